From an optimization exercise on the open Yosys and OpenROAD flow, aimed at small area, a short achievable clock period and few clock cycles per item; shortcuts taken in it are not production practice.
RTL that was checked went through simulation tests only; none was proved equivalent to the original.
Runs are listed by start time; runs that overlapped did not see each other's results, and the first one shown may already differ from the original design.
Not every run is shown, and edits may drop behaviour that the tests do not exercise.
For runs 2, 3, 6, 7, 16 to 18, 21, 22, 25 and 26, only the layout was checked, not whether the RTL still works.

$ cat design/flow/config.mk
export PLATFORM = sky130hd
export DESIGN_NAME = booth_multiplier
export DESIGN_NICKNAME = booth_multiplier
export VERILOG_FILES = /design/flow/design.v
export SDC_FILE = /design/flow/constraint.sdc
export NUM_CORES = 4
export LEC_CHECK = 0
export CAP_MARGIN = 20
export CORE_MARGIN = 2
export CORE_UTILIZATION = 40
export SLEW_MARGIN = 20
$ cat design/flow/constraint.sdc
create_clock -name core_clock -period 5.0 [get_ports {clk}]
set_input_delay 1.0000 -clock core_clock [delete_from_list [all_inputs] [get_ports {clk}]]
set_output_delay 1.0000 -clock core_clock [all_outputs]
set_load 0.01 [all_outputs]
$ cat design/flow/design.v
module booth_multiplier #(
  parameter MUL_WIDTH = 32
) (
  input                        clk,
  input                        rst_n,
  input                        start,
  input                        sign,
  input      [  MUL_WIDTH-1:0] data_in1,
  input      [  MUL_WIDTH-1:0] data_in2,
  output     [2*MUL_WIDTH-1:0] data_out,
  output reg                   ready
);
  reg  [    MUL_WIDTH:0] multiplicand;
  reg  [2*MUL_WIDTH+2:0] product;
  reg                    running;
  reg  [  MUL_WIDTH-1:0] counter;
  reg                    shift_right;
  wire [    MUL_WIDTH:0] in1;
  wire [    MUL_WIDTH:0] in2;
  wire [    MUL_WIDTH:0] sum_result;
  wire [    MUL_WIDTH:0] sub_result;
  wire [            1:0] booth_state;
  assign in1         = sign ? {data_in1[MUL_WIDTH-1], data_in1} : {1'b0, data_in1};
  assign in2         = sign ? {data_in2[MUL_WIDTH-1], data_in2} : {1'b0, data_in2};
  assign sum_result  = product[2*MUL_WIDTH+2:MUL_WIDTH+2] + multiplicand;
  assign sub_result  = product[2*MUL_WIDTH+2:MUL_WIDTH+2] - multiplicand;
  assign data_out    = product[2*MUL_WIDTH:1];
  assign booth_state = product[1:0];
  always @(posedge clk) begin
    if (counter == MUL_WIDTH + 1) begin
      ready   <= 'b1;
      running <= 'b0;
    end else begin
      if (running == 'b1) begin
        if (shift_right == 'b0 && booth_state == 2'b01) begin
          product     <= {sum_result, product[MUL_WIDTH+1:0]};
          shift_right <= 'b1;
        end else if (shift_right == 'b0 && booth_state == 2'b10) begin
          product     <= {sub_result, product[MUL_WIDTH+1:0]};
          shift_right <= 'b1;
        end else begin
          shift_right <= 'b0;
          product     <= {product[2*MUL_WIDTH+2], product[2*MUL_WIDTH+2:1]};
          counter     <= counter + 1;
        end
      end
    end
    if (running == 'b0 && start == 'b1) begin
      multiplicand <= in1;
      product      <= {{(MUL_WIDTH + 1) {1'b0}}, in2, 1'b0};
      running      <= 'b1;
      ready        <= 'b0;
      counter      <= 'd0;
      shift_right  <= 'b0;
    end
    if (rst_n == 'b0) begin
      multiplicand <= {(MUL_WIDTH + 1) {1'b0}};
      product      <= {(2 * MUL_WIDTH + 3) {1'b0}};
      ready        <= 'b1;
      running      <= 'b0;
      counter      <= 'd0;
      shift_right  <= 'b0;
    end
  end
endmodule
$ cat design/flow/run.sh
#!/bin/bash
# synth_recipe.tcl (not shown) runs the flow's synth.tcl, then flattens the netlist and writes it again
# the make line also repeats each setting of config.mk as NAME=value (left out here)
make -C /OpenROAD-flow-scripts/flow DESIGN_CONFIG=/design/flow/config.mk WORK_HOME=/design/flow/orfs CLKGATE_MAP_FILE= SYNTH_SCRIPT=/design/flow/synth_recipe.tcl finish
==> flow_summary.yaml, run 1 <==
routing:
  remaining_drc_errors: 0
  avgViaCountPerCell: 5.58
  drt-initial-drc-count: 574
  vias: 9289
  ant_nets: 0
  dr.pass1.iters: 6
  routed_wl_microns: 28200
  avgRoutedWirePerCell_microns: 17.0
critical_path:
  slowest_stage: "or4_4"
  worstSetupStartpointType: "register"
  r2r_start: "multiplicand[10]"
  reg2reg_slack_ns: 1.63
  critPathMaxFanout: 12
  path_buf_inv: 1
  startpoint: "multiplicand[10]"
  cp.required_ns: 5.36
  reg2reg_depth: 10
  critical_path_class: "register to register"
  max_stage_delay_ns: 0.59
  cp-end-kind: "register"
  crit_family: "compound AO/OA/AOI/OAI gates"
  timing.rr.end: "product[63]"
  cp.arrival_ns: 3.73
  path_cells: "inv_1 -> ha_1 -> or4_4 -> a2111oi_4 -> nor3b_1 -> o21bai_1 -> a41o_1 -> a211oi_1 -> or4_1 -> a31oi_1"
grt:
  grt_pass1_wl_microns: 46100
  overflow: 0
  grt_max_degree: 100
  grt.total_usage_pct: 21.8
  antenna_found_initial: 0
  grt_pass1_vias: 8867
placement:
  dp_hpwl_microns: 18900
  dp.cells: 1632
  gp_congestion: 0.864
  port-buffer-count: 132
finish:
  diodes: 0
  drive_gt1_share_pct: 5.52
  syn2layout_area_growth_pct: 16.2
  layout.nets: 1463
  seq_area_sq_mm: 0.00270
  multiInputGateArea_sq_mm: 0.00603
  finalNonFillerCells: 1664
  fillers: 2442
synthesis:
  synthArstFlopShare_pct: 0
  synth_top_area_share_pct: 27.6
  yosys_warnings: 1
  syn_nets: 1448
  synth_area_leaders: "dfxtp_1 (28%), ha_1 (8.4%), nand2_1 (7.7%)"
  syn-cell-area_sq_mm: 0.00980
  ys_ff_latch: 135
  synth_edf_count: 0
  netlist_instances: 1312
  synth.largest_area_cell: "dfxtp_1"
  avgSynthCellArea_sq_um: 7.47
  yosysSeqAreaShare_pct: 27.6
  synth_flop_cell: "dfxtp_1"
  ys_types: 90
hold_path:
  hold_path.class: "register to register"
  min_delay_path_depth: 2
  hold_start: "multiplicand[30]"
  worstHoldEndpoint: "multiplicand[30]"
clock_network:
  cts_tree: "built"
  cts_buffers: 17
  insertion_delay_ns: 0.44
  cts.root.buffer_cell: "clkbuf_16"
  clkTransAtPathRegs_ns: 0.07
  cts.sinks: 135
  post_cts_resized: 0
  cts_hold_buf: 0
  cts.path.max_buffers: 2
  htreeDepth: 4
  cts_setup_buffers: 0
sta:
  worst_pin_slew_ns: 1.04
  setup_tns_ns: 0
  rsz0062_at_grt: "no"
  setup_violations: 0
  clock.fmax_mhz: 297
  slew_violations: 0
  final.min_clock_period_ns: 3.37
  maxSlewHeadroom_pct: 30.9
  hold_viol_final: 0
  fin_skew_ns: 0.0135
  fin_crit_sh_pct: 67.3
die:
  core-area_sq_mm: 0.0242
  die_w_microns: 161
  rows: 57
  ioPinCount: 133
  die_y_microns: 161
  dieArea_sq_mm: 0.0258
  start_util_pct: 40.5
outcome:
  status: "timing/DRC/antenna clean"
run:
  max-cap-violations: 0
routing by layer:
metal  up-vias  share of wire [%]  track usage, %
met2       331                 44            34.2
met5         -                  0               0
met3        39                8.1            6.20
met1      4285                 47            29.1
met4         0                1.5            6.96
li1       4634                  -               -
worst register-to-register path, stage by stage, from the launching register on:
cell and delay, ns:
dfxtp_1 0.36, inv_1 0.06, ha_1 0.42, or4_4 0.59, a2111oi_4 0.43, nor3b_1 0.12
o21bai_1 0.35, a41o_1 0.30, a211oi_1 0.12, or4_1 0.42, a31oi_1 0.13
cells in the mapped netlist (12+ instances only):
cell,number
a211oi_1,16
a21o_1,17
a21oi_1,113
a311oi_1,43
buf_4,64
clkbuf_1,64
dfxtp_1,135
ha_1,66
inv_1,69
nand2_1,200
nand2b_1,13
nand3_1,26
nand4_1,16
nor2_1,135
nor3_1,16
o211ai_1,12
o21ai_0,56
o21bai_1,15
xnor2_1,13
xor2_1,23
per-stage QoR:
stage | worst slack [ns] | utilization, % | hold WS (ns) | area (sq um)
after global routing | 1.44 | 47.1 | 0.493 | 11400
after detailed placement | 1.71 | 44.7 | 0.470 | 10800
after floorplan | 2.03 | - | 0.453 | 9800
after CTS | 1.70 | 47.1 | 0.479 | 11400
final | 1.63 | 47.1 | 0.473 | 11400
after global placement | 1.76 | 44.7 | 0.463 | 10800
placed cells by master (no fill, tap or decap), types with 5 or more instances in the layout:
master	n
o21ai_0	56
nand2b_1	12
a221o_1	10
nand2_1	199
xnor2_1	13
nor4_1	10
a211oi_1	16
a21o_1	17
and4_1	7
nand4_1	16
a311oi_1	43
dfxtp_1	135
a22oi_1	8
xor2_1	23
or3_1	8
ha_1	66
inv_1	68
nor2b_1	8
nand3_1	26
inv_6	6
o31ai_1	11
a21oi_1	113
clkdlybuf4s50_1	132
clkbuf_16	17
and3_1	8
o211ai_1	12
nor2_1	135
mux2i_1	5
buf_4	12
nor3_1	16
o21bai_1	15
o22ai_1	7
a31oi_1	6
o221ai_1	10
registers in the layout, summed over array words and instances (netlist names):
register and count:
ready 1, product 67, multiplicand 33, counter 32, running 1, shift_right 1
how the worst max path moves through the flow:
stage / to / slack, ns / depth (start not counted)
floorplan: product[66] / 2.03 / 13
global placement: product[65] / 1.76 / 10
detailed placement: product[65] / 1.71 / 10
CTS: product[65] / 1.70 / 10
global route: product[62] / 1.44 / 11
finish: product[63] / 1.63 / 10
kinds of logic (layout without fill, tap and decap cells):
kind of cell	Yosys count	in the layout	share of synthesized area [%]
AO/OA/AOI/OAI	380	380	27.2
XOR/XNOR	36	36	3.22
adder cells (fa/ha/maj)	68	68	8.84
buffers and inverters	217	245	11.1
flip-flops	135	135	27.6
multiplexers	5	5	0.511
AND/OR/NAND/NOR	471	471	21.6
cell type report:
class	count	share of cell area [%]
Clock inverter	15	1.33
Multi-Input combinational cell	960	53.0
Inverter	69	2.27
Clock buffer	17	3.74
Tap cell	324	3.56
Sequential cell	135	23.7
Timing Repair Buffer	144	12.4
Testbench counts, summed over its fixed seeds: cycles 163,969, items 3,200.
Power of run 1 is not shown: the default activity estimate is doubtful for this run.
==> run 2, diff against run 1 <==
==> design/flow/design.v (replaced) <==
module booth_multiplier #(
  parameter MUL_WIDTH = 32
) (
  input                        clk,
  input                        rst_n,
  input                        start,
  input                        sign,
  input      [  MUL_WIDTH-1:0] data_in1,
  input      [  MUL_WIDTH-1:0] data_in2,
  output     [2*MUL_WIDTH-1:0] data_out,
  output reg                   ready
);
  reg  [32:0] a_r;          
  reg  [33:17] b_r;         
  reg  [49:0] r0, r1, r2;     
  reg  [17:0] lo_r;         
  wire [32:0] a_in = {sign & data_in1[31], data_in1};
  wire [33:0] b_in = {{2{sign & data_in2[31]}}, data_in2};
  wire [32:0] am = ready ? a_in : a_r;
  wire [8:0] x0, x1, x2;
  assign x0[0] = ~ready & b_r[17];
  assign x1[0] = ready ? b_in[0] : b_r[18];
  assign x2[0] = ready ? b_in[1] : b_r[19];
  assign x0[1] = ready ? b_in[1] : b_r[19];
  assign x1[1] = ready ? b_in[2] : b_r[20];
  assign x2[1] = ready ? b_in[3] : b_r[21];
  assign x0[2] = ready ? b_in[3] : b_r[21];
  assign x1[2] = ready ? b_in[4] : b_r[22];
  assign x2[2] = ready ? b_in[5] : b_r[23];
  assign x0[3] = ready ? b_in[5] : b_r[23];
  assign x1[3] = ready ? b_in[6] : b_r[24];
  assign x2[3] = ready ? b_in[7] : b_r[25];
  assign x0[4] = ready ? b_in[7] : b_r[25];
  assign x1[4] = ready ? b_in[8] : b_r[26];
  assign x2[4] = ready ? b_in[9] : b_r[27];
  assign x0[5] = ready ? b_in[9] : b_r[27];
  assign x1[5] = ready ? b_in[10] : b_r[28];
  assign x2[5] = ready ? b_in[11] : b_r[29];
  assign x0[6] = ready ? b_in[11] : b_r[29];
  assign x1[6] = ready ? b_in[12] : b_r[30];
  assign x2[6] = ready ? b_in[13] : b_r[31];
  assign x0[7] = ready ? b_in[13] : b_r[31];
  assign x1[7] = ready ? b_in[14] : b_r[32];
  assign x2[7] = ready ? b_in[15] : b_r[33];
  assign x0[8] = ready & b_in[15];
  assign x1[8] = ready & b_in[16];
  assign x2[8] = ready & b_in[17];
  wire [8:0] neg, one, two;
  wire [33:0] ax = {am[32], am};
  wire [33:0] ax1 = {am, 1'b0};
  wire [33:0] pp0;
  wire [33:0] pp1;
  wire [33:0] pp2;
  wire [33:0] pp3;
  wire [33:0] pp4;
  wire [33:0] pp5;
  wire [33:0] pp6;
  wire [33:0] pp7;
  wire [33:0] pp8;
  genvar g;
  generate
    for (g = 0; g < 9; g = g + 1) begin : g_booth
      assign neg[g] = x2[g];
      assign one[g] = x1[g] ^ x0[g];
      assign two[g] = (x2[g] & ~x1[g] & ~x0[g]) | (~x2[g] & x1[g] & x0[g]);
    end
  endgenerate
  assign pp0 = (({34{one[0]}} & ax) | ({34{two[0]}} & ax1)) ^ {34{neg[0]}};
  assign pp1 = (({34{one[1]}} & ax) | ({34{two[1]}} & ax1)) ^ {34{neg[1]}};
  assign pp2 = (({34{one[2]}} & ax) | ({34{two[2]}} & ax1)) ^ {34{neg[2]}};
  assign pp3 = (({34{one[3]}} & ax) | ({34{two[3]}} & ax1)) ^ {34{neg[3]}};
  assign pp4 = (({34{one[4]}} & ax) | ({34{two[4]}} & ax1)) ^ {34{neg[4]}};
  assign pp5 = (({34{one[5]}} & ax) | ({34{two[5]}} & ax1)) ^ {34{neg[5]}};
  assign pp6 = (({34{one[6]}} & ax) | ({34{two[6]}} & ax1)) ^ {34{neg[6]}};
  assign pp7 = (({34{one[7]}} & ax) | ({34{two[7]}} & ax1)) ^ {34{neg[7]}};
  assign pp8 = (({34{one[8]}} & ax) | ({34{two[8]}} & ax1)) ^ {34{neg[8]}};
  wire [31:0] acc0 = r0[49:18] & {32{~ready}};
  wire [31:0] acc1 = r1[49:18] & {32{~ready}};
  wire [31:0] acc2 = r2[49:18] & {32{~ready}};
  wire [19:0] lo_sum = {2'd0, r0[17:0]} + {2'd0, r1[17:0]} + {2'd0, r2[17:0]};
  wire [1:0] lo_cy = lo_sum[19:18] & {2{~ready}};
  wire [63:0] t0, t1, t2;
  wire hs0;
  wire hc0;
  wire hs1;
  wire hc1;
  wire hs2;
  wire hc2;
  wire fs0;
  wire fc0;
  wire hs3;
  wire hc3;
  wire fs1;
  wire fc1;
  wire hs4;
  wire hc4;
  wire fs2;
  wire fc2;
  wire fs3;
  wire fc3;
  wire hs5;
  wire hc5;
  wire fs4;
  wire fc4;
  wire fs5;
  wire fc5;
  wire fs6;
  wire fc6;
  wire fs7;
  wire fc7;
  wire fs8;
  wire fc8;
  wire fs9;
  wire fc9;
  wire hs6;
  wire hc6;
  wire fs10;
  wire fc10;
  wire fs11;
  wire fc11;
  wire fs12;
  wire fc12;
  wire fs13;
  wire fc13;
  wire fs14;
  wire fc14;
  wire fs15;
  wire fc15;
  wire fs16;
  wire fc16;
  wire fs17;
  wire fc17;
  wire fs18;
  wire fc18;
  wire fs19;
  wire fc19;
  wire fs20;
  wire fc20;
  wire hs7;
  wire hc7;
  wire fs21;
  wire fc21;
  wire fs22;
  wire fc22;
  wire fs23;
  wire fc23;
  wire fs24;
  wire fc24;
  wire fs25;
  wire fc25;
  wire fs26;
  wire fc26;
  wire fs27;
  wire fc27;
  wire hs8;
  wire hc8;
  wire fs28;
  wire fc28;
  wire fs29;
  wire fc29;
  wire fs30;
  wire fc30;
  wire fs31;
  wire fc31;
  wire fs32;
  wire fc32;
  wire fs33;
  wire fc33;
  wire fs34;
  wire fc34;
  wire hs9;
  wire hc9;
  wire fs35;
  wire fc35;
  wire fs36;
  wire fc36;
  wire fs37;
  wire fc37;
  wire fs38;
  wire fc38;
  wire fs39;
  wire fc39;
  wire fs40;
  wire fc40;
  wire fs41;
  wire fc41;
  wire hs10;
  wire hc10;
  wire fs42;
  wire fc42;
  wire fs43;
  wire fc43;
  wire fs44;
  wire fc44;
  wire fs45;
  wire fc45;
  wire fs46;
  wire fc46;
  wire fs47;
  wire fc47;
  wire fs48;
  wire fc48;
  wire hs11;
  wire hc11;
  wire fs49;
  wire fc49;
  wire fs50;
  wire fc50;
  wire fs51;
  wire fc51;
  wire fs52;
  wire fc52;
  wire fs53;
  wire fc53;
  wire fs54;
  wire fc54;
  wire fs55;
  wire fc55;
  wire hs12;
  wire hc12;
  wire fs56;
  wire fc56;
  wire fs57;
  wire fc57;
  wire fs58;
  wire fc58;
  wire fs59;
  wire fc59;
  wire fs60;
  wire fc60;
  wire fs61;
  wire fc61;
  wire fs62;
  wire fc62;
  wire hs13;
  wire hc13;
  wire fs63;
  wire fc63;
  wire fs64;
  wire fc64;
  wire hs14;
  wire hc14;
  wire fs65;
  wire fc65;
  wire hs15;
  wire hc15;
  wire fs66;
  wire fc66;
  wire hs16;
  wire hc16;
  wire hs17;
  wire hc17;
  wire fs67;
  wire fc67;
  wire hs18;
  wire hc18;
  wire fs68;
  wire fc68;
  wire hs19;
  wire hc19;
  wire fs69;
  wire fc69;
  wire fs70;
  wire fc70;
  wire hs20;
  wire hc20;
  wire fs71;
  wire fc71;
  wire fs72;
  wire fc72;
  wire hs21;
  wire hc21;
  wire fs73;
  wire fc73;
  wire fs74;
  wire fc74;
  wire fs75;
  wire fc75;
  wire fs76;
  wire fc76;
  wire fs77;
  wire fc77;
  wire fs78;
  wire fc78;
  wire fs79;
  wire fc79;
  wire fs80;
  wire fc80;
  wire fs81;
  wire fc81;
  wire fs82;
  wire fc82;
  wire fs83;
  wire fc83;
  wire fs84;
  wire fc84;
  wire fs85;
  wire fc85;
  wire fs86;
  wire fc86;
  wire fs87;
  wire fc87;
  wire fs88;
  wire fc88;
  wire fs89;
  wire fc89;
  wire fs90;
  wire fc90;
  wire fs91;
  wire fc91;
  wire fs92;
  wire fc92;
  wire fs93;
  wire fc93;
  wire fs94;
  wire fc94;
  wire fs95;
  wire fc95;
  wire fs96;
  wire fc96;
  wire fs97;
  wire fc97;
  wire fs98;
  wire fc98;
  wire fs99;
  wire fc99;
  wire fs100;
  wire fc100;
  wire fs101;
  wire fc101;
  wire fs102;
  wire fc102;
  wire fs103;
  wire fc103;
  wire fs104;
  wire fc104;
  wire fs105;
  wire fc105;
  wire fs106;
  wire fc106;
  wire fs107;
  wire fc107;
  wire fs108;
  wire fc108;
  wire fs109;
  wire fc109;
  wire fs110;
  wire fc110;
  wire fs111;
  wire fc111;
  wire fs112;
  wire fc112;
  wire fs113;
  wire fc113;
  wire fs114;
  wire fc114;
  wire fs115;
  wire fc115;
  wire fs116;
  wire fc116;
  wire fs117;
  wire fc117;
  wire fs118;
  wire fc118;
  wire fs119;
  wire fc119;
  wire fs120;
  wire fc120;
  wire fs121;
  wire fc121;
  wire fs122;
  wire fc122;
  wire fs123;
  wire fc123;
  wire fs124;
  wire fc124;
  wire fs125;
  wire fc125;
  wire fs126;
  wire fc126;
  wire fs127;
  wire fc127;
  wire fs128;
  wire fc128;
  wire fs129;
  wire fc129;
  wire fs130;
  wire fc130;
  wire fs131;
  wire fc131;
  wire fs132;
  wire fc132;
  wire fs133;
  wire fc133;
  wire fs134;
  wire fc134;
  wire fs135;
  wire fc135;
  wire fs136;
  wire fc136;
  wire fs137;
  wire fc137;
  wire fs138;
  wire fc138;
  wire fs139;
  wire fc139;
  wire fs140;
  wire fc140;
  wire fs141;
  wire fc141;
  wire fs142;
  wire fc142;
  wire fs143;
  wire fc143;
  wire fs144;
  wire fc144;
  wire fs145;
  wire fc145;
  wire fs146;
  wire fc146;
  wire fs147;
  wire fc147;
  wire fs148;
  wire fc148;
  wire fs149;
  wire fc149;
  wire fs150;
  wire fc150;
  wire fs151;
  wire fc151;
  wire fs152;
  wire fc152;
  wire hs22;
  wire hc22;
  wire fs153;
  wire fc153;
  wire fs154;
  wire fc154;
  wire fs155;
  wire fc155;
  wire hs23;
  wire hc23;
  wire fs156;
  wire fc156;
  wire hs24;
  wire hc24;
  wire fs157;
  wire fc157;
  wire fs158;
  wire fc158;
  wire fs159;
  wire fc159;
  wire hs25;
  wire hc25;
  wire fs160;
  wire fc160;
  wire hs26;
  wire hc26;
  wire fs161;
  wire fc161;
  wire fs162;
  wire fc162;
  wire fs163;
  wire fc163;
  wire fs164;
  wire fc164;
  wire fs165;
  wire fc165;
  wire fs166;
  wire fc166;
  wire fs167;
  wire fc167;
  wire fs168;
  wire fc168;
  wire fs169;
  wire fc169;
  wire fs170;
  wire fc170;
  wire fs171;
  wire fc171;
  wire fs172;
  wire fc172;
  wire fs173;
  wire fc173;
  wire fs174;
  wire fc174;
  wire fs175;
  wire fc175;
  wire fs176;
  wire fc176;
  wire fs177;
  wire fc177;
  wire fs178;
  wire fc178;
  wire fs179;
  wire fc179;
  wire fs180;
  wire fc180;
  wire fs181;
  wire fc181;
  wire fs182;
  wire fc182;
  wire fs183;
  wire fc183;
  wire fs184;
  wire fc184;
  wire fs185;
  wire fc185;
  wire fs186;
  wire fc186;
  wire fs187;
  wire fc187;
  wire fs188;
  wire fc188;
  wire fs189;
  wire fc189;
  wire fs190;
  wire fc190;
  wire fs191;
  wire fc191;
  wire fs192;
  wire fc192;
  wire fs193;
  wire fc193;
  wire fs194;
  wire fc194;
  wire fs195;
  wire fc195;
  wire fs196;
  wire fc196;
  wire fs197;
  wire fc197;
  wire fs198;
  wire fc198;
  wire fs199;
  wire fc199;
  wire fs200;
  wire fc200;
  wire fs201;
  wire fc201;
  wire fs202;
  wire fc202;
  wire fs203;
  wire fc203;
  wire fs204;
  wire fc204;
  wire fs205;
  wire fc205;
  wire fs206;
  wire fc206;
  wire fs207;
  wire fc207;
  wire fs208;
  wire fc208;
  wire fs209;
  wire fc209;
  wire fs210;
  wire fc210;
  wire fs211;
  wire fc211;
  wire fs212;
  wire fc212;
  wire fs213;
  wire fc213;
  wire fs214;
  wire fc214;
  wire fs215;
  wire fc215;
  wire fs216;
  wire fc216;
  wire fs217;
  wire fc217;
  wire fs218;
  wire fc218;
  wire fs219;
  wire fc219;
  wire fs220;
  wire fc220;
  wire fs221;
  wire fc221;
  wire fs222;
  wire fc222;
  wire fs223;
  wire fc223;
  wire fs224;
  wire fc224;
  wire fs225;
  wire fc225;
  wire fs226;
  wire fc226;
  wire fs227;
  wire fc227;
  wire fs228;
  wire fc228;
  wire fs229;
  wire fc229;
  wire fs230;
  wire fc230;
  wire fs231;
  wire fc231;
  wire fs232;
  wire fc232;
  wire fs233;
  wire fc233;
  wire fs234;
  wire fc234;
  wire fs235;
  wire fc235;
  wire fs236;
  wire fc236;
  wire fs237;
  wire fc237;
  wire hs27;
  wire hc27;
  wire fs238;
  wire fc238;
  wire hs28;
  wire hc28;
  wire hs29;
  wire hc29;
  wire fs239;
  wire fc239;
  wire fs240;
  wire fc240;
  wire fs241;
  wire fc241;
  wire fs242;
  wire fc242;
  wire fs243;
  wire fc243;
  wire fs244;
  wire fc244;
  wire fs245;
  wire fc245;
  wire fs246;
  wire fc246;
  wire fs247;
  wire fc247;
  wire fs248;
  wire fc248;
  wire fs249;
  wire fc249;
  wire fs250;
  wire fc250;
  wire fs251;
  wire fc251;
  wire fs252;
  wire fc252;
  wire fs253;
  wire fc253;
  wire fs254;
  wire fc254;
  wire fs255;
  wire fc255;
  wire fs256;
  wire fc256;
  wire fs257;
  wire fc257;
  wire fs258;
  wire fc258;
  wire fs259;
  wire fc259;
  wire fs260;
  wire fc260;
  wire fs261;
  wire fc261;
  wire fs262;
  wire fc262;
  wire fs263;
  wire fc263;
  wire fs264;
  wire fc264;
  wire fs265;
  wire fc265;
  wire fs266;
  wire fc266;
  wire fs267;
  wire fc267;
  wire fs268;
  wire fc268;
  wire fs269;
  wire fc269;
  wire fs270;
  wire fc270;
  wire fs271;
  wire fc271;
  wire fs272;
  wire fc272;
  wire fs273;
  wire fc273;
  wire fs274;
  wire fc274;
  wire fs275;
  wire fc275;
  wire fs276;
  wire fc276;
  wire fs277;
  wire fc277;
  wire fs278;
  wire fc278;
  wire fs279;
  wire fc279;
  wire fs280;
  wire fc280;
  wire fs281;
  wire fc281;
  wire fs282;
  wire fc282;
  wire fs283;
  wire fc283;
  assign hs0 = ~ready ^ acc0[16];
  assign hc0 = ~ready & acc0[16];
  assign hs1 = acc0[10] ^ acc1[10];
  assign hc1 = acc0[10] & acc1[10];
  assign hs2 = acc0[11] ^ acc1[11];
  assign hc2 = acc0[11] & acc1[11];
  assign fs0 = acc0[12] ^ acc1[12] ^ acc2[12];
  assign fc0 = (acc0[12] & acc1[12]) | (acc0[12] & acc2[12]) | (acc1[12] & acc2[12]);
  assign hs3 = neg[6] ^ pp0[12];
  assign hc3 = neg[6] & pp0[12];
  assign fs1 = acc0[13] ^ acc1[13] ^ acc2[13];
  assign fc1 = (acc0[13] & acc1[13]) | (acc0[13] & acc2[13]) | (acc1[13] & acc2[13]);
  assign hs4 = pp0[13] ^ pp1[11];
  assign hc4 = pp0[13] & pp1[11];
  assign fs2 = acc0[14] ^ acc1[14] ^ acc2[14];
  assign fc2 = (acc0[14] & acc1[14]) | (acc0[14] & acc2[14]) | (acc1[14] & acc2[14]);
  assign fs3 = neg[7] ^ pp0[14] ^ pp1[12];
  assign fc3 = (neg[7] & pp0[14]) | (neg[7] & pp1[12]) | (pp0[14] & pp1[12]);
  assign hs5 = pp2[10] ^ pp3[8];
  assign hc5 = pp2[10] & pp3[8];
  assign fs4 = ~ready ^ acc0[15] ^ acc1[15];
  assign fc4 = (~ready & acc0[15]) | (~ready & acc1[15]) | (acc0[15] & acc1[15]);
  assign fs5 = acc2[15] ^ pp0[15] ^ pp1[13];
  assign fc5 = (acc2[15] & pp0[15]) | (acc2[15] & pp1[13]) | (pp0[15] & pp1[13]);
  assign fs6 = pp2[11] ^ pp3[9] ^ pp4[7];
  assign fc6 = (pp2[11] & pp3[9]) | (pp2[11] & pp4[7]) | (pp3[9] & pp4[7]);
  assign fs7 = acc1[16] ^ acc2[16] ^ hs0;
  assign fc7 = (acc1[16] & acc2[16]) | (acc1[16] & hs0) | (acc2[16] & hs0);
  assign fs8 = neg[8] ^ pp0[16] ^ pp1[14];
  assign fc8 = (neg[8] & pp0[16]) | (neg[8] & pp1[14]) | (pp0[16] & pp1[14]);
  assign fs9 = pp2[12] ^ pp3[10] ^ pp4[8];
  assign fc9 = (pp2[12] & pp3[10]) | (pp2[12] & pp4[8]) | (pp3[10] & pp4[8]);
  assign hs6 = pp5[6] ^ pp6[4];
  assign hc6 = pp5[6] & pp6[4];
  assign fs10 = acc0[17] ^ acc1[17] ^ acc2[17];
  assign fc10 = (acc0[17] & acc1[17]) | (acc0[17] & acc2[17]) | (acc1[17] & acc2[17]);
  assign fs11 = hc0 ^ pp0[17] ^ pp1[15];
  assign fc11 = (hc0 & pp0[17]) | (hc0 & pp1[15]) | (pp0[17] & pp1[15]);
  assign fs12 = pp2[13] ^ pp3[11] ^ pp4[9];
  assign fc12 = (pp2[13] & pp3[11]) | (pp2[13] & pp4[9]) | (pp3[11] & pp4[9]);
  assign fs13 = pp5[7] ^ pp6[5] ^ pp7[3];
  assign fc13 = (pp5[7] & pp6[5]) | (pp5[7] & pp7[3]) | (pp6[5] & pp7[3]);
  assign fs14 = ~ready ^ acc0[18] ^ acc1[18];
  assign fc14 = (~ready & acc0[18]) | (~ready & acc1[18]) | (acc0[18] & acc1[18]);
  assign fs15 = acc2[18] ^ pp0[18] ^ pp1[16];
  assign fc15 = (acc2[18] & pp0[18]) | (acc2[18] & pp1[16]) | (pp0[18] & pp1[16]);
  assign fs16 = pp2[14] ^ pp3[12] ^ pp4[10];
  assign fc16 = (pp2[14] & pp3[12]) | (pp2[14] & pp4[10]) | (pp3[12] & pp4[10]);
  assign fs17 = pp5[8] ^ pp6[6] ^ pp7[4];
  assign fc17 = (pp5[8] & pp6[6]) | (pp5[8] & pp7[4]) | (pp6[6] & pp7[4]);
  assign fs18 = acc0[19] ^ acc1[19] ^ acc2[19];
  assign fc18 = (acc0[19] & acc1[19]) | (acc0[19] & acc2[19]) | (acc1[19] & acc2[19]);
  assign fs19 = pp0[19] ^ pp1[17] ^ pp2[15];
  assign fc19 = (pp0[19] & pp1[17]) | (pp0[19] & pp2[15]) | (pp1[17] & pp2[15]);
  assign fs20 = pp3[13] ^ pp4[11] ^ pp5[9];
  assign fc20 = (pp3[13] & pp4[11]) | (pp3[13] & pp5[9]) | (pp4[11] & pp5[9]);
  assign hs7 = pp6[7] ^ pp7[5];
  assign hc7 = pp6[7] & pp7[5];
  assign fs21 = ~ready ^ acc0[20] ^ acc1[20];
  assign fc21 = (~ready & acc0[20]) | (~ready & acc1[20]) | (acc0[20] & acc1[20]);
  assign fs22 = acc2[20] ^ pp0[20] ^ pp1[18];
  assign fc22 = (acc2[20] & pp0[20]) | (acc2[20] & pp1[18]) | (pp0[20] & pp1[18]);
  assign fs23 = pp2[16] ^ pp3[14] ^ pp4[12];
  assign fc23 = (pp2[16] & pp3[14]) | (pp2[16] & pp4[12]) | (pp3[14] & pp4[12]);
  assign fs24 = pp5[10] ^ pp6[8] ^ pp7[6];
  assign fc24 = (pp5[10] & pp6[8]) | (pp5[10] & pp7[6]) | (pp6[8] & pp7[6]);
  assign fs25 = acc0[21] ^ acc1[21] ^ acc2[21];
  assign fc25 = (acc0[21] & acc1[21]) | (acc0[21] & acc2[21]) | (acc1[21] & acc2[21]);
  assign fs26 = pp0[21] ^ pp1[19] ^ pp2[17];
  assign fc26 = (pp0[21] & pp1[19]) | (pp0[21] & pp2[17]) | (pp1[19] & pp2[17]);
  assign fs27 = pp3[15] ^ pp4[13] ^ pp5[11];
  assign fc27 = (pp3[15] & pp4[13]) | (pp3[15] & pp5[11]) | (pp4[13] & pp5[11]);
  assign hs8 = pp6[9] ^ pp7[7];
  assign hc8 = pp6[9] & pp7[7];
  assign fs28 = ~ready ^ acc0[22] ^ acc1[22];
  assign fc28 = (~ready & acc0[22]) | (~ready & acc1[22]) | (acc0[22] & acc1[22]);
  assign fs29 = acc2[22] ^ pp0[22] ^ pp1[20];
  assign fc29 = (acc2[22] & pp0[22]) | (acc2[22] & pp1[20]) | (pp0[22] & pp1[20]);
  assign fs30 = pp2[18] ^ pp3[16] ^ pp4[14];
  assign fc30 = (pp2[18] & pp3[16]) | (pp2[18] & pp4[14]) | (pp3[16] & pp4[14]);
  assign fs31 = pp5[12] ^ pp6[10] ^ pp7[8];
  assign fc31 = (pp5[12] & pp6[10]) | (pp5[12] & pp7[8]) | (pp6[10] & pp7[8]);
  assign fs32 = acc0[23] ^ acc1[23] ^ acc2[23];
  assign fc32 = (acc0[23] & acc1[23]) | (acc0[23] & acc2[23]) | (acc1[23] & acc2[23]);
  assign fs33 = pp0[23] ^ pp1[21] ^ pp2[19];
  assign fc33 = (pp0[23] & pp1[21]) | (pp0[23] & pp2[19]) | (pp1[21] & pp2[19]);
  assign fs34 = pp3[17] ^ pp4[15] ^ pp5[13];
  assign fc34 = (pp3[17] & pp4[15]) | (pp3[17] & pp5[13]) | (pp4[15] & pp5[13]);
  assign hs9 = pp6[11] ^ pp7[9];
  assign hc9 = pp6[11] & pp7[9];
  assign fs35 = ~ready ^ acc0[24] ^ acc1[24];
  assign fc35 = (~ready & acc0[24]) | (~ready & acc1[24]) | (acc0[24] & acc1[24]);
  assign fs36 = acc2[24] ^ pp0[24] ^ pp1[22];
  assign fc36 = (acc2[24] & pp0[24]) | (acc2[24] & pp1[22]) | (pp0[24] & pp1[22]);
  assign fs37 = pp2[20] ^ pp3[18] ^ pp4[16];
  assign fc37 = (pp2[20] & pp3[18]) | (pp2[20] & pp4[16]) | (pp3[18] & pp4[16]);
  assign fs38 = pp5[14] ^ pp6[12] ^ pp7[10];
  assign fc38 = (pp5[14] & pp6[12]) | (pp5[14] & pp7[10]) | (pp6[12] & pp7[10]);
  assign fs39 = acc0[25] ^ acc1[25] ^ acc2[25];
  assign fc39 = (acc0[25] & acc1[25]) | (acc0[25] & acc2[25]) | (acc1[25] & acc2[25]);
  assign fs40 = pp0[25] ^ pp1[23] ^ pp2[21];
  assign fc40 = (pp0[25] & pp1[23]) | (pp0[25] & pp2[21]) | (pp1[23] & pp2[21]);
  assign fs41 = pp3[19] ^ pp4[17] ^ pp5[15];
  assign fc41 = (pp3[19] & pp4[17]) | (pp3[19] & pp5[15]) | (pp4[17] & pp5[15]);
  assign hs10 = pp6[13] ^ pp7[11];
  assign hc10 = pp6[13] & pp7[11];
  assign fs42 = ~ready ^ acc0[26] ^ acc1[26];
  assign fc42 = (~ready & acc0[26]) | (~ready & acc1[26]) | (acc0[26] & acc1[26]);
  assign fs43 = acc2[26] ^ pp0[26] ^ pp1[24];
  assign fc43 = (acc2[26] & pp0[26]) | (acc2[26] & pp1[24]) | (pp0[26] & pp1[24]);
  assign fs44 = pp2[22] ^ pp3[20] ^ pp4[18];
  assign fc44 = (pp2[22] & pp3[20]) | (pp2[22] & pp4[18]) | (pp3[20] & pp4[18]);
  assign fs45 = pp5[16] ^ pp6[14] ^ pp7[12];
  assign fc45 = (pp5[16] & pp6[14]) | (pp5[16] & pp7[12]) | (pp6[14] & pp7[12]);
  assign fs46 = acc0[27] ^ acc1[27] ^ acc2[27];
  assign fc46 = (acc0[27] & acc1[27]) | (acc0[27] & acc2[27]) | (acc1[27] & acc2[27]);
  assign fs47 = pp0[27] ^ pp1[25] ^ pp2[23];
  assign fc47 = (pp0[27] & pp1[25]) | (pp0[27] & pp2[23]) | (pp1[25] & pp2[23]);
  assign fs48 = pp3[21] ^ pp4[19] ^ pp5[17];
  assign fc48 = (pp3[21] & pp4[19]) | (pp3[21] & pp5[17]) | (pp4[19] & pp5[17]);
  assign hs11 = pp6[15] ^ pp7[13];
  assign hc11 = pp6[15] & pp7[13];
  assign fs49 = ~ready ^ acc0[28] ^ acc1[28];
  assign fc49 = (~ready & acc0[28]) | (~ready & acc1[28]) | (acc0[28] & acc1[28]);
  assign fs50 = acc2[28] ^ pp0[28] ^ pp1[26];
  assign fc50 = (acc2[28] & pp0[28]) | (acc2[28] & pp1[26]) | (pp0[28] & pp1[26]);
  assign fs51 = pp2[24] ^ pp3[22] ^ pp4[20];
  assign fc51 = (pp2[24] & pp3[22]) | (pp2[24] & pp4[20]) | (pp3[22] & pp4[20]);
  assign fs52 = pp5[18] ^ pp6[16] ^ pp7[14];
  assign fc52 = (pp5[18] & pp6[16]) | (pp5[18] & pp7[14]) | (pp6[16] & pp7[14]);
  assign fs53 = acc0[29] ^ acc1[29] ^ acc2[29];
  assign fc53 = (acc0[29] & acc1[29]) | (acc0[29] & acc2[29]) | (acc1[29] & acc2[29]);
  assign fs54 = pp0[29] ^ pp1[27] ^ pp2[25];
  assign fc54 = (pp0[29] & pp1[27]) | (pp0[29] & pp2[25]) | (pp1[27] & pp2[25]);
  assign fs55 = pp3[23] ^ pp4[21] ^ pp5[19];
  assign fc55 = (pp3[23] & pp4[21]) | (pp3[23] & pp5[19]) | (pp4[21] & pp5[19]);
  assign hs12 = pp6[17] ^ pp7[15];
  assign hc12 = pp6[17] & pp7[15];
  assign fs56 = ~ready ^ acc0[30] ^ acc1[30];
  assign fc56 = (~ready & acc0[30]) | (~ready & acc1[30]) | (acc0[30] & acc1[30]);
  assign fs57 = acc2[30] ^ pp0[30] ^ pp1[28];
  assign fc57 = (acc2[30] & pp0[30]) | (acc2[30] & pp1[28]) | (pp0[30] & pp1[28]);
  assign fs58 = pp2[26] ^ pp3[24] ^ pp4[22];
  assign fc58 = (pp2[26] & pp3[24]) | (pp2[26] & pp4[22]) | (pp3[24] & pp4[22]);
  assign fs59 = pp5[20] ^ pp6[18] ^ pp7[16];
  assign fc59 = (pp5[20] & pp6[18]) | (pp5[20] & pp7[16]) | (pp6[18] & pp7[16]);
  assign fs60 = acc0[31] ^ acc1[31] ^ acc2[31];
  assign fc60 = (acc0[31] & acc1[31]) | (acc0[31] & acc2[31]) | (acc1[31] & acc2[31]);
  assign fs61 = pp0[31] ^ pp1[29] ^ pp2[27];
  assign fc61 = (pp0[31] & pp1[29]) | (pp0[31] & pp2[27]) | (pp1[29] & pp2[27]);
  assign fs62 = pp3[25] ^ pp4[23] ^ pp5[21];
  assign fc62 = (pp3[25] & pp4[23]) | (pp3[25] & pp5[21]) | (pp4[23] & pp5[21]);
  assign hs13 = pp6[19] ^ pp7[17];
  assign hc13 = pp6[19] & pp7[17];
  assign fs63 = ~ready ^ pp0[32] ^ pp1[30];
  assign fc63 = (~ready & pp0[32]) | (~ready & pp1[30]) | (pp0[32] & pp1[30]);
  assign fs64 = pp2[28] ^ pp3[26] ^ pp4[24];
  assign fc64 = (pp2[28] & pp3[26]) | (pp2[28] & pp4[24]) | (pp3[26] & pp4[24]);
  assign hs14 = pp5[22] ^ pp6[20];
  assign hc14 = pp5[22] & pp6[20];
  assign fs65 = pp1[31] ^ pp2[29] ^ pp3[27];
  assign fc65 = (pp1[31] & pp2[29]) | (pp1[31] & pp3[27]) | (pp2[29] & pp3[27]);
  assign hs15 = pp4[25] ^ pp5[23];
  assign hc15 = pp4[25] & pp5[23];
  assign fs66 = ~ready ^ pp1[32] ^ pp2[30];
  assign fc66 = (~ready & pp1[32]) | (~ready & pp2[30]) | (pp1[32] & pp2[30]);
  assign hs16 = acc0[4] ^ acc1[4];
  assign hc16 = acc0[4] & acc1[4];
  assign hs17 = acc0[5] ^ acc1[5];
  assign hc17 = acc0[5] & acc1[5];
  assign fs67 = acc0[6] ^ acc1[6] ^ acc2[6];
  assign fc67 = (acc0[6] & acc1[6]) | (acc0[6] & acc2[6]) | (acc1[6] & acc2[6]);
  assign hs18 = neg[3] ^ pp0[6];
  assign hc18 = neg[3] & pp0[6];
  assign fs68 = acc0[7] ^ acc1[7] ^ acc2[7];
  assign fc68 = (acc0[7] & acc1[7]) | (acc0[7] & acc2[7]) | (acc1[7] & acc2[7]);
  assign hs19 = pp0[7] ^ pp1[5];
  assign hc19 = pp0[7] & pp1[5];
  assign fs69 = acc0[8] ^ acc1[8] ^ acc2[8];
  assign fc69 = (acc0[8] & acc1[8]) | (acc0[8] & acc2[8]) | (acc1[8] & acc2[8]);
  assign fs70 = neg[4] ^ pp0[8] ^ pp1[6];
  assign fc70 = (neg[4] & pp0[8]) | (neg[4] & pp1[6]) | (pp0[8] & pp1[6]);
  assign hs20 = pp2[4] ^ pp3[2];
  assign hc20 = pp2[4] & pp3[2];
  assign fs71 = acc0[9] ^ acc1[9] ^ acc2[9];
  assign fc71 = (acc0[9] & acc1[9]) | (acc0[9] & acc2[9]) | (acc1[9] & acc2[9]);
  assign fs72 = pp0[9] ^ pp1[7] ^ pp2[5];
  assign fc72 = (pp0[9] & pp1[7]) | (pp0[9] & pp2[5]) | (pp1[7] & pp2[5]);
  assign hs21 = pp3[3] ^ pp4[1];
  assign hc21 = pp3[3] & pp4[1];
  assign fs73 = acc2[10] ^ hs1 ^ neg[5];
  assign fc73 = (acc2[10] & hs1) | (acc2[10] & neg[5]) | (hs1 & neg[5]);
  assign fs74 = pp0[10] ^ pp1[8] ^ pp2[6];
  assign fc74 = (pp0[10] & pp1[8]) | (pp0[10] & pp2[6]) | (pp1[8] & pp2[6]);
  assign fs75 = pp3[4] ^ pp4[2] ^ pp5[0];
  assign fc75 = (pp3[4] & pp4[2]) | (pp3[4] & pp5[0]) | (pp4[2] & pp5[0]);
  assign fs76 = acc2[11] ^ hc1 ^ hs2;
  assign fc76 = (acc2[11] & hc1) | (acc2[11] & hs2) | (hc1 & hs2);
  assign fs77 = pp0[11] ^ pp1[9] ^ pp2[7];
  assign fc77 = (pp0[11] & pp1[9]) | (pp0[11] & pp2[7]) | (pp1[9] & pp2[7]);
  assign fs78 = pp3[5] ^ pp4[3] ^ pp5[1];
  assign fc78 = (pp3[5] & pp4[3]) | (pp3[5] & pp5[1]) | (pp4[3] & pp5[1]);
  assign fs79 = hc2 ^ fs0 ^ pp1[10];
  assign fc79 = (hc2 & fs0) | (hc2 & pp1[10]) | (fs0 & pp1[10]);
  assign fs80 = pp2[8] ^ pp3[6] ^ pp4[4];
  assign fc80 = (pp2[8] & pp3[6]) | (pp2[8] & pp4[4]) | (pp3[6] & pp4[4]);
  assign fs81 = pp5[2] ^ pp6[0] ^ hs3;
  assign fc81 = (pp5[2] & pp6[0]) | (pp5[2] & hs3) | (pp6[0] & hs3);
  assign fs82 = fc0 ^ fs1 ^ pp2[9];
  assign fc82 = (fc0 & fs1) | (fc0 & pp2[9]) | (fs1 & pp2[9]);
  assign fs83 = pp3[7] ^ pp4[5] ^ pp5[3];
  assign fc83 = (pp3[7] & pp4[5]) | (pp3[7] & pp5[3]) | (pp4[5] & pp5[3]);
  assign fs84 = pp6[1] ^ hc3 ^ hs4;
  assign fc84 = (pp6[1] & hc3) | (pp6[1] & hs4) | (hc3 & hs4);
  assign fs85 = fc1 ^ fs2 ^ pp4[6];
  assign fc85 = (fc1 & fs2) | (fc1 & pp4[6]) | (fs2 & pp4[6]);
  assign fs86 = pp5[4] ^ pp6[2] ^ pp7[0];
  assign fc86 = (pp5[4] & pp6[2]) | (pp5[4] & pp7[0]) | (pp6[2] & pp7[0]);
  assign fs87 = hc4 ^ hs5 ^ fs3;
  assign fc87 = (hc4 & hs5) | (hc4 & fs3) | (hs5 & fs3);
  assign fs88 = fc2 ^ fs4 ^ pp5[5];
  assign fc88 = (fc2 & fs4) | (fc2 & pp5[5]) | (fs4 & pp5[5]);
  assign fs89 = pp6[3] ^ pp7[1] ^ hc5;
  assign fc89 = (pp6[3] & pp7[1]) | (pp6[3] & hc5) | (pp7[1] & hc5);
  assign fs90 = fc3 ^ fs5 ^ fs6;
  assign fc90 = (fc3 & fs5) | (fc3 & fs6) | (fs5 & fs6);
  assign fs91 = fc4 ^ fs7 ^ pp7[2];
  assign fc91 = (fc4 & fs7) | (fc4 & pp7[2]) | (fs7 & pp7[2]);
  assign fs92 = pp8[0] ^ hs6 ^ fc5;
  assign fc92 = (pp8[0] & hs6) | (pp8[0] & fc5) | (hs6 & fc5);
  assign fs93 = fc6 ^ fs8 ^ fs9;
  assign fc93 = (fc6 & fs8) | (fc6 & fs9) | (fs8 & fs9);
  assign fs94 = fs10 ^ fc7 ^ pp8[1];
  assign fc94 = (fs10 & fc7) | (fs10 & pp8[1]) | (fc7 & pp8[1]);
  assign fs95 = hc6 ^ fc8 ^ fc9;
  assign fc95 = (hc6 & fc8) | (hc6 & fc9) | (fc8 & fc9);
  assign fs96 = fs11 ^ fs12 ^ fs13;
  assign fc96 = (fs11 & fs12) | (fs11 & fs13) | (fs12 & fs13);
  assign fs97 = fc10 ^ fs14 ^ pp8[2];
  assign fc97 = (fc10 & fs14) | (fc10 & pp8[2]) | (fs14 & pp8[2]);
  assign fs98 = fc11 ^ fc12 ^ fc13;
  assign fc98 = (fc11 & fc12) | (fc11 & fc13) | (fc12 & fc13);
  assign fs99 = fs15 ^ fs16 ^ fs17;
  assign fc99 = (fs15 & fs16) | (fs15 & fs17) | (fs16 & fs17);
  assign fs100 = fc14 ^ fs18 ^ pp8[3];
  assign fc100 = (fc14 & fs18) | (fc14 & pp8[3]) | (fs18 & pp8[3]);
  assign fs101 = hs7 ^ fc15 ^ fc16;
  assign fc101 = (hs7 & fc15) | (hs7 & fc16) | (fc15 & fc16);
  assign fs102 = fc17 ^ fs19 ^ fs20;
  assign fc102 = (fc17 & fs19) | (fc17 & fs20) | (fs19 & fs20);
  assign fs103 = fc18 ^ fs21 ^ pp8[4];
  assign fc103 = (fc18 & fs21) | (fc18 & pp8[4]) | (fs21 & pp8[4]);
  assign fs104 = hc7 ^ fc19 ^ fc20;
  assign fc104 = (hc7 & fc19) | (hc7 & fc20) | (fc19 & fc20);
  assign fs105 = fs22 ^ fs23 ^ fs24;
  assign fc105 = (fs22 & fs23) | (fs22 & fs24) | (fs23 & fs24);
  assign fs106 = fc21 ^ fs25 ^ pp8[5];
  assign fc106 = (fc21 & fs25) | (fc21 & pp8[5]) | (fs25 & pp8[5]);
  assign fs107 = hs8 ^ fc22 ^ fc23;
  assign fc107 = (hs8 & fc22) | (hs8 & fc23) | (fc22 & fc23);
  assign fs108 = fc24 ^ fs26 ^ fs27;
  assign fc108 = (fc24 & fs26) | (fc24 & fs27) | (fs26 & fs27);
  assign fs109 = fc25 ^ fs28 ^ pp8[6];
  assign fc109 = (fc25 & fs28) | (fc25 & pp8[6]) | (fs28 & pp8[6]);
  assign fs110 = hc8 ^ fc26 ^ fc27;
  assign fc110 = (hc8 & fc26) | (hc8 & fc27) | (fc26 & fc27);
  assign fs111 = fs29 ^ fs30 ^ fs31;
  assign fc111 = (fs29 & fs30) | (fs29 & fs31) | (fs30 & fs31);
  assign fs112 = fc28 ^ fs32 ^ pp8[7];
  assign fc112 = (fc28 & fs32) | (fc28 & pp8[7]) | (fs32 & pp8[7]);
  assign fs113 = hs9 ^ fc29 ^ fc30;
  assign fc113 = (hs9 & fc29) | (hs9 & fc30) | (fc29 & fc30);
  assign fs114 = fc31 ^ fs33 ^ fs34;
  assign fc114 = (fc31 & fs33) | (fc31 & fs34) | (fs33 & fs34);
  assign fs115 = fc32 ^ fs35 ^ pp8[8];
  assign fc115 = (fc32 & fs35) | (fc32 & pp8[8]) | (fs35 & pp8[8]);
  assign fs116 = hc9 ^ fc33 ^ fc34;
  assign fc116 = (hc9 & fc33) | (hc9 & fc34) | (fc33 & fc34);
  assign fs117 = fs36 ^ fs37 ^ fs38;
  assign fc117 = (fs36 & fs37) | (fs36 & fs38) | (fs37 & fs38);
  assign fs118 = fc35 ^ fs39 ^ pp8[9];
  assign fc118 = (fc35 & fs39) | (fc35 & pp8[9]) | (fs39 & pp8[9]);
  assign fs119 = hs10 ^ fc36 ^ fc37;
  assign fc119 = (hs10 & fc36) | (hs10 & fc37) | (fc36 & fc37);
  assign fs120 = fc38 ^ fs40 ^ fs41;
  assign fc120 = (fc38 & fs40) | (fc38 & fs41) | (fs40 & fs41);
  assign fs121 = fc39 ^ fs42 ^ pp8[10];
  assign fc121 = (fc39 & fs42) | (fc39 & pp8[10]) | (fs42 & pp8[10]);
  assign fs122 = hc10 ^ fc40 ^ fc41;
  assign fc122 = (hc10 & fc40) | (hc10 & fc41) | (fc40 & fc41);
  assign fs123 = fs43 ^ fs44 ^ fs45;
  assign fc123 = (fs43 & fs44) | (fs43 & fs45) | (fs44 & fs45);
  assign fs124 = fc42 ^ fs46 ^ pp8[11];
  assign fc124 = (fc42 & fs46) | (fc42 & pp8[11]) | (fs46 & pp8[11]);
  assign fs125 = hs11 ^ fc43 ^ fc44;
  assign fc125 = (hs11 & fc43) | (hs11 & fc44) | (fc43 & fc44);
  assign fs126 = fc45 ^ fs47 ^ fs48;
  assign fc126 = (fc45 & fs47) | (fc45 & fs48) | (fs47 & fs48);
  assign fs127 = fc46 ^ fs49 ^ pp8[12];
  assign fc127 = (fc46 & fs49) | (fc46 & pp8[12]) | (fs49 & pp8[12]);
  assign fs128 = hc11 ^ fc47 ^ fc48;
  assign fc128 = (hc11 & fc47) | (hc11 & fc48) | (fc47 & fc48);
  assign fs129 = fs50 ^ fs51 ^ fs52;
  assign fc129 = (fs50 & fs51) | (fs50 & fs52) | (fs51 & fs52);
  assign fs130 = fc49 ^ fs53 ^ pp8[13];
  assign fc130 = (fc49 & fs53) | (fc49 & pp8[13]) | (fs53 & pp8[13]);
  assign fs131 = hs12 ^ fc50 ^ fc51;
  assign fc131 = (hs12 & fc50) | (hs12 & fc51) | (fc50 & fc51);
  assign fs132 = fc52 ^ fs54 ^ fs55;
  assign fc132 = (fc52 & fs54) | (fc52 & fs55) | (fs54 & fs55);
  assign fs133 = fc53 ^ fs56 ^ pp8[14];
  assign fc133 = (fc53 & fs56) | (fc53 & pp8[14]) | (fs56 & pp8[14]);
  assign fs134 = hc12 ^ fc54 ^ fc55;
  assign fc134 = (hc12 & fc54) | (hc12 & fc55) | (fc54 & fc55);
  assign fs135 = fs57 ^ fs58 ^ fs59;
  assign fc135 = (fs57 & fs58) | (fs57 & fs59) | (fs58 & fs59);
  assign fs136 = fc56 ^ fs60 ^ pp8[15];
  assign fc136 = (fc56 & fs60) | (fc56 & pp8[15]) | (fs60 & pp8[15]);
  assign fs137 = hs13 ^ fc57 ^ fc58;
  assign fc137 = (hs13 & fc57) | (hs13 & fc58) | (fc57 & fc58);
  assign fs138 = fc59 ^ fs61 ^ fs62;
  assign fc138 = (fc59 & fs61) | (fc59 & fs62) | (fs61 & fs62);
  assign fs139 = fc60 ^ pp7[18] ^ pp8[16];
  assign fc139 = (fc60 & pp7[18]) | (fc60 & pp8[16]) | (pp7[18] & pp8[16]);
  assign fs140 = hc13 ^ hs14 ^ fc61;
  assign fc140 = (hc13 & hs14) | (hc13 & fc61) | (hs14 & fc61);
  assign fs141 = fc62 ^ fs63 ^ fs64;
  assign fc141 = (fc62 & fs63) | (fc62 & fs64) | (fs63 & fs64);
  assign fs142 = pp6[21] ^ pp7[19] ^ pp8[17];
  assign fc142 = (pp6[21] & pp7[19]) | (pp6[21] & pp8[17]) | (pp7[19] & pp8[17]);
  assign fs143 = ~pp0[33] ^ hc14 ^ hs15;
  assign fc143 = (~pp0[33] & hc14) | (~pp0[33] & hs15) | (hc14 & hs15);
  assign fs144 = fc63 ^ fc64 ^ fs65;
  assign fc144 = (fc63 & fc64) | (fc63 & fs65) | (fc64 & fs65);
  assign fs145 = pp3[28] ^ pp4[26] ^ pp5[24];
  assign fc145 = (pp3[28] & pp4[26]) | (pp3[28] & pp5[24]) | (pp4[26] & pp5[24]);
  assign fs146 = pp6[22] ^ pp7[20] ^ pp8[18];
  assign fc146 = (pp6[22] & pp7[20]) | (pp6[22] & pp8[18]) | (pp7[20] & pp8[18]);
  assign fs147 = hc15 ^ fc65 ^ fs66;
  assign fc147 = (hc15 & fc65) | (hc15 & fs66) | (fc65 & fs66);
  assign fs148 = pp2[31] ^ pp3[29] ^ pp4[27];
  assign fc148 = (pp2[31] & pp3[29]) | (pp2[31] & pp4[27]) | (pp3[29] & pp4[27]);
  assign fs149 = pp5[25] ^ pp6[23] ^ pp7[21];
  assign fc149 = (pp5[25] & pp6[23]) | (pp5[25] & pp7[21]) | (pp6[23] & pp7[21]);
  assign fs150 = pp8[19] ^ ~pp1[33] ^ fc66;
  assign fc150 = (pp8[19] & ~pp1[33]) | (pp8[19] & fc66) | (~pp1[33] & fc66);
  assign fs151 = ~ready ^ pp2[32] ^ pp3[30];
  assign fc151 = (~ready & pp2[32]) | (~ready & pp3[30]) | (pp2[32] & pp3[30]);
  assign fs152 = pp4[28] ^ pp5[26] ^ pp6[24];
  assign fc152 = (pp4[28] & pp5[26]) | (pp4[28] & pp6[24]) | (pp5[26] & pp6[24]);
  assign hs22 = pp7[22] ^ pp8[20];
  assign hc22 = pp7[22] & pp8[20];
  assign fs153 = pp3[31] ^ pp4[29] ^ pp5[27];
  assign fc153 = (pp3[31] & pp4[29]) | (pp3[31] & pp5[27]) | (pp4[29] & pp5[27]);
  assign fs154 = pp6[25] ^ pp7[23] ^ pp8[21];
  assign fc154 = (pp6[25] & pp7[23]) | (pp6[25] & pp8[21]) | (pp7[23] & pp8[21]);
  assign fs155 = ~ready ^ pp3[32] ^ pp4[30];
  assign fc155 = (~ready & pp3[32]) | (~ready & pp4[30]) | (pp3[32] & pp4[30]);
  assign hs23 = pp5[28] ^ pp6[26];
  assign hc23 = pp5[28] & pp6[26];
  assign fs156 = pp4[31] ^ pp5[29] ^ pp6[27];
  assign fc156 = (pp4[31] & pp5[29]) | (pp4[31] & pp6[27]) | (pp5[29] & pp6[27]);
  assign hs24 = ~ready ^ pp4[32];
  assign hc24 = ~ready & pp4[32];
  assign fs157 = acc0[0] ^ acc1[0] ^ acc2[0];
  assign fc157 = (acc0[0] & acc1[0]) | (acc0[0] & acc2[0]) | (acc1[0] & acc2[0]);
  assign fs158 = acc0[1] ^ acc1[1] ^ acc2[1];
  assign fc158 = (acc0[1] & acc1[1]) | (acc0[1] & acc2[1]) | (acc1[1] & acc2[1]);
  assign fs159 = acc0[2] ^ acc1[2] ^ acc2[2];
  assign fc159 = (acc0[2] & acc1[2]) | (acc0[2] & acc2[2]) | (acc1[2] & acc2[2]);
  assign hs25 = neg[1] ^ pp0[2];
  assign hc25 = neg[1] & pp0[2];
  assign fs160 = acc0[3] ^ acc1[3] ^ acc2[3];
  assign fc160 = (acc0[3] & acc1[3]) | (acc0[3] & acc2[3]) | (acc1[3] & acc2[3]);
  assign hs26 = pp0[3] ^ pp1[1];
  assign hc26 = pp0[3] & pp1[1];
  assign fs161 = acc2[4] ^ hs16 ^ neg[2];
  assign fc161 = (acc2[4] & hs16) | (acc2[4] & neg[2]) | (hs16 & neg[2]);
  assign fs162 = pp0[4] ^ pp1[2] ^ pp2[0];
  assign fc162 = (pp0[4] & pp1[2]) | (pp0[4] & pp2[0]) | (pp1[2] & pp2[0]);
  assign fs163 = acc2[5] ^ hc16 ^ hs17;
  assign fc163 = (acc2[5] & hc16) | (acc2[5] & hs17) | (hc16 & hs17);
  assign fs164 = pp0[5] ^ pp1[3] ^ pp2[1];
  assign fc164 = (pp0[5] & pp1[3]) | (pp0[5] & pp2[1]) | (pp1[3] & pp2[1]);
  assign fs165 = hc17 ^ fs67 ^ pp1[4];
  assign fc165 = (hc17 & fs67) | (hc17 & pp1[4]) | (fs67 & pp1[4]);
  assign fs166 = pp2[2] ^ pp3[0] ^ hs18;
  assign fc166 = (pp2[2] & pp3[0]) | (pp2[2] & hs18) | (pp3[0] & hs18);
  assign fs167 = fc67 ^ fs68 ^ pp2[3];
  assign fc167 = (fc67 & fs68) | (fc67 & pp2[3]) | (fs68 & pp2[3]);
  assign fs168 = pp3[1] ^ hc18 ^ hs19;
  assign fc168 = (pp3[1] & hc18) | (pp3[1] & hs19) | (hc18 & hs19);
  assign fs169 = fc68 ^ fs69 ^ pp4[0];
  assign fc169 = (fc68 & fs69) | (fc68 & pp4[0]) | (fs69 & pp4[0]);
  assign fs170 = hc19 ^ hs20 ^ fs70;
  assign fc170 = (hc19 & hs20) | (hc19 & fs70) | (hs20 & fs70);
  assign fs171 = fc69 ^ fs71 ^ hc20;
  assign fc171 = (fc69 & fs71) | (fc69 & hc20) | (fs71 & hc20);
  assign fs172 = hs21 ^ fc70 ^ fs72;
  assign fc172 = (hs21 & fc70) | (hs21 & fs72) | (fc70 & fs72);
  assign fs173 = fc71 ^ fs73 ^ hc21;
  assign fc173 = (fc71 & fs73) | (fc71 & hc21) | (fs73 & hc21);
  assign fs174 = fc72 ^ fs74 ^ fs75;
  assign fc174 = (fc72 & fs74) | (fc72 & fs75) | (fs74 & fs75);
  assign fs175 = fs76 ^ fc73 ^ fc74;
  assign fc175 = (fs76 & fc73) | (fs76 & fc74) | (fc73 & fc74);
  assign fs176 = fc75 ^ fs77 ^ fs78;
  assign fc176 = (fc75 & fs77) | (fc75 & fs78) | (fs77 & fs78);
  assign fs177 = fc76 ^ fc77 ^ fc78;
  assign fc177 = (fc76 & fc77) | (fc76 & fc78) | (fc77 & fc78);
  assign fs178 = fs79 ^ fs80 ^ fs81;
  assign fc178 = (fs79 & fs80) | (fs79 & fs81) | (fs80 & fs81);
  assign fs179 = fc79 ^ fc80 ^ fs82;
  assign fc179 = (fc79 & fc80) | (fc79 & fs82) | (fc80 & fs82);
  assign fs180 = fs83 ^ fc81 ^ fs84;
  assign fc180 = (fs83 & fc81) | (fs83 & fs84) | (fc81 & fs84);
  assign fs181 = fc82 ^ fc83 ^ fs85;
  assign fc181 = (fc82 & fc83) | (fc82 & fs85) | (fc83 & fs85);
  assign fs182 = fs86 ^ fc84 ^ fs87;
  assign fc182 = (fs86 & fc84) | (fs86 & fs87) | (fc84 & fs87);
  assign fs183 = fc85 ^ fc86 ^ fs88;
  assign fc183 = (fc85 & fc86) | (fc85 & fs88) | (fc86 & fs88);
  assign fs184 = fs89 ^ fc87 ^ fs90;
  assign fc184 = (fs89 & fc87) | (fs89 & fs90) | (fc87 & fs90);
  assign fs185 = fc88 ^ fs91 ^ fc89;
  assign fc185 = (fc88 & fs91) | (fc88 & fc89) | (fs91 & fc89);
  assign fs186 = fc90 ^ fs92 ^ fs93;
  assign fc186 = (fc90 & fs92) | (fc90 & fs93) | (fs92 & fs93);
  assign fs187 = fc91 ^ fs94 ^ fc92;
  assign fc187 = (fc91 & fs94) | (fc91 & fc92) | (fs94 & fc92);
  assign fs188 = fc93 ^ fs95 ^ fs96;
  assign fc188 = (fc93 & fs95) | (fc93 & fs96) | (fs95 & fs96);
  assign fs189 = fc94 ^ fs97 ^ fc95;
  assign fc189 = (fc94 & fs97) | (fc94 & fc95) | (fs97 & fc95);
  assign fs190 = fc96 ^ fs98 ^ fs99;
  assign fc190 = (fc96 & fs98) | (fc96 & fs99) | (fs98 & fs99);
  assign fs191 = fc97 ^ fs100 ^ fc98;
  assign fc191 = (fc97 & fs100) | (fc97 & fc98) | (fs100 & fc98);
  assign fs192 = fc99 ^ fs101 ^ fs102;
  assign fc192 = (fc99 & fs101) | (fc99 & fs102) | (fs101 & fs102);
  assign fs193 = fc100 ^ fs103 ^ fc101;
  assign fc193 = (fc100 & fs103) | (fc100 & fc101) | (fs103 & fc101);
  assign fs194 = fc102 ^ fs104 ^ fs105;
  assign fc194 = (fc102 & fs104) | (fc102 & fs105) | (fs104 & fs105);
  assign fs195 = fc103 ^ fs106 ^ fc104;
  assign fc195 = (fc103 & fs106) | (fc103 & fc104) | (fs106 & fc104);
  assign fs196 = fc105 ^ fs107 ^ fs108;
  assign fc196 = (fc105 & fs107) | (fc105 & fs108) | (fs107 & fs108);
  assign fs197 = fc106 ^ fs109 ^ fc107;
  assign fc197 = (fc106 & fs109) | (fc106 & fc107) | (fs109 & fc107);
  assign fs198 = fc108 ^ fs110 ^ fs111;
  assign fc198 = (fc108 & fs110) | (fc108 & fs111) | (fs110 & fs111);
  assign fs199 = fc109 ^ fs112 ^ fc110;
  assign fc199 = (fc109 & fs112) | (fc109 & fc110) | (fs112 & fc110);
  assign fs200 = fc111 ^ fs113 ^ fs114;
  assign fc200 = (fc111 & fs113) | (fc111 & fs114) | (fs113 & fs114);
  assign fs201 = fc112 ^ fs115 ^ fc113;
  assign fc201 = (fc112 & fs115) | (fc112 & fc113) | (fs115 & fc113);
  assign fs202 = fc114 ^ fs116 ^ fs117;
  assign fc202 = (fc114 & fs116) | (fc114 & fs117) | (fs116 & fs117);
  assign fs203 = fc115 ^ fs118 ^ fc116;
  assign fc203 = (fc115 & fs118) | (fc115 & fc116) | (fs118 & fc116);
  assign fs204 = fc117 ^ fs119 ^ fs120;
  assign fc204 = (fc117 & fs119) | (fc117 & fs120) | (fs119 & fs120);
  assign fs205 = fc118 ^ fs121 ^ fc119;
  assign fc205 = (fc118 & fs121) | (fc118 & fc119) | (fs121 & fc119);
  assign fs206 = fc120 ^ fs122 ^ fs123;
  assign fc206 = (fc120 & fs122) | (fc120 & fs123) | (fs122 & fs123);
  assign fs207 = fc121 ^ fs124 ^ fc122;
  assign fc207 = (fc121 & fs124) | (fc121 & fc122) | (fs124 & fc122);
  assign fs208 = fc123 ^ fs125 ^ fs126;
  assign fc208 = (fc123 & fs125) | (fc123 & fs126) | (fs125 & fs126);
  assign fs209 = fc124 ^ fs127 ^ fc125;
  assign fc209 = (fc124 & fs127) | (fc124 & fc125) | (fs127 & fc125);
  assign fs210 = fc126 ^ fs128 ^ fs129;
  assign fc210 = (fc126 & fs128) | (fc126 & fs129) | (fs128 & fs129);
  assign fs211 = fc127 ^ fs130 ^ fc128;
  assign fc211 = (fc127 & fs130) | (fc127 & fc128) | (fs130 & fc128);
  assign fs212 = fc129 ^ fs131 ^ fs132;
  assign fc212 = (fc129 & fs131) | (fc129 & fs132) | (fs131 & fs132);
  assign fs213 = fc130 ^ fs133 ^ fc131;
  assign fc213 = (fc130 & fs133) | (fc130 & fc131) | (fs133 & fc131);
  assign fs214 = fc132 ^ fs134 ^ fs135;
  assign fc214 = (fc132 & fs134) | (fc132 & fs135) | (fs134 & fs135);
  assign fs215 = fc133 ^ fs136 ^ fc134;
  assign fc215 = (fc133 & fs136) | (fc133 & fc134) | (fs136 & fc134);
  assign fs216 = fc135 ^ fs137 ^ fs138;
  assign fc216 = (fc135 & fs137) | (fc135 & fs138) | (fs137 & fs138);
  assign fs217 = fc136 ^ fs139 ^ fc137;
  assign fc217 = (fc136 & fs139) | (fc136 & fc137) | (fs139 & fc137);
  assign fs218 = fc138 ^ fs140 ^ fs141;
  assign fc218 = (fc138 & fs140) | (fc138 & fs141) | (fs140 & fs141);
  assign fs219 = fc139 ^ fs142 ^ fs143;
  assign fc219 = (fc139 & fs142) | (fc139 & fs143) | (fs142 & fs143);
  assign fs220 = fc140 ^ fc141 ^ fs144;
  assign fc220 = (fc140 & fc141) | (fc140 & fs144) | (fc141 & fs144);
  assign fs221 = fc142 ^ fs145 ^ fs146;
  assign fc221 = (fc142 & fs145) | (fc142 & fs146) | (fs145 & fs146);
  assign fs222 = fc143 ^ fc144 ^ fs147;
  assign fc222 = (fc143 & fc144) | (fc143 & fs147) | (fc144 & fs147);
  assign fs223 = fc145 ^ fc146 ^ fs148;
  assign fc223 = (fc145 & fc146) | (fc145 & fs148) | (fc146 & fs148);
  assign fs224 = fs149 ^ fc147 ^ fs150;
  assign fc224 = (fs149 & fc147) | (fs149 & fs150) | (fc147 & fs150);
  assign fs225 = hs22 ^ fc148 ^ fc149;
  assign fc225 = (hs22 & fc148) | (hs22 & fc149) | (fc148 & fc149);
  assign fs226 = fs151 ^ fs152 ^ fc150;
  assign fc226 = (fs151 & fs152) | (fs151 & fc150) | (fs152 & fc150);
  assign fs227 = ~pp2[33] ^ hc22 ^ fc151;
  assign fc227 = (~pp2[33] & hc22) | (~pp2[33] & fc151) | (hc22 & fc151);
  assign fs228 = fc152 ^ fs153 ^ fs154;
  assign fc228 = (fc152 & fs153) | (fc152 & fs154) | (fs153 & fs154);
  assign fs229 = pp7[24] ^ pp8[22] ^ hs23;
  assign fc229 = (pp7[24] & pp8[22]) | (pp7[24] & hs23) | (pp8[22] & hs23);
  assign fs230 = fc153 ^ fc154 ^ fs155;
  assign fc230 = (fc153 & fc154) | (fc153 & fs155) | (fc154 & fs155);
  assign fs231 = pp7[25] ^ pp8[23] ^ ~pp3[33];
  assign fc231 = (pp7[25] & pp8[23]) | (pp7[25] & ~pp3[33]) | (pp8[23] & ~pp3[33]);
  assign fs232 = hc23 ^ fc155 ^ fs156;
  assign fc232 = (hc23 & fc155) | (hc23 & fs156) | (fc155 & fs156);
  assign fs233 = pp5[30] ^ pp6[28] ^ pp7[26];
  assign fc233 = (pp5[30] & pp6[28]) | (pp5[30] & pp7[26]) | (pp6[28] & pp7[26]);
  assign fs234 = pp8[24] ^ hs24 ^ fc156;
  assign fc234 = (pp8[24] & hs24) | (pp8[24] & fc156) | (hs24 & fc156);
  assign fs235 = pp5[31] ^ pp6[29] ^ pp7[27];
  assign fc235 = (pp5[31] & pp6[29]) | (pp5[31] & pp7[27]) | (pp6[29] & pp7[27]);
  assign fs236 = pp8[25] ^ ~pp4[33] ^ hc24;
  assign fc236 = (pp8[25] & ~pp4[33]) | (pp8[25] & hc24) | (~pp4[33] & hc24);
  assign fs237 = ~ready ^ pp5[32] ^ pp6[30];
  assign fc237 = (~ready & pp5[32]) | (~ready & pp6[30]) | (pp5[32] & pp6[30]);
  assign hs27 = pp7[28] ^ pp8[26];
  assign hc27 = pp7[28] & pp8[26];
  assign fs238 = pp6[31] ^ pp7[29] ^ pp8[27];
  assign fc238 = (pp6[31] & pp7[29]) | (pp6[31] & pp8[27]) | (pp7[29] & pp8[27]);
  assign hs28 = ~ready ^ pp6[32];
  assign hc28 = ~ready & pp6[32];
  assign hs29 = fs157 ^ lo_cy[0];
  assign hc29 = fs157 & lo_cy[0];
  assign fs239 = fc157 ^ fs158 ^ lo_cy[1];
  assign fc239 = (fc157 & fs158) | (fc157 & lo_cy[1]) | (fs158 & lo_cy[1]);
  assign fs240 = fc158 ^ fs159 ^ pp1[0];
  assign fc240 = (fc158 & fs159) | (fc158 & pp1[0]) | (fs159 & pp1[0]);
  assign fs241 = fc159 ^ fs160 ^ hc25;
  assign fc241 = (fc159 & fs160) | (fc159 & hc25) | (fs160 & hc25);
  assign fs242 = fc160 ^ fs161 ^ hc26;
  assign fc242 = (fc160 & fs161) | (fc160 & hc26) | (fs161 & hc26);
  assign fs243 = fs163 ^ fc161 ^ fc162;
  assign fc243 = (fs163 & fc161) | (fs163 & fc162) | (fc161 & fc162);
  assign fs244 = fc163 ^ fc164 ^ fs165;
  assign fc244 = (fc163 & fc164) | (fc163 & fs165) | (fc164 & fs165);
  assign fs245 = fc165 ^ fs167 ^ fc166;
  assign fc245 = (fc165 & fs167) | (fc165 & fc166) | (fs167 & fc166);
  assign fs246 = fc167 ^ fs169 ^ fc168;
  assign fc246 = (fc167 & fs169) | (fc167 & fc168) | (fs169 & fc168);
  assign fs247 = fc169 ^ fs171 ^ fc170;
  assign fc247 = (fc169 & fs171) | (fc169 & fc170) | (fs171 & fc170);
  assign fs248 = fc171 ^ fs173 ^ fc172;
  assign fc248 = (fc171 & fs173) | (fc171 & fc172) | (fs173 & fc172);
  assign fs249 = fc173 ^ fc174 ^ fs175;
  assign fc249 = (fc173 & fc174) | (fc173 & fs175) | (fc174 & fs175);
  assign fs250 = fc175 ^ fc176 ^ fs177;
  assign fc250 = (fc175 & fc176) | (fc175 & fs177) | (fc176 & fs177);
  assign fs251 = fc177 ^ fs179 ^ fc178;
  assign fc251 = (fc177 & fs179) | (fc177 & fc178) | (fs179 & fc178);
  assign fs252 = fc179 ^ fs181 ^ fc180;
  assign fc252 = (fc179 & fs181) | (fc179 & fc180) | (fs181 & fc180);
  assign fs253 = fc181 ^ fs183 ^ fc182;
  assign fc253 = (fc181 & fs183) | (fc181 & fc182) | (fs183 & fc182);
  assign fs254 = fc183 ^ fs185 ^ fc184;
  assign fc254 = (fc183 & fs185) | (fc183 & fc184) | (fs185 & fc184);
  assign fs255 = fc185 ^ fs187 ^ fc186;
  assign fc255 = (fc185 & fs187) | (fc185 & fc186) | (fs187 & fc186);
  assign fs256 = fc187 ^ fs189 ^ fc188;
  assign fc256 = (fc187 & fs189) | (fc187 & fc188) | (fs189 & fc188);
  assign fs257 = fc189 ^ fs191 ^ fc190;
  assign fc257 = (fc189 & fs191) | (fc189 & fc190) | (fs191 & fc190);
  assign fs258 = fc191 ^ fs193 ^ fc192;
  assign fc258 = (fc191 & fs193) | (fc191 & fc192) | (fs193 & fc192);
  assign fs259 = fc193 ^ fs195 ^ fc194;
  assign fc259 = (fc193 & fs195) | (fc193 & fc194) | (fs195 & fc194);
  assign fs260 = fc195 ^ fs197 ^ fc196;
  assign fc260 = (fc195 & fs197) | (fc195 & fc196) | (fs197 & fc196);
  assign fs261 = fc197 ^ fs199 ^ fc198;
  assign fc261 = (fc197 & fs199) | (fc197 & fc198) | (fs199 & fc198);
  assign fs262 = fc199 ^ fs201 ^ fc200;
  assign fc262 = (fc199 & fs201) | (fc199 & fc200) | (fs201 & fc200);
  assign fs263 = fc201 ^ fs203 ^ fc202;
  assign fc263 = (fc201 & fs203) | (fc201 & fc202) | (fs203 & fc202);
  assign fs264 = fc203 ^ fs205 ^ fc204;
  assign fc264 = (fc203 & fs205) | (fc203 & fc204) | (fs205 & fc204);
  assign fs265 = fc205 ^ fs207 ^ fc206;
  assign fc265 = (fc205 & fs207) | (fc205 & fc206) | (fs207 & fc206);
  assign fs266 = fc207 ^ fs209 ^ fc208;
  assign fc266 = (fc207 & fs209) | (fc207 & fc208) | (fs209 & fc208);
  assign fs267 = fc209 ^ fs211 ^ fc210;
  assign fc267 = (fc209 & fs211) | (fc209 & fc210) | (fs211 & fc210);
  assign fs268 = fc211 ^ fs213 ^ fc212;
  assign fc268 = (fc211 & fs213) | (fc211 & fc212) | (fs213 & fc212);
  assign fs269 = fc213 ^ fs215 ^ fc214;
  assign fc269 = (fc213 & fs215) | (fc213 & fc214) | (fs215 & fc214);
  assign fs270 = fc215 ^ fs217 ^ fc216;
  assign fc270 = (fc215 & fs217) | (fc215 & fc216) | (fs217 & fc216);
  assign fs271 = fc217 ^ fs219 ^ fc218;
  assign fc271 = (fc217 & fs219) | (fc217 & fc218) | (fs219 & fc218);
  assign fs272 = fs221 ^ fc219 ^ fc220;
  assign fc272 = (fs221 & fc219) | (fs221 & fc220) | (fc219 & fc220);
  assign fs273 = fc221 ^ fs223 ^ fc222;
  assign fc273 = (fc221 & fs223) | (fc221 & fc222) | (fs223 & fc222);
  assign fs274 = fc223 ^ fs225 ^ fc224;
  assign fc274 = (fc223 & fs225) | (fc223 & fc224) | (fs225 & fc224);
  assign fs275 = fc225 ^ fs227 ^ fs228;
  assign fc275 = (fc225 & fs227) | (fc225 & fs228) | (fs227 & fs228);
  assign fs276 = fs229 ^ fc227 ^ fc228;
  assign fc276 = (fs229 & fc227) | (fs229 & fc228) | (fc227 & fc228);
  assign fs277 = fs231 ^ fc229 ^ fc230;
  assign fc277 = (fs231 & fc229) | (fs231 & fc230) | (fc229 & fc230);
  assign fs278 = fc231 ^ fs233 ^ fc232;
  assign fc278 = (fc231 & fs233) | (fc231 & fc232) | (fs233 & fc232);
  assign fs279 = fc233 ^ fs235 ^ fs236;
  assign fc279 = (fc233 & fs235) | (fc233 & fs236) | (fs235 & fs236);
  assign fs280 = hs27 ^ fc235 ^ fs237;
  assign fc280 = (hs27 & fc235) | (hs27 & fs237) | (fc235 & fs237);
  assign fs281 = ~pp5[33] ^ hc27 ^ fc237;
  assign fc281 = (~pp5[33] & hc27) | (~pp5[33] & fc237) | (hc27 & fc237);
  assign fs282 = pp7[30] ^ pp8[28] ^ hs28;
  assign fc282 = (pp7[30] & pp8[28]) | (pp7[30] & hs28) | (pp8[28] & hs28);
  assign fs283 = pp7[31] ^ pp8[29] ^ ~pp6[33];
  assign fc283 = (pp7[31] & pp8[29]) | (pp7[31] & ~pp6[33]) | (pp8[29] & ~pp6[33]);
  assign t0[0] = hs29;
  assign t1[0] = neg[0];
  assign t2[0] = pp0[0];
  assign t0[1] = hc29;
  assign t1[1] = fs239;
  assign t2[1] = pp0[1];
  assign t0[2] = fc239;
  assign t1[2] = hs25;
  assign t2[2] = fs240;
  assign t0[3] = hs26;
  assign t1[3] = fc240;
  assign t2[3] = fs241;
  assign t0[4] = fs162;
  assign t1[4] = fc241;
  assign t2[4] = fs242;
  assign t0[5] = fs164;
  assign t1[5] = fc242;
  assign t2[5] = fs243;
  assign t0[6] = fs166;
  assign t1[6] = fc243;
  assign t2[6] = fs244;
  assign t0[7] = fs168;
  assign t1[7] = fc244;
  assign t2[7] = fs245;
  assign t0[8] = fs170;
  assign t1[8] = fc245;
  assign t2[8] = fs246;
  assign t0[9] = fs172;
  assign t1[9] = fc246;
  assign t2[9] = fs247;
  assign t0[10] = fs174;
  assign t1[10] = fc247;
  assign t2[10] = fs248;
  assign t0[11] = fs176;
  assign t1[11] = fc248;
  assign t2[11] = fs249;
  assign t0[12] = fs178;
  assign t1[12] = fc249;
  assign t2[12] = fs250;
  assign t0[13] = fs180;
  assign t1[13] = fc250;
  assign t2[13] = fs251;
  assign t0[14] = fs182;
  assign t1[14] = fc251;
  assign t2[14] = fs252;
  assign t0[15] = fs184;
  assign t1[15] = fc252;
  assign t2[15] = fs253;
  assign t0[16] = fs186;
  assign t1[16] = fc253;
  assign t2[16] = fs254;
  assign t0[17] = fs188;
  assign t1[17] = fc254;
  assign t2[17] = fs255;
  assign t0[18] = fs190;
  assign t1[18] = fc255;
  assign t2[18] = fs256;
  assign t0[19] = fs192;
  assign t1[19] = fc256;
  assign t2[19] = fs257;
  assign t0[20] = fs194;
  assign t1[20] = fc257;
  assign t2[20] = fs258;
  assign t0[21] = fs196;
  assign t1[21] = fc258;
  assign t2[21] = fs259;
  assign t0[22] = fs198;
  assign t1[22] = fc259;
  assign t2[22] = fs260;
  assign t0[23] = fs200;
  assign t1[23] = fc260;
  assign t2[23] = fs261;
  assign t0[24] = fs202;
  assign t1[24] = fc261;
  assign t2[24] = fs262;
  assign t0[25] = fs204;
  assign t1[25] = fc262;
  assign t2[25] = fs263;
  assign t0[26] = fs206;
  assign t1[26] = fc263;
  assign t2[26] = fs264;
  assign t0[27] = fs208;
  assign t1[27] = fc264;
  assign t2[27] = fs265;
  assign t0[28] = fs210;
  assign t1[28] = fc265;
  assign t2[28] = fs266;
  assign t0[29] = fs212;
  assign t1[29] = fc266;
  assign t2[29] = fs267;
  assign t0[30] = fs214;
  assign t1[30] = fc267;
  assign t2[30] = fs268;
  assign t0[31] = fs216;
  assign t1[31] = fc268;
  assign t2[31] = fs269;
  assign t0[32] = fs218;
  assign t1[32] = fc269;
  assign t2[32] = fs270;
  assign t0[33] = fs220;
  assign t1[33] = fc270;
  assign t2[33] = fs271;
  assign t0[34] = fs222;
  assign t1[34] = fc271;
  assign t2[34] = fs272;
  assign t0[35] = fs224;
  assign t1[35] = fc272;
  assign t2[35] = fs273;
  assign t0[36] = fs226;
  assign t1[36] = fc273;
  assign t2[36] = fs274;
  assign t0[37] = fc226;
  assign t1[37] = fs275;
  assign t2[37] = fc274;
  assign t0[38] = fs230;
  assign t1[38] = fc275;
  assign t2[38] = fs276;
  assign t0[39] = fs232;
  assign t1[39] = fc276;
  assign t2[39] = fs277;
  assign t0[40] = fs234;
  assign t1[40] = fc277;
  assign t2[40] = fs278;
  assign t0[41] = fc234;
  assign t1[41] = fs279;
  assign t2[41] = fc278;
  assign t0[42] = fc236;
  assign t1[42] = fs280;
  assign t2[42] = fc279;
  assign t0[43] = fs238;
  assign t1[43] = fc280;
  assign t2[43] = fs281;
  assign t0[44] = fc238;
  assign t1[44] = fs282;
  assign t2[44] = fc281;
  assign t0[45] = hc28;
  assign t1[45] = fs283;
  assign t2[45] = fc282;
  assign t0[46] = pp7[32];
  assign t1[46] = pp8[30];
  assign t2[46] = fc283;
  assign t0[47] = pp8[31];
  assign t1[47] = ~pp7[33];
  assign t2[47] = 1'b0;
  assign t0[48] = pp8[32];
  assign t1[48] = 1'b0;
  assign t2[48] = 1'b0;
  assign t0[49] = ~pp8[33];
  assign t1[49] = 1'b0;
  assign t2[49] = 1'b0;
  assign t0[50] = 1'b0;
  assign t1[50] = 1'b0;
  assign t2[50] = 1'b0;
  assign t0[51] = 1'b0;
  assign t1[51] = 1'b0;
  assign t2[51] = 1'b0;
  assign t0[52] = 1'b0;
  assign t1[52] = 1'b0;
  assign t2[52] = 1'b0;
  assign t0[53] = 1'b0;
  assign t1[53] = 1'b0;
  assign t2[53] = 1'b0;
  assign t0[54] = 1'b0;
  assign t1[54] = 1'b0;
  assign t2[54] = 1'b0;
  assign t0[55] = 1'b0;
  assign t1[55] = 1'b0;
  assign t2[55] = 1'b0;
  assign t0[56] = 1'b0;
  assign t1[56] = 1'b0;
  assign t2[56] = 1'b0;
  assign t0[57] = 1'b0;
  assign t1[57] = 1'b0;
  assign t2[57] = 1'b0;
  assign t0[58] = 1'b0;
  assign t1[58] = 1'b0;
  assign t2[58] = 1'b0;
  assign t0[59] = 1'b0;
  assign t1[59] = 1'b0;
  assign t2[59] = 1'b0;
  assign t0[60] = 1'b0;
  assign t1[60] = 1'b0;
  assign t2[60] = 1'b0;
  assign t0[61] = 1'b0;
  assign t1[61] = 1'b0;
  assign t2[61] = 1'b0;
  assign t0[62] = 1'b0;
  assign t1[62] = 1'b0;
  assign t2[62] = 1'b0;
  assign t0[63] = 1'b0;
  assign t1[63] = 1'b0;
  assign t2[63] = 1'b0;
  assign data_out = {r0[45:0] + r1[45:0] + r2[45:0], lo_r};
  always @(posedge clk) begin
    a_r <= a_in;
    b_r <= b_in[33:17];
    if (!ready) lo_r <= lo_sum[17:0];
    if (!ready || start) begin
      r0 <= t0[49:0];
      r1 <= t1[49:0];
      r2 <= t2[49:0];
    end
    ready <= ~(rst_n & ready & start);
  end
endmodule
==> design/flow/flow/run.sh (new file) <==
#!/bin/bash
# Own layout flow: the standard layout (standard.sh) with one change to
# synthesis.  Yosys's synth is called with -noabc as well, which drops the
# generic "abc -fast" pass that runs before ORFS's full-adder extraction, so
# extract_fa sees the design's full adders as written and maps them without
# polarity inverters around the adder cells.  Everything else is unchanged:
# fsm and share are still skipped, the design is flattened and renamed the
# same way, and ABC still maps the remaining logic after adder extraction.
set -euo pipefail
sed 's/yosys synth -nofsm -noshare /yosys synth -nofsm -noshare -noabc /' synth_recipe.tcl > own_synth.tcl
grep -q -- '-noabc' own_synth.tcl
sed 's#synth_recipe\.tcl#own_synth.tcl#g' standard.sh > own_standard.sh
grep -q 'own_synth\.tcl' own_standard.sh
bash own_standard.sh > flow.log 2>&1
==> design/flow/standard.sh (new file) <==
#!/bin/bash
# synth_recipe.tcl (not shown) runs the flow's synth.tcl, then flattens the netlist and writes it again
# the make line also repeats each setting of config.mk as NAME=value (left out here)
make -C /OpenROAD-flow-scripts/flow DESIGN_CONFIG=/design/flow/config.mk WORK_HOME=/design/flow/orfs CLKGATE_MAP_FILE= SYNTH_SCRIPT=/design/flow/synth_recipe.tcl "${@:-finish}"
removed: design/flow/run.sh
==> run 2 against run 1 <==
- routed wire length increased to 3.6 times the previous value
- the layout now fails its checks (negative setup slack)
- non-clock buffer count increased by 255
- via count grew 150%
- synthesized cell count rose by 98%
- area after synthesis grew to 2.5 times the previous value
- largest cell class unchanged
- first-iteration DRC count grew to 4.6 times the previous value
- register-to-register slack got worse by 1.1 ns
- die area increased by 150%
- setup slack worse by 1.7 ns
- clock skew grew 0.025 ns
- sequential share of layout area down 4.0 points
- cell count rose by 110%
- critical path type is now register to output port
==> flow_summary.yaml, run 2 <==
outcome:
  status: "complete, but fails checks"
  so_faults: "negative setup slack"
sta:
  worst_pin_slew_ns: 0.782
  hold_viol_final: 0
  clock.fmax_mhz: 198
  fin_crit_sh_pct: 101
  fin_skew_ns: 0.0384
  whs_ns: 0.800
  setup_ws_ns: -0.0597
  slew_violations: 0
  setup_violations: 6
  rsz0062_at_grt: "yes"
  maxSlewHeadroom_pct: 47.6
  final.min_clock_period_ns: 5.06
hold_path:
  hold_path.class: "register to register"
finish:
  regMostFlops: "r0"
  layout.nets: 3206
  fillers: 5721
  multiInputGateArea_sq_mm: 0.0180
  drive_gt1_share_pct: 15.9
  largest_reg_flops: 50
  seq_area_sq_mm: 0.00590
  mostFrequentLayoutCell: "fa_1"
  design_area_sq_mm: 0.0299
  final_cell_mix: "fa_1 (323), a21oi_1 (316), o21ai_0 (284)"
  syn2layout_area_growth_pct: 20.4
  diodes: 0
  top_regs: "r0 x50, r1 x48, r2 x47"
die:
  die_w_microns: 253
  rows: 91
  start_util_pct: 40.4
  ioPinCount: 133
  core-area_sq_mm: 0.0615
  dieArea_sq_mm: 0.0641
  die_y_microns: 253
synthesis:
  synthArstFlopShare_pct: 0
  syn-cell-area_sq_mm: 0.0248
  synth_area_leaders: "fa_1 (26%), edfxtp_1 (20%), a21oi_1 (6.6%)"
  netlist_instances: 2592
  yosysMostFrequentCell: "a21oi_1"
  synth_flop_cell: "edfxtp_1"
  synth_edf_count: 163
  ys_ff_latch: 213
  yosysSeqAreaShare_pct: 23.8
  yosys_warnings: 1
  synth.largest_area_cell: "fa_1"
  avgSynthCellArea_sq_um: 9.58
  syn_nets: 3063
  synth_top_area_share_pct: 26.2
  ys_types: 67
  synth_common_cells: "a21oi_1 (328), fa_1 (325), o21ai_0 (289)"
routing:
  ant_nets: 0
  avgRoutedWirePerCell_microns: 29.0
  dr.pass1.iters: 8
  vias: 22900
  drt-initial-drc-count: 2628
  avgViaCountPerCell: 6.45
  remaining_drc_errors: 0
  routed_wl_microns: 103000
clock_network:
  clkTransAtPathRegs_ns: 0.06
  cts.sinks: 213
  cts_buffers: 28
  cts_hold_buf: 0
  cts.path.max_buffers: 3
  insertion_delay_ns: 0.60
  cts.root.buffer_cell: "clkbuf_16"
  cts_tree: "built"
  htreeDepth: 1
run:
  max-cap-violations: 0
critical_path:
  path_cells: "fa_1 -> ha_1 -> a21o_1 -> a31o_4 -> o2111a_2 -> nor4_4 -> buf_4 -> o21ai_4 -> a31oi_4 -> o21ai_2 -> a21oi_2 -> xnor2_1 -> buf_2"
  cp-end-kind: "output port"
  cp.required_ns: 4.00
  max_stage_delay_ns: 0.53
  cp.arrival_ns: 4.06
  critical_path_class: "register to output port"
  reg2reg_slack_ns: 0.49
  worstSetupStartpointType: "register"
  slowest_stage: "fa_1"
  critPathMaxFanout: 3
grt:
  grt_pass1_vias: 22800
  grt.total_usage_pct: 32.1
  overflow: 0
  grt_max_degree: 98
  grt_pass1_wl_microns: 152000
  antenna_found_initial: 1
placement:
  dp_hpwl_microns: 78000
  port-buffer-count: 132
  gp_congestion: 0.976
  place_area_sq_mm: 0.0286
## run 2: worst max-delay path: cells and delay by family, from the launching register on
kind                     cells  cell delay [ns]
AND/OR/NAND/NOR              1             0.38
adder cells (fa/ha/maj)      2             0.86
flip-flops                   1             0.40
buffers and inverters        2             0.33
AO/OA/AOI/OAI                7             1.38
XOR/XNOR                     1             0.15
## run 2: worst paths after layout
check,startpoint,endpoint,cells past startpoint
worst max-delay path,r0[5],data_out[62],13
worst min-delay path,r2[1],lo_r[1],2
worst max register to register,ready,r2[19],10
worst min register to register,r2[1],lo_r[1],2
## run 2: timing repair
action / CTS / global route
setup endpoints to repair: 29 / 24
pin swaps: 35 / 38
gates resized for setup: 92 / 49
buffers inserted: 12 / 7
## run 2: kinds of logic after synthesis
family,share of synthesized area [%]
buf+inv,5.63
fa+ha+maj,30.2
simple gates,7.41
mux,3.44
xor+xnor,4.55
flops,23.8
compound gates,25.0
## run 2: metal layers
metal	global-route usage [%]	wire length [microns]	share of wire [%]	vias up
li1	-	-	-	9762
met1	40.6	38000	37	11300
met2	51.6	47300	46	1503
met3	5.95	10400	10	319
met4	18.5	7230	7.0	0
met5	0	0	0	-
## run 2: through the flow
step / setup slack [ns] / util (%) / setup TNS (ns) / std cells
2_1_floorplan: 0.232 / - / 0 / 2592
3_3_place_gp: -0.276 / 46.5 / -0.995 / 3479
3_5_place_dp: -0.286 / 46.5 / -1.27 / 3479
4_1_cts: -0.249 / 48.3 / -1.27 / 3542
5_1_grt: -0.262 / 48.6 / -1.47 / 3546
6_report: -0.0597 / 48.6 / -0.107 / 3546
## run 2: final cells by class
cell class,instances,area share (%)
Clock buffer,32,2.40
Clock inverter,19,0.607
Inverter,62,0.779
Multi-Input combinational cell,2031,60.2
Sequential cell,213,19.7
Tap cell,790,3.31
Timing Repair Buffer,399,12.9
Power of run 2 is not shown: the default activity estimate is doubtful for this run.
==> run 3, diff against run 2 <==
--- a/design/flow/design.v
+++ b/design/flow/design.v
@@ -1528,7 +1528,9 @@
   assign t0[63] = 1'b0;
   assign t1[63] = 1'b0;
   assign t2[63] = 1'b0;
-  assign data_out = {r0[45:0] + r1[45:0] + r2[45:0], lo_r};
+  wire [45:0] os0 = r0[45:0] ^ r1[45:0] ^ r2[45:0];
+  wire [45:0] oc0 = (r0[45:0] & r1[45:0]) | (r0[45:0] & r2[45:0]) | (r1[45:0] & r2[45:0]);
+  assign data_out = {os0 + {oc0[44:0], 1'b0}, lo_r};
   always @(posedge clk) begin
     a_r <= a_in;
     b_r <= b_in[33:17];
==> design/flow/flow/run.sh (replaced) <==
#!/bin/bash
# Own layout flow: the standard layout (standard.sh) with two changes.
#  1. Synthesis: Yosys's synth is also given -noabc, which drops the generic
#     "abc -fast" pass that runs before ORFS's full-adder extraction, so
#     extract_fa sees the design's full adders as written and maps them
#     without polarity inverters around the adder cells.  fsm and share are
#     still skipped, the design is flattened and renamed the same way, and ABC
#     still maps the remaining logic after adder extraction.
#  2. Port buffers: every input and output port still gets a buffer, but a
#     plain sky130_fd_sc_hd__buf_2 instead of the slow clkdlybuf4s50_1 that
#     buffer_ports picks by default.
# Each tool's output goes to flow.log here and to ORFS's own logs under orfs/logs.
set -euo pipefail
sed 's/yosys synth -nofsm -noshare /yosys synth -nofsm -noshare -noabc /' synth_recipe.tcl > own_synth.tcl
grep -q -- '-noabc' own_synth.tcl
sed -e 's#synth_recipe\.tcl#own_synth.tcl#g' \
    -e "s#CLKGATE_MAP_FILE= #CLKGATE_MAP_FILE= 'BUFFER_PORTS_ARGS=-buffer_cell sky130_fd_sc_hd__buf_2' #" \
    standard.sh > own_standard.sh
grep -q 'own_synth\.tcl' own_standard.sh
grep -q 'BUFFER_PORTS_ARGS' own_standard.sh
bash own_standard.sh > flow.log 2>&1
==> run 3 against run 2 <==
- cell count up 12%
- critical endpoint is now data_out[57]
- the layout still fails its checks (negative setup slack)
- count of clock-buffer cells in the layout up 2
- hold slack worse by 0.30 ns
==> flow_summary.yaml, run 3 <==
critical_path:
  cp-end-kind: "output port"
  path_buf_inv: 5
  max_stage_delay_ns: 0.56
  worstSetupStartpointType: "register"
  path_cells: "fa_1 -> ha_4 -> buf_6 -> o21a_1 -> o211ai_1 -> buf_4 -> a211oi_4 -> o211ai_2 -> a21oi_4 -> a31oi_4 -> buf_12 -> buf_8 -> o31ai_4 -> nor2_2 -> xnor2_1 -> buf_2"
  cp.arrival_ns: 4.06
  critPathMaxFanout: 5
  r2r_start: "ready"
  cp.required_ns: 4.00
  startpoint: "r2[8]"
  crit_family: "compound AO/OA/AOI/OAI gates"
  critical_path_class: "register to output port"
  slowest_stage: "fa_1"
sta:
  rsz0062_at_grt: "yes"
  setup_violations: 3
  slew_violations: 0
  setup_ws_ns: -0.0563
  worst_pin_slew_ns: 1.09
  clock.fmax_mhz: 198
  fin_crit_sh_pct: 101
  hold_viol_final: 0
  maxSlewHeadroom_pct: 27.2
  fin_skew_ns: 0.0372
  final.min_clock_period_ns: 5.06
grt:
  grt_max_degree: 103
  grt.total_usage_pct: 35.6
  antenna_found_initial: 3
  grt_pass1_wl_microns: 185000
  grt_pass1_vias: 26200
  overflow: 0
hold_path:
  hold_path.class: "primary input to register"
  hold_start: "data_in2[18]"
die:
  ioPinCount: 133
  die_w_microns: 267
  die_y_microns: 267
  start_util_pct: 40.3
  rows: 96
  dieArea_sq_mm: 0.0711
  core-area_sq_mm: 0.0685
synthesis:
  ys_ff_latch: 213
  syn-cell-area_sq_mm: 0.0276
  avgSynthCellArea_sq_um: 9.20
  synth_area_leaders: "fa_1 (24%), edfxtp_1 (18%), o21ai_0 (7.2%)"
  yosysSeqAreaShare_pct: 21.4
  synth_common_cells: "o21ai_0 (398), fa_1 (326), a21oi_1 (301)"
  synthArstFlopShare_pct: 0
  netlist_instances: 2998
  syn_nets: 3487
  synth.largest_area_cell: "fa_1"
  synth_flop_cell: "edfxtp_1"
  ys_types: 67
  yosysMostFrequentCell: "o21ai_0"
  yosys_warnings: 1
  synth_top_area_share_pct: 23.7
  synth_edf_count: 163
clock_network:
  cts.sinks: 213
  clkTransAtPathRegs_ns: 0.06
  cts_hold_buf: 0
  insertion_delay_ns: 0.60
  htreeDepth: 1
  cts_tree: "built"
  cts_buffers: 28
  cts.path.max_buffers: 3
  cts.root.buffer_cell: "clkbuf_16"
finish:
  final_util_pct: 46.4
  regMostFlops: "r0"
  finalNonFillerCells: 3967
  mostFrequentLayoutCell: "o21ai_0"
  largest_reg_flops: 50
  diodes: 0
  drive_gt1_share_pct: 18.6
  top_regs: "r0 x50, r1 x48, r2 x47"
  final_cell_mix: "o21ai_0 (392), fa_1 (322), a21oi_1 (294)"
  syn2layout_area_growth_pct: 15.3
  layout.nets: 3552
placement:
  dp_hpwl_microns: 95500
  port-buffer-count: 132
  gp_congestion: 1.01
  dp.cells: 3895
routing:
  drt-initial-drc-count: 4109
  remaining_drc_errors: 0
  vias: 27500
  ant_nets: 0
  avgViaCountPerCell: 6.92
  routed_wl_microns: 129000
  dr.pass1.iters: 6
  avgRoutedWirePerCell_microns: 32.4
outcome:
  status: "complete, but fails checks"
  so_faults: "negative setup slack"
run:
  max-cap-violations: 0
==> run 3: cell types whose count changed in the layout (fill, tap and decap cells not counted), moves of 22 or more <==
| cell | change |
|---|---|
| a21oi_1 | -22 |
| a221oi_1 | +22 |
| a22oi_1 | +67 |
| buf_2 | +121 |
| clkdlybuf4s50_1 | -101 |
| mux2i_1 | -33 |
| mux2i_2 | +27 |
| nand2_1 | -53 |
| nand3_1 | +110 |
| o21ai_0 | +108 |
| o221ai_1 | +56 |
| o311ai_0 | +22 |
| xnor2_1 | -26 |
==> run 3: per-layer routing <==
metal  GRT usage (%)  routed length, microns  vias to the layer above
met4            21.9                    9810                        2
met3            6.32                   12700                      379
li1                -                       -                    11500
met2            56.2                   58000                     1954
met1            45.4                   48200                    13700
met5               0                      18                        -
==> run 3: area by class of cell <==
type | count | area, sq um
clock buffer | 34 | 808
clock inverter | 18 | 277
fill | 6474 | 36700
inverter | 61 | 229
multi-input combinational | 2377 | 20500
sequential | 213 | 5900
tap | 882 | 1100
timing repair buffer | 382 | 2990
==> run 3: logic make-up (layout without fill, tap and decap cells) <==
kind of cell | count (synthesis) | after routing | share of synthesized area, %
buffers and inverters | 408 | 495 | 6.17
XOR/XNOR | 108 | 108 | 3.43
adder cells (fa/ha/maj) | 421 | 421 | 28.0
AO/OA/AOI/OAI | 1313 | 1313 | 29.9
multiplexers | 83 | 83 | 3.28
flip-flops | 213 | 213 | 21.4
AND/OR/NAND/NOR | 452 | 452 | 7.88
==> run 3: repair_timing <==
action	in CTS	in global routing
pin swaps	21	17
gates resized for setup	31	24
setup buffers	13	7
endpoints found under the setup margin	19	17
==> run 3: final timing paths <==
| path | slack (ns) | depth (start not counted) | endpoint |
|---|---|---|---|
| hold / removal | 0.50 | 1 | b_r[18] |
| setup reg to reg | 0.20 | 9 | r2[21] |
| hold reg to reg | 0.68 | 1 | lo_r[0] |
| setup / recovery | -0.06 | 16 | data_out[57] |
==> run 3: stage by stage <==
step,instance area [sq um],hold WS [ns],worst slack (ns),setup TNS (ns)
2_1_floorplan,27600,0.595,0.117,0
3_3_place_gp,30300,0.660,-0.0892,-0.161
3_5_place_dp,30300,0.655,0.0361,0
4_1_cts,31600,0.482,-0.0641,-0.133
5_1_grt,31800,0.493,-0.209,-1.36
6_report,31800,0.503,-0.0563,-0.105
==> run 3: worst reg2reg max path: cells and delay by family (launching register included) <==
family                     cells  cell delay (ns)
buffers and inverters          2             0.61
DFF                            1             0.65
adders and majority gates      4             1.98
muxes                          1             0.56
AOI/OAI and AO/OA              2             0.72
Power of run 3 is not shown: the default activity estimate is doubtful for this run.
==> run 4, diff against run 3 <==
--- a/design/flow/design.v
+++ b/design/flow/design.v
@@ -16,35 +16,36 @@
   reg  [17:0] lo_r;         
   wire [32:0] a_in = {sign & data_in1[31], data_in1};
   wire [33:0] b_in = {{2{sign & data_in2[31]}}, data_in2};
-  wire [32:0] am = ready ? a_in : a_r;
+  reg         idle_r;
+  wire [32:0] am = idle_r ? a_in : a_r;
   wire [8:0] x0, x1, x2;
-  assign x0[0] = ~ready & b_r[17];
-  assign x1[0] = ready ? b_in[0] : b_r[18];
-  assign x2[0] = ready ? b_in[1] : b_r[19];
-  assign x0[1] = ready ? b_in[1] : b_r[19];
-  assign x1[1] = ready ? b_in[2] : b_r[20];
-  assign x2[1] = ready ? b_in[3] : b_r[21];
-  assign x0[2] = ready ? b_in[3] : b_r[21];
-  assign x1[2] = ready ? b_in[4] : b_r[22];
-  assign x2[2] = ready ? b_in[5] : b_r[23];
-  assign x0[3] = ready ? b_in[5] : b_r[23];
-  assign x1[3] = ready ? b_in[6] : b_r[24];
-  assign x2[3] = ready ? b_in[7] : b_r[25];
-  assign x0[4] = ready ? b_in[7] : b_r[25];
-  assign x1[4] = ready ? b_in[8] : b_r[26];
-  assign x2[4] = ready ? b_in[9] : b_r[27];
-  assign x0[5] = ready ? b_in[9] : b_r[27];
-  assign x1[5] = ready ? b_in[10] : b_r[28];
-  assign x2[5] = ready ? b_in[11] : b_r[29];
-  assign x0[6] = ready ? b_in[11] : b_r[29];
-  assign x1[6] = ready ? b_in[12] : b_r[30];
-  assign x2[6] = ready ? b_in[13] : b_r[31];
-  assign x0[7] = ready ? b_in[13] : b_r[31];
-  assign x1[7] = ready ? b_in[14] : b_r[32];
-  assign x2[7] = ready ? b_in[15] : b_r[33];
-  assign x0[8] = ready & b_in[15];
-  assign x1[8] = ready & b_in[16];
-  assign x2[8] = ready & b_in[17];
+  assign x0[0] = ~idle_r & b_r[17];
+  assign x1[0] = idle_r ? b_in[0] : b_r[18];
+  assign x2[0] = idle_r ? b_in[1] : b_r[19];
+  assign x0[1] = idle_r ? b_in[1] : b_r[19];
+  assign x1[1] = idle_r ? b_in[2] : b_r[20];
+  assign x2[1] = idle_r ? b_in[3] : b_r[21];
+  assign x0[2] = idle_r ? b_in[3] : b_r[21];
+  assign x1[2] = idle_r ? b_in[4] : b_r[22];
+  assign x2[2] = idle_r ? b_in[5] : b_r[23];
+  assign x0[3] = idle_r ? b_in[5] : b_r[23];
+  assign x1[3] = idle_r ? b_in[6] : b_r[24];
+  assign x2[3] = idle_r ? b_in[7] : b_r[25];
+  assign x0[4] = idle_r ? b_in[7] : b_r[25];
+  assign x1[4] = idle_r ? b_in[8] : b_r[26];
+  assign x2[4] = idle_r ? b_in[9] : b_r[27];
+  assign x0[5] = idle_r ? b_in[9] : b_r[27];
+  assign x1[5] = idle_r ? b_in[10] : b_r[28];
+  assign x2[5] = idle_r ? b_in[11] : b_r[29];
+  assign x0[6] = idle_r ? b_in[11] : b_r[29];
+  assign x1[6] = idle_r ? b_in[12] : b_r[30];
+  assign x2[6] = idle_r ? b_in[13] : b_r[31];
+  assign x0[7] = idle_r ? b_in[13] : b_r[31];
+  assign x1[7] = idle_r ? b_in[14] : b_r[32];
+  assign x2[7] = idle_r ? b_in[15] : b_r[33];
+  assign x0[8] = idle_r & b_in[15];
+  assign x1[8] = idle_r & b_in[16];
+  assign x2[8] = idle_r & b_in[17];
   wire [8:0] neg, one, two;
   wire [33:0] ax = {am[32], am};
   wire [33:0] ax1 = {am, 1'b0};
@@ -1541,5 +1542,6 @@
       r2 <= t2[49:0];
     end
     ready <= ~(rst_n & ready & start);
+    idle_r <= ~(rst_n & idle_r & start);
   end
 endmodule
--- a/design/flow/config.mk
+++ b/design/flow/config.mk
@@ -5,6 +5,7 @@
 export SDC_FILE = /design/flow/constraint.sdc
 export NUM_CORES = 4
 export LEC_CHECK = 0
+export ABC_CLOCK_PERIOD_IN_PS = 3800
 export CAP_MARGIN = 20
 export CORE_MARGIN = 2
 export CORE_UTILIZATION = 40
==> run 4 against run 3 <==
- the run now finishes clean
- first-iteration DRC count fell by 20%
- hold slack better by 0.0070 ns
- routed wire length fell by 4.7%
- die area is 3.6% lower
- cell area shrank 4.4%
- flip-flop and latch count increased by 1
- cell count down 5.6%
- critical path depth is 4 lower
- maximum frequency rose by 2.4%
==> flow_summary.yaml, run 4 <==
grt:
  grt.total_usage_pct: 35.2
  grt_pass1_wl_microns: 174000
  grt_pass1_vias: 24300
  antenna_found_initial: 3
  overflow: 0
  grt_max_degree: 83
sta:
  clock.fmax_mhz: 202
  slew_violations: 0
  worst_pin_slew_ns: 1.12
  maxSlewHeadroom_pct: 24.8
  setup_ws_ns: 0.0604
  fin_skew_ns: 0.0197
  fin_crit_sh_pct: 98.8
  hold_viol_final: 0
  setup_tns_ns: 0
  rsz0062_at_grt: "yes"
  setup_violations: 0
  final.min_clock_period_ns: 4.94
placement:
  place_area_sq_mm: 0.0292
  pre_cts_ws_ns: 0.233
  port-buffer-count: 132
  dp_hpwl_microns: 90200
  gp_congestion: 1.00
critical_path:
  crit_path_frequent_cell: "a31oi_4"
  worstSetupStartpointType: "register"
  cp.arrival_ns: 3.94
  critPathMaxFanout: 3
  critical_path_class: "register to output port"
  cp.required_ns: 4.00
  slowest_stage: "fa_1"
  cp-end-kind: "output port"
  max_stage_delay_ns: 0.54
  path_cells: "fa_1 -> ha_1 -> a2111oi_4 -> o21ai_2 -> a31oi_4 -> o21ai_4 -> a211oi_4 -> o31ai_4 -> a31oi_4 -> o31ai_2 -> xor2_1 -> buf_2"
routing:
  dr.pass1.iters: 6
  drt-initial-drc-count: 3287
  avgViaCountPerCell: 6.74
  avgRoutedWirePerCell_microns: 32.8
  vias: 25200
  ant_nets: 0
  routed_wl_microns: 123000
  remaining_drc_errors: 0
synthesis:
  yosys-mux-area-fraction_pct: 3.44
  synth_area_leaders: "fa_1 (25%), edfxtp_1 (18%), a21oi_1 (5.2%)"
  synth_compound_area_share_pct: 27.7
  yosysSeqAreaShare_pct: 22.3
  synth_flop_cell: "edfxtp_1"
  ys_ff_latch: 214
  synth_common_cells: "fa_1 (326), a21oi_1 (275), o21ai_0 (232)"
  avgSynthCellArea_sq_um: 9.57
  synth.largest_area_cell: "fa_1"
  synth_top_area_share_pct: 24.6
  ys_types: 75
  synthAdderAreaFrac_pct: 29.1
  yosys_warnings: 1
  netlist_instances: 2774
  synth_top_family_by_area: "adder cells"
  yosysMostFrequentCell: "fa_1"
  synthArstFlopShare_pct: 0
  syn-cell-area_sq_mm: 0.0266
  synth_edf_count: 163
  syn_nets: 3263
  synthXorXnorAreaFrac_pct: 4.75
  yosys.area_share.simple_pct: 7.01
hold_path:
  hold_path.class: "primary input to register"
finish:
  syn2layout_area_growth_pct: 14.4
  drive_gt1_share_pct: 18.5
  layout.nets: 3348
  top_regs: "r0 x50, r1 x48, r2 x47"
  mostFrequentLayoutCell: "fa_1"
  final_cell_mix: "fa_1 (324), a21oi_1 (267), o21ai_0 (230)"
  fillers: 6175
  seq_area_sq_mm: 0.00592
  design_area_sq_mm: 0.0304
  largest_reg_flops: 50
  multiInputGateArea_sq_mm: 0.0195
  regMostFlops: "r0"
clock_network:
  cts.path.max_buffers: 3
  cts.root.buffer_cell: "clkbuf_16"
  cts.sinks: 214
  insertion_delay_ns: 0.59
  cts_tree: "built"
  cts_buffers: 27
  htreeDepth: 1
  clkTransAtPathRegs_ns: 0.06
die:
  rows: 94
  ioPinCount: 133
  dieArea_sq_mm: 0.0685
  die_w_microns: 262
  core-area_sq_mm: 0.0657
  die_y_microns: 262
  start_util_pct: 40.4
run:
  max-cap-violations: 0
outcome:
  status: "timing/DRC/antenna clean"
## run 4: changes by cell type after synthesis, moves of 21 or more
cell | before | now
xnor2_1 | 86 | 121
o311ai_0 | 22 | 0
a21oi_1 | 301 | 275
buf_2 | 97 | 71
nand3_1 | 123 | 57
a21boi_0 | 2 | 28
o21ai_1 | 7 | 88
o21ai_0 | 398 | 232
nand2_1 | 104 | 83
o221ai_1 | 135 | 92
## run 4: cells by family after synthesis
| family | count (synthesis) |
|---|---|
| mux | 84 |
| flops | 214 |
| xor+xnor | 144 |
| simple gates | 376 |
| fa+ha+maj | 421 |
| compound gates | 1162 |
| buf+inv | 373 |
## run 4: timing repair
item | in CTS | in global routing
pin swaps | 6 | 11
resized for setup | 13 | 27
cloned | 0 | 0
hold endpoints to repair | 0 | 0
hold buffers | 0 | 0
setup buffers | 3 | 6
endpoints found under the setup margin | 13 | 12
## run 4: per-layer routing
| layer | up-vias | GRT usage, % | routed length (microns) |
|---|---|---|---|
| met5 | - | 0 | 0 |
| met4 | 0 | 26.7 | 11600 |
| met3 | 403 | 6.86 | 11100 |
| met2 | 1661 | 54.9 | 54800 |
| met1 | 12600 | 43.2 | 45200 |
| li1 | 10500 | - | - |
## run 4: layout make-up
type	count	area share [%]
tap	864	3.56
multi-input combinational	2187	64.2
clock inverter	18	0.614
antenna	1	0.00824
timing repair buffer	367	9.09
sequential	214	19.5
inverter	62	0.766
clock buffer	31	2.27
## run 4: critical path: cells and delay by family (launching register included)
kind | cells | cell delay (ns)
DFF | 1 | 0.43
xor gates and xnor gates | 1 | 0.14
AOI/OAI and AO/OA | 8 | 1.79
buffers and inverters | 1 | 0.15
adders and majority gates | 2 | 0.84
## run 4: worst paths after layout
path | start | end | slack, ns | cells after the start
min | data_in2[21] | b_r[21] | 0.51 | 1
min reg2reg | r2[0] | lo_r[0] | 0.67 | 1
max reg2reg | idle_r | r2[18] | 0.35 | 9
max | r0[6] | data_out[62] | 0.06 | 12
## run 4: through the flow
stage	hold slack [ns]	instances	util (%)
after floorplan	0.595	2774	-
after global placement	0.617	3685	44.4
after detailed placement	0.658	3685	44.4
after CTS	0.486	3737	45.9
after global routing	0.504	3743	46.2
final	0.510	3744	46.2
Testbench counts for the RTL of run 4, summed over its fixed seeds: cycles 6,408, items 3,200.
Power of run 4 is not shown: the default activity estimate is doubtful for this run.
==> run 5, diff against run 4 <==
--- a/design/flow/config.mk
+++ b/design/flow/config.mk
@@ -5,7 +5,6 @@
 export SDC_FILE = /design/flow/constraint.sdc
 export NUM_CORES = 4
 export LEC_CHECK = 0
-export ABC_CLOCK_PERIOD_IN_PS = 3800
 export CAP_MARGIN = 20
 export CORE_MARGIN = 2
 export CORE_UTILIZATION = 40
==> run 5 against run 4 <==
- register-to-register slack is essentially flat
- first-iteration DRC count is the same
- synthesized cell count is the same
- sequential share of layout area is the same
- setup slack is the same
- critical path type unchanged
- largest cell class unchanged
==> flow_summary.yaml, run 5 <==
routing:
  avgRoutedWirePerCell_microns: 32.8
  ant_nets: 0
  routed_wl_microns: 123000
  remaining_drc_errors: 0
  avgViaCountPerCell: 6.74
  dr.pass1.iters: 6
  drt-initial-drc-count: 3287
  vias: 25200
sta:
  clock.fmax_mhz: 202
  maxSlewHeadroom_pct: 24.8
  rsz0062_at_grt: "yes"
  slew_violations: 0
  final.min_clock_period_ns: 4.94
  setup_violations: 0
  whs_ns: 0.510
  hold_viol_final: 0
  worst_pin_slew_ns: 1.12
  fin_crit_sh_pct: 98.8
  setup_ws_ns: 0.0604
  fin_skew_ns: 0.0197
die:
  ioPinCount: 133
  die_w_microns: 262
  dieArea_sq_mm: 0.0685
  die_y_microns: 262
  rows: 94
  core-area_sq_mm: 0.0657
  start_util_pct: 40.4
clock_network:
  cts_buffers: 27
  cts_hold_buf: 0
  cts.path.max_buffers: 3
  clkTransAtPathRegs_ns: 0.06
  insertion_delay_ns: 0.59
  htreeDepth: 1
  cts.root.buffer_cell: "clkbuf_16"
  cts.sinks: 214
  cts_tree: "built"
finish:
  fillers: 6175
  regMostFlops: "r0"
  largest_reg_flops: 50
  drive_gt1_share_pct: 18.5
  layout.nets: 3348
  top_regs: "r0 x50, r1 x48, r2 x47"
  mostFrequentLayoutCell: "fa_1"
  final_cell_mix: "fa_1 (324), a21oi_1 (267), o21ai_0 (230)"
  syn2layout_area_growth_pct: 14.4
  finalNonFillerCells: 3744
placement:
  port-buffer-count: 132
  dp_hpwl_microns: 90200
  dp.cells: 3685
  pre_cts_ws_ns: 0.233
  gp_congestion: 1.00
critical_path:
  cp.arrival_ns: 3.94
  cp.required_ns: 4.00
  critPathMaxFanout: 3
  worstSetupStartpointType: "register"
  cp-end-kind: "output port"
  critical_path_class: "register to output port"
synthesis:
  synth_flop_cell: "edfxtp_1"
  yosysMostFrequentCell: "fa_1"
  synth_top_area_share_pct: 24.6
  syn-cell-area_sq_mm: 0.0266
  netlist_instances: 2774
  syn_nets: 3263
  yosysSeqAreaShare_pct: 22.3
  synth.largest_area_cell: "fa_1"
  yosys_warnings: 1
  synthArstFlopShare_pct: 0
  ys_types: 75
  avgSynthCellArea_sq_um: 9.57
  synth_edf_count: 163
  synth_common_cells: "fa_1 (326), a21oi_1 (275), o21ai_0 (232)"
  ys_ff_latch: 214
  synth_area_leaders: "fa_1 (25%), edfxtp_1 (18%), a21oi_1 (5.2%)"
grt:
  grt_pass1_vias: 24300
  grt_max_degree: 83
  grt_pass1_wl_microns: 174000
  grt.total_usage_pct: 35.2
  antenna_found_initial: 3
  overflow: 0
run:
  max-cap-violations: 0
hold_path:
  hold_path.class: "primary input to register"
outcome:
  status: "timing/DRC/antenna clean"
run 5: stage by stage:
stage / area (sq um) / TNS (ns) / util, %
floorplan: 26600 / 0 / -
finish: 30400 / 0 / 46.2
detailed placement: 29200 / 0 / 44.4
CTS: 30200 / 0 / 45.9
global route: 30400 / -0.111 / 46.2
global placement: 29200 / 0 / 44.4
run 5: worst max-delay path, cell delays in order, from the launching register on:
cell and delay, ns:
edfxtp_1 0.43, fa_1 0.54, ha_1 0.30, a2111oi_4 0.38, o21ai_2 0.17, a31oi_4 0.27, o21ai_4 0.13, a211oi_4 0.36
o31ai_4 0.12, a31oi_4 0.26, o31ai_2 0.10, xor2_1 0.14, buf_2 0.15
run 5: worst paths after layout:
| check | start | end | slack (ns) | cells past startpoint |
|---|---|---|---|---|
| max reg2reg | idle_r | r2[18] | 0.35 | 9 |
| max | r0[6] | data_out[62] | 0.06 | 12 |
| min | data_in2[21] | b_r[21] | 0.51 | 1 |
| min reg2reg | r2[0] | lo_r[0] | 0.67 | 1 |
run 5: area by class of cell:
type                    instances  area [sq um]  share of cell area (%)
multi-input cells            2187         19500                    64.2
well taps                     864          1080                    3.56
clock inverters                18           186                   0.614
repair buffers                367          2760                    9.09
diodes                          1          2.50                 0.00824
inverters                      62           233                   0.766
clock buffers                  31           691                    2.27
flip-flops and latches        214          5920                    19.5
run 5: layer usage:
metal	share of wire, %	GRT usage, %	wire, microns
met4	9.5	26.7	11600
met1	37	43.2	45200
met2	45	54.9	54800
met5	0	0	0
met3	9.0	6.86	11100
run 5: kinds of logic after synthesis:
kind of cell | after synthesis | synth area share [%]
flip-flops | 214 | 22.3
AND/OR/NAND/NOR | 376 | 7.01
multiplexers | 84 | 3.44
buffers and inverters | 373 | 5.76
adder cells (fa/ha/maj) | 421 | 29.1
AO/OA/AOI/OAI | 1162 | 27.7
XOR/XNOR | 144 | 4.75
run 5: timing repair:
item,CTS,global route
pin swaps,6,11
setup endpoints to repair,13,12
buffers inserted,3,6
gates resized for setup,13,27
Power of run 5 is not shown: the default activity estimate is doubtful for this run.
==> run 6: too many edits to list; what changed since run 5 <==
design/flow/design.v: 1547 -> 1568 lines; modules unchanged: 0
  booth_multiplier: edited, 1547 -> 1568 lines, shown in part
==> module booth_multiplier, changes in run 6, first 56 of 2026 lines <==
@@ -12,13 +12,15 @@
 );
   reg  [32:0] a_r;          
   reg  [33:17] b_r;         
-  reg  [49:0] r0, r1, r2;     
+  reg  [49:0] r0, r1;     
   reg  [17:0] lo_r;         
   wire [32:0] a_in = {sign & data_in1[31], data_in1};
   wire [33:0] b_in = {{2{sign & data_in2[31]}}, data_in2};
-  reg         idle_r;
-  wire [32:0] am = idle_r ? a_in : a_r;
+  wire go = ready & start & rst_n;    
+  reg         idle_a0, idle_r, idle_g;
+  wire [32:0] am0 = idle_a0 ? a_in : a_r;
   wire [8:0] x0, x1, x2;
+  wire [8:0] neg, one, two;
   assign x0[0] = ~idle_r & b_r[17];
   assign x1[0] = idle_r ? b_in[0] : b_r[18];
   assign x2[0] = idle_r ? b_in[1] : b_r[19];
@@ -46,9 +48,42 @@
   assign x0[8] = idle_r & b_in[15];
   assign x1[8] = idle_r & b_in[16];
   assign x2[8] = idle_r & b_in[17];
-  wire [8:0] neg, one, two;
-  wire [33:0] ax = {am[32], am};
-  wire [33:0] ax1 = {am, 1'b0};
+  wire [8:0] neg_d = x2;
+  wire [8:0] one_d = x1 ^ x0;
+  wire [8:0] two_d = (x2 & ~x1 & ~x0) | (~x2 & x1 & x0);
+  assign neg[0] = neg_d[0];
+  assign one[0] = one_d[0];
+  assign two[0] = two_d[0];
+  assign neg[1] = neg_d[1];
+  assign one[1] = one_d[1];
+  assign two[1] = two_d[1];
+  assign neg[2] = neg_d[2];
+  assign one[2] = one_d[2];
+  assign two[2] = two_d[2];
+  assign neg[3] = neg_d[3];
+  assign one[3] = one_d[3];
+  assign two[3] = two_d[3];
+  assign neg[4] = neg_d[4];
+  assign one[4] = one_d[4];
+  assign two[4] = two_d[4];
+  assign neg[5] = neg_d[5];
+  assign one[5] = one_d[5];
+  assign two[5] = two_d[5];
+  assign neg[6] = neg_d[6];
+  assign one[6] = one_d[6];
+  assign two[6] = two_d[6];
+  assign neg[7] = neg_d[7];
+  assign one[7] = one_d[7];
+  assign two[7] = two_d[7];
+  assign neg[8] = neg_d[8];
+  assign one[8] = one_d[8];
+  assign two[8] = two_d[8];
--- a/design/flow/config.mk
+++ b/design/flow/config.mk
@@ -8,4 +8,5 @@
 export CAP_MARGIN = 20
 export CORE_MARGIN = 2
 export CORE_UTILIZATION = 40
+export SETUP_SLACK_MARGIN = 0.3
 export SLEW_MARGIN = 20
==> run 6 against run 5 <==
- flip-flop and latch count is 44 lower
- routed wire length decreased by 18%
- count of clock-buffer cells in the layout fell by 13
- non-clock buffer count grew 36
- critical endpoint is now r1[22]
- synthesized cell count rose by 1.9%
- area after synthesis is 6.6% lower
- global-route usage fell by 3.8 points
==> flow_summary.yaml, run 6 <==
outcome:
  status: "timing/DRC/antenna clean"
routing:
  drt-initial-drc-count: 2903
  vias: 24600
  dr.pass1.iters: 11
  ant_nets: 0
  avgViaCountPerCell: 6.68
  routed_wl_microns: 101000
  avgRoutedWirePerCell_microns: 27.4
  remaining_drc_errors: 0
finish:
  drive_gt1_share_pct: 19.2
  regMostFlops: "r0"
  layout.nets: 3318
  seq_area_sq_mm: 0.00459
  multiInputGateArea_sq_mm: 0.0189
  final_cell_mix: "o21ai_0 (316), fa_1 (295), a21oi_1 (278)"
  finalNonFillerCells: 3680
  largest_reg_flops: 50
  design_area_sq_mm: 0.0286
  mostFrequentLayoutCell: "o21ai_0"
  top_regs: "r0 x50, r1 x49, a_r x33"
  fillers: 5837
  syn2layout_area_growth_pct: 15.4
synthesis:
  synth_edf_count: 117
  ys_ff_latch: 170
  synth_compound_area_share_pct: 28.6
  synth_area_leaders: "fa_1 (24%), edfxtp_1 (14%), o21ai_0 (6.4%)"
  synthArstFlopShare_pct: 0
  synthXorXnorAreaFrac_pct: 5.55
  synth.largest_area_cell: "fa_1"
  syn-cell-area_sq_mm: 0.0248
  yosys_warnings: 1
  synth_top_family_by_area: "compound AO/OA/AOI/OAI gates"
  yosys-mux-area-fraction_pct: 3.56
  yosysSeqAreaShare_pct: 18.4
  yosysMostFrequentCell: "o21ai_0"
  synth_flop_cell: "edfxtp_1"
  syn_nets: 3268
  avgSynthCellArea_sq_um: 8.77
  netlist_instances: 2826
  ys_types: 70
  yosys.area_share.simple_pct: 9.00
  synth_common_cells: "o21ai_0 (317), fa_1 (297), clkbuf_1 (295)"
  synthAdderAreaFrac_pct: 27.9
  synth_top_area_share_pct: 24.0
sta:
  hold_viol_final: 0
  fin_crit_sh_pct: 93.2
  worst_pin_slew_ns: 1.05
  rsz0062_at_grt: "yes"
  maxSlewHeadroom_pct: 29.9
  clock.fmax_mhz: 215
  fin_skew_ns: 0.0233
  setup_ws_ns: 0.342
  setup_violations: 0
  slew_violations: 0
  final.min_clock_period_ns: 4.66
clock_network:
  cts.sinks: 170
  insertion_delay_ns: 0.52
  clkTransAtPathRegs_ns: 0.08
  cts_tree: "built"
  htreeDepth: 4
  cts.path.max_buffers: 2
  cts_buffers: 17
  cts.root.buffer_cell: "clkbuf_16"
grt:
  grt_pass1_vias: 23600
  overflow: 0
  grt_pass1_wl_microns: 150000
  grt_max_degree: 66
  grt.total_usage_pct: 31.4
  antenna_found_initial: 1
placement:
  dp.cells: 3637
  place_area_sq_mm: 0.0277
  gp_congestion: 0.979
  pre_cts_ws_ns: -0.0958
  port-buffer-count: 132
  dp_hpwl_microns: 74800
critical_path:
  cp.arrival_ns: 4.89
  critical_path_class: "register to register"
  cp-end-kind: "register"
  cp.required_ns: 5.23
  critPathMaxFanout: 21
  worstSetupStartpointType: "register"
run:
  max-cap-violations: 0
die:
  core-area_sq_mm: 0.0615
  rows: 91
  start_util_pct: 40.3
  die_w_microns: 253
  dieArea_sq_mm: 0.0640
  die_y_microns: 253
  ioPinCount: 133
hold_path:
  hold_path.class: "primary input to register"
run 6: repair_timing:
action	CTS	global route
gates cloned	0	3
pin swaps	0	6
resized for setup	3	31
endpoints found under the setup margin	3	46
hold buffers	0	0
buffers inserted	0	7
run 6: layout make-up:
type | instances | share of cell area (%)
Clock inverter | 14 | 0.472
Clock buffer | 18 | 1.50
Multi-Input combinational cell | 2221 | 65.9
Sequential cell | 170 | 16.0
Tap cell | 790 | 3.45
Timing Repair Buffer | 403 | 11.8
Inverter | 63 | 0.831
Antenna cell | 1 | 0.00874
run 6: worst paths after layout:
| path | slack, ns | startpoint | cells past startpoint | to |
|---|---|---|---|---|
| worst max-delay path | 0.34 | idle_r | 11 | r1[22] |
| worst min-delay path | 0.58 | data_in2[20] | 1 | b_r[20] |
| worst max register to register | 0.34 | idle_r | 11 | r1[22] |
| worst min register to register | 0.58 | r1[0] | 1 | lo_r[0] |
run 6: per-layer routing:
metal | part of all wire (%) | wire length [microns] | vias up | track usage (%)
met5 | 0 | 0 | - | 0.154
met1 | 37 | 37200 | 12000 | 37.3
met3 | 8.5 | 8520 | 399 | 6.41
met2 | 46 | 46000 | 1617 | 50.1
met4 | 8.9 | 9000 | 0 | 23.8
li1 | - | - | 10600 | -
run 6: kinds of logic (layout without fill, tap and decap cells):
group,after synthesis,in the layout
AOI/OAI and AO/OA,1148,1148
xor gates and xnor gates,157,157
adders and majority gates,374,374
buffers and inverters,435,498
DFF,170,170
muxes,83,83
other,0,1
and+or+nand+nor,459,459
run 6: metrics by stage:
stage	TNS (ns)	util, %	hold WS, ns
global placement	-0.338	45.1	0.561
global route	0	46.5	0.560
detailed placement	-0.460	45.1	0.559
CTS	0	46.1	0.554
finish	0	46.5	0.576
floorplan	0	-	0.449
run 6: worst max-delay path: stages, from the launching register on:
cell and delay (ns):
dfxtp_4 0.41, buf_12 0.16, mux2_2 0.38, nand2_1 0.12
buf_12 0.17, o22ai_1 0.08, a221oi_1 0.54, fa_1 0.58
fa_1 0.49, fa_1 0.42, fa_1 0.54, fa_1 0.45
Power of run 6 is not shown: the default activity estimate is doubtful for this run.
==> run 7, diff against run 6 <==
--- a/design/flow/design.v
+++ b/design/flow/design.v
@@ -11,79 +11,112 @@
   output reg                   ready
 );
   reg  [32:0] a_r;          
-  reg  [33:17] b_r;         
   reg  [49:0] r0, r1;     
   reg  [17:0] lo_r;         
   wire [32:0] a_in = {sign & data_in1[31], data_in1};
   wire [33:0] b_in = {{2{sign & data_in2[31]}}, data_in2};
   wire go = ready & start & rst_n;    
-  reg         idle_a0, idle_r, idle_g;
+  reg         idle_a0, idle_a1, idle_r, idle_g;
   wire [32:0] am0 = idle_a0 ? a_in : a_r;
-  wire [8:0] x0, x1, x2;
+  wire [32:0] am1 = idle_a1 ? a_in : a_r;
+  wire [8:0] xp0, xp1, xp2, xb0, xb1, xb2;
   wire [8:0] neg, one, two;
-  assign x0[0] = ~idle_r & b_r[17];
-  assign x1[0] = idle_r ? b_in[0] : b_r[18];
-  assign x2[0] = idle_r ? b_in[1] : b_r[19];
-  assign x0[1] = idle_r ? b_in[1] : b_r[19];
-  assign x1[1] = idle_r ? b_in[2] : b_r[20];
-  assign x2[1] = idle_r ? b_in[3] : b_r[21];
-  assign x0[2] = idle_r ? b_in[3] : b_r[21];
-  assign x1[2] = idle_r ? b_in[4] : b_r[22];
-  assign x2[2] = idle_r ? b_in[5] : b_r[23];
-  assign x0[3] = idle_r ? b_in[5] : b_r[23];
-  assign x1[3] = idle_r ? b_in[6] : b_r[24];
-  assign x2[3] = idle_r ? b_in[7] : b_r[25];
-  assign x0[4] = idle_r ? b_in[7] : b_r[25];
-  assign x1[4] = idle_r ? b_in[8] : b_r[26];
-  assign x2[4] = idle_r ? b_in[9] : b_r[27];
-  assign x0[5] = idle_r ? b_in[9] : b_r[27];
-  assign x1[5] = idle_r ? b_in[10] : b_r[28];
-  assign x2[5] = idle_r ? b_in[11] : b_r[29];
-  assign x0[6] = idle_r ? b_in[11] : b_r[29];
-  assign x1[6] = idle_r ? b_in[12] : b_r[30];
-  assign x2[6] = idle_r ? b_in[13] : b_r[31];
-  assign x0[7] = idle_r ? b_in[13] : b_r[31];
-  assign x1[7] = idle_r ? b_in[14] : b_r[32];
-  assign x2[7] = idle_r ? b_in[15] : b_r[33];
-  assign x0[8] = idle_r & b_in[15];
-  assign x1[8] = idle_r & b_in[16];
-  assign x2[8] = idle_r & b_in[17];
-  wire [8:0] neg_d = x2;
-  wire [8:0] one_d = x1 ^ x0;
-  wire [8:0] two_d = (x2 & ~x1 & ~x0) | (~x2 & x1 & x0);
-  assign neg[0] = neg_d[0];
-  assign one[0] = one_d[0];
-  assign two[0] = two_d[0];
-  assign neg[1] = neg_d[1];
-  assign one[1] = one_d[1];
-  assign two[1] = two_d[1];
-  assign neg[2] = neg_d[2];
-  assign one[2] = one_d[2];
-  assign two[2] = two_d[2];
-  assign neg[3] = neg_d[3];
-  assign one[3] = one_d[3];
-  assign two[3] = two_d[3];
-  assign neg[4] = neg_d[4];
-  assign one[4] = one_d[4];
-  assign two[4] = two_d[4];
-  assign neg[5] = neg_d[5];
-  assign one[5] = one_d[5];
-  assign two[5] = two_d[5];
-  assign neg[6] = neg_d[6];
-  assign one[6] = one_d[6];
-  assign two[6] = two_d[6];
-  assign neg[7] = neg_d[7];
-  assign one[7] = one_d[7];
-  assign two[7] = two_d[7];
-  assign neg[8] = neg_d[8];
-  assign one[8] = one_d[8];
-  assign two[8] = two_d[8];
+  reg  [7:0] negb_r, oneb_r, twob_r;
+  assign xp0[0] = 1'b0;
+  assign xb0[0] = b_in[17];
+  assign xp1[0] = b_in[0];
+  assign xb1[0] = b_in[18];
+  assign xp2[0] = b_in[1];
+  assign xb2[0] = b_in[19];
+  assign xp0[1] = b_in[1];
+  assign xb0[1] = b_in[19];
+  assign xp1[1] = b_in[2];
+  assign xb1[1] = b_in[20];
+  assign xp2[1] = b_in[3];
+  assign xb2[1] = b_in[21];
+  assign xp0[2] = b_in[3];
+  assign xb0[2] = b_in[21];
+  assign xp1[2] = b_in[4];
+  assign xb1[2] = b_in[22];
+  assign xp2[2] = b_in[5];
+  assign xb2[2] = b_in[23];
+  assign xp0[3] = b_in[5];
+  assign xb0[3] = b_in[23];
+  assign xp1[3] = b_in[6];
+  assign xb1[3] = b_in[24];
+  assign xp2[3] = b_in[7];
+  assign xb2[3] = b_in[25];
+  assign xp0[4] = b_in[7];
+  assign xb0[4] = b_in[25];
+  assign xp1[4] = b_in[8];
+  assign xb1[4] = b_in[26];
+  assign xp2[4] = b_in[9];
+  assign xb2[4] = b_in[27];
+  assign xp0[5] = b_in[9];
+  assign xb0[5] = b_in[27];
+  assign xp1[5] = b_in[10];
+  assign xb1[5] = b_in[28];
+  assign xp2[5] = b_in[11];
+  assign xb2[5] = b_in[29];
+  assign xp0[6] = b_in[11];
+  assign xb0[6] = b_in[29];
+  assign xp1[6] = b_in[12];
+  assign xb1[6] = b_in[30];
+  assign xp2[6] = b_in[13];
+  assign xb2[6] = b_in[31];
+  assign xp0[7] = b_in[13];
+  assign xb0[7] = b_in[31];
+  assign xp1[7] = b_in[14];
+  assign xb1[7] = b_in[32];
+  assign xp2[7] = b_in[15];
+  assign xb2[7] = b_in[33];
+  assign xp0[8] = b_in[15];
+  assign xb0[8] = 1'b0;
+  assign xp1[8] = b_in[16];
+  assign xb1[8] = 1'b0;
+  assign xp2[8] = b_in[17];
+  assign xb2[8] = 1'b0;
+  wire [8:0] negp = xp2;
+  wire [8:0] onep = xp1 ^ xp0;
+  wire [8:0] twop = (xp2 & ~xp1 & ~xp0) | (~xp2 & xp1 & xp0);
+  wire [8:0] negb = xb2;
+  wire [8:0] oneb = xb1 ^ xb0;
+  wire [8:0] twob = (xb2 & ~xb1 & ~xb0) | (~xb2 & xb1 & xb0);
+  assign neg[0] = idle_r ? negp[0] : negb_r[0];
+  assign one[0] = idle_r ? onep[0] : oneb_r[0];
+  assign two[0] = idle_r ? twop[0] : twob_r[0];
+  assign neg[1] = idle_r ? negp[1] : negb_r[1];
+  assign one[1] = idle_r ? onep[1] : oneb_r[1];
+  assign two[1] = idle_r ? twop[1] : twob_r[1];
+  assign neg[2] = idle_r ? negp[2] : negb_r[2];
+  assign one[2] = idle_r ? onep[2] : oneb_r[2];
+  assign two[2] = idle_r ? twop[2] : twob_r[2];
+  assign neg[3] = idle_r ? negp[3] : negb_r[3];
+  assign one[3] = idle_r ? onep[3] : oneb_r[3];
+  assign two[3] = idle_r ? twop[3] : twob_r[3];
+  assign neg[4] = idle_r ? negp[4] : negb_r[4];
+  assign one[4] = idle_r ? onep[4] : oneb_r[4];
+  assign two[4] = idle_r ? twop[4] : twob_r[4];
+  assign neg[5] = idle_r ? negp[5] : negb_r[5];
+  assign one[5] = idle_r ? onep[5] : oneb_r[5];
+  assign two[5] = idle_r ? twop[5] : twob_r[5];
+  assign neg[6] = idle_r ? negp[6] : negb_r[6];
+  assign one[6] = idle_r ? onep[6] : oneb_r[6];
+  assign two[6] = idle_r ? twop[6] : twob_r[6];
+  assign neg[7] = idle_r ? negp[7] : negb_r[7];
+  assign one[7] = idle_r ? onep[7] : oneb_r[7];
+  assign two[7] = idle_r ? twop[7] : twob_r[7];
+  assign neg[8] = idle_r & negp[8];
+  assign one[8] = idle_r & onep[8];
+  assign two[8] = idle_r & twop[8];
   wire [33:0] axi = {a_in[32], a_in};
   wire [33:0] axi1 = {a_in, 1'b0};
   wire [33:0] axr = {a_r[32], a_r};
   wire [33:0] axr1 = {a_r, 1'b0};
   wire [33:0] ax0 = {am0[32], am0};
   wire [33:0] ax1_0 = {am0, 1'b0};
+  wire [33:0] ax1 = {am1[32], am1};
+  wire [33:0] ax1_1 = {am1, 1'b0};
   wire [33:0] pp0;
   wire [33:0] pp1;
   wire [33:0] pp2;
@@ -97,10 +130,10 @@
   assign pp1 = (({34{one[1]}} & ax0) | ({34{two[1]}} & ax1_0)) ^ {34{neg[1]}};
   assign pp2 = (({34{one[2]}} & ax0) | ({34{two[2]}} & ax1_0)) ^ {34{neg[2]}};
   assign pp3 = (({34{one[3]}} & ax0) | ({34{two[3]}} & ax1_0)) ^ {34{neg[3]}};
-  assign pp4 = (({34{one[4]}} & ax0) | ({34{two[4]}} & ax1_0)) ^ {34{neg[4]}};
-  assign pp5 = (({34{one[5]}} & ax0) | ({34{two[5]}} & ax1_0)) ^ {34{neg[5]}};
-  assign pp6 = (({34{one[6]}} & ax0) | ({34{two[6]}} & ax1_0)) ^ {34{neg[6]}};
-  assign pp7 = (({34{one[7]}} & ax0) | ({34{two[7]}} & ax1_0)) ^ {34{neg[7]}};
+  assign pp4 = (({34{one[4]}} & ax1) | ({34{two[4]}} & ax1_1)) ^ {34{neg[4]}};
+  assign pp5 = (({34{one[5]}} & ax1) | ({34{two[5]}} & ax1_1)) ^ {34{neg[5]}};
+  assign pp6 = (({34{one[6]}} & ax1) | ({34{two[6]}} & ax1_1)) ^ {34{neg[6]}};
+  assign pp7 = (({34{one[7]}} & ax1) | ({34{two[7]}} & ax1_1)) ^ {34{neg[7]}};
   assign pp8 = (({34{one[8]}} & axi) | ({34{two[8]}} & axi1)) ^ {34{neg[8]}};
   wire [31:0] acc0 = r0[49:18] & {32{~idle_g}};
   wire [31:0] acc1 = r1[49:18] & {32{~idle_g}};
@@ -1554,7 +1587,30 @@
   assign data_out = {r0[45:0] + r1[45:0], lo_r};
   always @(posedge clk) begin
     a_r <= a_in;
-    b_r <= b_in[33:17];
+    negb_r[0] <= negb[0];
+    negb_r[1] <= negb[1];
+    negb_r[2] <= negb[2];
+    negb_r[3] <= negb[3];
+    negb_r[4] <= negb[4];
+    negb_r[5] <= negb[5];
+    negb_r[6] <= negb[6];
+    negb_r[7] <= negb[7];
+    oneb_r[0] <= oneb[0];
+    oneb_r[1] <= oneb[1];
+    oneb_r[2] <= oneb[2];
+    oneb_r[3] <= oneb[3];
+    oneb_r[4] <= oneb[4];
+    oneb_r[5] <= oneb[5];
+    oneb_r[6] <= oneb[6];
+    oneb_r[7] <= oneb[7];
+    twob_r[0] <= twob[0];
+    twob_r[1] <= twob[1];
+    twob_r[2] <= twob[2];
+    twob_r[3] <= twob[3];
+    twob_r[4] <= twob[4];
+    twob_r[5] <= twob[5];
+    twob_r[6] <= twob[6];
+    twob_r[7] <= twob[7];
     if (!ready) lo_r <= lo_sum[17:0];
     if (!ready || start) begin
       r0 <= t0[49:0];
@@ -1562,6 +1618,7 @@
     end
     ready <= ~go;
     idle_a0 <= ~(rst_n & idle_a0 & start);
+    idle_a1 <= ~(rst_n & idle_a1 & start);
     idle_r <= ~(rst_n & idle_r & start);
     idle_g <= ~(rst_n & idle_g & start);
   end
==> run 7 against run 6 <==
- die area shrank 14%
- critical path depth is the same
- register-to-register slack gained 0.19 ns
- hold slack lost 0.066 ns
- flip-flop and latch count grew 8
- setup slack gained 0.16 ns
- count of clock-buffer cells in the layout grew 2
- highest routed layer is now met5
==> flow_summary.yaml, run 7 <==
critical_path:
  timing.rr.end: "r1[17]"
  worstSetupStartpointType: "register"
  path_cells: "ha_1 -> fa_1 -> a211oi_2 -> o21ai_2 -> a21boi_2 -> o221ai_2 -> a31oi_1 -> nor4bb_1 -> or3_1 -> xnor2_1 -> buf_2"
  reg2reg_slack_ns: 0.53
  path_buf_inv: 1
  critical_path_class: "register to output port"
  cp.required_ns: 4.00
  max_stage_delay_ns: 0.45
  slowest_stage: "fa_1"
  critPathMaxFanout: 4
  cp-end-kind: "output port"
  cp.arrival_ns: 3.49
  crit_family: "compound AO/OA/AOI/OAI gates"
  reg2reg_depth: 9
  r2r_start: "idle_r"
clock_network:
  insertion_delay_ns: 0.47
  cts.sinks: 178
  clkTransAtPathRegs_ns: 0.07
  cts.path.max_buffers: 2
  cts_buffers: 17
  htreeDepth: 4
  cts.root.buffer_cell: "clkbuf_16"
  cts_tree: "built"
routing:
  dr.pass1.iters: 8
  vias: 15700
  ant_nets: 0
  remaining_drc_errors: 0
  routed_wl_microns: 65300
  avgViaCountPerCell: 5.85
  avgRoutedWirePerCell_microns: 24.4
  drt-initial-drc-count: 1513
hold_path:
  hold_path.class: "register to register"
  min_delay_path_depth: 1
  hold_start: "idle_g"
  worstHoldEndpoint: "idle_g"
placement:
  port-buffer-count: 132
  dp_hpwl_microns: 52000
  gp_congestion: 0.922
sta:
  final.min_clock_period_ns: 4.49
  slew_violations: 0
  hold_viol_final: 0
  setup_violations: 0
  fin_crit_sh_pct: 89.9
  worst_pin_slew_ns: 0.810
  setup_tns_ns: 0
  maxSlewHeadroom_pct: 46.0
  fin_skew_ns: 0.0136
  clock.fmax_mhz: 223
  rsz0062_at_grt: "no"
synthesis:
  yosys_warnings: 1
  synth_edf_count: 117
  synth_flop_cell: "edfxtp_1"
  synth_common_cells: "xnor2_1 (342), fa_1 (297), a22oi_1 (287)"
  avgSynthCellArea_sq_um: 11.1
  yosysSeqAreaShare_pct: 22.3
  ys_ff_latch: 178
  syn-cell-area_sq_mm: 0.0212
  synth_top_area_share_pct: 28.0
  synthArstFlopShare_pct: 0
  ys_types: 69
  yosysMostFrequentCell: "xnor2_1"
  netlist_instances: 1914
  syn_nets: 2356
  synth_area_leaders: "fa_1 (28%), edfxtp_1 (17%), xnor2_1 (14%)"
  synth.largest_area_cell: "fa_1"
grt:
  overflow: 0
  grt_pass1_wl_microns: 101000
  grt_max_degree: 54
  grt_pass1_vias: 16500
  grt.total_usage_pct: 24.8
  antenna_found_initial: 1
die:
  start_util_pct: 40.4
  die_w_microns: 234
  ioPinCount: 133
  dieArea_sq_mm: 0.0549
  die_y_microns: 234
  core-area_sq_mm: 0.0524
  rows: 84
finish:
  layout.nets: 2421
  syn2layout_area_growth_pct: 10.6
  drive_gt1_share_pct: 16.6
  top_regs: "r0 x50, r1 x49, a_r x33"
  mostFrequentLayoutCell: "xnor2_1"
  regMostFlops: "r0"
  final_cell_mix: "xnor2_1 (342), fa_1 (297), a22oi_1 (287)"
  largest_reg_flops: 50
run:
  max-cap-violations: 0
outcome:
  status: "timing/DRC/antenna clean"
==> run 7: cell types whose count changed after synthesis, sizes merged, moves of 19 or more <==
cell / delta
nand3: -159
nor2: -38
mux2: +31
clkbuf: -215
xnor2: +202
a22oi: +218
a21oi: -214
buf: -19
mux2i: -38
a221oi: -89
o221ai: -69
o22ai: -238
o21ai: -277
==> run 7: what timing repair did <==
item | in CTS | in global routing
hold buffers | 0 | 0
endpoints found under the setup margin | 0 | 5
setup buffers | 0 | 1
hold endpoints to repair | 0 | 0
resized for setup | 0 | 4
==> run 7: area by class of cell <==
type | instances | area [sq um]
sequential | 178 | 4740
clock inverter | 12 | 159
multi-input combinational | 1542 | 15700
fill | 4896 | 29000
inverter | 56 | 213
timing repair buffer | 184 | 1310
tap | 688 | 861
clock buffer | 20 | 437
antenna | 1 | 2.50
==> run 7: logic make-up after synthesis <==
logic type / after synthesis / share of synthesized area, %
buffers and inverters: 194 / 4.02
XOR/XNOR: 365 / 15.1
AO/OA/AOI/OAI: 485 / 16.3
flip-flops: 178 / 22.3
multiplexers: 76 / 3.98
AND/OR/NAND/NOR: 242 / 5.69
adder cells (fa/ha/maj): 374 / 32.6
==> run 7: how the worst max path moves through the flow <==
stage | depth (start not counted) | endpoint | slack (ns) | start
after detailed placement | 12 | r1[19] | 0.22 | data_in2[2]
final | 11 | data_out[42] | 0.51 | r0[0]
after floorplan | 10 | r1[18] | 0.31 | data_in2[17]
after global routing | 11 | data_out[42] | 0.33 | r0[0]
after global placement | 13 | r1[19] | 0.19 | data_in2[1]
after CTS | 11 | data_out[54] | 0.33 | r0[0]
==> run 7: layer usage <==
metal / GRT usage, % / part of all wire [%]
met1: 30.6 / 40
met2: 42.5 / 49
met3: 3.98 / 5.8
met4: 11.1 / 4.8
met5: 0 / 0.020
==> run 7: metrics by stage <==
step	cells	utilization (%)	area (sq um)	worst slack, ns	hold WS, ns
6_report	2681	44.7	23400	0.507	0.510
5_1_grt	2680	44.7	23400	0.328	0.535
4_1_cts	2679	44.7	23400	0.333	0.516
3_5_place_dp	2647	43.5	22800	0.216	0.498
3_3_place_gp	2647	43.5	22800	0.186	0.489
2_1_floorplan	1914	-	21200	0.308	0.449
Power of run 7 is not shown: the default activity estimate is doubtful for this run.
==> run 8, diff against run 7 <==
--- a/design/flow/design.v
+++ b/design/flow/design.v
@@ -16,9 +16,8 @@
   wire [32:0] a_in = {sign & data_in1[31], data_in1};
   wire [33:0] b_in = {{2{sign & data_in2[31]}}, data_in2};
   wire go = ready & start & rst_n;    
-  reg         idle_a0, idle_a1, idle_r, idle_g;
+  reg         idle_a0, idle_r, idle_g;
   wire [32:0] am0 = idle_a0 ? a_in : a_r;
-  wire [32:0] am1 = idle_a1 ? a_in : a_r;
   wire [8:0] xp0, xp1, xp2, xb0, xb1, xb2;
   wire [8:0] neg, one, two;
   reg  [7:0] negb_r, oneb_r, twob_r;
@@ -115,8 +114,6 @@
   wire [33:0] axr1 = {a_r, 1'b0};
   wire [33:0] ax0 = {am0[32], am0};
   wire [33:0] ax1_0 = {am0, 1'b0};
-  wire [33:0] ax1 = {am1[32], am1};
-  wire [33:0] ax1_1 = {am1, 1'b0};
   wire [33:0] pp0;
   wire [33:0] pp1;
   wire [33:0] pp2;
@@ -130,10 +127,10 @@
   assign pp1 = (({34{one[1]}} & ax0) | ({34{two[1]}} & ax1_0)) ^ {34{neg[1]}};
   assign pp2 = (({34{one[2]}} & ax0) | ({34{two[2]}} & ax1_0)) ^ {34{neg[2]}};
   assign pp3 = (({34{one[3]}} & ax0) | ({34{two[3]}} & ax1_0)) ^ {34{neg[3]}};
-  assign pp4 = (({34{one[4]}} & ax1) | ({34{two[4]}} & ax1_1)) ^ {34{neg[4]}};
-  assign pp5 = (({34{one[5]}} & ax1) | ({34{two[5]}} & ax1_1)) ^ {34{neg[5]}};
-  assign pp6 = (({34{one[6]}} & ax1) | ({34{two[6]}} & ax1_1)) ^ {34{neg[6]}};
-  assign pp7 = (({34{one[7]}} & ax1) | ({34{two[7]}} & ax1_1)) ^ {34{neg[7]}};
+  assign pp4 = (({34{one[4]}} & ax0) | ({34{two[4]}} & ax1_0)) ^ {34{neg[4]}};
+  assign pp5 = (({34{one[5]}} & ax0) | ({34{two[5]}} & ax1_0)) ^ {34{neg[5]}};
+  assign pp6 = (({34{one[6]}} & ax0) | ({34{two[6]}} & ax1_0)) ^ {34{neg[6]}};
+  assign pp7 = (({34{one[7]}} & ax0) | ({34{two[7]}} & ax1_0)) ^ {34{neg[7]}};
   assign pp8 = (({34{one[8]}} & axi) | ({34{two[8]}} & axi1)) ^ {34{neg[8]}};
   wire [31:0] acc0 = r0[49:18] & {32{~idle_g}};
   wire [31:0] acc1 = r1[49:18] & {32{~idle_g}};
@@ -1618,7 +1615,6 @@
     end
     ready <= ~go;
     idle_a0 <= ~(rst_n & idle_a0 & start);
-    idle_a1 <= ~(rst_n & idle_a1 & start);
     idle_r <= ~(rst_n & idle_r & start);
     idle_g <= ~(rst_n & idle_g & start);
   end
==> run 8 against run 7 <==
- highest routed layer unchanged
- clock skew is 0.0028 ns lower
- routed wire length is 2.1% higher
- utilization is 0.17 points lower
- register-to-register slack worse by 0.09 ns
- cell count is 1.6% lower
==> flow_summary.yaml, run 8 <==
outcome:
  status: "timing/DRC/antenna clean"
die:
  dieArea_sq_mm: 0.0537
  core-area_sq_mm: 0.0513
  die_y_microns: 232
  die_w_microns: 232
  start_util_pct: 40.5
  ioPinCount: 133
  rows: 83
finish:
  finalNonFillerCells: 2639
  syn2layout_area_growth_pct: 10.1
  top_regs: "r0 x50, r1 x49, a_r x33"
  regMostFlops: "r0"
  final_cell_mix: "xnor2_1 (337), fa_1 (297), a22oi_1 (288)"
  largest_reg_flops: 50
  layout.nets: 2386
  mostFrequentLayoutCell: "xnor2_1"
  final_util_pct: 44.5
  multiInputGateArea_sq_mm: 0.0152
  drive_gt1_share_pct: 15.4
  fillers: 4835
  seq_area_sq_mm: 0.00472
synthesis:
  synth_top_area_share_pct: 28.6
  synth_compound_area_share_pct: 16.1
  synth_flop_cell: "edfxtp_1"
  avgSynthCellArea_sq_um: 10.9
  synth_area_leaders: "fa_1 (29%), edfxtp_1 (17%), xnor2_1 (14%)"
  yosys_warnings: 1
  syn-cell-area_sq_mm: 0.0208
  synthAdderAreaFrac_pct: 33.3
  yosysSeqAreaShare_pct: 22.7
  synth_common_cells: "xnor2_1 (337), fa_1 (297), a22oi_1 (288)"
  synthArstFlopShare_pct: 0
  ys_ff_latch: 177
  netlist_instances: 1900
  yosys-mux-area-fraction_pct: 2.28
  synth.largest_area_cell: "fa_1"
  yosysMostFrequentCell: "xnor2_1"
  yosys.area_share.simple_pct: 5.79
  synth_top_family_by_area: "adder cells"
  syn_nets: 2342
  synth_edf_count: 117
  ys_types: 60
  synthXorXnorAreaFrac_pct: 15.4
placement:
  port-buffer-count: 132
  dp_hpwl_microns: 49700
  dp.cells: 2605
  gp_congestion: 0.950
sta:
  worst_pin_slew_ns: 0.731
  rsz0062_at_grt: "no"
  fin_crit_sh_pct: 91.3
  clock.fmax_mhz: 219
  final.min_clock_period_ns: 4.56
  fin_skew_ns: 0.0108
  slew_violations: 0
  setup_violations: 0
  hold_viol_final: 0
  setup_tns_ns: 0
  maxSlewHeadroom_pct: 51.2
routing:
  routed_wl_microns: 66700
  vias: 15600
  remaining_drc_errors: 0
  ant_nets: 0
  avgRoutedWirePerCell_microns: 25.3
  avgViaCountPerCell: 5.93
  dr.pass1.iters: 6
  drt-initial-drc-count: 1779
grt:
  busiest_layer: "met2"
  use_met1_pct: 33.8
  grtUsageMet3_pct: 6.45
  grt_max_degree: 37
  overflow: 0
  grt_pass1_wl_microns: 101000
  antenna_found_initial: 5
  grt_pass1_vias: 16200
  met2_usage_pct: 39.1
  grt.total_usage_pct: 25.3
hold_path:
  min_delay_path_depth: 1
  hold_path.class: "register to register"
critical_path:
  cp.arrival_ns: 4.80
  cp-end-kind: "register"
  worstSetupStartpointType: "register"
  critPathMaxFanout: 33
  reg2reg_depth: 9
  critical_path_class: "register to register"
  cp.required_ns: 5.24
clock_network:
  cts_buffers: 17
  cts.root.buffer_cell: "clkbuf_16"
  insertion_delay_ns: 0.50
  cts.sinks: 177
  clkTransAtPathRegs_ns: 0.07
  cts_setup_buffers: 0
  cts.path.max_buffers: 2
  cts_tree: "built"
  htreeDepth: 4
run:
  max-cap-violations: 0
## run 8: final cells by class
type                       count  share of cell area (%)
tap                          680                    3.72
clock inverter                11                   0.422
multi-input combinational   1499                    66.5
clock buffer                  21                    2.02
antenna                        2                  0.0219
sequential                   177                    20.7
timing repair buffer         187                    5.58
inverter                      62                    1.03
## run 8: cells by family (layout without fill, tap and decap cells)
group,after synthesis,in the layout
AOI/OAI and AO/OA,469,469
xor gates and xnor gates,364,364
adders and majority gates,374,374
buffers and inverters,224,281
DFF,177,177
muxes,43,43
other,0,2
and+or+nand+nor,249,249
## run 8: critical path, stage by stage (launching register included)
cell and delay [ns]:
dfxtp_1 0.33, buf_4 0.38, mux2_2 0.60, a22oi_1 0.27
xnor2_1 0.12, fa_1 0.69, fa_1 0.49, fa_1 0.42
fa_1 0.57, fa_1 0.41
## run 8: through the flow
stage	cell area, sq um	setup WS, ns	hold WS (ns)
6_report	22800	0.436	0.409
5_1_grt	22800	0.300	0.442
4_1_cts	22800	0.402	0.412
3_5_place_dp	22300	0.140	0.395
3_3_place_gp	22300	0.179	0.392
2_1_floorplan	20800	0.314	0.449
## run 8: what timing repair did
action,4_1_cts,5_1_grt
pin swaps,0,1
gates resized for setup,1,3
endpoints found under the setup margin,3,11
hold buffers,0,0
## run 8: metal layers
layer	up-vias	wire, microns	part of all wire [%]
li1	6700	-	-
met1	7985	27800	42
met2	805	30000	45
met3	154	6080	9.1
met4	2	2700	4.0
met5	-	13	0.019
## run 8: path summary, 6_finish.rpt
| path | startpoint | endpoint | slack (ns) |
|---|---|---|---|
| max | idle_a0 | r1[25] | 0.44 |
| min | idle_a0 | idle_a0 | 0.41 |
| max reg2reg | idle_a0 | r1[25] | 0.44 |
| min reg2reg | idle_a0 | idle_a0 | 0.41 |
Testbench counts for the RTL of run 8, summed over its fixed seeds: cycles 6,408, items 3,200.
Power of run 8 is not shown: the default activity estimate is doubtful for this run.
==> run 9, diff against run 8 <==
--- a/design/flow/config.mk
+++ b/design/flow/config.mk
@@ -8,5 +8,5 @@
 export CAP_MARGIN = 20
 export CORE_MARGIN = 2
 export CORE_UTILIZATION = 40
-export SETUP_SLACK_MARGIN = 0.3
+export SETUP_SLACK_MARGIN = 0.6
 export SLEW_MARGIN = 20
==> run 9 against run 8 <==
- maximum frequency increased by 4.1%
- register-to-register slack improved by 0.24 ns
- critical path type is now register to output port
- non-clock buffer count increased by 25
- die area unchanged
- cell count increased by 0.87%
- via count decreased by 0.39%
==> flow_summary.yaml, run 9 <==
synthesis:
  synthAdderAreaFrac_pct: 33.3
  synth_top_area_share_pct: 28.6
  synth_common_cells: "xnor2_1 (337), fa_1 (297), a22oi_1 (288)"
  synth_compound_area_share_pct: 16.1
  syn-cell-area_sq_mm: 0.0208
  synth_flop_cell: "edfxtp_1"
  synth_area_leaders: "fa_1 (29%), edfxtp_1 (17%), xnor2_1 (14%)"
  netlist_instances: 1900
  ys_ff_latch: 177
  syn_nets: 2342
  synth_edf_count: 117
  synth.largest_area_cell: "fa_1"
  avgSynthCellArea_sq_um: 10.9
  synthXorXnorAreaFrac_pct: 15.4
  yosysMostFrequentCell: "xnor2_1"
  yosysSeqAreaShare_pct: 22.7
  yosys.area_share.simple_pct: 5.79
  yosys_warnings: 1
  yosys-mux-area-fraction_pct: 2.28
  ys_types: 60
  synth_top_family_by_area: "adder cells"
  synthArstFlopShare_pct: 0
placement:
  place_area_sq_mm: 0.0224
  port-buffer-count: 132
  gp_congestion: 0.923
  dp_hpwl_microns: 50100
routing:
  avgRoutedWirePerCell_microns: 25.2
  vias: 15600
  drt-initial-drc-count: 1715
  routed-wl-met3_microns: 6000
  ant_nets: 0
  dr.pass1.iters: 7
  avgViaCountPerCell: 5.85
  routed_wl_microns: 67200
  m1WireLength_microns: 28800
  highest_layer: "met4"
  wl_met2_microns: 30100
  remaining_drc_errors: 0
critical_path:
  max_stage_delay_ns: 0.37
  reg2reg_slack_ns: 0.68
  cp.arrival_ns: 3.38
  worstSetupStartpointType: "register"
  path_buf_inv: 1
  cp-end-kind: "output port"
  critical_path_class: "register to output port"
  slowest_stage: "edfxtp_1"
  reg2reg_depth: 10
  r2r_start: "idle_g"
  path_cells: "ha_2 -> fa_2 -> a21oi_2 -> o21ai_2 -> a21oi_4 -> o31ai_4 -> a41oi_2 -> o21ai_4 -> a31o_4 -> a221oi_2 -> xnor2_1 -> buf_2"
  critPathMaxFanout: 5
  crit_family: "compound AO/OA/AOI/OAI gates"
  timing.rr.end: "r1[22]"
  cp.required_ns: 4.00
sta:
  setup_violations: 0
  maxSlewHeadroom_pct: 49.0
  final.min_clock_period_ns: 4.38
  worst_pin_slew_ns: 0.764
  fin_skew_ns: 0.0189
  clock.fmax_mhz: 228
  rsz0062_at_grt: "yes"
  fin_crit_sh_pct: 87.7
  hold_viol_final: 0
  slew_violations: 0
die:
  core-area_sq_mm: 0.0513
  die_y_microns: 232
  start_util_pct: 40.5
  ioPinCount: 133
  rows: 83
  dieArea_sq_mm: 0.0537
  die_w_microns: 232
finish:
  diodes: 0
  fillers: 4828
  largest_reg_flops: 50
  top_regs: "r0 x50, r1 x49, a_r x33"
  regMostFlops: "r0"
  design_area_sq_mm: 0.0235
  mostFrequentLayoutCell: "xnor2_1"
  syn2layout_area_growth_pct: 13.0
  layout.nets: 2411
  final_cell_mix: "xnor2_1 (336), fa_1 (290), a22oi_1 (288)"
  drive_gt1_share_pct: 18.2
clock_network:
  insertion_delay_ns: 0.50
  cts_buffers: 17
  cts.sinks: 177
  clkTransAtPathRegs_ns: 0.07
  cts_tree: "built"
  htreeDepth: 4
  cts.path.max_buffers: 2
  cts.root.buffer_cell: "clkbuf_16"
  cts_hold_buf: 0
hold_path:
  hold_start: "idle_a0"
  min_delay_path_depth: 1
  hold_path.class: "register to register"
  worstHoldEndpoint: "idle_a0"
grt:
  overflow: 0
  grt_max_degree: 75
  grt.total_usage_pct: 25.3
  grt_pass1_wl_microns: 101000
  antenna_found_initial: 1
  grt_pass1_vias: 15700
run:
  max-cap-violations: 0
outcome:
  status: "timing/DRC/antenna clean"
-- run 9: cell counts after synthesis --
No cell type changed its count.
-- run 9: repair_timing --
item / 4_1_cts / 5_1_grt
endpoints found under the setup margin: 19 / 39
cloned: 0 / 4
pin swaps: 18 / 17
resized for setup: 17 / 41
buffers inserted: 8 / 6
-- run 9: per-stage QoR --
step,cells,setup slack [ns],util [%],hold WS (ns),TNS (ns)
after floorplan,1900,0.582,-,0.449,0
after global placement,2611,-0.00951,43.6,0.393,-0.00951
after detailed placement,2611,-0.0248,43.6,0.400,-0.0248
after CTS,2651,0.541,45.0,0.429,0
after global routing,2662,0.491,45.7,0.468,0
final,2662,0.616,45.7,0.455,0
-- run 9: layout make-up --
type | count | area [sq um] | area share [%]
Clock buffer | 18 | 429 | 1.83
Sequential cell | 177 | 4720 | 20.1
Multi-Input combinational cell | 1499 | 15400 | 65.9
Clock inverter | 14 | 154 | 0.656
Timing Repair Buffer | 212 | 1600 | 6.82
Tap cell | 680 | 851 | 3.63
Inverter | 62 | 250 | 1.07
-- run 9: logic make-up (layout without fill, tap and decap cells) --
logic type,after synthesis,after routing
buf+inv,224,306
flops,177,177
compound gates,469,469
xor+xnor,364,364
simple gates,249,249
fa+ha+maj,374,374
mux,43,43
-- run 9: how the worst max path moves through the flow --
stage | startpoint | to | slack (ns) | depth (start not counted)
global placement | data_in2[5] | r1[22] | -0.01 | 9
detailed placement | data_in2[5] | r1[22] | -0.02 | 9
CTS | r1[0] | data_out[56] | 0.54 | 12
floorplan | data_in2[17] | r1[17] | 0.58 | 10
global route | r0[0] | data_out[40] | 0.49 | 12
finish | r1[0] | data_out[56] | 0.62 | 12
-- run 9: layer usage --
layer,vias to the layer above,GRT usage (%)
met5,-,0
met4,0,8.33
met3,113,6.20
met2,737,38.3
met1,7975,35.4
li1,6760,-
Power of run 9 is not shown: the default activity estimate is doubtful for this run.
==> run 10, diff against run 9 <==
--- a/design/flow/config.mk
+++ b/design/flow/config.mk
@@ -8,5 +8,5 @@
 export CAP_MARGIN = 20
 export CORE_MARGIN = 2
 export CORE_UTILIZATION = 40
-export SETUP_SLACK_MARGIN = 0.6
+export SETUP_SLACK_MARGIN = 0.9
 export SLEW_MARGIN = 20
==> run 10 against run 9 <==
- critical path type unchanged
- first-iteration DRC count is 6.3% lower
- non-clock buffer count is 91 higher
- via count is 5.8% higher
- global-route usage is 1.7 points higher
- die area stayed put
- routed wire length is 10% higher
- clock skew is 0.0021 ns lower
- flip-flop and latch count stayed put
- still clean on timing, DRC and antenna
- utilization is 5.1 points higher
==> flow_summary.yaml, run 10 <==
outcome:
  status: "timing/DRC/antenna clean"
finish:
  final_cell_mix: "xnor2_1 (306), a22oi_1 (229), fa_1 (196)"
  drive_gt1_share_pct: 33.6
  final_util_pct: 50.8
  diodes: 0
  mostFrequentLayoutCell: "xnor2_1"
  fillers: 4474
  syn2layout_area_growth_pct: 25.5
  largest_reg_flops: 50
  regMostFlops: "r0"
  layout.nets: 2503
  top_regs: "r0 x50, r1 x49, a_r x33"
grt:
  overflow: 0
  grt_pass1_wl_microns: 107000
  grt.total_usage_pct: 27.0
  antenna_found_initial: 1
  grt_pass1_vias: 16800
  grt_max_degree: 37
synthesis:
  synthArstFlopShare_pct: 0
  synthAdderAreaFrac_pct: 33.3
  yosysSeqAreaShare_pct: 22.7
  synthXorXnorAreaFrac_pct: 15.4
  synth_edf_count: 117
  synth_flop_cell: "edfxtp_1"
  synth_top_family_by_area: "adder cells"
  yosys_warnings: 1
  yosys.area_share.simple_pct: 5.79
  synth_top_area_share_pct: 28.6
  syn_nets: 2342
  ys_types: 60
  netlist_instances: 1900
  ys_ff_latch: 177
  yosysMostFrequentCell: "xnor2_1"
  syn-cell-area_sq_mm: 0.0208
  avgSynthCellArea_sq_um: 10.9
  synth.largest_area_cell: "fa_1"
  synth_area_leaders: "fa_1 (29%), edfxtp_1 (17%), xnor2_1 (14%)"
  synth_common_cells: "xnor2_1 (337), fa_1 (297), a22oi_1 (288)"
  yosys-mux-area-fraction_pct: 2.28
  synth_compound_area_share_pct: 16.1
critical_path:
  worstSetupStartpointType: "register"
  crit_cells: 12
  r2r_start: "idle_a0"
  reg2reg_depth: 10
  cp-end-kind: "output port"
  critPathMaxFanout: 4
  cp.arrival_ns: 3.44
  path_cells: "ha_4 -> fa_2 -> a21oi_2 -> o21ai_2 -> a21oi_4 -> o31ai_4 -> a21o_1 -> a21o_1 -> a221o_1 -> a221oi_2 -> xnor2_1 -> buf_2"
  timing.rr.end: "r1[23]"
  crit_path_frequent_cell: "a21o_1"
  max_stage_delay_ns: 0.43
  cp.required_ns: 4.00
  critical_path_class: "register to output port"
  reg2reg_slack_ns: 0.78
  crit_family: "compound AO/OA/AOI/OAI gates"
  endpoint: "data_out[40]"
  startpoint: "r0[0]"
  path_buf_inv: 1
  slowest_stage: "edfxtp_1"
die:
  rows: 83
  dieArea_sq_mm: 0.0537
  core-area_sq_mm: 0.0513
  die_y_microns: 232
  ioPinCount: 133
  die_w_microns: 232
  start_util_pct: 40.5
clock_network:
  cts.root.buffer_cell: "clkbuf_16"
  insertion_delay_ns: 0.51
  clkTransAtPathRegs_ns: 0.08
  cts.path.max_buffers: 2
  cts.sinks: 177
  cts_buffers: 17
  htreeDepth: 4
  cts_hold_buf: 0
  cts_tree: "built"
routing:
  avgRoutedWirePerCell_microns: 26.8
  drt-initial-drc-count: 1607
  ant_nets: 0
  vias: 16500
  dr.pass1.iters: 6
  remaining_drc_errors: 0
  avgViaCountPerCell: 5.99
  routed_wl_microns: 73900
hold_path:
  hold_path.class: "register to register"
placement:
  gp_congestion: 0.926
  dp_hpwl_microns: 50200
  port-buffer-count: 132
sta:
  worst_pin_slew_ns: 0.754
  hold_viol_final: 0
  fin_skew_ns: 0.0168
  setup_violations: 0
  rsz0062_at_grt: "yes"
  final.min_clock_period_ns: 4.44
  maxSlewHeadroom_pct: 49.7
  fin_crit_sh_pct: 88.7
  clock.fmax_mhz: 225
  slew_violations: 0
  setup_tns_ns: 0
run:
  max-cap-violations: 0
run 10: per-stage QoR:
step                std cells  instance area, sq um  setup slack (ns)  hold slack [ns]
floorplan                1900                 21200             0.582            0.449
global placement         2615                 22600             0.208            0.392
detailed placement       2615                 22600             0.147            0.394
CTS                      2708                 24900             0.570            0.462
global route             2754                 26100             0.435            0.484
finish                   2754                 26100             0.563            0.469
run 10: worst reg2reg max path, cell delays in order (launching register included):
cell and delay, ns:
dfxtp_2 0.39, buf_12 0.19, mux2_4 0.40, buf_4 0.22, a22oi_2 0.17, xnor2_1 0.12
fa_1 0.63, fa_2 0.48, fa_2 0.37, fa_2 0.57, fa_2 0.43
run 10: how the worst min path moves through the flow:
stage,start,to,cells past startpoint
after global placement,idle_a0,idle_a0,1
after global routing,idle_a0,idle_a0,1
final,idle_a0,idle_a0,1
after detailed placement,idle_a0,idle_a0,1
after floorplan,ready,ready,1
after CTS,idle_a0,idle_a0,1
run 10: logic make-up (layout without fill, tap and decap cells):
logic type,after synthesis,count (layout)
fa+ha+maj,374,374
buf+inv,224,397
xor+xnor,364,364
flops,177,177
simple gates,249,249
mux,43,44
compound gates,469,469
run 10: layout make-up:
class / instances / area, sq um / share of cell area, %
inverters: 62 / 262 / 1.00
clock buffers: 17 / 425 / 1.63
well taps: 680 / 851 / 3.26
multi-input cells: 1500 / 16800 / 64.5
repair buffers: 303 / 2830 / 10.9
flip-flops and latches: 177 / 4720 / 18.1
clock inverters: 15 / 160 / 0.614
run 10: timing repair:
action,CTS,global route
pin swaps,147,113
buffers inserted,47,41
setup endpoints to repair,80,73
gates resized for setup,213,144
cloned,14,5
run 10: metal layers:
layer	track usage (%)	vias to the layer above	wire length [microns]
li1	-	6941	-
met1	35.6	8371	29300
met2	41.0	964	32900
met3	7.44	209	7620
met4	12.7	0	4140
met5	0	-	0
Power of run 10 is not shown: the default activity estimate is doubtful for this run.
==> run 11, diff against run 10 <==
--- a/design/flow/config.mk
+++ b/design/flow/config.mk
@@ -7,6 +7,6 @@
 export LEC_CHECK = 0
 export CAP_MARGIN = 20
 export CORE_MARGIN = 2
-export CORE_UTILIZATION = 40
-export SETUP_SLACK_MARGIN = 0.9
+export CORE_UTILIZATION = 70
+export SETUP_SLACK_MARGIN = 0.6
 export SLEW_MARGIN = 20
==> run 11 against run 10 <==
- utilization rose by 27 points
- critical path depth fell by 1
- hold slack got worse by 0.013 ns
- cell area fell by 12%
- cell count fell by 14%
- clock skew rose by 0.0083 ns
- global-route usage rose by 14 points
- count of clock-buffer cells in the layout did not move
- still clean on timing, DRC and antenna
==> flow_summary.yaml, run 11 <==
synthesis:
  ys_types: 60
  synth_compound_area_share_pct: 16.1
  synthXorXnorAreaFrac_pct: 15.4
  avgSynthCellArea_sq_um: 10.9
  synth_flop_cell: "edfxtp_1"
  synth_top_area_share_pct: 28.6
  syn-cell-area_sq_mm: 0.0208
  synthArstFlopShare_pct: 0
  ys_ff_latch: 177
  yosys_warnings: 1
  netlist_instances: 1900
  yosys.area_share.simple_pct: 5.79
  synth_common_cells: "xnor2_1 (337), fa_1 (297), a22oi_1 (288)"
  yosysSeqAreaShare_pct: 22.7
  synth_area_leaders: "fa_1 (29%), edfxtp_1 (17%), xnor2_1 (14%)"
  synth_top_family_by_area: "adder cells"
  synth.largest_area_cell: "fa_1"
  synthAdderAreaFrac_pct: 33.3
  synth_edf_count: 117
  yosys-mux-area-fraction_pct: 2.28
  syn_nets: 2342
  yosysMostFrequentCell: "xnor2_1"
grt:
  grt_max_degree: 57
  grt_pass1_vias: 16200
  overflow: 0
  antenna_found_initial: 1
  grt.total_usage_pct: 41.4
  grt_pass1_wl_microns: 96200
sta:
  setup_tns_ns: 0
  worst_pin_slew_ns: 0.842
  rsz0062_at_grt: "yes"
  clock.fmax_mhz: 225
  hold_viol_final: 0
  slew_violations: 0
  fin_crit_sh_pct: 88.8
  fin_skew_ns: 0.0251
  final.min_clock_period_ns: 4.44
  setup_violations: 0
  maxSlewHeadroom_pct: 43.9
clock_network:
  cts_hold_buf: 0
  cts.path.max_buffers: 2
  clkTransAtPathRegs_ns: 0.08
  cts.root.buffer_cell: "clkbuf_16"
  cts_tree: "built"
  cts.sinks: 177
  htreeDepth: 4
  cts_buffers: 17
  insertion_delay_ns: 0.47
routing:
  avgViaCountPerCell: 6.96
  drt-initial-drc-count: 2766
  vias: 16500
  avgRoutedWirePerCell_microns: 26.8
  ant_nets: 0
  dr.pass1.iters: 10
  remaining_drc_errors: 0
  routed_wl_microns: 63500
critical_path:
  timing.rr.end: "r1[33]"
  worstSetupStartpointType: "register"
  critical_path_class: "register to register"
  reg2reg_depth: 11
  critPathMaxFanout: 18
  startpoint: "idle_r"
  reg2reg_slack_ns: 0.56
  endpoint: "r1[33]"
  cp.required_ns: 5.18
  cp.arrival_ns: 4.62
  r2r_start: "idle_r"
  cp-end-kind: "register"
hold_path:
  hold_path.class: "register to register"
  hold_start: "idle_a0"
  min_delay_path_depth: 1
die:
  rows: 63
  die_w_microns: 176
  die_y_microns: 176
  ioPinCount: 133
  dieArea_sq_mm: 0.0311
  start_util_pct: 70.6
  core-area_sq_mm: 0.0294
finish:
  diodes: 0
  final_cell_mix: "xnor2_1 (336), fa_1 (289), a22oi_1 (288)"
  layout.nets: 2406
  multiInputGateArea_sq_mm: 0.0153
  syn2layout_area_growth_pct: 10.1
  mostFrequentLayoutCell: "xnor2_1"
  fillers: 1970
  drive_gt1_share_pct: 17.3
  regMostFlops: "r0"
  top_regs: "r0 x50, r1 x49, a_r x33"
  largest_reg_flops: 50
  seq_area_sq_mm: 0.00472
outcome:
  status: "timing/DRC/antenna clean"
placement:
  port-buffer-count: 132
  dp_hpwl_microns: 46500
  gp_congestion: 1.00
run:
  max-cap-violations: 0
-- run 11: cell counts after synthesis --
No cell type changed its count.
-- run 11: layout make-up --
| type | count | share of cell area (%) |
|---|---|---|
| repair buffers | 207 | 6.60 |
| multi-input cells | 1499 | 67.0 |
| clock inverters | 15 | 0.711 |
| flip-flops and latches | 177 | 20.7 |
| clock buffers | 17 | 1.86 |
| well taps | 390 | 2.13 |
| inverters | 62 | 1.07 |
-- run 11: per-layer routing --
layer	vias to the layer above	track usage, %	wire (microns)
li1	6750	-	-
met2	1438	61.3	27000
met4	2	15.8	3250
met5	-	1.12	13
met3	277	12.0	9250
met1	7999	58.2	24000
-- run 11: cells by family after synthesis --
group           count (synthesis)
compound gates                469
fa+ha+maj                     374
xor+xnor                      364
simple gates                  249
buf+inv                       224
flops                         177
mux                            43
-- run 11: critical path, cell delays in order, from the launching register on --
cell and delay [ns]:
dfxtp_4 0.46, buf_4 0.21, mux2i_1 0.23, buf_4 0.21, inv_2 0.16, buf_12 0.21, xnor2_1 0.26, fa_1 0.50
fa_1 0.43, fa_1 0.47, fa_1 0.57, fa_1 0.45
-- run 11: metrics by stage --
| stage | hold slack, ns | setup slack (ns) | std cells | area (sq um) | utilization (%) |
|---|---|---|---|---|---|
| 4_1_cts | 0.422 | 0.550 | 2353 | 22600 | 76.9 |
| 5_1_grt | 0.473 | 0.552 | 2367 | 22900 | 77.8 |
| 6_report | 0.456 | 0.561 | 2367 | 22900 | 77.8 |
| 3_5_place_dp | 0.404 | 0.00993 | 2319 | 22000 | 74.8 |
| 2_1_floorplan | 0.449 | 0.582 | 1900 | 20900 | - |
| 3_3_place_gp | 0.394 | 0.0254 | 2319 | 22000 | 74.8 |
-- run 11: timing repair --
item                       4_1_cts  5_1_grt
setup endpoints to repair       45       48
cloned                           0        3
resized for setup                9       21
buffers inserted                 2       11
pin swaps                        2       12
-- run 11: how the worst min path moves through the flow --
| stage | to | slack (ns) |
|---|---|---|
| after CTS | idle_a0 | 0.42 |
| after global routing | idle_a0 | 0.47 |
| final | idle_a0 | 0.46 |
| after floorplan | ready | 0.45 |
| after global placement | idle_a0 | 0.39 |
| after detailed placement | idle_a0 | 0.40 |
Power of run 11 is not shown: the default activity estimate is doubtful for this run.
==> run 12, diff against run 11 <==
--- a/design/flow/config.mk
+++ b/design/flow/config.mk
@@ -7,6 +7,6 @@
 export LEC_CHECK = 0
 export CAP_MARGIN = 20
 export CORE_MARGIN = 2
-export CORE_UTILIZATION = 70
-export SETUP_SLACK_MARGIN = 0.6
+export CORE_UTILIZATION = 55
+export SETUP_SLACK_MARGIN = 0.5
 export SLEW_MARGIN = 20
==> run 12 against run 11 <==
- still clean on timing, DRC and antenna
- clock skew decreased by 0.0073 ns
- cell count increased by 5.0%
- maximum frequency increased by 1.1%
- utilization decreased by 16 points
- via count decreased by 5.1%
- sequential share of layout area decreased by 0.13 points
- setup slack improved by 0.049 ns
- critical path type unchanged
- critical endpoint is now r1[19]
==> flow_summary.yaml, run 12 <==
synthesis:
  yosysSeqAreaShare_pct: 22.7
  yosysMostFrequentCell: "xnor2_1"
  syn_nets: 2342
  avgSynthCellArea_sq_um: 10.9
  synth_common_cells: "xnor2_1 (337), fa_1 (297), a22oi_1 (288)"
  synth.largest_area_cell: "fa_1"
  ys_types: 60
  synth_edf_count: 117
  yosys_warnings: 1
  synthArstFlopShare_pct: 0
  ys_ff_latch: 177
  syn-cell-area_sq_mm: 0.0208
  synth_area_leaders: "fa_1 (29%), edfxtp_1 (17%), xnor2_1 (14%)"
  synth_top_area_share_pct: 28.6
  synth_flop_cell: "edfxtp_1"
  netlist_instances: 1900
routing:
  routed_wl_microns: 64500
  avgViaCountPerCell: 6.29
  drt-initial-drc-count: 1685
  remaining_drc_errors: 0
  ant_nets: 0
  vias: 15600
  avgRoutedWirePerCell_microns: 26.0
  dr.pass1.iters: 8
die:
  die_y_microns: 198
  rows: 71
  die_w_microns: 198
  core-area_sq_mm: 0.0374
  start_util_pct: 55.5
  dieArea_sq_mm: 0.0393
  ioPinCount: 133
critical_path:
  reg2reg_slack_ns: 0.61
  crit_family: "adder cells"
  max_stage_delay_ns: 0.57
  cp.required_ns: 5.21
  crit_cells: 10
  critical_path_class: "register to register"
  cp-end-kind: "register"
  path_cells: "buf_8 -> mux2_2 -> buf_4 -> a22oi_1 -> xnor2_1 -> fa_1 -> fa_1 -> fa_1 -> fa_1 -> fa_1"
  crit_path_frequent_cell: "fa_1"
  reg2reg_depth: 10
  critPathMaxFanout: 33
  slowest_stage: "fa_1"
  path_buf_inv: 2
  worstSetupStartpointType: "register"
  cp.arrival_ns: 4.60
grt:
  met2_usage_pct: 48.9
  busiest_layer: "met1"
  grt.total_usage_pct: 34.0
  grt_pass1_vias: 15600
  grtUsageMet3_pct: 8.72
  grt_pass1_wl_microns: 98100
  grt_max_degree: 46
  overflow: 0
  antenna_found_initial: 0
  use_met1_pct: 50.2
sta:
  worst_pin_slew_ns: 0.829
  slew_violations: 0
  final.min_clock_period_ns: 4.39
  rsz0062_at_grt: "yes"
  fin_crit_sh_pct: 87.8
  fin_skew_ns: 0.0178
  clock.fmax_mhz: 228
  setup_tns_ns: 0
  setup_violations: 0
  hold_viol_final: 0
  maxSlewHeadroom_pct: 44.7
clock_network:
  htreeDepth: 4
  cts_buffers: 17
  cts.path.max_buffers: 2
  cts_hold_buf: 0
  insertion_delay_ns: 0.47
  cts_tree: "built"
  cts.root.buffer_cell: "clkbuf_16"
  cts.sinks: 177
  clkTransAtPathRegs_ns: 0.08
outcome:
  status: "timing/DRC/antenna clean"
placement:
  place_area_sq_mm: 0.0222
  gp_congestion: 0.952
  port-buffer-count: 132
  dp_hpwl_microns: 48800
finish:
  diodes: 0
  mostFrequentLayoutCell: "xnor2_1"
  regMostFlops: "r0"
  syn2layout_area_growth_pct: 10.8
  layout.nets: 2404
  top_regs: "r0 x50, r1 x49, a_r x33"
  largest_reg_flops: 50
  design_area_sq_mm: 0.0230
  final_util_pct: 61.5
  drive_gt1_share_pct: 16.7
  final_cell_mix: "xnor2_1 (337), fa_1 (294), a22oi_1 (288)"
hold_path:
  min_delay_path_depth: 1
  hold_path.class: "register to register"
run:
  max-cap-violations: 0
run 12: cell counts after synthesis:
Identical to the previous run, type by type.
run 12: metal layers:
metal  routed length (microns)  up-vias
met4                      2020        0
met3                      6790      118
li1                          -     6745
met1                     28600     7905
met5                         0        -
met2                     27200      866
run 12: worst paths after layout:
| path | startpoint | endpoint |
|---|---|---|
| worst min register to register | idle_a0 | idle_a0 |
| worst max-delay path | idle_a0 | r1[19] |
| worst min-delay path | idle_a0 | idle_a0 |
| worst max register to register | idle_a0 | r1[19] |
run 12: cells by family after synthesis:
kind of cell | synth area share [%]
AO/OA/AOI/OAI | 16.1
XOR/XNOR | 15.4
adder cells (fa/ha/maj) | 33.3
buffers and inverters | 4.51
flip-flops | 22.7
multiplexers | 2.28
AND/OR/NAND/NOR | 5.79
run 12: repair_timing:
action | 4_1_cts | 5_1_grt
setup buffers | 1 | 6
endpoints found under the setup margin | 36 | 36
resized for setup | 5 | 14
pin swaps | 1 | 5
cloned | 0 | 1
run 12: per-stage QoR:
step	instances	hold WS [ns]	setup WS [ns]
detailed placement	2446	0.394	0.0627
global route	2486	0.452	0.477
CTS	2479	0.412	0.505
global placement	2446	0.392	0.0403
finish	2486	0.439	0.610
floorplan	1900	0.449	0.506
run 12: cell type report:
type / count / area (sq um)
Sequential cell: 177 / 4720
Tap cell: 511 / 639
Clock inverter: 15 / 160
Clock buffer: 17 / 425
Timing Repair Buffer: 205 / 1540
Inverter: 62 / 244
Multi-Input combinational cell: 1499 / 15300
Fill cell: 3151 / 14400
run 12: worst register-to-register path, cell delays in order, from the launching register on:
cell and delay [ns]:
dfxtp_1 0.36, buf_8 0.28, mux2_2 0.49, buf_4 0.22, a22oi_1 0.21, xnor2_1 0.12
fa_1 0.57, fa_1 0.47, fa_1 0.41, fa_1 0.51, fa_1 0.50
Power of run 12 is not shown: the default activity estimate is doubtful for this run.
==> run 13, diff against run 12 <==
--- a/design/flow/config.mk
+++ b/design/flow/config.mk
@@ -8,5 +8,5 @@
 export CAP_MARGIN = 20
 export CORE_MARGIN = 2
 export CORE_UTILIZATION = 55
-export SETUP_SLACK_MARGIN = 0.5
+export SETUP_SLACK_MARGIN = 0.7
 export SLEW_MARGIN = 20
==> run 13 against run 12 <==
- utilization is 1.7 points higher
- critical endpoint is now data_out[56]
- routed wire length is 3.7% higher
- register-to-register slack better by 0.12 ns
==> flow_summary.yaml, run 13 <==
outcome:
  status: "timing/DRC/antenna clean"
sta:
  final.min_clock_period_ns: 4.33
  worst_pin_slew_ns: 1.05
  rsz0062_at_grt: "yes"
  clock.fmax_mhz: 231
  whs_ns: 0.458
  hold_viol_final: 0
  fin_crit_sh_pct: 86.6
  fin_skew_ns: 0.0123
  setup_violations: 0
  slew_violations: 0
  setup_ws_ns: 0.672
  maxSlewHeadroom_pct: 29.8
clock_network:
  insertion_delay_ns: 0.48
  htreeDepth: 4
  cts_buffers: 17
  cts_hold_buf: 0
  cts_tree: "built"
  cts.root.buffer_cell: "clkbuf_16"
  cts.path.max_buffers: 2
  clkTransAtPathRegs_ns: 0.08
  cts.sinks: 177
routing:
  drt-initial-drc-count: 1650
  routed_wl_microns: 66900
  ant_nets: 0
  avgViaCountPerCell: 6.37
  vias: 16000
  dr.pass1.iters: 6
  remaining_drc_errors: 0
  avgRoutedWirePerCell_microns: 26.7
critical_path:
  timing.rr.end: "r1[29]"
  startpoint: "r1[0]"
  r2r_start: "idle_a0"
  cp.required_ns: 4.00
  cp-end-kind: "output port"
  critical_path_class: "register to output port"
  critPathMaxFanout: 5
  cp.arrival_ns: 3.33
  endpoint: "data_out[56]"
  worstSetupStartpointType: "register"
  reg2reg_slack_ns: 0.73
  reg2reg_depth: 9
finish:
  final_cell_mix: "xnor2_1 (331), a22oi_1 (272), fa_1 (266)"
  diodes: 0
  mostFrequentLayoutCell: "xnor2_1"
  syn2layout_area_growth_pct: 13.8
  final_util_pct: 63.2
  regMostFlops: "r0"
  drive_gt1_share_pct: 21.2
  largest_reg_flops: 50
  top_regs: "r0 x50, r1 x49, a_r x33"
  fillers: 3117
  layout.nets: 2424
placement:
  pre_cts_ws_ns: -0.0655
  dp_hpwl_microns: 49400
  port-buffer-count: 132
  gp_congestion: 0.983
run:
  max-cap-violations: 0
synthesis:
  ys_types: 60
  synth.largest_area_cell: "fa_1"
  syn_nets: 2342
  synth_common_cells: "xnor2_1 (337), fa_1 (297), a22oi_1 (288)"
  synthArstFlopShare_pct: 0
  netlist_instances: 1900
  synth_flop_cell: "edfxtp_1"
  yosys_warnings: 1
  yosysMostFrequentCell: "xnor2_1"
  avgSynthCellArea_sq_um: 10.9
  synth_top_area_share_pct: 28.6
  synth_area_leaders: "fa_1 (29%), edfxtp_1 (17%), xnor2_1 (14%)"
  synth_edf_count: 117
  ys_ff_latch: 177
  yosysSeqAreaShare_pct: 22.7
  syn-cell-area_sq_mm: 0.0208
grt:
  grt_pass1_wl_microns: 99300
  grt.total_usage_pct: 34.5
  grt_pass1_vias: 15400
  antenna_found_initial: 0
  overflow: 0
  grt_max_degree: 69
die:
  start_util_pct: 55.5
  ioPinCount: 133
  die_w_microns: 198
  core-area_sq_mm: 0.0374
  die_y_microns: 198
  dieArea_sq_mm: 0.0393
  rows: 71
hold_path:
  hold_path.class: "register to register"
## run 13: cell count changes in the layout (fill, tap and decap cells not counted), moves of 3 or more
cell       change
buf_4         +18
a21oi_1        -8
clkbuf_16      +5
a22oi_2       +16
xnor2_1        -6
fa_1          -28
ha_4           +3
a22oi_1       -16
ha_2           +6
a21oi_2        +8
inv_8          +5
fa_2          +28
ha_1           -9
xnor2_2        +6
## run 13: how the worst min path moves through the flow
| stage | start | slack (ns) | endpoint | depth (start not counted) |
|---|---|---|---|---|
| 3_3_place_gp | idle_a0 | 0.39 | idle_a0 | 1 |
| 5_1_grt | idle_a0 | 0.48 | idle_a0 | 1 |
| 4_1_cts | idle_a0 | 0.46 | idle_a0 | 1 |
| 6_report | idle_a0 | 0.46 | idle_a0 | 1 |
| 2_1_floorplan | ready | 0.45 | ready | 1 |
| 3_5_place_dp | idle_a0 | 0.40 | idle_a0 | 1 |
## run 13: critical path, stage by stage, from the launching register on
cell and delay [ns]:
edfxtp_1 0.38, ha_2 0.21, fa_2 0.37, a21oi_2 0.18, o21ai_2 0.10, a21oi_4 0.20
o31ai_4 0.10, a41oi_2 0.33, o21ai_4 0.13, a31o_4 0.26, a221oi_4 0.26, xnor2_1 0.16
buf_2 0.16
## run 13: logic make-up (layout without fill, tap and decap cells)
group / Yosys count / after routing / synth area share (%)
compound gates: 469 / 469 / 16.1
xor+xnor: 364 / 364 / 15.4
simple gates: 249 / 249 / 5.79
mux: 43 / 43 / 2.28
flops: 177 / 177 / 22.7
buf+inv: 224 / 319 / 4.51
fa+ha+maj: 374 / 374 / 33.3
## run 13: metrics by stage
| step | std cells | instance area, sq um | setup TNS [ns] |
|---|---|---|---|
| finish | 2506 | 23600 | 0 |
| CTS | 2490 | 23000 | 0 |
| global route | 2506 | 23600 | 0 |
| global placement | 2445 | 22200 | -0.0379 |
| detailed placement | 2445 | 22200 | -0.331 |
| floorplan | 1900 | 21000 | 0 |
## run 13: routing by layer
| metal | wire length [microns] | global-route usage [%] |
|---|---|---|
| met4 | 2540 | 11.5 |
| met5 | 0 | 0 |
| met1 | 28100 | 51.2 |
| met2 | 28500 | 49.4 |
| met3 | 7840 | 8.57 |
## run 13: what timing repair did
action                     CTS  global route
gates resized for setup     23            80
pin swaps                   13            36
cloned                       2             6
setup buffers               11            10
setup endpoints to repair   68            56
hold endpoints to repair     0             0
## run 13: layout make-up
class / count / area (sq um) / area share [%]
Clock buffer: 17 / 425 / 1.80
Clock inverter: 15 / 155 / 0.657
Inverter: 62 / 246 / 1.04
Multi-Input combinational cell: 1499 / 15600 / 66.2
Sequential cell: 177 / 4720 / 20.0
Tap cell: 511 / 639 / 2.71
Timing Repair Buffer: 225 / 1800 / 7.60
Power of run 13 is not shown: the default activity estimate is doubtful for this run.
==> run 14, diff against run 13 <==
==> design/flow/config.mk (replaced) <==
export PLATFORM = sky130hd
export DESIGN_NAME = booth_multiplier
export DESIGN_NICKNAME = booth_multiplier
export VERILOG_FILES = /design/flow/design.v
export SDC_FILE = /design/flow/constraint.sdc
export NUM_CORES = 4
export LEC_CHECK = 0
export CAP_MARGIN = 5
export CORE_MARGIN = 2
export CORE_UTILIZATION = 55
export SETUP_SLACK_MARGIN = 0.6
export SLEW_MARGIN = 5
==> run 14 against run 13 <==
- global-route usage decreased by 0.13 points
- clock skew increased by 0.0066 ns
- maximum frequency is essentially flat
- area after synthesis unchanged
- cell area fell by 1.8%
- hold slack about the same
- cell count down 0.24%
- flip-flop and latch count is the same
==> flow_summary.yaml, run 14 <==
outcome:
  status: "timing/DRC/antenna clean"
grt:
  grt_pass1_vias: 15600
  met2_usage_pct: 50.8
  grt_max_degree: 61
  busiest_layer: "met2"
  overflow: 0
  grtUsageMet3_pct: 9.78
  grt_pass1_wl_microns: 98900
  use_met1_pct: 49.6
  antenna_found_initial: 0
  grt.total_usage_pct: 34.4
sta:
  final.min_clock_period_ns: 4.32
  worst_pin_slew_ns: 0.954
  rsz0062_at_grt: "yes"
  slew_violations: 0
  hold_viol_final: 0
  setup_violations: 0
  fin_crit_sh_pct: 86.5
  clock.fmax_mhz: 231
  setup_tns_ns: 0
  fin_skew_ns: 0.0189
  maxSlewHeadroom_pct: 36.4
die:
  core-area_sq_mm: 0.0374
  start_util_pct: 55.5
  ioPinCount: 133
  die_y_microns: 198
  die_w_microns: 198
  rows: 71
  dieArea_sq_mm: 0.0393
finish:
  fillers: 3106
  finalNonFillerCells: 2500
  largest_reg_flops: 50
  diodes: 0
  design_area_sq_mm: 0.0232
  mostFrequentLayoutCell: "xnor2_1"
  final_cell_mix: "xnor2_1 (337), fa_1 (290), a22oi_1 (288)"
  regMostFlops: "r0"
  final_util_pct: 62.1
  drive_gt1_share_pct: 18.0
  layout.nets: 2418
  syn2layout_area_growth_pct: 11.8
  top_regs: "r0 x50, r1 x49, a_r x33"
synthesis:
  avgSynthCellArea_sq_um: 10.9
  yosys_warnings: 1
  synthArstFlopShare_pct: 0
  yosysSeqAreaShare_pct: 22.7
  syn_nets: 2342
  netlist_instances: 1900
  synth_flop_cell: "edfxtp_1"
  synth_edf_count: 117
  syn-cell-area_sq_mm: 0.0208
  synth_common_cells: "xnor2_1 (337), fa_1 (297), a22oi_1 (288)"
  yosysMostFrequentCell: "xnor2_1"
  synth_area_leaders: "fa_1 (29%), edfxtp_1 (17%), xnor2_1 (14%)"
  ys_ff_latch: 177
  ys_types: 60
  synth.largest_area_cell: "fa_1"
  synth_top_area_share_pct: 28.6
critical_path:
  startpoint: "r0[0]"
  critPathMaxFanout: 4
  worstSetupStartpointType: "register"
  reg2reg_slack_ns: 0.70
  r2r_start: "idle_a0"
  cp.arrival_ns: 3.32
  critical_path_class: "register to output port"
  cp.required_ns: 4.00
  cp-end-kind: "output port"
clock_network:
  cts_tree: "built"
  clkTransAtPathRegs_ns: 0.08
  cts.path.max_buffers: 2
  cts_buffers: 17
  htreeDepth: 4
  cts_hold_buf: 0
  insertion_delay_ns: 0.47
  cts.sinks: 177
  cts.root.buffer_cell: "clkbuf_16"
placement:
  gp_congestion: 0.981
  port-buffer-count: 132
  dp_hpwl_microns: 49400
  dp.cells: 2450
  place_area_sq_mm: 0.0222
routing:
  avgViaCountPerCell: 6.29
  ant_nets: 0
  dr.pass1.iters: 6
  avgRoutedWirePerCell_microns: 26.6
  vias: 15700
  routed_wl_microns: 66500
  remaining_drc_errors: 0
  drt-initial-drc-count: 1549
hold_path:
  hold_path.class: "register to register"
  hold_start: "idle_a0"
run:
  max-cap-violations: 0
[run 14: timing repair]
item / CTS / global route
gates resized for setup: 9 / 34
setup endpoints to repair: 48 / 39
pin swaps: 9 / 22
buffers inserted: 6 / 8
cloned: 0 / 4
endpoints found under the hold margin: 0 / 0
[run 14: worst max-delay path, cell delays in order (launching register included)]
cell and delay [ns]:
edfxtp_1 0.38, ha_2 0.21, fa_2 0.38, a21oi_4 0.16, o21ai_2 0.10, a21oi_4 0.19, o31ai_4 0.14, a21o_1 0.18
a21o_1 0.16, a221o_1 0.35, a221oi_2 0.29, xnor2_1 0.15, buf_2 0.15
[run 14: path summary, 6_finish.rpt]
kind,to,depth (start not counted)
max,data_out[40],12
min,idle_a0,1
max reg2reg,r1[18],10
min reg2reg,idle_a0,1
[run 14: cell families after synthesis]
family,count (synthesis),synth area share [%]
AOI/OAI and AO/OA,469,16.1
and+or+nand+nor,249,5.79
muxes,43,2.28
buffers and inverters,224,4.51
adders and majority gates,374,33.3
xor gates and xnor gates,364,15.4
DFF,177,22.7
[run 14: cell type report]
type                       count  area, sq um  area share, %
clock buffer                  18          429           1.85
multi-input combinational   1499        15400           66.2
sequential                   177         4720           20.3
tap                          511          639           2.76
clock inverter                14          159          0.685
timing repair buffer         219         1640           7.07
inverter                      62          249           1.07
[run 14: metrics by stage]
stage	hold WS, ns	worst slack (ns)
5_1_grt	0.487	0.567
3_5_place_dp	0.403	-0.0608
6_report	0.457	0.676
3_3_place_gp	0.391	-0.0462
2_1_floorplan	0.449	0.582
4_1_cts	0.422	0.597
[run 14: per-layer routing]
| layer | share of wire, % | routed length, microns |
|---|---|---|
| met1 | 43 | 28300 |
| met2 | 44 | 29100 |
| met3 | 11 | 7310 |
| met4 | 2.7 | 1820 |
| met5 | 0 | 0 |
Power of run 14 is not shown: the default activity estimate is doubtful for this run.
==> run 15, diff against run 14 <==
--- a/design/flow/config.mk
+++ b/design/flow/config.mk
@@ -5,8 +5,8 @@
 export SDC_FILE = /design/flow/constraint.sdc
 export NUM_CORES = 4
 export LEC_CHECK = 0
-export CAP_MARGIN = 5
+export CAP_MARGIN = 20
 export CORE_MARGIN = 2
 export CORE_UTILIZATION = 55
 export SETUP_SLACK_MARGIN = 0.6
-export SLEW_MARGIN = 5
+export SLEW_MARGIN = 20
==> run 15 against run 14 <==
- setup slack did not move
- register-to-register slack about the same
- critical path type unchanged
- global-route usage stayed put
- highest routed layer unchanged
- cell area did not move
- critical path depth unchanged
==> flow_summary.yaml, run 15 <==
finish:
  diodes: 0
  multiInputGateArea_sq_mm: 0.0154
  top_regs: "r0 x50, r1 x49, a_r x33"
  layout.nets: 2418
  regMostFlops: "r0"
  drive_gt1_share_pct: 18.0
  mostFrequentLayoutCell: "xnor2_1"
  final_cell_mix: "xnor2_1 (337), fa_1 (290), a22oi_1 (288)"
  syn2layout_area_growth_pct: 11.8
  fillers: 3106
  largest_reg_flops: 50
  final_util_pct: 62.1
  seq_area_sq_mm: 0.00472
synthesis:
  netlist_instances: 1900
  synthArstFlopShare_pct: 0
  syn-cell-area_sq_mm: 0.0208
  avgSynthCellArea_sq_um: 10.9
  ys_ff_latch: 177
  synth_common_cells: "xnor2_1 (337), fa_1 (297), a22oi_1 (288)"
  syn_nets: 2342
  synth_top_area_share_pct: 28.6
  synth_edf_count: 117
  synth.largest_area_cell: "fa_1"
  yosysSeqAreaShare_pct: 22.7
  yosys_warnings: 1
  synth_flop_cell: "edfxtp_1"
  yosysMostFrequentCell: "xnor2_1"
  synth_area_leaders: "fa_1 (29%), edfxtp_1 (17%), xnor2_1 (14%)"
  ys_types: 60
hold_path:
  hold_start: "idle_a0"
  hold_path.class: "register to register"
clock_network:
  cts_hold_buf: 0
  cts.sinks: 177
  htreeDepth: 4
  cts.root.buffer_cell: "clkbuf_16"
  cts_tree: "built"
  cts_buffers: 17
  insertion_delay_ns: 0.47
  cts.path.max_buffers: 2
  clkTransAtPathRegs_ns: 0.08
critical_path:
  critical_path_class: "register to output port"
  worstSetupStartpointType: "register"
  cp-end-kind: "output port"
  startpoint: "r0[0]"
  critPathMaxFanout: 4
  r2r_start: "idle_a0"
  cp.arrival_ns: 3.32
  cp.required_ns: 4.00
sta:
  hold_viol_final: 0
  maxSlewHeadroom_pct: 36.4
  fin_skew_ns: 0.0189
  worst_pin_slew_ns: 0.954
  fin_crit_sh_pct: 86.5
  final.min_clock_period_ns: 4.32
  clock.fmax_mhz: 231
  slew_violations: 0
  setup_violations: 0
  rsz0062_at_grt: "yes"
die:
  dieArea_sq_mm: 0.0393
  die_w_microns: 198
  rows: 71
  ioPinCount: 133
  start_util_pct: 55.5
  die_y_microns: 198
  core-area_sq_mm: 0.0374
placement:
  port-buffer-count: 132
  dp_hpwl_microns: 49400
  gp_congestion: 0.981
grt:
  overflow: 0
  antenna_found_initial: 0
  grt_pass1_wl_microns: 98900
  grt_pass1_vias: 15600
  grt.total_usage_pct: 34.4
  grt_max_degree: 61
routing:
  avgRoutedWirePerCell_microns: 26.6
  dr.pass1.iters: 6
  drt-initial-drc-count: 1549
  remaining_drc_errors: 0
  ant_nets: 0
  vias: 15700
  routed_wl_microns: 66500
  avgViaCountPerCell: 6.29
outcome:
  status: "timing/DRC/antenna clean"
run:
  max-cap-violations: 0
-- run 15: cell counts in the layout (fill, tap and decap cells not counted) --
No cell type changed its count.
-- run 15: per-stage QoR --
stage	instance area (sq um)	setup WS, ns	cells	hold slack (ns)	TNS (ns)
after floorplan	20900	0.582	1900	0.449	0
after global placement	22200	-0.0462	2450	0.391	-0.115
after detailed placement	22200	-0.0608	2450	0.403	-0.280
after CTS	22900	0.597	2488	0.422	0
after global routing	23200	0.567	2500	0.487	0
final	23200	0.676	2500	0.457	0
-- run 15: what timing repair did --
action | 4_1_cts | 5_1_grt
endpoints found under the setup margin | 48 | 39
pin swaps | 9 | 22
gates cloned | 0 | 4
buffers inserted | 6 | 8
resized for setup | 9 | 34
-- run 15: final timing paths --
check / slack [ns] / endpoint / depth (start not counted)
max: 0.68 / data_out[40] / 12
min: 0.46 / idle_a0 / 1
max reg2reg: 0.70 / r1[18] / 10
min reg2reg: 0.46 / idle_a0 / 1
-- run 15: kinds of logic after synthesis --
family	after synthesis	synth area share (%)
and+or+nand+nor	249	5.79
adders and majority gates	374	33.3
xor gates and xnor gates	364	15.4
muxes	43	2.28
DFF	177	22.7
AOI/OAI and AO/OA	469	16.1
buffers and inverters	224	4.51
-- run 15: final cells by class --
class                   count  share of cell area (%)
repair buffers            219                    7.07
flip-flops and latches    177                    20.3
clock buffers              18                    1.85
clock inverters            14                   0.685
inverters                  62                    1.07
multi-input cells        1499                    66.2
well taps                 511                    2.76
-- run 15: per-layer routing --
metal / global-route usage [%] / wire (microns) / up-vias
li1: - / - / 6774
met5: 0 / 0 / -
met2: 50.8 / 29100 / 900
met4: 9.41 / 1820 / 0
met1: 49.6 / 28300 / 7951
met3: 9.78 / 7310 / 95
-- run 15: worst max-delay path, cell delays in order (launching register included) --
cell      delay [ns]
edfxtp_1        0.38
ha_2            0.21
fa_2            0.38
a21oi_4         0.16
o21ai_2         0.10
a21oi_4         0.19
o31ai_4         0.14
a21o_1          0.18
a21o_1          0.16
a221o_1         0.35
a221oi_2        0.29
xnor2_1         0.15
buf_2           0.15
Power of run 15 is not shown: the default activity estimate is doubtful for this run.
==> run 16, diff against run 15 <==
--- a/design/flow/design.v
+++ b/design/flow/design.v
@@ -16,8 +16,9 @@
   wire [32:0] a_in = {sign & data_in1[31], data_in1};
   wire [33:0] b_in = {{2{sign & data_in2[31]}}, data_in2};
   wire go = ready & start & rst_n;    
-  reg         idle_a0, idle_r, idle_g;
+  reg         idle_a0, idle_a1, idle_r, idle_g;
   wire [32:0] am0 = idle_a0 ? a_in : a_r;
+  wire [32:0] am1 = idle_a1 ? a_in : a_r;
   wire [8:0] xp0, xp1, xp2, xb0, xb1, xb2;
   wire [8:0] neg, one, two;
   reg  [7:0] negb_r, oneb_r, twob_r;
@@ -114,6 +115,8 @@
   wire [33:0] axr1 = {a_r, 1'b0};
   wire [33:0] ax0 = {am0[32], am0};
   wire [33:0] ax1_0 = {am0, 1'b0};
+  wire [33:0] ax1 = {am1[32], am1};
+  wire [33:0] ax1_1 = {am1, 1'b0};
   wire [33:0] pp0;
   wire [33:0] pp1;
   wire [33:0] pp2;
@@ -127,10 +130,10 @@
   assign pp1 = (({34{one[1]}} & ax0) | ({34{two[1]}} & ax1_0)) ^ {34{neg[1]}};
   assign pp2 = (({34{one[2]}} & ax0) | ({34{two[2]}} & ax1_0)) ^ {34{neg[2]}};
   assign pp3 = (({34{one[3]}} & ax0) | ({34{two[3]}} & ax1_0)) ^ {34{neg[3]}};
-  assign pp4 = (({34{one[4]}} & ax0) | ({34{two[4]}} & ax1_0)) ^ {34{neg[4]}};
-  assign pp5 = (({34{one[5]}} & ax0) | ({34{two[5]}} & ax1_0)) ^ {34{neg[5]}};
-  assign pp6 = (({34{one[6]}} & ax0) | ({34{two[6]}} & ax1_0)) ^ {34{neg[6]}};
-  assign pp7 = (({34{one[7]}} & ax0) | ({34{two[7]}} & ax1_0)) ^ {34{neg[7]}};
+  assign pp4 = (({34{one[4]}} & ax1) | ({34{two[4]}} & ax1_1)) ^ {34{neg[4]}};
+  assign pp5 = (({34{one[5]}} & ax1) | ({34{two[5]}} & ax1_1)) ^ {34{neg[5]}};
+  assign pp6 = (({34{one[6]}} & ax1) | ({34{two[6]}} & ax1_1)) ^ {34{neg[6]}};
+  assign pp7 = (({34{one[7]}} & ax1) | ({34{two[7]}} & ax1_1)) ^ {34{neg[7]}};
   assign pp8 = (({34{one[8]}} & axi) | ({34{two[8]}} & axi1)) ^ {34{neg[8]}};
   wire [31:0] acc0 = r0[49:18] & {32{~idle_g}};
   wire [31:0] acc1 = r1[49:18] & {32{~idle_g}};
@@ -1615,6 +1618,7 @@
     end
     ready <= ~go;
     idle_a0 <= ~(rst_n & idle_a0 & start);
+    idle_a1 <= ~(rst_n & idle_a1 & start);
     idle_r <= ~(rst_n & idle_r & start);
     idle_g <= ~(rst_n & idle_g & start);
   end
==> run 16 against run 15 <==
- via count grew 1.8%
- routed wire length grew 0.86%
- register-to-register slack is essentially flat
- critical path type unchanged
- synthesized cell count grew 0.74%
- clock skew shrank 0.0019 ns
- highest routed layer is now met5
- flip-flop and latch count grew 1
- global-route usage shrank 0.86 points
==> flow_summary.yaml, run 16 <==
synthesis:
  syn_nets: 2356
  ys_types: 69
  synth.largest_area_cell: "fa_1"
  yosys-mux-area-fraction_pct: 3.98
  yosysMostFrequentCell: "xnor2_1"
  ys_ff_latch: 178
  synthXorXnorAreaFrac_pct: 15.1
  netlist_instances: 1914
  synth_compound_area_share_pct: 16.3
  synth_top_area_share_pct: 28.0
  yosysSeqAreaShare_pct: 22.3
  syn-cell-area_sq_mm: 0.0212
  synth_flop_cell: "edfxtp_1"
  synth_edf_count: 117
  synth_common_cells: "xnor2_1 (342), fa_1 (297), a22oi_1 (287)"
  synthAdderAreaFrac_pct: 32.6
  yosys.area_share.simple_pct: 5.69
  synth_top_family_by_area: "adder cells"
  yosys_warnings: 1
  synth_area_leaders: "fa_1 (28%), edfxtp_1 (17%), xnor2_1 (14%)"
  avgSynthCellArea_sq_um: 11.1
  synthArstFlopShare_pct: 0
clock_network:
  cts.root.buffer_cell: "clkbuf_16"
  cts_hold_buf: 0
  cts.sinks: 178
  cts_tree: "built"
  cts.path.max_buffers: 2
  htreeDepth: 4
  cts_buffers: 17
  insertion_delay_ns: 0.47
  clkTransAtPathRegs_ns: 0.08
critical_path:
  cp.arrival_ns: 3.33
  max_stage_delay_ns: 0.41
  worstSetupStartpointType: "register"
  cp-end-kind: "output port"
  critPathMaxFanout: 6
  reg2reg_slack_ns: 0.69
  reg2reg_depth: 9
  r2r_start: "idle_a0"
  path_buf_inv: 1
  critical_path_class: "register to output port"
  slowest_stage: "ha_2"
  cp.required_ns: 4.00
  crit_family: "compound AO/OA/AOI/OAI gates"
  path_cells: "ha_2 -> nand3_1 -> nor3_1 -> o21ai_2 -> a31o_2 -> o21ai_4 -> a41oi_4 -> o31a_1 -> xnor2_1 -> buf_2"
  timing.rr.end: "r1[22]"
finish:
  drive_gt1_share_pct: 20.3
  syn2layout_area_growth_pct: 12.2
  mostFrequentLayoutCell: "xnor2_1"
  final_cell_mix: "xnor2_1 (342), fa_1 (280), a22oi_1 (276)"
  layout.nets: 2445
  top_regs: "r0 x50, r1 x49, a_r x33"
  finalNonFillerCells: 2527
  diodes: 0
  regMostFlops: "r0"
  largest_reg_flops: 50
  final_util_pct: 62.8
placement:
  gp_congestion: 0.959
  dp.cells: 2477
  dp_hpwl_microns: 52000
  port-buffer-count: 132
die:
  die_w_microns: 200
  start_util_pct: 56.0
  rows: 71
  ioPinCount: 133
  core-area_sq_mm: 0.0378
  dieArea_sq_mm: 0.0401
  die_y_microns: 200
grt:
  overflow: 0
  grt_pass1_wl_microns: 101000
  grt_pass1_vias: 16400
  grt_max_degree: 51
  antenna_found_initial: 1
  grt.total_usage_pct: 33.5
sta:
  whs_ns: 0.420
  slew_violations: 0
  setup_tns_ns: 0
  hold_viol_final: 0
  setup_violations: 0
  fin_skew_ns: 0.0170
  final.min_clock_period_ns: 4.33
  clock.fmax_mhz: 231
  worst_pin_slew_ns: 0.902
  fin_crit_sh_pct: 86.7
  maxSlewHeadroom_pct: 39.8
  rsz0062_at_grt: "yes"
routing:
  drt-initial-drc-count: 1499
  avgViaCountPerCell: 6.33
  dr.pass1.iters: 9
  ant_nets: 0
  vias: 16000
  avgRoutedWirePerCell_microns: 26.5
  routed_wl_microns: 67100
  remaining_drc_errors: 0
run:
  max-cap-violations: 0
hold_path:
  min_delay_path_depth: 1
  hold_path.class: "register to register"
  hold_start: "idle_a1"
  worstHoldEndpoint: "idle_a1"
outcome:
  status: "timing/DRC/antenna clean"
[run 16: cell types whose count changed after synthesis, moves of 6 or more]
| cell | before | now |
|---|---|---|
| clkbuf_1 | 111 | 81 |
| mux2_2 | 34 | 64 |
| nand2_1 | 88 | 69 |
| buf_2 | 17 | 30 |
| buf_1 | 15 | 6 |
| inv_1 | 52 | 46 |
| nor2b_1 | 57 | 51 |
[run 16: cell type report]
cell class,count,area [sq um]
flip-flops and latches,178,4740
well taps,511,639
clock inverters,13,181
clock buffers,19,464
multi-input cells,1542,16000
repair buffers,208,1540
fillers,3109,14100
inverters,56,219
[run 16: worst reg2reg max path: stages (launching register included)]
cell     delay [ns]
dfxtp_1        0.34
buf_4          0.25
mux2_2         0.50
a22oi_1        0.33
xnor2_1        0.14
fa_1           0.66
fa_1           0.49
fa_2           0.38
fa_1           0.53
fa_1           0.43
[run 16: repair_timing]
item,in CTS,in global routing
setup endpoints to repair,33,33
pin swaps,4,13
gates resized for setup,13,49
gates cloned,0,4
buffers inserted,1,13
[run 16: worst max-delay path by stage]
stage	startpoint	endpoint	slack, ns	depth (start not counted)
2_1_floorplan	data_in2[17]	r1[17]	0.58	10
3_3_place_gp	data_in2[0]	r1[27]	0.21	9
3_5_place_dp	data_in2[0]	r1[27]	0.20	9
4_1_cts	r0[0]	data_out[42]	0.60	11
5_1_grt	r1[7]	data_out[62]	0.55	10
6_report	r0[12]	data_out[63]	0.67	10
[run 16: logic make-up after synthesis]
logic type                 Yosys count
and+or+nand+nor                    242
adders and majority gates          374
xor gates and xnor gates           365
muxes                               76
DFF                                178
buffers and inverters              194
AOI/OAI and AO/OA                  485
[run 16: metal layers]
metal | global-route usage, % | part of all wire (%)
met1 | 40.8 | 38
met2 | 57.3 | 49
met3 | 4.33 | 6.0
met4 | 19.8 | 6.5
met5 | 0 | 0.019
[run 16: through the flow]
stage | area, sq um | worst slack [ns]
after floorplan | 21400 | 0.577
after global placement | 22600 | 0.208
after detailed placement | 22600 | 0.195
after CTS | 23300 | 0.601
after global routing | 23800 | 0.549
final | 23800 | 0.667
Power of run 16 is not shown: the default activity estimate is doubtful for this run.
==> run 17: too many edits to list; what changed since run 16 <==
design/flow/design.v: 1625 -> 1693 lines; modules unchanged: 0
  booth_multiplier: edited, 1625 -> 1693 lines, shown in part
==> module booth_multiplier, changes in run 17, first 35 of 1749 lines <==
@@ -16,9 +16,8 @@
   wire [32:0] a_in = {sign & data_in1[31], data_in1};
   wire [33:0] b_in = {{2{sign & data_in2[31]}}, data_in2};
   wire go = ready & start & rst_n;    
-  reg         idle_a0, idle_a1, idle_r, idle_g;
+  reg         idle_a0, idle_r, idle_g;
   wire [32:0] am0 = idle_a0 ? a_in : a_r;
-  wire [32:0] am1 = idle_a1 ? a_in : a_r;
   wire [8:0] xp0, xp1, xp2, xb0, xb1, xb2;
   wire [8:0] neg, one, two;
   reg  [7:0] negb_r, oneb_r, twob_r;
@@ -115,8 +114,6 @@
   wire [33:0] axr1 = {a_r, 1'b0};
   wire [33:0] ax0 = {am0[32], am0};
   wire [33:0] ax1_0 = {am0, 1'b0};
-  wire [33:0] ax1 = {am1[32], am1};
-  wire [33:0] ax1_1 = {am1, 1'b0};
   wire [33:0] pp0;
   wire [33:0] pp1;
   wire [33:0] pp2;
@@ -130,10 +127,10 @@
   assign pp1 = (({34{one[1]}} & ax0) | ({34{two[1]}} & ax1_0)) ^ {34{neg[1]}};
   assign pp2 = (({34{one[2]}} & ax0) | ({34{two[2]}} & ax1_0)) ^ {34{neg[2]}};
   assign pp3 = (({34{one[3]}} & ax0) | ({34{two[3]}} & ax1_0)) ^ {34{neg[3]}};
-  assign pp4 = (({34{one[4]}} & ax1) | ({34{two[4]}} & ax1_1)) ^ {34{neg[4]}};
-  assign pp5 = (({34{one[5]}} & ax1) | ({34{two[5]}} & ax1_1)) ^ {34{neg[5]}};
-  assign pp6 = (({34{one[6]}} & ax1) | ({34{two[6]}} & ax1_1)) ^ {34{neg[6]}};
-  assign pp7 = (({34{one[7]}} & ax1) | ({34{two[7]}} & ax1_1)) ^ {34{neg[7]}};
+  assign pp4 = (({34{one[4]}} & ax0) | ({34{two[4]}} & ax1_0)) ^ {34{neg[4]}};
+  assign pp5 = (({34{one[5]}} & ax0) | ({34{two[5]}} & ax1_0)) ^ {34{neg[5]}};
+  assign pp6 = (({34{one[6]}} & ax0) | ({34{two[6]}} & ax1_0)) ^ {34{neg[6]}};
+  assign pp7 = (({34{one[7]}} & ax0) | ({34{two[7]}} & ax1_0)) ^ {34{neg[7]}};
   assign pp8 = (({34{one[8]}} & axi) | ({34{two[8]}} & axi1)) ^ {34{neg[8]}};
   wire [31:0] acc0 = r0[49:18] & {32{~idle_g}};
   wire [31:0] acc1 = r1[49:18] & {32{~idle_g}};
==> run 17 against run 16 <==
- flip-flop and latch count decreased by 1
- critical endpoint is now data_out[58]
- via count decreased by 0.19%
- first-iteration DRC count increased by 7.1%
- cell count increased by 0.20%
- cell area increased by 0.85%
- synthesized cell count increased by 0.42%
- utilization increased by 0.83 points
- maximum frequency decreased by 1.1%
- still clean on timing, DRC and antenna
- register-to-register slack improved by 0.03 ns
- global-route usage increased by 0.90 points
- clock skew decreased by 0.0017 ns
- die area decreased by 0.77%
==> flow_summary.yaml, run 17 <==
synthesis:
  syn_nets: 2382
  synthXorXnorAreaFrac_pct: 15.2
  yosys_warnings: 1
  synth_area_leaders: "fa_1 (28%), edfxtp_1 (17%), xnor2_1 (14%)"
  synth_compound_area_share_pct: 15.8
  synth.largest_area_cell: "fa_1"
  synth_flop_cell: "edfxtp_1"
  yosys.area_share.simple_pct: 6.16
  netlist_instances: 1922
  ys_ff_latch: 177
  yosys-mux-area-fraction_pct: 2.25
  synthArstFlopShare_pct: 0
  yosysSeqAreaShare_pct: 22.4
  synth_top_area_share_pct: 28.3
  avgSynthCellArea_sq_um: 10.9
  yosysMostFrequentCell: "xnor2_1"
  synthAdderAreaFrac_pct: 33.9
  syn-cell-area_sq_mm: 0.0210
  synth_edf_count: 117
  synth_common_cells: "xnor2_1 (341), fa_1 (297), a22oi_1 (287)"
  synth_top_family_by_area: "adder cells"
  ys_types: 65
placement:
  dp.cells: 2465
  dp_hpwl_microns: 48800
  gp_congestion: 0.922
  port-buffer-count: 132
finish:
  largest_reg_flops: 50
  diodes: 0
  mostFrequentLayoutCell: "xnor2_1"
  drive_gt1_share_pct: 20.3
  regMostFlops: "r0"
  final_cell_mix: "xnor2_1 (336), a22oi_1 (280), fa_1 (271)"
  syn2layout_area_growth_pct: 14.0
  finalNonFillerCells: 2532
  top_regs: "r0 x50, r1 x49, a_r x33"
  layout.nets: 2468
  fillers: 3111
sta:
  rsz0062_at_grt: "yes"
  fin_skew_ns: 0.0153
  clock.fmax_mhz: 228
  setup_violations: 0
  maxSlewHeadroom_pct: 41.3
  hold_viol_final: 0
  final.min_clock_period_ns: 4.38
  setup_tns_ns: 0
  worst_pin_slew_ns: 0.879
  fin_crit_sh_pct: 87.6
  slew_violations: 0
hold_path:
  hold_start: "idle_a0"
  worstHoldEndpoint: "idle_a0"
  min_delay_path_depth: 1
  hold_path.class: "register to register"
grt:
  grt_pass1_vias: 16200
  overflow: 0
  antenna_found_initial: 2
  grt_max_degree: 39
  grt.total_usage_pct: 34.4
  grt_pass1_wl_microns: 100000
critical_path:
  max_stage_delay_ns: 0.55
  r2r_start: "idle_r"
  reg2reg_depth: 9
  timing.rr.end: "r1[33]"
  reg2reg_slack_ns: 0.72
  cp-end-kind: "output port"
  path_cells: "ha_4 -> nand4_1 -> or3_4 -> nor2_1 -> o211ai_1 -> o211a_2 -> a311oi_4 -> a31oi_4 -> o21ba_4 -> xnor2_2 -> buf_2"
  critical_path_class: "register to output port"
  critPathMaxFanout: 8
  worstSetupStartpointType: "register"
  cp.arrival_ns: 3.38
  cp.required_ns: 4.00
  slowest_stage: "edfxtp_1"
die:
  die_w_microns: 200
  die_y_microns: 200
  core-area_sq_mm: 0.0377
  start_util_pct: 55.9
  dieArea_sq_mm: 0.0398
  rows: 71
  ioPinCount: 133
clock_network:
  htreeDepth: 4
  cts.sinks: 177
  cts_tree: "built"
  cts_hold_buf: 0
  insertion_delay_ns: 0.47
  cts_buffers: 17
  cts.path.max_buffers: 2
  clkTransAtPathRegs_ns: 0.07
  cts.root.buffer_cell: "clkbuf_16"
routing:
  ant_nets: 0
  vias: 16000
  remaining_drc_errors: 0
  routed_wl_microns: 67700
  avgViaCountPerCell: 6.31
  avgRoutedWirePerCell_microns: 26.7
  drt-initial-drc-count: 1605
  dr.pass1.iters: 6
run:
  max-cap-violations: 0
outcome:
  status: "timing/DRC/antenna clean"
run 17: area by class of cell:
type / instances / area, sq um / area share, %
clock inverters: 12 / 158 / 0.657
clock buffers: 20 / 437 / 1.82
multi-input cells: 1525 / 15900 / 66.5
flip-flops and latches: 177 / 4720 / 19.7
well taps: 511 / 639 / 2.67
inverters: 61 / 231 / 0.965
repair buffers: 226 / 1850 / 7.72
run 17: through the flow:
stage | utilization, % | hold slack, ns | area [sq um] | worst slack (ns)
global route | 63.7 | 0.495 | 24000 | 0.493
detailed placement | 59.7 | 0.433 | 22500 | 0.165
finish | 63.7 | 0.470 | 24000 | 0.621
floorplan | - | 0.449 | 21300 | 0.500
CTS | 61.8 | 0.449 | 23300 | 0.552
global placement | 59.7 | 0.431 | 22500 | 0.196
run 17: repair_timing:
action,4_1_cts,5_1_grt
cloned,0,7
gates resized for setup,31,73
pin swaps,8,51
setup buffers,5,23
endpoints found under the hold margin,0,0
endpoints found under the setup margin,23,36
run 17: metal layers:
metal  up-vias  global-route usage [%]  wire (microns)
met4         2                    11.6            2360
li1       6889                       -               -
met1      8059                    48.8           27800
met2       882                    51.5           30000
met3       134                    8.84            7410
met5         -                       0              10
run 17: cell families after synthesis:
logic type / Yosys count
AND/OR/NAND/NOR: 259
XOR/XNOR: 364
adder cells (fa/ha/maj): 392
flip-flops: 177
AO/OA/AOI/OAI: 467
buffers and inverters: 220
multiplexers: 43
run 17: how the worst max path moves through the flow:
| stage | start | endpoint | slack [ns] |
|---|---|---|---|
| final | r0[19] | data_out[58] | 0.62 |
| after floorplan | data_in2[9] | r1[33] | 0.50 |
| after global placement | data_in2[7] | r1[26] | 0.20 |
| after detailed placement | data_in2[7] | r1[24] | 0.17 |
| after global routing | r1[19] | data_out[58] | 0.49 |
| after CTS | r0[18] | data_out[57] | 0.55 |
run 17: worst max-delay path, delay by kind of cell (launching register included):
family | cells | cell delay (ns)
xor+xnor | 1 | 0.12
flops | 1 | 0.55
simple gates | 3 | 0.61
fa+ha+maj | 1 | 0.39
compound gates | 5 | 1.07
buf+inv | 1 | 0.14
Power of run 17 is not shown: the default activity estimate is doubtful for this run.
==> run 18: too many edits to list; what changed since run 17 <==
design/flow/design.v: 1693 -> 1617 lines; modules unchanged: 0
  booth_multiplier: edited, 1693 -> 1617 lines, shown in part
==> module booth_multiplier, changes in run 18, first 131 of 1206 lines <==
@@ -139,182 +139,144 @@
   wire [63:0] t0, t1;
   wire hs0;
   wire hc0;
-  wire fs0;
-  wire fc0;
   wire hs1;
   wire hc1;
-  wire fs1;
-  wire fc1;
+  wire fs0;
+  wire fc0;
   wire hs2;
   wire hc2;
+  wire fs1;
+  wire fc1;
   wire fs2;
   wire fc2;
-  wire hs3;
-  wire hc3;
   wire fs3;
   wire fc3;
-  wire hs4;
-  wire hc4;
   wire fs4;
   wire fc4;
-  wire hs5;
-  wire hc5;
   wire fs5;
   wire fc5;
-  wire hs6;
-  wire hc6;
   wire fs6;
   wire fc6;
-  wire hs7;
-  wire hc7;
   wire fs7;
   wire fc7;
-  wire hs8;
-  wire hc8;
-  wire hs9;
-  wire hc9;
-  wire hs10;
-  wire hc10;
+  wire hs3;
+  wire hc3;
   wire fs8;
   wire fc8;
-  wire hs11;
-  wire hc11;
   wire fs9;
   wire fc9;
-  wire hs12;
-  wire hc12;
   wire fs10;
   wire fc10;
   wire fs11;
   wire fc11;
-  wire hs13;
-  wire hc13;
   wire fs12;
   wire fc12;
+  wire hs4;
+  wire hc4;
   wire fs13;
   wire fc13;
-  wire hs14;
-  wire hc14;
   wire fs14;
   wire fc14;
   wire fs15;
   wire fc15;
-  wire hs15;
-  wire hc15;
   wire fs16;
   wire fc16;
   wire fs17;
   wire fc17;
-  wire hs16;
-  wire hc16;
+  wire hs5;
+  wire hc5;
   wire fs18;
   wire fc18;
   wire fs19;
   wire fc19;
-  wire hs17;
-  wire hc17;
   wire fs20;
   wire fc20;
   wire fs21;
   wire fc21;
-  wire hs18;
-  wire hc18;
   wire fs22;
   wire fc22;
+  wire hs6;
+  wire hc6;
   wire fs23;
   wire fc23;
-  wire hs19;
-  wire hc19;
   wire fs24;
   wire fc24;
   wire fs25;
   wire fc25;
-  wire hs20;
-  wire hc20;
   wire fs26;
   wire fc26;
   wire fs27;
   wire fc27;
-  wire hs21;
-  wire hc21;
+  wire hs7;
+  wire hc7;
   wire fs28;
   wire fc28;
   wire fs29;
   wire fc29;
-  wire hs22;
-  wire hc22;
   wire fs30;
   wire fc30;
   wire fs31;
   wire fc31;
-  wire hs23;
-  wire hc23;
   wire fs32;
   wire fc32;
+  wire hs8;
==> run 18 against run 17 <==
- global-route usage increased by 0.80 points
- utilization is 1.2 points higher
- die area fell by 0.79%
- cell count up 1.4%
- flip-flop and latch count unchanged
- routed wire length grew 2.4%
- largest cell class unchanged
- critical path depth rose by 1
- still clean
- first-iteration DRC count down 12%
- maximum frequency fell by 4.1%
- cell area rose by 1.4%
- hold slack worse by 0.019 ns
==> flow_summary.yaml, run 18 <==
outcome:
  status: "timing/DRC/antenna clean"
clock_network:
  cts_hold_buf: 0
  htreeDepth: 4
  cts.sinks: 177
  cts.root.buffer_cell: "clkbuf_16"
  cts.path.max_buffers: 2
  cts_buffers: 17
  insertion_delay_ns: 0.46
  clkTransAtPathRegs_ns: 0.08
  cts_tree: "built"
die:
  core-area_sq_mm: 0.0375
  start_util_pct: 55.7
  ioPinCount: 133
  rows: 71
  die_w_microns: 199
  dieArea_sq_mm: 0.0395
  die_y_microns: 199
synthesis:
  yosys-mux-area-fraction_pct: 2.31
  synth_area_leaders: "fa_1 (28%), edfxtp_1 (17%), xnor2_1 (14%)"
  synth_common_cells: "xnor2_1 (335), fa_1 (297), a22oi_1 (288)"
  synth_flop_cell: "edfxtp_1"
  yosys.area_share.simple_pct: 6.18
  syn_nets: 2365
  netlist_instances: 1923
  yosys_warnings: 1
  yosysSeqAreaShare_pct: 22.6
  synth_top_family_by_area: "adder cells"
  ys_types: 69
  synth_top_area_share_pct: 28.5
  synthArstFlopShare_pct: 0
  synthAdderAreaFrac_pct: 33.1
  avgSynthCellArea_sq_um: 10.9
  synth.largest_area_cell: "fa_1"
  synth_compound_area_share_pct: 16.1
  yosysMostFrequentCell: "xnor2_1"
  ys_ff_latch: 177
  synth_edf_count: 117
  syn-cell-area_sq_mm: 0.0209
  synthXorXnorAreaFrac_pct: 15.1
hold_path:
  hold_path.class: "register to register"
grt:
  overflow: 0
  grt_pass1_vias: 16800
  busiest_layer: "met2"
  antenna_found_initial: 0
  grt.total_usage_pct: 35.2
  use_met1_pct: 41.4
  grtUsageMet3_pct: 5.92
  grt_pass1_wl_microns: 102000
  grt_max_degree: 42
  met2_usage_pct: 59.9
critical_path:
  slowest_stage: "a221o_1"
  endpoint: "data_out[62]"
  r2r_start: "idle_a0"
  critical_path_class: "register to output port"
  reg2reg_slack_ns: 0.71
  cp.required_ns: 4.00
  startpoint: "r0[0]"
  critPathMaxFanout: 4
  path_buf_inv: 2
  timing.rr.end: "r1[26]"
  max_stage_delay_ns: 0.40
  cp-end-kind: "output port"
  path_cells: "ha_2 -> fa_2 -> a21o_4 -> a221o_1 -> a2111oi_4 -> buf_6 -> nor3_4 -> nor3b_4 -> o21ai_2 -> a2111oi_2 -> nor3b_1 -> buf_2"
  reg2reg_depth: 9
  crit_cells: 12
  worstSetupStartpointType: "register"
  crit_family: "compound AO/OA/AOI/OAI gates"
  cp.arrival_ns: 3.57
finish:
  seq_area_sq_mm: 0.00472
  diodes: 0
  layout.nets: 2485
  multiInputGateArea_sq_mm: 0.0159
  final_cell_mix: "xnor2_1 (332), a22oi_1 (273), fa_1 (236)"
  top_regs: "r0 x50, r1 x49, a_r x33"
  drive_gt1_share_pct: 24.5
  regMostFlops: "r0"
  largest_reg_flops: 50
  syn2layout_area_growth_pct: 16.6
  mostFrequentLayoutCell: "xnor2_1"
  fillers: 3076
placement:
  port-buffer-count: 132
  dp_hpwl_microns: 49900
  gp_congestion: 0.919
routing:
  dr.pass1.iters: 6
  ant_nets: 0
  avgViaCountPerCell: 6.30
  avgRoutedWirePerCell_microns: 27.0
  vias: 16200
  remaining_drc_errors: 0
  drt-initial-drc-count: 1416
  routed_wl_microns: 69200
sta:
  rsz0062_at_grt: "yes"
  setup_violations: 0
  fin_skew_ns: 0.0148
  fin_crit_sh_pct: 91.3
  setup_tns_ns: 0
  worst_pin_slew_ns: 0.810
  clock.fmax_mhz: 219
  final.min_clock_period_ns: 4.57
  maxSlewHeadroom_pct: 45.7
  hold_viol_final: 0
  slew_violations: 0
run:
  max-cap-violations: 0
## run 18: changes by cell type after synthesis, moves of 5 or more
cell      previous run  this run
a21o_1              25        20
a21oi_1             61        66
buf_1               21        29
buf_2               13         2
clkbuf_1           105       113
ha_1                95        77
nor2_1              58        63
o21ai_0             35        41
xnor2_1            341       335
## run 18: worst register-to-register path, delay by kind of cell, from the launching register on
family | cells | cell delay [ns]
buffers and inverters | 1 | 0.21
xor gates and xnor gates | 1 | 0.14
muxes | 1 | 0.60
DFF | 1 | 0.39
adders and majority gates | 5 | 2.42
AOI/OAI and AO/OA | 1 | 0.27
## run 18: how the worst min path moves through the flow
stage	startpoint	endpoint	slack, ns	cells after the start
6_report	idle_a0	idle_a0	0.45	1
5_1_grt	idle_a0	idle_a0	0.46	1
4_1_cts	idle_a0	idle_a0	0.43	1
3_5_place_dp	idle_a0	idle_a0	0.40	1
3_3_place_gp	idle_a0	idle_a0	0.39	1
2_1_floorplan	ready	ready	0.45	1
## run 18: cell families after synthesis
family,after synthesis
muxes,44
xor gates and xnor gates,361
buffers and inverters,230
adders and majority gates,374
DFF,177
and+or+nand+nor,259
AOI/OAI and AO/OA,478
## run 18: layout make-up
cell class | instances | share of cell area (%)
repair buffers | 266 | 9.20
inverters | 65 | 1.04
clock buffers | 17 | 1.75
multi-input cells | 1516 | 65.4
clock inverters | 15 | 0.617
flip-flops and latches | 177 | 19.4
well taps | 511 | 2.63
## run 18: metal layers
| layer | up-vias | wire length [microns] |
|---|---|---|
| met5 | - | 0 |
| li1 | 6955 | - |
| met4 | 0 | 5030 |
| met2 | 845 | 33800 |
| met1 | 8178 | 25400 |
| met3 | 203 | 5040 |
## run 18: repair_timing
| action | 4_1_cts | 5_1_grt |
|---|---|---|
| endpoints found under the hold margin | 0 | 0 |
| gates resized for setup | 20 | 114 |
| pin swaps | 8 | 69 |
| setup buffers | 3 | 37 |
| setup endpoints to repair | 63 | 55 |
| gates cloned | 1 | 9 |
## run 18: through the flow
stage | setup WS (ns) | hold slack (ns) | util [%] | instance area (sq um) | cells
floorplan | 0.372 | 0.449 | - | 21300 | 1923
global placement | 0.103 | 0.393 | 60.3 | 22600 | 2485
detailed placement | 0.0775 | 0.397 | 60.3 | 22600 | 2485
CTS | 0.372 | 0.428 | 62.2 | 23300 | 2521
global route | 0.316 | 0.464 | 64.9 | 24300 | 2567
finish | 0.434 | 0.450 | 64.9 | 24300 | 2567
Power of run 18 is not shown: the default activity estimate is doubtful for this run.
==> run 19, diff against run 18 <==
==> design/flow/design.v: back to that of run 8 <==
--- a/design/flow/config.mk
+++ b/design/flow/config.mk
@@ -8,5 +8,6 @@
 export CAP_MARGIN = 20
 export CORE_MARGIN = 2
 export CORE_UTILIZATION = 55
+export PLACE_DENSITY = 0.7
 export SETUP_SLACK_MARGIN = 0.6
 export SLEW_MARGIN = 20
==> run 19 against run 18 <==
- synthesized cell count shrank 1.2%
- cell count shrank 2.3%
- hold slack gained 0.00084 ns
- register-to-register slack lost 0.04 ns
- setup slack gained 0.20 ns
- non-clock buffer count shrank 38
- sequential share of layout area grew 0.83 points
- utilization shrank 2.5 points
- clock skew grew 0.0025 ns
- via count shrank 1.4%
- routed wire length shrank 8.2%
==> flow_summary.yaml, run 19 <==
finish:
  largest_reg_flops: 50
  layout.nets: 2427
  fillers: 3030
  top_regs: "r0 x50, r1 x49, a_r x33"
  diodes: 0
  finalNonFillerCells: 2509
  mostFrequentLayoutCell: "xnor2_1"
  regMostFlops: "r0"
  syn2layout_area_growth_pct: 12.4
  design_area_sq_mm: 0.0233
  final_cell_mix: "xnor2_1 (337), a22oi_1 (286), fa_1 (286)"
  drive_gt1_share_pct: 18.8
routing:
  vias: 15900
  routed_wl_microns: 63600
  dr.pass1.iters: 6
  remaining_drc_errors: 0
  drt-initial-drc-count: 2131
  avgRoutedWirePerCell_microns: 25.3
  avgViaCountPerCell: 6.36
  ant_nets: 0
critical_path:
  worstSetupStartpointType: "primary input"
  max_stage_delay_ns: 0.54
  critical_path_class: "primary input to register"
  cp.required_ns: 5.21
  timing.rr.end: "r1[18]"
  critPathMaxFanout: 8
  slowest_stage: "fa_1"
  crit_path_frequent_cell: "fa_1"
  r2r_start: "idle_a0"
  reg2reg_depth: 10
  cp.arrival_ns: 4.58
  path_cells: "buf_2 -> nor2_1 -> a21oi_2 -> a21oi_4 -> buf_12 -> clkbuf_16 -> a22oi_1 -> xnor2_1 -> fa_1 -> fa_1 -> fa_1 -> fa_1 -> fa_1"
  reg2reg_slack_ns: 0.67
  cp-end-kind: "register"
sta:
  rsz0062_at_grt: "yes"
  clock.fmax_mhz: 229
  slew_violations: 0
  worst_pin_slew_ns: 0.871
  setup_violations: 0
  fin_crit_sh_pct: 87.4
  hold_viol_final: 0
  maxSlewHeadroom_pct: 41.9
  fin_skew_ns: 0.0173
  final.min_clock_period_ns: 4.37
synthesis:
  netlist_instances: 1900
  avgSynthCellArea_sq_um: 10.9
  syn_nets: 2342
  synth.largest_area_cell: "fa_1"
  yosysMostFrequentCell: "xnor2_1"
  syn-cell-area_sq_mm: 0.0208
  yosysSeqAreaShare_pct: 22.7
  synth_flop_cell: "edfxtp_1"
  synth_area_leaders: "fa_1 (29%), edfxtp_1 (17%), xnor2_1 (14%)"
  synthArstFlopShare_pct: 0
  synth_common_cells: "xnor2_1 (337), fa_1 (297), a22oi_1 (288)"
  ys_ff_latch: 177
  yosys_warnings: 1
  synth_top_area_share_pct: 28.6
  synth_edf_count: 117
  ys_types: 60
die:
  ioPinCount: 133
  die_y_microns: 198
  core-area_sq_mm: 0.0374
  rows: 71
  die_w_microns: 198
  start_util_pct: 55.5
  dieArea_sq_mm: 0.0393
clock_network:
  insertion_delay_ns: 0.47
  cts.root.buffer_cell: "clkbuf_16"
  htreeDepth: 4
  cts_tree: "built"
  cts.path.max_buffers: 2
  clkTransAtPathRegs_ns: 0.09
  cts.sinks: 177
  cts_buffers: 17
  cts_hold_buf: 0
outcome:
  status: "timing/DRC/antenna clean"
placement:
  dp.cells: 2454
  gp_congestion: 0.989
  place_area_sq_mm: 0.0222
  port-buffer-count: 132
  dp_hpwl_microns: 47500
grt:
  antenna_found_initial: 0
  grtUsageMet3_pct: 9.03
  overflow: 0
  busiest_layer: "met2"
  met2_usage_pct: 48.8
  grt_pass1_vias: 15800
  grt_max_degree: 61
  grt.total_usage_pct: 32.7
  grt_pass1_wl_microns: 95600
  use_met1_pct: 46.1
run:
  max-cap-violations: 0
hold_path:
  worstHoldEndpoint: "idle_a0"
  hold_start: "idle_a0"
  hold_path.class: "register to register"
  min_delay_path_depth: 1
-- run 19: layout make-up --
| class | instances | area, sq um | area share, % |
|---|---|---|---|
| timing repair buffer | 228 | 1720 | 7.37 |
| clock buffer | 17 | 425 | 1.82 |
| inverter | 62 | 248 | 1.06 |
| multi-input combinational | 1499 | 15400 | 66.0 |
| clock inverter | 15 | 176 | 0.756 |
| tap | 511 | 639 | 2.74 |
| sequential | 177 | 4720 | 20.2 |
-- run 19: layer usage --
| layer | vias up | wire length [microns] |
|---|---|---|
| met2 | 1079 | 27300 |
| li1 | 6797 | - |
| met5 | - | 0 |
| met1 | 7896 | 26000 |
| met4 | 0 | 2720 |
| met3 | 176 | 7520 |
-- run 19: what timing repair did --
action                                  CTS  global route
gates cloned                              0             5
pin swaps                                13            35
endpoints found under the setup margin   61            49
resized for setup                        10            40
setup buffers                             7            11
-- run 19: stage by stage --
step / worst slack [ns] / hold WS (ns) / TNS [ns] / util [%]
2_1_floorplan: 0.582 / 0.449 / 0 / -
3_3_place_gp: -0.143 / 0.390 / -1.61 / 59.5
3_5_place_dp: -0.151 / 0.400 / -2.74 / 59.5
4_1_cts: 0.590 / 0.418 / 0 / 61.3
5_1_grt: 0.547 / 0.471 / 0 / 62.4
6_report: 0.632 / 0.451 / 0 / 62.4
-- run 19: worst max path at each step --
stage | cells past startpoint | slack [ns] | to | from
after floorplan | 10 | 0.58 | r1[17] | data_in2[17]
after global placement | 9 | -0.14 | r1[31] | data_in2[5]
after detailed placement | 9 | -0.15 | r1[33] | data_in2[5]
after CTS | 12 | 0.59 | data_out[40] | r1[0]
after global routing | 14 | 0.55 | r1[23] | data_in2[3]
final | 13 | 0.63 | r1[23] | data_in2[3]
-- run 19: logic make-up (layout without fill, tap and decap cells) --
| kind of cell | count (synthesis) | after routing | synth area share (%) |
|---|---|---|---|
| DFF | 177 | 177 | 22.7 |
| xor gates and xnor gates | 364 | 364 | 15.4 |
| buffers and inverters | 224 | 322 | 4.51 |
| adders and majority gates | 374 | 374 | 33.3 |
| and+or+nand+nor | 249 | 249 | 5.79 |
| muxes | 43 | 43 | 2.28 |
| AOI/OAI and AO/OA | 469 | 469 | 16.1 |
-- run 19: worst max-delay path: cells and delay by family --
family | cells | cell delay, ns
and+or+nand+nor | 1 | 0.07
xor gates and xnor gates | 1 | 0.19
adders and majority gates | 5 | 2.29
AOI/OAI and AO/OA | 3 | 0.53
buffers and inverters | 3 | 0.47
Testbench counts for the RTL of run 19, summed over its fixed seeds: cycles 6,408, items 3,200.
Power of run 19 is not shown: the default activity estimate is doubtful for this run.
==> run 20, diff against run 19 <==
--- a/design/flow/config.mk
+++ b/design/flow/config.mk
@@ -8,6 +8,6 @@
 export CAP_MARGIN = 20
 export CORE_MARGIN = 2
 export CORE_UTILIZATION = 55
-export PLACE_DENSITY = 0.7
 export SETUP_SLACK_MARGIN = 0.6
 export SLEW_MARGIN = 20
+export TNS_END_PERCENT = 100
==> run 20 against run 19 <==
- critical endpoint is now data_out[40]
- cell count decreased by 0.36%
- still clean
- cell area down 0.57%
- flip-flop and latch count is the same
- first-iteration DRC count fell by 27%
- utilization is 0.36 points lower
- setup slack improved by 0.044 ns
- clock skew up 0.0016 ns
==> flow_summary.yaml, run 20 <==
placement:
  port-buffer-count: 132
  dp_hpwl_microns: 49400
  gp_congestion: 0.981
  dp.cells: 2450
grt:
  grt_max_degree: 61
  grt_pass1_vias: 15600
  grt.total_usage_pct: 34.4
  grt_pass1_wl_microns: 98900
  overflow: 0
  antenna_found_initial: 0
finish:
  drive_gt1_share_pct: 18.0
  final_cell_mix: "xnor2_1 (337), fa_1 (290), a22oi_1 (288)"
  largest_reg_flops: 50
  finalNonFillerCells: 2500
  layout.nets: 2418
  regMostFlops: "r0"
  multiInputGateArea_sq_mm: 0.0154
  syn2layout_area_growth_pct: 11.8
  final_util_pct: 62.1
  mostFrequentLayoutCell: "xnor2_1"
  fillers: 3106
  seq_area_sq_mm: 0.00472
  top_regs: "r0 x50, r1 x49, a_r x33"
  diodes: 0
synthesis:
  yosys_warnings: 1
  ys_ff_latch: 177
  synth_common_cells: "xnor2_1 (337), fa_1 (297), a22oi_1 (288)"
  syn-cell-area_sq_mm: 0.0208
  syn_nets: 2342
  synth_flop_cell: "edfxtp_1"
  yosysMostFrequentCell: "xnor2_1"
  ys_types: 60
  netlist_instances: 1900
  synthArstFlopShare_pct: 0
  synth_top_area_share_pct: 28.6
  synth.largest_area_cell: "fa_1"
  synth_area_leaders: "fa_1 (29%), edfxtp_1 (17%), xnor2_1 (14%)"
  avgSynthCellArea_sq_um: 10.9
  yosysSeqAreaShare_pct: 22.7
  synth_edf_count: 117
routing:
  avgRoutedWirePerCell_microns: 26.6
  drt-initial-drc-count: 1549
  vias: 15700
  avgViaCountPerCell: 6.29
  ant_nets: 0
  routed_wl_microns: 66500
  remaining_drc_errors: 0
  dr.pass1.iters: 6
die:
  rows: 71
  dieArea_sq_mm: 0.0393
  core-area_sq_mm: 0.0374
  die_w_microns: 198
  die_y_microns: 198
  ioPinCount: 133
  start_util_pct: 55.5
hold_path:
  hold_start: "idle_a0"
  min_delay_path_depth: 1
  hold_path.class: "register to register"
  worstHoldEndpoint: "idle_a0"
outcome:
  status: "timing/DRC/antenna clean"
clock_network:
  cts_tree: "built"
  cts_buffers: 17
  insertion_delay_ns: 0.47
  clkTransAtPathRegs_ns: 0.08
  htreeDepth: 4
  cts.root.buffer_cell: "clkbuf_16"
  cts_hold_buf: 0
  cts.path.max_buffers: 2
  cts.sinks: 177
sta:
  slew_violations: 0
  whs_ns: 0.457
  hold_viol_final: 0
  worst_pin_slew_ns: 0.954
  maxSlewHeadroom_pct: 36.4
  setup_tns_ns: 0
  fin_crit_sh_pct: 86.5
  setup_violations: 0
  clock.fmax_mhz: 231
  rsz0062_at_grt: "yes"
  fin_skew_ns: 0.0189
  final.min_clock_period_ns: 4.32
critical_path:
  critical_path_class: "register to output port"
  startpoint: "r0[0]"
  reg2reg_slack_ns: 0.70
  r2r_start: "idle_a0"
  critPathMaxFanout: 4
  timing.rr.end: "r1[18]"
  cp-end-kind: "output port"
  max_stage_delay_ns: 0.38
  path_cells: "ha_2 -> fa_2 -> a21oi_4 -> o21ai_2 -> a21oi_4 -> o31ai_4 -> a21o_1 -> a21o_1 -> a221o_1 -> a221oi_2 -> xnor2_1 -> buf_2"
  reg2reg_depth: 10
  cp.arrival_ns: 3.32
  cp.required_ns: 4.00
  slowest_stage: "edfxtp_1"
  worstSetupStartpointType: "register"
run:
  max-cap-violations: 0
run 20: timing repair:
action,in CTS,in global routing
buffers inserted,6,8
setup endpoints to repair,48,39
cloned,0,4
resized for setup,9,34
pin swaps,9,22
run 20: worst max-delay path, delay by kind of cell, from the launching register on:
family	cells	cell delay, ns
DFF	1	0.38
buffers and inverters	1	0.15
xor gates and xnor gates	1	0.15
adders and majority gates	2	0.59
AOI/OAI and AO/OA	8	1.57
run 20: worst max-delay path by stage:
| stage | end | slack, ns | cells after the start |
|---|---|---|---|
| 2_1_floorplan | r1[17] | 0.58 | 10 |
| 3_3_place_gp | r1[32] | -0.05 | 9 |
| 3_5_place_dp | r1[32] | -0.06 | 9 |
| 4_1_cts | data_out[40] | 0.60 | 12 |
| 5_1_grt | r1[31] | 0.57 | 13 |
| 6_report | data_out[40] | 0.68 | 12 |
run 20: cell families after synthesis:
group | Yosys count | synth area share (%)
AOI/OAI and AO/OA | 469 | 16.1
and+or+nand+nor | 249 | 5.79
muxes | 43 | 2.28
adders and majority gates | 374 | 33.3
DFF | 177 | 22.7
buffers and inverters | 224 | 4.51
xor gates and xnor gates | 364 | 15.4
run 20: final cells by class:
type	instances	share of cell area (%)
tap	511	2.76
clock inverter	14	0.685
timing repair buffer	219	7.07
clock buffer	18	1.85
multi-input combinational	1499	66.2
inverter	62	1.07
sequential	177	20.3
run 20: layer usage:
layer / vias to the layer above / track usage (%) / routed length [microns]
met1: 7951 / 49.6 / 28300
met5: - / 0 / 0
met2: 900 / 50.8 / 29100
li1: 6774 / - / -
met3: 95 / 9.78 / 7310
met4: 0 / 9.41 / 1820
run 20: per-stage QoR:
step	setup WS, ns	cell area, sq um
5_1_grt	0.567	23200
6_report	0.676	23200
2_1_floorplan	0.582	20900
3_3_place_gp	-0.0462	22200
3_5_place_dp	-0.0608	22200
4_1_cts	0.597	22900
Power of run 20 is not shown: the default activity estimate is doubtful for this run.
==> run 21, diff against run 20 <==
--- a/design/flow/design.v
+++ b/design/flow/design.v
@@ -1581,7 +1581,569 @@
   assign t1[62] = 1'b0;
   assign t0[63] = 1'b0;
   assign t1[63] = 1'b0;
-  assign data_out = {r0[45:0] + r1[45:0], lo_r};
+  wire [45:0] oa = r0[45:0];
+  wire [45:0] ob = r1[45:0];
+  wire [45:0] og0 = oa & ob;
+  wire [45:0] op0 = oa ^ ob;
+  wire [45:0] og1, op1;
+  assign og1[0] = og0[0];
+  assign op1[0] = op0[0];
+  assign og1[1] = og0[1] | (op0[1] & og0[0]);
+  assign op1[1] = op0[1] & op0[0];
+  assign og1[2] = og0[2];
+  assign op1[2] = op0[2];
+  assign og1[3] = og0[3] | (op0[3] & og0[2]);
+  assign op1[3] = op0[3] & op0[2];
+  assign og1[4] = og0[4];
+  assign op1[4] = op0[4];
+  assign og1[5] = og0[5] | (op0[5] & og0[4]);
+  assign op1[5] = op0[5] & op0[4];
+  assign og1[6] = og0[6];
+  assign op1[6] = op0[6];
+  assign og1[7] = og0[7] | (op0[7] & og0[6]);
+  assign op1[7] = op0[7] & op0[6];
+  assign og1[8] = og0[8];
+  assign op1[8] = op0[8];
+  assign og1[9] = og0[9] | (op0[9] & og0[8]);
+  assign op1[9] = op0[9] & op0[8];
+  assign og1[10] = og0[10];
+  assign op1[10] = op0[10];
+  assign og1[11] = og0[11] | (op0[11] & og0[10]);
+  assign op1[11] = op0[11] & op0[10];
+  assign og1[12] = og0[12];
+  assign op1[12] = op0[12];
+  assign og1[13] = og0[13] | (op0[13] & og0[12]);
+  assign op1[13] = op0[13] & op0[12];
+  assign og1[14] = og0[14];
+  assign op1[14] = op0[14];
+  assign og1[15] = og0[15] | (op0[15] & og0[14]);
+  assign op1[15] = op0[15] & op0[14];
+  assign og1[16] = og0[16];
+  assign op1[16] = op0[16];
+  assign og1[17] = og0[17] | (op0[17] & og0[16]);
+  assign op1[17] = op0[17] & op0[16];
+  assign og1[18] = og0[18];
+  assign op1[18] = op0[18];
+  assign og1[19] = og0[19] | (op0[19] & og0[18]);
+  assign op1[19] = op0[19] & op0[18];
+  assign og1[20] = og0[20];
+  assign op1[20] = op0[20];
+  assign og1[21] = og0[21] | (op0[21] & og0[20]);
+  assign op1[21] = op0[21] & op0[20];
+  assign og1[22] = og0[22];
+  assign op1[22] = op0[22];
+  assign og1[23] = og0[23] | (op0[23] & og0[22]);
+  assign op1[23] = op0[23] & op0[22];
+  assign og1[24] = og0[24];
+  assign op1[24] = op0[24];
+  assign og1[25] = og0[25] | (op0[25] & og0[24]);
+  assign op1[25] = op0[25] & op0[24];
+  assign og1[26] = og0[26];
+  assign op1[26] = op0[26];
+  assign og1[27] = og0[27] | (op0[27] & og0[26]);
+  assign op1[27] = op0[27] & op0[26];
+  assign og1[28] = og0[28];
+  assign op1[28] = op0[28];
+  assign og1[29] = og0[29] | (op0[29] & og0[28]);
+  assign op1[29] = op0[29] & op0[28];
+  assign og1[30] = og0[30];
+  assign op1[30] = op0[30];
+  assign og1[31] = og0[31] | (op0[31] & og0[30]);
+  assign op1[31] = op0[31] & op0[30];
+  assign og1[32] = og0[32];
+  assign op1[32] = op0[32];
+  assign og1[33] = og0[33] | (op0[33] & og0[32]);
+  assign op1[33] = op0[33] & op0[32];
+  assign og1[34] = og0[34];
+  assign op1[34] = op0[34];
+  assign og1[35] = og0[35] | (op0[35] & og0[34]);
+  assign op1[35] = op0[35] & op0[34];
+  assign og1[36] = og0[36];
+  assign op1[36] = op0[36];
+  assign og1[37] = og0[37] | (op0[37] & og0[36]);
+  assign op1[37] = op0[37] & op0[36];
+  assign og1[38] = og0[38];
+  assign op1[38] = op0[38];
+  assign og1[39] = og0[39] | (op0[39] & og0[38]);
+  assign op1[39] = op0[39] & op0[38];
+  assign og1[40] = og0[40];
+  assign op1[40] = op0[40];
+  assign og1[41] = og0[41] | (op0[41] & og0[40]);
+  assign op1[41] = op0[41] & op0[40];
+  assign og1[42] = og0[42];
+  assign op1[42] = op0[42];
+  assign og1[43] = og0[43] | (op0[43] & og0[42]);
+  assign op1[43] = op0[43] & op0[42];
+  assign og1[44] = og0[44];
+  assign op1[44] = op0[44];
+  assign og1[45] = og0[45] | (op0[45] & og0[44]);
+  assign op1[45] = op0[45] & op0[44];
+  wire [45:0] og2, op2;
+  assign og2[0] = og1[0];
+  assign op2[0] = op1[0];
+  assign og2[1] = og1[1];
+  assign op2[1] = op1[1];
+  assign og2[2] = og1[2] | (op1[2] & og1[1]);
+  assign op2[2] = op1[2] & op1[1];
+  assign og2[3] = og1[3] | (op1[3] & og1[1]);
+  assign op2[3] = op1[3] & op1[1];
+  assign og2[4] = og1[4];
+  assign op2[4] = op1[4];
+  assign og2[5] = og1[5];
+  assign op2[5] = op1[5];
+  assign og2[6] = og1[6] | (op1[6] & og1[5]);
+  assign op2[6] = op1[6] & op1[5];
+  assign og2[7] = og1[7] | (op1[7] & og1[5]);
+  assign op2[7] = op1[7] & op1[5];
+  assign og2[8] = og1[8];
+  assign op2[8] = op1[8];
+  assign og2[9] = og1[9];
+  assign op2[9] = op1[9];
+  assign og2[10] = og1[10] | (op1[10] & og1[9]);
+  assign op2[10] = op1[10] & op1[9];
+  assign og2[11] = og1[11] | (op1[11] & og1[9]);
+  assign op2[11] = op1[11] & op1[9];
+  assign og2[12] = og1[12];
+  assign op2[12] = op1[12];
+  assign og2[13] = og1[13];
+  assign op2[13] = op1[13];
+  assign og2[14] = og1[14] | (op1[14] & og1[13]);
+  assign op2[14] = op1[14] & op1[13];
+  assign og2[15] = og1[15] | (op1[15] & og1[13]);
+  assign op2[15] = op1[15] & op1[13];
+  assign og2[16] = og1[16];
+  assign op2[16] = op1[16];
+  assign og2[17] = og1[17];
+  assign op2[17] = op1[17];
+  assign og2[18] = og1[18] | (op1[18] & og1[17]);
+  assign op2[18] = op1[18] & op1[17];
+  assign og2[19] = og1[19] | (op1[19] & og1[17]);
+  assign op2[19] = op1[19] & op1[17];
+  assign og2[20] = og1[20];
+  assign op2[20] = op1[20];
+  assign og2[21] = og1[21];
+  assign op2[21] = op1[21];
+  assign og2[22] = og1[22] | (op1[22] & og1[21]);
+  assign op2[22] = op1[22] & op1[21];
+  assign og2[23] = og1[23] | (op1[23] & og1[21]);
+  assign op2[23] = op1[23] & op1[21];
+  assign og2[24] = og1[24];
+  assign op2[24] = op1[24];
+  assign og2[25] = og1[25];
+  assign op2[25] = op1[25];
+  assign og2[26] = og1[26] | (op1[26] & og1[25]);
+  assign op2[26] = op1[26] & op1[25];
+  assign og2[27] = og1[27] | (op1[27] & og1[25]);
+  assign op2[27] = op1[27] & op1[25];
+  assign og2[28] = og1[28];
+  assign op2[28] = op1[28];
+  assign og2[29] = og1[29];
+  assign op2[29] = op1[29];
+  assign og2[30] = og1[30] | (op1[30] & og1[29]);
+  assign op2[30] = op1[30] & op1[29];
+  assign og2[31] = og1[31] | (op1[31] & og1[29]);
+  assign op2[31] = op1[31] & op1[29];
+  assign og2[32] = og1[32];
+  assign op2[32] = op1[32];
+  assign og2[33] = og1[33];
+  assign op2[33] = op1[33];
+  assign og2[34] = og1[34] | (op1[34] & og1[33]);
+  assign op2[34] = op1[34] & op1[33];
+  assign og2[35] = og1[35] | (op1[35] & og1[33]);
+  assign op2[35] = op1[35] & op1[33];
+  assign og2[36] = og1[36];
+  assign op2[36] = op1[36];
+  assign og2[37] = og1[37];
+  assign op2[37] = op1[37];
+  assign og2[38] = og1[38] | (op1[38] & og1[37]);
+  assign op2[38] = op1[38] & op1[37];
+  assign og2[39] = og1[39] | (op1[39] & og1[37]);
+  assign op2[39] = op1[39] & op1[37];
+  assign og2[40] = og1[40];
+  assign op2[40] = op1[40];
+  assign og2[41] = og1[41];
+  assign op2[41] = op1[41];
+  assign og2[42] = og1[42] | (op1[42] & og1[41]);
+  assign op2[42] = op1[42] & op1[41];
+  assign og2[43] = og1[43] | (op1[43] & og1[41]);
+  assign op2[43] = op1[43] & op1[41];
+  assign og2[44] = og1[44];
+  assign op2[44] = op1[44];
+  assign og2[45] = og1[45];
+  assign op2[45] = op1[45];
+  wire [45:0] og3, op3;
+  assign og3[0] = og2[0];
+  assign op3[0] = op2[0];
+  assign og3[1] = og2[1];
+  assign op3[1] = op2[1];
+  assign og3[2] = og2[2];
+  assign op3[2] = op2[2];
+  assign og3[3] = og2[3];
+  assign op3[3] = op2[3];
+  assign og3[4] = og2[4] | (op2[4] & og2[3]);
+  assign op3[4] = op2[4] & op2[3];
+  assign og3[5] = og2[5] | (op2[5] & og2[3]);
+  assign op3[5] = op2[5] & op2[3];
+  assign og3[6] = og2[6] | (op2[6] & og2[3]);
+  assign op3[6] = op2[6] & op2[3];
+  assign og3[7] = og2[7] | (op2[7] & og2[3]);
+  assign op3[7] = op2[7] & op2[3];
+  assign og3[8] = og2[8];
+  assign op3[8] = op2[8];
+  assign og3[9] = og2[9];
+  assign op3[9] = op2[9];
+  assign og3[10] = og2[10];
+  assign op3[10] = op2[10];
+  assign og3[11] = og2[11];
+  assign op3[11] = op2[11];
+  assign og3[12] = og2[12] | (op2[12] & og2[11]);
+  assign op3[12] = op2[12] & op2[11];
+  assign og3[13] = og2[13] | (op2[13] & og2[11]);
+  assign op3[13] = op2[13] & op2[11];
+  assign og3[14] = og2[14] | (op2[14] & og2[11]);
+  assign op3[14] = op2[14] & op2[11];
+  assign og3[15] = og2[15] | (op2[15] & og2[11]);
+  assign op3[15] = op2[15] & op2[11];
+  assign og3[16] = og2[16];
+  assign op3[16] = op2[16];
+  assign og3[17] = og2[17];
+  assign op3[17] = op2[17];
+  assign og3[18] = og2[18];
+  assign op3[18] = op2[18];
+  assign og3[19] = og2[19];
+  assign op3[19] = op2[19];
+  assign og3[20] = og2[20] | (op2[20] & og2[19]);
+  assign op3[20] = op2[20] & op2[19];
+  assign og3[21] = og2[21] | (op2[21] & og2[19]);
+  assign op3[21] = op2[21] & op2[19];
+  assign og3[22] = og2[22] | (op2[22] & og2[19]);
+  assign op3[22] = op2[22] & op2[19];
+  assign og3[23] = og2[23] | (op2[23] & og2[19]);
+  assign op3[23] = op2[23] & op2[19];
+  assign og3[24] = og2[24];
+  assign op3[24] = op2[24];
+  assign og3[25] = og2[25];
+  assign op3[25] = op2[25];
+  assign og3[26] = og2[26];
+  assign op3[26] = op2[26];
+  assign og3[27] = og2[27];
+  assign op3[27] = op2[27];
+  assign og3[28] = og2[28] | (op2[28] & og2[27]);
+  assign op3[28] = op2[28] & op2[27];
+  assign og3[29] = og2[29] | (op2[29] & og2[27]);
+  assign op3[29] = op2[29] & op2[27];
+  assign og3[30] = og2[30] | (op2[30] & og2[27]);
+  assign op3[30] = op2[30] & op2[27];
+  assign og3[31] = og2[31] | (op2[31] & og2[27]);
+  assign op3[31] = op2[31] & op2[27];
+  assign og3[32] = og2[32];
+  assign op3[32] = op2[32];
+  assign og3[33] = og2[33];
+  assign op3[33] = op2[33];
+  assign og3[34] = og2[34];
+  assign op3[34] = op2[34];
+  assign og3[35] = og2[35];
+  assign op3[35] = op2[35];
+  assign og3[36] = og2[36] | (op2[36] & og2[35]);
+  assign op3[36] = op2[36] & op2[35];
+  assign og3[37] = og2[37] | (op2[37] & og2[35]);
+  assign op3[37] = op2[37] & op2[35];
+  assign og3[38] = og2[38] | (op2[38] & og2[35]);
+  assign op3[38] = op2[38] & op2[35];
+  assign og3[39] = og2[39] | (op2[39] & og2[35]);
+  assign op3[39] = op2[39] & op2[35];
+  assign og3[40] = og2[40];
+  assign op3[40] = op2[40];
+  assign og3[41] = og2[41];
+  assign op3[41] = op2[41];
+  assign og3[42] = og2[42];
+  assign op3[42] = op2[42];
+  assign og3[43] = og2[43];
+  assign op3[43] = op2[43];
+  assign og3[44] = og2[44] | (op2[44] & og2[43]);
+  assign op3[44] = op2[44] & op2[43];
+  assign og3[45] = og2[45] | (op2[45] & og2[43]);
+  assign op3[45] = op2[45] & op2[43];
+  wire [45:0] og4, op4;
+  assign og4[0] = og3[0];
+  assign op4[0] = op3[0];
+  assign og4[1] = og3[1];
+  assign op4[1] = op3[1];
+  assign og4[2] = og3[2];
+  assign op4[2] = op3[2];
+  assign og4[3] = og3[3];
+  assign op4[3] = op3[3];
+  assign og4[4] = og3[4];
+  assign op4[4] = op3[4];
+  assign og4[5] = og3[5];
+  assign op4[5] = op3[5];
+  assign og4[6] = og3[6];
+  assign op4[6] = op3[6];
+  assign og4[7] = og3[7];
+  assign op4[7] = op3[7];
+  assign og4[8] = og3[8] | (op3[8] & og3[7]);
+  assign op4[8] = op3[8] & op3[7];
+  assign og4[9] = og3[9] | (op3[9] & og3[7]);
+  assign op4[9] = op3[9] & op3[7];
+  assign og4[10] = og3[10] | (op3[10] & og3[7]);
+  assign op4[10] = op3[10] & op3[7];
+  assign og4[11] = og3[11] | (op3[11] & og3[7]);
+  assign op4[11] = op3[11] & op3[7];
+  assign og4[12] = og3[12] | (op3[12] & og3[7]);
+  assign op4[12] = op3[12] & op3[7];
+  assign og4[13] = og3[13] | (op3[13] & og3[7]);
+  assign op4[13] = op3[13] & op3[7];
+  assign og4[14] = og3[14] | (op3[14] & og3[7]);
+  assign op4[14] = op3[14] & op3[7];
+  assign og4[15] = og3[15] | (op3[15] & og3[7]);
+  assign op4[15] = op3[15] & op3[7];
+  assign og4[16] = og3[16];
+  assign op4[16] = op3[16];
+  assign og4[17] = og3[17];
+  assign op4[17] = op3[17];
+  assign og4[18] = og3[18];
+  assign op4[18] = op3[18];
+  assign og4[19] = og3[19];
+  assign op4[19] = op3[19];
+  assign og4[20] = og3[20];
+  assign op4[20] = op3[20];
+  assign og4[21] = og3[21];
+  assign op4[21] = op3[21];
+  assign og4[22] = og3[22];
+  assign op4[22] = op3[22];
+  assign og4[23] = og3[23];
+  assign op4[23] = op3[23];
+  assign og4[24] = og3[24] | (op3[24] & og3[23]);
+  assign op4[24] = op3[24] & op3[23];
+  assign og4[25] = og3[25] | (op3[25] & og3[23]);
+  assign op4[25] = op3[25] & op3[23];
+  assign og4[26] = og3[26] | (op3[26] & og3[23]);
+  assign op4[26] = op3[26] & op3[23];
+  assign og4[27] = og3[27] | (op3[27] & og3[23]);
+  assign op4[27] = op3[27] & op3[23];
+  assign og4[28] = og3[28] | (op3[28] & og3[23]);
+  assign op4[28] = op3[28] & op3[23];
+  assign og4[29] = og3[29] | (op3[29] & og3[23]);
+  assign op4[29] = op3[29] & op3[23];
+  assign og4[30] = og3[30] | (op3[30] & og3[23]);
+  assign op4[30] = op3[30] & op3[23];
+  assign og4[31] = og3[31] | (op3[31] & og3[23]);
+  assign op4[31] = op3[31] & op3[23];
+  assign og4[32] = og3[32];
+  assign op4[32] = op3[32];
+  assign og4[33] = og3[33];
+  assign op4[33] = op3[33];
+  assign og4[34] = og3[34];
+  assign op4[34] = op3[34];
+  assign og4[35] = og3[35];
+  assign op4[35] = op3[35];
+  assign og4[36] = og3[36];
+  assign op4[36] = op3[36];
+  assign og4[37] = og3[37];
+  assign op4[37] = op3[37];
+  assign og4[38] = og3[38];
+  assign op4[38] = op3[38];
+  assign og4[39] = og3[39];
+  assign op4[39] = op3[39];
+  assign og4[40] = og3[40] | (op3[40] & og3[39]);
+  assign op4[40] = op3[40] & op3[39];
+  assign og4[41] = og3[41] | (op3[41] & og3[39]);
+  assign op4[41] = op3[41] & op3[39];
+  assign og4[42] = og3[42] | (op3[42] & og3[39]);
+  assign op4[42] = op3[42] & op3[39];
+  assign og4[43] = og3[43] | (op3[43] & og3[39]);
+  assign op4[43] = op3[43] & op3[39];
+  assign og4[44] = og3[44] | (op3[44] & og3[39]);
+  assign op4[44] = op3[44] & op3[39];
+  assign og4[45] = og3[45] | (op3[45] & og3[39]);
+  assign op4[45] = op3[45] & op3[39];
+  wire [45:0] og5, op5;
+  assign og5[0] = og4[0];
+  assign op5[0] = op4[0];
+  assign og5[1] = og4[1];
+  assign op5[1] = op4[1];
+  assign og5[2] = og4[2];
+  assign op5[2] = op4[2];
+  assign og5[3] = og4[3];
+  assign op5[3] = op4[3];
+  assign og5[4] = og4[4];
+  assign op5[4] = op4[4];
+  assign og5[5] = og4[5];
+  assign op5[5] = op4[5];
+  assign og5[6] = og4[6];
+  assign op5[6] = op4[6];
+  assign og5[7] = og4[7];
+  assign op5[7] = op4[7];
+  assign og5[8] = og4[8];
+  assign op5[8] = op4[8];
+  assign og5[9] = og4[9];
+  assign op5[9] = op4[9];
+  assign og5[10] = og4[10];
+  assign op5[10] = op4[10];
+  assign og5[11] = og4[11];
+  assign op5[11] = op4[11];
+  assign og5[12] = og4[12];
+  assign op5[12] = op4[12];
+  assign og5[13] = og4[13];
+  assign op5[13] = op4[13];
+  assign og5[14] = og4[14];
+  assign op5[14] = op4[14];
+  assign og5[15] = og4[15];
+  assign op5[15] = op4[15];
+  assign og5[16] = og4[16] | (op4[16] & og4[15]);
+  assign op5[16] = op4[16] & op4[15];
+  assign og5[17] = og4[17] | (op4[17] & og4[15]);
+  assign op5[17] = op4[17] & op4[15];
+  assign og5[18] = og4[18] | (op4[18] & og4[15]);
+  assign op5[18] = op4[18] & op4[15];
+  assign og5[19] = og4[19] | (op4[19] & og4[15]);
+  assign op5[19] = op4[19] & op4[15];
+  assign og5[20] = og4[20] | (op4[20] & og4[15]);
+  assign op5[20] = op4[20] & op4[15];
+  assign og5[21] = og4[21] | (op4[21] & og4[15]);
+  assign op5[21] = op4[21] & op4[15];
+  assign og5[22] = og4[22] | (op4[22] & og4[15]);
+  assign op5[22] = op4[22] & op4[15];
+  assign og5[23] = og4[23] | (op4[23] & og4[15]);
+  assign op5[23] = op4[23] & op4[15];
+  assign og5[24] = og4[24] | (op4[24] & og4[15]);
+  assign op5[24] = op4[24] & op4[15];
+  assign og5[25] = og4[25] | (op4[25] & og4[15]);
+  assign op5[25] = op4[25] & op4[15];
+  assign og5[26] = og4[26] | (op4[26] & og4[15]);
+  assign op5[26] = op4[26] & op4[15];
+  assign og5[27] = og4[27] | (op4[27] & og4[15]);
+  assign op5[27] = op4[27] & op4[15];
+  assign og5[28] = og4[28] | (op4[28] & og4[15]);
+  assign op5[28] = op4[28] & op4[15];
+  assign og5[29] = og4[29] | (op4[29] & og4[15]);
+  assign op5[29] = op4[29] & op4[15];
+  assign og5[30] = og4[30] | (op4[30] & og4[15]);
+  assign op5[30] = op4[30] & op4[15];
+  assign og5[31] = og4[31] | (op4[31] & og4[15]);
+  assign op5[31] = op4[31] & op4[15];
+  assign og5[32] = og4[32];
+  assign op5[32] = op4[32];
+  assign og5[33] = og4[33];
+  assign op5[33] = op4[33];
+  assign og5[34] = og4[34];
+  assign op5[34] = op4[34];
+  assign og5[35] = og4[35];
+  assign op5[35] = op4[35];
+  assign og5[36] = og4[36];
+  assign op5[36] = op4[36];
+  assign og5[37] = og4[37];
+  assign op5[37] = op4[37];
+  assign og5[38] = og4[38];
+  assign op5[38] = op4[38];
+  assign og5[39] = og4[39];
+  assign op5[39] = op4[39];
+  assign og5[40] = og4[40];
+  assign op5[40] = op4[40];
+  assign og5[41] = og4[41];
+  assign op5[41] = op4[41];
+  assign og5[42] = og4[42];
+  assign op5[42] = op4[42];
+  assign og5[43] = og4[43];
+  assign op5[43] = op4[43];
+  assign og5[44] = og4[44];
+  assign op5[44] = op4[44];
+  assign og5[45] = og4[45];
+  assign op5[45] = op4[45];
+  wire [45:0] og6, op6;
+  assign og6[0] = og5[0];
+  assign op6[0] = op5[0];
+  assign og6[1] = og5[1];
+  assign op6[1] = op5[1];
+  assign og6[2] = og5[2];
+  assign op6[2] = op5[2];
+  assign og6[3] = og5[3];
+  assign op6[3] = op5[3];
+  assign og6[4] = og5[4];
+  assign op6[4] = op5[4];
+  assign og6[5] = og5[5];
+  assign op6[5] = op5[5];
+  assign og6[6] = og5[6];
+  assign op6[6] = op5[6];
+  assign og6[7] = og5[7];
+  assign op6[7] = op5[7];
+  assign og6[8] = og5[8];
+  assign op6[8] = op5[8];
+  assign og6[9] = og5[9];
+  assign op6[9] = op5[9];
+  assign og6[10] = og5[10];
+  assign op6[10] = op5[10];
+  assign og6[11] = og5[11];
+  assign op6[11] = op5[11];
+  assign og6[12] = og5[12];
+  assign op6[12] = op5[12];
+  assign og6[13] = og5[13];
+  assign op6[13] = op5[13];
+  assign og6[14] = og5[14];
+  assign op6[14] = op5[14];
+  assign og6[15] = og5[15];
+  assign op6[15] = op5[15];
+  assign og6[16] = og5[16];
+  assign op6[16] = op5[16];
+  assign og6[17] = og5[17];
+  assign op6[17] = op5[17];
+  assign og6[18] = og5[18];
+  assign op6[18] = op5[18];
+  assign og6[19] = og5[19];
+  assign op6[19] = op5[19];
+  assign og6[20] = og5[20];
+  assign op6[20] = op5[20];
+  assign og6[21] = og5[21];
+  assign op6[21] = op5[21];
+  assign og6[22] = og5[22];
+  assign op6[22] = op5[22];
+  assign og6[23] = og5[23];
+  assign op6[23] = op5[23];
+  assign og6[24] = og5[24];
+  assign op6[24] = op5[24];
+  assign og6[25] = og5[25];
+  assign op6[25] = op5[25];
+  assign og6[26] = og5[26];
+  assign op6[26] = op5[26];
+  assign og6[27] = og5[27];
+  assign op6[27] = op5[27];
+  assign og6[28] = og5[28];
+  assign op6[28] = op5[28];
+  assign og6[29] = og5[29];
+  assign op6[29] = op5[29];
+  assign og6[30] = og5[30];
+  assign op6[30] = op5[30];
+  assign og6[31] = og5[31];
+  assign op6[31] = op5[31];
+  assign og6[32] = og5[32] | (op5[32] & og5[31]);
+  assign op6[32] = op5[32] & op5[31];
+  assign og6[33] = og5[33] | (op5[33] & og5[31]);
+  assign op6[33] = op5[33] & op5[31];
+  assign og6[34] = og5[34] | (op5[34] & og5[31]);
+  assign op6[34] = op5[34] & op5[31];
+  assign og6[35] = og5[35] | (op5[35] & og5[31]);
+  assign op6[35] = op5[35] & op5[31];
+  assign og6[36] = og5[36] | (op5[36] & og5[31]);
+  assign op6[36] = op5[36] & op5[31];
+  assign og6[37] = og5[37] | (op5[37] & og5[31]);
+  assign op6[37] = op5[37] & op5[31];
+  assign og6[38] = og5[38] | (op5[38] & og5[31]);
+  assign op6[38] = op5[38] & op5[31];
+  assign og6[39] = og5[39] | (op5[39] & og5[31]);
+  assign op6[39] = op5[39] & op5[31];
+  assign og6[40] = og5[40] | (op5[40] & og5[31]);
+  assign op6[40] = op5[40] & op5[31];
+  assign og6[41] = og5[41] | (op5[41] & og5[31]);
+  assign op6[41] = op5[41] & op5[31];
+  assign og6[42] = og5[42] | (op5[42] & og5[31]);
+  assign op6[42] = op5[42] & op5[31];
+  assign og6[43] = og5[43] | (op5[43] & og5[31]);
+  assign op6[43] = op5[43] & op5[31];
+  assign og6[44] = og5[44] | (op5[44] & og5[31]);
+  assign op6[44] = op5[44] & op5[31];
+  assign og6[45] = og5[45] | (op5[45] & og5[31]);
+  assign op6[45] = op5[45] & op5[31];
+  assign data_out = {op0 ^ {og6[44:0], 1'b0}, lo_r};
   always @(posedge clk) begin
     a_r <= a_in;
     negb_r[0] <= negb[0];
--- a/design/flow/config.mk
+++ b/design/flow/config.mk
@@ -10,4 +10,3 @@
 export CORE_UTILIZATION = 55
 export SETUP_SLACK_MARGIN = 0.6
 export SLEW_MARGIN = 20
-export TNS_END_PERCENT = 100
==> run 21 against run 20 <==
- critical path depth is the same
- utilization up 0.87 points
- via count shrank 2.7%
- synthesized cell count is 5.8% lower
- maximum frequency decreased by 2.0%
- area after synthesis fell by 2.5%
- count of clock-buffer cells in the layout rose by 1
- hold slack worse by 0.011 ns
- routed wire length shrank 0.16%
- cell count down 5.2%
- critical path type is now primary input to register
- register-to-register slack improved by 0.02 ns
- global-route usage rose by 1.2 points
==> flow_summary.yaml, run 21 <==
clock_network:
  htreeDepth: 4
  cts_tree: "built"
  cts.path.max_buffers: 2
  clkTransAtPathRegs_ns: 0.08
  insertion_delay_ns: 0.48
  cts_hold_buf: 0
  cts.sinks: 177
  cts_buffers: 17
  cts.root.buffer_cell: "clkbuf_16"
synthesis:
  ys_ff_latch: 177
  syn-cell-area_sq_mm: 0.0202
  avgSynthCellArea_sq_um: 11.3
  synthArstFlopShare_pct: 0
  synth_top_area_share_pct: 29.9
  synth_area_leaders: "fa_1 (30%), edfxtp_1 (17%), xnor2_1 (15%)"
  ys_types: 55
  syn_nets: 2236
  synth_flop_cell: "edfxtp_1"
  synth.largest_area_cell: "fa_1"
  yosysMostFrequentCell: "xnor2_1"
  synth_common_cells: "xnor2_1 (346), fa_1 (302), a22oi_1 (287)"
  yosysSeqAreaShare_pct: 23.3
  synth_edf_count: 117
  netlist_instances: 1789
  yosys_warnings: 1
critical_path:
  reg2reg_slack_ns: 0.72
  cp.arrival_ns: 4.63
  worstSetupStartpointType: "primary input"
  reg2reg_depth: 9
  cp-end-kind: "register"
  max_stage_delay_ns: 0.53
  critPathMaxFanout: 8
  critical_path_class: "primary input to register"
  crit_path_frequent_cell: "fa_1"
  cp.required_ns: 5.22
  slowest_stage: "fa_1"
  path_cells: "buf_8 -> or3b_4 -> a31oi_4 -> buf_6 -> clkbuf_16 -> a22oi_1 -> xnor2_1 -> fa_1 -> fa_1 -> fa_2 -> fa_1 -> fa_2"
  timing.rr.end: "r1[28]"
  r2r_start: "idle_a0"
die:
  core-area_sq_mm: 0.0364
  ioPinCount: 133
  dieArea_sq_mm: 0.0383
  die_y_microns: 196
  rows: 70
  start_util_pct: 55.5
  die_w_microns: 196
placement:
  gp_congestion: 0.913
  port-buffer-count: 132
  dp_hpwl_microns: 47900
routing:
  vias: 15300
  routed_wl_microns: 66400
  avgRoutedWirePerCell_microns: 28.0
  ant_nets: 0
  avgViaCountPerCell: 6.45
  dr.pass1.iters: 5
  drt-initial-drc-count: 1533
  remaining_drc_errors: 0
grt:
  busiest_layer: "met2"
  grt_max_degree: 49
  grt.total_usage_pct: 35.6
  grt_pass1_wl_microns: 99900
  overflow: 0
  grt_pass1_vias: 15800
  use_met1_pct: 47.1
  antenna_found_initial: 4
  met2_usage_pct: 55.4
  grtUsageMet3_pct: 8.90
finish:
  drive_gt1_share_pct: 21.2
  fillers: 2979
  seq_area_sq_mm: 0.00472
  syn2layout_area_growth_pct: 13.3
  largest_reg_flops: 50
  layout.nets: 2335
  multiInputGateArea_sq_mm: 0.0151
  final_cell_mix: "xnor2_1 (345), a22oi_1 (285), fa_1 (254)"
  mostFrequentLayoutCell: "xnor2_1"
  top_regs: "r0 x50, r1 x49, a_r x33"
  regMostFlops: "r0"
hold_path:
  hold_start: "idle_a0"
  worstHoldEndpoint: "idle_a0"
  min_delay_path_depth: 1
  hold_path.class: "register to register"
sta:
  maxSlewHeadroom_pct: 45.3
  slew_violations: 0
  rsz0062_at_grt: "yes"
  setup_tns_ns: 0
  fin_skew_ns: 0.0212
  worst_pin_slew_ns: 0.821
  setup_violations: 0
  fin_crit_sh_pct: 88.3
  hold_viol_final: 0
  final.min_clock_period_ns: 4.41
  clock.fmax_mhz: 227
run:
  max-cap-violations: 0
outcome:
  status: "timing/DRC/antenna clean"
-- run 21: worst max-delay path by stage --
stage / startpoint / end / depth (start not counted)
6_report: data_in2[4] / r1[32] / 12
5_1_grt: r1[11] / data_out[62] / 12
4_1_cts: r1[0] / data_out[55] / 13
3_5_place_dp: data_in2[5] / r1[28] / 11
3_3_place_gp: data_in2[5] / r1[35] / 11
2_1_floorplan: data_in2[4] / r1[22] / 10
-- run 21: routing by layer --
metal	wire length, microns	vias up
met5	27	-
met4	2950	4
met3	6700	175
met2	30400	909
met1	26300	7788
li1	-	6418
-- run 21: area by class of cell --
type                            instances  area share (%)
Inverter                               60            1.03
Clock buffer                           19            2.02
Timing Repair Buffer                  219            7.22
Tap cell                              468            2.55
Antenna cell                            1          0.0109
Multi-Input combinational cell       1413            66.1
Sequential cell                       177            20.6
Clock inverter                         13           0.508
-- run 21: cells by family (layout without fill, tap and decap cells) --
kind of cell / Yosys count / in the layout / synth area share, %
fa+ha+maj: 379 / 379 / 34.6
mux: 43 / 43 / 2.34
xor+xnor: 368 / 368 / 15.9
other cells: 0 / 1 / 0
compound gates: 411 / 411 / 14.7
buf+inv: 199 / 311 / 3.88
simple gates: 212 / 212 / 5.24
flops: 177 / 177 / 23.3
-- run 21: timing repair --
item | in CTS | in global routing
pin swaps | 10 | 33
resized for setup | 23 | 33
endpoints found under the setup margin | 25 | 45
buffers inserted | 5 | 12
hold endpoints to repair | 0 | 0
gates cloned | 0 | 2
-- run 21: per-stage QoR --
| stage | setup slack (ns) | instances | cell area [sq um] | hold slack, ns | utilization [%] |
|---|---|---|---|---|---|
| after floorplan | 0.460 | 1789 | 20500 | 0.436 | - |
| after global placement | 0.126 | 2318 | 21900 | 0.429 | 60.2 |
| after detailed placement | 0.0933 | 2318 | 21900 | 0.430 | 60.2 |
| after CTS | 0.588 | 2355 | 22700 | 0.448 | 62.2 |
| after global routing | 0.436 | 2369 | 22900 | 0.467 | 62.9 |
| final | 0.587 | 2370 | 22900 | 0.446 | 62.9 |
-- run 21: worst max-delay path: cells and delay by family --
| family | cells | cell delay [ns] |
|---|---|---|
| adders and majority gates | 5 | 2.28 |
| xor gates and xnor gates | 1 | 0.21 |
| and+or+nand+nor | 1 | 0.39 |
| buffers and inverters | 3 | 0.41 |
| AOI/OAI and AO/OA | 2 | 0.33 |
Power of run 21 is not shown: the default activity estimate is doubtful for this run.
==> run 22, diff against run 21 <==
--- a/design/flow/config.mk
+++ b/design/flow/config.mk
@@ -8,5 +8,5 @@
 export CAP_MARGIN = 20
 export CORE_MARGIN = 2
 export CORE_UTILIZATION = 55
-export SETUP_SLACK_MARGIN = 0.6
+export SETUP_SLACK_MARGIN = 0.3
 export SLEW_MARGIN = 20
==> run 22 against run 21 <==
- area after synthesis stayed put
- via count is 3.2% lower
- sequential share of layout area is 0.32 points higher
- synthesized cell count stayed put
- setup slack worse by 0.11 ns
- hold slack better by 0.011 ns
- non-clock buffer count stayed put
- routed wire length is 4.4% lower
- first-iteration DRC count is 10% lower
- count of clock-buffer cells in the layout is 1 higher
- cell area is 1.5% lower
- die area stayed put
- critical endpoint is now r1[19]
- highest routed layer is now met4
==> flow_summary.yaml, run 22 <==
outcome:
  status: "timing/DRC/antenna clean"
sta:
  maxSlewHeadroom_pct: 27.0
  rsz0062_at_grt: "no"
  fin_crit_sh_pct: 90.6
  slew_violations: 0
  fin_skew_ns: 0.0167
  hold_viol_final: 0
  worst_pin_slew_ns: 1.08
  clock.fmax_mhz: 221
  setup_violations: 0
  setup_tns_ns: 0
  final.min_clock_period_ns: 4.53
die:
  die_w_microns: 196
  ioPinCount: 133
  core-area_sq_mm: 0.0364
  start_util_pct: 55.5
  dieArea_sq_mm: 0.0383
  rows: 70
  die_y_microns: 196
run:
  max-cap-violations: 0
synthesis:
  avgSynthCellArea_sq_um: 11.3
  synthArstFlopShare_pct: 0
  syn_nets: 2236
  netlist_instances: 1789
  synth.largest_area_cell: "fa_1"
  synth_area_leaders: "fa_1 (30%), edfxtp_1 (17%), xnor2_1 (15%)"
  ys_types: 55
  yosys_warnings: 1
  synth_top_area_share_pct: 29.9
  synth_common_cells: "xnor2_1 (346), fa_1 (302), a22oi_1 (287)"
  synth_flop_cell: "edfxtp_1"
  ys_ff_latch: 177
  syn-cell-area_sq_mm: 0.0202
  synth_edf_count: 117
  yosysSeqAreaShare_pct: 23.3
  yosysMostFrequentCell: "xnor2_1"
finish:
  mostFrequentLayoutCell: "xnor2_1"
  largest_reg_flops: 50
  drive_gt1_share_pct: 17.5
  layout.nets: 2335
  regMostFlops: "r0"
  syn2layout_area_growth_pct: 11.5
  final_cell_mix: "xnor2_1 (346), fa_1 (302), a22oi_1 (287)"
  top_regs: "r0 x50, r1 x49, a_r x33"
routing:
  dr.pass1.iters: 7
  avgRoutedWirePerCell_microns: 26.8
  avgViaCountPerCell: 6.25
  ant_nets: 0
  remaining_drc_errors: 0
  vias: 14800
  routed_wl_microns: 63500
  drt-initial-drc-count: 1378
grt:
  grt_pass1_vias: 15400
  overflow: 0
  grt_pass1_wl_microns: 96800
  grt_max_degree: 51
  antenna_found_initial: 1
  grt.total_usage_pct: 34.5
placement:
  port-buffer-count: 132
  gp_congestion: 0.936
  dp_hpwl_microns: 48900
clock_network:
  cts.root.buffer_cell: "clkbuf_16"
  cts_buffers: 17
  cts.path.max_buffers: 2
  cts.sinks: 177
  cts_hold_buf: 0
  insertion_delay_ns: 0.47
  cts_tree: "built"
  clkTransAtPathRegs_ns: 0.08
  htreeDepth: 4
critical_path:
  cp.arrival_ns: 4.74
  critical_path_class: "primary input to register"
  cp-end-kind: "register"
  worstSetupStartpointType: "primary input"
  cp.required_ns: 5.22
  critPathMaxFanout: 27
hold_path:
  hold_path.class: "register to register"
-- run 22: cell counts after synthesis --
Identical to the previous run, type by type.
-- run 22: area by class of cell --
class                   instances  area [sq um]
flip-flops and latches        177          4720
multi-input cells            1413         14900
diodes                          1          2.50
fillers                      3042         13900
clock buffers                  20           458
clock inverters                12           118
repair buffers                219          1560
well taps                     468           586
inverters                      60           228
-- run 22: what timing repair did --
| item | CTS | global route |
|---|---|---|
| setup buffers | 1 | 0 |
| pin swaps | 1 | 2 |
| setup endpoints to repair | 2 | 10 |
| resized for setup | 1 | 8 |
-- run 22: critical path, cell delays in order --
cell	delay, ns
buf_2	0.10
or3b_2	0.50
a31oi_4	0.22
buf_12	0.22
a22oi_1	0.12
xnor2_1	0.18
fa_1	0.56
fa_1	0.44
fa_1	0.40
fa_1	0.55
fa_1	0.42
-- run 22: layer usage --
metal | GRT usage (%) | share of wire [%] | routed length, microns | up-vias
met4 | 21.0 | 6.8 | 4320 | 0
met2 | 58.4 | 50 | 31500 | 636
met3 | 5.17 | 5.7 | 3630 | 167
li1 | - | - | - | 6422
met5 | 0 | 0 | 0 | -
met1 | 41.8 | 38 | 24000 | 7577
-- run 22: worst paths after layout --
path	startpoint	endpoint	slack (ns)	cells past startpoint
setup reg to reg	idle_r	r1[19]	0.54	10
hold / removal	ready	ready	0.46	1
hold reg to reg	ready	ready	0.46	1
setup / recovery	data_in2[4]	r1[19]	0.47	11
-- run 22: logic make-up after synthesis --
logic type / synth area share [%]
AOI/OAI and AO/OA: 14.7
adders and majority gates: 34.6
xor gates and xnor gates: 15.9
and+or+nand+nor: 5.24
buffers and inverters: 3.88
DFF: 23.3
muxes: 2.34
-- run 22: metrics by stage --
step	cells	area, sq um	utilization [%]	hold WS [ns]	setup slack (ns)
2_1_floorplan	1789	20300	-	0.436	0.300
4_1_cts	2369	22500	61.8	0.464	0.359
3_3_place_gp	2336	21900	60.2	0.433	0.0667
5_1_grt	2370	22600	62.0	0.486	0.318
3_5_place_dp	2336	21900	60.2	0.444	0.0159
6_report	2370	22600	62.0	0.457	0.472
Power of run 22 is not shown: the default activity estimate is doubtful for this run.
==> run 23, diff against run 22 <==
==> design/flow/design.v: back to that of run 8 <==
--- a/design/flow/config.mk
+++ b/design/flow/config.mk
@@ -8,5 +8,6 @@
 export CAP_MARGIN = 20
 export CORE_MARGIN = 2
 export CORE_UTILIZATION = 55
-export SETUP_SLACK_MARGIN = 0.3
+export GPL_TIMING_DRIVEN = 0
+export SETUP_SLACK_MARGIN = 0.6
 export SLEW_MARGIN = 20
==> run 23 against run 22 <==
- sequential share of layout area is 2.1 points lower
- register-to-register slack better by 0.10 ns
- hold slack better by 0.17 ns
- critical endpoint is now data_out[40]
- utilization is 5.1 points higher
- count of clock-buffer cells in the layout is 2 lower
- synthesized cell count is 6.2% higher
- critical path type is now register to output port
- die area is 2.5% higher
- maximum frequency is 2.6% higher
- setup slack better by 0.12 ns
- first-iteration DRC count is 57% higher
- clock skew is 0.0069 ns higher
==> flow_summary.yaml, run 23 <==
sta:
  fin_crit_sh_pct: 88.2
  worst_pin_slew_ns: 0.927
  fin_skew_ns: 0.0236
  setup_ws_ns: 0.589
  setup_violations: 0
  maxSlewHeadroom_pct: 38.2
  final.min_clock_period_ns: 4.41
  hold_viol_final: 0
  clock.fmax_mhz: 227
  slew_violations: 0
  rsz0062_at_grt: "yes"
synthesis:
  synth_flop_cell: "edfxtp_1"
  synth.largest_area_cell: "fa_1"
  synth_common_cells: "xnor2_1 (337), fa_1 (297), a22oi_1 (288)"
  netlist_instances: 1900
  avgSynthCellArea_sq_um: 10.9
  synth_edf_count: 117
  yosysMostFrequentCell: "xnor2_1"
  synthXorXnorAreaFrac_pct: 15.4
  synth_top_family_by_area: "adder cells"
  yosys-mux-area-fraction_pct: 2.28
  ys_types: 60
  yosys_warnings: 1
  yosys.area_share.simple_pct: 5.79
  synthAdderAreaFrac_pct: 33.3
  yosysSeqAreaShare_pct: 22.7
  synth_area_leaders: "fa_1 (29%), edfxtp_1 (17%), xnor2_1 (14%)"
  syn-cell-area_sq_mm: 0.0208
  synth_top_area_share_pct: 28.6
  ys_ff_latch: 177
  synth_compound_area_share_pct: 16.1
  synthArstFlopShare_pct: 0
  syn_nets: 2342
finish:
  seq_area_sq_mm: 0.00472
  final_cell_mix: "xnor2_1 (287), fa_1 (268), a22oi_1 (244)"
  regMostFlops: "r0"
  fillers: 2859
  top_regs: "r0 x50, r1 x49, a_r x33"
  multiInputGateArea_sq_mm: 0.0162
  drive_gt1_share_pct: 28.1
  mostFrequentLayoutCell: "xnor2_1"
  layout.nets: 2555
  syn2layout_area_growth_pct: 20.7
  largest_reg_flops: 50
  diodes: 0
placement:
  port-buffer-count: 131
  gp_congestion: 1.03
  pre_cts_ws_ns: -0.600
  dp_hpwl_microns: 63800
critical_path:
  timing.rr.end: "r1[23]"
  cp.arrival_ns: 3.41
  r2r_start: "idle_r"
  worstSetupStartpointType: "register"
  cp-end-kind: "output port"
  critPathMaxFanout: 3
  startpoint: "r1[0]"
  cp.required_ns: 4.00
  reg2reg_depth: 12
  reg2reg_slack_ns: 0.64
  critical_path_class: "register to output port"
hold_path:
  hold_path.class: "register to register"
  min_delay_path_depth: 1
  hold_start: "ready"
  worstHoldEndpoint: "ready"
die:
  die_y_microns: 198
  die_w_microns: 198
  start_util_pct: 55.5
  ioPinCount: 133
  core-area_sq_mm: 0.0374
  dieArea_sq_mm: 0.0393
  rows: 71
routing:
  dr.pass1.iters: 8
  avgRoutedWirePerCell_microns: 31.1
  avgViaCountPerCell: 6.57
  drt-initial-drc-count: 2166
  routed_wl_microns: 82000
  vias: 17300
  ant_nets: 0
  remaining_drc_errors: 0
grt:
  antenna_found_initial: 2
  grt_max_degree: 53
  grt.total_usage_pct: 42.4
  overflow: 0
  grt_pass1_wl_microns: 117000
  grt_pass1_vias: 17100
clock_network:
  insertion_delay_ns: 0.49
  cts_buffers: 17
  cts_hold_buf: 0
  cts.sinks: 177
  cts.path.max_buffers: 2
  clkTransAtPathRegs_ns: 0.08
  cts.root.buffer_cell: "clkbuf_16"
  cts_tree: "built"
  htreeDepth: 4
run:
  max-cap-violations: 0
outcome:
  status: "timing/DRC/antenna clean"
run 23: cell types whose count changed in the layout (fill, tap and decap cells not counted), moves of 31 or more:
cell and delta:
a22oi_2 +44, buf_4 +31, xnor2_1 -59, fa_1 -34, clkbuf_2 +33, xnor2_2 +50, a22oi_1 -43
run 23: cell type report:
| cell class | count | share of cell area [%] |
|---|---|---|
| multi-input combinational | 1499 | 64.8 |
| sequential | 177 | 18.8 |
| inverter | 62 | 1.02 |
| tap | 511 | 2.55 |
| clock inverter | 14 | 0.729 |
| timing repair buffer | 194 | 4.93 |
| buffer | 162 | 5.45 |
| clock buffer | 18 | 1.71 |
run 23: metal layers:
layer / vias up / GRT usage, % / wire length (microns)
met1: 8726 / 55.9 / 32000
met4: 2 / 20.9 / 4800
met5: - / 0 / 13
li1: 7060 / - / -
met3: 250 / 13.0 / 9710
met2: 1276 / 63.7 / 35500
run 23: timing repair:
item | CTS | global route
resized for setup | 253 | 231
setup buffers | 24 | 38
hold endpoints to repair | 0 | 0
setup endpoints to repair | 85 | 69
pin swaps | 21 | 59
run 23: logic make-up (layout without fill, tap and decap cells):
kind of cell	count (synthesis)	in the layout
AO/OA/AOI/OAI	469	469
adder cells (fa/ha/maj)	374	374
XOR/XNOR	364	364
AND/OR/NAND/NOR	249	249
buffers and inverters	224	450
flip-flops	177	177
multiplexers	43	43
run 23: worst max-delay path by stage:
| stage | cells past startpoint | endpoint | slack (ns) |
|---|---|---|---|
| final | 12 | data_out[40] | 0.59 |
| after detailed placement | 10 | r1[35] | -0.60 |
| after global routing | 11 | data_out[63] | 0.53 |
| after global placement | 10 | r1[31] | -0.54 |
| after floorplan | 10 | r1[17] | 0.58 |
| after CTS | 12 | data_out[40] | 0.58 |
run 23: through the flow:
stage	setup TNS, ns	cell area [sq um]	instances	util, %	hold slack [ns]
floorplan	0	20900	1900	-	0.449
global placement	-52.31	22200	2542	59.5	0.545
detailed placement	-28.58	22300	2543	59.6	0.589
CTS	0	23900	2599	64.0	0.608
global route	0	25100	2637	67.0	0.620
finish	0	25100	2637	67.0	0.631
run 23: worst max-delay path, cell delays in order, from the launching register on:
cell	delay [ns]
edfxtp_1	0.43
ha_4	0.19
fa_2	0.37
a21oi_2	0.18
o21ai_2	0.09
a21oi_4	0.20
o31ai_4	0.10
a21o_1	0.20
a21o_1	0.17
a221o_1	0.37
a221oi_2	0.31
xnor2_1	0.15
buf_2	0.15
Testbench counts for the RTL of run 23, summed over its fixed seeds: cycles 6,408, items 3,200.
Power of run 23 is not shown: the default activity estimate is doubtful for this run.
==> run 24, diff against run 23 <==
--- a/design/flow/config.mk
+++ b/design/flow/config.mk
@@ -8,6 +8,6 @@
 export CAP_MARGIN = 20
 export CORE_MARGIN = 2
 export CORE_UTILIZATION = 55
-export GPL_TIMING_DRIVEN = 0
+export GPL_ROUTABILITY_DRIVEN = 0
 export SETUP_SLACK_MARGIN = 0.6
 export SLEW_MARGIN = 20
==> run 24 against run 23 <==
- critical path type unchanged
- hold slack worse by 0.16 ns
- non-clock buffer count is 133 lower
- count of clock-buffer cells in the layout down 1
- cell count decreased by 5.0%
- register-to-register slack better by 0.04 ns
- routed wire length decreased by 19%
- critical endpoint is now data_out[56]
- largest cell class unchanged
- clock skew is 0.0058 ns lower
- synthesized cell count stayed put
- via count down 9.3%
- utilization is 4.7 points lower
==> flow_summary.yaml, run 24 <==
hold_path:
  hold_path.class: "register to register"
synthesis:
  synthArstFlopShare_pct: 0
  avgSynthCellArea_sq_um: 10.9
  ys_types: 60
  netlist_instances: 1900
  synth_top_area_share_pct: 28.6
  syn-cell-area_sq_mm: 0.0208
  synth.largest_area_cell: "fa_1"
  synth_area_leaders: "fa_1 (29%), edfxtp_1 (17%), xnor2_1 (14%)"
  synth_common_cells: "xnor2_1 (337), fa_1 (297), a22oi_1 (288)"
  syn_nets: 2342
  synth_flop_cell: "edfxtp_1"
  ys_ff_latch: 177
  yosysSeqAreaShare_pct: 22.7
  yosys_warnings: 1
  synth_edf_count: 117
  yosysMostFrequentCell: "xnor2_1"
sta:
  worst_pin_slew_ns: 0.760
  hold_viol_final: 0
  clock.fmax_mhz: 229
  whs_ns: 0.469
  rsz0062_at_grt: "yes"
  setup_tns_ns: 0
  fin_skew_ns: 0.0178
  setup_violations: 0
  final.min_clock_period_ns: 4.37
  slew_violations: 0
  fin_crit_sh_pct: 87.3
  maxSlewHeadroom_pct: 49.2
routing:
  remaining_drc_errors: 0
  routed_wl_microns: 66100
  dr.pass1.iters: 6
  avgRoutedWirePerCell_microns: 26.4
  vias: 15700
  ant_nets: 0
  avgViaCountPerCell: 6.27
  drt-initial-drc-count: 1768
critical_path:
  crit_family: "compound AO/OA/AOI/OAI gates"
  slowest_stage: "edfxtp_1"
  critPathMaxFanout: 5
  max_stage_delay_ns: 0.39
  cp.required_ns: 4.00
  critical_path_class: "register to output port"
  path_buf_inv: 1
  cp.arrival_ns: 3.37
  path_cells: "ha_2 -> fa_2 -> a21oi_4 -> o21ai_2 -> a21oi_4 -> o31ai_4 -> a41oi_4 -> o21ai_4 -> a31o_4 -> a221oi_2 -> xnor2_1 -> buf_2"
  worstSetupStartpointType: "register"
  cp-end-kind: "output port"
  crit_path_frequent_cell: "a21oi_4"
finish:
  regMostFlops: "r0"
  layout.nets: 2422
  drive_gt1_share_pct: 19.0
  mostFrequentLayoutCell: "xnor2_1"
  top_regs: "r0 x50, r1 x49, a_r x33"
  final_cell_mix: "xnor2_1 (337), a22oi_1 (286), fa_1 (274)"
  syn2layout_area_growth_pct: 12.2
  diodes: 0
  largest_reg_flops: 50
  final_util_pct: 62.3
die:
  core-area_sq_mm: 0.0374
  start_util_pct: 55.5
  rows: 71
  die_y_microns: 198
  die_w_microns: 198
  ioPinCount: 133
  dieArea_sq_mm: 0.0393
grt:
  grt.total_usage_pct: 34.3
  grt_pass1_vias: 15800
  grt_pass1_wl_microns: 99500
  antenna_found_initial: 0
  overflow: 0
  grt_max_degree: 45
clock_network:
  cts.root.buffer_cell: "clkbuf_16"
  cts_buffers: 17
  cts.path.max_buffers: 2
  clkTransAtPathRegs_ns: 0.08
  cts.sinks: 177
  cts_tree: "built"
  insertion_delay_ns: 0.48
  htreeDepth: 4
placement:
  port-buffer-count: 132
  dp_hpwl_microns: 49400
run:
  max-cap-violations: 0
outcome:
  status: "timing/DRC/antenna clean"
-- run 24: worst paths after layout --
path         startpoint            to  slack [ns]  cells after the start
max               r0[0]  data_out[56]        0.63                     12
min             idle_a0       idle_a0        0.47                      1
max reg2reg      idle_r        r1[33]        0.68                      9
min reg2reg     idle_a0       idle_a0        0.47                      1
-- run 24: stage by stage --
stage / cell area [sq um] / worst slack [ns] / cells
final: 23300 / 0.633 / 2504
after global routing: 23300 / 0.516 / 2504
after CTS: 22900 / 0.571 / 2491
after detailed placement: 22300 / 0.157 / 2453
after global placement: 22300 / 0.157 / 2453
after floorplan: 20900 / 0.582 / 1900
-- run 24: logic make-up after synthesis --
logic type	Yosys count	synth area share [%]
AOI/OAI and AO/OA	469	16.1
buffers and inverters	224	4.51
xor gates and xnor gates	364	15.4
DFF	177	22.7
muxes	43	2.28
and+or+nand+nor	249	5.79
adders and majority gates	374	33.3
-- run 24: what timing repair did --
action                     CTS  global route
hold buffers                 0             0
cloned                       0             5
resized for setup            9            41
buffers inserted             6             8
setup endpoints to repair   57            38
pin swaps                   12            25
-- run 24: per-layer routing --
| layer | vias to the layer above | global-route usage [%] | wire [microns] |
|---|---|---|---|
| li1 | 6778 | - | - |
| met1 | 7962 | 50.3 | 28900 |
| met2 | 863 | 51.0 | 29300 |
| met3 | 93 | 7.29 | 6130 |
| met4 | 0 | 10.2 | 1800 |
| met5 | - | 0 | 0 |
-- run 24: cell type report --
type	instances	area [sq um]
Multi-Input combinational cell	1499	15400
Fill cell	3090	14100
Sequential cell	177	4720
Timing Repair Buffer	223	1690
Tap cell	511	639
Clock buffer	17	425
Inverter	62	246
Clock inverter	15	165
Power of run 24 is not shown: the default activity estimate is doubtful for this run.
==> run 25, diff against run 24 <==
--- a/design/flow/design.v
+++ b/design/flow/design.v
@@ -867,78 +867,78 @@
   assign hc16 = hc8 & fs7;
   assign fs18 = fs8 ^ fc7 ^ pp0[15];
   assign fc18 = (fs8 & fc7) | (fs8 & pp0[15]) | (fc7 & pp0[15]);
-  assign fs19 = fc8 ^ fs9 ^ pp0[16];
-  assign fc19 = (fc8 & fs9) | (fc8 & pp0[16]) | (fs9 & pp0[16]);
-  assign hs17 = pp1[14] ^ pp2[12];
-  assign hc17 = pp1[14] & pp2[12];
-  assign fs20 = fs10 ^ fc9 ^ pp0[17];
-  assign fc20 = (fs10 & fc9) | (fs10 & pp0[17]) | (fc9 & pp0[17]);
-  assign fs21 = pp1[15] ^ pp2[13] ^ pp3[11];
-  assign fc21 = (pp1[15] & pp2[13]) | (pp1[15] & pp3[11]) | (pp2[13] & pp3[11]);
-  assign fs22 = fs11 ^ fc10 ^ pp0[18];
-  assign fc22 = (fs11 & fc10) | (fs11 & pp0[18]) | (fc10 & pp0[18]);
-  assign fs23 = pp1[16] ^ pp2[14] ^ pp3[12];
-  assign fc23 = (pp1[16] & pp2[14]) | (pp1[16] & pp3[12]) | (pp2[14] & pp3[12]);
-  assign fs24 = hs9 ^ fc11 ^ pp0[19];
-  assign fc24 = (hs9 & fc11) | (hs9 & pp0[19]) | (fc11 & pp0[19]);
-  assign fs25 = pp1[17] ^ pp2[15] ^ pp3[13];
-  assign fc25 = (pp1[17] & pp2[15]) | (pp1[17] & pp3[13]) | (pp2[15] & pp3[13]);
-  assign fs26 = hc9 ^ fs12 ^ pp0[20];
-  assign fc26 = (hc9 & fs12) | (hc9 & pp0[20]) | (fs12 & pp0[20]);
-  assign fs27 = pp1[18] ^ pp2[16] ^ pp3[14];
-  assign fc27 = (pp1[18] & pp2[16]) | (pp1[18] & pp3[14]) | (pp2[16] & pp3[14]);
-  assign fs28 = hs10 ^ fc12 ^ pp0[21];
-  assign fc28 = (hs10 & fc12) | (hs10 & pp0[21]) | (fc12 & pp0[21]);
-  assign fs29 = pp1[19] ^ pp2[17] ^ pp3[15];
-  assign fc29 = (pp1[19] & pp2[17]) | (pp1[19] & pp3[15]) | (pp2[17] & pp3[15]);
-  assign fs30 = hc10 ^ fs13 ^ pp0[22];
-  assign fc30 = (hc10 & fs13) | (hc10 & pp0[22]) | (fs13 & pp0[22]);
-  assign fs31 = pp1[20] ^ pp2[18] ^ pp3[16];
-  assign fc31 = (pp1[20] & pp2[18]) | (pp1[20] & pp3[16]) | (pp2[18] & pp3[16]);
-  assign fs32 = hs11 ^ fc13 ^ pp0[23];
-  assign fc32 = (hs11 & fc13) | (hs11 & pp0[23]) | (fc13 & pp0[23]);
-  assign fs33 = pp1[21] ^ pp2[19] ^ pp3[17];
-  assign fc33 = (pp1[21] & pp2[19]) | (pp1[21] & pp3[17]) | (pp2[19] & pp3[17]);
-  assign fs34 = hc11 ^ fs14 ^ pp0[24];
-  assign fc34 = (hc11 & fs14) | (hc11 & pp0[24]) | (fs14 & pp0[24]);
-  assign fs35 = pp1[22] ^ pp2[20] ^ pp3[18];
-  assign fc35 = (pp1[22] & pp2[20]) | (pp1[22] & pp3[18]) | (pp2[20] & pp3[18]);
-  assign fs36 = hs12 ^ fc14 ^ pp0[25];
-  assign fc36 = (hs12 & fc14) | (hs12 & pp0[25]) | (fc14 & pp0[25]);
-  assign fs37 = pp1[23] ^ pp2[21] ^ pp3[19];
-  assign fc37 = (pp1[23] & pp2[21]) | (pp1[23] & pp3[19]) | (pp2[21] & pp3[19]);
-  assign fs38 = hc12 ^ fs15 ^ pp0[26];
-  assign fc38 = (hc12 & fs15) | (hc12 & pp0[26]) | (fs15 & pp0[26]);
-  assign fs39 = pp1[24] ^ pp2[22] ^ pp3[20];
-  assign fc39 = (pp1[24] & pp2[22]) | (pp1[24] & pp3[20]) | (pp2[22] & pp3[20]);
-  assign fs40 = hs13 ^ fc15 ^ pp0[27];
-  assign fc40 = (hs13 & fc15) | (hs13 & pp0[27]) | (fc15 & pp0[27]);
-  assign fs41 = pp1[25] ^ pp2[23] ^ pp3[21];
-  assign fc41 = (pp1[25] & pp2[23]) | (pp1[25] & pp3[21]) | (pp2[23] & pp3[21]);
-  assign fs42 = hc13 ^ fs16 ^ pp0[28];
-  assign fc42 = (hc13 & fs16) | (hc13 & pp0[28]) | (fs16 & pp0[28]);
-  assign fs43 = pp1[26] ^ pp2[24] ^ pp3[22];
-  assign fc43 = (pp1[26] & pp2[24]) | (pp1[26] & pp3[22]) | (pp2[24] & pp3[22]);
-  assign fs44 = hs14 ^ fc16 ^ pp0[29];
-  assign fc44 = (hs14 & fc16) | (hs14 & pp0[29]) | (fc16 & pp0[29]);
-  assign fs45 = pp1[27] ^ pp2[25] ^ pp3[23];
-  assign fc45 = (pp1[27] & pp2[25]) | (pp1[27] & pp3[23]) | (pp2[25] & pp3[23]);
-  assign fs46 = hc14 ^ fs17 ^ pp0[30];
-  assign fc46 = (hc14 & fs17) | (hc14 & pp0[30]) | (fs17 & pp0[30]);
-  assign fs47 = pp1[28] ^ pp2[26] ^ pp3[24];
-  assign fc47 = (pp1[28] & pp2[26]) | (pp1[28] & pp3[24]) | (pp2[26] & pp3[24]);
-  assign fs48 = hs15 ^ fc17 ^ pp0[31];
-  assign fc48 = (hs15 & fc17) | (hs15 & pp0[31]) | (fc17 & pp0[31]);
-  assign fs49 = pp1[29] ^ pp2[27] ^ pp3[25];
-  assign fc49 = (pp1[29] & pp2[27]) | (pp1[29] & pp3[25]) | (pp2[27] & pp3[25]);
-  assign fs50 = ~idle_g ^ hc15 ^ pp0[32];
-  assign fc50 = (~idle_g & hc15) | (~idle_g & pp0[32]) | (hc15 & pp0[32]);
-  assign fs51 = pp1[30] ^ pp2[28] ^ pp3[26];
-  assign fc51 = (pp1[30] & pp2[28]) | (pp1[30] & pp3[26]) | (pp2[28] & pp3[26]);
-  assign fs52 = pp1[31] ^ pp2[29] ^ pp3[27];
-  assign fc52 = (pp1[31] & pp2[29]) | (pp1[31] & pp3[27]) | (pp2[29] & pp3[27]);
-  assign hs18 = ~idle_g ^ pp1[32];
-  assign hc18 = ~idle_g & pp1[32];
+  assign fs19 = fc8 ^ pp8[0] ^ fs9;
+  assign fc19 = (fc8 & pp8[0]) | (fc8 & fs9) | (pp8[0] & fs9);
+  assign hs17 = pp0[16] ^ pp1[14];
+  assign hc17 = pp0[16] & pp1[14];
+  assign fs20 = fs10 ^ pp8[1] ^ fc9;
+  assign fc20 = (fs10 & pp8[1]) | (fs10 & fc9) | (pp8[1] & fc9);
+  assign fs21 = pp0[17] ^ pp1[15] ^ pp2[13];
+  assign fc21 = (pp0[17] & pp1[15]) | (pp0[17] & pp2[13]) | (pp1[15] & pp2[13]);
+  assign fs22 = fs11 ^ fc10 ^ pp8[2];
+  assign fc22 = (fs11 & fc10) | (fs11 & pp8[2]) | (fc10 & pp8[2]);
+  assign fs23 = pp0[18] ^ pp1[16] ^ pp2[14];
+  assign fc23 = (pp0[18] & pp1[16]) | (pp0[18] & pp2[14]) | (pp1[16] & pp2[14]);
+  assign fs24 = hs9 ^ fc11 ^ pp8[3];
+  assign fc24 = (hs9 & fc11) | (hs9 & pp8[3]) | (fc11 & pp8[3]);
+  assign fs25 = pp0[19] ^ pp1[17] ^ pp2[15];
+  assign fc25 = (pp0[19] & pp1[17]) | (pp0[19] & pp2[15]) | (pp1[17] & pp2[15]);
+  assign fs26 = hc9 ^ fs12 ^ pp8[4];
+  assign fc26 = (hc9 & fs12) | (hc9 & pp8[4]) | (fs12 & pp8[4]);
+  assign fs27 = pp0[20] ^ pp1[18] ^ pp2[16];
+  assign fc27 = (pp0[20] & pp1[18]) | (pp0[20] & pp2[16]) | (pp1[18] & pp2[16]);
+  assign fs28 = hs10 ^ fc12 ^ pp8[5];
+  assign fc28 = (hs10 & fc12) | (hs10 & pp8[5]) | (fc12 & pp8[5]);
+  assign fs29 = pp0[21] ^ pp1[19] ^ pp2[17];
+  assign fc29 = (pp0[21] & pp1[19]) | (pp0[21] & pp2[17]) | (pp1[19] & pp2[17]);
+  assign fs30 = hc10 ^ fs13 ^ pp8[6];
+  assign fc30 = (hc10 & fs13) | (hc10 & pp8[6]) | (fs13 & pp8[6]);
+  assign fs31 = pp0[22] ^ pp1[20] ^ pp2[18];
+  assign fc31 = (pp0[22] & pp1[20]) | (pp0[22] & pp2[18]) | (pp1[20] & pp2[18]);
+  assign fs32 = hs11 ^ fc13 ^ pp8[7];
+  assign fc32 = (hs11 & fc13) | (hs11 & pp8[7]) | (fc13 & pp8[7]);
+  assign fs33 = pp0[23] ^ pp1[21] ^ pp2[19];
+  assign fc33 = (pp0[23] & pp1[21]) | (pp0[23] & pp2[19]) | (pp1[21] & pp2[19]);
+  assign fs34 = hc11 ^ fs14 ^ pp8[8];
+  assign fc34 = (hc11 & fs14) | (hc11 & pp8[8]) | (fs14 & pp8[8]);
+  assign fs35 = pp0[24] ^ pp1[22] ^ pp2[20];
+  assign fc35 = (pp0[24] & pp1[22]) | (pp0[24] & pp2[20]) | (pp1[22] & pp2[20]);
+  assign fs36 = hs12 ^ fc14 ^ pp8[9];
+  assign fc36 = (hs12 & fc14) | (hs12 & pp8[9]) | (fc14 & pp8[9]);
+  assign fs37 = pp0[25] ^ pp1[23] ^ pp2[21];
+  assign fc37 = (pp0[25] & pp1[23]) | (pp0[25] & pp2[21]) | (pp1[23] & pp2[21]);
+  assign fs38 = hc12 ^ fs15 ^ pp8[10];
+  assign fc38 = (hc12 & fs15) | (hc12 & pp8[10]) | (fs15 & pp8[10]);
+  assign fs39 = pp0[26] ^ pp1[24] ^ pp2[22];
+  assign fc39 = (pp0[26] & pp1[24]) | (pp0[26] & pp2[22]) | (pp1[24] & pp2[22]);
+  assign fs40 = hs13 ^ fc15 ^ pp8[11];
+  assign fc40 = (hs13 & fc15) | (hs13 & pp8[11]) | (fc15 & pp8[11]);
+  assign fs41 = pp0[27] ^ pp1[25] ^ pp2[23];
+  assign fc41 = (pp0[27] & pp1[25]) | (pp0[27] & pp2[23]) | (pp1[25] & pp2[23]);
+  assign fs42 = hc13 ^ fs16 ^ pp8[12];
+  assign fc42 = (hc13 & fs16) | (hc13 & pp8[12]) | (fs16 & pp8[12]);
+  assign fs43 = pp0[28] ^ pp1[26] ^ pp2[24];
+  assign fc43 = (pp0[28] & pp1[26]) | (pp0[28] & pp2[24]) | (pp1[26] & pp2[24]);
+  assign fs44 = hs14 ^ fc16 ^ pp8[13];
+  assign fc44 = (hs14 & fc16) | (hs14 & pp8[13]) | (fc16 & pp8[13]);
+  assign fs45 = pp0[29] ^ pp1[27] ^ pp2[25];
+  assign fc45 = (pp0[29] & pp1[27]) | (pp0[29] & pp2[25]) | (pp1[27] & pp2[25]);
+  assign fs46 = hc14 ^ fs17 ^ pp8[14];
+  assign fc46 = (hc14 & fs17) | (hc14 & pp8[14]) | (fs17 & pp8[14]);
+  assign fs47 = pp0[30] ^ pp1[28] ^ pp2[26];
+  assign fc47 = (pp0[30] & pp1[28]) | (pp0[30] & pp2[26]) | (pp1[28] & pp2[26]);
+  assign fs48 = hs15 ^ fc17 ^ pp8[15];
+  assign fc48 = (hs15 & fc17) | (hs15 & pp8[15]) | (fc17 & pp8[15]);
+  assign fs49 = pp0[31] ^ pp1[29] ^ pp2[27];
+  assign fc49 = (pp0[31] & pp1[29]) | (pp0[31] & pp2[27]) | (pp1[29] & pp2[27]);
+  assign fs50 = ~idle_g ^ hc15 ^ pp8[16];
+  assign fc50 = (~idle_g & hc15) | (~idle_g & pp8[16]) | (hc15 & pp8[16]);
+  assign fs51 = pp0[32] ^ pp1[30] ^ pp2[28];
+  assign fc51 = (pp0[32] & pp1[30]) | (pp0[32] & pp2[28]) | (pp1[30] & pp2[28]);
+  assign fs52 = pp8[17] ^ pp1[31] ^ pp2[29];
+  assign fc52 = (pp8[17] & pp1[31]) | (pp8[17] & pp2[29]) | (pp1[31] & pp2[29]);
+  assign hs18 = ~idle_g ^ pp8[18];
+  assign hc18 = ~idle_g & pp8[18];
   assign hs19 = hc5 ^ fs4;
   assign hc19 = hc5 & fs4;
   assign fs53 = hs6 ^ fc4 ^ pp0[9];
@@ -975,144 +975,144 @@
   assign fc66 = (pp4[7] & pp5[5]) | (pp4[7] & pp6[3]) | (pp5[5] & pp6[3]);
   assign fs67 = pp7[1] ^ hc16 ^ fs18;
   assign fc67 = (pp7[1] & hc16) | (pp7[1] & fs18) | (hc16 & fs18);
-  assign fs68 = pp3[10] ^ pp4[8] ^ pp5[6];
-  assign fc68 = (pp3[10] & pp4[8]) | (pp3[10] & pp5[6]) | (pp4[8] & pp5[6]);
-  assign fs69 = pp6[4] ^ pp7[2] ^ pp8[0];
-  assign fc69 = (pp6[4] & pp7[2]) | (pp6[4] & pp8[0]) | (pp7[2] & pp8[0]);
-  assign fs70 = hs17 ^ fc18 ^ fs19;
-  assign fc70 = (hs17 & fc18) | (hs17 & fs19) | (fc18 & fs19);
-  assign fs71 = pp4[9] ^ pp5[7] ^ pp6[5];
-  assign fc71 = (pp4[9] & pp5[7]) | (pp4[9] & pp6[5]) | (pp5[7] & pp6[5]);
-  assign fs72 = pp7[3] ^ pp8[1] ^ hc17;
-  assign fc72 = (pp7[3] & pp8[1]) | (pp7[3] & hc17) | (pp8[1] & hc17);
-  assign fs73 = fc19 ^ fs20 ^ fs21;
-  assign fc73 = (fc19 & fs20) | (fc19 & fs21) | (fs20 & fs21);
-  assign fs74 = pp4[10] ^ pp5[8] ^ pp6[6];
-  assign fc74 = (pp4[10] & pp5[8]) | (pp4[10] & pp6[6]) | (pp5[8] & pp6[6]);
-  assign fs75 = pp7[4] ^ pp8[2] ^ fc20;
-  assign fc75 = (pp7[4] & pp8[2]) | (pp7[4] & fc20) | (pp8[2] & fc20);
-  assign fs76 = fc21 ^ fs22 ^ fs23;
-  assign fc76 = (fc21 & fs22) | (fc21 & fs23) | (fs22 & fs23);
-  assign fs77 = pp4[11] ^ pp5[9] ^ pp6[7];
-  assign fc77 = (pp4[11] & pp5[9]) | (pp4[11] & pp6[7]) | (pp5[9] & pp6[7]);
-  assign fs78 = pp7[5] ^ pp8[3] ^ fc22;
-  assign fc78 = (pp7[5] & pp8[3]) | (pp7[5] & fc22) | (pp8[3] & fc22);
-  assign fs79 = fc23 ^ fs24 ^ fs25;
-  assign fc79 = (fc23 & fs24) | (fc23 & fs25) | (fs24 & fs25);
-  assign fs80 = pp4[12] ^ pp5[10] ^ pp6[8];
-  assign fc80 = (pp4[12] & pp5[10]) | (pp4[12] & pp6[8]) | (pp5[10] & pp6[8]);
-  assign fs81 = pp7[6] ^ pp8[4] ^ fc24;
-  assign fc81 = (pp7[6] & pp8[4]) | (pp7[6] & fc24) | (pp8[4] & fc24);
-  assign fs82 = fc25 ^ fs26 ^ fs27;
-  assign fc82 = (fc25 & fs26) | (fc25 & fs27) | (fs26 & fs27);
-  assign fs83 = pp4[13] ^ pp5[11] ^ pp6[9];
-  assign fc83 = (pp4[13] & pp5[11]) | (pp4[13] & pp6[9]) | (pp5[11] & pp6[9]);
-  assign fs84 = pp7[7] ^ pp8[5] ^ fc26;
-  assign fc84 = (pp7[7] & pp8[5]) | (pp7[7] & fc26) | (pp8[5] & fc26);
-  assign fs85 = fc27 ^ fs28 ^ fs29;
-  assign fc85 = (fc27 & fs28) | (fc27 & fs29) | (fs28 & fs29);
-  assign fs86 = pp4[14] ^ pp5[12] ^ pp6[10];
-  assign fc86 = (pp4[14] & pp5[12]) | (pp4[14] & pp6[10]) | (pp5[12] & pp6[10]);
-  assign fs87 = pp7[8] ^ pp8[6] ^ fc28;
-  assign fc87 = (pp7[8] & pp8[6]) | (pp7[8] & fc28) | (pp8[6] & fc28);
-  assign fs88 = fc29 ^ fs30 ^ fs31;
-  assign fc88 = (fc29 & fs30) | (fc29 & fs31) | (fs30 & fs31);
-  assign fs89 = pp4[15] ^ pp5[13] ^ pp6[11];
-  assign fc89 = (pp4[15] & pp5[13]) | (pp4[15] & pp6[11]) | (pp5[13] & pp6[11]);
-  assign fs90 = pp7[9] ^ pp8[7] ^ fc30;
-  assign fc90 = (pp7[9] & pp8[7]) | (pp7[9] & fc30) | (pp8[7] & fc30);
-  assign fs91 = fc31 ^ fs32 ^ fs33;
-  assign fc91 = (fc31 & fs32) | (fc31 & fs33) | (fs32 & fs33);
-  assign fs92 = pp4[16] ^ pp5[14] ^ pp6[12];
-  assign fc92 = (pp4[16] & pp5[14]) | (pp4[16] & pp6[12]) | (pp5[14] & pp6[12]);
-  assign fs93 = pp7[10] ^ pp8[8] ^ fc32;
-  assign fc93 = (pp7[10] & pp8[8]) | (pp7[10] & fc32) | (pp8[8] & fc32);
-  assign fs94 = fc33 ^ fs34 ^ fs35;
-  assign fc94 = (fc33 & fs34) | (fc33 & fs35) | (fs34 & fs35);
-  assign fs95 = pp4[17] ^ pp5[15] ^ pp6[13];
-  assign fc95 = (pp4[17] & pp5[15]) | (pp4[17] & pp6[13]) | (pp5[15] & pp6[13]);
-  assign fs96 = pp7[11] ^ pp8[9] ^ fc34;
-  assign fc96 = (pp7[11] & pp8[9]) | (pp7[11] & fc34) | (pp8[9] & fc34);
-  assign fs97 = fc35 ^ fs36 ^ fs37;
-  assign fc97 = (fc35 & fs36) | (fc35 & fs37) | (fs36 & fs37);
-  assign fs98 = pp4[18] ^ pp5[16] ^ pp6[14];
-  assign fc98 = (pp4[18] & pp5[16]) | (pp4[18] & pp6[14]) | (pp5[16] & pp6[14]);
-  assign fs99 = pp7[12] ^ pp8[10] ^ fc36;
-  assign fc99 = (pp7[12] & pp8[10]) | (pp7[12] & fc36) | (pp8[10] & fc36);
-  assign fs100 = fc37 ^ fs38 ^ fs39;
-  assign fc100 = (fc37 & fs38) | (fc37 & fs39) | (fs38 & fs39);
-  assign fs101 = pp4[19] ^ pp5[17] ^ pp6[15];
-  assign fc101 = (pp4[19] & pp5[17]) | (pp4[19] & pp6[15]) | (pp5[17] & pp6[15]);
-  assign fs102 = pp7[13] ^ pp8[11] ^ fc38;
-  assign fc102 = (pp7[13] & pp8[11]) | (pp7[13] & fc38) | (pp8[11] & fc38);
-  assign fs103 = fc39 ^ fs40 ^ fs41;
-  assign fc103 = (fc39 & fs40) | (fc39 & fs41) | (fs40 & fs41);
-  assign fs104 = pp4[20] ^ pp5[18] ^ pp6[16];
-  assign fc104 = (pp4[20] & pp5[18]) | (pp4[20] & pp6[16]) | (pp5[18] & pp6[16]);
-  assign fs105 = pp7[14] ^ pp8[12] ^ fc40;
-  assign fc105 = (pp7[14] & pp8[12]) | (pp7[14] & fc40) | (pp8[12] & fc40);
-  assign fs106 = fc41 ^ fs42 ^ fs43;
-  assign fc106 = (fc41 & fs42) | (fc41 & fs43) | (fs42 & fs43);
-  assign fs107 = pp4[21] ^ pp5[19] ^ pp6[17];
-  assign fc107 = (pp4[21] & pp5[19]) | (pp4[21] & pp6[17]) | (pp5[19] & pp6[17]);
-  assign fs108 = pp7[15] ^ pp8[13] ^ fc42;
-  assign fc108 = (pp7[15] & pp8[13]) | (pp7[15] & fc42) | (pp8[13] & fc42);
-  assign fs109 = fc43 ^ fs44 ^ fs45;
-  assign fc109 = (fc43 & fs44) | (fc43 & fs45) | (fs44 & fs45);
-  assign fs110 = pp4[22] ^ pp5[20] ^ pp6[18];
-  assign fc110 = (pp4[22] & pp5[20]) | (pp4[22] & pp6[18]) | (pp5[20] & pp6[18]);
-  assign fs111 = pp7[16] ^ pp8[14] ^ fc44;
-  assign fc111 = (pp7[16] & pp8[14]) | (pp7[16] & fc44) | (pp8[14] & fc44);
-  assign fs112 = fc45 ^ fs46 ^ fs47;
-  assign fc112 = (fc45 & fs46) | (fc45 & fs47) | (fs46 & fs47);
-  assign fs113 = pp4[23] ^ pp5[21] ^ pp6[19];
-  assign fc113 = (pp4[23] & pp5[21]) | (pp4[23] & pp6[19]) | (pp5[21] & pp6[19]);
-  assign fs114 = pp7[17] ^ pp8[15] ^ fc46;
-  assign fc114 = (pp7[17] & pp8[15]) | (pp7[17] & fc46) | (pp8[15] & fc46);
-  assign fs115 = fc47 ^ fs48 ^ fs49;
-  assign fc115 = (fc47 & fs48) | (fc47 & fs49) | (fs48 & fs49);
-  assign fs116 = pp4[24] ^ pp5[22] ^ pp6[20];
-  assign fc116 = (pp4[24] & pp5[22]) | (pp4[24] & pp6[20]) | (pp5[22] & pp6[20]);
-  assign fs117 = pp7[18] ^ pp8[16] ^ fc48;
-  assign fc117 = (pp7[18] & pp8[16]) | (pp7[18] & fc48) | (pp8[16] & fc48);
-  assign fs118 = fc49 ^ fs50 ^ fs51;
-  assign fc118 = (fc49 & fs50) | (fc49 & fs51) | (fs50 & fs51);
-  assign fs119 = pp4[25] ^ pp5[23] ^ pp6[21];
-  assign fc119 = (pp4[25] & pp5[23]) | (pp4[25] & pp6[21]) | (pp5[23] & pp6[21]);
-  assign fs120 = pp7[19] ^ pp8[17] ^ ~pp0[33];
-  assign fc120 = (pp7[19] & pp8[17]) | (pp7[19] & ~pp0[33]) | (pp8[17] & ~pp0[33]);
+  assign fs68 = pp2[12] ^ pp3[10] ^ pp4[8];
+  assign fc68 = (pp2[12] & pp3[10]) | (pp2[12] & pp4[8]) | (pp3[10] & pp4[8]);
+  assign fs69 = pp5[6] ^ pp6[4] ^ pp7[2];
+  assign fc69 = (pp5[6] & pp6[4]) | (pp5[6] & pp7[2]) | (pp6[4] & pp7[2]);
+  assign fs70 = fs19 ^ hs17 ^ fc18;
+  assign fc70 = (fs19 & hs17) | (fs19 & fc18) | (hs17 & fc18);
+  assign fs71 = pp3[11] ^ pp4[9] ^ pp5[7];
+  assign fc71 = (pp3[11] & pp4[9]) | (pp3[11] & pp5[7]) | (pp4[9] & pp5[7]);
+  assign fs72 = pp6[5] ^ pp7[3] ^ fc19;
+  assign fc72 = (pp6[5] & pp7[3]) | (pp6[5] & fc19) | (pp7[3] & fc19);
+  assign fs73 = fs20 ^ hc17 ^ fs21;
+  assign fc73 = (fs20 & hc17) | (fs20 & fs21) | (hc17 & fs21);
+  assign fs74 = pp3[12] ^ pp4[10] ^ pp5[8];
+  assign fc74 = (pp3[12] & pp4[10]) | (pp3[12] & pp5[8]) | (pp4[10] & pp5[8]);
+  assign fs75 = pp6[6] ^ pp7[4] ^ fs22;
+  assign fc75 = (pp6[6] & pp7[4]) | (pp6[6] & fs22) | (pp7[4] & fs22);
+  assign fs76 = fc20 ^ fc21 ^ fs23;
+  assign fc76 = (fc20 & fc21) | (fc20 & fs23) | (fc21 & fs23);
+  assign fs77 = pp3[13] ^ pp4[11] ^ pp5[9];
+  assign fc77 = (pp3[13] & pp4[11]) | (pp3[13] & pp5[9]) | (pp4[11] & pp5[9]);
+  assign fs78 = pp6[7] ^ pp7[5] ^ fc22;
+  assign fc78 = (pp6[7] & pp7[5]) | (pp6[7] & fc22) | (pp7[5] & fc22);
+  assign fs79 = fs24 ^ fc23 ^ fs25;
+  assign fc79 = (fs24 & fc23) | (fs24 & fs25) | (fc23 & fs25);
+  assign fs80 = pp3[14] ^ pp4[12] ^ pp5[10];
+  assign fc80 = (pp3[14] & pp4[12]) | (pp3[14] & pp5[10]) | (pp4[12] & pp5[10]);
+  assign fs81 = pp6[8] ^ pp7[6] ^ fc24;
+  assign fc81 = (pp6[8] & pp7[6]) | (pp6[8] & fc24) | (pp7[6] & fc24);
+  assign fs82 = fs26 ^ fc25 ^ fs27;
+  assign fc82 = (fs26 & fc25) | (fs26 & fs27) | (fc25 & fs27);
+  assign fs83 = pp3[15] ^ pp4[13] ^ pp5[11];
+  assign fc83 = (pp3[15] & pp4[13]) | (pp3[15] & pp5[11]) | (pp4[13] & pp5[11]);
+  assign fs84 = pp6[9] ^ pp7[7] ^ fc26;
+  assign fc84 = (pp6[9] & pp7[7]) | (pp6[9] & fc26) | (pp7[7] & fc26);
+  assign fs85 = fs28 ^ fc27 ^ fs29;
+  assign fc85 = (fs28 & fc27) | (fs28 & fs29) | (fc27 & fs29);
+  assign fs86 = pp3[16] ^ pp4[14] ^ pp5[12];
+  assign fc86 = (pp3[16] & pp4[14]) | (pp3[16] & pp5[12]) | (pp4[14] & pp5[12]);
+  assign fs87 = pp6[10] ^ pp7[8] ^ fc28;
+  assign fc87 = (pp6[10] & pp7[8]) | (pp6[10] & fc28) | (pp7[8] & fc28);
+  assign fs88 = fs30 ^ fc29 ^ fs31;
+  assign fc88 = (fs30 & fc29) | (fs30 & fs31) | (fc29 & fs31);
+  assign fs89 = pp3[17] ^ pp4[15] ^ pp5[13];
+  assign fc89 = (pp3[17] & pp4[15]) | (pp3[17] & pp5[13]) | (pp4[15] & pp5[13]);
+  assign fs90 = pp6[11] ^ pp7[9] ^ fc30;
+  assign fc90 = (pp6[11] & pp7[9]) | (pp6[11] & fc30) | (pp7[9] & fc30);
+  assign fs91 = fs32 ^ fc31 ^ fs33;
+  assign fc91 = (fs32 & fc31) | (fs32 & fs33) | (fc31 & fs33);
+  assign fs92 = pp3[18] ^ pp4[16] ^ pp5[14];
+  assign fc92 = (pp3[18] & pp4[16]) | (pp3[18] & pp5[14]) | (pp4[16] & pp5[14]);
+  assign fs93 = pp6[12] ^ pp7[10] ^ fc32;
+  assign fc93 = (pp6[12] & pp7[10]) | (pp6[12] & fc32) | (pp7[10] & fc32);
+  assign fs94 = fs34 ^ fc33 ^ fs35;
+  assign fc94 = (fs34 & fc33) | (fs34 & fs35) | (fc33 & fs35);
+  assign fs95 = pp3[19] ^ pp4[17] ^ pp5[15];
+  assign fc95 = (pp3[19] & pp4[17]) | (pp3[19] & pp5[15]) | (pp4[17] & pp5[15]);
+  assign fs96 = pp6[13] ^ pp7[11] ^ fc34;
+  assign fc96 = (pp6[13] & pp7[11]) | (pp6[13] & fc34) | (pp7[11] & fc34);
+  assign fs97 = fs36 ^ fc35 ^ fs37;
+  assign fc97 = (fs36 & fc35) | (fs36 & fs37) | (fc35 & fs37);
+  assign fs98 = pp3[20] ^ pp4[18] ^ pp5[16];
+  assign fc98 = (pp3[20] & pp4[18]) | (pp3[20] & pp5[16]) | (pp4[18] & pp5[16]);
+  assign fs99 = pp6[14] ^ pp7[12] ^ fc36;
+  assign fc99 = (pp6[14] & pp7[12]) | (pp6[14] & fc36) | (pp7[12] & fc36);
+  assign fs100 = fs38 ^ fc37 ^ fs39;
+  assign fc100 = (fs38 & fc37) | (fs38 & fs39) | (fc37 & fs39);
+  assign fs101 = pp3[21] ^ pp4[19] ^ pp5[17];
+  assign fc101 = (pp3[21] & pp4[19]) | (pp3[21] & pp5[17]) | (pp4[19] & pp5[17]);
+  assign fs102 = pp6[15] ^ pp7[13] ^ fc38;
+  assign fc102 = (pp6[15] & pp7[13]) | (pp6[15] & fc38) | (pp7[13] & fc38);
+  assign fs103 = fs40 ^ fc39 ^ fs41;
+  assign fc103 = (fs40 & fc39) | (fs40 & fs41) | (fc39 & fs41);
+  assign fs104 = pp3[22] ^ pp4[20] ^ pp5[18];
+  assign fc104 = (pp3[22] & pp4[20]) | (pp3[22] & pp5[18]) | (pp4[20] & pp5[18]);
+  assign fs105 = pp6[16] ^ pp7[14] ^ fc40;
+  assign fc105 = (pp6[16] & pp7[14]) | (pp6[16] & fc40) | (pp7[14] & fc40);
+  assign fs106 = fs42 ^ fc41 ^ fs43;
+  assign fc106 = (fs42 & fc41) | (fs42 & fs43) | (fc41 & fs43);
+  assign fs107 = pp3[23] ^ pp4[21] ^ pp5[19];
+  assign fc107 = (pp3[23] & pp4[21]) | (pp3[23] & pp5[19]) | (pp4[21] & pp5[19]);
+  assign fs108 = pp6[17] ^ pp7[15] ^ fc42;
+  assign fc108 = (pp6[17] & pp7[15]) | (pp6[17] & fc42) | (pp7[15] & fc42);
+  assign fs109 = fs44 ^ fc43 ^ fs45;
+  assign fc109 = (fs44 & fc43) | (fs44 & fs45) | (fc43 & fs45);
+  assign fs110 = pp3[24] ^ pp4[22] ^ pp5[20];
+  assign fc110 = (pp3[24] & pp4[22]) | (pp3[24] & pp5[20]) | (pp4[22] & pp5[20]);
+  assign fs111 = pp6[18] ^ pp7[16] ^ fc44;
+  assign fc111 = (pp6[18] & pp7[16]) | (pp6[18] & fc44) | (pp7[16] & fc44);
+  assign fs112 = fs46 ^ fc45 ^ fs47;
+  assign fc112 = (fs46 & fc45) | (fs46 & fs47) | (fc45 & fs47);
+  assign fs113 = pp3[25] ^ pp4[23] ^ pp5[21];
+  assign fc113 = (pp3[25] & pp4[23]) | (pp3[25] & pp5[21]) | (pp4[23] & pp5[21]);
+  assign fs114 = pp6[19] ^ pp7[17] ^ fc46;
+  assign fc114 = (pp6[19] & pp7[17]) | (pp6[19] & fc46) | (pp7[17] & fc46);
+  assign fs115 = fs48 ^ fc47 ^ fs49;
+  assign fc115 = (fs48 & fc47) | (fs48 & fs49) | (fc47 & fs49);
+  assign fs116 = pp3[26] ^ pp4[24] ^ pp5[22];
+  assign fc116 = (pp3[26] & pp4[24]) | (pp3[26] & pp5[22]) | (pp4[24] & pp5[22]);
+  assign fs117 = pp6[20] ^ pp7[18] ^ fc48;
+  assign fc117 = (pp6[20] & pp7[18]) | (pp6[20] & fc48) | (pp7[18] & fc48);
+  assign fs118 = fs50 ^ fc49 ^ fs51;
+  assign fc118 = (fs50 & fc49) | (fs50 & fs51) | (fc49 & fs51);
+  assign fs119 = pp3[27] ^ pp4[25] ^ pp5[23];
+  assign fc119 = (pp3[27] & pp4[25]) | (pp3[27] & pp5[23]) | (pp4[25] & pp5[23]);
+  assign fs120 = pp6[21] ^ pp7[19] ^ ~pp0[33];
+  assign fc120 = (pp6[21] & pp7[19]) | (pp6[21] & ~pp0[33]) | (pp7[19] & ~pp0[33]);
   assign fs121 = fc50 ^ fc51 ^ fs52;
   assign fc121 = (fc50 & fc51) | (fc50 & fs52) | (fc51 & fs52);
-  assign fs122 = pp2[30] ^ pp3[28] ^ pp4[26];
-  assign fc122 = (pp2[30] & pp3[28]) | (pp2[30] & pp4[26]) | (pp3[28] & pp4[26]);
-  assign fs123 = pp5[24] ^ pp6[22] ^ pp7[20];
-  assign fc123 = (pp5[24] & pp6[22]) | (pp5[24] & pp7[20]) | (pp6[22] & pp7[20]);
-  assign fs124 = pp8[18] ^ hs18 ^ fc52;
-  assign fc124 = (pp8[18] & hs18) | (pp8[18] & fc52) | (hs18 & fc52);
-  assign fs125 = pp2[31] ^ pp3[29] ^ pp4[27];
-  assign fc125 = (pp2[31] & pp3[29]) | (pp2[31] & pp4[27]) | (pp3[29] & pp4[27]);
-  assign fs126 = pp5[25] ^ pp6[23] ^ pp7[21];
-  assign fc126 = (pp5[25] & pp6[23]) | (pp5[25] & pp7[21]) | (pp6[23] & pp7[21]);
-  assign fs127 = pp8[19] ^ ~pp1[33] ^ hc18;
-  assign fc127 = (pp8[19] & ~pp1[33]) | (pp8[19] & hc18) | (~pp1[33] & hc18);
-  assign fs128 = ~idle_g ^ pp2[32] ^ pp3[30];
-  assign fc128 = (~idle_g & pp2[32]) | (~idle_g & pp3[30]) | (pp2[32] & pp3[30]);
-  assign fs129 = pp4[28] ^ pp5[26] ^ pp6[24];
-  assign fc129 = (pp4[28] & pp5[26]) | (pp4[28] & pp6[24]) | (pp5[26] & pp6[24]);
-  assign hs22 = pp7[22] ^ pp8[20];
-  assign hc22 = pp7[22] & pp8[20];
-  assign fs130 = pp3[31] ^ pp4[29] ^ pp5[27];
-  assign fc130 = (pp3[31] & pp4[29]) | (pp3[31] & pp5[27]) | (pp4[29] & pp5[27]);
-  assign fs131 = pp6[25] ^ pp7[23] ^ pp8[21];
-  assign fc131 = (pp6[25] & pp7[23]) | (pp6[25] & pp8[21]) | (pp7[23] & pp8[21]);
-  assign fs132 = ~idle_g ^ pp3[32] ^ pp4[30];
-  assign fc132 = (~idle_g & pp3[32]) | (~idle_g & pp4[30]) | (pp3[32] & pp4[30]);
-  assign hs23 = pp5[28] ^ pp6[26];
-  assign hc23 = pp5[28] & pp6[26];
-  assign fs133 = pp4[31] ^ pp5[29] ^ pp6[27];
-  assign fc133 = (pp4[31] & pp5[29]) | (pp4[31] & pp6[27]) | (pp5[29] & pp6[27]);
-  assign hs24 = ~idle_g ^ pp4[32];
-  assign hc24 = ~idle_g & pp4[32];
+  assign fs122 = pp1[32] ^ pp2[30] ^ pp3[28];
+  assign fc122 = (pp1[32] & pp2[30]) | (pp1[32] & pp3[28]) | (pp2[30] & pp3[28]);
+  assign fs123 = pp4[26] ^ pp5[24] ^ pp6[22];
+  assign fc123 = (pp4[26] & pp5[24]) | (pp4[26] & pp6[22]) | (pp5[24] & pp6[22]);
+  assign fs124 = pp7[20] ^ hs18 ^ fc52;
+  assign fc124 = (pp7[20] & hs18) | (pp7[20] & fc52) | (hs18 & fc52);
+  assign fs125 = pp8[19] ^ pp2[31] ^ pp3[29];
+  assign fc125 = (pp8[19] & pp2[31]) | (pp8[19] & pp3[29]) | (pp2[31] & pp3[29]);
+  assign fs126 = pp4[27] ^ pp5[25] ^ pp6[23];
+  assign fc126 = (pp4[27] & pp5[25]) | (pp4[27] & pp6[23]) | (pp5[25] & pp6[23]);
+  assign fs127 = pp7[21] ^ ~pp1[33] ^ hc18;
+  assign fc127 = (pp7[21] & ~pp1[33]) | (pp7[21] & hc18) | (~pp1[33] & hc18);
+  assign fs128 = ~idle_g ^ pp8[20] ^ pp2[32];
+  assign fc128 = (~idle_g & pp8[20]) | (~idle_g & pp2[32]) | (pp8[20] & pp2[32]);
+  assign fs129 = pp3[30] ^ pp4[28] ^ pp5[26];
+  assign fc129 = (pp3[30] & pp4[28]) | (pp3[30] & pp5[26]) | (pp4[28] & pp5[26]);
+  assign hs22 = pp6[24] ^ pp7[22];
+  assign hc22 = pp6[24] & pp7[22];
+  assign fs130 = pp8[21] ^ pp3[31] ^ pp4[29];
+  assign fc130 = (pp8[21] & pp3[31]) | (pp8[21] & pp4[29]) | (pp3[31] & pp4[29]);
+  assign fs131 = pp5[27] ^ pp6[25] ^ pp7[23];
+  assign fc131 = (pp5[27] & pp6[25]) | (pp5[27] & pp7[23]) | (pp6[25] & pp7[23]);
+  assign fs132 = ~idle_g ^ pp8[22] ^ pp3[32];
+  assign fc132 = (~idle_g & pp8[22]) | (~idle_g & pp3[32]) | (pp8[22] & pp3[32]);
+  assign hs23 = pp4[30] ^ pp5[28];
+  assign hc23 = pp4[30] & pp5[28];
+  assign fs133 = pp8[23] ^ pp4[31] ^ pp5[29];
+  assign fc133 = (pp8[23] & pp4[31]) | (pp8[23] & pp5[29]) | (pp4[31] & pp5[29]);
+  assign hs24 = ~idle_g ^ pp8[24];
+  assign hc24 = ~idle_g & pp8[24];
   assign hs25 = hc3 ^ fs2;
   assign hc25 = hc3 & fs2;
   assign fs134 = hs4 ^ fc2 ^ pp0[5];
@@ -1165,66 +1165,66 @@
   assign fc156 = (fc68 & fc69) | (fc68 & fs71) | (fc69 & fs71);
   assign fs157 = fs72 ^ fc70 ^ fs73;
   assign fc157 = (fs72 & fc70) | (fs72 & fs73) | (fc70 & fs73);
-  assign fs158 = fc71 ^ fs74 ^ fc72;
-  assign fc158 = (fc71 & fs74) | (fc71 & fc72) | (fs74 & fc72);
-  assign fs159 = fc73 ^ fs75 ^ fs76;
-  assign fc159 = (fc73 & fs75) | (fc73 & fs76) | (fs75 & fs76);
+  assign fs158 = fc71 ^ fs74 ^ fs75;
+  assign fc158 = (fc71 & fs74) | (fc71 & fs75) | (fs74 & fs75);
+  assign fs159 = fc72 ^ fc73 ^ fs76;
+  assign fc159 = (fc72 & fc73) | (fc72 & fs76) | (fc73 & fs76);
   assign fs160 = fc74 ^ fs77 ^ fc75;
   assign fc160 = (fc74 & fs77) | (fc74 & fc75) | (fs77 & fc75);
-  assign fs161 = fc76 ^ fs78 ^ fs79;
-  assign fc161 = (fc76 & fs78) | (fc76 & fs79) | (fs78 & fs79);
+  assign fs161 = fs78 ^ fc76 ^ fs79;
+  assign fc161 = (fs78 & fc76) | (fs78 & fs79) | (fc76 & fs79);
   assign fs162 = fc77 ^ fs80 ^ fc78;
   assign fc162 = (fc77 & fs80) | (fc77 & fc78) | (fs80 & fc78);
-  assign fs163 = fc79 ^ fs81 ^ fs82;
-  assign fc163 = (fc79 & fs81) | (fc79 & fs82) | (fs81 & fs82);
+  assign fs163 = fs81 ^ fc79 ^ fs82;
+  assign fc163 = (fs81 & fc79) | (fs81 & fs82) | (fc79 & fs82);
   assign fs164 = fc80 ^ fs83 ^ fc81;
   assign fc164 = (fc80 & fs83) | (fc80 & fc81) | (fs83 & fc81);
-  assign fs165 = fc82 ^ fs84 ^ fs85;
-  assign fc165 = (fc82 & fs84) | (fc82 & fs85) | (fs84 & fs85);
+  assign fs165 = fs84 ^ fc82 ^ fs85;
+  assign fc165 = (fs84 & fc82) | (fs84 & fs85) | (fc82 & fs85);
   assign fs166 = fc83 ^ fs86 ^ fc84;
   assign fc166 = (fc83 & fs86) | (fc83 & fc84) | (fs86 & fc84);
-  assign fs167 = fc85 ^ fs87 ^ fs88;
-  assign fc167 = (fc85 & fs87) | (fc85 & fs88) | (fs87 & fs88);
+  assign fs167 = fs87 ^ fc85 ^ fs88;
+  assign fc167 = (fs87 & fc85) | (fs87 & fs88) | (fc85 & fs88);
   assign fs168 = fc86 ^ fs89 ^ fc87;
   assign fc168 = (fc86 & fs89) | (fc86 & fc87) | (fs89 & fc87);
-  assign fs169 = fc88 ^ fs90 ^ fs91;
-  assign fc169 = (fc88 & fs90) | (fc88 & fs91) | (fs90 & fs91);
+  assign fs169 = fs90 ^ fc88 ^ fs91;
+  assign fc169 = (fs90 & fc88) | (fs90 & fs91) | (fc88 & fs91);
   assign fs170 = fc89 ^ fs92 ^ fc90;
   assign fc170 = (fc89 & fs92) | (fc89 & fc90) | (fs92 & fc90);
-  assign fs171 = fc91 ^ fs93 ^ fs94;
-  assign fc171 = (fc91 & fs93) | (fc91 & fs94) | (fs93 & fs94);
+  assign fs171 = fs93 ^ fc91 ^ fs94;
+  assign fc171 = (fs93 & fc91) | (fs93 & fs94) | (fc91 & fs94);
   assign fs172 = fc92 ^ fs95 ^ fc93;
   assign fc172 = (fc92 & fs95) | (fc92 & fc93) | (fs95 & fc93);
-  assign fs173 = fc94 ^ fs96 ^ fs97;
-  assign fc173 = (fc94 & fs96) | (fc94 & fs97) | (fs96 & fs97);
+  assign fs173 = fs96 ^ fc94 ^ fs97;
+  assign fc173 = (fs96 & fc94) | (fs96 & fs97) | (fc94 & fs97);
   assign fs174 = fc95 ^ fs98 ^ fc96;
   assign fc174 = (fc95 & fs98) | (fc95 & fc96) | (fs98 & fc96);
-  assign fs175 = fc97 ^ fs99 ^ fs100;
-  assign fc175 = (fc97 & fs99) | (fc97 & fs100) | (fs99 & fs100);
+  assign fs175 = fs99 ^ fc97 ^ fs100;
+  assign fc175 = (fs99 & fc97) | (fs99 & fs100) | (fc97 & fs100);
   assign fs176 = fc98 ^ fs101 ^ fc99;
   assign fc176 = (fc98 & fs101) | (fc98 & fc99) | (fs101 & fc99);
-  assign fs177 = fc100 ^ fs102 ^ fs103;
-  assign fc177 = (fc100 & fs102) | (fc100 & fs103) | (fs102 & fs103);
+  assign fs177 = fs102 ^ fc100 ^ fs103;
+  assign fc177 = (fs102 & fc100) | (fs102 & fs103) | (fc100 & fs103);
   assign fs178 = fc101 ^ fs104 ^ fc102;
   assign fc178 = (fc101 & fs104) | (fc101 & fc102) | (fs104 & fc102);
-  assign fs179 = fc103 ^ fs105 ^ fs106;
-  assign fc179 = (fc103 & fs105) | (fc103 & fs106) | (fs105 & fs106);
+  assign fs179 = fs105 ^ fc103 ^ fs106;
+  assign fc179 = (fs105 & fc103) | (fs105 & fs106) | (fc103 & fs106);
   assign fs180 = fc104 ^ fs107 ^ fc105;
   assign fc180 = (fc104 & fs107) | (fc104 & fc105) | (fs107 & fc105);
-  assign fs181 = fc106 ^ fs108 ^ fs109;
-  assign fc181 = (fc106 & fs108) | (fc106 & fs109) | (fs108 & fs109);
+  assign fs181 = fs108 ^ fc106 ^ fs109;
+  assign fc181 = (fs108 & fc106) | (fs108 & fs109) | (fc106 & fs109);
   assign fs182 = fc107 ^ fs110 ^ fc108;
   assign fc182 = (fc107 & fs110) | (fc107 & fc108) | (fs110 & fc108);
-  assign fs183 = fc109 ^ fs111 ^ fs112;
-  assign fc183 = (fc109 & fs111) | (fc109 & fs112) | (fs111 & fs112);
+  assign fs183 = fs111 ^ fc109 ^ fs112;
+  assign fc183 = (fs111 & fc109) | (fs111 & fs112) | (fc109 & fs112);
   assign fs184 = fc110 ^ fs113 ^ fc111;
   assign fc184 = (fc110 & fs113) | (fc110 & fc111) | (fs113 & fc111);
-  assign fs185 = fc112 ^ fs114 ^ fs115;
-  assign fc185 = (fc112 & fs114) | (fc112 & fs115) | (fs114 & fs115);
+  assign fs185 = fs114 ^ fc112 ^ fs115;
+  assign fc185 = (fs114 & fc112) | (fs114 & fs115) | (fc112 & fs115);
   assign fs186 = fc113 ^ fs116 ^ fc114;
   assign fc186 = (fc113 & fs116) | (fc113 & fc114) | (fs116 & fc114);
-  assign fs187 = fc115 ^ fs117 ^ fs118;
-  assign fc187 = (fc115 & fs117) | (fc115 & fs118) | (fs117 & fs118);
+  assign fs187 = fs117 ^ fc115 ^ fs118;
+  assign fc187 = (fs117 & fc115) | (fs117 & fs118) | (fc115 & fs118);
   assign fs188 = fc116 ^ fs119 ^ fs120;
   assign fc188 = (fc116 & fs119) | (fc116 & fs120) | (fs119 & fs120);
   assign fs189 = fc117 ^ fc118 ^ fs121;
@@ -1245,30 +1245,30 @@
   assign fc196 = (~pp2[33] & hc22) | (~pp2[33] & fc128) | (hc22 & fc128);
   assign fs197 = fc129 ^ fs130 ^ fs131;
   assign fc197 = (fc129 & fs130) | (fc129 & fs131) | (fs130 & fs131);
-  assign fs198 = pp7[24] ^ pp8[22] ^ hs23;
-  assign fc198 = (pp7[24] & pp8[22]) | (pp7[24] & hs23) | (pp8[22] & hs23);
+  assign fs198 = pp6[26] ^ pp7[24] ^ hs23;
+  assign fc198 = (pp6[26] & pp7[24]) | (pp6[26] & hs23) | (pp7[24] & hs23);
   assign fs199 = fc130 ^ fc131 ^ fs132;
   assign fc199 = (fc130 & fc131) | (fc130 & fs132) | (fc131 & fs132);
-  assign fs200 = pp7[25] ^ pp8[23] ^ ~pp3[33];
-  assign fc200 = (pp7[25] & pp8[23]) | (pp7[25] & ~pp3[33]) | (pp8[23] & ~pp3[33]);
+  assign fs200 = pp6[27] ^ pp7[25] ^ ~pp3[33];
+  assign fc200 = (pp6[27] & pp7[25]) | (pp6[27] & ~pp3[33]) | (pp7[25] & ~pp3[33]);
   assign fs201 = hc23 ^ fc132 ^ fs133;
   assign fc201 = (hc23 & fc132) | (hc23 & fs133) | (fc132 & fs133);
-  assign fs202 = pp5[30] ^ pp6[28] ^ pp7[26];
-  assign fc202 = (pp5[30] & pp6[28]) | (pp5[30] & pp7[26]) | (pp6[28] & pp7[26]);
-  assign fs203 = pp8[24] ^ hs24 ^ fc133;
-  assign fc203 = (pp8[24] & hs24) | (pp8[24] & fc133) | (hs24 & fc133);
-  assign fs204 = pp5[31] ^ pp6[29] ^ pp7[27];
-  assign fc204 = (pp5[31] & pp6[29]) | (pp5[31] & pp7[27]) | (pp6[29] & pp7[27]);
-  assign fs205 = pp8[25] ^ ~pp4[33] ^ hc24;
-  assign fc205 = (pp8[25] & ~pp4[33]) | (pp8[25] & hc24) | (~pp4[33] & hc24);
-  assign fs206 = ~idle_g ^ pp5[32] ^ pp6[30];
-  assign fc206 = (~idle_g & pp5[32]) | (~idle_g & pp6[30]) | (pp5[32] & pp6[30]);
-  assign hs27 = pp7[28] ^ pp8[26];
-  assign hc27 = pp7[28] & pp8[26];
-  assign fs207 = pp6[31] ^ pp7[29] ^ pp8[27];
-  assign fc207 = (pp6[31] & pp7[29]) | (pp6[31] & pp8[27]) | (pp7[29] & pp8[27]);
-  assign hs28 = ~idle_g ^ pp6[32];
-  assign hc28 = ~idle_g & pp6[32];
+  assign fs202 = pp4[32] ^ pp5[30] ^ pp6[28];
+  assign fc202 = (pp4[32] & pp5[30]) | (pp4[32] & pp6[28]) | (pp5[30] & pp6[28]);
+  assign fs203 = pp7[26] ^ hs24 ^ fc133;
+  assign fc203 = (pp7[26] & hs24) | (pp7[26] & fc133) | (hs24 & fc133);
+  assign fs204 = pp8[25] ^ pp5[31] ^ pp6[29];
+  assign fc204 = (pp8[25] & pp5[31]) | (pp8[25] & pp6[29]) | (pp5[31] & pp6[29]);
+  assign fs205 = pp7[27] ^ ~pp4[33] ^ hc24;
+  assign fc205 = (pp7[27] & ~pp4[33]) | (pp7[27] & hc24) | (~pp4[33] & hc24);
+  assign fs206 = ~idle_g ^ pp8[26] ^ pp5[32];
+  assign fc206 = (~idle_g & pp8[26]) | (~idle_g & pp5[32]) | (pp8[26] & pp5[32]);
+  assign hs27 = pp6[30] ^ pp7[28];
+  assign hc27 = pp6[30] & pp7[28];
+  assign fs207 = pp8[27] ^ pp6[31] ^ pp7[29];
+  assign fc207 = (pp8[27] & pp6[31]) | (pp8[27] & pp7[29]) | (pp6[31] & pp7[29]);
+  assign hs28 = ~idle_g ^ pp8[28];
+  assign hc28 = ~idle_g & pp8[28];
   assign hs29 = fc0 ^ fs1;
   assign hc29 = fc0 & fs1;
   assign fs208 = hs3 ^ fc1 ^ pp0[3];
@@ -1339,8 +1339,8 @@
   assign fc240 = (fc190 & fs192) | (fc190 & fc191) | (fs192 & fc191);
   assign fs241 = fc192 ^ fs194 ^ fs195;
   assign fc241 = (fc192 & fs194) | (fc192 & fs195) | (fs194 & fs195);
-  assign fs242 = fc194 ^ fs196 ^ fs197;
-  assign fc242 = (fc194 & fs196) | (fc194 & fs197) | (fs196 & fs197);
+  assign fs242 = fc194 ^ fs196 ^ fc195;
+  assign fc242 = (fc194 & fs196) | (fc194 & fc195) | (fs196 & fc195);
   assign fs243 = fs198 ^ fc196 ^ fc197;
   assign fc243 = (fs198 & fc196) | (fs198 & fc197) | (fc196 & fc197);
   assign fs244 = fs200 ^ fc198 ^ fc199;
@@ -1353,10 +1353,10 @@
   assign fc247 = (hs27 & fc204) | (hs27 & fs206) | (fc204 & fs206);
   assign fs248 = ~pp5[33] ^ hc27 ^ fc206;
   assign fc248 = (~pp5[33] & hc27) | (~pp5[33] & fc206) | (hc27 & fc206);
-  assign fs249 = pp7[30] ^ pp8[28] ^ hs28;
-  assign fc249 = (pp7[30] & pp8[28]) | (pp7[30] & hs28) | (pp8[28] & hs28);
-  assign fs250 = pp7[31] ^ pp8[29] ^ ~pp6[33];
-  assign fc250 = (pp7[31] & pp8[29]) | (pp7[31] & ~pp6[33]) | (pp8[29] & ~pp6[33]);
+  assign fs249 = pp6[32] ^ pp7[30] ^ hs28;
+  assign fc249 = (pp6[32] & pp7[30]) | (pp6[32] & hs28) | (pp7[30] & hs28);
+  assign fs250 = pp8[29] ^ pp7[31] ^ ~pp6[33];
+  assign fc250 = (pp8[29] & pp7[31]) | (pp8[29] & ~pp6[33]) | (pp7[31] & ~pp6[33]);
   assign hs30 = hs2 ^ neg[0];
   assign hc30 = hs2 & neg[0];
   assign fs251 = fs0 ^ hc2 ^ pp0[1];
@@ -1431,8 +1431,8 @@
   assign fc285 = (fs193 & fc239) | (fs193 & fs240) | (fc239 & fs240);
   assign fs286 = fc193 ^ fs241 ^ fc240;
   assign fc286 = (fc193 & fs241) | (fc193 & fc240) | (fs241 & fc240);
-  assign fs287 = fc195 ^ fs242 ^ fc241;
-  assign fc287 = (fc195 & fs242) | (fc195 & fc241) | (fs242 & fc241);
+  assign fs287 = fs197 ^ fc241 ^ fs242;
+  assign fc287 = (fs197 & fc241) | (fs197 & fs242) | (fc241 & fs242);
   assign fs288 = fs199 ^ fc242 ^ fs243;
   assign fc288 = (fs199 & fc242) | (fs199 & fs243) | (fc242 & fs243);
   assign fs289 = fs201 ^ fc243 ^ fs244;
@@ -1449,8 +1449,8 @@
   assign fc294 = (fc207 & fs249) | (fc207 & fc248) | (fs249 & fc248);
   assign fs295 = hc28 ^ fs250 ^ fc249;
   assign fc295 = (hc28 & fs250) | (hc28 & fc249) | (fs250 & fc249);
-  assign fs296 = pp7[32] ^ pp8[30] ^ fc250;
-  assign fc296 = (pp7[32] & pp8[30]) | (pp7[32] & fc250) | (pp8[30] & fc250);
+  assign fs296 = pp8[30] ^ pp7[32] ^ fc250;
+  assign fc296 = (pp8[30] & pp7[32]) | (pp8[30] & fc250) | (pp7[32] & fc250);
   assign hs31 = pp8[31] ^ ~pp7[33];
   assign hc31 = pp8[31] & ~pp7[33];
   assign t0[0] = hs30;
@@ -1529,8 +1529,8 @@
   assign t1[36] = fc285;
   assign t0[37] = fs287;
   assign t1[37] = fc286;
-  assign t0[38] = fs288;
-  assign t1[38] = fc287;
+  assign t0[38] = fc287;
+  assign t1[38] = fs288;
   assign t0[39] = fc288;
   assign t1[39] = fs289;
   assign t0[40] = fc289;
--- a/design/flow/config.mk
+++ b/design/flow/config.mk
@@ -8,6 +8,5 @@
 export CAP_MARGIN = 20
 export CORE_MARGIN = 2
 export CORE_UTILIZATION = 55
-export GPL_ROUTABILITY_DRIVEN = 0
 export SETUP_SLACK_MARGIN = 0.6
 export SLEW_MARGIN = 20
==> run 25 against run 24 <==
- utilization is 0.090 points higher
- cell area is 0.15% higher
- routed wire length is 2.5% higher
- register-to-register slack better by 0.03 ns
- via count is 1.7% higher
- sequential share of layout area hardly changed
- critical path type unchanged
==> flow_summary.yaml, run 25 <==
synthesis:
  synth_area_leaders: "fa_1 (29%), edfxtp_1 (17%), xnor2_1 (14%)"
  synth_common_cells: "xnor2_1 (337), fa_1 (297), a22oi_1 (288)"
  syn-cell-area_sq_mm: 0.0208
  yosys_warnings: 1
  ys_types: 60
  synthAdderAreaFrac_pct: 33.3
  synth.largest_area_cell: "fa_1"
  synthArstFlopShare_pct: 0
  synth_top_area_share_pct: 28.6
  syn_nets: 2342
  ys_ff_latch: 177
  synth_top_family_by_area: "adder cells"
  yosysMostFrequentCell: "xnor2_1"
  yosys.area_share.simple_pct: 5.79
  synth_edf_count: 117
  avgSynthCellArea_sq_um: 10.9
  synth_compound_area_share_pct: 16.1
  synth_flop_cell: "edfxtp_1"
  netlist_instances: 1900
  yosys-mux-area-fraction_pct: 2.28
  yosysSeqAreaShare_pct: 22.7
  synthXorXnorAreaFrac_pct: 15.4
placement:
  gp_congestion: 0.930
  port-buffer-count: 132
  dp_hpwl_microns: 49100
  dp.cells: 2456
  place_area_sq_mm: 0.0224
critical_path:
  worstSetupStartpointType: "register"
  cp.arrival_ns: 3.39
  critPathMaxFanout: 4
  path_buf_inv: 1
  max_stage_delay_ns: 0.42
  cp-end-kind: "output port"
  slowest_stage: "edfxtp_1"
  cp.required_ns: 4.00
  crit_family: "compound AO/OA/AOI/OAI gates"
  critical_path_class: "register to output port"
  crit_path_frequent_cell: "a21o_1"
  path_cells: "ha_4 -> fa_2 -> a21oi_2 -> o21ai_2 -> a21oi_4 -> o31ai_4 -> a21o_1 -> a21o_1 -> a221o_1 -> a221oi_2 -> xnor2_1 -> buf_2"
clock_network:
  cts_hold_buf: 0
  clkTransAtPathRegs_ns: 0.08
  htreeDepth: 4
  cts_tree: "built"
  insertion_delay_ns: 0.47
  cts.root.buffer_cell: "clkbuf_16"
  cts_buffers: 17
  cts.path.max_buffers: 2
  cts.sinks: 177
sta:
  clock.fmax_mhz: 228
  setup_tns_ns: 0
  worst_pin_slew_ns: 0.828
  fin_skew_ns: 0.0152
  final.min_clock_period_ns: 4.39
  setup_violations: 0
  fin_crit_sh_pct: 87.7
  slew_violations: 0
  maxSlewHeadroom_pct: 44.8
  rsz0062_at_grt: "yes"
  hold_viol_final: 0
finish:
  final_util_pct: 62.3
  layout.nets: 2422
  finalNonFillerCells: 2505
  fillers: 3098
  design_area_sq_mm: 0.0233
  largest_reg_flops: 50
  final_cell_mix: "xnor2_1 (333), fa_1 (278), a22oi_1 (276)"
  regMostFlops: "r0"
  mostFrequentLayoutCell: "xnor2_1"
  syn2layout_area_growth_pct: 12.3
  top_regs: "r0 x50, r1 x49, a_r x33"
  drive_gt1_share_pct: 19.7
grt:
  grt_max_degree: 75
  grt_pass1_vias: 16100
  grt.total_usage_pct: 35.4
  overflow: 0
  antenna_found_initial: 2
  grt_pass1_wl_microns: 102000
routing:
  routed_wl_microns: 67800
  avgViaCountPerCell: 6.37
  remaining_drc_errors: 0
  ant_nets: 0
  avgRoutedWirePerCell_microns: 27.0
  dr.pass1.iters: 7
  drt-initial-drc-count: 1726
  vias: 16000
die:
  dieArea_sq_mm: 0.0393
  start_util_pct: 55.5
  ioPinCount: 133
  core-area_sq_mm: 0.0374
  rows: 71
  die_w_microns: 198
  die_y_microns: 198
hold_path:
  hold_path.class: "register to register"
outcome:
  status: "timing/DRC/antenna clean"
run:
  max-cap-violations: 0
==> run 25: cell types whose count changed in the layout (fill, tap and decap cells not counted), sizes merged <==
cell | before | now
buf | 218 | 221
bufinv | 0 | 1
clkbuf | 22 | 20
clkinv | 9 | 2
clkinvlp | 0 | 5
diode | 0 | 1
==> run 25: repair_timing <==
action                                 CTS  global route
pin swaps                                4            10
buffers inserted                         3            10
setup endpoints to repair               11            43
endpoints found under the hold margin    0             0
gates resized for setup                  4            38
cloned                                   0             2
==> run 25: path summary, 6_finish.rpt <==
check,from,end,slack (ns),cells after the start
worst min register to register,idle_a0,idle_a0,0.44,1
worst max register to register,idle_g,r1[19],0.71,9
worst max-delay path,r0[0],data_out[40],0.61,12
worst min-delay path,idle_a0,idle_a0,0.44,1
==> run 25: cells by family (layout without fill, tap and decap cells) <==
kind of cell | after synthesis | after routing
xor gates and xnor gates | 364 | 364
DFF | 177 | 177
buffers and inverters | 224 | 317
muxes | 43 | 43
adders and majority gates | 374 | 374
other | 0 | 1
AOI/OAI and AO/OA | 469 | 469
and+or+nand+nor | 249 | 249
==> run 25: routing by layer <==
metal	track usage, %	vias to the layer above	wire length, microns
met5	0	-	27
met4	12.0	4	1890
met3	10.6	126	8400
met2	52.3	999	29900
met1	49.8	8055	27500
li1	-	6773	-
==> run 25: metrics by stage <==
| step | setup WS [ns] | hold slack, ns |
|---|---|---|
| global route | 0.531 | 0.460 |
| detailed placement | 0.161 | 0.396 |
| finish | 0.614 | 0.444 |
| CTS | 0.569 | 0.413 |
| floorplan | 0.437 | 0.449 |
| global placement | 0.173 | 0.390 |
==> run 25: final cells by class <==
| type | count | area (sq um) | area share [%] |
|---|---|---|---|
| antenna | 1 | 2.50 | 0.0107 |
| clock buffer | 18 | 429 | 1.84 |
| clock inverter | 14 | 126 | 0.542 |
| inverter | 62 | 244 | 1.05 |
| multi-input combinational | 1499 | 15500 | 66.4 |
| sequential | 177 | 4720 | 20.3 |
| tap | 511 | 639 | 2.74 |
| timing repair buffer | 223 | 1670 | 7.16 |
==> run 25: worst register-to-register path, stage by stage, from the launching register on <==
cell	delay, ns
dfxtp_4	0.41
buf_4	0.40
nor2b_1	0.13
buf_4	0.18
fa_1	0.44
fa_1	0.53
fa_1	0.45
fa_2	0.57
fa_1	0.43
fa_1	0.49
Power of run 25 is not shown: the default activity estimate is doubtful for this run.
==> run 26, diff against run 25 <==
--- a/design/flow/design.v
+++ b/design/flow/design.v
@@ -1581,7 +1581,569 @@
   assign t1[62] = 1'b0;
   assign t0[63] = 1'b0;
   assign t1[63] = 1'b0;
-  assign data_out = {r0[45:0] + r1[45:0], lo_r};
+  wire [45:0] oa = r0[45:0];
+  wire [45:0] ob = r1[45:0];
+  wire [45:0] og0 = oa & ob;
+  wire [45:0] op0 = oa ^ ob;
+  wire [45:0] og1, op1;
+  assign og1[0] = og0[0];
+  assign op1[0] = op0[0];
+  assign og1[1] = og0[1] | (op0[1] & og0[0]);
+  assign op1[1] = op0[1] & op0[0];
+  assign og1[2] = og0[2];
+  assign op1[2] = op0[2];
+  assign og1[3] = og0[3] | (op0[3] & og0[2]);
+  assign op1[3] = op0[3] & op0[2];
+  assign og1[4] = og0[4];
+  assign op1[4] = op0[4];
+  assign og1[5] = og0[5] | (op0[5] & og0[4]);
+  assign op1[5] = op0[5] & op0[4];
+  assign og1[6] = og0[6];
+  assign op1[6] = op0[6];
+  assign og1[7] = og0[7] | (op0[7] & og0[6]);
+  assign op1[7] = op0[7] & op0[6];
+  assign og1[8] = og0[8];
+  assign op1[8] = op0[8];
+  assign og1[9] = og0[9] | (op0[9] & og0[8]);
+  assign op1[9] = op0[9] & op0[8];
+  assign og1[10] = og0[10];
+  assign op1[10] = op0[10];
+  assign og1[11] = og0[11] | (op0[11] & og0[10]);
+  assign op1[11] = op0[11] & op0[10];
+  assign og1[12] = og0[12];
+  assign op1[12] = op0[12];
+  assign og1[13] = og0[13] | (op0[13] & og0[12]);
+  assign op1[13] = op0[13] & op0[12];
+  assign og1[14] = og0[14];
+  assign op1[14] = op0[14];
+  assign og1[15] = og0[15] | (op0[15] & og0[14]);
+  assign op1[15] = op0[15] & op0[14];
+  assign og1[16] = og0[16];
+  assign op1[16] = op0[16];
+  assign og1[17] = og0[17] | (op0[17] & og0[16]);
+  assign op1[17] = op0[17] & op0[16];
+  assign og1[18] = og0[18];
+  assign op1[18] = op0[18];
+  assign og1[19] = og0[19] | (op0[19] & og0[18]);
+  assign op1[19] = op0[19] & op0[18];
+  assign og1[20] = og0[20];
+  assign op1[20] = op0[20];
+  assign og1[21] = og0[21] | (op0[21] & og0[20]);
+  assign op1[21] = op0[21] & op0[20];
+  assign og1[22] = og0[22];
+  assign op1[22] = op0[22];
+  assign og1[23] = og0[23] | (op0[23] & og0[22]);
+  assign op1[23] = op0[23] & op0[22];
+  assign og1[24] = og0[24];
+  assign op1[24] = op0[24];
+  assign og1[25] = og0[25] | (op0[25] & og0[24]);
+  assign op1[25] = op0[25] & op0[24];
+  assign og1[26] = og0[26];
+  assign op1[26] = op0[26];
+  assign og1[27] = og0[27] | (op0[27] & og0[26]);
+  assign op1[27] = op0[27] & op0[26];
+  assign og1[28] = og0[28];
+  assign op1[28] = op0[28];
+  assign og1[29] = og0[29] | (op0[29] & og0[28]);
+  assign op1[29] = op0[29] & op0[28];
+  assign og1[30] = og0[30];
+  assign op1[30] = op0[30];
+  assign og1[31] = og0[31] | (op0[31] & og0[30]);
+  assign op1[31] = op0[31] & op0[30];
+  assign og1[32] = og0[32];
+  assign op1[32] = op0[32];
+  assign og1[33] = og0[33] | (op0[33] & og0[32]);
+  assign op1[33] = op0[33] & op0[32];
+  assign og1[34] = og0[34];
+  assign op1[34] = op0[34];
+  assign og1[35] = og0[35] | (op0[35] & og0[34]);
+  assign op1[35] = op0[35] & op0[34];
+  assign og1[36] = og0[36];
+  assign op1[36] = op0[36];
+  assign og1[37] = og0[37] | (op0[37] & og0[36]);
+  assign op1[37] = op0[37] & op0[36];
+  assign og1[38] = og0[38];
+  assign op1[38] = op0[38];
+  assign og1[39] = og0[39] | (op0[39] & og0[38]);
+  assign op1[39] = op0[39] & op0[38];
+  assign og1[40] = og0[40];
+  assign op1[40] = op0[40];
+  assign og1[41] = og0[41] | (op0[41] & og0[40]);
+  assign op1[41] = op0[41] & op0[40];
+  assign og1[42] = og0[42];
+  assign op1[42] = op0[42];
+  assign og1[43] = og0[43] | (op0[43] & og0[42]);
+  assign op1[43] = op0[43] & op0[42];
+  assign og1[44] = og0[44];
+  assign op1[44] = op0[44];
+  assign og1[45] = og0[45] | (op0[45] & og0[44]);
+  assign op1[45] = op0[45] & op0[44];
+  wire [45:0] og2, op2;
+  assign og2[0] = og1[0];
+  assign op2[0] = op1[0];
+  assign og2[1] = og1[1];
+  assign op2[1] = op1[1];
+  assign og2[2] = og1[2] | (op1[2] & og1[1]);
+  assign op2[2] = op1[2] & op1[1];
+  assign og2[3] = og1[3] | (op1[3] & og1[1]);
+  assign op2[3] = op1[3] & op1[1];
+  assign og2[4] = og1[4];
+  assign op2[4] = op1[4];
+  assign og2[5] = og1[5];
+  assign op2[5] = op1[5];
+  assign og2[6] = og1[6] | (op1[6] & og1[5]);
+  assign op2[6] = op1[6] & op1[5];
+  assign og2[7] = og1[7] | (op1[7] & og1[5]);
+  assign op2[7] = op1[7] & op1[5];
+  assign og2[8] = og1[8];
+  assign op2[8] = op1[8];
+  assign og2[9] = og1[9];
+  assign op2[9] = op1[9];
+  assign og2[10] = og1[10] | (op1[10] & og1[9]);
+  assign op2[10] = op1[10] & op1[9];
+  assign og2[11] = og1[11] | (op1[11] & og1[9]);
+  assign op2[11] = op1[11] & op1[9];
+  assign og2[12] = og1[12];
+  assign op2[12] = op1[12];
+  assign og2[13] = og1[13];
+  assign op2[13] = op1[13];
+  assign og2[14] = og1[14] | (op1[14] & og1[13]);
+  assign op2[14] = op1[14] & op1[13];
+  assign og2[15] = og1[15] | (op1[15] & og1[13]);
+  assign op2[15] = op1[15] & op1[13];
+  assign og2[16] = og1[16];
+  assign op2[16] = op1[16];
+  assign og2[17] = og1[17];
+  assign op2[17] = op1[17];
+  assign og2[18] = og1[18] | (op1[18] & og1[17]);
+  assign op2[18] = op1[18] & op1[17];
+  assign og2[19] = og1[19] | (op1[19] & og1[17]);
+  assign op2[19] = op1[19] & op1[17];
+  assign og2[20] = og1[20];
+  assign op2[20] = op1[20];
+  assign og2[21] = og1[21];
+  assign op2[21] = op1[21];
+  assign og2[22] = og1[22] | (op1[22] & og1[21]);
+  assign op2[22] = op1[22] & op1[21];
+  assign og2[23] = og1[23] | (op1[23] & og1[21]);
+  assign op2[23] = op1[23] & op1[21];
+  assign og2[24] = og1[24];
+  assign op2[24] = op1[24];
+  assign og2[25] = og1[25];
+  assign op2[25] = op1[25];
+  assign og2[26] = og1[26] | (op1[26] & og1[25]);
+  assign op2[26] = op1[26] & op1[25];
+  assign og2[27] = og1[27] | (op1[27] & og1[25]);
+  assign op2[27] = op1[27] & op1[25];
+  assign og2[28] = og1[28];
+  assign op2[28] = op1[28];
+  assign og2[29] = og1[29];
+  assign op2[29] = op1[29];
+  assign og2[30] = og1[30] | (op1[30] & og1[29]);
+  assign op2[30] = op1[30] & op1[29];
+  assign og2[31] = og1[31] | (op1[31] & og1[29]);
+  assign op2[31] = op1[31] & op1[29];
+  assign og2[32] = og1[32];
+  assign op2[32] = op1[32];
+  assign og2[33] = og1[33];
+  assign op2[33] = op1[33];
+  assign og2[34] = og1[34] | (op1[34] & og1[33]);
+  assign op2[34] = op1[34] & op1[33];
+  assign og2[35] = og1[35] | (op1[35] & og1[33]);
+  assign op2[35] = op1[35] & op1[33];
+  assign og2[36] = og1[36];
+  assign op2[36] = op1[36];
+  assign og2[37] = og1[37];
+  assign op2[37] = op1[37];
+  assign og2[38] = og1[38] | (op1[38] & og1[37]);
+  assign op2[38] = op1[38] & op1[37];
+  assign og2[39] = og1[39] | (op1[39] & og1[37]);
+  assign op2[39] = op1[39] & op1[37];
+  assign og2[40] = og1[40];
+  assign op2[40] = op1[40];
+  assign og2[41] = og1[41];
+  assign op2[41] = op1[41];
+  assign og2[42] = og1[42] | (op1[42] & og1[41]);
+  assign op2[42] = op1[42] & op1[41];
+  assign og2[43] = og1[43] | (op1[43] & og1[41]);
+  assign op2[43] = op1[43] & op1[41];
+  assign og2[44] = og1[44];
+  assign op2[44] = op1[44];
+  assign og2[45] = og1[45];
+  assign op2[45] = op1[45];
+  wire [45:0] og3, op3;
+  assign og3[0] = og2[0];
+  assign op3[0] = op2[0];
+  assign og3[1] = og2[1];
+  assign op3[1] = op2[1];
+  assign og3[2] = og2[2];
+  assign op3[2] = op2[2];
+  assign og3[3] = og2[3];
+  assign op3[3] = op2[3];
+  assign og3[4] = og2[4] | (op2[4] & og2[3]);
+  assign op3[4] = op2[4] & op2[3];
+  assign og3[5] = og2[5] | (op2[5] & og2[3]);
+  assign op3[5] = op2[5] & op2[3];
+  assign og3[6] = og2[6] | (op2[6] & og2[3]);
+  assign op3[6] = op2[6] & op2[3];
+  assign og3[7] = og2[7] | (op2[7] & og2[3]);
+  assign op3[7] = op2[7] & op2[3];
+  assign og3[8] = og2[8];
+  assign op3[8] = op2[8];
+  assign og3[9] = og2[9];
+  assign op3[9] = op2[9];
+  assign og3[10] = og2[10];
+  assign op3[10] = op2[10];
+  assign og3[11] = og2[11];
+  assign op3[11] = op2[11];
+  assign og3[12] = og2[12] | (op2[12] & og2[11]);
+  assign op3[12] = op2[12] & op2[11];
+  assign og3[13] = og2[13] | (op2[13] & og2[11]);
+  assign op3[13] = op2[13] & op2[11];
+  assign og3[14] = og2[14] | (op2[14] & og2[11]);
+  assign op3[14] = op2[14] & op2[11];
+  assign og3[15] = og2[15] | (op2[15] & og2[11]);
+  assign op3[15] = op2[15] & op2[11];
+  assign og3[16] = og2[16];
+  assign op3[16] = op2[16];
+  assign og3[17] = og2[17];
+  assign op3[17] = op2[17];
+  assign og3[18] = og2[18];
+  assign op3[18] = op2[18];
+  assign og3[19] = og2[19];
+  assign op3[19] = op2[19];
+  assign og3[20] = og2[20] | (op2[20] & og2[19]);
+  assign op3[20] = op2[20] & op2[19];
+  assign og3[21] = og2[21] | (op2[21] & og2[19]);
+  assign op3[21] = op2[21] & op2[19];
+  assign og3[22] = og2[22] | (op2[22] & og2[19]);
+  assign op3[22] = op2[22] & op2[19];
+  assign og3[23] = og2[23] | (op2[23] & og2[19]);
+  assign op3[23] = op2[23] & op2[19];
+  assign og3[24] = og2[24];
+  assign op3[24] = op2[24];
+  assign og3[25] = og2[25];
+  assign op3[25] = op2[25];
+  assign og3[26] = og2[26];
+  assign op3[26] = op2[26];
+  assign og3[27] = og2[27];
+  assign op3[27] = op2[27];
+  assign og3[28] = og2[28] | (op2[28] & og2[27]);
+  assign op3[28] = op2[28] & op2[27];
+  assign og3[29] = og2[29] | (op2[29] & og2[27]);
+  assign op3[29] = op2[29] & op2[27];
+  assign og3[30] = og2[30] | (op2[30] & og2[27]);
+  assign op3[30] = op2[30] & op2[27];
+  assign og3[31] = og2[31] | (op2[31] & og2[27]);
+  assign op3[31] = op2[31] & op2[27];
+  assign og3[32] = og2[32];
+  assign op3[32] = op2[32];
+  assign og3[33] = og2[33];
+  assign op3[33] = op2[33];
+  assign og3[34] = og2[34];
+  assign op3[34] = op2[34];
+  assign og3[35] = og2[35];
+  assign op3[35] = op2[35];
+  assign og3[36] = og2[36] | (op2[36] & og2[35]);
+  assign op3[36] = op2[36] & op2[35];
+  assign og3[37] = og2[37] | (op2[37] & og2[35]);
+  assign op3[37] = op2[37] & op2[35];
+  assign og3[38] = og2[38] | (op2[38] & og2[35]);
+  assign op3[38] = op2[38] & op2[35];
+  assign og3[39] = og2[39] | (op2[39] & og2[35]);
+  assign op3[39] = op2[39] & op2[35];
+  assign og3[40] = og2[40];
+  assign op3[40] = op2[40];
+  assign og3[41] = og2[41];
+  assign op3[41] = op2[41];
+  assign og3[42] = og2[42];
+  assign op3[42] = op2[42];
+  assign og3[43] = og2[43];
+  assign op3[43] = op2[43];
+  assign og3[44] = og2[44] | (op2[44] & og2[43]);
+  assign op3[44] = op2[44] & op2[43];
+  assign og3[45] = og2[45] | (op2[45] & og2[43]);
+  assign op3[45] = op2[45] & op2[43];
+  wire [45:0] og4, op4;
+  assign og4[0] = og3[0];
+  assign op4[0] = op3[0];
+  assign og4[1] = og3[1];
+  assign op4[1] = op3[1];
+  assign og4[2] = og3[2];
+  assign op4[2] = op3[2];
+  assign og4[3] = og3[3];
+  assign op4[3] = op3[3];
+  assign og4[4] = og3[4];
+  assign op4[4] = op3[4];
+  assign og4[5] = og3[5];
+  assign op4[5] = op3[5];
+  assign og4[6] = og3[6];
+  assign op4[6] = op3[6];
+  assign og4[7] = og3[7];
+  assign op4[7] = op3[7];
+  assign og4[8] = og3[8] | (op3[8] & og3[7]);
+  assign op4[8] = op3[8] & op3[7];
+  assign og4[9] = og3[9] | (op3[9] & og3[7]);
+  assign op4[9] = op3[9] & op3[7];
+  assign og4[10] = og3[10] | (op3[10] & og3[7]);
+  assign op4[10] = op3[10] & op3[7];
+  assign og4[11] = og3[11] | (op3[11] & og3[7]);
+  assign op4[11] = op3[11] & op3[7];
+  assign og4[12] = og3[12] | (op3[12] & og3[7]);
+  assign op4[12] = op3[12] & op3[7];
+  assign og4[13] = og3[13] | (op3[13] & og3[7]);
+  assign op4[13] = op3[13] & op3[7];
+  assign og4[14] = og3[14] | (op3[14] & og3[7]);
+  assign op4[14] = op3[14] & op3[7];
+  assign og4[15] = og3[15] | (op3[15] & og3[7]);
+  assign op4[15] = op3[15] & op3[7];
+  assign og4[16] = og3[16];
+  assign op4[16] = op3[16];
+  assign og4[17] = og3[17];
+  assign op4[17] = op3[17];
+  assign og4[18] = og3[18];
+  assign op4[18] = op3[18];
+  assign og4[19] = og3[19];
+  assign op4[19] = op3[19];
+  assign og4[20] = og3[20];
+  assign op4[20] = op3[20];
+  assign og4[21] = og3[21];
+  assign op4[21] = op3[21];
+  assign og4[22] = og3[22];
+  assign op4[22] = op3[22];
+  assign og4[23] = og3[23];
+  assign op4[23] = op3[23];
+  assign og4[24] = og3[24] | (op3[24] & og3[23]);
+  assign op4[24] = op3[24] & op3[23];
+  assign og4[25] = og3[25] | (op3[25] & og3[23]);
+  assign op4[25] = op3[25] & op3[23];
+  assign og4[26] = og3[26] | (op3[26] & og3[23]);
+  assign op4[26] = op3[26] & op3[23];
+  assign og4[27] = og3[27] | (op3[27] & og3[23]);
+  assign op4[27] = op3[27] & op3[23];
+  assign og4[28] = og3[28] | (op3[28] & og3[23]);
+  assign op4[28] = op3[28] & op3[23];
+  assign og4[29] = og3[29] | (op3[29] & og3[23]);
+  assign op4[29] = op3[29] & op3[23];
+  assign og4[30] = og3[30] | (op3[30] & og3[23]);
+  assign op4[30] = op3[30] & op3[23];
+  assign og4[31] = og3[31] | (op3[31] & og3[23]);
+  assign op4[31] = op3[31] & op3[23];
+  assign og4[32] = og3[32];
+  assign op4[32] = op3[32];
+  assign og4[33] = og3[33];
+  assign op4[33] = op3[33];
+  assign og4[34] = og3[34];
+  assign op4[34] = op3[34];
+  assign og4[35] = og3[35];
+  assign op4[35] = op3[35];
+  assign og4[36] = og3[36];
+  assign op4[36] = op3[36];
+  assign og4[37] = og3[37];
+  assign op4[37] = op3[37];
+  assign og4[38] = og3[38];
+  assign op4[38] = op3[38];
+  assign og4[39] = og3[39];
+  assign op4[39] = op3[39];
+  assign og4[40] = og3[40] | (op3[40] & og3[39]);
+  assign op4[40] = op3[40] & op3[39];
+  assign og4[41] = og3[41] | (op3[41] & og3[39]);
+  assign op4[41] = op3[41] & op3[39];
+  assign og4[42] = og3[42] | (op3[42] & og3[39]);
+  assign op4[42] = op3[42] & op3[39];
+  assign og4[43] = og3[43] | (op3[43] & og3[39]);
+  assign op4[43] = op3[43] & op3[39];
+  assign og4[44] = og3[44] | (op3[44] & og3[39]);
+  assign op4[44] = op3[44] & op3[39];
+  assign og4[45] = og3[45] | (op3[45] & og3[39]);
+  assign op4[45] = op3[45] & op3[39];
+  wire [45:0] og5, op5;
+  assign og5[0] = og4[0];
+  assign op5[0] = op4[0];
+  assign og5[1] = og4[1];
+  assign op5[1] = op4[1];
+  assign og5[2] = og4[2];
+  assign op5[2] = op4[2];
+  assign og5[3] = og4[3];
+  assign op5[3] = op4[3];
+  assign og5[4] = og4[4];
+  assign op5[4] = op4[4];
+  assign og5[5] = og4[5];
+  assign op5[5] = op4[5];
+  assign og5[6] = og4[6];
+  assign op5[6] = op4[6];
+  assign og5[7] = og4[7];
+  assign op5[7] = op4[7];
+  assign og5[8] = og4[8];
+  assign op5[8] = op4[8];
+  assign og5[9] = og4[9];
+  assign op5[9] = op4[9];
+  assign og5[10] = og4[10];
+  assign op5[10] = op4[10];
+  assign og5[11] = og4[11];
+  assign op5[11] = op4[11];
+  assign og5[12] = og4[12];
+  assign op5[12] = op4[12];
+  assign og5[13] = og4[13];
+  assign op5[13] = op4[13];
+  assign og5[14] = og4[14];
+  assign op5[14] = op4[14];
+  assign og5[15] = og4[15];
+  assign op5[15] = op4[15];
+  assign og5[16] = og4[16] | (op4[16] & og4[15]);
+  assign op5[16] = op4[16] & op4[15];
+  assign og5[17] = og4[17] | (op4[17] & og4[15]);
+  assign op5[17] = op4[17] & op4[15];
+  assign og5[18] = og4[18] | (op4[18] & og4[15]);
+  assign op5[18] = op4[18] & op4[15];
+  assign og5[19] = og4[19] | (op4[19] & og4[15]);
+  assign op5[19] = op4[19] & op4[15];
+  assign og5[20] = og4[20] | (op4[20] & og4[15]);
+  assign op5[20] = op4[20] & op4[15];
+  assign og5[21] = og4[21] | (op4[21] & og4[15]);
+  assign op5[21] = op4[21] & op4[15];
+  assign og5[22] = og4[22] | (op4[22] & og4[15]);
+  assign op5[22] = op4[22] & op4[15];
+  assign og5[23] = og4[23] | (op4[23] & og4[15]);
+  assign op5[23] = op4[23] & op4[15];
+  assign og5[24] = og4[24] | (op4[24] & og4[15]);
+  assign op5[24] = op4[24] & op4[15];
+  assign og5[25] = og4[25] | (op4[25] & og4[15]);
+  assign op5[25] = op4[25] & op4[15];
+  assign og5[26] = og4[26] | (op4[26] & og4[15]);
+  assign op5[26] = op4[26] & op4[15];
+  assign og5[27] = og4[27] | (op4[27] & og4[15]);
+  assign op5[27] = op4[27] & op4[15];
+  assign og5[28] = og4[28] | (op4[28] & og4[15]);
+  assign op5[28] = op4[28] & op4[15];
+  assign og5[29] = og4[29] | (op4[29] & og4[15]);
+  assign op5[29] = op4[29] & op4[15];
+  assign og5[30] = og4[30] | (op4[30] & og4[15]);
+  assign op5[30] = op4[30] & op4[15];
+  assign og5[31] = og4[31] | (op4[31] & og4[15]);
+  assign op5[31] = op4[31] & op4[15];
+  assign og5[32] = og4[32];
+  assign op5[32] = op4[32];
+  assign og5[33] = og4[33];
+  assign op5[33] = op4[33];
+  assign og5[34] = og4[34];
+  assign op5[34] = op4[34];
+  assign og5[35] = og4[35];
+  assign op5[35] = op4[35];
+  assign og5[36] = og4[36];
+  assign op5[36] = op4[36];
+  assign og5[37] = og4[37];
+  assign op5[37] = op4[37];
+  assign og5[38] = og4[38];
+  assign op5[38] = op4[38];
+  assign og5[39] = og4[39];
+  assign op5[39] = op4[39];
+  assign og5[40] = og4[40];
+  assign op5[40] = op4[40];
+  assign og5[41] = og4[41];
+  assign op5[41] = op4[41];
+  assign og5[42] = og4[42];
+  assign op5[42] = op4[42];
+  assign og5[43] = og4[43];
+  assign op5[43] = op4[43];
+  assign og5[44] = og4[44];
+  assign op5[44] = op4[44];
+  assign og5[45] = og4[45];
+  assign op5[45] = op4[45];
+  wire [45:0] og6, op6;
+  assign og6[0] = og5[0];
+  assign op6[0] = op5[0];
+  assign og6[1] = og5[1];
+  assign op6[1] = op5[1];
+  assign og6[2] = og5[2];
+  assign op6[2] = op5[2];
+  assign og6[3] = og5[3];
+  assign op6[3] = op5[3];
+  assign og6[4] = og5[4];
+  assign op6[4] = op5[4];
+  assign og6[5] = og5[5];
+  assign op6[5] = op5[5];
+  assign og6[6] = og5[6];
+  assign op6[6] = op5[6];
+  assign og6[7] = og5[7];
+  assign op6[7] = op5[7];
+  assign og6[8] = og5[8];
+  assign op6[8] = op5[8];
+  assign og6[9] = og5[9];
+  assign op6[9] = op5[9];
+  assign og6[10] = og5[10];
+  assign op6[10] = op5[10];
+  assign og6[11] = og5[11];
+  assign op6[11] = op5[11];
+  assign og6[12] = og5[12];
+  assign op6[12] = op5[12];
+  assign og6[13] = og5[13];
+  assign op6[13] = op5[13];
+  assign og6[14] = og5[14];
+  assign op6[14] = op5[14];
+  assign og6[15] = og5[15];
+  assign op6[15] = op5[15];
+  assign og6[16] = og5[16];
+  assign op6[16] = op5[16];
+  assign og6[17] = og5[17];
+  assign op6[17] = op5[17];
+  assign og6[18] = og5[18];
+  assign op6[18] = op5[18];
+  assign og6[19] = og5[19];
+  assign op6[19] = op5[19];
+  assign og6[20] = og5[20];
+  assign op6[20] = op5[20];
+  assign og6[21] = og5[21];
+  assign op6[21] = op5[21];
+  assign og6[22] = og5[22];
+  assign op6[22] = op5[22];
+  assign og6[23] = og5[23];
+  assign op6[23] = op5[23];
+  assign og6[24] = og5[24];
+  assign op6[24] = op5[24];
+  assign og6[25] = og5[25];
+  assign op6[25] = op5[25];
+  assign og6[26] = og5[26];
+  assign op6[26] = op5[26];
+  assign og6[27] = og5[27];
+  assign op6[27] = op5[27];
+  assign og6[28] = og5[28];
+  assign op6[28] = op5[28];
+  assign og6[29] = og5[29];
+  assign op6[29] = op5[29];
+  assign og6[30] = og5[30];
+  assign op6[30] = op5[30];
+  assign og6[31] = og5[31];
+  assign op6[31] = op5[31];
+  assign og6[32] = og5[32] | (op5[32] & og5[31]);
+  assign op6[32] = op5[32] & op5[31];
+  assign og6[33] = og5[33] | (op5[33] & og5[31]);
+  assign op6[33] = op5[33] & op5[31];
+  assign og6[34] = og5[34] | (op5[34] & og5[31]);
+  assign op6[34] = op5[34] & op5[31];
+  assign og6[35] = og5[35] | (op5[35] & og5[31]);
+  assign op6[35] = op5[35] & op5[31];
+  assign og6[36] = og5[36] | (op5[36] & og5[31]);
+  assign op6[36] = op5[36] & op5[31];
+  assign og6[37] = og5[37] | (op5[37] & og5[31]);
+  assign op6[37] = op5[37] & op5[31];
+  assign og6[38] = og5[38] | (op5[38] & og5[31]);
+  assign op6[38] = op5[38] & op5[31];
+  assign og6[39] = og5[39] | (op5[39] & og5[31]);
+  assign op6[39] = op5[39] & op5[31];
+  assign og6[40] = og5[40] | (op5[40] & og5[31]);
+  assign op6[40] = op5[40] & op5[31];
+  assign og6[41] = og5[41] | (op5[41] & og5[31]);
+  assign op6[41] = op5[41] & op5[31];
+  assign og6[42] = og5[42] | (op5[42] & og5[31]);
+  assign op6[42] = op5[42] & op5[31];
+  assign og6[43] = og5[43] | (op5[43] & og5[31]);
+  assign op6[43] = op5[43] & op5[31];
+  assign og6[44] = og5[44] | (op5[44] & og5[31]);
+  assign op6[44] = op5[44] & op5[31];
+  assign og6[45] = og5[45] | (op5[45] & og5[31]);
+  assign op6[45] = op5[45] & op5[31];
+  assign data_out = {op0 ^ {og6[44:0], 1'b0}, lo_r};
   always @(posedge clk) begin
     a_r <= a_in;
     negb_r[0] <= negb[0];
==> run 26 against run 25 <==
- setup slack got worse by 0.087 ns
- register-to-register slack barely moved
- still clean on timing, DRC and antenna
- sequential share of layout area fell by 0.12 points
- synthesized cell count fell by 5.8%
- count of clock-buffer cells in the layout rose by 1
- hold slack got worse by 0.011 ns
==> flow_summary.yaml, run 26 <==
outcome:
  status: "timing/DRC/antenna clean"
synthesis:
  avgSynthCellArea_sq_um: 11.3
  synthArstFlopShare_pct: 0
  ys_ff_latch: 177
  synth_common_cells: "xnor2_1 (346), fa_1 (302), a22oi_1 (287)"
  yosys_warnings: 1
  synth.largest_area_cell: "fa_1"
  synth_area_leaders: "fa_1 (30%), edfxtp_1 (17%), xnor2_1 (15%)"
  synth_top_family_by_area: "adder cells"
  yosysMostFrequentCell: "xnor2_1"
  yosys.area_share.simple_pct: 5.24
  synthXorXnorAreaFrac_pct: 15.9
  synthAdderAreaFrac_pct: 34.6
  synth_edf_count: 117
  netlist_instances: 1789
  synth_flop_cell: "edfxtp_1"
  synth_top_area_share_pct: 29.9
  syn-cell-area_sq_mm: 0.0202
  yosysSeqAreaShare_pct: 23.3
  syn_nets: 2236
  yosys-mux-area-fraction_pct: 2.34
  ys_types: 55
  synth_compound_area_share_pct: 14.7
placement:
  port-buffer-count: 132
  dp_hpwl_microns: 47500
  gp_congestion: 0.926
finish:
  mostFrequentLayoutCell: "xnor2_1"
  top_regs: "r0 x50, r1 x49, a_r x33"
  layout.nets: 2350
  drive_gt1_share_pct: 24.4
  largest_reg_flops: 50
  regMostFlops: "r0"
  final_util_pct: 64.3
  final_cell_mix: "xnor2_1 (336), a22oi_1 (271), fa_1 (233)"
  syn2layout_area_growth_pct: 15.8
  diodes: 0
clock_network:
  htreeDepth: 4
  cts.path.max_buffers: 2
  cts_hold_buf: 0
  cts_tree: "built"
  cts_buffers: 17
  cts.root.buffer_cell: "clkbuf_16"
  insertion_delay_ns: 0.48
  clkTransAtPathRegs_ns: 0.08
  cts.sinks: 177
critical_path:
  critical_path_class: "primary input to register"
  critPathMaxFanout: 5
  cp-end-kind: "register"
  worstSetupStartpointType: "primary input"
  cp.arrival_ns: 4.67
  cp.required_ns: 5.20
sta:
  final.min_clock_period_ns: 4.47
  maxSlewHeadroom_pct: 40.4
  whs_ns: 0.433
  fin_skew_ns: 0.0259
  hold_viol_final: 0
  rsz0062_at_grt: "yes"
  slew_violations: 0
  clock.fmax_mhz: 224
  worst_pin_slew_ns: 0.894
  setup_violations: 0
  fin_crit_sh_pct: 89.5
die:
  rows: 70
  die_y_microns: 196
  die_w_microns: 196
  start_util_pct: 55.6
  ioPinCount: 133
  core-area_sq_mm: 0.0364
  dieArea_sq_mm: 0.0384
routing:
  ant_nets: 0
  avgViaCountPerCell: 6.38
  dr.pass1.iters: 6
  drt-initial-drc-count: 1458
  remaining_drc_errors: 0
  vias: 15200
  routed_wl_microns: 67300
  avgRoutedWirePerCell_microns: 28.2
grt:
  grt_max_degree: 58
  antenna_found_initial: 0
  grt_pass1_wl_microns: 100000
  overflow: 0
  grt_pass1_vias: 16500
  grt.total_usage_pct: 35.8
hold_path:
  hold_path.class: "register to register"
run:
  max-cap-violations: 0
## run 26: cell count changes after synthesis, moves of 9 or more
cell and change:
xnor2_1 +9, buf_4 -12, o21ai_1 -11, nand2_1 -26
a21oi_1 -26
## run 26: per-layer routing
layer / up-vias / global-route usage, % / wire (microns)
li1: 6452 / - / -
met1: 7684 / 41.6 / 24900
met2: 825 / 60.6 / 32800
met3: 243 / 5.95 / 4740
met4: 0 / 25.4 / 4840
met5: - / 0 / 0
## run 26: final timing paths
kind,from,end,slack [ns],depth (start not counted)
worst max-delay path,data_in2[15],r1[25],0.53,12
worst min-delay path,idle_a0,idle_a0,0.43,1
worst max register to register,idle_r,r1[17],0.70,9
worst min register to register,idle_a0,idle_a0,0.43,1
## run 26: cell families (layout without fill, tap and decap cells)
kind of cell / Yosys count / after routing
buf+inv: 199 / 326
simple gates: 212 / 212
mux: 43 / 43
compound gates: 411 / 411
flops: 177 / 177
xor+xnor: 368 / 368
fa+ha+maj: 379 / 379
## run 26: critical path: stages
cell      delay (ns)
buf_6           0.09
or3b_4          0.39
a21boi_4        0.16
buf_12          0.14
buf_4           0.13
a22oi_2         0.11
xnor2_2         0.35
fa_2            0.54
fa_2            0.46
fa_2            0.35
fa_1            0.51
fa_2            0.43
## run 26: stage by stage
step | setup slack (ns) | instances | instance area [sq um] | setup TNS (ns)
floorplan | 0.264 | 1789 | 20600 | 0
global placement | -0.218 | 2318 | 22000 | -0.774
detailed placement | -0.241 | 2318 | 22000 | -0.891
global route | 0.474 | 2384 | 23400 | 0
finish | 0.527 | 2384 | 23400 | 0
CTS | 0.569 | 2358 | 22900 | 0
## run 26: layout make-up
class	instances	area, sq um
clock buffers	19	475
clock inverters	13	185
fillers	2902	13000
inverters	60	233
multi-input cells	1413	15400
flip-flops and latches	177	4720
well taps	468	586
repair buffers	234	1830
## run 26: what timing repair did
item,4_1_cts,5_1_grt
endpoints found under the hold margin,0,0
resized for setup,33,57
pin swaps,25,38
endpoints found under the setup margin,38,42
cloned,1,3
buffers inserted,7,23
Power of run 26 is not shown: the default activity estimate is doubtful for this run.
==> run 27, diff against run 26 <==
==> design/flow/design.v: back to that of run 8 <==
--- a/design/flow/flow/run.sh
+++ b/design/flow/flow/run.sh
@@ -7,14 +7,14 @@
 #     still skipped, the design is flattened and renamed the same way, and ABC
 #     still maps the remaining logic after adder extraction.
 #  2. Port buffers: every input and output port still gets a buffer, but a
-#     plain sky130_fd_sc_hd__buf_2 instead of the slow clkdlybuf4s50_1 that
+#     plain sky130_fd_sc_hd__buf_1 instead of the slow clkdlybuf4s50_1 that
 #     buffer_ports picks by default.
 # Each tool's output goes to flow.log here and to ORFS's own logs under orfs/logs.
 set -euo pipefail
 sed 's/yosys synth -nofsm -noshare /yosys synth -nofsm -noshare -noabc /' synth_recipe.tcl > own_synth.tcl
 grep -q -- '-noabc' own_synth.tcl
 sed -e 's#synth_recipe\.tcl#own_synth.tcl#g' \
-    -e "s#CLKGATE_MAP_FILE= #CLKGATE_MAP_FILE= 'BUFFER_PORTS_ARGS=-buffer_cell sky130_fd_sc_hd__buf_2' #" \
+    -e "s#CLKGATE_MAP_FILE= #CLKGATE_MAP_FILE= 'BUFFER_PORTS_ARGS=-buffer_cell sky130_fd_sc_hd__buf_1' #" \
     standard.sh > own_standard.sh
 grep -q 'own_synth\.tcl' own_standard.sh
 grep -q 'BUFFER_PORTS_ARGS' own_standard.sh
==> run 27 against run 26 <==
- still clean on timing, DRC and antenna
- count of clock-buffer cells in the layout decreased by 2
- utilization decreased by 1.6 points
- area after synthesis increased by 2.5%
- first-iteration DRC count increased by 15%
- setup slack improved by 0.12 ns
- cell count increased by 5.5%
- critical path type unchanged
==> flow_summary.yaml, run 27 <==
finish:
  multiInputGateArea_sq_mm: 0.0155
  mostFrequentLayoutCell: "xnor2_1"
  final_cell_mix: "xnor2_1 (335), a22oi_1 (278), fa_1 (270)"
  fillers: 3132
  diodes: 0
  largest_reg_flops: 50
  seq_area_sq_mm: 0.00472
  syn2layout_area_growth_pct: 13.0
  final_util_pct: 62.7
  top_regs: "r0 x50, r1 x49, a_r x33"
  regMostFlops: "r0"
  finalNonFillerCells: 2516
  layout.nets: 2434
  drive_gt1_share_pct: 14.3
synthesis:
  synth_edf_count: 117
  netlist_instances: 1900
  avgSynthCellArea_sq_um: 10.9
  ys_types: 60
  yosys_warnings: 1
  synthArstFlopShare_pct: 0
  synth_area_leaders: "fa_1 (29%), edfxtp_1 (17%), xnor2_1 (14%)"
  synthXorXnorAreaFrac_pct: 15.4
  synthAdderAreaFrac_pct: 33.3
  synth.largest_area_cell: "fa_1"
  syn-cell-area_sq_mm: 0.0208
  synth_top_family_by_area: "adder cells"
  ys_ff_latch: 177
  syn_nets: 2342
  synth_top_area_share_pct: 28.6
  yosysMostFrequentCell: "xnor2_1"
  yosys-mux-area-fraction_pct: 2.28
  synth_common_cells: "xnor2_1 (337), fa_1 (297), a22oi_1 (288)"
  yosysSeqAreaShare_pct: 22.7
  synth_flop_cell: "edfxtp_1"
  synth_compound_area_share_pct: 16.1
  yosys.area_share.simple_pct: 5.79
grt:
  busiest_layer: "met2"
  antenna_found_initial: 1
  grtUsageMet3_pct: 8.26
  grt_pass1_wl_microns: 99300
  overflow: 0
  grt_max_degree: 65
  grt.total_usage_pct: 34.7
  grt_pass1_vias: 15800
  met2_usage_pct: 52.2
  use_met1_pct: 49.1
die:
  core-area_sq_mm: 0.0374
  dieArea_sq_mm: 0.0393
  die_w_microns: 198
  ioPinCount: 133
  die_y_microns: 198
  rows: 71
  start_util_pct: 55.5
sta:
  fin_crit_sh_pct: 87.1
  clock.fmax_mhz: 230
  maxSlewHeadroom_pct: 33.8
  slew_violations: 0
  hold_viol_final: 0
  final.min_clock_period_ns: 4.36
  setup_tns_ns: 0
  rsz0062_at_grt: "yes"
  fin_skew_ns: 0.0134
  setup_violations: 0
  worst_pin_slew_ns: 0.993
clock_network:
  htreeDepth: 4
  clkTransAtPathRegs_ns: 0.09
  insertion_delay_ns: 0.48
  cts.path.max_buffers: 2
  cts.sinks: 177
  cts.root.buffer_cell: "clkbuf_16"
  cts_hold_buf: 0
  cts_buffers: 17
  cts_tree: "built"
outcome:
  status: "timing/DRC/antenna clean"
routing:
  remaining_drc_errors: 0
  vias: 15800
  avgViaCountPerCell: 6.27
  routed_wl_microns: 66900
  avgRoutedWirePerCell_microns: 26.6
  ant_nets: 0
  dr.pass1.iters: 6
  drt-initial-drc-count: 1683
critical_path:
  max_stage_delay_ns: 0.56
  worstSetupStartpointType: "primary input"
  critical_path_class: "primary input to register"
  critPathMaxFanout: 10
  cp-end-kind: "register"
  cp.arrival_ns: 4.58
  path_cells: "clkbuf_2 -> buf_4 -> nor2_2 -> a21oi_2 -> a21oi_4 -> buf_12 -> clkbuf_16 -> a22oi_1 -> xnor2_1 -> fa_2 -> fa_1 -> fa_1 -> fa_1 -> fa_1"
  crit_path_frequent_cell: "fa_1"
  cp.required_ns: 5.22
  slowest_stage: "fa_1"
hold_path:
  hold_path.class: "register to register"
placement:
  dp.cells: 2464
  dp_hpwl_microns: 49600
  gp_congestion: 0.939
  port-buffer-count: 132
run:
  max-cap-violations: 0
-- run 27: layout make-up --
type | instances | area share, %
Multi-Input combinational cell | 1499 | 66.0
Sequential cell | 177 | 20.1
Timing Repair Buffer | 235 | 7.36
Tap cell | 511 | 2.73
Clock buffer | 17 | 1.81
Inverter | 62 | 1.03
Clock inverter | 15 | 0.912
-- run 27: worst paths after layout --
kind | start | to | slack (ns) | cells after the start
hold / removal | idle_a0 | idle_a0 | 0.45 | 1
setup reg to reg | idle_r | r1[29] | 0.66 | 10
hold reg to reg | idle_a0 | idle_a0 | 0.45 | 1
setup / recovery | data_in2[1] | r1[21] | 0.64 | 14
-- run 27: stage by stage --
step / hold WS [ns] / worst slack (ns) / instance area [sq um]
CTS: 0.450 / 0.595 / 22900
finish: 0.446 / 0.644 / 23500
floorplan: 0.449 / 0.582 / 20900
detailed placement: 0.431 / 0.00903 / 22300
global placement: 0.429 / 0.0850 / 22300
global route: 0.487 / 0.528 / 23500
-- run 27: worst max-delay path, delay by kind of cell --
kind / cells / cell delay (ns)
fa+ha+maj: 5 / 2.33
buf+inv: 4 / 0.56
compound gates: 3 / 0.48
xor+xnor: 1 / 0.17
simple gates: 1 / 0.04
-- run 27: repair_timing --
| action | 4_1_cts | 5_1_grt |
|---|---|---|
| gates resized for setup | 9 | 69 |
| hold endpoints to repair | 0 | 0 |
| pin swaps | 3 | 39 |
| cloned | 0 | 6 |
| endpoints found under the setup margin | 26 | 55 |
| setup buffers | 3 | 11 |
-- run 27: logic make-up after synthesis --
logic type / after synthesis
compound gates: 469
xor+xnor: 364
fa+ha+maj: 374
buf+inv: 224
flops: 177
mux: 43
simple gates: 249
-- run 27: layer usage --
layer	up-vias	wire [microns]
li1	6807	-
met1	7941	28200
met5	-	13
met2	888	29500
met3	127	6850
met4	2	2270
Testbench counts for the RTL of run 27, summed over its fixed seeds: cycles 6,408, items 3,200.
Power of run 27 is not shown: the default activity estimate is doubtful for this run.
==> run 28, diff against run 27 <==
--- a/design/flow/flow/run.sh
+++ b/design/flow/flow/run.sh
@@ -7,14 +7,14 @@
 #     still skipped, the design is flattened and renamed the same way, and ABC
 #     still maps the remaining logic after adder extraction.
 #  2. Port buffers: every input and output port still gets a buffer, but a
-#     plain sky130_fd_sc_hd__buf_1 instead of the slow clkdlybuf4s50_1 that
+#     plain sky130_fd_sc_hd__buf_2 instead of the slow clkdlybuf4s50_1 that
 #     buffer_ports picks by default.
 # Each tool's output goes to flow.log here and to ORFS's own logs under orfs/logs.
 set -euo pipefail
 sed 's/yosys synth -nofsm -noshare /yosys synth -nofsm -noshare -noabc /' synth_recipe.tcl > own_synth.tcl
 grep -q -- '-noabc' own_synth.tcl
 sed -e 's#synth_recipe\.tcl#own_synth.tcl#g' \
-    -e "s#CLKGATE_MAP_FILE= #CLKGATE_MAP_FILE= 'BUFFER_PORTS_ARGS=-buffer_cell sky130_fd_sc_hd__buf_1' #" \
+    -e "s#CLKGATE_MAP_FILE= #CLKGATE_MAP_FILE= 'BUFFER_PORTS_ARGS=-buffer_cell sky130_fd_sc_hd__buf_2' #" \
     standard.sh > own_standard.sh
 grep -q 'own_synth\.tcl' own_standard.sh
 grep -q 'BUFFER_PORTS_ARGS' own_standard.sh
--- a/design/flow/config.mk
+++ b/design/flow/config.mk
@@ -7,6 +7,6 @@
 export LEC_CHECK = 0
 export CAP_MARGIN = 20
 export CORE_MARGIN = 2
-export CORE_UTILIZATION = 55
+export CORE_UTILIZATION = 60
 export SETUP_SLACK_MARGIN = 0.6
 export SLEW_MARGIN = 20
==> run 28 against run 27 <==
- clock skew grew 0.0051 ns
- still clean
- sequential share of layout area grew 0.26 points
- cell count shrank 3.0%
- routed wire length shrank 2.1%
- synthesized cell count is the same
- area after synthesis is the same
- largest cell class unchanged
- setup slack lost 0.027 ns
==> flow_summary.yaml, run 28 <==
synthesis:
  synth_edf_count: 117
  synth_compound_area_share_pct: 16.1
  synth_top_family_by_area: "adder cells"
  ys_types: 60
  syn-cell-area_sq_mm: 0.0208
  synth_top_area_share_pct: 28.6
  yosys-mux-area-fraction_pct: 2.28
  yosysSeqAreaShare_pct: 22.7
  yosys.area_share.simple_pct: 5.79
  avgSynthCellArea_sq_um: 10.9
  ys_ff_latch: 177
  netlist_instances: 1900
  synthXorXnorAreaFrac_pct: 15.4
  synthArstFlopShare_pct: 0
  synth_area_leaders: "fa_1 (29%), edfxtp_1 (17%), xnor2_1 (14%)"
  synth.largest_area_cell: "fa_1"
  yosys_warnings: 1
  synthAdderAreaFrac_pct: 33.3
  synth_common_cells: "xnor2_1 (337), fa_1 (297), a22oi_1 (288)"
  yosysMostFrequentCell: "xnor2_1"
  synth_flop_cell: "edfxtp_1"
  syn_nets: 2342
sta:
  setup_ws_ns: 0.617
  clock.fmax_mhz: 228
  setup_violations: 0
  worst_pin_slew_ns: 0.791
  hold_viol_final: 0
  fin_crit_sh_pct: 87.7
  slew_violations: 0
  final.min_clock_period_ns: 4.38
  rsz0062_at_grt: "yes"
  maxSlewHeadroom_pct: 47.2
  fin_skew_ns: 0.0185
  whs_ns: 0.438
clock_network:
  cts.path.max_buffers: 2
  insertion_delay_ns: 0.48
  cts.root.buffer_cell: "clkbuf_16"
  htreeDepth: 4
  cts_tree: "built"
  clkTransAtPathRegs_ns: 0.08
  cts.sinks: 177
  cts_buffers: 17
finish:
  diodes: 0
  regMostFlops: "r0"
  drive_gt1_share_pct: 18.4
  top_regs: "r0 x50, r1 x49, a_r x33"
  syn2layout_area_growth_pct: 11.5
  final_cell_mix: "xnor2_1 (336), a22oi_1 (285), fa_1 (285)"
  layout.nets: 2415
  mostFrequentLayoutCell: "xnor2_1"
  largest_reg_flops: 50
routing:
  routed_wl_microns: 65500
  remaining_drc_errors: 0
  dr.pass1.iters: 7
  ant_nets: 0
  drt-initial-drc-count: 1741
  avgViaCountPerCell: 6.53
  vias: 15900
  avgRoutedWirePerCell_microns: 26.8
critical_path:
  worstSetupStartpointType: "primary input"
  critPathMaxFanout: 9
  critical_path_class: "primary input to register"
  crit_family: "adder cells"
  cp.required_ns: 5.21
  crit_path_frequent_cell: "fa_1"
  path_cells: "clkbuf_4 -> nand2_1 -> nor2_1 -> a21oi_2 -> a21oi_4 -> buf_12 -> a22oi_2 -> xnor2_2 -> fa_1 -> fa_2 -> fa_1 -> fa_1 -> fa_1"
  cp-end-kind: "register"
  max_stage_delay_ns: 0.54
  path_buf_inv: 2
  slowest_stage: "fa_1"
  cp.arrival_ns: 4.59
die:
  die_w_microns: 190
  die_y_microns: 190
  dieArea_sq_mm: 0.0361
  core-area_sq_mm: 0.0343
  start_util_pct: 60.5
  rows: 68
  ioPinCount: 133
grt:
  grt.total_usage_pct: 36.7
  grt_pass1_wl_microns: 97900
  overflow: 0
  grt_max_degree: 48
  antenna_found_initial: 1
  grt_pass1_vias: 16000
placement:
  port-buffer-count: 132
  dp_hpwl_microns: 48100
  gp_congestion: 0.954
  pre_cts_ws_ns: -0.0733
hold_path:
  hold_path.class: "register to register"
outcome:
  status: "timing/DRC/antenna clean"
run:
  max-cap-violations: 0
==> run 28: logic make-up after synthesis <==
logic type	after synthesis
buf+inv	224
xor+xnor	364
fa+ha+maj	374
mux	43
simple gates	249
flops	177
compound gates	469
==> run 28: final cells by class <==
class | instances | area, sq um
clock inverter | 15 | 174
fill | 2716 | 11100
inverter | 62 | 250
tap | 455 | 569
timing repair buffer | 216 | 1630
multi-input combinational | 1499 | 15400
clock buffer | 17 | 425
sequential | 177 | 4720
==> run 28: through the flow <==
stage | cells | setup TNS (ns) | area, sq um | util (%)
after floorplan | 1900 | 0 | 20900 | -
after global placement | 2392 | -0.0542 | 22100 | 64.6
after detailed placement | 2392 | -0.138 | 22100 | 64.6
after CTS | 2427 | 0 | 22800 | 66.5
after global routing | 2441 | 0 | 23200 | 67.5
final | 2441 | 0 | 23200 | 67.5
==> run 28: worst register-to-register path: stages, from the launching register on <==
cell and delay (ns):
dfxtp_1 0.36, buf_8 0.23, mux2_2 0.48, buf_4 0.22
a22oi_1 0.21, xnor2_1 0.14, fa_1 0.51, fa_1 0.56
fa_1 0.42, fa_1 0.50, fa_1 0.50
==> run 28: worst paths after layout <==
check / startpoint / to / slack [ns] / depth (start not counted)
worst max-delay path: data_in2[5] / r1[18] / 0.62 / 13
worst max register to register: idle_a0 / r1[24] / 0.62 / 10
worst min register to register: idle_a0 / idle_a0 / 0.44 / 1
worst min-delay path: idle_a0 / idle_a0 / 0.44 / 1
==> run 28: metal layers <==
metal | vias up | GRT usage, % | part of all wire (%)
met2 | 1041 | 53.4 | 43
met1 | 7988 | 52.0 | 41
met4 | 2 | 12.7 | 3.7
met5 | - | 0 | 0.020
li1 | 6761 | - | -
met3 | 144 | 11.8 | 13
==> run 28: repair_timing <==
item / 4_1_cts / 5_1_grt
endpoints found under the setup margin: 54 / 44
cloned: 0 / 4
hold buffers: 0 / 0
gates resized for setup: 8 / 41
buffers inserted: 3 / 10
pin swaps: 3 / 20
Power of run 28 is not shown: the default activity estimate is doubtful for this run.

## static timing again, ports no longer ideal
How much do the figures lean on ideal ports? The routed layouts below were timed once more, with nothing changed but the port constraints.
Step 1: set_driving_cell puts a clkbuf_16 on clk and a buf_2 on each other input, an assumption about the parent block.
Step 2, shift: input delay + t, output delay - t, t = (earliest + latest rising clock arrival at the registers) / 2. This alone moves slack from input paths to output paths.
Slacks: no drivers / after step 1 / after step 2; pairs: no drivers / after step 1.
| run | t (ns) | setup WS [ns] | worst hold slack (ns) |
|---|---|---|---|
| run 1 | 0.479 | 1.633 / 1.633 / 1.633 | 0.473 / 0.473 / 0.473 |
| run 2 | 0.640 | -0.060 / -0.123 / -0.174 | 0.800 / 0.800 / 0.800 |
| run 3 | 0.650 | -0.056 / -0.124 / -0.061 | 0.503 / 0.458 / 0.684 |
| run 4 | 0.643 | 0.060 / -0.005 / 0.118 | 0.510 / 0.467 / 0.670 |
| run 5 | 0.643 | 0.060 / -0.005 / 0.118 | 0.510 / 0.467 / 0.670 |
| run 6 | 0.571 | 0.342 / 0.342 / -0.125 | 0.576 / 0.532 / 0.583 |
| run 7 | 0.523 | 0.507 / 0.449 / 0.179 | 0.510 / 0.510 / 0.510 |
| run 8 | 0.550 | 0.436 / 0.403 / 0.069 | 0.409 / 0.409 / 0.409 |
| run 9 | 0.554 | 0.616 / 0.555 / 0.148 | 0.455 / 0.455 / 0.455 |
| run 10 | 0.560 | 0.563 / 0.505 / 0.121 | 0.469 / 0.469 / 0.469 |
| run 11 | 0.507 | 0.561 / 0.561 / 0.099 | 0.456 / 0.456 / 0.456 |
| run 12 | 0.520 | 0.610 / 0.562 / 0.171 | 0.439 / 0.439 / 0.439 |
| run 13 | 0.530 | 0.672 / 0.614 / 0.232 | 0.458 / 0.458 / 0.458 |
| run 14 | 0.520 | 0.676 / 0.619 / 0.193 | 0.457 / 0.457 / 0.457 |
| run 15 | 0.520 | 0.676 / 0.619 / 0.193 | 0.457 / 0.457 / 0.457 |
| run 16 | 0.518 | 0.667 / 0.610 / 0.201 | 0.419 / 0.420 / 0.420 |
| run 17 | 0.524 | 0.621 / 0.564 / 0.139 | 0.470 / 0.470 / 0.470 |
| run 18 | 0.510 | 0.434 / 0.377 / 0.141 | 0.450 / 0.450 / 0.450 |
| run 19 | 0.516 | 0.632 / 0.622 / 0.153 | 0.451 / 0.451 / 0.451 |
| run 20 | 0.520 | 0.676 / 0.619 / 0.193 | 0.457 / 0.457 / 0.457 |
| run 21 | 0.526 | 0.587 / 0.550 / 0.079 | 0.446 / 0.446 / 0.446 |
| run 22 | 0.522 | 0.472 / 0.451 / -0.012 | 0.457 / 0.457 / 0.457 |
| run 23 | 0.538 | 0.589 / 0.529 / 0.094 | 0.631 / 0.625 / 0.631 |
| run 24 | 0.526 | 0.633 / 0.577 / 0.149 | 0.469 / 0.469 / 0.469 |
| run 25 | 0.520 | 0.614 / 0.559 / 0.176 | 0.444 / 0.444 / 0.444 |
| run 26 | 0.520 | 0.527 / 0.546 / 0.026 | 0.433 / 0.433 / 0.433 |
| run 27 | 0.526 | 0.644 / 0.603 / 0.148 | 0.446 / 0.446 / 0.446 |
| run 28 | 0.522 | 0.617 / 0.596 / 0.129 | 0.438 / 0.438 / 0.438 |
Met with ideal ports but missed after step 2: setup timing in run 6 and run 22. The setup slack of run 21, which loses most, moves by -0.037 ns with the drivers and by -0.508 ns with both steps.
